This design comes from an exercise in tuning for small area, a short achievable clock period and few clock cycles on the open sky130 flow, not from production work.
Function was checked by simulation only, so behaviour that the tests miss may differ from the original.
The runs stand in the order in which they began. Some may have run side by side, so a run need not build on the results above it, and the first need not be the original design.
Some runs may be left out. An edit can pass the tests and still lose a function that they never use.
Power is estimated from default activity; no workload was simulated.

[design/flow/run.sh]
#!/bin/bash
# synth_recipe.tcl (not shown) runs the flow's synth.tcl, then flattens the netlist and writes it again
# the make line also repeats each setting of config.mk as NAME=value (left out here)
make -C /OpenROAD-flow-scripts/flow DESIGN_CONFIG=/design/flow/config.mk WORK_HOME=/design/flow/orfs CLKGATE_MAP_FILE= SYNTH_SCRIPT=/design/flow/synth_recipe.tcl finish
[design/flow/config.mk]
export PLATFORM = sky130hd
export DESIGN_NAME = DT
export DESIGN_NICKNAME = DT
export VERILOG_FILES = /design/flow/design.v
export SDC_FILE = /design/flow/constraint.sdc
export NUM_CORES = 4
export LEC_CHECK = 0
export CAP_MARGIN = 20
export CORE_MARGIN = 2
export CORE_UTILIZATION = 40
export SLEW_MARGIN = 20
[design/flow/constraint.sdc]
create_clock -name core_clock -period 5.0 [get_ports {clk}]
set_input_delay 1.0000 -clock core_clock [delete_from_list [all_inputs] [get_ports {clk}]]
set_output_delay 1.0000 -clock core_clock [all_outputs]
set_load 0.01 [all_outputs]
[design/flow/design.v]
`timescale 1ns/10ps
module DT(
	input 			clk, 
	input			reset,
	output	reg		done ,
	output	reg		sti_rd ,
	output	reg 	[9:0]	sti_addr ,
	input		[15:0]	sti_di,
	output	reg		res_wr ,
	output	reg		res_rd ,
	output	reg 	[13:0]	res_addr ,
	output	reg 	[7:0]	res_do,
	input		[7:0]	res_di,
	output  reg fwpass_finish
	);
reg[3:0] current_state;
reg[3:0] next_state;
reg[3:0] counter;
reg[7:0] min;  
parameter INIT = 4'd0;
parameter READ_ROM_I = 4'd1;
parameter READ_ROM = 4'd2;
parameter FORWARD_R = 4'd3;
parameter FORWARD = 4'd4;
parameter FORWARD_W = 4'd5;
parameter FORWARD_FINISH = 4'd6;
parameter BACKWARD = 4'd7;
always@(posedge clk or negedge reset)
begin
	if(!reset) current_state <= INIT;
	else current_state <= next_state;
end 
always@(*)
begin
	case(current_state)
	INIT:
	begin
		next_state = READ_ROM_I;
	end
	READ_ROM_I:
	begin
		next_state = READ_ROM;
	end
	READ_ROM:
	begin
		if(counter == 4'd15) 
		begin 
			if(res_addr == 14'd16383) next_state = FORWARD_R;
			else next_state = READ_ROM_I; 
		end
        else next_state = READ_ROM;
	end
    FORWARD_R:
	begin
		if(res_addr == 14'd16254) next_state = FORWARD_FINISH;
        else if(res_di == 8'd1) next_state = FORWARD;
		else next_state = FORWARD_R;
	end
    FORWARD:
    begin
		if(counter == 14'd5) next_state = FORWARD_W;
        else next_state = FORWARD;
	end
    FORWARD_W:
    begin
		next_state = FORWARD_R;
	end
	FORWARD_FINISH:
	begin
		next_state = BACKWARD;
	end
	BACKWARD:
	begin
		next_state = BACKWARD;
	end
	default: next_state = INIT;
	endcase
end
always@(posedge clk or negedge reset)
begin 
	if(!reset)	sti_rd <= 1'd0;
	else if(next_state == READ_ROM_I) sti_rd <= 1'd1;
	else sti_rd <= 1'd0;
end
always@(posedge clk or negedge reset)
begin
	if(!reset) sti_addr <= 10'd0;
	else if(current_state == READ_ROM_I || current_state == FORWARD_R) sti_addr <= sti_addr + 1'd1;
	else sti_addr <= sti_addr;
end 
always@(posedge clk or negedge reset)
begin
	if(!reset) res_addr <= 14'd16383;
	else if(next_state == FORWARD_R && res_addr == 14'd16383) res_addr <= 14'd128;
	else if(next_state == READ_ROM ) res_addr <= res_addr + 1'd1;
	else if(next_state == FORWARD_R) res_addr <= res_addr + 1'd1;
    else if(next_state == FORWARD)
    begin
        case(counter)
        4'd0:res_addr <= res_addr - 14'd129;
        4'd1:res_addr <= res_addr + 14'd1;
        4'd2:res_addr <= res_addr + 14'd1;
        4'd3:res_addr <= res_addr + 14'd126;
        4'd4:res_addr <= res_addr + 14'd1;
		default: res_addr <= res_addr;
        endcase
    end
	else if(current_state == BACKWARD || current_state == FORWARD_FINISH ) 
	begin
		case(counter)
        4'd0:res_addr <= res_addr + 14'd129;
        4'd1:res_addr <= res_addr - 14'd1;
        4'd2:res_addr <= res_addr - 14'd1;
        4'd3:res_addr <= res_addr - 14'd126;
        4'd4:res_addr <= res_addr - 14'd1;
		4'd7:res_addr <= res_addr - 14'd1;
		default: res_addr <= res_addr;
        endcase
	end
	else res_addr <= res_addr;
end 
always@(posedge clk or negedge reset)
begin 
	if(!reset) counter <= 4'd15;
	else if(next_state == READ_ROM) counter <= counter - 1'd1;
	else if(next_state == READ_ROM_I) counter <= 4'd15;
    else if(next_state == FORWARD) counter <= counter + 1'd1;
	else if(next_state == BACKWARD && counter != 4'd7) counter <= counter + 1'd1;
	else counter <= 4'd0;
end
always@(posedge clk or negedge reset)
begin 
	if(!reset) res_rd <= 1'd0;
	else if(next_state == FORWARD_R || next_state == FORWARD || next_state == BACKWARD) res_rd <= 1'd1;
	else res_rd <= 1'd0;
end  
always@(posedge clk or negedge reset)
begin 
	if(!reset) res_wr <= 1'd0;
	else if(next_state == READ_ROM || next_state == FORWARD_W) res_wr <= 1'd1;
	else if(current_state == BACKWARD && counter == 4'd6) res_wr <= 1'd1;
	else res_wr <= 1'd0;
end
always@(posedge clk or negedge reset)
begin 
	if(!reset) res_do <= 8'd0;
	else if(next_state == READ_ROM || current_state == READ_ROM) res_do <= sti_di[counter];
	else if(next_state == FORWARD_W) res_do<= min + 8'd1;
	else if(next_state == BACKWARD) res_do <= min;
	else res_do <= 8'd0;
end
always@(posedge clk or negedge reset)
begin 
	if(!reset) min <= 8'd0;
	else if(current_state == FORWARD) 
    begin
        if(counter == 4'd1) min <= res_di;
        else if(res_di < min) min <= res_di;
    end
	else if(next_state == BACKWARD)
	begin 
		if(counter == 4'd1) min <= res_di + 1;
		else if(counter != 4'd5)
			begin
				if(res_di + 1 < min) min <= res_di + 1;
			end
		else 
			begin
				if(res_di < min) min <= res_di;
			end
	end
	else min <= 8'd0;
end
always@(posedge clk or negedge reset)
begin 
	if(!reset) fwpass_finish <= 1'd0;
	else if(next_state == FORWARD_FINISH) fwpass_finish <= 1'd1;
	else fwpass_finish <= 1'd0;
end
always@(posedge clk or negedge reset)
begin
	if(!reset) done <= 1'd0;
	else if(next_state == BACKWARD && res_addr == 14'd128) done <= 1'd1;
	else done <= 1'd0;
end
endmodule
==> impl_metrics.ini, run 1 <==
[logic_synthesis]
avgSynthCellArea_sq_um = 8.01
synth_top_area_share_pct = 15.4
synth_area_leader_cell = dfrtp_1
synth_edf_count = 0
synth_cell_type_count = 81
ys_seq_area_share_pct = 23.9
syn_inst = 691
synth_area_sq_mm = 0.00553
async_reset_ff_share_pct = 100
synthTopCellsByArea = dfrtp_1 15%, ha_1 9.5%, dfstp_2 8.5%
synth_warnings = 1
synth_flop_cell = dfrtp_1
ys_seq_elements = 52

[drt]
wirelength_mm = 16.6
wl_per_cell_um = 18.6
dr.first_iter.drc_count = 540
dr.pass1.iters = 5
routed_via_density = 6.22
drc_errors = 0
ant_nets = 0
vias = 5547

[global_routing]
antenna_found_initial = 0
overflow = 0
grt_pass1_wl_mm = 26.7
grt.total_usage_pct = 22.7
grt_max_degree = 53
grt_pass1_vias = 4935

[cts]
cts_resized = 0
cts_hold_buffers = 0
cts_buffers = 5
clock_path_buffers = 2
worstSkewPairLatency_ns = 0.30
h-tree-depth = 2
clk_pin_slew_ns = 0.08
postCtsSetupBuffers = 0
cts-root-buf = clkbuf_16
tritoncts = built
cts.sinks = 52

[timing]
finalSetupViolCount = 0
maxSlewHeadroom_pct = 34.9
slew_viol_final = 0
final.setup.tns_ns = 0
rsz0062_at_grt = false
fin_crit_ns = 4.45
hold_violations = 0
tightest_slew_ns = 0.976
fin_skew_ns = 0.0137
fin_crit_sh_pct = 89.1
fmax_mhz = 225
whs_ns = 0.487

[worst_setup_path]
path_class = flip-flop to flip-flop
cp-startpoint = counter[0]
cp_max_fo = 14
r2r_cells = 15
crit_end = res_addr[11]
slowest_delay_ns = 0.72
ff2ff_setup_slack_ns = 0.55
cp-start-kind = flip-flop
cp.arrival_ns = 4.65
worstPathCellList = inv_1 > ha_1 > nor3_1 > or3_1 > buf_4 > nand2_1 > ha_1 > o21ai_0 > o21ai_0 > a31oi_1 > and2_1 > xor2_1 > a211oi_1 > a221oi_1 > o21ai_0
crit_required_ns = 5.20
crit_top_cell = o21ai_0
reg2reg_from = counter[0]
cp_slowest_cell = dfstp_2
rr_endpoint = res_addr[11]
end_kind = flip-flop

[layout]
seqCellArea_sq_mm = 0.00132
final_cell_mix = 68 x nand2_1, 61 x clkdlybuf4s50_1, 54 x nor2_1, 54 x o21ai_0, 42 x ha_1
fin_nets = 784
drive_gt1_share_pct = 8.66
syn2layout_area_growth_pct = 14.2
antenna_cells = 0
layout_commonest_cell = nand2_1
nFillCells = 1361
multi_input_area_sq_mm = 0.00388
postLayoutCoreUtil_pct = 47.2

[floorplanning]
die_area_sq_mm = 0.0148
initial_utilization_pct = 41.3
dieWidth_um = 122
rows = 42
core_sq_mm = 0.0134
io_pins = 63
die_h_um = 122

[status]
status = finished clean

[power_and_ir_drop]
max-vdd-ir-drop_mv = 0.118
powerDensity_mw_per_mm2 = 134
p_leak_nw = 2.47

[placement]
io_buffers = 62
place_hpwl_mm = 12.0
gp_congestion = 0.902

[flow_run]
maxCapViolCount = 0

[worst_hold_path]
hold_path.class = flip-flop to flip-flop
synthesized netlist by cell type (4+ instances only):
library cell	n
a221o_1	6
xnor2_1	27
and2_1	7
o21a_1	4
a22oi_1	8
nor3_1	26
xor2_1	18
a211oi_1	7
mux2i_1	5
o31ai_1	4
nand4_1	9
o22ai_1	8
mux4_2	5
o21ai_0	54
o221ai_1	6
nand3_1	26
buf_2	18
a221oi_1	11
a32oi_1	5
inv_1	24
clkbuf_1	25
nor4_1	9
nor2b_1	8
a31oi_1	11
or3_1	9
nand2_1	68
and3_1	8
nor2_1	54
dfstp_2	18
nor3b_1	5
o211ai_1	11
a21o_1	6
a21oi_1	36
ha_1	42
dfrtp_1	34
logic make-up (layout without fill, tap and decap cells):
| logic type | after synthesis | after routing | share of synthesized area [%] |
|---|---|---|---|
| AND/OR/NAND/NOR | 247 | 247 | 22.0 |
| AO/OA/AOI/OAI | 217 | 217 | 27.8 |
| buffers and inverters | 76 | 101 | 6.17 |
| flip-flops | 52 | 52 | 23.9 |
| XOR/XNOR | 45 | 45 | 7.12 |
| adder cells (fa/ha/maj) | 43 | 43 | 9.86 |
| multiplexers | 11 | 11 | 3.14 |
power by group:
group          switching [mW]  internal (mW)
clock                   0.163          0.187
sequential           0.000130          0.422
combinational          0.0387         0.0370
total                   0.202          0.646
layer usage:
layer	share of wire, %	wire length [um]	up-vias	global-route usage [%]
met1	48	8020	2669	34.0
li1	-	-	2635	-
met2	44	7300	230	35.0
met3	6.8	1140	13	3.23
met5	0	0	-	0
met4	0.75	125	0	3.95
flip-flops by register name, summed over array words and instances (netlist names):
register	count
res_do	8
min	8
sti_rd	1
current_state	3
res_rd	1
counter	4
fwpass_finish	1
res_addr	14
done	1
res_wr	1
sti_addr	10
area by class of cell:
class | instances | area share (%)
timing repair buffer | 68 | 10.5
clock inverter | 2 | 0.218
tap | 176 | 3.48
inverter | 25 | 1.48
multi-input combinational | 563 | 61.4
clock buffer | 6 | 2.04
sequential | 52 | 20.9
critical path, delay by kind of cell, from the launching register on:
family,cells,cell delay (ns)
compound gates,6,1.28
xor+xnor,1,0.15
flops,1,0.72
fa+ha+maj,2,0.78
simple gates,4,1.09
buf+inv,2,0.34
worst min-delay path by stage:
stage	from	slack, ns	endpoint	cells past startpoint
5_1_grt	sti_addr[6]	0.52	sti_addr[6]	1
3_3_place_gp	sti_addr[9]	0.46	sti_addr[9]	1
3_5_place_dp	sti_addr[6]	0.48	sti_addr[6]	1
6_report	sti_addr[6]	0.49	sti_addr[6]	1
4_1_cts	sti_addr[6]	0.49	sti_addr[6]	1
2_1_floorplan	min[7]	0.49	res_do[7]	1
stage by stage:
stage	setup WS, ns	instances	instance area (sq um)	power [mW]
global placement	0.662	884	6180	0.504
detailed placement	0.600	884	6180	0.505
global route	0.186	892	6320	0.885
CTS	0.565	892	6320	0.858
finish	0.547	892	6320	0.848
floorplan	0.989	691	5530	0.466
Testbench counts, summed over its fixed seeds: cycles 3,540,294.
==> run 2: changes to the inputs <==
==> design/flow/design.v (replaced) <==
`timescale 1ns/10ps
module DT(
	input 			clk,
	input			reset,
	output	reg		done ,
	output	reg		sti_rd ,
	output	reg 	[9:0]	sti_addr ,
	input		[15:0]	sti_di,
	output	reg		res_wr ,
	output	reg		res_rd ,
	output	reg 	[13:0]	res_addr ,
	output		[7:0]	res_do,
	input		[7:0]	res_di,
	output  reg fwpass_finish
	);
localparam OP_INIT  = 3'd0;
localparam OP_W     = 3'd1;    
localparam OP_RD    = 3'd2;    
localparam OP_FETCH = 3'd3;    
localparam OP_F     = 3'd4;    
localparam OP_FIX   = 3'd5;    
localparam OP_DONE  = 3'd6;
reg [2:0] op;
reg       bwd;
reg [1:0] slot;           
reg [13:0] P;
reg [5:0] far, mid, near;
reg       vf, vm, vn;
reg [5:0] rdo;
reg       pred, fresh, procd;
assign res_do = {2'b00, rdo};
wire [6:0] prow = P[13:7];
wire [6:0] pcol = P[6:0];
wire [5:0] di = res_di[5:0];
wire [5:0] mA = (rdo < far) ? rdo : far;
wire [5:0] mB = (mid < di) ? mid : di;
wire [5:0] mn = (mA < mB) ? mA : mB;
wire [5:0] m1 = (&mn) ? mn : mn + 6'd1;
wire [6:0] rowadj = bwd ? prow + 7'd1 : prow - 7'd1;
wire [15:0] bits;
genvar gi;
generate for (gi = 0; gi < 16; gi = gi + 1) begin : g_bits
	assign bits[gi] = sti_di[15-gi];
end endgenerate
wire [15:0] meff = bits & {bits[14:0], 1'b1};
wire [3:0] ppos = pcol[3:0];
reg [15:0] below;
integer k;
always @(*) begin
	for (k = 0; k < 16; k = k + 1) below[k] = fresh || (k < ppos);
end
wire [15:0] cand = meff & below;
reg [3:0] nx;
always @(*) begin
	nx = 4'd0;
	for (k = 0; k < 16; k = k + 1) if (cand[k]) nx = k[3:0];
end
wire any = |cand;
wire adj = procd && (fresh ? (ppos == 4'd0 && meff[15]) : (ppos != 4'd0 && meff[ppos - 4'd1]));
reg [2:0] n_op; reg n_bwd; reg [1:0] n_slot; reg [13:0] n_P;
reg [5:0] n_far, n_mid, n_near; reg n_vf, n_vm, n_vn;
reg [5:0] n_rdo; reg n_pred, n_fresh, n_procd;
reg [13:0] n_addr; reg n_rd, n_wr, n_srd; reg [9:0] n_saddr; reg n_done, n_fw;
reg [13:0] xn;
reg obj, zk, lt, gt, fix;
reg [5:0] rval;
reg [1:0] s;
reg [6:0] coff;
always @(*) begin
	n_op = op; n_bwd = bwd; n_slot = slot; n_P = P;
	n_far = far; n_mid = mid; n_near = near; n_vf = vf; n_vm = vm; n_vn = vn;
	n_rdo = rdo; n_pred = pred; n_fresh = fresh; n_procd = procd;
	n_addr = res_addr; n_rd = 1'b0; n_wr = 1'b0; n_srd = 1'b0; n_saddr = sti_addr;
	n_done = 1'b0; n_fw = 1'b0;
	xn = P + 14'd1; obj = 1'b0; zk = 1'b0; lt = 1'b0; gt = 1'b0; fix = 1'b0;
	rval = rdo; s = 2'd0; coff = 7'd0;
	case (op)
	OP_INIT: begin
		n_bwd = 1'b0; n_P = 14'd0; n_op = OP_W; n_wr = 1'b1; n_addr = 14'd0; n_rdo = 6'd0;
		n_saddr = 10'd1; n_vf = 1'b0; n_vm = 1'b0; n_vn = 1'b0;
	end
	OP_W: begin
		if (sti_rd) n_saddr = sti_addr + 10'd1;
		if (P == 14'd16383) begin
			n_op = OP_FETCH; n_bwd = 1'b1; n_srd = 1'b1; n_saddr = 10'd1015;
			n_fresh = 1'b1; n_procd = 1'b0; n_pred = 1'b1;
		end else begin
			n_P = xn;
			n_far = mid; n_mid = near; n_vf = vm; n_vm = vn; n_vn = 1'b0;
			obj = (xn[13:7] != 7'd0) && (xn[13:7] != 7'd127) && (xn[6:0] != 7'd0) && (xn[6:0] != 7'd127)
			      && sti_di[~xn[3:0]];
			zk = (rdo == 6'd0) || (vm && mid == 6'd0) || (vn && near == 6'd0);
			if (!obj || zk) begin
				n_op = OP_W; n_wr = 1'b1; n_addr = xn; n_rdo = {5'd0, obj};
				n_srd = (xn[3:0] == 4'hf); n_fw = (xn == 14'd16383);
			end else begin
				s = !vm ? 2'd0 : !vn ? 2'd1 : 2'd2;
				n_op = OP_RD; n_slot = s; n_rd = 1'b1;
				n_addr = {prow - 7'd1, pcol + {5'd0, s}};
			end
		end
	end
	OP_RD: begin
		if (slot == 2'd2) begin
			n_near = di; n_vn = 1'b1;
			n_rdo = m1; n_addr = P;
			if (!bwd) begin
				n_op = OP_W; n_wr = 1'b1; n_srd = (P[3:0] == 4'hf);
			end else begin
				n_op = OP_F; n_rd = 1'b1; n_wr = pred || (mn == 6'd0);
			end
		end else begin
			if (slot == 2'd0) begin n_far = di; n_vf = 1'b1; end
			else begin n_mid = di; n_vm = 1'b1; end
			s = (slot == 2'd0 && !vm) ? 2'd1 : 2'd2;
			n_slot = s; n_op = OP_RD; n_rd = 1'b1;
			coff = bwd ? (7'd1 - {5'd0, s}) : ({5'd0, s} - 7'd1);
			n_addr = {rowadj, pcol + coff};
		end
	end
	OP_DONE: begin
		n_done = 1'b1;
	end
	default: begin  
		if (op == OP_F) begin
			lt = di < rdo; gt = di > rdo;
			n_pred = !lt;
			rval = lt ? di : rdo;
			fix = res_wr ? lt : gt;
		end
		n_rdo = rval;
		if (fix) begin
			n_op = OP_FIX; n_wr = 1'b1;
		end else if (any) begin
			n_P = {sti_addr, nx}; n_fresh = 1'b0; n_procd = 1'b1;
			if (adj) begin
				n_far = mid; n_mid = near; n_vf = vm; n_vm = vn; n_vn = 1'b0;
				zk = (vm && mid == 6'd0) || (vn && near == 6'd0);
			end else begin
				n_vf = 1'b0; n_vm = 1'b0; n_vn = 1'b0;
			end
			if (adj && !zk) begin
				s = !vm ? 2'd0 : !vn ? 2'd1 : 2'd2;
				n_op = OP_RD; n_slot = s; n_rd = 1'b1;
				n_addr = {prow + 7'd1, pcol - {5'd0, s}};
			end else begin
				n_op = OP_F; n_rd = 1'b1; n_wr = 1'b1; n_rdo = 6'd1; n_addr = {sti_addr, nx};
			end
		end else if (sti_addr == 10'd8) begin
			n_op = OP_DONE; n_done = 1'b1;
		end else begin
			n_op = OP_FETCH; n_srd = 1'b1; n_saddr = sti_addr - 10'd1;
			n_fresh = 1'b1; n_procd = procd && !fresh;
		end
	end
	endcase
end
always @(posedge clk or negedge reset) begin
	if (!reset) begin
		op <= OP_INIT; res_rd <= 1'b0; res_wr <= 1'b0; sti_rd <= 1'b0;
		done <= 1'b0; fwpass_finish <= 1'b0;
	end else begin
		op <= n_op; res_rd <= n_rd; res_wr <= n_wr; sti_rd <= n_srd;
		done <= n_done; fwpass_finish <= n_fw;
	end
end
always @(posedge clk) begin
	bwd <= n_bwd; slot <= n_slot; P <= n_P;
	far <= n_far; mid <= n_mid; near <= n_near; vf <= n_vf; vm <= n_vm; vn <= n_vn;
	rdo <= n_rdo; pred <= n_pred; fresh <= n_fresh; procd <= n_procd;
	res_addr <= n_addr; sti_addr <= n_saddr;
end
endmodule
==> run 2 against run 1 <==
First-iteration DRC count rose by 26%. Setup slack got worse by 0.31 ns. Sequential cell count rose by 26. Global-route usage rose by 0.64 points. Non-clock buffer count rose by 39. Count of clock-buffer cells in the layout rose by 5. Sequential share of layout area rose by 5.1 points. Worst hold slack improved by 0.041 ns. Critical path depth rose by 1. Routed wire length rose by 38%. Critical endpoint is now rdo[0].
==> impl_metrics.ini, run 2 <==
[logic_synthesis]
synth_top_area_share_pct = 28.1
yosysMostFrequentCell = nand2_1
syn_inst = 903
async_reset_ff_share_pct = 10.3
synth_edf_count = 70
ys_seq_elements = 78
synth_warnings = 1
synth_flop_cell = edfxtp_1
ys_seq_area_share_pct = 30.8
synthTopCellsByArea = edfxtp_1 28%, ha_1 7.0%, nand2_1 6.2%
synth_cell_type_count = 81
synth_common_cells = 124 x nand2_1, 77 x nor2_1, 70 x edfxtp_1, 57 x a21oi_1, 52 x o21ai_0
synth_area_leader_cell = edfxtp_1
synth_area_sq_mm = 0.00747
avgSynthCellArea_sq_um = 8.28

[drt]
dr.pass1.iters = 7
ant_nets = 0
routed_via_density = 5.92
wirelength_mm = 23.0
wl_per_cell_um = 19.1
dr.first_iter.drc_count = 680
vias = 7093
drc_errors = 0

[global_routing]
grt_pass1_vias = 6473
antenna_found_initial = 0
grt.total_usage_pct = 23.3
overflow = 0
grt_pass1_wl_mm = 36.3
grt_max_degree = 28

[cts]
clk_pin_slew_ns = 0.06
tritoncts = built
clock_path_buffers = 2
cts.sinks = 78
worstSkewPairLatency_ns = 0.35
cts_hold_buffers = 0
cts-root-buf = clkbuf_16
cts_buffers = 9
h-tree-depth = 3

[worst_setup_path]
end_kind = flip-flop
cp.arrival_ns = 4.95
worstPathCellList = clkdlybuf4s50_1 > inv_1 > ha_1 > nand4_1 > o211ai_4 > mux2i_1 > ha_1 > and4_4 > buf_4 > a41oi_1 > and3_4 > buf_4 > mux2i_4 > and4bb_2 > or4b_1 > o211ai_1
cp_slowest_cell = clkdlybuf4s50_1
slowest_delay_ns = 0.48
path_class = primary input to flip-flop
cp-start-kind = primary input
crit_required_ns = 5.19
cp_max_fo = 6

[timing]
fin_crit_sh_pct = 95.3
slew_viol_final = 0
maxSlewHeadroom_pct = 27.6
finalSetupViolCount = 0
fin_crit_ns = 4.76
whs_ns = 0.527
fin_skew_ns = 0.0124
hold_violations = 0
tightest_slew_ns = 1.08
rsz0062_at_grt = false
fmax_mhz = 210

[layout]
drive_gt1_share_pct = 10.5
syn2layout_area_growth_pct = 18.3
reg.largest.list = P: 14 flops, res_addr: 14 flops, sti_addr: 10 flops
final_area_sq_mm = 0.00884
fin_nets = 1037
antenna_cells = 0
final_cell_mix = 123 x nand2_1, 76 x nor2_1, 70 x edfxtp_1, 58 x clkdlybuf4s50_1, 55 x a21oi_1
layout_commonest_cell = nand2_1
postLayoutCoreUtil_pct = 48.7

[floorplanning]
io_pins = 63
rows = 49
die_area_sq_mm = 0.0198
core_sq_mm = 0.0181
dieWidth_um = 141
die_h_um = 141
initial_utilization_pct = 41.2

[placement]
post_dp_cell_area_sq_mm = 0.00845
gp_congestion = 0.915
io_buffers = 58
place_hpwl_mm = 16.9

[status]
status = finished clean

[worst_hold_path]
hold_path.class = flip-flop to flip-flop

[flow_run]
maxCapViolCount = 0
run 2: cell families after synthesis:
| group | count (synthesis) | synth area share, % |
|---|---|---|
| other | 1 | 0.0502 |
| buffers and inverters | 106 | 5.73 |
| multiplexers | 48 | 7.18 |
| adder cells (fa/ha/maj) | 45 | 7.84 |
| XOR/XNOR | 46 | 5.49 |
| flip-flops | 78 | 30.8 |
| AND/OR/NAND/NOR | 341 | 22.2 |
| AO/OA/AOI/OAI | 238 | 20.7 |
run 2: per-stage QoR:
step	cells	TNS [ns]	setup slack (ns)
6_report	1199	0	0.235
5_1_grt	1199	0	0.0129
4_1_cts	1196	0	0.00570
3_5_place_dp	1180	-2.08	-0.435
3_3_place_gp	1180	-1.35	-0.316
2_1_floorplan	904	0	0.107
run 2: cell type report:
| cell class | instances | area (sq um) |
|---|---|---|
| inverters | 50 | 188 |
| repair buffers | 107 | 948 |
| flip-flops and latches | 78 | 2300 |
| clock inverters | 4 | 48.8 |
| well taps | 229 | 287 |
| fillers | 1755 | 9300 |
| clock buffers | 11 | 233 |
| multi-input cells | 720 | 4840 |
run 2: critical path: cells and delay by family:
| family | cells | cell delay (ns) |
|---|---|---|
| compound gates | 3 | 0.63 |
| fa+ha+maj | 2 | 0.62 |
| buf+inv | 4 | 0.82 |
| mux | 2 | 0.57 |
| simple gates | 5 | 1.32 |
run 2: final timing paths:
check / startpoint / to / slack (ns) / depth (start not counted)
min reg2reg: pred / res_wr / 0.53 / 2
min in group asynchronous: reset / op[2] / 0.94 / 1
max: res_di[5] / rdo[0] / 0.24 / 16
max reg2reg: rdo[5] / rdo[0] / 0.48 / 18
max in group asynchronous: reset / res_wr / 3.77 / 1
min: pred / res_wr / 0.53 / 2
run 2: repair_timing:
item | in CTS | in global routing
resized for setup | 2 | 16
pin swaps | 1 | 7
setup buffers | 1 | 3
setup endpoints to repair | 2 | 7
run 2: per-layer routing:
metal | part of all wire [%] | global-route usage, % | vias up | wire length [um]
met5 | 0 | 0 | - | 0
met3 | 5.7 | 2.68 | 29 | 1310
met4 | 1.7 | 7.00 | 0 | 379
li1 | - | - | 3447 | -
met1 | 47 | 33.8 | 3370 | 10800
met2 | 45 | 36.6 | 247 | 10400
Testbench counts for the RTL of run 2, summed over its fixed seeds: cycles 592,173.
Power of run 2 is not shown: the default activity estimate is doubtful for this run.
==> run 3: changes to the inputs <==
==> design/flow/design.v (replaced) <==
`timescale 1ns/10ps
module DT(
	input 			clk,
	input			reset,
	output	reg		done ,
	output	reg		sti_rd ,
	output	reg 	[9:0]	sti_addr ,
	input		[15:0]	sti_di,
	output	reg		res_wr ,
	output	reg		res_rd ,
	output	reg 	[13:0]	res_addr ,
	output		[7:0]	res_do,
	input		[7:0]	res_di,
	output  reg fwpass_finish
	);
localparam OP_INIT  = 3'd0;
localparam OP_W     = 3'd1;    
localparam OP_RD    = 3'd2;    
localparam OP_FETCH = 3'd3;    
localparam OP_F     = 3'd4;    
localparam OP_FIX   = 3'd5;    
localparam OP_DONE  = 3'd6;
reg [2:0] op;
reg       bwd;
reg [1:0] slot;           
reg [5:0] far, mid, near;
reg       vf, vm, vn;
reg [5:0] rdo;
reg       pred, fresh, procd;
assign res_do = {2'b00, rdo};
wire [6:0] arow = res_addr[13:7];
wire [6:0] acol = res_addr[6:0];
wire [3:0] apos = res_addr[3:0];
wire [5:0] di = res_di[5:0];
wire       c_fr = far < rdo;
wire       c_mr = mid < rdo;
wire       c_mf = mid < far;
wire [5:0] mk = (!c_fr && !c_mr) ? rdo : (!c_mf ? far : mid);    
wire [5:0] mk1 = (&mk) ? mk : mk + 6'd1;
wire [5:0] di1 = di + 6'd1;                              
wire       flt = di < rdo;
wire       dlt = flt && (di < far) && (di < mid);
wire [5:0] m1 = dlt ? di1 : mk1;
wire       mz = (mk == 6'd0) || (di == 6'd0);
wire       feq = di == rdo;
wire       zks = (vm && mid == 6'd0) || (vn && near == 6'd0);
wire [1:0] s0 = !vm ? 2'd0 : !vn ? 2'd1 : 2'd2;
wire [6:0] rowp1 = arow + 7'd1;
wire [6:0] rowm1 = arow - 7'd1;
wire [6:0] colp1 = acol + 7'd1;
wire [6:0] colp2 = acol + 7'd2;
wire [6:0] colm1 = acol - 7'd1;
wire [6:0] colm2 = acol - 7'd2;
wire [6:0] colps = (s0 == 2'd0) ? acol : (s0 == 2'd1) ? colp1 : colp2;
wire [6:0] colms = (s0 == 2'd0) ? acol : (s0 == 2'd1) ? colm1 : colm2;
wire [15:0] rb;
genvar gi;
generate for (gi = 0; gi < 16; gi = gi + 1) begin : g_rb
	assign rb[gi] = sti_di[(14 - gi) & 15];
end endgenerate
wire inter_n = (arow != 7'd0) && (arow != 7'd127) && (acol <= 7'd125);
wire objn = inter_n && rb[apos];
wire [15:0] bits;
generate for (gi = 0; gi < 16; gi = gi + 1) begin : g_bits
	assign bits[gi] = sti_di[15-gi];
end endgenerate
wire [15:0] meff = bits & {bits[14:0], 1'b1};
reg [15:0] below;
integer k;
always @(*) begin
	for (k = 0; k < 16; k = k + 1) below[k] = fresh || (k < apos);
end
wire [15:0] cand = meff & below;
reg [3:0] nx;
always @(*) begin
	nx = 4'd0;
	for (k = 0; k < 16; k = k + 1) if (cand[k]) nx = k[3:0];
end
wire any = |cand;
reg [15:0] pre;
always @(*) begin
	pre[0] = 1'b0;
	for (k = 1; k < 16; k = k + 1) pre[k] = pre[k-1] | cand[k-1];
end
wire more = |(cand & pre);
wire [3:0] aposm1 = apos - 4'd1;
wire adj = procd && (fresh ? (apos == 4'd0 && meff[15]) : (apos != 4'd0 && meff[aposm1]));
reg [2:0] n_op; reg n_bwd; reg [1:0] n_slot;
reg [5:0] n_far, n_mid, n_near; reg n_vf, n_vm, n_vn;
reg [5:0] n_rdo; reg n_pred, n_fresh, n_procd;
reg [13:0] n_addr; reg n_rd, n_wr, n_srd; reg [9:0] n_saddr; reg n_done, n_fw;
reg fix;
reg [5:0] rval;
always @(*) begin
	n_op = op; n_bwd = bwd; n_slot = slot;
	n_far = far; n_mid = mid; n_near = near; n_vf = vf; n_vm = vm; n_vn = vn;
	n_rdo = rdo; n_pred = pred; n_fresh = fresh; n_procd = procd;
	n_addr = res_addr; n_rd = 1'b0; n_wr = 1'b0; n_srd = 1'b0; n_saddr = sti_addr;
	n_done = 1'b0; n_fw = 1'b0;
	fix = 1'b0; rval = rdo;
	case (op)
	OP_INIT: begin
		n_bwd = 1'b0; n_op = OP_W; n_wr = 1'b1; n_addr = 14'd0; n_rdo = 6'd0;
		n_saddr = 10'd1; n_vf = 1'b0; n_vm = 1'b0; n_vn = 1'b0;
	end
	OP_W: begin
		if (sti_rd) n_saddr = sti_addr + 10'd1;
		if (res_addr == 14'd16383) begin
			n_op = OP_FETCH; n_bwd = 1'b1; n_srd = 1'b1; n_saddr = 10'd1015;
			n_fresh = 1'b1; n_procd = 1'b0; n_pred = 1'b1;
		end else begin
			n_far = mid; n_mid = near; n_vf = vm; n_vm = vn; n_vn = 1'b0;
			if (objn && !(rdo == 6'd0 || zks)) begin
				n_op = OP_RD; n_slot = s0; n_rd = 1'b1;
				n_addr = {rowm1, colps};
			end else begin
				n_op = OP_W; n_wr = 1'b1; n_rdo = {5'd0, objn};
				n_addr = {(acol == 7'd127) ? rowp1 : arow, colp1};
				n_srd = (apos == 4'he); n_fw = (res_addr == 14'd16382);
			end
		end
	end
	OP_RD: begin
		if (slot == 2'd2) begin
			n_near = di; n_vn = 1'b1;
			n_rdo = m1;
			if (!bwd) begin
				n_op = OP_W; n_wr = 1'b1; n_srd = (apos == 4'h0);
				n_addr = {rowp1, colm1};
			end else begin
				n_op = OP_F; n_rd = 1'b1; n_wr = pred || mz;
				n_addr = {rowm1, colp1};
			end
		end else begin
			if (slot == 2'd0) begin n_far = di; n_vf = 1'b1; end
			else begin n_mid = di; n_vm = 1'b1; end
			n_slot = slot + 2'd1; n_op = OP_RD; n_rd = 1'b1;
			n_addr = {arow, bwd ? colm1 : colp1};
		end
	end
	OP_DONE: begin
		n_done = 1'b1;
	end
	default: begin  
		if (op == OP_F) begin
			n_pred = !flt;
			rval = flt ? di : rdo;
			fix = res_wr ? flt : !(flt || feq);
		end
		n_rdo = rval;
		if (fix) begin
			n_op = OP_FIX; n_wr = 1'b1;
		end else if (any) begin
			n_procd = 1'b1;
			if (!more && sti_addr != 10'd8) begin
				n_srd = 1'b1; n_saddr = sti_addr - 10'd1; n_fresh = 1'b1;
			end else n_fresh = 1'b0;
			if (adj) begin
				n_far = mid; n_mid = near; n_vf = vm; n_vm = vn; n_vn = 1'b0;
			end else begin
				n_vf = 1'b0; n_vm = 1'b0; n_vn = 1'b0;
			end
			if (adj && !zks) begin
				n_op = OP_RD; n_slot = s0; n_rd = 1'b1;
				n_addr = {rowp1, colms};
			end else begin
				n_op = OP_F; n_rd = 1'b1; n_wr = 1'b1; n_rdo = 6'd1; n_addr = {sti_addr, nx};
			end
		end else if (sti_addr == 10'd8) begin
			n_op = OP_DONE; n_done = 1'b1;
		end else begin
			n_op = OP_FETCH; n_srd = 1'b1; n_saddr = sti_addr - 10'd1;
			n_fresh = 1'b1; n_procd = procd && !fresh;
		end
	end
	endcase
end
always @(posedge clk or negedge reset) begin
	if (!reset) begin
		op <= OP_INIT; res_rd <= 1'b0; res_wr <= 1'b0; sti_rd <= 1'b0;
		done <= 1'b0; fwpass_finish <= 1'b0;
	end else begin
		op <= n_op; res_rd <= n_rd; res_wr <= n_wr; sti_rd <= n_srd;
		done <= n_done; fwpass_finish <= n_fw;
	end
end
always @(posedge clk) begin
	bwd <= n_bwd; slot <= n_slot;
	far <= n_far; mid <= n_mid; near <= n_near; vf <= n_vf; vm <= n_vm; vn <= n_vn;
	rdo <= n_rdo; pred <= n_pred; fresh <= n_fresh; procd <= n_procd;
	res_addr <= n_addr; sti_addr <= n_saddr;
end
endmodule
==> run 3 against run 2 <==
Maximum frequency grew 15%. Clock skew shrank 0.0033 ns. Routed wire length shrank 11%. Worst hold slack gained 0.013 ns. Via count shrank 8.8%. Largest cell class unchanged. Sequential cell count shrank 14. Non-clock buffer count shrank 26. Setup slack gained 0.64 ns. Critical path depth shrank 4.
==> impl_metrics.ini, run 3 <==
[logic_synthesis]
synth_edf_count = 56
synth_warnings = 1
synth_common_cells = 102 x nand2_1, 59 x o21ai_0, 56 x edfxtp_1, 49 x ha_1, 49 x nor2_1
synth_cell_type_count = 78
synth_top_area_share_pct = 25.7
synthTopCellsByArea = edfxtp_1 26%, ha_1 9.4%, nand2_1 5.9%
syn_inst = 784
async_reset_ff_share_pct = 12.5
synth_area_sq_mm = 0.00654
yosysMostFrequentCell = nand2_1
synth_area_leader_cell = edfxtp_1
ys_seq_area_share_pct = 28.8
synth_flop_cell = edfxtp_1
ys_seq_elements = 64
avgSynthCellArea_sq_um = 8.34

[cts]
cts_buffers = 9
clock_path_buffers = 2
tritoncts = built
worstSkewPairLatency_ns = 0.35
h-tree-depth = 3
cts_resized = 0
cts.sinks = 64
cts-root-buf = clkbuf_16
cts_hold_buffers = 0
postCtsSetupBuffers = 0
clk_pin_slew_ns = 0.06

[worst_setup_path]
r2r_cells = 12
ff2ff_setup_slack_ns = 0.87
crit_required_ns = 5.05
rr_endpoint = sti_addr[8]
end_kind = flip-flop
reg2reg_from = res_addr[1]
cp-start-kind = flip-flop
path_class = flip-flop to flip-flop
cp_max_fo = 15
cp.arrival_ns = 4.18

[placement]
place_hpwl_mm = 15.2
io_buffers = 58
gp_congestion = 0.936

[timing]
final.setup.tns_ns = 0
fmax_mhz = 242
fin_crit_sh_pct = 82.6
finalSetupViolCount = 0
hold_violations = 0
fin_skew_ns = 0.00911
rsz0062_at_grt = false
tightest_slew_ns = 1.02
whs_ns = 0.540
maxSlewHeadroom_pct = 31.3
fin_crit_ns = 4.13
slew_viol_final = 0

[layout]
regMostFlops = res_addr
drive_gt1_share_pct = 8.33
final_cell_mix = 102 x nand2_1, 59 x o21ai_0, 58 x clkdlybuf4s50_1, 56 x edfxtp_1
layout_commonest_cell = nand2_1
reg.largest.list = res_addr: 14 flops, sti_addr: 10 flops
antenna_cells = 0
fin_nets = 910
largest_register_ffs = 14
syn2layout_area_growth_pct = 17.7

[global_routing]
grt.total_usage_pct = 23.5
grt_max_degree = 29
grt_pass1_vias = 6140
overflow = 0
antenna_found_initial = 0
grt_pass1_wl_mm = 32.9

[floorplanning]
die_h_um = 132
io_pins = 63
dieWidth_um = 132
initial_utilization_pct = 41.0
rows = 46
core_sq_mm = 0.0159
die_area_sq_mm = 0.0174

[drt]
ant_nets = 0
dr.pass1.iters = 6
wirelength_mm = 20.4
vias = 6470
routed_via_density = 6.13
drc_errors = 0
dr.first_iter.drc_count = 697
wl_per_cell_um = 19.3

[worst_hold_path]
min_to = mid[5]
hold_path_depth = 2
hold_path.class = flip-flop to flip-flop
worstHoldStart = near[5]

[flow_run]
maxCapViolCount = 0

[status]
status = finished clean
run 3: cell count changes in the layout (fill, tap and decap cells not counted), moves of 8 or more:
cell,before,now
o21ai_0,51,59
edfxtp_1,70,56
buf_4,49,23
inv_1,50,39
mux2i_1,37,25
nor2_1,76,49
a21oi_1,55,41
o211ai_1,14,6
nand2_1,123,102
o31ai_1,3,11
ha_1,40,49
xnor2_1,32,14
run 3: final cells by class:
type	instances	area, sq um
clock inverter	7	96.3
fill	1570	8250
multi-input combinational	638	4310
inverter	41	154
tap	216	270
timing repair buffer	81	753
sequential	64	1880
clock buffer	9	225
run 3: worst max path at each step:
stage | from | endpoint | slack, ns | depth (start not counted)
final | res_addr[1] | sti_addr[8] | 0.87 | 12
after global routing | res_addr[1] | sti_addr[8] | 0.54 | 12
after CTS | res_addr[1] | sti_addr[3] | 0.91 | 12
after detailed placement | sti_di[10] | res_addr[11] | 0.79 | 10
after global placement | res_di[4] | res_addr[11] | 0.79 | 12
after floorplan | res_addr[0] | sti_addr[0] | 1.04 | 13
run 3: cell families after synthesis:
group,synth area share (%)
AND/OR/NAND/NOR,21.4
AO/OA/AOI/OAI,24.1
buffers and inverters,5.26
adder cells (fa/ha/maj),9.69
multiplexers,7.10
XOR/XNOR,3.62
other,0.0574
flip-flops,28.8
run 3: worst max-delay path: stages (launching register included):
cell and delay, ns:
edfxtp_1 0.36, buf_4 0.21, inv_1 0.16, ha_1 0.37, nor2b_1 0.11, o311ai_0 0.73, nand4_1 0.39, nor4_1 0.37
nand2_1 0.08, o21ai_0 0.08, nand4_1 0.19, a211oi_1 0.50, buf_4 0.27
run 3: per-stage QoR:
step           instance area [sq um]  setup slack [ns]  util (%)  cells
4_1_cts                         7690             0.910      48.3   1056
2_1_floorplan                   6540              1.04         -    785
3_3_place_gp                    7370             0.795      46.2   1040
5_1_grt                         7690             0.537      48.3   1056
3_5_place_dp                    7370             0.790      46.2   1040
6_report                        7690             0.871      48.3   1056
run 3: routing by layer:
layer,wire (um),GRT usage [%]
met1,8830,31.3
met2,9740,38.5
met3,1180,3.58
met4,602,8.82
met5,0,0
Testbench counts for the RTL of run 3, summed over its fixed seeds: cycles 583,583.
Power of run 3 is not shown: the default activity estimate is doubtful for this run.
==> run 4: changes to the inputs <==
--- a/design/flow/config.mk
+++ b/design/flow/config.mk
@@ -8,4 +8,5 @@
 export CAP_MARGIN = 20
 export CORE_MARGIN = 2
 export CORE_UTILIZATION = 40
+export SETUP_SLACK_MARGIN = 2.0
 export SLEW_MARGIN = 20
==> run 4 against run 3 <==
Still clean. Synthesized cell count is the same. Setup slack gained 1.1 ns. Via count grew 7.9%. Non-clock buffer count grew 75. Count of clock-buffer cells in the layout is the same. Register-to-register slack gained 1.1 ns. Sequential cell count is the same. Cell count grew 7.1%. Critical path type is now primary input to flip-flop.
==> impl_metrics.ini, run 4 <==
[drt]
wl_per_cell_um = 20.4
met2_length_mm = 11.1
ant_nets = 0
highest_layer = met4
wl_met1_mm = 9.61
dr.first_iter.drc_count = 550
vias = 6981
wl_met3_mm = 1.41
routed_via_density = 6.17
dr.pass1.iters = 6
wirelength_mm = 23.1
drc_errors = 0

[layout]
regMostFlops = res_addr
final_area_sq_mm = 0.00915
fin_cells = 1131
drive_gt1_share_pct = 29.9
antenna_cells = 0
final_cell_mix = 98 x nand2_1, 79 x buf_4, 56 x edfxtp_1, 44 x nor2_1, 41 x o21ai_0
syn2layout_area_growth_pct = 40.0
fin_nets = 985
layout_commonest_cell = nand2_1
largest_register_ffs = 14
nFillCells = 1407
postLayoutCoreUtil_pct = 57.4
reg.largest.list = res_addr: 14 flops, sti_addr: 10 flops

[worst_setup_path]
r2r_cells = 12
path_class = primary input to flip-flop
crit_required_ns = 5.06
crit_end = res_addr[11]
cp_slowest_cell = a221oi_4
slowest_delay_ns = 0.37
cp.arrival_ns = 3.11
worstPathCellList = buf_8 > ha_4 > a21oi_2 > nand2_1 > a221oi_4 > mux2i_4 > nor2_4 > a211oi_4 > o21a_1 > a21boi_4 > buf_12
cp_max_fo = 7
rr_endpoint = res_addr[9]
cp-startpoint = res_di[4]
end_kind = flip-flop
cp-start-kind = primary input
ff2ff_setup_slack_ns = 1.97
reg2reg_from = res_addr[0]

[timing]
finalSetupViolCount = 0
fin_skew_ns = 0.00571
tightest_slew_ns = 0.798
fin_crit_sh_pct = 61.0
final.setup.tns_ns = 0
fmax_mhz = 328
slew_viol_final = 0
fin_crit_ns = 3.05
maxSlewHeadroom_pct = 46.8
hold_violations = 0
rsz0062_at_grt = true

[logic_synthesis]
synth_edf_count = 56
async_reset_ff_share_pct = 12.5
synth_common_cells = 102 x nand2_1, 59 x o21ai_0, 56 x edfxtp_1, 49 x ha_1, 49 x nor2_1
syn_inst = 784
ys_seq_elements = 64
synth_cell_type_count = 78
synthTopCellsByArea = edfxtp_1 26%, ha_1 9.4%, nand2_1 5.9%
synth_warnings = 1
yosysMostFrequentCell = nand2_1
ys_seq_area_share_pct = 28.8
synth_top_area_share_pct = 25.7
synth_flop_cell = edfxtp_1
synth_area_sq_mm = 0.00654
avgSynthCellArea_sq_um = 8.34
synth_area_leader_cell = edfxtp_1

[placement]
gp_congestion = 0.863
place_hpwl_mm = 15.4
post_dp_cell_area_sq_mm = 0.00764
place_inst = 1034
io_buffers = 58

[floorplanning]
die_h_um = 132
core_sq_mm = 0.0159
die_area_sq_mm = 0.0174
rows = 46
io_pins = 63
initial_utilization_pct = 41.0
dieWidth_um = 132

[global_routing]
grt_pass1_vias = 6721
grt_pass1_wl_mm = 36.2
grt_max_degree = 22
antenna_found_initial = 0
overflow = 0
grt.total_usage_pct = 25.9

[cts]
cts.sinks = 64
tritoncts = built
h-tree-depth = 3
cts-root-buf = clkbuf_16
clk_pin_slew_ns = 0.05
worstSkewPairLatency_ns = 0.34
clock_path_buffers = 2
cts_buffers = 9

[status]
status = finished clean

[flow_run]
maxCapViolCount = 0

[worst_hold_path]
hold_path_depth = 2
worstHoldStart = near[5]
hold_path.class = flip-flop to flip-flop
[run 4: critical path, delay by kind of cell]
family / cells / cell delay (ns)
compound gates: 5 / 1.13
mux: 1 / 0.34
fa+ha+maj: 1 / 0.21
buf+inv: 2 / 0.24
simple gates: 2 / 0.19
[run 4: final cells by class]
type	count	area, sq um	share of cell area, %
inverters	41	173	1.89
flip-flops and latches	64	1880	20.6
clock inverters	7	62.6	0.684
well taps	216	270	2.95
repair buffers	156	1380	15.1
multi-input cells	638	5160	56.4
clock buffers	9	225	2.46
[run 4: logic make-up after synthesis]
group | synth area share [%]
adders and majority gates | 9.69
xor gates and xnor gates | 3.62
muxes | 7.10
AOI/OAI and AO/OA | 24.1
and+or+nand+nor | 21.4
buffers and inverters | 5.26
other | 0.0574
DFF | 28.8
[run 4: how the worst min path moves through the flow]
| stage | to | slack [ns] |
|---|---|---|
| after floorplan | mid[3] | 0.51 |
| after global placement | mid[5] | 0.52 |
| after detailed placement | mid[5] | 0.53 |
| after CTS | mid[5] | 0.55 |
| after global routing | mid[5] | 0.58 |
| final | mid[5] | 0.55 |
[run 4: metal layers]
metal / global-route usage [%] / up-vias
li1: - / 3204
met5: 0 / -
met4: 11.8 / 0
met2: 43.0 / 301
met1: 33.3 / 3414
met3: 4.19 / 62
[run 4: per-stage QoR]
| stage | hold slack, ns | setup WS [ns] |
|---|---|---|
| after floorplan | 0.508 | 1.83 |
| after global placement | 0.523 | 0.825 |
| after detailed placement | 0.531 | 0.751 |
| after CTS | 0.546 | 1.94 |
| after global routing | 0.585 | 1.83 |
| final | 0.547 | 1.95 |
[run 4: timing repair]
action,CTS,global route
gates cloned,0,0
pin swaps,26,14
setup endpoints to repair,78,73
setup buffers,69,12
hold buffers,0,0
gates resized for setup,142,68
Power of run 4 is not shown: the default activity estimate is doubtful for this run.
==> run 5: changes to the inputs <==
--- a/design/flow/config.mk
+++ b/design/flow/config.mk
@@ -8,5 +8,5 @@
 export CAP_MARGIN = 20
 export CORE_MARGIN = 2
 export CORE_UTILIZATION = 40
-export SETUP_SLACK_MARGIN = 2.0
+export SETUP_SLACK_MARGIN = 2.6
 export SLEW_MARGIN = 20
==> run 5 against run 4 <==
First-iteration DRC count grew 6.2%. Register-to-register slack got worse by 0.11 ns. Sequential share of layout area fell by 2.2 points. Via count rose by 6.5%. Critical endpoint is now res_addr[12]. Largest cell class unchanged.
==> impl_metrics.ini, run 5 <==
[drt]
routed_via_density = 6.13
ant_nets = 0
wl_per_cell_um = 20.6
drc_errors = 0
vias = 7438
dr.first_iter.drc_count = 584
wirelength_mm = 25.0
dr.pass1.iters = 5

[timing]
fin_crit_ns = 3.18
fin_skew_ns = 0.00735
slew_viol_final = 0
tightest_slew_ns = 1.03
hold_violations = 0
fin_crit_sh_pct = 63.6
rsz0062_at_grt = true
final.setup.tns_ns = 0
fmax_mhz = 314
whs_ns = 0.549
finalSetupViolCount = 0
maxSlewHeadroom_pct = 31.3

[global_routing]
antenna_found_initial = 0
grt_max_degree = 28
grt_pass1_vias = 7190
grt.total_usage_pct = 27.2
grt_pass1_wl_mm = 37.9
overflow = 0

[layout]
antenna_cells = 0
final_cell_mix = 133 x buf_4, 89 x nand2_1, 56 x edfxtp_1, 45 x buf_6, 41 x nor2_1
regMostFlops = res_addr
seqCellArea_sq_mm = 0.00188
drive_gt1_share_pct = 40.5
fin_cells = 1213
syn2layout_area_growth_pct = 57.0
final_area_sq_mm = 0.0103
fin_nets = 1067
layout_commonest_cell = buf_4
nFillCells = 1265
largest_register_ffs = 14
reg.largest.list = res_addr: 14 flops, sti_addr: 10 flops
multi_input_area_sq_mm = 0.00545

[status]
status = finished clean

[placement]
gp_congestion = 0.869
place_hpwl_mm = 15.6
io_buffers = 58
place_inst = 1035
post_dp_cell_area_sq_mm = 0.00768

[cts]
tritoncts = built
h-tree-depth = 3
worstSkewPairLatency_ns = 0.35
clock_path_buffers = 2
cts_buffers = 9
cts.sinks = 64
cts-root-buf = clkbuf_16
clk_pin_slew_ns = 0.06

[floorplanning]
rows = 46
dieWidth_um = 132
initial_utilization_pct = 41.0
die_area_sq_mm = 0.0174
core_sq_mm = 0.0159
die_h_um = 132
io_pins = 63

[worst_setup_path]
cp_slowest_cell = mux2i_4
end_kind = flip-flop
cp_max_fo = 7
path_class = primary input to flip-flop
path_buf_inv = 3
cp.arrival_ns = 3.20
worstPathCellList = buf_4 > inv_4 > ha_4 > inv_2 > a21o_1 > a221oi_4 > mux2i_4 > nor2_4 > a211oi_4 > o21a_1 > a21boi_4
crit_family = compound AO/OA/AOI/OAI gates
cp-start-kind = primary input
slowest_delay_ns = 0.36
crit_required_ns = 5.02

[logic_synthesis]
yosysMostFrequentCell = nand2_1
synth_area_sq_mm = 0.00654
ys_seq_area_share_pct = 28.8
async_reset_ff_share_pct = 12.5
synth_area_leader_cell = edfxtp_1
synth_common_cells = 102 x nand2_1, 59 x o21ai_0, 56 x edfxtp_1, 49 x ha_1, 49 x nor2_1
synth_cell_type_count = 78
synth_flop_cell = edfxtp_1
synth_top_area_share_pct = 25.7
avgSynthCellArea_sq_um = 8.34
synth_edf_count = 56
synthTopCellsByArea = edfxtp_1 26%, ha_1 9.4%, nand2_1 5.9%
synth_warnings = 1
syn_inst = 784
ys_seq_elements = 64

[flow_run]
maxCapViolCount = 0

[worst_hold_path]
hold_path.class = flip-flop to flip-flop
run 5: cell counts after synthesis:
Identical to the previous run, type by type.
run 5: path summary, 6_finish.rpt:
| kind | start | endpoint | slack [ns] | cells after the start |
|---|---|---|---|---|
| worst max-delay path | res_di[0] | res_addr[12] | 1.82 | 11 |
| worst min-delay path | near[5] | mid[5] | 0.55 | 2 |
| worst max register to register | res_addr[0] | sti_addr[4] | 1.86 | 13 |
| worst min register to register | near[5] | mid[5] | 0.55 | 2 |
| max in group asynchronous | reset | op[0] | 3.76 | 1 |
| min in group asynchronous | reset | done | 0.94 | 1 |
run 5: stage by stage:
step | util [%] | worst slack [ns]
6_report | 64.4 | 1.82
5_1_grt | 64.4 | 1.78
4_1_cts | 58.9 | 1.84
3_5_place_dp | 48.2 | 0.822
3_3_place_gp | 48.2 | 0.864
2_1_floorplan | - | 1.83
run 5: worst register-to-register path, delay by kind of cell (launching register included):
family | cells | cell delay, ns
buf+inv | 4 | 0.56
compound gates | 4 | 0.86
flops | 1 | 0.38
simple gates | 4 | 0.88
fa+ha+maj | 1 | 0.17
run 5: repair_timing:
action,CTS,global route
setup endpoints to repair,116,99
pin swaps,51,41
gates cloned,1,0
buffers inserted,105,56
gates resized for setup,264,91
hold buffers,0,0
run 5: cell type report:
cell class,instances,share of cell area [%]
repair buffers,238,21.2
flip-flops and latches,64,18.4
inverters,41,1.71
clock buffers,9,2.19
well taps,216,2.63
clock inverters,7,0.841
multi-input cells,638,53.1
run 5: cell families after synthesis:
kind of cell | count (synthesis) | share of synthesized area, %
other | 1 | 0.0574
flip-flops | 64 | 28.8
multiplexers | 39 | 7.10
AO/OA/AOI/OAI | 231 | 24.1
XOR/XNOR | 27 | 3.62
adder cells (fa/ha/maj) | 51 | 9.69
AND/OR/NAND/NOR | 288 | 21.4
buffers and inverters | 83 | 5.26
run 5: metal layers:
layer  wire length, um  GRT usage [%]
met1              9920           33.7
met2             12600           46.5
met3              1480           4.19
met4               996           12.8
met5                 0              0
Power of run 5 is not shown: the default activity estimate is doubtful for this run.
==> run 6: changes to the inputs <==
--- a/design/flow/config.mk
+++ b/design/flow/config.mk
@@ -8,5 +8,5 @@
 export CAP_MARGIN = 20
 export CORE_MARGIN = 2
 export CORE_UTILIZATION = 40
-export SETUP_SLACK_MARGIN = 2.6
+export SETUP_SLACK_MARGIN = 3.2
 export SLEW_MARGIN = 20
==> run 6 against run 5 <==
Routed wire length up 4.2%. Worst hold slack better by 0.011 ns. Critical path depth up 2. Maximum frequency up 2.0%. Sequential share of layout area down 0.53 points. Via count up 2.5%. Cell count up 2.6%. Global-route usage up 0.91 points. Clock skew up 0.0053 ns. Die area unchanged. Critical path type is now flip-flop to flip-flop. Critical endpoint is now sti_addr[2]. Largest cell class unchanged. Highest routed layer unchanged.
==> impl_metrics.ini, run 6 <==
[timing]
fin_crit_ns = 3.12
hold_violations = 0
maxSlewHeadroom_pct = 27.5
finalSetupViolCount = 0
fmax_mhz = 321
slew_viol_final = 0
final.setup.tns_ns = 0
fin_skew_ns = 0.0127
tightest_slew_ns = 1.08
fin_crit_sh_pct = 62.4
rsz0062_at_grt = true

[drt]
drc_errors = 0
highest_layer = met4
ant_nets = 0
routed_via_density = 6.12
dr.pass1.iters = 8
vias = 7623
met2_length_mm = 13.1
wl_per_cell_um = 20.9
wirelength_mm = 26.1
dr.first_iter.drc_count = 643
wl_met1_mm = 10.1
wl_met3_mm = 1.65

[cts]
clk_pin_slew_ns = 0.06
h-tree-depth = 3
cts-root-buf = clkbuf_16
worstSkewPairLatency_ns = 0.35
tritoncts = built
cts.sinks = 64
cts_buffers = 9
clock_path_buffers = 2
cts_hold_buffers = 0

[floorplanning]
dieWidth_um = 132
io_pins = 63
core_sq_mm = 0.0159
initial_utilization_pct = 41.0
die_h_um = 132
die_area_sq_mm = 0.0174
rows = 46

[layout]
syn2layout_area_growth_pct = 62.1
reg.largest.list = res_addr: 14 flops, sti_addr: 10 flops
final_cell_mix = 127 x buf_4, 99 x buf_6, 86 x nand2_1, 56 x edfxtp_1, 41 x nor2_1
fin_nets = 1099
antenna_cells = 0
drive_gt1_share_pct = 46.6
layout_commonest_cell = buf_4
regMostFlops = res_addr
largest_register_ffs = 14

[global_routing]
antenna_found_initial = 0
grt_max_degree = 22
overflow = 0
grt.total_usage_pct = 28.1
grt_pass1_vias = 7223
grt_pass1_wl_mm = 38.8

[logic_synthesis]
synth_edf_count = 56
synth_area_leader_cell = edfxtp_1
synth_warnings = 1
yosysMostFrequentCell = nand2_1
ys_seq_elements = 64
synth_area_sq_mm = 0.00654
synth_cell_type_count = 78
synth_top_area_share_pct = 25.7
synth_flop_cell = edfxtp_1
synthTopCellsByArea = edfxtp_1 26%, ha_1 9.4%, nand2_1 5.9%
synth_common_cells = 102 x nand2_1, 59 x o21ai_0, 56 x edfxtp_1, 49 x ha_1, 49 x nor2_1
async_reset_ff_share_pct = 12.5
syn_inst = 784
ys_seq_area_share_pct = 28.8
avgSynthCellArea_sq_um = 8.34

[worst_hold_path]
hold_path.class = flip-flop to flip-flop

[worst_setup_path]
cp_max_fo = 10
worstPathCellList = buf_12 > inv_8 > ha_4 > or3b_4 > o21ai_2 > nand4_1 > nor4_1 > nand2_1 > o21ai_0 > nand4_1 > buf_6 > a211oi_4 > buf_12
crit_family = simple AND/OR/NAND/NOR gates
ff2ff_setup_slack_ns = 1.88
end_kind = flip-flop
crit_required_ns = 5.06
slowest_delay_ns = 0.42
cp-start-kind = flip-flop
path_class = flip-flop to flip-flop
cp_slowest_cell = edfxtp_1
path_buf_inv = 4
cp.arrival_ns = 3.18

[placement]
place_hpwl_mm = 15.6
io_buffers = 58
gp_congestion = 0.901

[flow_run]
maxCapViolCount = 0

[status]
status = finished clean
==> run 6: cell count changes in the layout (fill, tap and decap cells not counted), moves of 4 or more <==
cell	delta
a21oi_2	+5
buf_2	+15
buf_4	-6
buf_6	+54
clkdlybuf4s50_1	-18
dlygate4sd2_1	-8
dlymetal6s2s_1	-5
o21ai_0	-7
o21ai_1	+10
o21ai_2	-4
==> run 6: layout make-up <==
cell class,instances,area [sq um]
fill,1232,5350
sequential,64,1890
clock inverter,7,119
tap,216,270
timing repair inverter,1,3.75
timing repair buffer,269,2470
multi-input combinational,638,5430
clock buffer,9,225
inverter,41,190
==> run 6: cells by family after synthesis <==
family | synth area share (%)
AOI/OAI and AO/OA | 24.1
and+or+nand+nor | 21.4
DFF | 28.8
xor gates and xnor gates | 3.62
muxes | 7.10
adders and majority gates | 9.69
other | 0.0574
buffers and inverters | 5.26
==> run 6: what timing repair did <==
action | CTS | global route
resized for setup | 408 | 103
buffers inserted | 148 | 47
pin swaps | 52 | 31
cloned | 1 | 0
hold endpoints to repair | 0 | 0
setup endpoints to repair | 148 | 133
==> run 6: layer usage <==
layer | vias up | global-route usage (%)
met5 | - | 0
met4 | 0 | 12.8
met3 | 88 | 4.27
met2 | 375 | 49.4
met1 | 3708 | 33.8
li1 | 3452 | -
==> run 6: worst paths after layout <==
kind / start / end / cells past startpoint
min reg2reg: near[3] / mid[3] / 2
min: near[3] / mid[3] / 2
max in group asynchronous: reset / op[0] / 1
max: res_addr[0] / sti_addr[2] / 13
max reg2reg: res_addr[0] / sti_addr[2] / 13
min in group asynchronous: reset / fwpass_finish / 1
==> run 6: worst register-to-register path, cell delays in order, from the launching register on <==
cell and delay, ns:
edfxtp_1 0.42, buf_12 0.17, inv_8 0.05, ha_4 0.16, or3b_4 0.40, o21ai_2 0.16
nand4_1 0.24, nor4_1 0.32, nand2_1 0.08, o21ai_0 0.08, nand4_1 0.13, buf_6 0.16
a211oi_4 0.26, buf_12 0.18
==> run 6: per-stage QoR <==
step	std cells	area, sq um	hold WS [ns]	worst slack [ns]	util, %
after floorplan	785	7090	0.508	1.83	-
after global placement	1033	7770	0.523	0.858	48.7
after detailed placement	1033	7770	0.543	0.782	48.7
after CTS	1198	9850	0.558	1.92	61.8
after global routing	1245	10600	0.614	1.62	66.5
final	1245	10600	0.559	1.88	66.5
Power of run 6 is not shown: the default activity estimate is doubtful for this run.
==> run 7: changes to the inputs <==
--- a/design/flow/design.v
+++ b/design/flow/design.v
@@ -89,15 +89,39 @@
 reg [5:0] n_far, n_mid, n_near; reg n_vf, n_vm, n_vn;
 reg [5:0] n_rdo; reg n_pred, n_fresh, n_procd;
 reg [13:0] n_addr; reg n_rd, n_wr, n_srd; reg [9:0] n_saddr; reg n_done, n_fw;
-reg fix;
-reg [5:0] rval;
+reg [2:0] np_op; reg [1:0] np_slot;
+reg np_vf, np_vm, np_sh, np_fresh, np_procd, np_one;
+reg [13:0] np_addr; reg np_rd, np_wr, np_srd, np_done;
+always @(*) begin
+	np_op = OP_FETCH; np_slot = s0; np_vf = 1'b0; np_vm = 1'b0; np_sh = 1'b0;
+	np_fresh = 1'b1; np_procd = procd && !fresh; np_one = 1'b0;
+	np_addr = res_addr; np_rd = 1'b0; np_wr = 1'b0; np_srd = 1'b0; np_done = 1'b0;
+	if (any) begin
+		np_procd = 1'b1;
+		np_fresh = !more && sti_addr != 10'd8;
+		np_srd = np_fresh;
+		np_sh = adj;
+		np_vf = adj && vm; np_vm = adj && vn;
+		np_rd = 1'b1;
+		if (adj && !zks) begin
+			np_op = OP_RD; np_addr = {rowp1, colms};
+		end else begin
+			np_op = OP_F; np_wr = 1'b1; np_one = 1'b1; np_addr = {sti_addr, nx};
+		end
+	end else if (sti_addr == 10'd8) begin
+		np_op = OP_DONE; np_done = 1'b1; np_fresh = fresh; np_procd = procd;
+	end else begin
+		np_srd = 1'b1;
+	end
+end
+wire fix = (op == OP_F) && (res_wr ? flt : !(flt || feq));
+wire [5:0] rval = (op == OP_F && flt) ? di : rdo;
 always @(*) begin
 	n_op = op; n_bwd = bwd; n_slot = slot;
 	n_far = far; n_mid = mid; n_near = near; n_vf = vf; n_vm = vm; n_vn = vn;
 	n_rdo = rdo; n_pred = pred; n_fresh = fresh; n_procd = procd;
 	n_addr = res_addr; n_rd = 1'b0; n_wr = 1'b0; n_srd = 1'b0; n_saddr = sti_addr;
 	n_done = 1'b0; n_fw = 1'b0;
-	fix = 1'b0; rval = rdo;
 	case (op)
 	OP_INIT: begin
 		n_bwd = 1'b0; n_op = OP_W; n_wr = 1'b1; n_addr = 14'd0; n_rdo = 6'd0;
@@ -142,35 +166,19 @@
 		n_done = 1'b1;
 	end
 	default: begin  
-		if (op == OP_F) begin
-			n_pred = !flt;
-			rval = flt ? di : rdo;
-			fix = res_wr ? flt : !(flt || feq);
-		end
-		n_rdo = rval;
+		if (op == OP_F) n_pred = !flt;
 		if (fix) begin
-			n_op = OP_FIX; n_wr = 1'b1;
-		end else if (any) begin
-			n_procd = 1'b1;
-			if (!more && sti_addr != 10'd8) begin
-				n_srd = 1'b1; n_saddr = sti_addr - 10'd1; n_fresh = 1'b1;
-			end else n_fresh = 1'b0;
-			if (adj) begin
-				n_far = mid; n_mid = near; n_vf = vm; n_vm = vn; n_vn = 1'b0;
-			end else begin
-				n_vf = 1'b0; n_vm = 1'b0; n_vn = 1'b0;
+			n_op = OP_FIX; n_wr = 1'b1; n_rdo = rval;
+		end else begin
+			n_op = np_op; n_slot = np_slot; n_addr = np_addr;
+			n_rd = np_rd; n_wr = np_wr; n_srd = np_srd; n_done = np_done;
+			n_fresh = np_fresh; n_procd = np_procd;
+			n_rdo = np_one ? 6'd1 : rval;
+			if (np_srd) n_saddr = sti_addr - 10'd1;
+			if (any) begin
+				n_vf = np_vf; n_vm = np_vm; n_vn = 1'b0;
+				if (np_sh) begin n_far = mid; n_mid = near; end
 			end
-			if (adj && !zks) begin
-				n_op = OP_RD; n_slot = s0; n_rd = 1'b1;
-				n_addr = {rowp1, colms};
-			end else begin
-				n_op = OP_F; n_rd = 1'b1; n_wr = 1'b1; n_rdo = 6'd1; n_addr = {sti_addr, nx};
-			end
-		end else if (sti_addr == 10'd8) begin
-			n_op = OP_DONE; n_done = 1'b1;
-		end else begin
-			n_op = OP_FETCH; n_srd = 1'b1; n_saddr = sti_addr - 10'd1;
-			n_fresh = 1'b1; n_procd = procd && !fresh;
 		end
 	end
 	endcase
--- a/design/flow/config.mk
+++ b/design/flow/config.mk
@@ -8,5 +8,5 @@
 export CAP_MARGIN = 20
 export CORE_MARGIN = 2
 export CORE_UTILIZATION = 40
-export SETUP_SLACK_MARGIN = 3.2
+export SETUP_SLACK_MARGIN = 2.0
 export SLEW_MARGIN = 20
==> run 7 against run 6 <==
Setup slack got worse by 0.36 ns. Utilization shrank 8.4 points. Cell count shrank 8.1%. Largest cell class unchanged. Critical path depth rose by 4. Register-to-register slack got worse by 0.36 ns. Count of clock-buffer cells in the layout increased by 2. First-iteration DRC count increased by 9.8%. Synthesized cell count is 0.51% lower. Cell area decreased by 13%. Via count down 7.7%.
==> impl_metrics.ini, run 7 <==
[status]
status = finished clean

[logic_synthesis]
synth_common_cells = 103 x nand2_1, 60 x nor2_1, 56 x edfxtp_1, 50 x ha_1, 44 x a21oi_1
yosysMostFrequentCell = nand2_1
synth_warnings = 1
synth_flop_cell = edfxtp_1
synth_edf_count = 56
ys_seq_elements = 64
synth_cell_type_count = 79
synth_area_leader_cell = edfxtp_1
synthTopCellsByArea = edfxtp_1 26%, ha_1 9.6%, nand2_1 5.9%
ys_seq_area_share_pct = 28.8
avgSynthCellArea_sq_um = 8.38
syn_inst = 780
synth_area_sq_mm = 0.00654
synth_top_area_share_pct = 25.7
async_reset_ff_share_pct = 12.5

[layout]
drive_gt1_share_pct = 27.7
multi_input_area_sq_mm = 0.00499
seqCellArea_sq_mm = 0.00189
reg.largest.list = res_addr: 14 flops, sti_addr: 10 flops
regMostFlops = res_addr
syn2layout_area_growth_pct = 41.6
final_cell_mix = 95 x nand2_1, 83 x buf_4, 58 x nor2_1, 56 x edfxtp_1, 42 x ha_1
fin_nets = 999
antenna_cells = 0
nFillCells = 1398
layout_commonest_cell = nand2_1
largest_register_ffs = 14

[timing]
whs_ns = 0.534
rsz0062_at_grt = true
maxSlewHeadroom_pct = 57.0
fin_skew_ns = 0.00996
fin_crit_ns = 3.48
fin_crit_sh_pct = 69.6
finalSetupViolCount = 0
hold_violations = 0
worst_slack_ns = 1.52
fmax_mhz = 287
final.setup.tns_ns = 0
slew_viol_final = 0
tightest_slew_ns = 0.638

[cts]
worstSkewPairLatency_ns = 0.34
h-tree-depth = 3
cts_buffers = 9
cts-root-buf = clkbuf_16
clk_pin_slew_ns = 0.06
cts_hold_buffers = 0
cts.sinks = 64
tritoncts = built
clock_path_buffers = 2

[floorplanning]
die_area_sq_mm = 0.0174
core_sq_mm = 0.0159
rows = 46
dieWidth_um = 132
io_pins = 63
initial_utilization_pct = 41.0
die_h_um = 132

[global_routing]
grt.total_usage_pct = 25.9
antenna_found_initial = 0
grt_pass1_vias = 6654
grt_max_degree = 25
grt_pass1_wl_mm = 36.4
overflow = 0

[worst_setup_path]
end_kind = flip-flop
worstPathCellList = buf_6 > ha_4 > o21a_1 > o21ai_2 > a221oi_2 > o221ai_1 > buf_4 > buf_6 > mux2i_4 > ha_4 > nand3_2 > nor2_1 > mux2_4 > mux2i_4 > mux2_4 > mux2i_1 > o22ai_1
cp.arrival_ns = 3.56
crit_family = multiplexers
cp_max_fo = 5
path_buf_inv = 3
cp-start-kind = flip-flop
slowest_delay_ns = 0.43
crit_required_ns = 5.08
cp_slowest_cell = edfxtp_1
path_class = flip-flop to flip-flop

[drt]
dr.first_iter.drc_count = 706
ant_nets = 0
wl_per_cell_um = 20.4
routed_via_density = 6.15
vias = 7037
dr.pass1.iters = 6
wirelength_mm = 23.4
drc_errors = 0

[placement]
place_hpwl_mm = 15.4
gp_congestion = 0.903
io_buffers = 58
dp_slack_ns = 0.697

[power_and_ir_drop]
powerDensity_mw_per_mm2 = 152
p_leak_nw = 3.86
max-vdd-ir-drop_mv = 0.181
design_power_total_mw = 1.41

[worst_hold_path]
hold_path.class = flip-flop to flip-flop

[flow_run]
maxCapViolCount = 0
-- run 7: kinds of logic (layout without fill, tap and decap cells) --
logic type | Yosys count | count (layout) | share of synthesized area [%]
xor gates and xnor gates | 35 | 35 | 4.69
muxes | 41 | 41 | 7.40
other | 1 | 2 | 0.0573
DFF | 64 | 64 | 28.8
AOI/OAI and AO/OA | 216 | 218 | 22.6
and+or+nand+nor | 289 | 289 | 21.3
adders and majority gates | 51 | 51 | 9.72
buffers and inverters | 83 | 228 | 5.47
-- run 7: power breakdown --
| group | switching (mW) | internal (mW) | total [mW] |
|---|---|---|---|
| Combinational | 0.0825 | 0.0730 | 0.156 |
| Clock | 0.244 | 0.437 | 0.680 |
| Sequential | 0 | 0.576 | 0.576 |
-- run 7: layer usage --
layer	global-route usage [%]	share of wire, %	vias to the layer above
li1	-	-	3210
met1	33.8	42	3438
met2	43.3	48	323
met3	4.69	6.7	66
met4	8.94	3.3	0
met5	0	0	-
-- run 7: worst reg2reg max path, cell delays in order (launching register included) --
cell	delay, ns
edfxtp_1	0.43
buf_6	0.16
ha_4	0.24
o21a_1	0.11
o21ai_2	0.05
a221oi_2	0.25
o221ai_1	0.17
buf_4	0.18
buf_6	0.12
mux2i_4	0.19
ha_4	0.20
nand3_2	0.07
nor2_1	0.04
mux2_4	0.28
mux2i_4	0.17
mux2_4	0.32
mux2i_1	0.13
o22ai_1	0.09
-- run 7: layout make-up --
| type | instances | share of cell area [%] |
|---|---|---|
| clock buffers | 11 | 2.51 |
| repair buffers | 172 | 17.6 |
| multi-input cells | 636 | 53.9 |
| clock inverters | 5 | 0.878 |
| inverters | 40 | 1.77 |
| well taps | 216 | 2.92 |
| flip-flops and latches | 64 | 20.4 |
-- run 7: timing repair --
action,CTS,global route
resized for setup,138,47
setup endpoints to repair,79,75
buffers inserted,67,35
cloned,2,2
pin swaps,30,31
-- run 7: worst paths after layout --
check	from	endpoint	slack, ns	cells after the start
min in group asynchronous	reset	done	0.95	1
max reg2reg	mid[2]	rdo[1]	1.52	17
min reg2reg	pred	res_wr	0.53	2
max	mid[2]	rdo[1]	1.52	17
max in group asynchronous	reset	op[0]	3.72	1
min	pred	res_wr	0.53	2
-- run 7: through the flow --
step / cells / instance area [sq um] / util, %
floorplan: 781 / 6820 / -
global placement: 1022 / 7510 / 47.1
detailed placement: 1022 / 7510 / 47.1
CTS: 1107 / 8770 / 55.0
global route: 1144 / 9260 / 58.1
finish: 1144 / 9260 / 58.1
Testbench counts for the RTL of run 7, summed over its fixed seeds: cycles 583,583.
==> run 8: changes to the inputs <==
--- a/design/flow/design.v
+++ b/design/flow/design.v
@@ -35,14 +35,19 @@
 wire       c_fr = far < rdo;
 wire       c_mr = mid < rdo;
 wire       c_mf = mid < far;
-wire [5:0] mk = (!c_fr && !c_mr) ? rdo : (!c_mf ? far : mid);    
-wire [5:0] mk1 = (&mk) ? mk : mk + 6'd1;
+wire       sel_r = !c_fr && !c_mr;
+wire       sel_f = !sel_r && !c_mf;
+wire [5:0] mk = sel_r ? rdo : (sel_f ? far : mid);        
+wire [5:0] rdo1 = (&rdo) ? rdo : rdo + 6'd1;
+wire [5:0] far1 = (&far) ? far : far + 6'd1;
+wire [5:0] mid1 = (&mid) ? mid : mid + 6'd1;
+wire [5:0] mk1 = sel_r ? rdo1 : (sel_f ? far1 : mid1);
 wire [5:0] di1 = di + 6'd1;                              
 wire       flt = di < rdo;
+wire       fgt = rdo < di;
 wire       dlt = flt && (di < far) && (di < mid);
 wire [5:0] m1 = dlt ? di1 : mk1;
 wire       mz = (mk == 6'd0) || (di == 6'd0);
-wire       feq = di == rdo;
 wire       zks = (vm && mid == 6'd0) || (vn && near == 6'd0);
 wire [1:0] s0 = !vm ? 2'd0 : !vn ? 2'd1 : 2'd2;
 wire [6:0] rowp1 = arow + 7'd1;
@@ -65,26 +70,37 @@
 	assign bits[gi] = sti_di[15-gi];
 end endgenerate
 wire [15:0] meff = bits & {bits[14:0], 1'b1};
+integer k;
 reg [15:0] below;
-integer k;
 always @(*) begin
 	for (k = 0; k < 16; k = k + 1) below[k] = fresh || (k < apos);
 end
 wire [15:0] cand = meff & below;
-reg [3:0] nx;
-always @(*) begin
-	nx = 4'd0;
-	for (k = 0; k < 16; k = k + 1) if (cand[k]) nx = k[3:0];
-end
-wire any = |cand;
-reg [15:0] pre;
-always @(*) begin
-	pre[0] = 1'b0;
-	for (k = 1; k < 16; k = k + 1) pre[k] = pre[k-1] | cand[k-1];
-end
-wire more = |(cand & pre);
-wire [3:0] aposm1 = apos - 4'd1;
-wire adj = procd && (fresh ? (apos == 4'd0 && meff[15]) : (apos != 4'd0 && meff[aposm1]));
+wire [7:0] a1, m1t; wire [7:0] i1;
+wire [3:0] a2, m2; wire [7:0] i2;
+wire [1:0] a3, m3; wire [5:0] i3;
+generate for (gi = 0; gi < 8; gi = gi + 1) begin : g_t1
+	assign a1[gi] = cand[2*gi+1] | cand[2*gi];
+	assign m1t[gi] = cand[2*gi+1] & cand[2*gi];
+	assign i1[gi] = cand[2*gi+1];
+end endgenerate
+generate for (gi = 0; gi < 4; gi = gi + 1) begin : g_t2
+	assign a2[gi] = a1[2*gi+1] | a1[2*gi];
+	assign m2[gi] = m1t[2*gi+1] | m1t[2*gi] | (a1[2*gi+1] & a1[2*gi]);
+	assign i2[2*gi+1] = a1[2*gi+1];
+	assign i2[2*gi] = a1[2*gi+1] ? i1[2*gi+1] : i1[2*gi];
+end endgenerate
+generate for (gi = 0; gi < 2; gi = gi + 1) begin : g_t3
+	assign a3[gi] = a2[2*gi+1] | a2[2*gi];
+	assign m3[gi] = m2[2*gi+1] | m2[2*gi] | (a2[2*gi+1] & a2[2*gi]);
+	assign i3[3*gi+2] = a2[2*gi+1];
+	assign i3[3*gi+1:3*gi] = a2[2*gi+1] ? i2[4*gi+3:4*gi+2] : i2[4*gi+1:4*gi];
+end endgenerate
+wire any = a3[1] | a3[0];
+wire more = m3[1] | m3[0] | (a3[1] & a3[0]);
+wire [3:0] nx = a3[1] ? {1'b1, i3[5:3]} : {1'b0, i3[2:0]};
+wire [15:0] msh = {meff[14:0], 1'b0};
+wire adj = procd && (fresh ? (apos == 4'd0 && meff[15]) : msh[apos]);
 reg [2:0] n_op; reg n_bwd; reg [1:0] n_slot;
 reg [5:0] n_far, n_mid, n_near; reg n_vf, n_vm, n_vn;
 reg [5:0] n_rdo; reg n_pred, n_fresh, n_procd;
@@ -114,7 +130,7 @@
 		np_srd = 1'b1;
 	end
 end
-wire fix = (op == OP_F) && (res_wr ? flt : !(flt || feq));
+wire fix = (op == OP_F) && (res_wr ? flt : fgt);
 wire [5:0] rval = (op == OP_F && flt) ? di : rdo;
 always @(*) begin
 	n_op = op; n_bwd = bwd; n_slot = slot;
==> run 8 against run 7 <==
Global-route usage decreased by 0.059 points. Critical path depth shrank 8. Utilization is 3.5 points lower. Synthesized cell count grew 4.7%. Worst hold slack improved by 0.026 ns. Via count up 1.1%. Non-clock buffer count fell by 21. Setup slack gained 0.43 ns. First-iteration DRC count shrank 18%. Cell count grew 1.7%. Sequential share of layout area is 0.51 points higher. Critical endpoint is now sti_addr[0]. Highest routed layer unchanged.
==> impl_metrics.ini, run 8 <==
[timing]
fin_crit_ns = 3.05
final.setup.tns_ns = 0
fmax_mhz = 328
slew_viol_final = 0
hold_violations = 0
maxSlewHeadroom_pct = 59.5
tightest_slew_ns = 0.607
fin_crit_sh_pct = 60.9
fin_skew_ns = 0.00658
rsz0062_at_grt = true
finalSetupViolCount = 0

[global_routing]
antenna_found_initial = 0
grt_pass1_vias = 6677
grt_max_degree = 26
grt_pass1_wl_mm = 36.5
overflow = 0
grt.total_usage_pct = 25.9

[logic_synthesis]
synth_flop_cell = edfxtp_1
ys_seq_area_share_pct = 27.9
synth_warnings = 1
synth_area_sq_mm = 0.00674
avgSynthCellArea_sq_um = 8.25
ys_seq_elements = 64
yosysMostFrequentCell = nand2_1
synth_cell_type_count = 79
async_reset_ff_share_pct = 12.5
synth_common_cells = 93 x nand2_1, 60 x nor2_1, 56 x edfxtp_1, 56 x o21ai_0, 54 x ha_1
synth_area_leader_cell = edfxtp_1
syn_inst = 817
synthTopCellsByArea = edfxtp_1 25%, ha_1 10%, nand2_1 5.2%
synth_edf_count = 56
synth_top_area_share_pct = 24.9

[drt]
highest_layer = met4
wl_per_cell_um = 20.3
ant_nets = 0
dr.pass1.iters = 6
dr.first_iter.drc_count = 580
routed_via_density = 6.12
wirelength_mm = 23.6
drc_errors = 0
wl_met1_mm = 10.1
vias = 7117
met2_length_mm = 11.1
wl_met3_mm = 1.58

[layout]
nFillCells = 1522
fin_nets = 1018
regMostFlops = res_addr
reg.largest.list = res_addr: 14 flops, sti_addr: 10 flops
largest_register_ffs = 14
syn2layout_area_growth_pct = 33.8
antenna_cells = 0
final_area_sq_mm = 0.00902
final_cell_mix = 88 x nand2_1, 78 x buf_4, 56 x edfxtp_1, 53 x nor2_1, 52 x o21ai_0
seqCellArea_sq_mm = 0.00188
drive_gt1_share_pct = 23.4
layout_commonest_cell = nand2_1
multi_input_area_sq_mm = 0.00499

[cts]
worstSkewPairLatency_ns = 0.34
cts-root-buf = clkbuf_16
cts.sinks = 64
tritoncts = built
clock_path_buffers = 2
cts_buffers = 9
h-tree-depth = 3
clk_pin_slew_ns = 0.06

[floorplanning]
dieWidth_um = 134
initial_utilization_pct = 40.8
io_pins = 63
die_area_sq_mm = 0.0179
core_sq_mm = 0.0165
rows = 47
die_h_um = 134

[placement]
post_dp_cell_area_sq_mm = 0.00758
io_buffers = 58
gp_congestion = 0.851
place_hpwl_mm = 16.1

[worst_hold_path]
hold_path.class = flip-flop to flip-flop

[flow_run]
maxCapViolCount = 0

[worst_setup_path]
cp-start-kind = primary input
cp_max_fo = 5
crit_required_ns = 5.04
cp.arrival_ns = 3.09
end_kind = flip-flop
path_class = primary input to flip-flop
ff2ff_setup_slack_ns = 1.98

[status]
status = finished clean
-- run 8: kinds of logic (layout without fill, tap and decap cells) --
| group | after synthesis | in the layout | share of synthesized area [%] |
|---|---|---|---|
| buffers and inverters | 90 | 214 | 5.88 |
| AND/OR/NAND/NOR | 296 | 296 | 21.4 |
| flip-flops | 64 | 64 | 27.9 |
| other | 1 | 2 | 0.0556 |
| AO/OA/AOI/OAI | 248 | 249 | 25.1 |
| multiplexers | 36 | 36 | 5.92 |
| adder cells (fa/ha/maj) | 54 | 54 | 10.0 |
| XOR/XNOR | 28 | 28 | 3.64 |
-- run 8: final timing paths --
check,start,endpoint,cells past startpoint
max,sti_di[0],sti_addr[0],9
min,near[3],mid[3],2
max reg2reg,res_addr[0],sti_addr[0],11
min reg2reg,near[3],mid[3],2
max in group asynchronous,reset,op[1],1
min in group asynchronous,reset,done,1
-- run 8: what timing repair did --
item | CTS | global route
hold buffers | 0 | 0
pin swaps | 28 | 30
setup buffers | 52 | 26
setup endpoints to repair | 88 | 68
cloned | 2 | 1
hold endpoints to repair | 0 | 0
resized for setup | 128 | 48
-- run 8: stage by stage --
| step | hold WS [ns] | instances | util, % | worst slack [ns] |
|---|---|---|---|---|
| floorplan | 0.517 | 818 | - | 1.88 |
| global placement | 0.536 | 1066 | 45.9 | 0.863 |
| detailed placement | 0.546 | 1066 | 45.9 | 0.838 |
| CTS | 0.561 | 1136 | 52.2 | 1.94 |
| global route | 0.617 | 1163 | 54.6 | 1.87 |
| finish | 0.561 | 1163 | 54.6 | 1.95 |
-- run 8: final cells by class --
class                           instances  area share [%]
Sequential cell                        64            20.9
Tap cell                              220            3.05
Inverter                               46            2.11
Timing Repair Buffer                  151            15.0
Timing Repair inverter                  1          0.0555
Multi-Input combinational cell        665            55.3
Clock buffer                            9            2.50
Clock inverter                          7            1.05
-- run 8: per-layer routing --
layer	global-route usage [%]	vias to the layer above
met5	0	-
met4	10.4	0
met3	4.01	67
met2	42.3	336
met1	34.3	3387
li1	-	3327
-- run 8: worst max-delay path, stage by stage --
cell           delay [ns]
dlygate4sd2_1        0.25
and3_4               0.17
o21bai_4             0.18
nand3b_1             0.17
buf_6                0.15
or2_1                0.22
o21bai_2             0.21
a221oi_4             0.42
o221a_4              0.31
Testbench counts for the RTL of run 8, summed over its fixed seeds: cycles 583,583.
Power of run 8 is not shown: the default activity estimate is doubtful for this run.
==> run 9: changes to the inputs <==
--- a/design/flow/config.mk
+++ b/design/flow/config.mk
@@ -8,5 +8,5 @@
 export CAP_MARGIN = 20
 export CORE_MARGIN = 2
 export CORE_UTILIZATION = 40
-export SETUP_SLACK_MARGIN = 2.0
+export SETUP_SLACK_MARGIN = 2.4
 export SLEW_MARGIN = 20
==> run 9 against run 8 <==
Still clean on timing, DRC and antenna. Cell count up 2.7%. Synthesized cell count unchanged. Sequential share of layout area down 1.3 points. Critical path depth up 2.
==> impl_metrics.ini, run 9 <==
[status]
status = finished clean

[logic_synthesis]
avgSynthCellArea_sq_um = 8.25
synthSimpleGateAreaFrac_pct = 21.4
syn_inst = 817
yosysMostFrequentCell = nand2_1
synth_common_cells = 93 x nand2_1, 60 x nor2_1, 56 x edfxtp_1, 56 x o21ai_0, 54 x ha_1
synth_compound_area_share_pct = 25.1
synth_cell_type_count = 79
synth_flop_cell = edfxtp_1
synth_fa_ha_area_share_pct = 10.0
synth_xor_area_share_pct = 3.64
ys_seq_elements = 64
synth_warnings = 1
synth_edf_count = 56
synth_area_sq_mm = 0.00674
synthTopCellsByArea = edfxtp_1 25%, ha_1 10%, nand2_1 5.2%
synth_top_area_share_pct = 24.9
synth_area_leader_cell = edfxtp_1
synth_top_family_by_area = compound AO/OA/AOI/OAI gates
ys_seq_area_share_pct = 27.9
synth_mux_area_share_pct = 5.92
async_reset_ff_share_pct = 12.5

[worst_setup_path]
cp-start-kind = flip-flop
cp_max_fo = 8
crit_required_ns = 5.10
rr_endpoint = res_addr[8]
r2r_cells = 11
ff2ff_setup_slack_ns = 1.96
cp-startpoint = res_addr[0]
end_kind = flip-flop
path_class = flip-flop to flip-flop
reg2reg_from = res_addr[0]
cp.arrival_ns = 3.14

[drt]
wirelength_mm = 25.1
drc_errors = 0
vias = 7393
dr.pass1.iters = 5
wl_per_cell_um = 21.0
dr.first_iter.drc_count = 625
routed_via_density = 6.19
ant_nets = 0

[cts]
h-tree-depth = 3
cts_hold_buffers = 0
cts.sinks = 64
cts_buffers = 9
worstSkewPairLatency_ns = 0.35
clock_path_buffers = 2
tritoncts = built
clk_pin_slew_ns = 0.06
cts-root-buf = clkbuf_16

[global_routing]
antenna_found_initial = 0
grt_pass1_vias = 7130
grt_max_degree = 26
grt_pass1_wl_mm = 38.9
overflow = 0
grt.total_usage_pct = 27.6

[timing]
hold_violations = 0
finalSetupViolCount = 0
fin_skew_ns = 0.00583
rsz0062_at_grt = true
whs_ns = 0.553
slew_viol_final = 0
fmax_mhz = 329
tightest_slew_ns = 0.690
fin_crit_ns = 3.04
final.setup.tns_ns = 0
fin_crit_sh_pct = 60.8
maxSlewHeadroom_pct = 53.6

[floorplanning]
die_h_um = 134
io_pins = 63
die_area_sq_mm = 0.0179
core_sq_mm = 0.0165
dieWidth_um = 134
initial_utilization_pct = 40.8
rows = 47

[layout]
antenna_cells = 0
largest_register_ffs = 14
fin_nets = 1049
layout_commonest_cell = buf_4
final_cell_mix = 95 x buf_4, 81 x nand2_1, 56 x edfxtp_1, 48 x nor2_1, 48 x ha_1
fin_cells = 1194
regMostFlops = res_addr
drive_gt1_share_pct = 28.9
final_area_sq_mm = 0.00960
syn2layout_area_growth_pct = 42.5
reg.largest.list = res_addr: 14 flops, sti_addr: 10 flops

[placement]
gp_congestion = 0.919
place_hpwl_mm = 16.5
post_dp_cell_area_sq_mm = 0.00767
place_inst = 1064
io_buffers = 58

[worst_hold_path]
hold_path_depth = 2
worstHoldStart = near[2]
hold_path.class = flip-flop to flip-flop
min_to = mid[2]

[flow_run]
maxCapViolCount = 0
==> run 9: worst max-delay path, cell delays in order (launching register included) <==
cell	delay [ns]
edfxtp_1	0.49
buf_4	0.17
buf_6	0.13
mux4_2	0.49
or3_1	0.36
nand4_1	0.14
nor4_4	0.08
and2_4	0.23
a22oi_4	0.24
buf_12	0.15
nor3_2	0.04
a211o_1	0.26
==> run 9: cells by family (layout without fill, tap and decap cells) <==
logic type,count (synthesis),after routing
buf+inv,90,245
flops,64,64
fa+ha+maj,54,54
other cells,1,2
mux,36,36
simple gates,296,296
compound gates,248,249
xor+xnor,28,28
==> run 9: how the worst max path moves through the flow <==
stage | endpoint | slack, ns | cells after the start
6_report | res_addr[8] | 1.96 | 11
4_1_cts | vn | 2.02 | 12
3_5_place_dp | res_addr[11] | 0.83 | 9
3_3_place_gp | res_addr[11] | 0.88 | 9
5_1_grt | sti_addr[9] | 1.84 | 11
2_1_floorplan | sti_addr[0] | 1.88 | 12
==> run 9: per-layer routing <==
metal  share of wire, %  up-vias  global-route usage, %
met2                 49      329                   47.3
met5                  0        -                      0
met4                4.2        0                   14.5
li1                   -     3403                      -
met3                5.9       74                   4.01
met1                 40     3587                   33.8
==> run 9: through the flow <==
stage / utilization [%] / worst slack, ns
floorplan: - / 1.88
finish: 58.1 / 1.96
CTS: 54.5 / 2.02
detailed placement: 46.4 / 0.832
global route: 58.1 / 1.84
global placement: 46.4 / 0.875
==> run 9: area by class of cell <==
type                       count  area, sq um
clock buffer                   9          225
timing repair inverter         1         7.51
fill                        1418         6920
clock inverter                 7          119
inverter                      46          201
sequential                    64         1880
tap                          220          275
multi-input combinational    665         5190
timing repair buffer         182         1710
==> run 9: what timing repair did <==
item | CTS | global route
endpoints found under the setup margin | 98 | 98
pin swaps | 43 | 41
gates cloned | 2 | 0
gates resized for setup | 187 | 58
buffers inserted | 66 | 46
Power of run 9 is not shown: the default activity estimate is doubtful for this run.
==> run 10: changes to the inputs <==
--- a/design/flow/config.mk
+++ b/design/flow/config.mk
@@ -7,6 +7,8 @@
 export LEC_CHECK = 0
 export CAP_MARGIN = 20
 export CORE_MARGIN = 2
-export CORE_UTILIZATION = 40
-export SETUP_SLACK_MARGIN = 2.4
+export CORE_UTILIZATION = 65
+export CTS_BUF_LIST = sky130_fd_sc_hd__clkbuf_8
+export CTS_CLUSTER_SIZE = 40
+export SETUP_SLACK_MARGIN = 2.0
 export SLEW_MARGIN = 20
==> run 10 against run 9 <==
Still clean on timing, DRC and antenna. Global-route usage increased by 13 points. Maximum frequency down 1.3%. Synthesized cell count unchanged. First-iteration DRC count is 140% higher. Critical path type unchanged.
==> impl_metrics.ini, run 10 <==
[timing]
rsz0062_at_grt = true
tightest_slew_ns = 0.854
worst_slack_ns = 1.92
finalSetupViolCount = 0
slew_viol_final = 0
fin_crit_sh_pct = 61.6
final.setup.tns_ns = 0
fin_crit_ns = 3.08
hold_violations = 0
fin_skew_ns = 0.0215
maxSlewHeadroom_pct = 42.6
fmax_mhz = 325

[logic_synthesis]
synth_warnings = 1
syn_inst = 817
yosysMostFrequentCell = nand2_1
avgSynthCellArea_sq_um = 8.25
synth_top_area_share_pct = 24.9
synth_flop_cell = edfxtp_1
synthTopCellsByArea = edfxtp_1 25%, ha_1 10%, nand2_1 5.2%
synth_cell_type_count = 79
synth_common_cells = 93 x nand2_1, 60 x nor2_1, 56 x edfxtp_1, 56 x o21ai_0, 54 x ha_1
synth_area_sq_mm = 0.00674
synth_edf_count = 56
ys_seq_area_share_pct = 27.9
synth_area_leader_cell = edfxtp_1
async_reset_ff_share_pct = 12.5
ys_seq_elements = 64

[layout]
postLayoutCoreUtil_pct = 83.9
final_cell_mix = 89 x nand2_1, 59 x buf_4, 56 x edfxtp_1, 55 x nor2_1
drive_gt1_share_pct = 20.1
syn2layout_area_growth_pct = 26.7
regMostFlops = res_addr
fin_nets = 997
largest_register_ffs = 14
reg.largest.list = res_addr: 14 flops, sti_addr: 10 flops
layout_commonest_cell = nand2_1
antenna_cells = 0
fin_cells = 1058

[cts]
cts_buffers = 9
worstSkewPairLatency_ns = 0.38
clk_pin_slew_ns = 0.10
cts.sinks = 64
h-tree-depth = 3
tritoncts = built
clock_path_buffers = 2
cts-root-buf = clkbuf_8

[placement]
dp_slack_ns = 0.738
place_hpwl_mm = 15.4
io_buffers = 58
place_inst = 974
gp_congestion = 0.951

[worst_hold_path]
hold_path.class = flip-flop to flip-flop
worstHoldStart = near[2]
hold_path_depth = 2
min_to = mid[2]

[status]
status = finished clean

[worst_setup_path]
crit_required_ns = 5.21
crit_top_cell = inv_1
ff2ff_setup_slack_ns = 1.92
cp_slowest_cell = dfrtp_2
worstPathCellList = inv_1 > nor2_1 > nand2b_1 > inv_1 > nand2_1 > clkinvlp_4 > a22oi_4 > buf_4 > buf_6 > o221a_2 > o22ai_1
cp_max_fo = 16
r2r_cells = 11
rr_endpoint = res_addr[10]
slowest_delay_ns = 0.59
cp.arrival_ns = 3.29
path_class = flip-flop to flip-flop
cp-start-kind = flip-flop
reg2reg_from = op[1]
end_kind = flip-flop
cp-startpoint = op[1]

[flow_run]
maxCapViolCount = 0

[floorplanning]
die_area_sq_mm = 0.0112
initial_utilization_pct = 66.2
die_h_um = 106
rows = 37
core_sq_mm = 0.0102
io_pins = 63
dieWidth_um = 106

[global_routing]
grt_max_degree = 28
grt.total_usage_pct = 40.5
antenna_found_initial = 0
overflow = 0
grt_pass1_wl_mm = 36.0
grt_pass1_vias = 7095

[drt]
dr.pass1.iters = 6
drc_errors = 0
wirelength_mm = 24.6
dr.first_iter.drc_count = 1476
vias = 7699
routed_via_density = 7.28
wl_per_cell_um = 23.2
ant_nets = 0
-- run 10: critical path: cells and delay by family, from the launching register on --
| family | cells | cell delay (ns) |
|---|---|---|
| buf+inv | 5 | 0.97 |
| flops | 1 | 0.59 |
| simple gates | 3 | 0.89 |
| compound gates | 3 | 0.45 |
-- run 10: worst max path at each step --
stage                        end  slack [ns]
floorplan            sti_addr[0]        1.88
global placement          rdo[5]        0.78
detailed placement        far[5]        0.74
CTS                  res_addr[8]        1.96
global route        res_addr[10]        1.84
finish              res_addr[10]        1.92
-- run 10: routing by layer --
layer	wire [um]	GRT usage, %	up-vias
li1	-	-	3283
met1	8680	49.3	3536
met2	11300	67.2	680
met3	2650	6.86	200
met4	1950	24.5	0
met5	0	0	-
-- run 10: layout make-up --
class	instances	area, sq um
multi-input combinational	665	4890
sequential	64	1880
fill	595	1640
timing repair buffer	131	1220
inverter	46	188
tap	136	170
clock buffer	9	124
clock inverter	7	63.8
-- run 10: logic make-up after synthesis --
| kind of cell | after synthesis | share of synthesized area, % |
|---|---|---|
| AND/OR/NAND/NOR | 296 | 21.4 |
| AO/OA/AOI/OAI | 248 | 25.1 |
| buffers and inverters | 90 | 5.88 |
| flip-flops | 64 | 27.9 |
| adder cells (fa/ha/maj) | 54 | 10.0 |
| multiplexers | 36 | 5.92 |
| XOR/XNOR | 28 | 3.64 |
| other | 1 | 0.0556 |
-- run 10: timing repair --
item / in CTS / in global routing
gates cloned: 2 / 1
setup endpoints to repair: 87 / 69
resized for setup: 104 / 66
hold buffers: 0 / 0
pin swaps: 24 / 25
buffers inserted: 34 / 31
hold endpoints to repair: 0 / 0
-- run 10: through the flow --
step | hold WS [ns] | area [sq um]
final | 0.555 | 8540
after global routing | 0.580 | 8540
after CTS | 0.555 | 8050
after detailed placement | 0.536 | 7410
after global placement | 0.536 | 7410
after floorplan | 0.517 | 6850
Power of run 10 is not shown: the default activity estimate is doubtful for this run.
==> run 11: changes to the inputs <==
--- a/design/flow/design.v
+++ b/design/flow/design.v
@@ -26,7 +26,10 @@
 reg [5:0] far, mid, near;
 reg       vf, vm, vn;
 reg [5:0] rdo;
-reg       pred, fresh, procd;
+reg       pred;
+reg       nb;             
+reg       la_any, la_more, la_adj, pos0;
+reg [3:0] la_nx;          
 assign res_do = {2'b00, rdo};
 wire [6:0] arow = res_addr[13:7];
 wire [6:0] acol = res_addr[6:0];
@@ -58,25 +61,25 @@
 wire [6:0] colm2 = acol - 7'd2;
 wire [6:0] colps = (s0 == 2'd0) ? acol : (s0 == 2'd1) ? colp1 : colp2;
 wire [6:0] colms = (s0 == 2'd0) ? acol : (s0 == 2'd1) ? colm1 : colm2;
-wire [15:0] rb;
+wire [15:0] bits;                        
 genvar gi;
-generate for (gi = 0; gi < 16; gi = gi + 1) begin : g_rb
-	assign rb[gi] = sti_di[(14 - gi) & 15];
-end endgenerate
-wire inter_n = (arow != 7'd0) && (arow != 7'd127) && (acol <= 7'd125);
-wire objn = inter_n && rb[apos];
-wire [15:0] bits;
 generate for (gi = 0; gi < 16; gi = gi + 1) begin : g_bits
 	assign bits[gi] = sti_di[15-gi];
 end endgenerate
+wire [3:0] nbi = (op == OP_W) ? apos + 4'd2 : apos;
+wire       nb_n = bits[nbi];
+wire inter_n = (arow != 7'd0) && (arow != 7'd127) && (acol <= 7'd125);
+wire objn = inter_n && nb;
 wire [15:0] meff = bits & {bits[14:0], 1'b1};
+wire [15:0] msh = {meff[14:0], 1'b0};
+wire        refresh = sti_rd;           
 integer k;
 reg [15:0] below;
 always @(*) begin
-	for (k = 0; k < 16; k = k + 1) below[k] = fresh || (k < apos);
+	for (k = 0; k < 16; k = k + 1) below[k] = refresh || (k < la_nx);
 end
 wire [15:0] cand = meff & below;
-wire [7:0] a1, m1t; wire [7:0] i1;
+wire [7:0] a1, m1t, i1;
 wire [3:0] a2, m2; wire [7:0] i2;
 wire [1:0] a3, m3; wire [5:0] i3;
 generate for (gi = 0; gi < 8; gi = gi + 1) begin : g_t1
@@ -96,38 +99,41 @@
 	assign i3[3*gi+2] = a2[2*gi+1];
 	assign i3[3*gi+1:3*gi] = a2[2*gi+1] ? i2[4*gi+3:4*gi+2] : i2[4*gi+1:4*gi];
 end endgenerate
-wire any = a3[1] | a3[0];
-wire more = m3[1] | m3[0] | (a3[1] & a3[0]);
-wire [3:0] nx = a3[1] ? {1'b1, i3[5:3]} : {1'b0, i3[2:0]};
-wire [15:0] msh = {meff[14:0], 1'b0};
-wire adj = procd && (fresh ? (apos == 4'd0 && meff[15]) : msh[apos]);
+wire       s_any = a3[1] | a3[0];
+wire       s_more = m3[1] | m3[0] | (a3[1] & a3[0]);
+wire [3:0] s_nx = a3[1] ? {1'b1, i3[5:3]} : {1'b0, i3[2:0]};
+wire       s_adj = refresh ? (pos0 && meff[15]) : msh[la_nx];
+wire       wany = |meff;
 reg [2:0] n_op; reg n_bwd; reg [1:0] n_slot;
 reg [5:0] n_far, n_mid, n_near; reg n_vf, n_vm, n_vn;
-reg [5:0] n_rdo; reg n_pred, n_fresh, n_procd;
+reg [5:0] n_rdo; reg n_pred;
 reg [13:0] n_addr; reg n_rd, n_wr, n_srd; reg [9:0] n_saddr; reg n_done, n_fw;
-reg [2:0] np_op; reg [1:0] np_slot;
-reg np_vf, np_vm, np_sh, np_fresh, np_procd, np_one;
-reg [13:0] np_addr; reg np_rd, np_wr, np_srd, np_done;
+reg mv;                   
+reg n_pos0;
+reg [2:0] np_op;
+reg np_mv, np_one, np_srd, np_done, np_rd, np_wr, np_pos0;
+reg [13:0] np_addr;
+wire lastw = (sti_addr == 10'd8);
 always @(*) begin
-	np_op = OP_FETCH; np_slot = s0; np_vf = 1'b0; np_vm = 1'b0; np_sh = 1'b0;
-	np_fresh = 1'b1; np_procd = procd && !fresh; np_one = 1'b0;
-	np_addr = res_addr; np_rd = 1'b0; np_wr = 1'b0; np_srd = 1'b0; np_done = 1'b0;
-	if (any) begin
-		np_procd = 1'b1;
-		np_fresh = !more && sti_addr != 10'd8;
-		np_srd = np_fresh;
-		np_sh = adj;
-		np_vf = adj && vm; np_vm = adj && vn;
-		np_rd = 1'b1;
-		if (adj && !zks) begin
+	np_op = OP_FETCH; np_mv = 1'b0; np_one = 1'b0; np_srd = 1'b0; np_done = 1'b0;
+	np_rd = 1'b0; np_wr = 1'b0; np_addr = res_addr; np_pos0 = pos0;
+	if (sti_rd) begin
+		if (op == OP_FETCH && !wany) begin
+			if (lastw) begin np_op = OP_DONE; np_done = 1'b1; end
+			else begin np_srd = 1'b1; np_pos0 = 1'b0; end
+		end
+	end else if (la_any) begin
+		np_mv = 1'b1; np_rd = 1'b1; np_pos0 = (la_nx == 4'd0);
+		np_srd = !la_more && !lastw;
+		if (la_adj && !zks) begin
 			np_op = OP_RD; np_addr = {rowp1, colms};
 		end else begin
-			np_op = OP_F; np_wr = 1'b1; np_one = 1'b1; np_addr = {sti_addr, nx};
-		end
-	end else if (sti_addr == 10'd8) begin
-		np_op = OP_DONE; np_done = 1'b1; np_fresh = fresh; np_procd = procd;
+			np_op = OP_F; np_wr = 1'b1; np_one = 1'b1; np_addr = {sti_addr, la_nx};
+		end
+	end else if (lastw) begin
+		np_op = OP_DONE; np_done = 1'b1;
 	end else begin
-		np_srd = 1'b1;
+		np_srd = 1'b1; np_pos0 = 1'b0;
 	end
 end
 wire fix = (op == OP_F) && (res_wr ? flt : fgt);
@@ -135,9 +141,9 @@
 always @(*) begin
 	n_op = op; n_bwd = bwd; n_slot = slot;
 	n_far = far; n_mid = mid; n_near = near; n_vf = vf; n_vm = vm; n_vn = vn;
-	n_rdo = rdo; n_pred = pred; n_fresh = fresh; n_procd = procd;
+	n_rdo = rdo; n_pred = pred;
 	n_addr = res_addr; n_rd = 1'b0; n_wr = 1'b0; n_srd = 1'b0; n_saddr = sti_addr;
-	n_done = 1'b0; n_fw = 1'b0;
+	n_done = 1'b0; n_fw = 1'b0; mv = 1'b0; n_pos0 = pos0;
 	case (op)
 	OP_INIT: begin
 		n_bwd = 1'b0; n_op = OP_W; n_wr = 1'b1; n_addr = 14'd0; n_rdo = 6'd0;
@@ -147,7 +153,7 @@
 		if (sti_rd) n_saddr = sti_addr + 10'd1;
 		if (res_addr == 14'd16383) begin
 			n_op = OP_FETCH; n_bwd = 1'b1; n_srd = 1'b1; n_saddr = 10'd1015;
-			n_fresh = 1'b1; n_procd = 1'b0; n_pred = 1'b1;
+			n_pred = 1'b1; n_pos0 = 1'b0;
 		end else begin
 			n_far = mid; n_mid = near; n_vf = vm; n_vm = vn; n_vn = 1'b0;
 			if (objn && !(rdo == 6'd0 || zks)) begin
@@ -156,7 +162,7 @@
 			end else begin
 				n_op = OP_W; n_wr = 1'b1; n_rdo = {5'd0, objn};
 				n_addr = {(acol == 7'd127) ? rowp1 : arow, colp1};
-				n_srd = (apos == 4'he); n_fw = (res_addr == 14'd16382);
+				n_srd = (apos == 4'hd); n_fw = (res_addr == 14'd16382);
 			end
 		end
 	end
@@ -165,7 +171,7 @@
 			n_near = di; n_vn = 1'b1;
 			n_rdo = m1;
 			if (!bwd) begin
-				n_op = OP_W; n_wr = 1'b1; n_srd = (apos == 4'h0);
+				n_op = OP_W; n_wr = 1'b1; n_srd = (apos == 4'hf);
 				n_addr = {rowp1, colm1};
 			end else begin
 				n_op = OP_F; n_rd = 1'b1; n_wr = pred || mz;
@@ -186,14 +192,18 @@
 		if (fix) begin
 			n_op = OP_FIX; n_wr = 1'b1; n_rdo = rval;
 		end else begin
-			n_op = np_op; n_slot = np_slot; n_addr = np_addr;
+			n_op = np_op; n_slot = s0; n_addr = np_addr;
 			n_rd = np_rd; n_wr = np_wr; n_srd = np_srd; n_done = np_done;
-			n_fresh = np_fresh; n_procd = np_procd;
+			n_pos0 = np_pos0; mv = np_mv;
 			n_rdo = np_one ? 6'd1 : rval;
 			if (np_srd) n_saddr = sti_addr - 10'd1;
-			if (any) begin
-				n_vf = np_vf; n_vm = np_vm; n_vn = 1'b0;
-				if (np_sh) begin n_far = mid; n_mid = near; end
+			if (np_mv) begin
+				n_vn = 1'b0;
+				if (la_adj) begin
+					n_far = mid; n_mid = near; n_vf = vm; n_vm = vn;
+				end else begin
+					n_vf = 1'b0; n_vm = 1'b0;
+				end
 			end
 		end
 	end
@@ -211,7 +221,13 @@
 always @(posedge clk) begin
 	bwd <= n_bwd; slot <= n_slot;
 	far <= n_far; mid <= n_mid; near <= n_near; vf <= n_vf; vm <= n_vm; vn <= n_vn;
-	rdo <= n_rdo; pred <= n_pred; fresh <= n_fresh; procd <= n_procd;
+	rdo <= n_rdo; pred <= n_pred; pos0 <= n_pos0;
 	res_addr <= n_addr; sti_addr <= n_saddr;
+	if (!bwd) begin
+		if (op != OP_RD || slot == 2'd2) nb <= nb_n;
+	end
+	if (bwd && (refresh || mv)) begin
+		la_any <= s_any; la_more <= s_more; la_nx <= s_nx; la_adj <= s_adj;
+	end
 end
 endmodule
--- a/design/flow/config.mk
+++ b/design/flow/config.mk
@@ -7,8 +7,6 @@
 export LEC_CHECK = 0
 export CAP_MARGIN = 20
 export CORE_MARGIN = 2
-export CORE_UTILIZATION = 65
-export CTS_BUF_LIST = sky130_fd_sc_hd__clkbuf_8
-export CTS_CLUSTER_SIZE = 40
+export CORE_UTILIZATION = 40
 export SETUP_SLACK_MARGIN = 2.0
 export SLEW_MARGIN = 20
==> run 11 against run 10 <==
Sequential share of layout area is 2.9 points higher. Register-to-register slack better by 0.14 ns. Critical path depth is 1 lower. Clock skew is 0.014 ns lower.
==> impl_metrics.ini, run 11 <==
[status]
status = finished clean

[drt]
routed_via_density = 6.12
highest_layer = met4
wl_met1_mm = 9.97
met2_length_mm = 10.1
vias = 6841
drc_errors = 0
wl_per_cell_um = 19.7
dr.pass1.iters = 5
dr.first_iter.drc_count = 661
wirelength_mm = 22.1
wl_met3_mm = 1.41
ant_nets = 0

[logic_synthesis]
syn_inst = 838
ys_seq_elements = 71
synthTopCellsByArea = edfxtp_1 27%, ha_1 9.6%, nand2_1 5.6%
avgSynthCellArea_sq_um = 8.37
async_reset_ff_share_pct = 11.3
synth_edf_count = 63
synth_area_sq_mm = 0.00701
synth_flop_cell = edfxtp_1
synth_cell_type_count = 76
synth_warnings = 1
ys_seq_area_share_pct = 29.8
synth_top_area_share_pct = 27.0
synth_area_leader_cell = edfxtp_1
yosysMostFrequentCell = nand2_1
synth_common_cells = 104 x nand2_1, 63 x edfxtp_1, 59 x o21ai_0, 54 x ha_1, 50 x a21oi_1

[layout]
regMostFlops = res_addr
reg.largest.list = res_addr: 14 flops, sti_addr: 10 flops
syn2layout_area_growth_pct = 19.9
seqCellArea_sq_mm = 0.00209
final_area_sq_mm = 0.00841
final_cell_mix = 103 x nand2_1, 63 x edfxtp_1, 56 x o21ai_0, 49 x ha_1
layout_commonest_cell = nand2_1
largest_register_ffs = 14
fin_nets = 967
nFillCells = 1657
drive_gt1_share_pct = 11.0
multi_input_area_sq_mm = 0.00480

[floorplanning]
io_pins = 63
initial_utilization_pct = 40.7
die_area_sq_mm = 0.0186
rows = 48
dieWidth_um = 136
core_sq_mm = 0.0172
die_h_um = 136

[global_routing]
antenna_found_initial = 1
overflow = 0
grt_pass1_vias = 6404
grt.total_usage_pct = 24.2
grt_pass1_wl_mm = 34.9
grt_max_degree = 27

[placement]
gp_congestion = 0.876
place_hpwl_mm = 15.8
io_buffers = 58
post_dp_cell_area_sq_mm = 0.00779

[cts]
cts.sinks = 71
cts_hold_buffers = 0
clock_path_buffers = 2
tritoncts = built
cts_buffers = 9
cts-root-buf = clkbuf_16
worstSkewPairLatency_ns = 0.35
h-tree-depth = 3
clk_pin_slew_ns = 0.06

[timing]
fin_skew_ns = 0.00737
whs_ns = 0.551
rsz0062_at_grt = true
fin_crit_ns = 2.99
hold_violations = 0
slew_viol_final = 0
maxSlewHeadroom_pct = 47.8
final.setup.tns_ns = 0
fmax_mhz = 335
finalSetupViolCount = 0
tightest_slew_ns = 0.777
fin_crit_sh_pct = 59.8

[worst_setup_path]
cp-start-kind = primary input
cp.arrival_ns = 3.08
cp-startpoint = res_di[3]
r2r_cells = 8
end_kind = flip-flop
reg2reg_from = res_addr[2]
crit_required_ns = 5.09
rr_endpoint = res_addr[10]
path_class = primary input to flip-flop
ff2ff_setup_slack_ns = 2.06
crit_end = rdo[0]
cp_max_fo = 8

[flow_run]
maxCapViolCount = 0

[worst_hold_path]
hold_path.class = flip-flop to flip-flop
[run 11: cell count changes after synthesis, sizes merged, moves of 7 or more]
cell	before	now
nand4	7	18
nand2	93	104
and3	5	13
nor2	60	49
edfxtp	56	63
clkbuf	24	32
[run 11: through the flow]
step           util, %  setup slack [ns]  std cells
2_1_floorplan        -              2.00        839
3_3_place_gp      45.2             0.819       1088
3_5_place_dp      45.2             0.736       1088
4_1_cts           48.0              2.00       1115
5_1_grt           48.8              1.92       1117
6_report          48.8              2.01       1118
[run 11: timing repair]
| item | in CTS | in global routing |
|---|---|---|
| pin swaps | 6 | 10 |
| gates cloned | 0 | 1 |
| gates resized for setup | 45 | 33 |
| setup buffers | 11 | 1 |
| endpoints found under the setup margin | 68 | 54 |
[run 11: cell families after synthesis]
family / synth area share, %
other cells: 0.0535
xor+xnor: 4.99
buf+inv: 5.51
compound gates: 21.4
fa+ha+maj: 9.63
flops: 29.8
mux: 6.14
simple gates: 22.5
[run 11: layout make-up]
class | instances | share of cell area (%)
Timing Repair Buffer | 84 | 9.64
Clock buffer | 14 | 2.90
Tap cell | 225 | 3.35
Clock inverter | 2 | 0.119
Inverter | 43 | 2.01
Sequential cell | 71 | 24.9
Antenna cell | 1 | 0.0297
Multi-Input combinational cell | 678 | 57.1
[run 11: critical path: stages]
cell and delay, ns:
dlygate4sd2_1 0.26, buf_6 0.16, ha_1 0.31, o2111ai_1 0.10, a21oi_2 0.08, a311oi_4 0.37, nand4b_1 0.19, buf_6 0.19
mux2i_1 0.12, o31a_1 0.30
[run 11: how the worst min path moves through the flow]
stage | startpoint | end | slack [ns] | cells after the start
after floorplan | near[2] | mid[2] | 0.52 | 2
after global placement | near[2] | mid[2] | 0.54 | 2
after detailed placement | near[0] | mid[0] | 0.54 | 2
after CTS | near[2] | mid[2] | 0.55 | 2
after global routing | near[0] | mid[0] | 0.57 | 2
final | near[0] | mid[0] | 0.55 | 2
[run 11: metal layers]
| metal | GRT usage [%] | vias up |
|---|---|---|
| met3 | 3.17 | 38 |
| li1 | - | 3243 |
| met5 | 0 | - |
| met4 | 9.09 | 0 |
| met1 | 33.7 | 3263 |
| met2 | 38.3 | 297 |
Testbench counts for the RTL of run 11, summed over its fixed seeds: cycles 587,452.
Power of run 11 is not shown: the default activity estimate is doubtful for this run.
==> run 12: changes to the inputs <==
--- a/design/flow/design.v
+++ b/design/flow/design.v
@@ -23,8 +23,9 @@
 reg [2:0] op;
 reg       bwd;
 reg [1:0] slot;           
-reg [5:0] far, mid, near;
-reg       vf, vm, vn;
+reg [5:0] far, mid;
+reg       vf, vm;
+reg       sh;             
 reg [5:0] rdo;
 reg       pred;
 reg       nb;             
@@ -51,8 +52,11 @@
 wire       dlt = flt && (di < far) && (di < mid);
 wire [5:0] m1 = dlt ? di1 : mk1;
 wire       mz = (mk == 6'd0) || (di == 6'd0);
-wire       zks = (vm && mid == 6'd0) || (vn && near == 6'd0);
-wire [1:0] s0 = !vm ? 2'd0 : !vn ? 2'd1 : 2'd2;
+wire [5:0] wf = sh ? far : mid;
+wire       wvf = sh ? vf : vm;
+wire       wvm = sh && vm;
+wire       zks = (wvf && wf == 6'd0) || (wvm && mid == 6'd0);
+wire [1:0] s0 = !wvf ? 2'd0 : !wvm ? 2'd1 : 2'd2;
 wire [6:0] rowp1 = arow + 7'd1;
 wire [6:0] rowm1 = arow - 7'd1;
 wire [6:0] colp1 = acol + 7'd1;
@@ -105,7 +109,7 @@
 wire       s_adj = refresh ? (pos0 && meff[15]) : msh[la_nx];
 wire       wany = |meff;
 reg [2:0] n_op; reg n_bwd; reg [1:0] n_slot;
-reg [5:0] n_far, n_mid, n_near; reg n_vf, n_vm, n_vn;
+reg [5:0] n_far, n_mid; reg n_vf, n_vm, n_sh;
 reg [5:0] n_rdo; reg n_pred;
 reg [13:0] n_addr; reg n_rd, n_wr, n_srd; reg [9:0] n_saddr; reg n_done, n_fw;
 reg mv;                   
@@ -140,14 +144,14 @@
 wire [5:0] rval = (op == OP_F && flt) ? di : rdo;
 always @(*) begin
 	n_op = op; n_bwd = bwd; n_slot = slot;
-	n_far = far; n_mid = mid; n_near = near; n_vf = vf; n_vm = vm; n_vn = vn;
+	n_far = far; n_mid = mid; n_vf = vf; n_vm = vm; n_sh = sh;
 	n_rdo = rdo; n_pred = pred;
 	n_addr = res_addr; n_rd = 1'b0; n_wr = 1'b0; n_srd = 1'b0; n_saddr = sti_addr;
 	n_done = 1'b0; n_fw = 1'b0; mv = 1'b0; n_pos0 = pos0;
 	case (op)
 	OP_INIT: begin
 		n_bwd = 1'b0; n_op = OP_W; n_wr = 1'b1; n_addr = 14'd0; n_rdo = 6'd0;
-		n_saddr = 10'd1; n_vf = 1'b0; n_vm = 1'b0; n_vn = 1'b0;
+		n_saddr = 10'd1; n_vf = 1'b0; n_vm = 1'b0; n_sh = 1'b0;
 	end
 	OP_W: begin
 		if (sti_rd) n_saddr = sti_addr + 10'd1;
@@ -155,7 +159,7 @@
 			n_op = OP_FETCH; n_bwd = 1'b1; n_srd = 1'b1; n_saddr = 10'd1015;
 			n_pred = 1'b1; n_pos0 = 1'b0;
 		end else begin
-			n_far = mid; n_mid = near; n_vf = vm; n_vm = vn; n_vn = 1'b0;
+			n_far = wf; n_vf = wvf; n_vm = wvm; n_sh = 1'b0;
 			if (objn && !(rdo == 6'd0 || zks)) begin
 				n_op = OP_RD; n_slot = s0; n_rd = 1'b1;
 				n_addr = {rowm1, colps};
@@ -168,7 +172,7 @@
 	end
 	OP_RD: begin
 		if (slot == 2'd2) begin
-			n_near = di; n_vn = 1'b1;
+			n_far = mid; n_mid = di; n_vf = 1'b1; n_vm = 1'b1; n_sh = 1'b1;
 			n_rdo = m1;
 			if (!bwd) begin
 				n_op = OP_W; n_wr = 1'b1; n_srd = (apos == 4'hf);
@@ -198,9 +202,9 @@
 			n_rdo = np_one ? 6'd1 : rval;
 			if (np_srd) n_saddr = sti_addr - 10'd1;
 			if (np_mv) begin
-				n_vn = 1'b0;
+				n_sh = 1'b0;
 				if (la_adj) begin
-					n_far = mid; n_mid = near; n_vf = vm; n_vm = vn;
+					n_far = wf; n_vf = wvf; n_vm = wvm;
 				end else begin
 					n_vf = 1'b0; n_vm = 1'b0;
 				end
@@ -220,7 +224,7 @@
 end
 always @(posedge clk) begin
 	bwd <= n_bwd; slot <= n_slot;
-	far <= n_far; mid <= n_mid; near <= n_near; vf <= n_vf; vm <= n_vm; vn <= n_vn;
+	far <= n_far; mid <= n_mid; vf <= n_vf; vm <= n_vm; sh <= n_sh;
 	rdo <= n_rdo; pred <= n_pred; pos0 <= n_pos0;
 	res_addr <= n_addr; sti_addr <= n_saddr;
 	if (!bwd) begin
--- a/design/flow/config.mk
+++ b/design/flow/config.mk
@@ -8,5 +8,5 @@
 export CAP_MARGIN = 20
 export CORE_MARGIN = 2
 export CORE_UTILIZATION = 40
-export SETUP_SLACK_MARGIN = 2.0
+export SETUP_SLACK_MARGIN = 2.5
 export SLEW_MARGIN = 20
==> run 12 against run 11 <==
Global-route usage up 2.3 points. Synthesized area fell by 1.1%. Non-clock buffer count is 98 higher. First-iteration DRC count rose by 3.0%. Worst hold slack better by 0.029 ns. Maximum frequency is 8.1% higher. Routed wire length increased by 12%. Sequential cell count shrank 5. Critical path type unchanged. Critical endpoint is now sti_addr[2]. Largest cell class unchanged.
==> impl_metrics.ini, run 12 <==
[cts]
cts.sinks = 66
worstSkewPairLatency_ns = 0.35
clk_pin_slew_ns = 0.06
tritoncts = built
cts-root-buf = clkbuf_16
cts_buffers = 9
clock_path_buffers = 2
h-tree-depth = 3
cts_hold_buffers = 0

[timing]
fmax_mhz = 362
fin_skew_ns = 0.00790
maxSlewHeadroom_pct = 47.2
fin_crit_sh_pct = 55.3
hold_violations = 0
tightest_slew_ns = 0.789
rsz0062_at_grt = true
finalSetupViolCount = 0
final.setup.tns_ns = 0
worst_slack_ns = 2.24
slew_viol_final = 0
fin_crit_ns = 2.76

[placement]
dp_slack_ns = 0.816
gp_congestion = 0.890
place_hpwl_mm = 16.5
io_buffers = 58

[drt]
vias = 7444
drc_errors = 0
dr.pass1.iters = 6
wirelength_mm = 24.8
routed_via_density = 6.09
dr.first_iter.drc_count = 681
ant_nets = 0
wl_per_cell_um = 20.3

[worst_hold_path]
min_to = slot[0]
hold_path.class = flip-flop to flip-flop
worstHoldStart = slot[0]
hold_path_depth = 1

[floorplanning]
core_sq_mm = 0.0171
die_area_sq_mm = 0.0184
initial_utilization_pct = 40.5
dieWidth_um = 136
rows = 48
die_h_um = 136
io_pins = 63

[global_routing]
grt_pass1_wl_mm = 37.7
grt.total_usage_pct = 26.5
antenna_found_initial = 0
grt_max_degree = 22
grt_pass1_vias = 6675
overflow = 0

[layout]
reg.largest.list = res_addr: 14 flops, sti_addr: 10 flops
postLayoutCoreUtil_pct = 55.8
regMostFlops = res_addr
seqCellArea_sq_mm = 0.00194
antenna_cells = 0
syn2layout_area_growth_pct = 37.7
final_cell_mix = 106 x buf_4, 81 x nand2_1, 66 x nor2_1, 58 x edfxtp_1
largest_register_ffs = 14
fin_nets = 1071
multi_input_area_sq_mm = 0.00525
layout_commonest_cell = buf_4
nFillCells = 1587
drive_gt1_share_pct = 28.7

[status]
status = finished clean

[worst_setup_path]
r2r_cells = 8
rr_endpoint = nb
slowest_delay_ns = 0.28
ff2ff_setup_slack_ns = 2.31
worstPathCellList = buf_4 > inv_6 > ha_4 > nand2b_1 > a21oi_2 > nor3_4 > mux2i_4 > buf_12 > buf_6 > o311ai_4 > a21oi_4 > buf_12 > buf_16
reg2reg_from = op[2]
crit_required_ns = 5.07
cp-start-kind = primary input
cp_max_fo = 7
cp_slowest_cell = mux2i_4
crit_top_cell = buf_12
cp.arrival_ns = 2.83
path_class = primary input to flip-flop
end_kind = flip-flop

[logic_synthesis]
synth_flop_cell = edfxtp_1
synth_cell_type_count = 89
synth_top_area_share_pct = 25.1
yosysMostFrequentCell = nand2_1
synth_area_sq_mm = 0.00694
ys_seq_elements = 66
avgSynthCellArea_sq_um = 8.24
synth_edf_count = 58
synth_warnings = 1
synthTopCellsByArea = edfxtp_1 25%, ha_1 9.6%, nand2_1 4.8%
async_reset_ff_share_pct = 12.1
syn_inst = 842
ys_seq_area_share_pct = 28.0
synth_area_leader_cell = edfxtp_1
synth_common_cells = 88 x nand2_1, 77 x nor2_1, 58 x edfxtp_1, 58 x o21ai_0, 54 x a21oi_1

[flow_run]
maxCapViolCount = 0
## run 12: layout make-up
cell class                      instances  share of cell area, %
Clock buffer                           10                   2.40
Tap cell                              225                   2.95
Timing Repair Buffer                  182                   16.5
Inverter                               47                   2.28
Clock inverter                          6                  0.603
Sequential cell                        66                   20.4
Multi-Input combinational cell        686                   54.9
## run 12: routing by layer
metal	vias to the layer above	track usage [%]	part of all wire, %
met4	0	7.23	2.0
li1	3450	-	-
met1	3616	39.4	45
met2	344	40.2	45
met5	-	0	0
met3	34	3.48	7.9
## run 12: logic make-up after synthesis
group | after synthesis | share of synthesized area, %
xor+xnor | 34 | 4.29
simple gates | 321 | 22.9
mux | 33 | 5.92
compound gates | 242 | 23.3
flops | 66 | 28.0
buf+inv | 91 | 5.86
fa+ha+maj | 54 | 9.72
other cells | 1 | 0.0541
## run 12: repair_timing
action                                  in CTS  in global routing
endpoints found under the setup margin     106                 85
pin swaps                                   28                 37
cloned                                       1                  0
gates resized for setup                    147                 80
buffers inserted                            65                 47
## run 12: worst max path at each step
stage               from      endpoint  slack, ns  depth (start not counted)
2_1_floorplan  res_di[4]  res_addr[10]       2.05                          8
3_3_place_gp   res_di[4]   res_addr[6]       0.84                          9
3_5_place_dp   res_di[4]   res_addr[4]       0.82                          9
4_1_cts        res_di[4]  res_addr[12]       2.19                         12
5_1_grt        res_di[4]  res_addr[11]       2.14                         12
6_report       res_di[1]   sti_addr[2]       2.24                         13
## run 12: critical path: cells and delay by family
| kind | cells | cell delay [ns] |
|---|---|---|
| adder cells (fa/ha/maj) | 1 | 0.20 |
| multiplexers | 1 | 0.28 |
| buffers and inverters | 6 | 0.69 |
| AO/OA/AOI/OAI | 3 | 0.35 |
| AND/OR/NAND/NOR | 2 | 0.30 |
## run 12: stage by stage
step / hold WS [ns] / cell area [sq um] / instances
after floorplan: 0.522 / 7100 / 843
after global placement: 0.564 / 7820 / 1093
after detailed placement: 0.570 / 7820 / 1093
after CTS: 0.577 / 8970 / 1175
after global routing: 0.601 / 9550 / 1222
final: 0.580 / 9550 / 1222
Testbench counts for the RTL of run 12, summed over its fixed seeds: cycles 587,452.
Power of run 12 is not shown: the default activity estimate is doubtful for this run.
==> run 13: changes to the inputs <==
==> design/flow/design.v: back to that of run 11 <==
--- a/design/flow/config.mk
+++ b/design/flow/config.mk
@@ -8,5 +8,7 @@
 export CAP_MARGIN = 20
 export CORE_MARGIN = 2
 export CORE_UTILIZATION = 40
-export SETUP_SLACK_MARGIN = 2.5
+export CTS_BUF_LIST = sky130_fd_sc_hd__clkbuf_8
+export CTS_CLUSTER_SIZE = 40
+export SETUP_SLACK_MARGIN = 2.0
 export SLEW_MARGIN = 20
==> run 13 against run 12 <==
Die area increased by 1.1%. Cell area fell by 14%. Utilization down 7.9 points. Synthesized cell count shrank 0.48%.
==> impl_metrics.ini, run 13 <==
[worst_setup_path]
rr_endpoint = nb
cp.arrival_ns = 3.05
ff2ff_setup_slack_ns = 2.04
crit_required_ns = 5.10
path_class = flip-flop to flip-flop
cp_max_fo = 16
reg2reg_from = op[1]
cp-start-kind = flip-flop
r2r_cells = 7
end_kind = flip-flop

[placement]
dp_slack_ns = 0.736
io_buffers = 58
gp_congestion = 0.876
place_hpwl_mm = 15.8

[timing]
finalSetupViolCount = 0
final.setup.tns_ns = 0
fmax_mhz = 338
maxSlewHeadroom_pct = 47.8
rsz0062_at_grt = true
fin_skew_ns = 0.0142
hold_violations = 0
tightest_slew_ns = 0.778
fin_crit_sh_pct = 59.1
fin_crit_ns = 2.96
worst_slack_ns = 2.04
slew_viol_final = 0
whs_ns = 0.553

[logic_synthesis]
synth_fa_ha_area_share_pct = 9.63
synth_area_sq_mm = 0.00701
synth_flop_cell = edfxtp_1
synth_top_area_share_pct = 27.0
synthTopCellsByArea = edfxtp_1 27%, ha_1 9.6%, nand2_1 5.6%
synth_warnings = 1
async_reset_ff_share_pct = 11.3
synth_xor_area_share_pct = 4.99
synth_top_family_by_area = simple AND/OR/NAND/NOR gates
synth_edf_count = 63
synth_mux_area_share_pct = 6.14
yosysMostFrequentCell = nand2_1
synth_compound_area_share_pct = 21.4
synth_cell_type_count = 76
synth_area_leader_cell = edfxtp_1
avgSynthCellArea_sq_um = 8.37
ys_seq_elements = 71
syn_inst = 838
synthSimpleGateAreaFrac_pct = 22.5
ys_seq_area_share_pct = 29.8
synth_common_cells = 104 x nand2_1, 63 x edfxtp_1, 59 x o21ai_0, 54 x ha_1, 50 x a21oi_1

[layout]
regMostFlops = res_addr
reg.largest.list = res_addr: 14 flops, sti_addr: 10 flops
syn2layout_area_growth_pct = 17.6
drive_gt1_share_pct = 10.5
layout_commonest_cell = nand2_1
final_cell_mix = 103 x nand2_1, 63 x edfxtp_1, 58 x o21ai_0, 52 x ha_1, 47 x a21oi_1
largest_register_ffs = 14
antenna_cells = 0
fin_nets = 964

[cts]
h-tree-depth = 3
tritoncts = built
worstSkewPairLatency_ns = 0.37
cts_buffers = 9
clock_path_buffers = 2
cts-root-buf = clkbuf_8
clk_pin_slew_ns = 0.08
cts.sinks = 71
cts_hold_buffers = 0

[worst_hold_path]
hold_path.class = flip-flop to flip-flop
min_to = mid[0]
worstHoldStart = near[0]
hold_path_depth = 2

[drt]
routed_via_density = 6.10
wl_per_cell_um = 19.7
dr.first_iter.drc_count = 684
wirelength_mm = 21.9
dr.pass1.iters = 6
vias = 6796
drc_errors = 0
ant_nets = 0

[global_routing]
grt_max_degree = 27
grt.total_usage_pct = 24.1
antenna_found_initial = 1
grt_pass1_wl_mm = 34.7
overflow = 0
grt_pass1_vias = 6398

[floorplanning]
die_h_um = 136
die_area_sq_mm = 0.0186
initial_utilization_pct = 40.7
core_sq_mm = 0.0172
rows = 48
dieWidth_um = 136
io_pins = 63

[flow_run]
maxCapViolCount = 0

[status]
status = finished clean
run 13: layout make-up:
| cell class | instances | area, sq um |
|---|---|---|
| clock buffer | 9 | 124 |
| clock inverter | 7 | 28.8 |
| fill | 1676 | 8990 |
| inverter | 43 | 166 |
| multi-input combinational | 678 | 4770 |
| sequential | 71 | 2090 |
| tap | 225 | 282 |
| timing repair buffer | 81 | 779 |
run 13: layer usage:
metal	vias to the layer above	share of wire, %	global-route usage, %
li1	3220	-	-
met1	3255	45	33.8
met2	279	46	37.7
met3	42	6.5	3.69
met4	0	2.2	8.33
met5	-	0	0
run 13: logic make-up (layout without fill, tap and decap cells):
group / count (synthesis) / in the layout
other: 1 / 2
muxes: 36 / 36
xor gates and xnor gates: 40 / 40
AOI/OAI and AO/OA: 231 / 231
and+or+nand+nor: 315 / 315
DFF: 71 / 71
buffers and inverters: 90 / 140
adders and majority gates: 54 / 54
run 13: how the worst max path moves through the flow:
stage                from     endpoint  slack (ns)  cells past startpoint
6_report            op[1]           nb        2.04                      7
5_1_grt            rdo[2]       rdo[1]        1.99                      9
4_1_cts        sti_di[11]  sti_addr[4]        2.00                      8
3_5_place_dp    res_di[5]       far[2]        0.74                     11
3_3_place_gp    res_di[5]  res_addr[7]        0.82                     10
2_1_floorplan   res_di[1]       far[0]        2.00                      9
run 13: repair_timing:
action,in CTS,in global routing
gates resized for setup,39,30
pin swaps,5,5
buffers inserted,10,0
hold endpoints to repair,0,0
setup endpoints to repair,68,47
run 13: stage by stage:
stage | cell area [sq um] | utilization [%] | std cells
6_report | 8250 | 47.8 | 1114
5_1_grt | 8250 | 47.8 | 1114
4_1_cts | 8150 | 47.3 | 1114
3_5_place_dp | 7790 | 45.2 | 1088
3_3_place_gp | 7790 | 45.2 | 1088
2_1_floorplan | 7050 | - | 839
run 13: critical path, stage by stage, from the launching register on:
cell and delay, ns:
dfrtp_2 0.52, nor2_1 0.17, buf_4 0.22, nand2_2 0.23, inv_4 0.28, xnor2_4 0.18
mux4_2 0.53, mux4_2 0.54
Testbench counts for the RTL of run 13, summed over its fixed seeds: cycles 587,452.
Power of run 13 is not shown: the default activity estimate is doubtful for this run.
==> run 14: changes to the inputs <==
--- a/design/flow/config.mk
+++ b/design/flow/config.mk
@@ -7,7 +7,7 @@
 export LEC_CHECK = 0
 export CAP_MARGIN = 20
 export CORE_MARGIN = 2
-export CORE_UTILIZATION = 40
+export CORE_UTILIZATION = 65
 export CTS_BUF_LIST = sky130_fd_sc_hd__clkbuf_8
 export CTS_CLUSTER_SIZE = 40
 export SETUP_SLACK_MARGIN = 2.0
==> run 14 against run 13 <==
Register-to-register slack better by 0.05 ns. Still clean on timing, DRC and antenna. Cell area down 2.2%. Clock skew up 0.0040 ns. First-iteration DRC count is 65% higher. Cell count fell by 8.6%. Sequential cell count is the same. Largest cell class unchanged. Count of clock-buffer cells in the layout is the same.
==> impl_metrics.ini, run 14 <==
[logic_synthesis]
synth_warnings = 1
synth_xor_area_share_pct = 4.99
synth_cell_type_count = 76
synth_flop_cell = edfxtp_1
synthSimpleGateAreaFrac_pct = 22.5
ys_seq_area_share_pct = 29.8
synth_common_cells = 104 x nand2_1, 63 x edfxtp_1, 59 x o21ai_0, 54 x ha_1, 50 x a21oi_1
synth_fa_ha_area_share_pct = 9.63
synth_area_sq_mm = 0.00701
synth_area_leader_cell = edfxtp_1
synth_compound_area_share_pct = 21.4
synth_edf_count = 63
synth_mux_area_share_pct = 6.14
yosysMostFrequentCell = nand2_1
ys_seq_elements = 71
synth_top_family_by_area = simple AND/OR/NAND/NOR gates
avgSynthCellArea_sq_um = 8.37
synth_top_area_share_pct = 27.0
synthTopCellsByArea = edfxtp_1 27%, ha_1 9.6%, nand2_1 5.6%
async_reset_ff_share_pct = 11.3
syn_inst = 838

[timing]
tightest_slew_ns = 1.10
maxSlewHeadroom_pct = 26.9
fin_crit_ns = 2.96
fin_skew_ns = 0.0182
slew_viol_final = 0
fin_crit_sh_pct = 59.3
rsz0062_at_grt = true
final.setup.tns_ns = 0
hold_violations = 0
fmax_mhz = 337
finalSetupViolCount = 0

[layout]
regMostFlops = res_addr
reg.largest.list = res_addr: 14 flops, sti_addr: 10 flops
fin_nets = 957
nFillCells = 753
drive_gt1_share_pct = 10.8
final_cell_mix = 101 x nand2_1, 63 x edfxtp_1, 58 x o21ai_0, 52 x ha_1, 52 x clkdlybuf4s50_1
antenna_cells = 0
syn2layout_area_growth_pct = 14.9
largest_register_ffs = 14
layout_commonest_cell = nand2_1
postLayoutCoreUtil_pct = 77.4

[global_routing]
grt.total_usage_pct = 37.5
grt_max_degree = 27
antenna_found_initial = 0
grt_pass1_wl_mm = 33.9
overflow = 0
grt_pass1_vias = 6665

[cts]
h-tree-depth = 3
clk_pin_slew_ns = 0.08
cts_buffers = 9
tritoncts = built
cts-root-buf = clkbuf_8
cts.sinks = 71
clock_path_buffers = 2
worstSkewPairLatency_ns = 0.37

[worst_hold_path]
hold_path.class = flip-flop to flip-flop

[worst_setup_path]
crit_required_ns = 5.09
cp-start-kind = primary input
cp_max_fo = 7
cp.arrival_ns = 3.05
end_kind = flip-flop
path_class = primary input to flip-flop

[placement]
io_buffers = 58
place_hpwl_mm = 15.7
gp_congestion = 0.987

[drt]
routed_via_density = 7.12
wl_per_cell_um = 21.5
dr.first_iter.drc_count = 1126
wirelength_mm = 21.9
drc_errors = 0
vias = 7252
dr.pass1.iters = 5
ant_nets = 0

[floorplanning]
die_h_um = 108
io_pins = 63
initial_utilization_pct = 67.3
dieWidth_um = 108
core_sq_mm = 0.0104
rows = 37
die_area_sq_mm = 0.0116

[status]
status = finished clean

[flow_run]
maxCapViolCount = 0
==> run 14: area by class of cell <==
class / instances / area, sq um / area share [%]
Inverter: 43 / 168 / 2.08
Tap cell: 136 / 170 / 2.11
Clock buffer: 9 / 124 / 1.54
Multi-Input combinational cell: 678 / 4740 / 58.8
Clock inverter: 7 / 72.6 / 0.900
Sequential cell: 71 / 2090 / 26.0
Timing Repair Buffer: 73 / 688 / 8.54
Timing Repair inverter: 1 / 5.00 / 0.0621
==> run 14: routing by layer <==
layer	up-vias	track usage (%)	share of wire (%)
met5	-	0	0
met4	0	15.6	3.2
met3	71	6.90	11
met2	547	61.2	48
met1	3422	49.0	38
li1	3212	-	-
==> run 14: kinds of logic after synthesis <==
logic type | count (synthesis)
and+or+nand+nor | 315
other | 1
adders and majority gates | 54
buffers and inverters | 90
xor gates and xnor gates | 40
AOI/OAI and AO/OA | 231
DFF | 71
muxes | 36
==> run 14: critical path: stages <==
cell and delay [ns]:
buf_4 0.15, inv_1 0.09, ha_1 0.29, nor2b_1 0.14
o21a_1 0.18, o21bai_2 0.19, a21o_1 0.22, and3_4 0.22
o221ai_4 0.15, a211oi_4 0.26, buf_12 0.16
==> run 14: final timing paths <==
kind,cells past startpoint,slack [ns],to,start
max,11,2.04,res_addr[13],res_di[1]
min in group asynchronous,1,0.92,op[0],reset
max reg2reg,7,2.09,nb,op[1]
min reg2reg,2,0.57,mid[2],near[2]
max in group asynchronous,1,3.75,op[1],reset
min,2,0.57,mid[2],near[2]
==> run 14: metrics by stage <==
step,hold slack [ns],instance area [sq um],worst slack (ns),cells
6_report,0.566,8060,2.04,1018
5_1_grt,0.592,8060,1.95,1018
4_1_cts,0.560,7900,2.01,1014
3_5_place_dp,0.538,7610,0.882,990
3_3_place_gp,0.547,7610,0.890,990
2_1_floorplan,0.518,7050,2.00,839
==> run 14: repair_timing <==
action	4_1_cts	5_1_grt
hold buffers	0	0
pin swaps	3	3
gates resized for setup	38	35
buffers inserted	8	3
setup endpoints to repair	70	63
endpoints found under the hold margin	0	0
gates cloned	0	1
Power of run 14 is not shown: the default activity estimate is doubtful for this run.
==> run 15: changes to the inputs <==
==> design/flow/flow/run.sh (new file) <==
#!/bin/bash
# The standard layout, with the port buffers made from the smallest buffer cell.
set -euo pipefail
bash standard.sh 'BUFFER_PORTS_ARGS=-buffer_cell sky130_fd_sc_hd__buf_1' finish > layout.log 2>&1
==> design/flow/standard.sh (new file) <==
#!/bin/bash
# synth_recipe.tcl (not shown) runs the flow's synth.tcl, then flattens the netlist and writes it again
# the make line also repeats each setting of config.mk as NAME=value (left out here)
make -C /OpenROAD-flow-scripts/flow DESIGN_CONFIG=/design/flow/config.mk WORK_HOME=/design/flow/orfs CLKGATE_MAP_FILE= SYNTH_SCRIPT=/design/flow/synth_recipe.tcl "${@:-finish}"
--- a/design/flow/config.mk
+++ b/design/flow/config.mk
@@ -7,7 +7,7 @@
 export LEC_CHECK = 0
 export CAP_MARGIN = 20
 export CORE_MARGIN = 2
-export CORE_UTILIZATION = 65
+export CORE_UTILIZATION = 40
 export CTS_BUF_LIST = sky130_fd_sc_hd__clkbuf_8
 export CTS_CLUSTER_SIZE = 40
 export SETUP_SLACK_MARGIN = 2.0
removed: design/flow/run.sh
==> run 15 against run 14 <==
Die area rose by 60%. Non-clock buffer count is 7 higher. Cell count up 9.3%. Maximum frequency shrank 0.34%. Sequential share of layout area grew 0.51 points. Count of clock-buffer cells in the layout rose by 2. Cell area shrank 1.9%. Critical path depth did not move.
==> impl_metrics.ini, run 15 <==
[global_routing]
grt_max_degree = 24
grt_pass1_vias = 6219
grt_pass1_wl_mm = 33.6
antenna_found_initial = 0
overflow = 0
grt.total_usage_pct = 23.1

[logic_synthesis]
synth_top_area_share_pct = 27.0
synth_cell_type_count = 76
async_reset_ff_share_pct = 11.3
yosysMostFrequentCell = nand2_1
synth_area_leader_cell = edfxtp_1
avgSynthCellArea_sq_um = 8.37
synthTopCellsByArea = edfxtp_1 27%, ha_1 9.6%, nand2_1 5.6%
ys_seq_area_share_pct = 29.8
synth_edf_count = 63
ys_seq_elements = 71
synth_warnings = 1
syn_inst = 838
synth_common_cells = 104 x nand2_1, 63 x edfxtp_1, 59 x o21ai_0, 54 x ha_1, 50 x a21oi_1
synth_area_sq_mm = 0.00701
synth_flop_cell = edfxtp_1

[drt]
dr.pass1.iters = 5
vias = 6830
dr.first_iter.drc_count = 647
ant_nets = 0
drc_errors = 0
routed_via_density = 6.14
wl_per_cell_um = 19.3
wirelength_mm = 21.4

[cts]
cts_buffers = 9
h-tree-depth = 3
clk_pin_slew_ns = 0.09
tritoncts = built
cts.sinks = 71
worstSkewPairLatency_ns = 0.39
cts-root-buf = clkbuf_8
clock_path_buffers = 2
cts_hold_buffers = 0

[worst_setup_path]
path_class = primary input to flip-flop
cp_max_fo = 10
cp_slowest_cell = a311oi_2
cp.arrival_ns = 3.10
cp-start-kind = primary input
crit_top_cell = buf_6
r2r_cells = 8
end_kind = flip-flop
reg2reg_from = op[2]
ff2ff_setup_slack_ns = 2.10
rr_endpoint = nb
worstPathCellList = buf_2 > buf_6 > ha_4 > a211oi_2 > nand2_1 > a311oi_2 > nand4b_1 > buf_6 > buf_4 > mux2i_1 > o31a_1
crit_required_ns = 5.12
slowest_delay_ns = 0.38

[timing]
maxSlewHeadroom_pct = 46.4
whs_ns = 0.539
final.setup.tns_ns = 0
rsz0062_at_grt = true
fin_skew_ns = 0.0132
hold_violations = 0
fin_crit_ns = 2.97
fin_crit_sh_pct = 59.5
slew_viol_final = 0
fmax_mhz = 336
tightest_slew_ns = 0.799
finalSetupViolCount = 0

[floorplanning]
initial_utilization_pct = 40.7
dieWidth_um = 136
rows = 48
die_h_um = 136
core_sq_mm = 0.0172
io_pins = 63
die_area_sq_mm = 0.0186

[placement]
gp_congestion = 0.893
io_buffers = 58
place_hpwl_mm = 15.7
post_dp_cell_area_sq_mm = 0.00740

[status]
status = finished clean

[layout]
final_cell_mix = 102 x nand2_1, 63 x edfxtp_1, 59 x o21ai_0, 54 x buf_1, 53 x ha_1
antenna_cells = 0
fin_nets = 963
layout_commonest_cell = nand2_1
drive_gt1_share_pct = 10.6
final_area_sq_mm = 0.00791
nFillCells = 1743
largest_register_ffs = 14
syn2layout_area_growth_pct = 12.8
reg.largest.list = res_addr: 14 flops, sti_addr: 10 flops
regMostFlops = res_addr

[flow_run]
maxCapViolCount = 0

[worst_hold_path]
hold_path.class = primary input to asynchronous set/reset pin
run 15: cells by family (layout without fill, tap and decap cells):
logic type / after synthesis / after routing / share of synthesized area [%]
simple gates: 315 / 315 / 22.5
compound gates: 231 / 231 / 21.4
buf+inv: 90 / 139 / 5.51
flops: 71 / 71 / 29.8
fa+ha+maj: 54 / 54 / 9.63
xor+xnor: 40 / 40 / 4.99
mux: 36 / 36 / 6.14
other cells: 1 / 2 / 0.0535
run 15: repair_timing:
item | in CTS | in global routing
setup buffers | 5 | 7
gates resized for setup | 24 | 19
pin swaps | 2 | 3
setup endpoints to repair | 61 | 60
run 15: metrics by stage:
step / setup WS (ns) / std cells / util, %
final: 2.03 / 1113 / 45.9
after global placement: 1.07 / 1085 / 42.9
after floorplan: 2.00 / 839 / -
after detailed placement: 1.04 / 1085 / 42.9
after CTS: 1.99 / 1106 / 45.1
after global routing: 1.97 / 1113 / 45.9
run 15: final cells by class:
type,instances,area [sq um],share of cell area [%]
sequential,71,2090,26.5
timing repair buffer,80,410,5.19
multi-input combinational,678,4730,59.8
clock inverter,5,80.1,1.01
tap,225,282,3.56
inverter,43,166,2.10
clock buffer,11,151,1.91
run 15: worst max-delay path by stage:
stage / startpoint / end / depth (start not counted)
2_1_floorplan: res_di[1] / far[0] / 9
3_3_place_gp: res_di[3] / rdo[4] / 7
3_5_place_dp: res_di[3] / rdo[3] / 7
4_1_cts: res_di[5] / far[0] / 11
5_1_grt: res_di[5] / rdo[0] / 11
6_report: res_di[5] / rdo[0] / 11
run 15: routing by layer:
layer | GRT usage, % | routed length [um] | vias to the layer above
met2 | 36.5 | 9940 | 308
met5 | 0 | 0 | -
li1 | - | - | 3221
met3 | 3.80 | 1460 | 41
met1 | 32.7 | 9510 | 3260
met4 | 6.60 | 523 | 0
run 15: worst max-delay path: cells and delay by family:
family	cells	cell delay (ns)
compound gates	3	0.90
fa+ha+maj	1	0.25
buf+inv	4	0.57
mux	1	0.11
simple gates	2	0.28
Power of run 15 is not shown: the default activity estimate is doubtful for this run.
==> run 16: changes to the inputs <==
==> design/flow/design.v: back to that of run 12 <==
==> design/flow/run.sh (new file) <==
#!/bin/bash
# synth_recipe.tcl (not shown) runs the flow's synth.tcl, then flattens the netlist and writes it again
# the make line also repeats each setting of config.mk as NAME=value (left out here)
make -C /OpenROAD-flow-scripts/flow DESIGN_CONFIG=/design/flow/config.mk WORK_HOME=/design/flow/orfs CLKGATE_MAP_FILE= SYNTH_SCRIPT=/design/flow/synth_recipe.tcl finish
--- a/design/flow/config.mk
+++ b/design/flow/config.mk
@@ -7,7 +7,7 @@
 export LEC_CHECK = 0
 export CAP_MARGIN = 20
 export CORE_MARGIN = 2
-export CORE_UTILIZATION = 40
+export CORE_UTILIZATION = 65
 export CTS_BUF_LIST = sky130_fd_sc_hd__clkbuf_8
 export CTS_CLUSTER_SIZE = 40
 export SETUP_SLACK_MARGIN = 2.0
removed: design/flow/flow/run.sh
removed: design/flow/standard.sh
==> run 16 against run 15 <==
Routed wire length increased by 6.5%. Still clean. Sequential cell count shrank 5. Utilization increased by 34 points. Non-clock buffer count rose by 17.
==> impl_metrics.ini, run 16 <==
[worst_setup_path]
cp.arrival_ns = 3.05
worstPathCellList = buf_4 > inv_2 > ha_4 > nand4_1 > a21oi_4 > nor3_4 > mux2i_2 > buf_6 > buf_4 > o21ai_2 > a32oi_1 > o21ai_0
crit_family = compound AO/OA/AOI/OAI gates
crit_required_ns = 5.08
slowest_delay_ns = 0.27
end_kind = flip-flop
cp_max_fo = 6
path_class = primary input to flip-flop
crit_top_cell = buf_4
ff2ff_setup_slack_ns = 2.07
reg2reg_from = op[1]
path_buf_inv = 4
cp_slowest_cell = ha_4
cp-start-kind = primary input
cp-startpoint = res_di[5]

[layout]
syn2layout_area_growth_pct = 18.6
layout_commonest_cell = nand2_1
final_cell_mix = 87 x nand2_1, 75 x nor2_1, 58 x edfxtp_1, 56 x o21ai_0, 49 x ha_1
final_area_sq_mm = 0.00822
regMostFlops = res_addr
drive_gt1_share_pct = 13.9
nFillCells = 696
reg.largest.list = res_addr: 14 flops, sti_addr: 10 flops
fin_nets = 986
antenna_cells = 0
fin_cells = 1048
largest_register_ffs = 14

[logic_synthesis]
synth_area_sq_mm = 0.00694
synth_common_cells = 88 x nand2_1, 77 x nor2_1, 58 x edfxtp_1, 58 x o21ai_0, 54 x a21oi_1
syn_inst = 842
synth_flop_cell = edfxtp_1
ys_seq_elements = 66
async_reset_ff_share_pct = 12.1
synth_edf_count = 58
ys_seq_area_share_pct = 28.0
synthTopCellsByArea = edfxtp_1 25%, ha_1 9.6%, nand2_1 4.8%
synth_cell_type_count = 89
synth_top_area_share_pct = 25.1
yosysMostFrequentCell = nand2_1
avgSynthCellArea_sq_um = 8.24
synth_area_leader_cell = edfxtp_1
synth_warnings = 1

[timing]
hold_violations = 0
slew_viol_final = 0
final.setup.tns_ns = 0
fin_crit_ns = 2.97
fmax_mhz = 337
maxSlewHeadroom_pct = 43.3
fin_crit_sh_pct = 59.4
fin_skew_ns = 0.0158
rsz0062_at_grt = true
finalSetupViolCount = 0
tightest_slew_ns = 0.851
whs_ns = 0.586

[floorplanning]
initial_utilization_pct = 67.2
die_area_sq_mm = 0.0115
io_pins = 63
dieWidth_um = 107
rows = 37
die_h_um = 107
core_sq_mm = 0.0103

[cts]
cts.sinks = 66
tritoncts = built
worstSkewPairLatency_ns = 0.36
cts_buffers = 9
cts-root-buf = clkbuf_8
clock_path_buffers = 2
h-tree-depth = 3
clk_pin_slew_ns = 0.08

[drt]
wirelength_mm = 22.8
dr.first_iter.drc_count = 1114
ant_nets = 0
vias = 7463
dr.pass1.iters = 6
drc_errors = 0
wl_per_cell_um = 21.8
routed_via_density = 7.12

[placement]
io_buffers = 58
place_inst = 1002
place_hpwl_mm = 15.9
post_dp_cell_area_sq_mm = 0.00761
gp_congestion = 0.994

[status]
status = finished clean

[flow_run]
maxCapViolCount = 0

[worst_hold_path]
hold_path.class = flip-flop to flip-flop
worstHoldStart = slot[0]

[global_routing]
grt_max_degree = 22
grt_pass1_vias = 6889
grt_pass1_wl_mm = 35.5
antenna_found_initial = 0
overflow = 0
grt.total_usage_pct = 39.3
## run 16: layer usage
layer | routed length (um) | track usage, % | vias up
li1 | - | - | 3287
met1 | 8560 | 51.5 | 3423
met2 | 10500 | 63.7 | 609
met3 | 2500 | 5.87 | 144
met4 | 1320 | 18.7 | 0
met5 | 0 | 0 | -
## run 16: path summary, 6_finish.rpt
path	to	cells past startpoint
setup / recovery	rdo[5]	12
hold / removal	slot[0]	1
setup reg to reg	res_addr[10]	9
hold reg to reg	slot[0]	1
max in group asynchronous	op[1]	1
min in group asynchronous	res_rd	1
## run 16: through the flow
stage	utilization [%]	setup WS [ns]
floorplan	-	2.01
global placement	73.7	1.09
detailed placement	73.7	0.950
CTS	78.2	2.00
global route	79.7	1.95
finish	79.7	2.03
## run 16: layout make-up
class	count	area, sq um	share of cell area (%)
timing repair buffer	97	903	11.0
clock buffer	9	124	1.51
inverter	47	181	2.21
multi-input combinational	686	4810	58.4
sequential	66	1940	23.6
tap	136	170	2.07
clock inverter	7	93.8	1.14
## run 16: worst reg2reg max path, delay by kind of cell, from the launching register on
kind / cells / cell delay [ns]
flip-flops: 1 / 0.55
AND/OR/NAND/NOR: 4 / 1.10
AO/OA/AOI/OAI: 4 / 0.80
buffers and inverters: 1 / 0.33
## run 16: cells by family after synthesis
logic type / Yosys count / share of synthesized area (%)
xor+xnor: 34 / 4.29
fa+ha+maj: 54 / 9.72
mux: 33 / 5.92
other cells: 1 / 0.0541
compound gates: 242 / 23.3
flops: 66 / 28.0
buf+inv: 91 / 5.86
simple gates: 321 / 22.9
## run 16: repair_timing
| action | 4_1_cts | 5_1_grt |
|---|---|---|
| resized for setup | 37 | 26 |
| hold buffers | 0 | 0 |
| cloned | 1 | 0 |
| setup buffers | 17 | 12 |
| endpoints found under the setup margin | 65 | 71 |
| pin swaps | 11 | 9 |
Testbench counts for the RTL of run 16, summed over its fixed seeds: cycles 587,452.
Power of run 16 is not shown: the default activity estimate is doubtful for this run.
==> run 17: changes to the inputs <==
--- a/design/flow/design.v
+++ b/design/flow/design.v
@@ -42,10 +42,7 @@
 wire       sel_r = !c_fr && !c_mr;
 wire       sel_f = !sel_r && !c_mf;
 wire [5:0] mk = sel_r ? rdo : (sel_f ? far : mid);        
-wire [5:0] rdo1 = (&rdo) ? rdo : rdo + 6'd1;
-wire [5:0] far1 = (&far) ? far : far + 6'd1;
-wire [5:0] mid1 = (&mid) ? mid : mid + 6'd1;
-wire [5:0] mk1 = sel_r ? rdo1 : (sel_f ? far1 : mid1);
+wire [5:0] mk1 = (&mk) ? mk : mk + 6'd1;
 wire [5:0] di1 = di + 6'd1;                              
 wire       flt = di < rdo;
 wire       fgt = rdo < di;
==> design/flow/flow/run.sh (new file) <==
#!/bin/bash
# The standard layout, with the port buffers made from the smallest buffer cell.
set -euo pipefail
bash standard.sh 'BUFFER_PORTS_ARGS=-buffer_cell sky130_fd_sc_hd__buf_1' finish > layout.log 2>&1
==> design/flow/standard.sh (new file) <==
#!/bin/bash
# synth_recipe.tcl (not shown) runs the flow's synth.tcl, then flattens the netlist and writes it again
# the make line also repeats each setting of config.mk as NAME=value (left out here)
make -C /OpenROAD-flow-scripts/flow DESIGN_CONFIG=/design/flow/config.mk WORK_HOME=/design/flow/orfs CLKGATE_MAP_FILE= SYNTH_SCRIPT=/design/flow/synth_recipe.tcl "${@:-finish}"
--- a/design/flow/config.mk
+++ b/design/flow/config.mk
@@ -7,7 +7,7 @@
 export LEC_CHECK = 0
 export CAP_MARGIN = 20
 export CORE_MARGIN = 2
-export CORE_UTILIZATION = 65
+export CORE_UTILIZATION = 40
 export CTS_BUF_LIST = sky130_fd_sc_hd__clkbuf_8
 export CTS_CLUSTER_SIZE = 40
 export SETUP_SLACK_MARGIN = 2.0
removed: design/flow/run.sh
==> run 17 against run 16 <==
Non-clock buffer count grew 24. Maximum frequency shrank 4.5%. Global-route usage shrank 15 points. First-iteration DRC count shrank 54%. Synthesized area shrank 3.5%. Sequential share of layout area is essentially flat. Clock skew shrank 0.0089 ns. Routed wire length shrank 2.8%. Utilization shrank 30 points. Count of clock-buffer cells in the layout grew 5. Via count shrank 9.0%. Cell area grew 0.14%. Critical path type is now flip-flop to flip-flop.
==> impl_metrics.ini, run 17 <==
[layout]
drive_gt1_share_pct = 20.1
largest_register_ffs = 14
fin_cells = 1130
reg.largest.list = res_addr: 14 flops, sti_addr: 10 flops
fin_nets = 981
syn2layout_area_growth_pct = 23.0
layout_commonest_cell = nand2_1
regMostFlops = res_addr
antenna_cells = 0
final_cell_mix = 95 x nand2_1, 61 x nor2_1, 58 x edfxtp_1, 56 x buf_1, 55 x o21ai_0

[cts]
h-tree-depth = 3
cts_hold_buffers = 0
cts.sinks = 66
tritoncts = built
clk_pin_slew_ns = 0.07
cts-root-buf = clkbuf_8
clock_path_buffers = 2
cts_buffers = 9
worstSkewPairLatency_ns = 0.37

[logic_synthesis]
async_reset_ff_share_pct = 12.1
synth_top_area_share_pct = 26.0
synthTopCellsByArea = edfxtp_1 26%, ha_1 9.3%, nand2_1 5.5%
synth_compound_area_share_pct = 23.2
synth_fa_ha_area_share_pct = 9.49
synth_cell_type_count = 78
synth_warnings = 1
synth_top_family_by_area = compound AO/OA/AOI/OAI gates
synth_edf_count = 58
synth_area_sq_mm = 0.00670
synth_xor_area_share_pct = 4.06
synth_area_leader_cell = edfxtp_1
ys_seq_elements = 66
synth_flop_cell = edfxtp_1
synthSimpleGateAreaFrac_pct = 22.3
yosysMostFrequentCell = nand2_1
synth_mux_area_share_pct = 6.17
syn_inst = 815
avgSynthCellArea_sq_um = 8.21
synth_common_cells = 98 x nand2_1, 67 x nor2_1, 59 x o21ai_0, 58 x edfxtp_1, 50 x ha_1
ys_seq_area_share_pct = 29.0

[worst_setup_path]
cp_max_fo = 4
end_kind = flip-flop
cp_slowest_cell = or4_4
slowest_delay_ns = 0.52
ff2ff_setup_slack_ns = 1.89
cp.arrival_ns = 3.22
reg2reg_from = far[2]
cp-start-kind = flip-flop
path_class = flip-flop to flip-flop
r2r_cells = 12
rr_endpoint = rdo[0]
worstPathCellList = ha_4 > nand2_4 > o21ai_4 > a221oi_4 > or2_4 > buf_6 > o21ai_4 > ha_4 > inv_4 > or4_4 > mux2i_2 > a21oi_1
crit_required_ns = 5.11

[timing]
fmax_mhz = 322
fin_skew_ns = 0.00690
maxSlewHeadroom_pct = 49.1
finalSetupViolCount = 0
whs_ns = 0.525
fin_crit_ns = 3.11
final.setup.tns_ns = 0
tightest_slew_ns = 0.761
hold_violations = 0
slew_viol_final = 0
fin_crit_sh_pct = 62.2
rsz0062_at_grt = true

[placement]
gp_congestion = 0.945
place_hpwl_mm = 15.5
io_buffers = 58
place_inst = 1058

[drt]
wirelength_mm = 22.2
vias = 6793
drc_errors = 0
wl_per_cell_um = 19.6
dr.pass1.iters = 5
dr.first_iter.drc_count = 514
ant_nets = 0
routed_via_density = 6.01

[floorplanning]
die_h_um = 133
dieWidth_um = 133
io_pins = 63
core_sq_mm = 0.0165
initial_utilization_pct = 40.7
die_area_sq_mm = 0.0178
rows = 47

[worst_hold_path]
hold_path.class = flip-flop to flip-flop
hold_path_depth = 2
worstHoldStart = pred
min_to = res_wr

[global_routing]
overflow = 0
grt_pass1_wl_mm = 34.7
grt.total_usage_pct = 24.7
antenna_found_initial = 0
grt_max_degree = 23
grt_pass1_vias = 6364

[status]
status = finished clean

[flow_run]
maxCapViolCount = 0
-- run 17: metal layers --
layer / vias up / global-route usage, % / share of wire, %
met5: - / 0 / 0
met2: 279 / 40.2 / 48
li1: 3216 / - / -
met1: 3247 / 32.4 / 42
met3: 51 / 3.23 / 6.3
met4: 0 / 11.9 / 3.3
-- run 17: worst max-delay path by stage --
stage / slack (ns) / start / cells past startpoint / to
5_1_grt: 1.85 / mid[2] / 12 / rdo[0]
3_3_place_gp: 1.15 / res_di[2] / 10 / rdo[0]
2_1_floorplan: 2.01 / rdo[4] / 13 / rdo[0]
3_5_place_dp: 1.17 / res_di[2] / 10 / rdo[0]
4_1_cts: 1.87 / far[2] / 12 / rdo[1]
6_report: 1.89 / far[2] / 12 / rdo[0]
-- run 17: kinds of logic (layout without fill, tap and decap cells) --
kind of cell               after synthesis  after routing
adders and majority gates               51             51
muxes                                   33             33
xor gates and xnor gates                31             31
AOI/OAI and AO/OA                      238            238
and+or+nand+nor                        306            306
DFF                                     66             66
buffers and inverters                   89            183
other                                    1              2
-- run 17: worst max-delay path: cells and delay by family (launching register included) --
kind	cells	cell delay, ns
buffers and inverters	2	0.16
and+or+nand+nor	3	0.87
AOI/OAI and AO/OA	4	0.56
muxes	1	0.23
adders and majority gates	2	0.52
DFF	1	0.51
-- run 17: metrics by stage --
stage               cell area (sq um)  utilization [%]  setup slack, ns
global placement                 7170             43.6             1.15
CTS                              7780             47.3             1.87
floorplan                        6840                -             2.01
finish                           8230             50.0             1.89
detailed placement               7170             43.6             1.17
global route                     8230             50.0             1.85
-- run 17: area by class of cell --
cell class                 instances  area (sq um)
inverter                          46           181
tap                              220           275
timing repair buffer             121           748
clock inverter                     2          33.8
fill                            1621          8230
sequential                        66          1940
multi-input combinational        661          4860
clock buffer                      14           193
-- run 17: repair_timing --
action,in CTS,in global routing
setup buffers,35,21
endpoints found under the setup margin,72,73
pin swaps,16,23
gates cloned,0,0
gates resized for setup,25,66
Testbench counts for the RTL of run 17, summed over its fixed seeds: cycles 587,452.
Power of run 17 is not shown: the default activity estimate is doubtful for this run.
==> run 18: changes to the inputs <==
==> design/flow/design.v: back to that of run 11 <==
==> design/flow/config.mk (replaced) <==
export PLATFORM = sky130hd
export DESIGN_NAME = DT
export DESIGN_NICKNAME = DT
export VERILOG_FILES = /design/flow/design.v
export SDC_FILE = /design/flow/constraint.sdc
export NUM_CORES = 4
export LEC_CHECK = 0
export CAP_MARGIN = 0
export CORE_MARGIN = 2
export CORE_UTILIZATION = 40
export CTS_BUF_LIST = sky130_fd_sc_hd__clkbuf_8
export CTS_CLUSTER_SIZE = 40
export SETUP_SLACK_MARGIN = 2.0
export SLEW_MARGIN = 0
==> run 18 against run 17 <==
Still clean. Global-route usage is 1.5 points lower. Die area is 4.6% higher. Via count is 0.54% higher. Register-to-register slack better by 0.21 ns. Sequential cell count is 5 higher. Count of clock-buffer cells in the layout is 3 lower. Critical path depth is 1 lower. Synthesized area is 4.8% higher. Highest routed layer unchanged.
==> impl_metrics.ini, run 18 <==
[layout]
final_cell_mix = 102 x nand2_1, 63 x edfxtp_1, 59 x o21ai_0, 54 x buf_1, 53 x ha_1
reg.largest.list = res_addr: 14 flops, sti_addr: 10 flops
nFillCells = 1743
regMostFlops = res_addr
antenna_cells = 0
layout_commonest_cell = nand2_1
fin_nets = 963
final_area_sq_mm = 0.00791
largest_register_ffs = 14
drive_gt1_share_pct = 10.6
syn2layout_area_growth_pct = 12.8

[status]
status = finished clean

[cts]
worstSkewPairLatency_ns = 0.39
h-tree-depth = 3
clk_pin_slew_ns = 0.09
cts_buffers = 9
tritoncts = built
clock_path_buffers = 2
cts-root-buf = clkbuf_8
cts.sinks = 71
cts_hold_buffers = 0

[logic_synthesis]
synth_area_sq_mm = 0.00701
ys_seq_area_share_pct = 29.8
synthTopCellsByArea = edfxtp_1 27%, ha_1 9.6%, nand2_1 5.6%
synth_warnings = 1
synth_top_area_share_pct = 27.0
synth_common_cells = 104 x nand2_1, 63 x edfxtp_1, 59 x o21ai_0, 54 x ha_1, 50 x a21oi_1
avgSynthCellArea_sq_um = 8.37
ys_seq_elements = 71
synth_area_leader_cell = edfxtp_1
yosysMostFrequentCell = nand2_1
synth_flop_cell = edfxtp_1
syn_inst = 838
synth_edf_count = 63
async_reset_ff_share_pct = 11.3
synth_cell_type_count = 76

[timing]
fin_crit_ns = 2.97
final.setup.tns_ns = 0
finalSetupViolCount = 0
tightest_slew_ns = 0.799
maxSlewHeadroom_pct = 46.4
slew_viol_final = 0
fin_crit_sh_pct = 59.5
rsz0062_at_grt = true
fin_skew_ns = 0.0132
fmax_mhz = 336
hold_violations = 0

[drt]
wl_met1_mm = 9.51
routed_via_density = 6.14
wirelength_mm = 21.4
wl_per_cell_um = 19.3
highest_layer = met4
dr.pass1.iters = 5
dr.first_iter.drc_count = 647
wl_met3_mm = 1.46
drc_errors = 0
vias = 6830
met2_length_mm = 9.94
ant_nets = 0

[placement]
place_hpwl_mm = 15.7
gp_congestion = 0.893
post_dp_cell_area_sq_mm = 0.00740
io_buffers = 58

[worst_setup_path]
crit_required_ns = 5.12
cp-start-kind = primary input
cp_max_fo = 10
path_class = primary input to flip-flop
cp.arrival_ns = 3.10
end_kind = flip-flop

[flow_run]
maxCapViolCount = 0

[floorplanning]
dieWidth_um = 136
initial_utilization_pct = 40.7
core_sq_mm = 0.0172
rows = 48
io_pins = 63
die_area_sq_mm = 0.0186
die_h_um = 136

[global_routing]
grt.total_usage_pct = 23.1
grt_pass1_vias = 6219
overflow = 0
antenna_found_initial = 0
grt_max_degree = 24
grt_pass1_wl_mm = 33.6

[worst_hold_path]
hold_path.class = primary input to asynchronous set/reset pin
==> run 18: cell types whose count changed after synthesis, moves of 5 or more <==
cell / before / now
nor3_1: 25 / 19
nor2b_1: 6 / 13
xnor2_1: 17 / 26
nor2_1: 67 / 49
inv_1: 46 / 41
edfxtp_1: 58 / 63
nand2_1: 98 / 104
nand3_1: 31 / 45
a221oi_1: 2 / 8
nand4_1: 10 / 18
a31oi_1: 18 / 9
o22ai_1: 16 / 9
==> run 18: path summary, 6_finish.rpt <==
check / start / endpoint / slack (ns) / cells after the start
min in group core_clock: near[0] / mid[0] / 0.55 / 2
worst min-delay path: reset / op[0] / 0.54 / 1
worst min register to register: near[0] / mid[0] / 0.55 / 2
max in group asynchronous: reset / op[1] / 4.09 / 1
worst max register to register: op[2] / nb / 2.10 / 8
worst max-delay path: res_di[5] / rdo[0] / 2.03 / 11
==> run 18: repair_timing <==
action,in CTS,in global routing
buffers inserted,5,7
gates resized for setup,24,19
setup endpoints to repair,61,60
pin swaps,2,3
==> run 18: layer usage <==
layer  up-vias  track usage (%)
met3        41             3.80
met5         -                0
li1       3221                -
met2       308             36.5
met1      3260             32.7
met4         0             6.60
==> run 18: final cells by class <==
class	count	area (sq um)	share of cell area [%]
clock buffer	11	151	1.91
clock inverter	5	80.1	1.01
inverter	43	166	2.10
multi-input combinational	678	4730	59.8
sequential	71	2090	26.5
tap	225	282	3.56
timing repair buffer	80	410	5.19
==> run 18: worst max-delay path, stage by stage <==
cell      delay, ns
buf_2          0.12
buf_6          0.14
ha_4           0.25
a211oi_2       0.23
nand2_1        0.10
a311oi_2       0.38
nand4b_1       0.18
buf_6          0.18
buf_4          0.13
mux2i_1        0.11
o31a_1         0.29
==> run 18: logic make-up (layout without fill, tap and decap cells) <==
group	count (synthesis)	count (layout)	synth area share, %
AND/OR/NAND/NOR	315	315	22.5
AO/OA/AOI/OAI	231	231	21.4
buffers and inverters	90	139	5.51
flip-flops	71	71	29.8
adder cells (fa/ha/maj)	54	54	9.63
XOR/XNOR	40	40	4.99
multiplexers	36	36	6.14
other	1	2	0.0535
==> run 18: metrics by stage <==
stage / std cells / setup WS, ns / hold slack [ns] / util (%)
6_report: 1113 / 2.03 / 0.539 / 45.9
5_1_grt: 1113 / 1.97 / 0.592 / 45.9
4_1_cts: 1106 / 1.99 / 0.552 / 45.1
3_5_place_dp: 1085 / 1.04 / 0.532 / 42.9
3_3_place_gp: 1085 / 1.07 / 0.534 / 42.9
2_1_floorplan: 839 / 2.00 / 0.518 / -
Testbench counts for the RTL of run 18, summed over its fixed seeds: cycles 587,452.
Power of run 18 is not shown: the default activity estimate is doubtful for this run.
==> run 19: changes to the inputs <==
==> design/flow/config.mk (replaced) <==
export PLATFORM = sky130hd
export DESIGN_NAME = DT
export DESIGN_NICKNAME = DT
export VERILOG_FILES = /design/flow/design.v
export SDC_FILE = /design/flow/constraint.sdc
export NUM_CORES = 4
export LEC_CHECK = 0
export CAP_MARGIN = 20
export CORE_MARGIN = 2
export CORE_UTILIZATION = 65
export CTS_BUF_LIST = sky130_fd_sc_hd__clkbuf_8
export CTS_CLUSTER_SIZE = 40
export SETUP_SLACK_MARGIN = 2.0
export SLEW_MARGIN = 20
==> run 19 against run 18 <==
Count of clock-buffer cells in the layout is 2 lower. Maximum frequency is 0.26% lower. Synthesized area did not move. Worst hold slack better by 0.0056 ns. Register-to-register slack lost 0.08 ns. First-iteration DRC count grew 57%. Sequential cell count unchanged. Utilization is 28 points higher. Largest cell class unchanged.
==> impl_metrics.ini, run 19 <==
[floorplanning]
die_area_sq_mm = 0.0116
initial_utilization_pct = 67.3
core_sq_mm = 0.0104
dieWidth_um = 108
die_h_um = 108
rows = 37
io_pins = 63

[cts]
worstSkewPairLatency_ns = 0.38
cts.sinks = 71
cts-root-buf = clkbuf_8
h-tree-depth = 3
clk_pin_slew_ns = 0.10
cts_buffers = 9
tritoncts = built
clock_path_buffers = 2
cts_hold_buffers = 0

[layout]
reg.largest.list = res_addr: 14 flops, sti_addr: 10 flops
drive_gt1_share_pct = 9.45
layout_commonest_cell = nand2_1
largest_register_ffs = 14
multi_input_area_sq_mm = 0.00470
syn2layout_area_growth_pct = 9.04
nFillCells = 821
fin_nets = 953
postLayoutCoreUtil_pct = 73.4
regMostFlops = res_addr
antenna_cells = 0
final_cell_mix = 101 x nand2_1, 63 x edfxtp_1, 59 x o21ai_0, 54 x ha_1, 52 x buf_1
seqCellArea_sq_mm = 0.00209

[drt]
highest_layer = met4
dr.pass1.iters = 8
met2_length_mm = 10.0
drc_errors = 0
wl_met3_mm = 2.22
wl_per_cell_um = 21.3
wl_met1_mm = 8.53
dr.first_iter.drc_count = 1018
wirelength_mm = 21.6
vias = 7119
ant_nets = 0
routed_via_density = 7.02

[global_routing]
grt_pass1_vias = 6613
antenna_found_initial = 0
grt_max_degree = 27
overflow = 0
grt.total_usage_pct = 37.5
grt_pass1_wl_mm = 33.7

[worst_setup_path]
end_kind = flip-flop
cp-start-kind = flip-flop
cp.arrival_ns = 3.07
crit_required_ns = 5.09
path_class = flip-flop to flip-flop
cp_max_fo = 10

[logic_synthesis]
avgSynthCellArea_sq_um = 8.37
synth_edf_count = 63
synth_flop_cell = edfxtp_1
synth_warnings = 1
synthTopCellsByArea = edfxtp_1 27%, ha_1 9.6%, nand2_1 5.6%
synth_cell_type_count = 76
ys_seq_elements = 71
synth_common_cells = 104 x nand2_1, 63 x edfxtp_1, 59 x o21ai_0, 54 x ha_1, 50 x a21oi_1
synth_top_area_share_pct = 27.0
synth_area_leader_cell = edfxtp_1
ys_seq_area_share_pct = 29.8
yosysMostFrequentCell = nand2_1
async_reset_ff_share_pct = 11.3
synth_area_sq_mm = 0.00701
syn_inst = 838

[placement]
io_buffers = 58
gp_congestion = 0.967
place_hpwl_mm = 15.6

[timing]
fin_crit_sh_pct = 59.6
fmax_mhz = 335
fin_crit_ns = 2.98
final.setup.tns_ns = 0
tightest_slew_ns = 1.10
rsz0062_at_grt = true
finalSetupViolCount = 0
fin_skew_ns = 0.0253
maxSlewHeadroom_pct = 26.7
slew_viol_final = 0
hold_violations = 0

[worst_hold_path]
hold_path.class = primary input to asynchronous set/reset pin

[flow_run]
maxCapViolCount = 0

[status]
status = finished clean
[run 19: worst paths after layout]
path / start / to / slack [ns] / depth (start not counted)
max in group asynchronous: reset / op[2] / 4.07 / 1
min in group core_clock: near[1] / mid[1] / 0.58 / 2
max reg2reg: rdo[2] / rdo[1] / 2.02 / 9
max: rdo[2] / rdo[1] / 2.02 / 9
min reg2reg: near[1] / mid[1] / 0.58 / 2
min: reset / res_rd / 0.54 / 1
[run 19: final cells by class]
| class | count | area share, % |
|---|---|---|
| Multi-Input combinational cell | 678 | 61.4 |
| Tap cell | 136 | 2.22 |
| Timing Repair inverter | 1 | 0.0654 |
| Sequential cell | 71 | 27.4 |
| Timing Repair Buffer | 69 | 4.48 |
| Clock inverter | 7 | 0.605 |
| Inverter | 43 | 2.19 |
| Clock buffer | 9 | 1.62 |
[run 19: layer usage]
| layer | up-vias | track usage, % |
|---|---|---|
| li1 | 3200 | - |
| met1 | 3341 | 50.6 |
| met2 | 487 | 60.1 |
| met3 | 91 | 5.02 |
| met4 | 0 | 16.9 |
| met5 | - | 0 |
[run 19: worst max-delay path, stage by stage (launching register included)]
cell       delay [ns]
edfxtp_1         0.50
inv_1            0.15
ha_1             0.35
a21oi_1          0.16
o21ai_0          0.14
a2111oi_1        0.68
nor3_4           0.19
mux2_2           0.32
mux2i_1          0.13
o22ai_1          0.10
[run 19: what timing repair did]
item,4_1_cts,5_1_grt
pin swaps,3,3
endpoints found under the setup margin,59,59
resized for setup,22,20
buffers inserted,7,2
gates cloned,0,1
[run 19: kinds of logic after synthesis]
family                   after synthesis  share of synthesized area [%]
AND/OR/NAND/NOR                      315                           22.5
other                                  1                         0.0535
XOR/XNOR                              40                           4.99
adder cells (fa/ha/maj)               54                           9.63
AO/OA/AOI/OAI                        231                           21.4
flip-flops                            71                           29.8
buffers and inverters                 90                           5.51
multiplexers                          36                           6.14
[run 19: through the flow]
stage | setup WS (ns) | hold slack (ns) | area [sq um] | std cells
after floorplan | 2.00 | 0.518 | 7050 | 839
after global placement | 1.11 | 0.545 | 7230 | 988
after detailed placement | 1.06 | 0.557 | 7230 | 988
after CTS | 1.96 | 0.559 | 7560 | 1011
after global routing | 1.89 | 0.579 | 7650 | 1014
final | 2.02 | 0.544 | 7650 | 1014
Power of run 19 is not shown: the default activity estimate is doubtful for this run.
==> run 20: changes to the inputs <==
--- a/design/flow/config.mk
+++ b/design/flow/config.mk
@@ -7,8 +7,9 @@
 export LEC_CHECK = 0
 export CAP_MARGIN = 20
 export CORE_MARGIN = 2
-export CORE_UTILIZATION = 65
+export CORE_UTILIZATION = 40
 export CTS_BUF_LIST = sky130_fd_sc_hd__clkbuf_8
 export CTS_CLUSTER_SIZE = 40
-export SETUP_SLACK_MARGIN = 2.0
+export PLACE_DENSITY = 0.8
+export SETUP_SLACK_MARGIN = 2.2
 export SLEW_MARGIN = 20
==> run 20 against run 19 <==
Die area up 60%. Synthesized area is the same. Register-to-register slack better by 0.21 ns. Synthesized cell count is the same. Count of clock-buffer cells in the layout is the same. Setup slack improved by 0.20 ns. Non-clock buffer count rose by 20. Utilization decreased by 27 points. Critical path depth rose by 2.
==> impl_metrics.ini, run 20 <==
[status]
status = finished clean

[floorplanning]
core_sq_mm = 0.0172
io_pins = 63
dieWidth_um = 136
initial_utilization_pct = 40.7
die_h_um = 136
rows = 48
die_area_sq_mm = 0.0186

[global_routing]
overflow = 0
grt_pass1_wl_mm = 33.5
grt_pass1_vias = 6489
grt_max_degree = 27
grt.total_usage_pct = 22.9
antenna_found_initial = 0

[timing]
final.setup.tns_ns = 0
fin_crit_ns = 2.78
maxSlewHeadroom_pct = 39.0
fin_crit_sh_pct = 55.6
finalSetupViolCount = 0
hold_violations = 0
rsz0062_at_grt = true
fin_skew_ns = 0.0131
fmax_mhz = 360
tightest_slew_ns = 0.913
whs_ns = 0.533
slew_viol_final = 0

[logic_synthesis]
synth_edf_count = 63
ys_seq_area_share_pct = 29.8
synth_area_leader_cell = edfxtp_1
synth_top_area_share_pct = 27.0
synth_mux_area_share_pct = 6.14
synth_fa_ha_area_share_pct = 9.63
synth_common_cells = 104 x nand2_1, 63 x edfxtp_1, 59 x o21ai_0, 54 x ha_1, 50 x a21oi_1
synth_flop_cell = edfxtp_1
synth_area_sq_mm = 0.00701
synthSimpleGateAreaFrac_pct = 22.5
yosysMostFrequentCell = nand2_1
syn_inst = 838
async_reset_ff_share_pct = 11.3
avgSynthCellArea_sq_um = 8.37
synth_compound_area_share_pct = 21.4
ys_seq_elements = 71
synthTopCellsByArea = edfxtp_1 27%, ha_1 9.6%, nand2_1 5.6%
synth_warnings = 1
synth_top_family_by_area = simple AND/OR/NAND/NOR gates
synth_xor_area_share_pct = 4.99
synth_cell_type_count = 76

[worst_setup_path]
path_class = primary input to flip-flop
crit_end = rdo[0]
end_kind = flip-flop
cp-startpoint = res_di[2]
rr_endpoint = res_addr[4]
ff2ff_setup_slack_ns = 2.23
crit_required_ns = 5.13
r2r_cells = 8
cp-start-kind = primary input
cp_max_fo = 6
reg2reg_from = res_addr[0]
cp.arrival_ns = 2.91

[layout]
fin_nets = 972
regMostFlops = res_addr
final_area_sq_mm = 0.00805
final_cell_mix = 101 x nand2_1, 63 x edfxtp_1, 58 x o21ai_0, 54 x buf_1, 50 x ha_1
reg.largest.list = res_addr: 14 flops, sti_addr: 10 flops
antenna_cells = 0
largest_register_ffs = 14
layout_commonest_cell = nand2_1
drive_gt1_share_pct = 12.6
syn2layout_area_growth_pct = 14.8

[drt]
wl_per_cell_um = 18.9
vias = 7052
dr.first_iter.drc_count = 935
routed_via_density = 6.29
ant_nets = 0
drc_errors = 0
dr.pass1.iters = 6
wirelength_mm = 21.2

[cts]
cts_buffers = 9
cts_hold_buffers = 0
tritoncts = built
clk_pin_slew_ns = 0.08
clock_path_buffers = 2
h-tree-depth = 3
cts.sinks = 71
worstSkewPairLatency_ns = 0.38
cts-root-buf = clkbuf_8

[placement]
io_buffers = 58
place_hpwl_mm = 14.8
post_dp_cell_area_sq_mm = 0.00744
gp_congestion = 0.963

[worst_hold_path]
hold_path.class = primary input to asynchronous set/reset pin

[flow_run]
maxCapViolCount = 0
-- run 20: cell counts after synthesis --
Identical to the previous run, type by type.
-- run 20: worst max-delay path: stages --
cell and delay (ns):
buf_1 0.08, buf_6 0.13, ha_1 0.30, o2111ai_2 0.19
a21oi_1 0.08, a311oi_2 0.30, nand4b_1 0.17, buf_6 0.17
buf_4 0.14, mux2i_1 0.11, o31a_1 0.25
-- run 20: logic make-up after synthesis --
family	Yosys count
AND/OR/NAND/NOR	315
adder cells (fa/ha/maj)	54
other	1
buffers and inverters	90
AO/OA/AOI/OAI	231
flip-flops	71
XOR/XNOR	40
multiplexers	36
-- run 20: repair_timing --
| action | 4_1_cts | 5_1_grt |
|---|---|---|
| endpoints found under the setup margin | 80 | 51 |
| resized for setup | 41 | 16 |
| pin swaps | 10 | 2 |
| endpoints found under the hold margin | 0 | 0 |
| gates cloned | 0 | 0 |
| setup buffers | 15 | 11 |
-- run 20: per-layer routing --
layer  vias up  track usage [%]  share of wire [%]  wire length [um]
met5         -                0                  0                 0
met4         0             8.51                2.5               529
met3        46             3.02                8.7              1830
met2       397             37.5                 48             10100
met1      3363             30.8                 41              8730
li1       3246                -                  -                 -
-- run 20: worst min-delay path by stage --
stage | to | slack (ns) | cells after the start
floorplan | mid[2] | 0.52 | 2
global placement | mid[0] | 0.53 | 2
detailed placement | mid[1] | 0.54 | 2
CTS | fwpass_finish | 0.54 | 1
global route | fwpass_finish | 0.56 | 1
finish | fwpass_finish | 0.53 | 1
-- run 20: per-stage QoR --
step                      setup WS, ns  util [%]  cells
after floorplan                   2.14         -    839
after global placement            1.02      43.1   1080
after detailed placement         0.970      43.1   1080
after CTS                         2.15      45.9   1111
after global routing              2.14      46.7   1122
final                             2.22      46.7   1122
-- run 20: cell type report --
cell class,count,area [sq um]
Clock buffer,9,124
Tap cell,225,282
Multi-Input combinational cell,678,4810
Fill cell,1626,9190
Timing Repair Buffer,89,522
Clock inverter,7,33.8
Sequential cell,71,2090
Inverter,43,186
Power of run 20 is not shown: the default activity estimate is doubtful for this run.
==> run 21: changes to the inputs <==
--- a/design/flow/config.mk
+++ b/design/flow/config.mk
@@ -10,6 +10,6 @@
 export CORE_UTILIZATION = 40
 export CTS_BUF_LIST = sky130_fd_sc_hd__clkbuf_8
 export CTS_CLUSTER_SIZE = 40
-export PLACE_DENSITY = 0.8
-export SETUP_SLACK_MARGIN = 2.2
+export PLACE_DENSITY = 0.85
+export SETUP_SLACK_MARGIN = 2.4
 export SLEW_MARGIN = 20
==> run 21 against run 20 <==
Non-clock buffer count up 35. Still clean. Critical path depth grew 1. Count of clock-buffer cells in the layout is the same. Sequential cell count stayed put. First-iteration DRC count grew 13%. Sequential share of layout area fell by 1.5 points. Cell count grew 3.3%. Worst hold slack improved by 0.018 ns. Register-to-register slack improved by 0.09 ns. Synthesized cell count is the same. Die area stayed put. Maximum frequency decreased by 0.15%.
==> impl_metrics.ini, run 21 <==
[worst_setup_path]
crit_end = rdo[2]
path_buf_inv = 5
worstPathCellList = buf_6 > buf_8 > buf_6 > ha_4 > o21ai_1 > a21oi_2 > a311oi_2 > nand4b_1 > buf_6 > buf_6 > mux2i_2 > o22ai_2
cp_max_fo = 8
reg2reg_from = rdo[4]
end_kind = flip-flop
r2r_cells = 9
crit_top_cell = buf_6
rr_endpoint = rdo[2]
cp-startpoint = res_di[1]
cp_slowest_cell = a311oi_2
path_depth = 12
slowest_delay_ns = 0.34
path_class = primary input to flip-flop
ff2ff_setup_slack_ns = 2.32
cp.arrival_ns = 2.89
crit_required_ns = 5.10
crit_family = buffers and inverters
cp-start-kind = primary input

[floorplanning]
rows = 48
dieWidth_um = 136
die_area_sq_mm = 0.0186
core_sq_mm = 0.0172
die_h_um = 136
initial_utilization_pct = 40.7
io_pins = 63

[timing]
final.setup.tns_ns = 0
slew_viol_final = 0
finalSetupViolCount = 0
fmax_mhz = 359
tightest_slew_ns = 0.959
hold_violations = 0
worst_slack_ns = 2.22
fin_skew_ns = 0.0208
rsz0062_at_grt = true
fin_crit_ns = 2.78
fin_crit_sh_pct = 55.7
maxSlewHeadroom_pct = 36.0

[logic_synthesis]
synth_area_sq_mm = 0.00701
ys_seq_elements = 71
synth_fa_ha_area_share_pct = 9.63
synth_top_area_share_pct = 27.0
ys_seq_area_share_pct = 29.8
async_reset_ff_share_pct = 11.3
synth_warnings = 1
synthTopCellsByArea = edfxtp_1 27%, ha_1 9.6%, nand2_1 5.6%
synthSimpleGateAreaFrac_pct = 22.5
avgSynthCellArea_sq_um = 8.37
synth_compound_area_share_pct = 21.4
synth_cell_type_count = 76
synth_edf_count = 63
synth_common_cells = 104 x nand2_1, 63 x edfxtp_1, 59 x o21ai_0, 54 x ha_1, 50 x a21oi_1
yosysMostFrequentCell = nand2_1
synth_xor_area_share_pct = 4.99
syn_inst = 838
synth_flop_cell = edfxtp_1
synth_mux_area_share_pct = 6.14
synth_area_leader_cell = edfxtp_1
synth_top_family_by_area = simple AND/OR/NAND/NOR gates

[layout]
fin_cells = 1159
antenna_cells = 0
largest_register_ffs = 14
layout_commonest_cell = nand2_1
drive_gt1_share_pct = 18.4
fin_nets = 1009
final_cell_mix = 102 x nand2_1, 63 x edfxtp_1, 55 x o21ai_0, 55 x buf_4, 53 x buf_1
reg.largest.list = res_addr: 14 flops, sti_addr: 10 flops
syn2layout_area_growth_pct = 22.2
regMostFlops = res_addr

[global_routing]
grt_max_degree = 27
grt_pass1_vias = 6830
grt.total_usage_pct = 23.4
grt_pass1_wl_mm = 34.7
antenna_found_initial = 0
overflow = 0

[drt]
routed_via_density = 6.34
wl_met3_mm = 2.38
met2_length_mm = 10.8
wl_per_cell_um = 19.7
highest_layer = met4
wirelength_mm = 22.8
dr.first_iter.drc_count = 1060
dr.pass1.iters = 6
vias = 7348
ant_nets = 0
wl_met1_mm = 8.86
drc_errors = 0

[cts]
cts.sinks = 71
cts_buffers = 9
tritoncts = built
clock_path_buffers = 2
cts-root-buf = clkbuf_8
cts_hold_buffers = 0
clk_pin_slew_ns = 0.08
worstSkewPairLatency_ns = 0.38
h-tree-depth = 3

[flow_run]
maxCapViolCount = 0

[placement]
dp_slack_ns = 1.06
gp_congestion = 0.974
io_buffers = 58
place_hpwl_mm = 15.0
place_inst = 1081

[worst_hold_path]
hold_path.class = primary input to asynchronous set/reset pin

[status]
status = finished clean
==> run 21: changes by cell type in the layout (fill, tap and decap cells not counted), moves of 3 or more <==
cell,change
ha_1,-3
a21oi_1,-3
buf_4,+32
o21ai_1,+3
a21oi_4,+3
o21ai_0,-3
==> run 21: routing by layer <==
layer	up-vias	GRT usage, %
met2	505	39.2
li1	3309	-
met4	0	8.80
met3	91	4.03
met5	-	0
met1	3443	30.2
==> run 21: worst min-delay path by stage <==
| stage | slack (ns) | cells after the start | endpoint | from |
|---|---|---|---|---|
| 2_1_floorplan | 0.52 | 2 | mid[2] | near[2] |
| 3_3_place_gp | 0.53 | 2 | mid[1] | near[1] |
| 3_5_place_dp | 0.54 | 2 | mid[0] | near[0] |
| 4_1_cts | 0.54 | 1 | op[0] | reset |
| 5_1_grt | 0.57 | 1 | fwpass_finish | reset |
| 6_report | 0.55 | 1 | fwpass_finish | reset |
==> run 21: kinds of logic (layout without fill, tap and decap cells) <==
group | after synthesis | after routing
AO/OA/AOI/OAI | 231 | 231
XOR/XNOR | 40 | 40
adder cells (fa/ha/maj) | 54 | 54
buffers and inverters | 90 | 183
flip-flops | 71 | 71
multiplexers | 36 | 36
other | 1 | 2
AND/OR/NAND/NOR | 315 | 317
==> run 21: what timing repair did <==
action	in CTS	in global routing
pin swaps	14	16
gates resized for setup	46	40
setup endpoints to repair	81	73
buffers inserted	26	33
cloned	0	3
==> run 21: final cells by class <==
type | instances | area (sq um)
Fill cell | 1553 | 8670
Multi-Input combinational cell | 680 | 5030
Sequential cell | 71 | 2100
Timing Repair Buffer | 124 | 801
Tap cell | 225 | 282
Inverter | 43 | 181
Clock buffer | 9 | 124
Clock inverter | 7 | 56.3
==> run 21: through the flow <==
step / hold WS [ns] / util, % / cell area [sq um]
after global routing: 0.572 / 49.7 / 8570
final: 0.550 / 49.7 / 8570
after global placement: 0.526 / 43.7 / 7530
after detailed placement: 0.543 / 43.7 / 7530
after CTS: 0.542 / 47.1 / 8120
after floorplan: 0.518 / - / 7220
==> run 21: worst reg2reg max path, stage by stage (launching register included) <==
cell	delay, ns
edfxtp_1	0.50
inv_1	0.16
ha_1	0.33
a21o_1	0.18
a221oi_1	0.47
nor3_4	0.14
buf_4	0.20
mux2i_1	0.14
mux2i_2	0.19
o22ai_2	0.12
Power of run 21 is not shown: the default activity estimate is doubtful for this run.
==> run 22: changes to the inputs <==
--- a/design/flow/design.v
+++ b/design/flow/design.v
@@ -67,9 +67,10 @@
 	assign bits[gi] = sti_di[15-gi];
 end endgenerate
 wire [3:0] nbi = (op == OP_W) ? apos + 4'd2 : apos;
-wire       nb_n = bits[nbi];
-wire inter_n = (arow != 7'd0) && (arow != 7'd127) && (acol <= 7'd125);
-wire objn = inter_n && nb;
+wire       colw = (op == OP_W) ? (acol != 7'd125 && acol != 7'd126) : (acol != 7'd0 && acol != 7'd127);
+wire [6:0] nrow = (op == OP_W && acol < 7'd126) ? arow : rowp1;
+wire       nb_n = bits[nbi] && colw && nrow != 7'd0 && nrow != 7'd127;
+wire objn = nb;
 wire [15:0] meff = bits & {bits[14:0], 1'b1};
 wire [15:0] msh = {meff[14:0], 1'b0};
 wire        refresh = sti_rd;           
@@ -151,7 +152,7 @@
 	end
 	OP_W: begin
 		if (sti_rd) n_saddr = sti_addr + 10'd1;
-		if (res_addr == 14'd16383) begin
+		if (fwpass_finish) begin
 			n_op = OP_FETCH; n_bwd = 1'b1; n_srd = 1'b1; n_saddr = 10'd1015;
 			n_pred = 1'b1; n_pos0 = 1'b0;
 		end else begin
--- a/design/flow/config.mk
+++ b/design/flow/config.mk
@@ -10,6 +10,6 @@
 export CORE_UTILIZATION = 40
 export CTS_BUF_LIST = sky130_fd_sc_hd__clkbuf_8
 export CTS_CLUSTER_SIZE = 40
-export PLACE_DENSITY = 0.85
-export SETUP_SLACK_MARGIN = 2.4
+export PLACE_DENSITY = 0.8
+export SETUP_SLACK_MARGIN = 2.2
 export SLEW_MARGIN = 20
==> run 22 against run 21 <==
Sequential share of layout area up 0.41 points. First-iteration DRC count up 5.5%. Worst hold slack worse by 0.0025 ns. Die area up 2.4%. Critical endpoint is now rdo[1]. Utilization down 2.3 points. Synthesized cell count up 3.7%. Still clean on timing, DRC and antenna. Non-clock buffer count down 24. Synthesized area up 2.5%. Cell area down 1.7%. Sequential cell count unchanged. Critical path depth up 1.
==> impl_metrics.ini, run 22 <==
[power_and_ir_drop]
p_leak_nw = 3.24
max-vdd-ir-drop_mv = 0.110
powerDensity_mw_per_mm2 = 145
design_power_total_mw = 1.22

[layout]
drive_gt1_share_pct = 14.6
reg.largest.list = res_addr: 14 flops, sti_addr: 10 flops
postLayoutCoreUtil_pct = 47.4
largest_register_ffs = 14
regMostFlops = res_addr
final_cell_mix = 95 x nand2_1, 63 x edfxtp_1, 61 x nor2_1, 56 x buf_1, 49 x o21ai_0
syn2layout_area_growth_pct = 17.2
fin_cells = 1162
fin_nets = 1006
antenna_cells = 0
layout_commonest_cell = nand2_1

[drt]
drc_errors = 0
dr.pass1.iters = 7
wirelength_mm = 21.6
ant_nets = 0
wl_met1_mm = 9.00
highest_layer = met4
vias = 7361
wl_met3_mm = 1.92
met2_length_mm = 10.1
dr.first_iter.drc_count = 1118
wl_per_cell_um = 18.6
routed_via_density = 6.33

[timing]
final.setup.tns_ns = 0
hold_violations = 0
maxSlewHeadroom_pct = 23.9
slew_viol_final = 0
fin_crit_ns = 2.80
fin_crit_sh_pct = 56.0
tightest_slew_ns = 1.14
fmax_mhz = 357
fin_skew_ns = 0.00944
finalSetupViolCount = 0
rsz0062_at_grt = true

[placement]
place_inst = 1112
gp_congestion = 0.930
place_hpwl_mm = 14.7
io_buffers = 58

[worst_setup_path]
crit_required_ns = 5.09
cp_max_fo = 7
end_kind = flip-flop
cp.arrival_ns = 2.89
cp-start-kind = primary input
path_class = primary input to flip-flop

[flow_run]
maxCapViolCount = 0

[global_routing]
overflow = 0
antenna_found_initial = 0
grt_pass1_wl_mm = 34.0
grt_pass1_vias = 6673
grt.total_usage_pct = 21.4
grt_max_degree = 29

[floorplanning]
die_h_um = 138
initial_utilization_pct = 40.4
io_pins = 63
rows = 49
core_sq_mm = 0.0178
die_area_sq_mm = 0.0191
dieWidth_um = 138

[cts]
tritoncts = built
cts_buffers = 9
clock_path_buffers = 2
clk_pin_slew_ns = 0.08
h-tree-depth = 3
cts-root-buf = clkbuf_8
worstSkewPairLatency_ns = 0.36
cts.sinks = 71

[logic_synthesis]
synth_flop_cell = edfxtp_1
ys_seq_elements = 71
syn_inst = 869
async_reset_ff_share_pct = 11.3
synth_top_area_share_pct = 26.3
synth_cell_type_count = 84
synth_edf_count = 63
synthTopCellsByArea = edfxtp_1 26%, ha_1 9.1%, nand2_1 5.0%
synth_common_cells = 95 x nand2_1, 65 x nor2_1, 63 x edfxtp_1, 52 x ha_1, 52 x inv_1
avgSynthCellArea_sq_um = 8.27
synth_warnings = 1
synth_area_sq_mm = 0.00719
yosysMostFrequentCell = nand2_1
ys_seq_area_share_pct = 29.1
synth_area_leader_cell = edfxtp_1

[status]
status = finished clean

[worst_hold_path]
hold_path.class = flip-flop to flip-flop
==> run 22: cell count changes after synthesis, sizes merged, moves of 8 or more <==
| cell | delta |
|---|---|
| clkbuf | +10 |
| inv | +12 |
| nand2 | -9 |
| nand3 | -8 |
| nor2 | +16 |
| o21ai | -8 |
| o22ai | +8 |
==> run 22: kinds of logic (layout without fill, tap and decap cells) <==
family                     count (synthesis)  after routing  synth area share (%)
AOI/OAI and AO/OA                        245            245                  23.5
DFF                                       71             71                  29.1
adders and majority gates                 54             54                  9.33
buffers and inverters                    108            171                  5.83
and+or+nand+nor                          316            316                  21.6
muxes                                     38             38                  6.15
other                                      1              2                0.0522
xor gates and xnor gates                  36             36                  4.49
==> run 22: where the power goes <==
group          switching (mW)  internal, mW
clock                   0.246         0.231
sequential                  0         0.638
combinational          0.0621        0.0464
total                   0.308         0.916
==> run 22: layer usage <==
metal,global-route usage (%),vias to the layer above
li1,-,3384
met1,29.0,3466
met2,34.8,454
met3,3.46,57
met4,7.25,0
met5,0,-
==> run 22: what timing repair did <==
item,in CTS,in global routing
setup endpoints to repair,80,70
hold buffers,0,0
pin swaps,11,15
buffers inserted,13,21
resized for setup,32,33
gates cloned,0,0
==> run 22: cell type report <==
class	count	area, sq um
timing repair buffer	100	616
fill	1666	9360
clock buffer	9	124
inverter	55	220
tap	229	287
clock inverter	7	73.8
sequential	71	2100
multi-input combinational	691	5010
==> run 22: worst max-delay path: stages <==
cell      delay, ns
buf_1          0.09
buf_6          0.15
inv_4          0.05
ha_4           0.25
nand4_1        0.13
o21bai_4       0.24
buf_6          0.14
a211oi_4       0.27
buf_12         0.16
buf_4          0.11
nor2_1         0.03
a21oi_1        0.14
o22ai_1        0.12
==> run 22: path summary, 6_finish.rpt <==
kind / startpoint / endpoint / slack [ns] / depth (start not counted)
setup / recovery: res_di[2] / rdo[1] / 2.20 / 13
hold / removal: near[0] / mid[0] / 0.55 / 2
setup reg to reg: rdo[1] / res_wr / 2.25 / 8
hold reg to reg: near[0] / mid[0] / 0.55 / 2
max in group asynchronous: reset / op[0] / 4.09 / 1
min in group asynchronous: reset / fwpass_finish / 0.56 / 1
==> run 22: stage by stage <==
stage	instance area (sq um)	setup slack [ns]	hold slack [ns]
after global placement	7620	1.54	0.518
final	8420	2.20	0.548
after CTS	8130	2.12	0.543
after detailed placement	7620	1.47	0.525
after floorplan	7270	2.19	0.507
after global routing	8420	2.13	0.567
Testbench counts for the RTL of run 22, summed over its fixed seeds: cycles 587,452.
==> run 23: changes to the inputs <==
--- a/design/flow/design.v
+++ b/design/flow/design.v
@@ -67,10 +67,9 @@
 	assign bits[gi] = sti_di[15-gi];
 end endgenerate
 wire [3:0] nbi = (op == OP_W) ? apos + 4'd2 : apos;
-wire       colw = (op == OP_W) ? (acol != 7'd125 && acol != 7'd126) : (acol != 7'd0 && acol != 7'd127);
-wire [6:0] nrow = (op == OP_W && acol < 7'd126) ? arow : rowp1;
-wire       nb_n = bits[nbi] && colw && nrow != 7'd0 && nrow != 7'd127;
-wire objn = nb;
+wire       nb_n = bits[nbi];
+wire inter_n = (arow != 7'd0) && (arow != 7'd127) && (acol <= 7'd125);
+wire objn = inter_n && nb;
 wire [15:0] meff = bits & {bits[14:0], 1'b1};
 wire [15:0] msh = {meff[14:0], 1'b0};
 wire        refresh = sti_rd;           
@@ -152,7 +151,7 @@
 	end
 	OP_W: begin
 		if (sti_rd) n_saddr = sti_addr + 10'd1;
-		if (fwpass_finish) begin
+		if (res_addr == 14'd16383) begin
 			n_op = OP_FETCH; n_bwd = 1'b1; n_srd = 1'b1; n_saddr = 10'd1015;
 			n_pred = 1'b1; n_pos0 = 1'b0;
 		end else begin
==> design/flow/flow/run.sh (replaced) <==
#!/bin/bash
# The standard layout, with the port buffers made from the smallest buffer cell
# and the non-critical cells downsized after global routing.
set -euo pipefail
bash standard.sh 'BUFFER_PORTS_ARGS=-buffer_cell sky130_fd_sc_hd__buf_1' 'RECOVER_POWER=50' finish > layout.log 2>&1
==> run 23 against run 22 <==
Still clean. Maximum frequency fell by 17%. Synthesized area fell by 2.4%. Routed wire length fell by 2.2%. Worst hold slack got worse by 0.015 ns. Non-clock buffer count fell by 11. Count of clock-buffer cells in the layout did not move. Die area fell by 2.3%. Clock skew rose by 0.0048 ns. Cell count fell by 3.4%. Critical endpoint is now res_addr[1].
==> impl_metrics.ini, run 23 <==
[timing]
fmax_mhz = 295
fin_skew_ns = 0.0142
tightest_slew_ns = 1.27
finalSetupViolCount = 0
final.setup.tns_ns = 0
maxSlewHeadroom_pct = 15.6
whs_ns = 0.533
hold_violations = 0
slew_viol_final = 0
rsz0062_at_grt = true
fin_crit_ns = 3.39
fin_crit_sh_pct = 67.7

[logic_synthesis]
synth_top_area_share_pct = 27.0
ys_seq_elements = 71
synth_edf_count = 63
synth_area_sq_mm = 0.00701
yosysMostFrequentCell = nand2_1
synthTopCellsByArea = edfxtp_1 27%, ha_1 9.6%, nand2_1 5.6%
synth_flop_cell = edfxtp_1
synth_common_cells = 104 x nand2_1, 63 x edfxtp_1, 59 x o21ai_0, 54 x ha_1, 50 x a21oi_1
avgSynthCellArea_sq_um = 8.37
ys_seq_area_share_pct = 29.8
synth_area_leader_cell = edfxtp_1
async_reset_ff_share_pct = 11.3
syn_inst = 838
synth_cell_type_count = 76
synth_warnings = 1

[cts]
clk_pin_slew_ns = 0.08
cts_buffers = 9
clock_path_buffers = 2
cts-root-buf = clkbuf_8
cts_hold_buffers = 0
cts.sinks = 71
h-tree-depth = 3
worstSkewPairLatency_ns = 0.38
tritoncts = built

[worst_setup_path]
cp_max_fo = 26
r2r_cells = 8
crit_required_ns = 5.09
cp-start-kind = flip-flop
rr_endpoint = res_addr[1]
ff2ff_setup_slack_ns = 1.61
reg2reg_from = mid[1]
cp.arrival_ns = 3.47
path_class = flip-flop to flip-flop
end_kind = flip-flop
crit_end = res_addr[1]
cp-startpoint = mid[1]

[drt]
wl_per_cell_um = 18.8
routed_via_density = 6.33
vias = 7100
dr.first_iter.drc_count = 934
dr.pass1.iters = 8
ant_nets = 0
wirelength_mm = 21.1
drc_errors = 0

[layout]
fin_nets = 972
regMostFlops = res_addr
largest_register_ffs = 14
reg.largest.list = res_addr: 14 flops, sti_addr: 10 flops
drive_gt1_share_pct = 10.6
syn2layout_area_growth_pct = 13.6
nFillCells = 1643
final_cell_mix = 104 x nand2_1, 63 x edfxtp_1, 58 x o21ai_0, 52 x buf_1, 50 x ha_1
antenna_cells = 0
layout_commonest_cell = nand2_1

[floorplanning]
initial_utilization_pct = 40.7
io_pins = 63
dieWidth_um = 136
die_area_sq_mm = 0.0186
die_h_um = 136
rows = 48
core_sq_mm = 0.0172

[flow_run]
maxCapViolCount = 0

[worst_hold_path]
hold_path.class = primary input to asynchronous set/reset pin

[status]
status = finished clean

[global_routing]
grt_max_degree = 27
antenna_found_initial = 0
grt.total_usage_pct = 22.9
grt_pass1_vias = 6489
overflow = 0
grt_pass1_wl_mm = 33.5

[placement]
place_hpwl_mm = 14.8
io_buffers = 58
gp_congestion = 0.963
## run 23: cell count changes after synthesis, sizes merged, moves of 8 or more
cell and change:
clkbuf -10, nand3 +8, o22ai -8, nor2 -16, nand2 +9, o21ai +8
inv -12
## run 23: cell type report
type | count | area (sq um) | area share [%]
clock inverter | 7 | 33.8 | 0.424
inverter | 43 | 186 | 2.34
sequential | 71 | 2090 | 26.3
timing repair buffer | 89 | 472 | 5.92
clock buffer | 9 | 124 | 1.55
tap | 225 | 282 | 3.53
multi-input combinational | 678 | 4780 | 60.0
## run 23: per-layer routing
metal  vias up  share of wire [%]  global-route usage (%)
met3        68                8.7                    3.02
met5         -                  0                       0
met2       431                 47                    37.5
li1       3250                  -                       -
met4         0                3.0                    8.51
met1      3351                 41                    30.8
## run 23: repair_timing
| action | CTS | global route |
|---|---|---|
| resized for setup | 41 | 16 |
| endpoints found under the setup margin | 80 | 51 |
| pin swaps | 10 | 2 |
| setup buffers | 15 | 11 |
## run 23: logic make-up after synthesis
logic type                 after synthesis  synth area share [%]
AOI/OAI and AO/OA                      231                  21.4
buffers and inverters                   90                  5.51
and+or+nand+nor                        315                  22.5
xor gates and xnor gates                40                  4.99
muxes                                   36                  6.14
DFF                                     71                  29.8
adders and majority gates               54                  9.63
other                                    1                0.0535
## run 23: through the flow
step	instances	utilization, %	instance area (sq um)	worst slack, ns
final	1122	46.2	7970	1.61
after global routing	1122	46.2	7970	1.55
after CTS	1111	45.9	7910	2.15
after detailed placement	1080	43.1	7440	0.970
after global placement	1080	43.1	7440	1.02
after floorplan	839	-	7120	2.14
## run 23: how the worst min path moves through the flow
stage / from / to / slack (ns)
after detailed placement: near[1] / mid[1] / 0.54
final: reset / fwpass_finish / 0.53
after global placement: near[0] / mid[0] / 0.53
after global routing: reset / fwpass_finish / 0.55
after CTS: reset / fwpass_finish / 0.54
after floorplan: near[2] / mid[2] / 0.52
## run 23: worst max-delay path: stages (launching register included)
cell      delay [ns]
edfxtp_1        0.48
inv_1           0.15
ha_1            0.23
and2_0          0.18
a221oi_1        0.32
clkbuf_1        0.97
mux2_2          0.42
a32oi_1         0.15
o221ai_1        0.18
Testbench counts for the RTL of run 23, summed over its fixed seeds: cycles 587,452.
Power of run 23 is not shown: the default activity estimate is doubtful for this run.
==> run 24: changes to the inputs <==
==> design/flow/flow/run.sh (replaced) <==
#!/bin/bash
# The standard layout, with the port buffers made from the smallest buffer cell.
set -euo pipefail
bash standard.sh 'BUFFER_PORTS_ARGS=-buffer_cell sky130_fd_sc_hd__buf_1' finish > layout.log 2>&1
--- a/design/flow/config.mk
+++ b/design/flow/config.mk
@@ -10,6 +10,6 @@
 export CORE_UTILIZATION = 40
 export CTS_BUF_LIST = sky130_fd_sc_hd__clkbuf_8
 export CTS_CLUSTER_SIZE = 40
-export PLACE_DENSITY = 0.8
+export PLACE_DENSITY = 0.9
 export SETUP_SLACK_MARGIN = 2.2
 export SLEW_MARGIN = 20
==> run 24 against run 23 <==
Still clean. Routed wire length is 6.1% higher. Cell area is 2.8% higher. Sequential cell count stayed put.
==> impl_metrics.ini, run 24 <==
[layout]
final_cell_mix = 101 x nand2_1, 63 x edfxtp_1, 57 x o21ai_0, 53 x buf_1, 50 x ha_1
drive_gt1_share_pct = 14.2
layout_commonest_cell = nand2_1
fin_nets = 982
syn2layout_area_growth_pct = 16.8
largest_register_ffs = 14
antenna_cells = 0
reg.largest.list = res_addr: 14 flops, sti_addr: 10 flops
regMostFlops = res_addr
postLayoutCoreUtil_pct = 47.5

[drt]
drc_errors = 0
wirelength_mm = 22.4
vias = 7298
wl_per_cell_um = 19.8
dr.pass1.iters = 6
ant_nets = 0
routed_via_density = 6.45
dr.first_iter.drc_count = 1089

[timing]
fin_skew_ns = 0.00936
tightest_slew_ns = 1.03
finalSetupViolCount = 0
final.setup.tns_ns = 0
fmax_mhz = 352
fin_crit_ns = 2.84
fin_crit_sh_pct = 56.8
hold_violations = 0
rsz0062_at_grt = true
slew_viol_final = 0
maxSlewHeadroom_pct = 31.0

[cts]
clk_pin_slew_ns = 0.08
worstSkewPairLatency_ns = 0.37
clock_path_buffers = 2
cts_buffers = 9
h-tree-depth = 3
cts.sinks = 71
cts-root-buf = clkbuf_8
tritoncts = built

[logic_synthesis]
ys_seq_elements = 71
synth_area_sq_mm = 0.00701
synth_area_leader_cell = edfxtp_1
synth_flop_cell = edfxtp_1
synth_edf_count = 63
avgSynthCellArea_sq_um = 8.37
synth_cell_type_count = 76
ys_seq_area_share_pct = 29.8
synth_warnings = 1
yosysMostFrequentCell = nand2_1
async_reset_ff_share_pct = 11.3
synth_top_area_share_pct = 27.0
synthTopCellsByArea = edfxtp_1 27%, ha_1 9.6%, nand2_1 5.6%
syn_inst = 838
synth_common_cells = 104 x nand2_1, 63 x edfxtp_1, 59 x o21ai_0, 54 x ha_1, 50 x a21oi_1

[status]
status = finished clean

[placement]
place_hpwl_mm = 15.2
gp_congestion = 0.964
io_buffers = 58

[worst_hold_path]
hold_path.class = primary input to asynchronous set/reset pin

[global_routing]
grtUsageMet3_pct = 3.84
grt_pass1_vias = 6766
overflow = 0
grt.total_usage_pct = 23.5
grt_pass1_wl_mm = 34.3
use_met1_pct = 29.3
antenna_found_initial = 0
use_met2_pct = 39.9
grt_max_degree = 26
top_usage_layer = met2

[worst_setup_path]
cp_max_fo = 7
cp.arrival_ns = 2.92
cp-start-kind = primary input
crit_required_ns = 5.08
end_kind = flip-flop
path_class = primary input to flip-flop

[floorplanning]
io_pins = 63
die_area_sq_mm = 0.0186
rows = 48
core_sq_mm = 0.0172
dieWidth_um = 136
die_h_um = 136
initial_utilization_pct = 40.7

[flow_run]
maxCapViolCount = 0
-- run 24: cell counts after synthesis --
No cell type changed its count.
-- run 24: path summary, 6_finish.rpt --
kind | startpoint | end | slack [ns] | cells after the start
max | res_di[1] | res_addr[10] | 2.16 | 12
min | reset | fwpass_finish | 0.55 | 1
min reg2reg | near[0] | mid[0] | 0.56 | 2
min in group core_clock | near[0] | mid[0] | 0.56 | 2
max reg2reg | res_addr[1] | far[4] | 2.18 | 8
max in group asynchronous | reset | op[1] | 4.12 | 1
-- run 24: through the flow --
step                      hold slack, ns  setup WS [ns]  cell area (sq um)  std cells
after floorplan                    0.518           2.14               7120        839
after global placement             0.533           1.14               7430       1079
after detailed placement           0.536           1.03               7430       1079
after CTS                          0.548           2.18               7920       1112
after global routing               0.564           2.10               8190       1132
final                              0.546           2.16               8190       1132
-- run 24: what timing repair did --
item / in CTS / in global routing
buffers inserted: 16 / 20
cloned: 1 / 0
gates resized for setup: 38 / 27
hold buffers: 0 / 0
pin swaps: 7 / 8
endpoints found under the setup margin: 79 / 69
-- run 24: area by class of cell --
cell class | count | area (sq um)
Tap cell | 225 | 282
Timing Repair inverter | 1 | 5.00
Fill cell | 1581 | 9040
Multi-Input combinational cell | 678 | 4850
Sequential cell | 71 | 2090
Clock inverter | 6 | 52.6
Timing Repair Buffer | 98 | 589
Inverter | 43 | 185
Clock buffer | 10 | 138
-- run 24: cells by family (layout without fill, tap and decap cells) --
kind of cell,Yosys count,count (layout),synth area share (%)
XOR/XNOR,40,40,4.99
buffers and inverters,90,158,5.51
adder cells (fa/ha/maj),54,54,9.63
multiplexers,36,36,6.14
flip-flops,71,71,29.8
AND/OR/NAND/NOR,315,315,22.5
other,1,2,0.0535
AO/OA/AOI/OAI,231,231,21.4
-- run 24: metal layers --
layer  wire [um]  vias to the layer above
met2       10800                      536
li1            -                     3249
met1        8450                     3417
met4         852                        0
met3        2280                       96
met5           0                        -
-- run 24: worst max-delay path, stage by stage --
cell and delay, ns:
buf_6 0.09, buf_8 0.13, inv_12 0.05, ha_4 0.18, nor2b_1 0.12, o21a_1 0.17
o21bai_2 0.20, a21o_1 0.20, and3_4 0.22, o221ai_4 0.14, a211oi_4 0.25, buf_12 0.16
Power of run 24 is not shown: the default activity estimate is doubtful for this run.
==> run 25: changes to the inputs <==
--- a/design/flow/config.mk
+++ b/design/flow/config.mk
@@ -10,6 +10,6 @@
 export CORE_UTILIZATION = 40
 export CTS_BUF_LIST = sky130_fd_sc_hd__clkbuf_8
 export CTS_CLUSTER_SIZE = 40
-export PLACE_DENSITY = 0.9
-export SETUP_SLACK_MARGIN = 2.2
+export PLACE_DENSITY = 0.8
+export SETUP_SLACK_MARGIN = 2.3
 export SLEW_MARGIN = 20
==> run 25 against run 24 <==
Register-to-register slack better by 0.05 ns. Cell area up 2.5%. Sequential cell count unchanged. Utilization up 1.2 points. Via count down 2.2%. Non-clock buffer count up 8.
==> impl_metrics.ini, run 25 <==
[status]
status = finished clean

[cts]
tritoncts = built
clk_pin_slew_ns = 0.08
cts_buffers = 9
cts_hold_buffers = 0
cts.sinks = 71
clock_path_buffers = 2
worstSkewPairLatency_ns = 0.38
cts-root-buf = clkbuf_8
h-tree-depth = 3

[timing]
final.setup.tns_ns = 0
maxSlewHeadroom_pct = 27.6
hold_violations = 0
whs_ns = 0.533
fin_crit_sh_pct = 56.9
tightest_slew_ns = 1.09
finalSetupViolCount = 0
rsz0062_at_grt = true
fin_skew_ns = 0.0116
fin_crit_ns = 2.85
slew_viol_final = 0
fmax_mhz = 351

[global_routing]
overflow = 0
antenna_found_initial = 0
grt.total_usage_pct = 23.0
grt_pass1_wl_mm = 33.9
grt_max_degree = 26
grt_pass1_vias = 6583

[layout]
multi_input_area_sq_mm = 0.00496
reg.largest.list = res_addr: 14 flops, sti_addr: 10 flops
seqCellArea_sq_mm = 0.00209
fin_nets = 990
fin_cells = 1140
drive_gt1_share_pct = 16.4
postLayoutCoreUtil_pct = 48.7
syn2layout_area_growth_pct = 19.7
nFillCells = 1582
layout_commonest_cell = nand2_1
antenna_cells = 0
largest_register_ffs = 14
final_cell_mix = 100 x nand2_1, 63 x edfxtp_1, 56 x o21ai_0, 54 x buf_1, 48 x ha_1
regMostFlops = res_addr

[placement]
io_buffers = 58
gp_congestion = 0.953
place_hpwl_mm = 14.9
place_inst = 1080

[logic_synthesis]
synth_cell_type_count = 76
yosysMostFrequentCell = nand2_1
avgSynthCellArea_sq_um = 8.37
synth_top_area_share_pct = 27.0
synth_flop_cell = edfxtp_1
ys_seq_area_share_pct = 29.8
synthTopCellsByArea = edfxtp_1 27%, ha_1 9.6%, nand2_1 5.6%
synth_edf_count = 63
ys_seq_elements = 71
synth_common_cells = 104 x nand2_1, 63 x edfxtp_1, 59 x o21ai_0, 54 x ha_1, 50 x a21oi_1
synth_area_leader_cell = edfxtp_1
synth_warnings = 1
syn_inst = 838
async_reset_ff_share_pct = 11.3
synth_area_sq_mm = 0.00701

[floorplanning]
initial_utilization_pct = 40.7
die_h_um = 136
rows = 48
die_area_sq_mm = 0.0186
io_pins = 63
dieWidth_um = 136
core_sq_mm = 0.0172

[worst_setup_path]
crit_required_ns = 5.06
crit_family = compound AO/OA/AOI/OAI gates
slowest_delay_ns = 0.35
cp-start-kind = primary input
worstPathCellList = buf_1 > buf_6 > buf_6 > ha_4 > o21ai_1 > a21oi_2 > a311oi_2 > nand4b_1 > buf_6 > buf_6 > a41oi_4
cp_slowest_cell = a311oi_2
crit_top_cell = buf_6
path_buf_inv = 5
end_kind = flip-flop
path_class = primary input to flip-flop
cp_max_fo = 6
cp.arrival_ns = 2.90

[flow_run]
maxCapViolCount = 0

[drt]
vias = 7137
wl_per_cell_um = 19.4
highest_layer = met4
ant_nets = 0
met2_length_mm = 10.5
wl_met1_mm = 9.07
wl_met3_mm = 1.91
wirelength_mm = 22.2
drc_errors = 0
routed_via_density = 6.26
dr.first_iter.drc_count = 896
dr.pass1.iters = 7

[worst_hold_path]
hold_path.class = primary input to asynchronous set/reset pin
[run 25: cell counts after synthesis]
No cell type changed its count.
[run 25: path summary, 6_finish.rpt]
path | start | endpoint | slack [ns] | depth (start not counted)
worst max-delay path | res_di[1] | rdo[4] | 2.15 | 11
worst min-delay path | reset | op[2] | 0.53 | 1
worst max register to register | op[1] | nb | 2.23 | 7
worst min register to register | near[2] | mid[2] | 0.58 | 2
max in group asynchronous | reset | op[1] | 4.14 | 1
min in group core_clock | near[2] | mid[2] | 0.58 | 2
[run 25: layer usage]
layer	global-route usage, %	vias up
met5	0	-
met4	9.78	0
met3	3.58	66
met2	37.2	410
met1	30.5	3390
li1	-	3271
[run 25: metrics by stage]
| step | worst slack (ns) | instance area, sq um |
|---|---|---|
| 2_1_floorplan | 2.12 | 7190 |
| 3_3_place_gp | 1.08 | 7500 |
| 3_5_place_dp | 1.07 | 7500 |
| 4_1_cts | 2.19 | 8120 |
| 5_1_grt | 2.08 | 8400 |
| 6_report | 2.15 | 8400 |
[run 25: kinds of logic after synthesis]
kind of cell / after synthesis / synth area share (%)
AO/OA/AOI/OAI: 231 / 21.4
buffers and inverters: 90 / 5.51
other: 1 / 0.0535
AND/OR/NAND/NOR: 315 / 22.5
flip-flops: 71 / 29.8
XOR/XNOR: 40 / 4.99
adder cells (fa/ha/maj): 54 / 9.63
multiplexers: 36 / 6.14
[run 25: what timing repair did]
item / in CTS / in global routing
pin swaps: 12 / 13
gates cloned: 1 / 0
buffers inserted: 28 / 15
endpoints found under the hold margin: 0 / 0
resized for setup: 42 / 39
setup endpoints to repair: 87 / 68
[run 25: cell type report]
class                   instances  area share [%]
multi-input cells             678            59.0
clock buffers                   9            1.48
repair buffers                106            7.91
inverters                      43            2.21
repair inverters                1          0.0596
flip-flops and latches         71            24.9
clock inverters                 7            1.04
well taps                     225            3.35
Power of run 25 is not shown: the default activity estimate is doubtful for this run.
==> run 26: changes to the inputs <==
--- a/design/flow/config.mk
+++ b/design/flow/config.mk
@@ -7,9 +7,9 @@
 export LEC_CHECK = 0
 export CAP_MARGIN = 20
 export CORE_MARGIN = 2
-export CORE_UTILIZATION = 40
+export CORE_UTILIZATION = 60
 export CTS_BUF_LIST = sky130_fd_sc_hd__clkbuf_8
 export CTS_CLUSTER_SIZE = 40
 export PLACE_DENSITY = 0.8
-export SETUP_SLACK_MARGIN = 2.3
+export SETUP_SLACK_MARGIN = 2.2
 export SLEW_MARGIN = 20
==> run 26 against run 25 <==
Sequential share of layout area up 1.2 points. Cell area is 4.5% lower. Critical endpoint is now res_addr[9]. Count of clock-buffer cells in the layout unchanged. Setup slack improved by 0.077 ns. Cell count shrank 8.9%. Still clean.
==> impl_metrics.ini, run 26 <==
[logic_synthesis]
synth_flop_cell = edfxtp_1
synthTopCellsByArea = edfxtp_1 27%, ha_1 9.6%, nand2_1 5.6%
synth_edf_count = 63
avgSynthCellArea_sq_um = 8.37
synth_top_area_share_pct = 27.0
ys_seq_elements = 71
yosysMostFrequentCell = nand2_1
ys_seq_area_share_pct = 29.8
synth_warnings = 1
synth_cell_type_count = 76
async_reset_ff_share_pct = 11.3
synth_common_cells = 104 x nand2_1, 63 x edfxtp_1, 59 x o21ai_0, 54 x ha_1, 50 x a21oi_1
synth_area_sq_mm = 0.00701
syn_inst = 838
synth_area_leader_cell = edfxtp_1

[layout]
drive_gt1_share_pct = 12.3
reg.largest.list = res_addr: 14 flops, sti_addr: 10 flops
nFillCells = 911
antenna_cells = 0
layout_commonest_cell = nand2_1
syn2layout_area_growth_pct = 14.4
largest_register_ffs = 14
regMostFlops = res_addr
final_cell_mix = 102 x nand2_1, 63 x edfxtp_1, 59 x o21ai_0, 52 x buf_1, 51 x ha_1
fin_nets = 971

[worst_setup_path]
end_kind = flip-flop
cp_max_fo = 7
rr_endpoint = res_addr[10]
ff2ff_setup_slack_ns = 2.27
cp.arrival_ns = 2.87
worstPathCellList = buf_6 > inv_2 > ha_4 > nand3_1 > or2_4 > nand3_1 > a21o_1 > and3_4 > o221ai_4 > a211oi_4 > buf_12
crit_required_ns = 5.10
cp_slowest_cell = ha_4
path_class = primary input to flip-flop
cp-start-kind = primary input
slowest_delay_ns = 0.28
r2r_cells = 8
crit_top_cell = nand3_1
reg2reg_from = res_addr[2]

[global_routing]
grt_pass1_vias = 6583
grt_pass1_wl_mm = 32.9
grt.total_usage_pct = 32.3
antenna_found_initial = 0
overflow = 0
grt_max_degree = 25

[cts]
clock_path_buffers = 2
cts_buffers = 9
cts.sinks = 71
clk_pin_slew_ns = 0.09
h-tree-depth = 3
tritoncts = built
cts-root-buf = clkbuf_8
worstSkewPairLatency_ns = 0.37

[timing]
slew_viol_final = 0
fin_skew_ns = 0.0171
final.setup.tns_ns = 0
tightest_slew_ns = 0.937
fmax_mhz = 361
finalSetupViolCount = 0
fin_crit_ns = 2.77
rsz0062_at_grt = true
hold_violations = 0
fin_crit_sh_pct = 55.4
maxSlewHeadroom_pct = 37.4

[worst_hold_path]
hold_path_depth = 2
worstHoldStart = near[1]
hold_path.class = flip-flop to flip-flop
min_to = mid[1]

[floorplanning]
io_pins = 63
initial_utilization_pct = 61.4
die_area_sq_mm = 0.0126
dieWidth_um = 112
rows = 39
die_h_um = 112
core_sq_mm = 0.0114

[placement]
io_buffers = 58
place_hpwl_mm = 15.3
gp_congestion = 0.965

[drt]
wirelength_mm = 21.1
ant_nets = 0
vias = 7032
dr.pass1.iters = 6
wl_per_cell_um = 20.4
routed_via_density = 6.77
dr.first_iter.drc_count = 890
drc_errors = 0

[status]
status = finished clean

[flow_run]
maxCapViolCount = 0
-- run 26: worst max-delay path: cells and delay by family --
| kind | cells | cell delay (ns) |
|---|---|---|
| simple gates | 4 | 0.69 |
| compound gates | 3 | 0.52 |
| buf+inv | 3 | 0.37 |
| fa+ha+maj | 1 | 0.28 |
-- run 26: final cells by class --
| class | count | area [sq um] | share of cell area, % |
|---|---|---|---|
| inverter | 43 | 186 | 2.32 |
| clock inverter | 7 | 128 | 1.59 |
| multi-input combinational | 678 | 4790 | 59.7 |
| timing repair buffer | 88 | 519 | 6.47 |
| sequential | 71 | 2090 | 26.1 |
| tap | 143 | 179 | 2.23 |
| clock buffer | 9 | 124 | 1.54 |
-- run 26: through the flow --
| step | util [%] | hold WS [ns] | instance area, sq um | cells | setup WS (ns) |
|---|---|---|---|---|---|
| floorplan | - | 0.518 | 7120 | 839 | 2.14 |
| global placement | 64.2 | 0.530 | 7330 | 997 | 1.08 |
| detailed placement | 64.2 | 0.543 | 7330 | 997 | 1.09 |
| CTS | 68.5 | 0.559 | 7830 | 1024 | 2.20 |
| global route | 70.2 | 0.557 | 8020 | 1039 | 2.15 |
| finish | 70.2 | 0.566 | 8020 | 1039 | 2.23 |
-- run 26: what timing repair did --
action                                  in CTS  in global routing
endpoints found under the setup margin      77                 57
setup buffers                               11                 15
pin swaps                                    6                 10
gates cloned                                 0                  0
gates resized for setup                     37                 17
hold buffers                                 0                  0
-- run 26: logic make-up (layout without fill, tap and decap cells) --
kind of cell,count (synthesis),in the layout,share of synthesized area (%)
and+or+nand+nor,315,315,22.5
AOI/OAI and AO/OA,231,231,21.4
buffers and inverters,90,147,5.51
DFF,71,71,29.8
adders and majority gates,54,54,9.63
xor gates and xnor gates,40,40,4.99
muxes,36,36,6.14
other,1,2,0.0535
-- run 26: worst max-delay path by stage --
| stage | start | end | slack, ns |
|---|---|---|---|
| detailed placement | res_di[5] | rdo[3] | 1.09 |
| floorplan | res_di[1] | far[0] | 2.14 |
| global placement | res_di[5] | rdo[3] | 1.08 |
| finish | res_di[5] | res_addr[9] | 2.23 |
| CTS | res_di[1] | res_addr[12] | 2.20 |
| global route | res_di[5] | res_addr[8] | 2.15 |
-- run 26: layer usage --
layer	track usage [%]	wire (um)	vias up
li1	-	-	3243
met1	43.5	8490	3325
met4	11.1	577	0
met2	53.4	10100	407
met3	5.24	1990	57
met5	0	0	-
Power of run 26 is not shown: the default activity estimate is doubtful for this run.
==> run 27: changes to the inputs <==
--- a/design/flow/config.mk
+++ b/design/flow/config.mk
@@ -7,9 +7,9 @@
 export LEC_CHECK = 0
 export CAP_MARGIN = 20
 export CORE_MARGIN = 2
-export CORE_UTILIZATION = 60
+export CORE_UTILIZATION = 40
 export CTS_BUF_LIST = sky130_fd_sc_hd__clkbuf_8
 export CTS_CLUSTER_SIZE = 40
-export PLACE_DENSITY = 0.8
-export SETUP_SLACK_MARGIN = 2.2
+export PLACE_DENSITY = 0.7
+export SETUP_SLACK_MARGIN = 2.1
 export SLEW_MARGIN = 20
==> run 27 against run 26 <==
Die area grew 48%. Non-clock buffer count is 5 higher. Synthesized area stayed put. Register-to-register slack got worse by 0.13 ns. Worst hold slack lost 0.010 ns. Cell area increased by 0.25%. Synthesized cell count is the same. Sequential share of layout area decreased by 0.065 points. Setup slack worse by 0.17 ns. Critical endpoint is now rdo[0]. First-iteration DRC count shrank 34%.
==> impl_metrics.ini, run 27 <==
[worst_setup_path]
crit_top_cell = buf_6
path_buf_inv = 5
cp_max_fo = 6
cp-startpoint = res_di[5]
slowest_delay_ns = 0.37
path_class = primary input to flip-flop
crit_required_ns = 5.11
cp.arrival_ns = 3.05
ff2ff_setup_slack_ns = 2.14
end_kind = flip-flop
cp_slowest_cell = a311oi_2
reg2reg_from = op[1]
crit_family = compound AO/OA/AOI/OAI gates
worstPathCellList = buf_1 > buf_6 > buf_12 > ha_4 > a211oi_2 > nand2_1 > a311oi_2 > nand4b_1 > buf_6 > buf_6 > mux2i_1 > o31a_1
cp-start-kind = primary input

[floorplanning]
initial_utilization_pct = 40.7
die_area_sq_mm = 0.0186
core_sq_mm = 0.0172
dieWidth_um = 136
io_pins = 63
die_h_um = 136
rows = 48

[logic_synthesis]
async_reset_ff_share_pct = 11.3
synth_top_area_share_pct = 27.0
ys_seq_area_share_pct = 29.8
synth_area_leader_cell = edfxtp_1
synth_area_sq_mm = 0.00701
synth_edf_count = 63
avgSynthCellArea_sq_um = 8.37
synth_flop_cell = edfxtp_1
synth_cell_type_count = 76
synth_common_cells = 104 x nand2_1, 63 x edfxtp_1, 59 x o21ai_0, 54 x ha_1, 50 x a21oi_1
yosysMostFrequentCell = nand2_1
synthTopCellsByArea = edfxtp_1 27%, ha_1 9.6%, nand2_1 5.6%
syn_inst = 838
synth_warnings = 1
ys_seq_elements = 71

[global_routing]
antenna_found_initial = 0
overflow = 0
grt_max_degree = 27
grt.total_usage_pct = 22.3
grt_pass1_wl_mm = 32.8
grt_pass1_vias = 6339

[layout]
syn2layout_area_growth_pct = 14.6
largest_register_ffs = 14
final_cell_mix = 102 x nand2_1, 63 x edfxtp_1, 58 x o21ai_0, 54 x buf_1, 52 x ha_1
reg.largest.list = res_addr: 14 flops, sti_addr: 10 flops
fin_cells = 1126
fin_nets = 976
drive_gt1_share_pct = 12.1
antenna_cells = 0
regMostFlops = res_addr
final_area_sq_mm = 0.00804
layout_commonest_cell = nand2_1

[cts]
h-tree-depth = 3
cts-root-buf = clkbuf_8
cts_buffers = 9
cts.sinks = 71
worstSkewPairLatency_ns = 0.36
clock_path_buffers = 2
tritoncts = built
clk_pin_slew_ns = 0.08

[placement]
place_hpwl_mm = 15.0
post_dp_cell_area_sq_mm = 0.00739
gp_congestion = 0.941
io_buffers = 58
place_inst = 1081

[drt]
wl_per_cell_um = 18.5
ant_nets = 0
dr.pass1.iters = 7
wirelength_mm = 20.8
dr.first_iter.drc_count = 588
drc_errors = 0
vias = 6868
routed_via_density = 6.10

[timing]
finalSetupViolCount = 0
tightest_slew_ns = 0.855
rsz0062_at_grt = true
slew_viol_final = 0
maxSlewHeadroom_pct = 42.9
final.setup.tns_ns = 0
fin_skew_ns = 0.00909
hold_violations = 0
fin_crit_sh_pct = 58.7
fmax_mhz = 341
fin_crit_ns = 2.94

[worst_hold_path]
hold_path.class = primary input to asynchronous set/reset pin

[status]
status = finished clean

[flow_run]
maxCapViolCount = 0
## run 27: final cells by class
cell class	count	area (sq um)
fillers	1687	9200
multi-input cells	678	4750
flip-flops and latches	71	2090
repair buffers	93	549
well taps	225	282
inverters	43	169
clock buffers	9	124
clock inverters	7	72.6
## run 27: final timing paths
check                           cells past startpoint      to
worst max-delay path                               12  rdo[0]
worst min-delay path                                1  res_wr
worst max register to register                      7      nb
worst min register to register                      2  mid[2]
max in group asynchronous                           1   op[1]
min in group core_clock                             2  mid[2]
## run 27: repair_timing
item | 4_1_cts | 5_1_grt
gates resized for setup | 22 | 25
endpoints found under the setup margin | 67 | 65
pin swaps | 5 | 12
buffers inserted | 18 | 11
hold buffers | 0 | 0
## run 27: logic make-up (layout without fill, tap and decap cells)
family | Yosys count | in the layout | share of synthesized area [%]
other cells | 1 | 2 | 0.0535
fa+ha+maj | 54 | 54 | 9.63
buf+inv | 90 | 152 | 5.51
compound gates | 231 | 231 | 21.4
mux | 36 | 36 | 6.14
simple gates | 315 | 315 | 22.5
xor+xnor | 40 | 40 | 4.99
flops | 71 | 71 | 29.8
## run 27: per-layer routing
layer	vias to the layer above	share of wire [%]	track usage, %
met5	-	0	0
met4	0	2.7	8.74
met3	41	5.9	2.76
met2	294	47	35.8
met1	3290	44	30.6
li1	3243	-	-
## run 27: metrics by stage
stage / hold slack (ns) / util [%] / setup WS, ns
CTS: 0.557 / 45.5 / 2.01
detailed placement: 0.535 / 42.9 / 1.05
global route: 0.578 / 46.7 / 2.04
finish: 0.555 / 46.7 / 2.06
floorplan: 0.518 / - / 2.09
global placement: 0.537 / 42.9 / 1.14
Power of run 27 is not shown: the default activity estimate is doubtful for this run.
==> run 28: changes to the inputs <==
--- a/design/flow/config.mk
+++ b/design/flow/config.mk
@@ -9,7 +9,7 @@
 export CORE_MARGIN = 2
 export CORE_UTILIZATION = 40
 export CTS_BUF_LIST = sky130_fd_sc_hd__clkbuf_8
-export CTS_CLUSTER_SIZE = 40
-export PLACE_DENSITY = 0.7
-export SETUP_SLACK_MARGIN = 2.1
+export CTS_CLUSTER_SIZE = 30
+export PLACE_DENSITY = 0.8
+export SETUP_SLACK_MARGIN = 2.2
 export SLEW_MARGIN = 20
==> run 28 against run 27 <==
Sequential cell count unchanged. Via count grew 2.7%. Worst hold slack got worse by 0.023 ns. Utilization increased by 0.051 points. Clock skew rose by 0.0040 ns. Still clean on timing, DRC and antenna. Count of clock-buffer cells in the layout is the same. Largest cell class unchanged.
==> impl_metrics.ini, run 28 <==
[logic_synthesis]
synth_common_cells = 104 x nand2_1, 63 x edfxtp_1, 59 x o21ai_0, 54 x ha_1, 50 x a21oi_1
synth_area_leader_cell = edfxtp_1
synthSimpleGateAreaFrac_pct = 22.5
synth_fa_ha_area_share_pct = 9.63
async_reset_ff_share_pct = 11.3
synth_flop_cell = edfxtp_1
syn_inst = 838
yosysMostFrequentCell = nand2_1
synth_xor_area_share_pct = 4.99
synth_warnings = 1
synth_top_family_by_area = simple AND/OR/NAND/NOR gates
synth_mux_area_share_pct = 6.14
avgSynthCellArea_sq_um = 8.37
ys_seq_area_share_pct = 29.8
synth_cell_type_count = 76
synth_compound_area_share_pct = 21.4
synth_top_area_share_pct = 27.0
synth_edf_count = 63
synthTopCellsByArea = edfxtp_1 27%, ha_1 9.6%, nand2_1 5.6%
synth_area_sq_mm = 0.00701
ys_seq_elements = 71

[timing]
fin_crit_sh_pct = 55.6
slew_viol_final = 0
final.setup.tns_ns = 0
fmax_mhz = 360
fin_skew_ns = 0.0131
tightest_slew_ns = 0.913
hold_violations = 0
maxSlewHeadroom_pct = 39.0
finalSetupViolCount = 0
rsz0062_at_grt = true
fin_crit_ns = 2.78

[worst_hold_path]
hold_path.class = primary input to asynchronous set/reset pin

[drt]
wirelength_mm = 21.2
dr.first_iter.drc_count = 935
vias = 7052
drc_errors = 0
wl_per_cell_um = 18.9
ant_nets = 0
routed_via_density = 6.29
dr.pass1.iters = 6

[worst_setup_path]
reg2reg_from = res_addr[0]
ff2ff_setup_slack_ns = 2.23
cp_max_fo = 6
rr_endpoint = res_addr[4]
crit_top_cell = buf_6
worstPathCellList = buf_1 > buf_6 > ha_1 > o2111ai_2 > a21oi_1 > a311oi_2 > nand4b_1 > buf_6 > buf_4 > mux2i_1 > o31a_1
path_class = primary input to flip-flop
cp_slowest_cell = ha_1
crit_required_ns = 5.13
end_kind = flip-flop
r2r_cells = 8
slowest_delay_ns = 0.30
cp-start-kind = primary input
cp.arrival_ns = 2.91

[placement]
gp_congestion = 0.963
place_hpwl_mm = 14.8
io_buffers = 58

[layout]
final_cell_mix = 101 x nand2_1, 63 x edfxtp_1, 58 x o21ai_0, 54 x buf_1, 50 x ha_1
antenna_cells = 0
fin_nets = 972
largest_register_ffs = 14
reg.largest.list = res_addr: 14 flops, sti_addr: 10 flops
syn2layout_area_growth_pct = 14.8
regMostFlops = res_addr
nFillCells = 1626
layout_commonest_cell = nand2_1
drive_gt1_share_pct = 12.6

[floorplanning]
dieWidth_um = 136
die_area_sq_mm = 0.0186
io_pins = 63
initial_utilization_pct = 40.7
rows = 48
die_h_um = 136
core_sq_mm = 0.0172

[global_routing]
grt_max_degree = 27
overflow = 0
grt_pass1_vias = 6489
grt_pass1_wl_mm = 33.5
grt.total_usage_pct = 22.9
antenna_found_initial = 0

[flow_run]
maxCapViolCount = 0

[cts]
clock_path_buffers = 2
worstSkewPairLatency_ns = 0.38
clk_pin_slew_ns = 0.08
cts.sinks = 71
cts_buffers = 9
h-tree-depth = 3
cts-root-buf = clkbuf_8
tritoncts = built

[status]
status = finished clean
## run 28: changes by cell type in the layout (fill, tap and decap cells not counted), moves of 2 or more
cell | previous run | this run
clkinvlp_4 | 2 | 0
ha_1 | 52 | 50
buf_4 | 30 | 23
ha_4 | 2 | 4
inv_2 | 0 | 2
buf_6 | 5 | 9
## run 28: final cells by class
class	count	area [sq um]	area share, %
clock inverter	7	33.8	0.420
clock buffer	9	124	1.54
timing repair buffer	89	522	6.48
multi-input combinational	678	4810	59.7
tap	225	282	3.50
inverter	43	186	2.32
sequential	71	2090	26.0
## run 28: worst max-delay path: cells and delay by family
family	cells	cell delay [ns]
compound gates	4	0.82
fa+ha+maj	1	0.30
buf+inv	4	0.52
mux	1	0.11
simple gates	1	0.17
## run 28: repair_timing
item	4_1_cts	5_1_grt
pin swaps	10	2
buffers inserted	15	11
resized for setup	41	16
hold buffers	0	0
endpoints found under the setup margin	80	51
endpoints found under the hold margin	0	0
## run 28: worst max-delay path by stage
stage	startpoint	slack, ns	end	cells after the start
2_1_floorplan	res_di[1]	2.14	far[0]	9
3_3_place_gp	res_di[5]	1.02	rdo[4]	7
3_5_place_dp	res_di[5]	0.97	rdo[5]	7
4_1_cts	op[1]	2.15	nb	7
5_1_grt	res_di[1]	2.14	res_addr[11]	12
6_report	res_di[2]	2.22	rdo[0]	11
## run 28: through the flow
stage / cells / setup slack, ns / area [sq um] / util, % / hold WS (ns)
after floorplan: 839 / 2.14 / 7120 / - / 0.518
final: 1122 / 2.22 / 8050 / 46.7 / 0.533
after global placement: 1080 / 1.02 / 7440 / 43.1 / 0.534
after detailed placement: 1080 / 0.970 / 7440 / 43.1 / 0.540
after CTS: 1111 / 2.15 / 7910 / 45.9 / 0.537
after global routing: 1122 / 2.14 / 8050 / 46.7 / 0.556
## run 28: layer usage
metal	wire, um	part of all wire (%)	global-route usage [%]	vias to the layer above
met4	529	2.5	8.51	0
met2	10100	48	37.5	397
li1	-	-	-	3246
met3	1830	8.7	3.02	46
met1	8730	41	30.8	3363
met5	0	0	0	-
## run 28: cells by family after synthesis
family / after synthesis
AND/OR/NAND/NOR: 315
AO/OA/AOI/OAI: 231
buffers and inverters: 90
flip-flops: 71
adder cells (fa/ha/maj): 54
XOR/XNOR: 40
multiplexers: 36
other: 1
Power of run 28 is not shown: the default activity estimate is doubtful for this run.
==> run 29: changes to the inputs <==
==> design/flow/design.v: back to that of run 12 <==
--- a/design/flow/config.mk
+++ b/design/flow/config.mk
@@ -9,7 +9,7 @@
 export CORE_MARGIN = 2
 export CORE_UTILIZATION = 40
 export CTS_BUF_LIST = sky130_fd_sc_hd__clkbuf_8
-export CTS_CLUSTER_SIZE = 30
+export CTS_CLUSTER_SIZE = 40
 export PLACE_DENSITY = 0.8
 export SETUP_SLACK_MARGIN = 2.2
 export SLEW_MARGIN = 20
==> run 29 against run 28 <==
Via count up 4.5%. Critical endpoint is now nb. Utilization rose by 1.2 points. Sequential cell count fell by 5. Clock skew decreased by 0.0013 ns. Non-clock buffer count is 20 higher. Worst hold slack gained 0.052 ns. First-iteration DRC count increased by 1.6%. Synthesized cell count is 0.48% higher. Critical path depth is 2 lower. Count of clock-buffer cells in the layout is 1 higher. Setup slack lost 0.093 ns. Sequential share of layout area is 2.3 points lower.
==> impl_metrics.ini, run 29 <==
[global_routing]
use_met1_pct = 31.6
grt.total_usage_pct = 23.1
grt_pass1_wl_mm = 34.1
overflow = 0
use_met2_pct = 36.7
grtUsageMet3_pct = 3.55
antenna_found_initial = 0
grt_pass1_vias = 6594
grt_max_degree = 23
top_usage_layer = met2

[floorplanning]
initial_utilization_pct = 40.5
dieWidth_um = 136
io_pins = 63
rows = 48
die_area_sq_mm = 0.0184
core_sq_mm = 0.0171
die_h_um = 136

[logic_synthesis]
yosysMostFrequentCell = nand2_1
synth_area_sq_mm = 0.00694
synth_flop_cell = edfxtp_1
ys_seq_elements = 66
avgSynthCellArea_sq_um = 8.24
async_reset_ff_share_pct = 12.1
ys_seq_area_share_pct = 28.0
synth_warnings = 1
synth_cell_type_count = 89
syn_inst = 842
synth_common_cells = 88 x nand2_1, 77 x nor2_1, 58 x edfxtp_1, 58 x o21ai_0, 54 x a21oi_1
synth_top_area_share_pct = 25.1
synth_edf_count = 58
synth_area_leader_cell = edfxtp_1
synthTopCellsByArea = edfxtp_1 25%, ha_1 9.6%, nand2_1 4.8%

[drt]
drc_errors = 0
dr.first_iter.drc_count = 950
routed_via_density = 6.42
vias = 7368
wl_per_cell_um = 19.5
dr.pass1.iters = 6
wirelength_mm = 22.3
ant_nets = 0

[placement]
dp_slack_ns = 1.05
gp_congestion = 0.964
place_hpwl_mm = 15.2
io_buffers = 58

[status]
status = finished clean

[worst_setup_path]
cp-start-kind = flip-flop
crit_required_ns = 5.09
end_kind = flip-flop
crit_end = nb
reg2reg_from = op[1]
cp_max_fo = 22
cp-startpoint = op[1]
path_class = flip-flop to flip-flop
rr_endpoint = nb
cp.arrival_ns = 2.96
r2r_cells = 9
ff2ff_setup_slack_ns = 2.13

[cts]
cts.sinks = 66
clk_pin_slew_ns = 0.08
h-tree-depth = 3
cts_buffers = 9
worstSkewPairLatency_ns = 0.37
clock_path_buffers = 2
cts_hold_buffers = 0
cts-root-buf = clkbuf_8
tritoncts = built

[timing]
fin_crit_ns = 2.87
tightest_slew_ns = 0.804
maxSlewHeadroom_pct = 46.0
rsz0062_at_grt = true
hold_violations = 0
finalSetupViolCount = 0
worst_slack_ns = 2.13
fin_crit_sh_pct = 57.5
slew_viol_final = 0
fin_skew_ns = 0.0118
final.setup.tns_ns = 0
fmax_mhz = 348

[flow_run]
maxCapViolCount = 0

[layout]
largest_register_ffs = 14
regMostFlops = res_addr
syn2layout_area_growth_pct = 18.2
final_cell_mix = 87 x nand2_1, 73 x nor2_1, 58 x edfxtp_1, 54 x o21ai_0, 54 x buf_1
reg.largest.list = res_addr: 14 flops, sti_addr: 10 flops
layout_commonest_cell = nand2_1
drive_gt1_share_pct = 15.7
antenna_cells = 0
fin_nets = 999

[worst_hold_path]
hold_path_depth = 1
hold_path.class = flip-flop to flip-flop
==> run 29: changes by cell type in the layout (fill, tap and decap cells not counted), sizes merged, moves of 6 or more <==
cell	change
nand4	-6
nand2	-14
nor2	+28
o31ai	-6
buf	+20
==> run 29: worst min path at each step <==
stage	start	endpoint	slack, ns
floorplan	pred	res_wr	0.52
global placement	slot[0]	slot[0]	0.56
detailed placement	slot[0]	slot[0]	0.57
CTS	slot[0]	slot[0]	0.58
global route	slot[0]	slot[0]	0.63
finish	slot[0]	slot[0]	0.58
==> run 29: metrics by stage <==
step | cells | area [sq um] | util (%) | hold slack, ns
finish | 1148 | 8200 | 47.9 | 0.585
global route | 1148 | 8200 | 47.9 | 0.626
CTS | 1124 | 7910 | 46.2 | 0.575
detailed placement | 1090 | 7400 | 43.3 | 0.565
global placement | 1090 | 7400 | 43.3 | 0.562
floorplan | 843 | 7080 | - | 0.522
==> run 29: metal layers <==
layer	wire, um	up-vias
met4	814	0
met3	2220	81
met1	8930	3515
met2	10400	461
li1	-	3311
met5	0	-
==> run 29: what timing repair did <==
item	CTS	global route
cloned	1	0
gates resized for setup	36	24
pin swaps	7	11
setup endpoints to repair	77	65
buffers inserted	19	24
==> run 29: cell families after synthesis <==
family	after synthesis	share of synthesized area (%)
xor gates and xnor gates	34	4.29
adders and majority gates	54	9.72
and+or+nand+nor	321	22.9
muxes	33	5.92
AOI/OAI and AO/OA	242	23.3
DFF	66	28.0
buffers and inverters	91	5.86
other	1	0.0541
==> run 29: cell type report <==
class                           instances  area [sq um]
Tap cell                              225           282
Clock inverter                          4          43.8
Clock buffer                           10           138
Multi-Input combinational cell        687          4910
Timing Repair Buffer                  109           677
Fill cell                            1571          8920
Inverter                               47           210
Sequential cell                        66          1940
==> run 29: critical path: stages (launching register included) <==
cell	delay, ns
dfrtp_1	0.41
nor2_1	0.07
buf_4	0.21
nand2_2	0.33
clkinvlp_4	0.38
xnor2_4	0.36
mux4_2	0.36
mux2_2	0.28
nor2_1	0.10
a21oi_1	0.08
Testbench counts for the RTL of run 29, summed over its fixed seeds: cycles 587,452.
Power of run 29 is not shown: the default activity estimate is doubtful for this run.
==> run 30: changes to the inputs <==
--- a/design/flow/design.v
+++ b/design/flow/design.v
@@ -42,10 +42,7 @@
 wire       sel_r = !c_fr && !c_mr;
 wire       sel_f = !sel_r && !c_mf;
 wire [5:0] mk = sel_r ? rdo : (sel_f ? far : mid);        
-wire [5:0] rdo1 = (&rdo) ? rdo : rdo + 6'd1;
-wire [5:0] far1 = (&far) ? far : far + 6'd1;
-wire [5:0] mid1 = (&mid) ? mid : mid + 6'd1;
-wire [5:0] mk1 = sel_r ? rdo1 : (sel_f ? far1 : mid1);
+wire [5:0] mk1 = (&mk) ? mk : mk + 6'd1;
 wire [5:0] di1 = di + 6'd1;                              
 wire       flt = di < rdo;
 wire       fgt = rdo < di;
==> run 30 against run 29 <==
Highest routed layer unchanged. Sequential cell count is the same. Die area shrank 3.4%. Critical path type unchanged. Routed wire length grew 0.47%. Via count shrank 3.2%. Sequential share of layout area shrank 1.1 points. Critical path depth grew 3. Setup slack lost 0.18 ns. Cell area grew 5.0%. First-iteration DRC count shrank 25%. Synthesized cell count shrank 3.2%. Utilization grew 4.4 points.
==> impl_metrics.ini, run 30 <==
[cts]
h-tree-depth = 3
clk_pin_slew_ns = 0.08
cts.sinks = 66
cts-root-buf = clkbuf_8
cts_buffers = 9
tritoncts = built
clock_path_buffers = 2
worstSkewPairLatency_ns = 0.36
cts_hold_buffers = 0

[drt]
dr.pass1.iters = 5
drc_errors = 0
routed_via_density = 6.16
vias = 7130
wl_per_cell_um = 19.4
ant_nets = 0
wirelength_mm = 22.4
met2_length_mm = 11.0
wl_met1_mm = 8.70
wl_met3_mm = 1.80
highest_layer = met4
dr.first_iter.drc_count = 711

[global_routing]
antenna_found_initial = 0
overflow = 0
grt_max_degree = 22
grt_pass1_wl_mm = 34.1
grt_pass1_vias = 6448
grt.total_usage_pct = 23.9

[logic_synthesis]
syn_inst = 815
synthTopCellsByArea = edfxtp_1 26%, ha_1 9.3%, nand2_1 5.5%
synth_top_family_by_area = compound AO/OA/AOI/OAI gates
ys_seq_area_share_pct = 29.0
async_reset_ff_share_pct = 12.1
synth_area_sq_mm = 0.00670
synth_cell_type_count = 78
ys_seq_elements = 66
synth_area_leader_cell = edfxtp_1
synth_flop_cell = edfxtp_1
synth_edf_count = 58
synth_top_area_share_pct = 26.0
synthSimpleGateAreaFrac_pct = 22.3
synth_common_cells = 98 x nand2_1, 67 x nor2_1, 59 x o21ai_0, 58 x edfxtp_1, 50 x ha_1
synth_mux_area_share_pct = 6.17
synth_fa_ha_area_share_pct = 9.49
avgSynthCellArea_sq_um = 8.21
synth_xor_area_share_pct = 4.06
synth_warnings = 1
synth_compound_area_share_pct = 23.2
yosysMostFrequentCell = nand2_1

[layout]
antenna_cells = 0
syn2layout_area_growth_pct = 28.6
drive_gt1_share_pct = 23.9
largest_register_ffs = 14
regMostFlops = res_addr
fin_nets = 1009
final_cell_mix = 94 x nand2_1, 76 x buf_4, 63 x nor2_1, 58 x edfxtp_1, 55 x o21ai_0
layout_commonest_cell = nand2_1
reg.largest.list = res_addr: 14 flops, sti_addr: 10 flops
fin_cells = 1158

[timing]
slew_viol_final = 0
fin_crit_sh_pct = 61.1
tightest_slew_ns = 0.764
fin_skew_ns = 0.0111
fmax_mhz = 328
maxSlewHeadroom_pct = 48.9
worst_slack_ns = 1.95
rsz0062_at_grt = true
fin_crit_ns = 3.05
final.setup.tns_ns = 0
finalSetupViolCount = 0
whs_ns = 0.569
hold_violations = 0

[placement]
gp_congestion = 1.00
io_buffers = 58
dp_slack_ns = 1.18
place_inst = 1061
place_hpwl_mm = 14.9

[status]
status = finished clean

[floorplanning]
rows = 47
dieWidth_um = 133
io_pins = 63
initial_utilization_pct = 40.7
die_h_um = 133
core_sq_mm = 0.0165
die_area_sq_mm = 0.0178

[worst_setup_path]
cp.arrival_ns = 3.16
cp_max_fo = 4
slowest_delay_ns = 0.59
crit_required_ns = 5.11
cp_slowest_cell = or4_4
crit_top_cell = buf_6
worstPathCellList = buf_6 > ha_4 > nand2_2 > o21ai_2 > a221oi_4 > or2_4 > buf_6 > buf_6 > mux2i_4 > or4_4 > mux2i_1 > o21ai_1
path_class = flip-flop to flip-flop
cp-start-kind = flip-flop
end_kind = flip-flop

[worst_hold_path]
hold_path.class = flip-flop to flip-flop

[flow_run]
maxCapViolCount = 0
[run 30: per-stage QoR]
| step | util [%] | cell area [sq um] |
|---|---|---|
| finish | 52.3 | 8610 |
| global route | 52.3 | 8610 |
| CTS | 49.2 | 8100 |
| detailed placement | 44.1 | 7260 |
| global placement | 44.1 | 7260 |
| floorplan | - | 6900 |
[run 30: what timing repair did]
item | 4_1_cts | 5_1_grt
gates resized for setup | 56 | 58
setup buffers | 49 | 32
setup endpoints to repair | 72 | 70
pin swaps | 24 | 32
[run 30: worst max-delay path, delay by kind of cell, from the launching register on]
family | cells | cell delay (ns)
compound gates | 3 | 0.36
simple gates | 3 | 0.93
flops | 1 | 0.48
buf+inv | 3 | 0.42
fa+ha+maj | 1 | 0.27
mux | 2 | 0.36
[run 30: logic make-up (layout without fill, tap and decap cells)]
logic type | Yosys count | count (layout)
flip-flops | 66 | 66
AND/OR/NAND/NOR | 306 | 306
other | 1 | 2
adder cells (fa/ha/maj) | 51 | 51
XOR/XNOR | 31 | 31
buffers and inverters | 89 | 211
AO/OA/AOI/OAI | 238 | 238
multiplexers | 33 | 33
[run 30: path summary, 6_finish.rpt]
| path | startpoint | endpoint | cells past startpoint | slack (ns) |
|---|---|---|---|---|
| setup / recovery | far[2] | rdo[1] | 12 | 1.95 |
| hold / removal | pred | res_wr | 2 | 0.57 |
| setup reg to reg | far[2] | rdo[1] | 12 | 1.95 |
| hold reg to reg | pred | res_wr | 2 | 0.57 |
| max in group asynchronous | reset | op[1] | 1 | 4.00 |
| min in group asynchronous | reset | op[2] | 1 | 0.60 |
[run 30: metal layers]
layer	up-vias	global-route usage [%]
met1	3353	30.5
met3	71	3.84
met5	-	0
li1	3272	-
met2	434	40.2
met4	0	9.87
[run 30: layout make-up]
type,count,area (sq um)
inverter,46,198
multi-input combinational,661,4970
timing repair buffer,149,1000
clock buffer,10,138
tap,220,275
sequential,66,1940
fill,1484,7860
clock inverter,6,81.3
Testbench counts for the RTL of run 30, summed over its fixed seeds: cycles 587,452.
Power of run 30 is not shown: the default activity estimate is doubtful for this run.
==> run 31: changes to the inputs <==
==> design/flow/design.v: back to that of run 11 <==
--- a/design/flow/config.mk
+++ b/design/flow/config.mk
@@ -7,7 +7,7 @@
 export LEC_CHECK = 0
 export CAP_MARGIN = 20
 export CORE_MARGIN = 2
-export CORE_UTILIZATION = 40
+export CORE_UTILIZATION = 50
 export CTS_BUF_LIST = sky130_fd_sc_hd__clkbuf_8
 export CTS_CLUSTER_SIZE = 40
 export PLACE_DENSITY = 0.8
==> run 31 against run 30 <==
Cell area down 4.7%. Worst hold slack worse by 0.017 ns. Register-to-register slack better by 0.24 ns. Routed wire length down 6.6%. Clock skew about the same. Via count down 0.60%. Highest routed layer unchanged.
==> impl_metrics.ini, run 31 <==
[status]
status = finished clean

[worst_setup_path]
cp.arrival_ns = 2.91
cp_slowest_cell = mux4_2
cp_max_fo = 16
crit_top_cell = mux4_2
ff2ff_setup_slack_ns = 2.19
slowest_delay_ns = 0.55
worstPathCellList = nor2_1 > buf_4 > nand2_4 > inv_8 > xnor2_4 > mux4_2 > mux4_2
end_kind = flip-flop
path_class = flip-flop to flip-flop
r2r_cells = 7
cp-start-kind = flip-flop
crit_required_ns = 5.10

[layout]
postLayoutCoreUtil_pct = 59.5
antenna_cells = 0
layout_commonest_cell = nand2_1
final_cell_mix = 101 x nand2_1, 63 x edfxtp_1, 56 x o21ai_0, 53 x buf_1, 47 x ha_1
regMostFlops = res_addr
multi_input_area_sq_mm = 0.00487
largest_register_ffs = 14
syn2layout_area_growth_pct = 16.9
nFillCells = 1170
drive_gt1_share_pct = 15.1
fin_nets = 985
seqCellArea_sq_mm = 0.00209
reg.largest.list = res_addr: 14 flops, sti_addr: 10 flops

[timing]
fin_crit_sh_pct = 56.2
tightest_slew_ns = 0.796
finalSetupViolCount = 0
hold_violations = 0
fin_crit_ns = 2.81
fin_skew_ns = 0.0116
slew_viol_final = 0
rsz0062_at_grt = true
maxSlewHeadroom_pct = 46.8
final.setup.tns_ns = 0
fmax_mhz = 356

[worst_hold_path]
hold_path.class = primary input to asynchronous set/reset pin

[logic_synthesis]
async_reset_ff_share_pct = 11.3
ys_seq_elements = 71
avgSynthCellArea_sq_um = 8.37
synth_flop_cell = edfxtp_1
synth_top_area_share_pct = 27.0
synthTopCellsByArea = edfxtp_1 27%, ha_1 9.6%, nand2_1 5.6%
synth_area_sq_mm = 0.00701
synth_common_cells = 104 x nand2_1, 63 x edfxtp_1, 59 x o21ai_0, 54 x ha_1, 50 x a21oi_1
synth_edf_count = 63
synth_warnings = 1
syn_inst = 838
ys_seq_area_share_pct = 29.8
synth_cell_type_count = 76
yosysMostFrequentCell = nand2_1
synth_area_leader_cell = edfxtp_1

[global_routing]
grt_max_degree = 27
overflow = 0
antenna_found_initial = 0
grt_pass1_wl_mm = 31.7
grt.total_usage_pct = 27.1
grt_pass1_vias = 6242

[cts]
h-tree-depth = 3
tritoncts = built
clock_path_buffers = 2
cts_hold_buffers = 0
cts.sinks = 71
worstSkewPairLatency_ns = 0.37
cts-root-buf = clkbuf_8
clk_pin_slew_ns = 0.08
cts_buffers = 9

[floorplanning]
die_area_sq_mm = 0.0150
rows = 43
die_h_um = 122
dieWidth_um = 122
core_sq_mm = 0.0138
io_pins = 63
initial_utilization_pct = 50.9

[drt]
vias = 7087
routed_via_density = 6.50
dr.pass1.iters = 5
wl_per_cell_um = 19.2
wirelength_mm = 21.0
dr.first_iter.drc_count = 742
ant_nets = 0
drc_errors = 0

[placement]
place_hpwl_mm = 14.3
io_buffers = 58
gp_congestion = 0.943

[flow_run]
maxCapViolCount = 0
run 31: repair_timing:
item	CTS	global route
setup buffers	13	24
hold endpoints to repair	0	0
setup endpoints to repair	78	67
resized for setup	37	32
pin swaps	8	14
cloned	1	1
run 31: per-layer routing:
layer | share of wire (%) | wire, um | global-route usage (%) | vias up
li1 | - | - | - | 3269
met1 | 41 | 8640 | 35.8 | 3368
met2 | 47 | 9800 | 43.8 | 389
met3 | 9.0 | 1890 | 5.48 | 61
met4 | 3.0 | 622 | 10.3 | 0
met5 | 0 | 0 | 0 | -
run 31: worst paths after layout:
check	endpoint	start
max in group asynchronous	op[2]	reset
setup reg to reg	nb	op[1]
hold reg to reg	mid[2]	near[2]
min in group core_clock	mid[2]	near[2]
hold / removal	fwpass_finish	reset
setup / recovery	nb	op[1]
run 31: layout make-up:
cell class / instances / area share [%]
multi-input cells: 678 / 59.3
flip-flops and latches: 71 / 25.5
repair buffers: 101 / 7.45
well taps: 180 / 2.75
inverters: 43 / 2.26
clock buffers: 9 / 1.51
clock inverters: 7 / 1.10
repair inverters: 1 / 0.0610
run 31: per-stage QoR:
stage	cell area, sq um	setup slack [ns]	hold slack (ns)	std cells
3_3_place_gp	7380	1.01	0.532	1035
4_1_cts	7870	2.16	0.557	1065
3_5_place_dp	7380	0.989	0.543	1035
2_1_floorplan	7120	2.14	0.518	839
6_report	8200	2.19	0.551	1090
5_1_grt	8200	2.13	0.569	1090
run 31: logic make-up (layout without fill, tap and decap cells):
| kind of cell | Yosys count | count (layout) | share of synthesized area [%] |
|---|---|---|---|
| adders and majority gates | 54 | 54 | 9.63 |
| xor gates and xnor gates | 40 | 40 | 4.99 |
| AOI/OAI and AO/OA | 231 | 231 | 21.4 |
| and+or+nand+nor | 315 | 315 | 22.5 |
| other | 1 | 2 | 0.0535 |
| DFF | 71 | 71 | 29.8 |
| muxes | 36 | 36 | 6.14 |
| buffers and inverters | 90 | 161 | 5.51 |
run 31: critical path, delay by kind of cell, from the launching register on:
family / cells / cell delay, ns
AND/OR/NAND/NOR: 2 / 0.32
multiplexers: 2 / 1.09
buffers and inverters: 2 / 0.42
XOR/XNOR: 1 / 0.17
flip-flops: 1 / 0.53
Testbench counts for the RTL of run 31, summed over its fixed seeds: cycles 587,452.
Power of run 31 is not shown: the default activity estimate is doubtful for this run.
==> run 32: changes to the inputs <==
--- a/design/flow/config.mk
+++ b/design/flow/config.mk
@@ -7,9 +7,9 @@
 export LEC_CHECK = 0
 export CAP_MARGIN = 20
 export CORE_MARGIN = 2
-export CORE_UTILIZATION = 50
+export CORE_UTILIZATION = 40
 export CTS_BUF_LIST = sky130_fd_sc_hd__clkbuf_8
 export CTS_CLUSTER_SIZE = 40
 export PLACE_DENSITY = 0.8
-export SETUP_SLACK_MARGIN = 2.2
+export SETUP_SLACK_MARGIN = 2.25
 export SLEW_MARGIN = 20
==> run 32 against run 31 <==
Still clean. Die area up 24%. Critical path depth up 4. Non-clock buffer count down 7. Routed wire length rose by 2.7%. Clock skew is 0.0017 ns higher. Sequential cell count stayed put. Critical path type is now primary input to flip-flop.
==> impl_metrics.ini, run 32 <==
[worst_setup_path]
cp-startpoint = res_di[1]
ff2ff_setup_slack_ns = 2.22
crit_required_ns = 5.21
cp_max_fo = 6
cp.arrival_ns = 3.07
end_kind = flip-flop
path_buf_inv = 4
cp-start-kind = primary input
crit_family = simple AND/OR/NAND/NOR gates
rr_endpoint = nb
worstPathCellList = buf_1 > buf_6 > buf_4 > ha_1 > a21boi_1 > o21ai_1 > a21oi_2 > nand4b_1 > buf_6 > or3_4 > o2111ai_2
path_class = primary input to flip-flop
cp_slowest_cell = or3_4
reg2reg_from = op[1]
slowest_delay_ns = 0.38
r2r_cells = 7
crit_top_cell = buf_6

[global_routing]
antenna_found_initial = 0
overflow = 0
grt_pass1_vias = 6500
grt_max_degree = 26
grt.total_usage_pct = 22.5
grt_pass1_wl_mm = 33.2

[logic_synthesis]
synth_edf_count = 63
avgSynthCellArea_sq_um = 8.37
synth_flop_cell = edfxtp_1
syn_inst = 838
synth_top_area_share_pct = 27.0
ys_seq_elements = 71
yosysMostFrequentCell = nand2_1
synth_warnings = 1
synthTopCellsByArea = edfxtp_1 27%, ha_1 9.6%, nand2_1 5.6%
synth_area_sq_mm = 0.00701
ys_seq_area_share_pct = 29.8
synth_cell_type_count = 76
async_reset_ff_share_pct = 11.3
synth_area_leader_cell = edfxtp_1
synth_common_cells = 104 x nand2_1, 63 x edfxtp_1, 59 x o21ai_0, 54 x ha_1, 50 x a21oi_1

[cts]
clk_pin_slew_ns = 0.08
clock_path_buffers = 2
h-tree-depth = 3
cts_buffers = 9
tritoncts = built
worstSkewPairLatency_ns = 0.38
cts-root-buf = clkbuf_8
cts.sinks = 71

[drt]
wl_per_cell_um = 19.1
ant_nets = 0
wirelength_mm = 21.5
drc_errors = 0
dr.pass1.iters = 5
dr.first_iter.drc_count = 749
vias = 7106
routed_via_density = 6.29

[floorplanning]
die_area_sq_mm = 0.0186
io_pins = 63
core_sq_mm = 0.0172
initial_utilization_pct = 40.7
dieWidth_um = 136
rows = 48
die_h_um = 136

[layout]
layout_commonest_cell = nand2_1
antenna_cells = 0
fin_nets = 979
reg.largest.list = res_addr: 14 flops, sti_addr: 10 flops
regMostFlops = res_addr
drive_gt1_share_pct = 14.3
final_cell_mix = 101 x nand2_1, 63 x edfxtp_1, 56 x o21ai_0, 53 x buf_1, 50 x ha_1
syn2layout_area_growth_pct = 17.6
largest_register_ffs = 14

[timing]
final.setup.tns_ns = 0
fmax_mhz = 350
fin_crit_ns = 2.86
fin_crit_sh_pct = 57.2
rsz0062_at_grt = true
slew_viol_final = 0
tightest_slew_ns = 1.03
fin_skew_ns = 0.0133
finalSetupViolCount = 0
hold_violations = 0
maxSlewHeadroom_pct = 31.1
whs_ns = 0.542

[placement]
gp_congestion = 0.976
io_buffers = 58
place_hpwl_mm = 15.0

[worst_hold_path]
hold_path.class = primary input to asynchronous set/reset pin

[flow_run]
maxCapViolCount = 0

[status]
status = finished clean
-- run 32: cell type report --
| class | count | area [sq um] |
|---|---|---|
| Multi-Input combinational cell | 679 | 4900 |
| Sequential cell | 71 | 2090 |
| Clock buffer | 9 | 124 |
| Inverter | 43 | 185 |
| Clock inverter | 7 | 111 |
| Timing Repair Buffer | 94 | 548 |
| Tap cell | 225 | 282 |
| Fill cell | 1599 | 8990 |
| Timing Repair inverter | 1 | 5.00 |
-- run 32: logic make-up after synthesis --
logic type,Yosys count,synth area share [%]
AO/OA/AOI/OAI,231,21.4
XOR/XNOR,40,4.99
adder cells (fa/ha/maj),54,9.63
buffers and inverters,90,5.51
flip-flops,71,29.8
multiplexers,36,6.14
other,1,0.0535
AND/OR/NAND/NOR,315,22.5
-- run 32: routing by layer --
layer	global-route usage, %	vias to the layer above	share of wire [%]	wire length (um)
met1	30.3	3398	42	9010
met3	3.73	52	7.8	1680
met2	36.5	399	48	10300
met5	0	-	0	0
li1	-	3257	-	-
met4	7.99	0	2.6	566
-- run 32: repair_timing --
item | CTS | global route
gates resized for setup | 38 | 27
cloned | 1 | 2
pin swaps | 8 | 10
endpoints found under the setup margin | 85 | 69
hold buffers | 0 | 0
setup buffers | 15 | 16
-- run 32: how the worst max path moves through the flow --
stage | slack [ns] | cells past startpoint | to
2_1_floorplan | 2.12 | 9 | res_addr[10]
3_3_place_gp | 1.07 | 8 | rdo[5]
3_5_place_dp | 1.01 | 8 | rdo[5]
4_1_cts | 2.18 | 12 | res_addr[9]
5_1_grt | 2.10 | 12 | rdo[1]
6_report | 2.14 | 11 | rdo[5]
-- run 32: metrics by stage --
| step | setup slack (ns) | cell area [sq um] | util, % | instances |
|---|---|---|---|---|
| after floorplan | 2.12 | 7160 | - | 839 |
| after global placement | 1.07 | 7460 | 43.3 | 1079 |
| after detailed placement | 1.01 | 7460 | 43.3 | 1079 |
| after CTS | 2.18 | 7990 | 46.3 | 1111 |
| after global routing | 2.10 | 8250 | 47.8 | 1129 |
| final | 2.14 | 8250 | 47.8 | 1129 |
Power of run 32 is not shown: the default activity estimate is doubtful for this run.
==> run 33: changes to the inputs <==
--- a/design/flow/config.mk
+++ b/design/flow/config.mk
@@ -9,7 +9,8 @@
 export CORE_MARGIN = 2
 export CORE_UTILIZATION = 40
 export CTS_BUF_LIST = sky130_fd_sc_hd__clkbuf_8
-export CTS_CLUSTER_SIZE = 40
+export CTS_CLUSTER_DIAMETER = 200
+export CTS_CLUSTER_SIZE = 100
 export PLACE_DENSITY = 0.8
-export SETUP_SLACK_MARGIN = 2.25
+export SETUP_SLACK_MARGIN = 2.2
 export SLEW_MARGIN = 20
==> run 33 against run 32 <==
Global-route usage rose by 0.36 points. Routed wire length fell by 1.6%. First-iteration DRC count rose by 25%. Die area did not move. Maximum frequency rose by 2.8%. Synthesized cell count did not move. Sequential share of layout area rose by 0.63 points. Highest routed layer unchanged.
==> impl_metrics.ini, run 33 <==
[timing]
whs_ns = 0.533
fin_crit_sh_pct = 55.6
fin_skew_ns = 0.0131
maxSlewHeadroom_pct = 39.0
finalSetupViolCount = 0
rsz0062_at_grt = true
fmax_mhz = 360
slew_viol_final = 0
fin_crit_ns = 2.78
tightest_slew_ns = 0.913
hold_violations = 0
final.setup.tns_ns = 0

[worst_setup_path]
crit_top_cell = buf_6
reg2reg_from = res_addr[0]
ff2ff_setup_slack_ns = 2.23
cp_slowest_cell = ha_1
cp_max_fo = 6
slowest_delay_ns = 0.30
end_kind = flip-flop
cp-startpoint = res_di[2]
crit_required_ns = 5.13
rr_endpoint = res_addr[4]
r2r_cells = 8
path_buf_inv = 4
cp.arrival_ns = 2.91
worstPathCellList = buf_1 > buf_6 > ha_1 > o2111ai_2 > a21oi_1 > a311oi_2 > nand4b_1 > buf_6 > buf_4 > mux2i_1 > o31a_1
crit_family = compound AO/OA/AOI/OAI gates
path_class = primary input to flip-flop
cp-start-kind = primary input

[layout]
reg.largest.list = res_addr: 14 flops, sti_addr: 10 flops
drive_gt1_share_pct = 12.6
nFillCells = 1626
final_cell_mix = 101 x nand2_1, 63 x edfxtp_1, 58 x o21ai_0, 54 x buf_1, 50 x ha_1
regMostFlops = res_addr
final_area_sq_mm = 0.00805
layout_commonest_cell = nand2_1
antenna_cells = 0
fin_nets = 972
largest_register_ffs = 14
syn2layout_area_growth_pct = 14.8

[global_routing]
antenna_found_initial = 0
grt.total_usage_pct = 22.9
grt_pass1_vias = 6489
overflow = 0
grt_pass1_wl_mm = 33.5
grt_max_degree = 27

[placement]
place_hpwl_mm = 14.8
io_buffers = 58
gp_congestion = 0.963
post_dp_cell_area_sq_mm = 0.00744

[logic_synthesis]
synth_area_leader_cell = edfxtp_1
synth_top_area_share_pct = 27.0
synth_common_cells = 104 x nand2_1, 63 x edfxtp_1, 59 x o21ai_0, 54 x ha_1, 50 x a21oi_1
synth_area_sq_mm = 0.00701
synthTopCellsByArea = edfxtp_1 27%, ha_1 9.6%, nand2_1 5.6%
synth_edf_count = 63
syn_inst = 838
ys_seq_area_share_pct = 29.8
synth_flop_cell = edfxtp_1
ys_seq_elements = 71
async_reset_ff_share_pct = 11.3
synth_cell_type_count = 76
yosysMostFrequentCell = nand2_1
synth_warnings = 1
avgSynthCellArea_sq_um = 8.37

[drt]
highest_layer = met4
dr.pass1.iters = 6
wl_per_cell_um = 18.9
drc_errors = 0
wirelength_mm = 21.2
wl_met3_mm = 1.83
routed_via_density = 6.29
dr.first_iter.drc_count = 935
ant_nets = 0
met2_length_mm = 10.1
vias = 7052
wl_met1_mm = 8.73

[cts]
h-tree-depth = 3
cts_hold_buffers = 0
clock_path_buffers = 2
cts-root-buf = clkbuf_8
clk_pin_slew_ns = 0.08
cts.sinks = 71
tritoncts = built
worstSkewPairLatency_ns = 0.38
cts_buffers = 9

[status]
status = finished clean

[floorplanning]
core_sq_mm = 0.0172
io_pins = 63
rows = 48
initial_utilization_pct = 40.7
die_area_sq_mm = 0.0186
die_h_um = 136
dieWidth_um = 136

[worst_hold_path]
hold_path.class = primary input to asynchronous set/reset pin

[flow_run]
maxCapViolCount = 0
run 33: cell counts after synthesis:
No cell type changed its count.
run 33: how the worst max path moves through the flow:
| stage | endpoint | slack (ns) | cells after the start |
|---|---|---|---|
| 2_1_floorplan | far[0] | 2.14 | 9 |
| 6_report | rdo[0] | 2.22 | 11 |
| 3_5_place_dp | rdo[5] | 0.97 | 7 |
| 3_3_place_gp | rdo[4] | 1.02 | 7 |
| 4_1_cts | nb | 2.15 | 7 |
| 5_1_grt | res_addr[11] | 2.14 | 12 |
run 33: area by class of cell:
class / instances / area, sq um / share of cell area, %
sequential: 71 / 2090 / 26.0
tap: 225 / 282 / 3.50
clock inverter: 7 / 33.8 / 0.420
clock buffer: 9 / 124 / 1.54
multi-input combinational: 678 / 4810 / 59.7
inverter: 43 / 186 / 2.32
timing repair buffer: 89 / 522 / 6.48
run 33: timing repair:
action | CTS | global route
buffers inserted | 15 | 11
endpoints found under the setup margin | 80 | 51
pin swaps | 10 | 2
resized for setup | 41 | 16
run 33: cells by family (layout without fill, tap and decap cells):
group | count (synthesis) | in the layout | synth area share, %
simple gates | 315 | 315 | 22.5
compound gates | 231 | 231 | 21.4
buf+inv | 90 | 148 | 5.51
flops | 71 | 71 | 29.8
fa+ha+maj | 54 | 54 | 9.63
xor+xnor | 40 | 40 | 4.99
mux | 36 | 36 | 6.14
other cells | 1 | 2 | 0.0535
run 33: worst register-to-register path: stages, from the launching register on:
cell	delay [ns]
edfxtp_1	0.51
ha_1	0.25
and3_1	0.20
nor3_2	0.28
and4bb_2	0.36
and2_4	0.20
a31o_1	0.25
a211o_1	0.29
a22o_1	0.19
run 33: through the flow:
| step | setup slack, ns | utilization (%) | cells |
|---|---|---|---|
| floorplan | 2.14 | - | 839 |
| global placement | 1.02 | 43.1 | 1080 |
| detailed placement | 0.970 | 43.1 | 1080 |
| CTS | 2.15 | 45.9 | 1111 |
| global route | 2.14 | 46.7 | 1122 |
| finish | 2.22 | 46.7 | 1122 |
run 33: per-layer routing:
| metal | global-route usage, % | vias up |
|---|---|---|
| met2 | 37.5 | 397 |
| met3 | 3.02 | 46 |
| met4 | 8.51 | 0 |
| met5 | 0 | - |
| li1 | - | 3246 |
| met1 | 30.8 | 3363 |
Power of run 33 is not shown: the default activity estimate is doubtful for this run.
==> run 34: changes to the inputs <==
==> design/flow/design.v: back to that of run 8 <==
--- a/design/flow/config.mk
+++ b/design/flow/config.mk
@@ -9,8 +9,7 @@
 export CORE_MARGIN = 2
 export CORE_UTILIZATION = 40
 export CTS_BUF_LIST = sky130_fd_sc_hd__clkbuf_8
-export CTS_CLUSTER_DIAMETER = 200
-export CTS_CLUSTER_SIZE = 100
+export CTS_CLUSTER_SIZE = 40
 export PLACE_DENSITY = 0.8
 export SETUP_SLACK_MARGIN = 2.2
 export SLEW_MARGIN = 20
==> run 34 against run 33 <==
Still clean. First-iteration DRC count grew 18%. Via count up 8.5%. Setup slack got worse by 0.31 ns. Worst hold slack better by 0.011 ns. Cell area rose by 9.5%. Critical path type is now flip-flop to flip-flop. Critical endpoint is now sti_addr[9].
==> impl_metrics.ini, run 34 <==
[status]
status = finished clean

[worst_setup_path]
end_kind = flip-flop
slowest_delay_ns = 0.46
cp_max_fo = 6
path_class = flip-flop to flip-flop
crit_required_ns = 5.07
crit_family = compound AO/OA/AOI/OAI gates
path_buf_inv = 3
cp.arrival_ns = 3.16
cp-start-kind = flip-flop
cp_slowest_cell = edfxtp_1
worstPathCellList = buf_12 > clkinv_8 > ha_4 > and3b_1 > o211ai_1 > nand3b_1 > or2_1 > o21bai_1 > a221oi_2 > buf_4 > o221a_4

[floorplanning]
die_area_sq_mm = 0.0179
initial_utilization_pct = 40.8
core_sq_mm = 0.0165
dieWidth_um = 134
die_h_um = 134
io_pins = 63
rows = 47

[layout]
regMostFlops = res_addr
layout_commonest_cell = nand2_1
syn2layout_area_growth_pct = 30.7
antenna_cells = 0
largest_register_ffs = 14
drive_gt1_share_pct = 24.4
fin_nets = 1023
final_cell_mix = 83 x nand2_1, 71 x buf_4, 56 x edfxtp_1, 50 x o21ai_0
reg.largest.list = res_addr: 14 flops, sti_addr: 10 flops

[timing]
slew_viol_final = 0
fin_crit_ns = 3.09
fmax_mhz = 324
fin_skew_ns = 0.0137
tightest_slew_ns = 0.639
maxSlewHeadroom_pct = 57.2
finalSetupViolCount = 0
rsz0062_at_grt = true
hold_violations = 0
fin_crit_sh_pct = 61.8
final.setup.tns_ns = 0

[logic_synthesis]
async_reset_ff_share_pct = 12.5
synth_area_leader_cell = edfxtp_1
ys_seq_elements = 64
syn_inst = 817
synth_warnings = 1
synth_edf_count = 56
avgSynthCellArea_sq_um = 8.25
synth_cell_type_count = 79
yosysMostFrequentCell = nand2_1
synth_top_area_share_pct = 24.9
synth_area_sq_mm = 0.00674
synth_common_cells = 93 x nand2_1, 60 x nor2_1, 56 x edfxtp_1, 56 x o21ai_0, 54 x ha_1
synth_flop_cell = edfxtp_1
ys_seq_area_share_pct = 27.9
synthTopCellsByArea = edfxtp_1 25%, ha_1 10%, nand2_1 5.2%

[placement]
io_buffers = 58
place_hpwl_mm = 14.7
gp_congestion = 0.929

[global_routing]
grt_pass1_vias = 6806
grt_pass1_wl_mm = 35.7
grt_max_degree = 26
antenna_found_initial = 0
overflow = 0
grt.total_usage_pct = 24.9

[cts]
cts-root-buf = clkbuf_8
cts.sinks = 64
clk_pin_slew_ns = 0.08
cts_buffers = 9
worstSkewPairLatency_ns = 0.37
h-tree-depth = 3
clock_path_buffers = 2
tritoncts = built

[drt]
routed_via_density = 6.55
wirelength_mm = 24.8
wl_per_cell_um = 21.2
vias = 7651
dr.first_iter.drc_count = 1103
ant_nets = 0
drc_errors = 0
dr.pass1.iters = 8

[worst_hold_path]
hold_path.class = flip-flop to flip-flop

[flow_run]
maxCapViolCount = 0
[run 34: cell count changes in the layout (fill, tap and decap cells not counted), sizes merged, moves of 7 or more]
cell,change
edfxtp,-7
buf,+66
nand2,-11
nand4,-11
nor2,+11
and3,-8
[run 34: what timing repair did]
action	4_1_cts	5_1_grt
endpoints found under the setup margin	88	75
hold buffers	0	0
gates resized for setup	77	77
pin swaps	29	32
cloned	2	0
setup buffers	49	39
[run 34: tightest hold or removal path: stages (launching register included)]
cell      delay, ns
edfxtp_1       0.35
nand2_1        0.05
nand2_1        0.06
[run 34: path summary, 6_finish.rpt]
check | from | end | slack [ns] | cells past startpoint
worst max-delay path | res_addr[0] | sti_addr[9] | 1.91 | 11
worst min-delay path | near[4] | mid[4] | 0.54 | 2
worst max register to register | res_addr[0] | sti_addr[9] | 1.91 | 11
worst min register to register | near[4] | mid[4] | 0.54 | 2
max in group asynchronous | reset | op[1] | 4.07 | 1
min in group asynchronous | reset | fwpass_finish | 0.56 | 1
[run 34: area by class of cell]
cell class | instances | area [sq um]
Inverter | 46 | 210
Fill cell | 1395 | 7710
Sequential cell | 64 | 1880
Tap cell | 220 | 275
Clock inverter | 7 | 63.8
Timing Repair inverter | 1 | 5.00
Timing Repair Buffer | 156 | 1150
Clock buffer | 9 | 124
Multi-Input combinational cell | 665 | 5100
[run 34: routing by layer]
metal  wire length (um)  GRT usage, %  up-vias
met4               1380          11.2        0
met1               9330          31.9     3521
met2              11300          39.8      619
li1                   -             -     3351
met3               2720          5.97      160
met5                  0             0        -
[run 34: kinds of logic (layout without fill, tap and decap cells)]
logic type | count (synthesis) | in the layout | share of synthesized area, %
compound gates | 248 | 249 | 25.1
buf+inv | 90 | 219 | 5.88
flops | 64 | 64 | 27.9
simple gates | 296 | 296 | 21.4
other cells | 1 | 2 | 0.0556
fa+ha+maj | 54 | 54 | 10.0
mux | 36 | 36 | 5.92
xor+xnor | 28 | 28 | 3.64
[run 34: per-stage QoR]
stage | setup WS (ns) | cell area (sq um) | util [%] | std cells | hold slack (ns)
after floorplan | 1.88 | 6910 | - | 818 | 0.517
after global placement | 1.29 | 7250 | 43.9 | 1062 | 0.528
after detailed placement | 1.23 | 7250 | 43.9 | 1062 | 0.534
after CTS | 2.07 | 8170 | 49.4 | 1129 | 0.548
after global routing | 1.89 | 8810 | 53.3 | 1168 | 0.578
final | 1.91 | 8810 | 53.3 | 1168 | 0.544
Testbench counts for the RTL of run 34, summed over its fixed seeds: cycles 583,583.
Power of run 34 is not shown: the default activity estimate is doubtful for this run.
==> run 35: changes to the inputs <==
==> design/flow/design.v: back to that of run 11 <==
--- a/design/flow/config.mk
+++ b/design/flow/config.mk
@@ -10,6 +10,7 @@
 export CORE_UTILIZATION = 40
 export CTS_BUF_LIST = sky130_fd_sc_hd__clkbuf_8
 export CTS_CLUSTER_SIZE = 40
-export PLACE_DENSITY = 0.8
+export GPL_TIMING_DRIVEN = 0
+export PLACE_DENSITY = 0.75
 export SETUP_SLACK_MARGIN = 2.2
 export SLEW_MARGIN = 20
==> run 35 against run 34 <==
Count of clock-buffer cells in the layout increased by 1. Cell area decreased by 5.6%. Sequential cell count increased by 7.
==> impl_metrics.ini, run 35 <==
[global_routing]
grt.total_usage_pct = 23.4
antenna_found_initial = 0
grt_pass1_wl_mm = 34.1
grt_max_degree = 12
grt_pass1_vias = 6585
overflow = 0

[worst_setup_path]
path_class = primary input to flip-flop
ff2ff_setup_slack_ns = 2.27
end_kind = flip-flop
cp-startpoint = res_di[5]
reg2reg_from = res_addr[1]
crit_required_ns = 5.11
cp-start-kind = primary input
cp_max_fo = 7
cp.arrival_ns = 2.90

[cts]
cts-root-buf = clkbuf_8
cts_buffers = 9
clock_path_buffers = 2
tritoncts = built
worstSkewPairLatency_ns = 0.37
cts_hold_buffers = 0
h-tree-depth = 3
clk_pin_slew_ns = 0.08
cts.sinks = 71

[floorplanning]
rows = 48
die_area_sq_mm = 0.0186
die_h_um = 136
initial_utilization_pct = 40.7
dieWidth_um = 136
core_sq_mm = 0.0172
io_pins = 63

[layout]
regMostFlops = res_addr
final_area_sq_mm = 0.00832
drive_gt1_share_pct = 13.1
fin_nets = 1015
layout_commonest_cell = nand2_1
reg.largest.list = res_addr: 14 flops, sti_addr: 10 flops
syn2layout_area_growth_pct = 18.6
final_cell_mix = 103 x nand2_1, 63 x edfxtp_1, 57 x o21ai_0, 54 x buf_1, 48 x ha_1
largest_register_ffs = 14
antenna_cells = 0

[drt]
dr.first_iter.drc_count = 779
wl_per_cell_um = 18.8
drc_errors = 0
wirelength_mm = 21.9
ant_nets = 0
vias = 7190
routed_via_density = 6.17
dr.pass1.iters = 6

[timing]
slew_viol_final = 0
fin_crit_ns = 2.79
fin_crit_sh_pct = 55.9
fmax_mhz = 358
final.setup.tns_ns = 0
hold_violations = 0
fin_skew_ns = 0.0108
tightest_slew_ns = 1.09
finalSetupViolCount = 0
worst_slack_ns = 2.21
whs_ns = 0.546
maxSlewHeadroom_pct = 27.6
rsz0062_at_grt = true

[logic_synthesis]
synth_common_cells = 104 x nand2_1, 63 x edfxtp_1, 59 x o21ai_0, 54 x ha_1, 50 x a21oi_1
synth_area_leader_cell = edfxtp_1
synth_area_sq_mm = 0.00701
avgSynthCellArea_sq_um = 8.37
async_reset_ff_share_pct = 11.3
synth_top_area_share_pct = 27.0
ys_seq_elements = 71
synthTopCellsByArea = edfxtp_1 27%, ha_1 9.6%, nand2_1 5.6%
synth_edf_count = 63
yosysMostFrequentCell = nand2_1
synth_warnings = 1
synth_flop_cell = edfxtp_1
syn_inst = 838
synth_cell_type_count = 76
ys_seq_area_share_pct = 29.8

[placement]
gp_congestion = 0.980
dp_slack_ns = 1.19
place_hpwl_mm = 16.1
post_dp_cell_area_sq_mm = 0.00762
io_buffers = 58

[status]
status = finished clean

[flow_run]
maxCapViolCount = 0

[worst_hold_path]
hold_path.class = primary input to asynchronous set/reset pin
[run 35: changes by cell type in the layout (fill, tap and decap cells not counted), sizes merged, moves of 7 or more]
cell    previous run  this run
and3               5        13
clkbuf            10        42
nand4              7        18
nand2             93       104
buf              155       100
edfxtp            56        63
nor2              60        49
[run 35: kinds of logic after synthesis]
group / Yosys count / synth area share, %
and+or+nand+nor: 315 / 22.5
AOI/OAI and AO/OA: 231 / 21.4
buffers and inverters: 90 / 5.51
DFF: 71 / 29.8
adders and majority gates: 54 / 9.63
xor gates and xnor gates: 40 / 4.99
muxes: 36 / 6.14
other: 1 / 0.0535
[run 35: final cells by class]
class                      instances  area (sq um)
buffer                            47           234
tap                              225           282
inverter                          43           174
timing repair buffer              85           507
sequential                        71          2090
clock inverter                     6          76.3
fill                            1629          8920
clock buffer                      10           138
multi-input combinational        678          4820
[run 35: layer usage]
metal,global-route usage [%],part of all wire (%)
met1,32.0,41
met2,37.1,47
met3,3.58,8.7
met4,9.26,2.8
met5,0,0
[run 35: final timing paths]
path	endpoint	cells past startpoint
setup / recovery	rdo[2]	10
hold / removal	op[0]	1
setup reg to reg	far[5]	10
hold reg to reg	mid[2]	2
max in group asynchronous	res_wr	1
min in group core_clock	mid[2]	2
[run 35: worst max-delay path, cell delays in order]
cell and delay, ns:
buf_8 0.13, ha_1 0.35, o2111ai_2 0.10, a21oi_1 0.08, a311oi_2 0.36, nand4b_1 0.24, buf_6 0.20, buf_4 0.13
mux2i_1 0.19, o22ai_1 0.13
[run 35: metrics by stage]
stage	util, %	cells
after CTS	46.8	1150
after detailed placement	44.2	1123
final	48.3	1165
after global routing	48.3	1165
after global placement	44.2	1122
after floorplan	-	839
[run 35: repair_timing]
action | 4_1_cts | 5_1_grt
setup buffers | 11 | 15
cloned | 0 | 0
resized for setup | 32 | 27
endpoints found under the setup margin | 75 | 62
pin swaps | 8 | 9
Testbench counts for the RTL of run 35, summed over its fixed seeds: cycles 587,452.
Power of run 35 is not shown: the default activity estimate is doubtful for this run.
==> run 36: changes to the inputs <==
--- a/design/flow/config.mk
+++ b/design/flow/config.mk
@@ -10,7 +10,6 @@
 export CORE_UTILIZATION = 40
 export CTS_BUF_LIST = sky130_fd_sc_hd__clkbuf_8
 export CTS_CLUSTER_SIZE = 40
-export GPL_TIMING_DRIVEN = 0
-export PLACE_DENSITY = 0.75
+export PLACE_DENSITY = 0.85
 export SETUP_SLACK_MARGIN = 2.2
 export SLEW_MARGIN = 20
==> run 36 against run 35 <==
Synthesized area stayed put. Register-to-register slack worse by 0.05 ns. Cell area is 2.8% lower. Cell count is 3.9% lower. Critical path type unchanged.
==> impl_metrics.ini, run 36 <==
[layout]
drive_gt1_share_pct = 13.0
layout_commonest_cell = nand2_1
regMostFlops = res_addr
antenna_cells = 0
syn2layout_area_growth_pct = 15.3
final_cell_mix = 101 x nand2_1, 63 x edfxtp_1, 56 x o21ai_0, 53 x buf_1, 50 x ha_1
fin_nets = 969
largest_register_ffs = 14
reg.largest.list = res_addr: 14 flops, sti_addr: 10 flops

[drt]
drc_errors = 0
dr.first_iter.drc_count = 980
ant_nets = 0
dr.pass1.iters = 6
wirelength_mm = 21.8
highest_layer = met4
routed_via_density = 6.39
wl_per_cell_um = 19.5
wl_met1_mm = 8.65
vias = 7147
wl_met3_mm = 2.12
met2_length_mm = 10.3

[logic_synthesis]
avgSynthCellArea_sq_um = 8.37
synthSimpleGateAreaFrac_pct = 22.5
synth_top_area_share_pct = 27.0
synth_edf_count = 63
synthTopCellsByArea = edfxtp_1 27%, ha_1 9.6%, nand2_1 5.6%
synth_xor_area_share_pct = 4.99
yosysMostFrequentCell = nand2_1
synth_top_family_by_area = simple AND/OR/NAND/NOR gates
ys_seq_elements = 71
ys_seq_area_share_pct = 29.8
synth_area_sq_mm = 0.00701
syn_inst = 838
synth_cell_type_count = 76
synth_compound_area_share_pct = 21.4
async_reset_ff_share_pct = 11.3
synth_warnings = 1
synth_common_cells = 104 x nand2_1, 63 x edfxtp_1, 59 x o21ai_0, 54 x ha_1, 50 x a21oi_1
synth_area_leader_cell = edfxtp_1
synth_fa_ha_area_share_pct = 9.63
synth_flop_cell = edfxtp_1
synth_mux_area_share_pct = 6.14

[worst_setup_path]
end_kind = flip-flop
ff2ff_setup_slack_ns = 2.22
path_class = primary input to flip-flop
crit_required_ns = 5.10
cp_max_fo = 7
reg2reg_from = op[1]
rr_endpoint = nb
r2r_cells = 7
cp-start-kind = primary input
cp.arrival_ns = 2.95

[global_routing]
overflow = 0
antenna_found_initial = 0
grt.total_usage_pct = 22.4
grt_pass1_vias = 6519
grt_max_degree = 27
grt_pass1_wl_mm = 33.0

[placement]
place_hpwl_mm = 14.9
io_buffers = 58
gp_congestion = 0.939

[cts]
clock_path_buffers = 2
worstSkewPairLatency_ns = 0.38
cts.sinks = 71
cts_buffers = 9
cts_hold_buffers = 0
h-tree-depth = 3
cts-root-buf = clkbuf_8
tritoncts = built
clk_pin_slew_ns = 0.08

[floorplanning]
die_h_um = 136
io_pins = 63
die_area_sq_mm = 0.0186
rows = 48
initial_utilization_pct = 40.7
core_sq_mm = 0.0172
dieWidth_um = 136

[timing]
rsz0062_at_grt = true
finalSetupViolCount = 0
final.setup.tns_ns = 0
slew_viol_final = 0
fin_crit_ns = 2.86
hold_violations = 0
maxSlewHeadroom_pct = 33.8
tightest_slew_ns = 0.993
fin_skew_ns = 0.0131
fin_crit_sh_pct = 57.2
fmax_mhz = 350

[flow_run]
maxCapViolCount = 0

[worst_hold_path]
hold_path.class = primary input to asynchronous set/reset pin

[status]
status = finished clean
==> run 36: critical path, stage by stage <==
cell	delay [ns]
buf_6	0.09
buf_8	0.13
inv_12	0.05
ha_4	0.18
nor2b_4	0.11
o21a_1	0.19
o21bai_2	0.21
a21o_1	0.20
and3_4	0.22
o221ai_4	0.14
a211oi_4	0.25
buf_12	0.16
==> run 36: how the worst max path moves through the flow <==
stage              start           end  slack, ns
6_report       res_di[1]  res_addr[11]       2.14
5_1_grt        res_di[1]  res_addr[10]       2.07
4_1_cts        res_di[1]  res_addr[10]       2.15
3_5_place_dp   res_di[5]        rdo[0]       1.07
3_3_place_gp   res_di[5]        rdo[0]       1.10
2_1_floorplan  res_di[1]        far[0]       2.14
==> run 36: final cells by class <==
class | instances | area, sq um
clock buffer | 9 | 124
clock inverter | 7 | 63.8
fill | 1616 | 9150
inverter | 43 | 185
multi-input combinational | 679 | 4840
sequential | 71 | 2090
tap | 225 | 282
timing repair buffer | 84 | 489
timing repair inverter | 1 | 5.00
==> run 36: layer usage <==
metal	global-route usage (%)	up-vias
met3	4.03	74
met2	36.2	457
li1	-	3234
met5	0	-
met4	9.26	0
met1	29.7	3382
==> run 36: through the flow <==
step / hold WS [ns] / instances / area (sq um) / setup WS (ns) / utilization (%)
after global placement: 0.535 / 1079 / 7430 / 1.10 / 43.1
after CTS: 0.530 / 1112 / 7920 / 2.15 / 45.9
after global routing: 0.569 / 1119 / 8080 / 2.07 / 46.9
after floorplan: 0.518 / 839 / 7120 / 2.14 / -
after detailed placement: 0.545 / 1079 / 7430 / 1.07 / 43.1
final: 0.526 / 1119 / 8080 / 2.14 / 46.9
==> run 36: logic make-up (layout without fill, tap and decap cells) <==
family / after synthesis / count (layout)
multiplexers: 36 / 36
AO/OA/AOI/OAI: 231 / 231
AND/OR/NAND/NOR: 315 / 316
buffers and inverters: 90 / 144
flip-flops: 71 / 71
adder cells (fa/ha/maj): 54 / 54
other: 1 / 2
XOR/XNOR: 40 / 40
==> run 36: repair_timing <==
| action | 4_1_cts | 5_1_grt |
|---|---|---|
| gates cloned | 1 | 1 |
| resized for setup | 36 | 22 |
| setup buffers | 16 | 6 |
| pin swaps | 9 | 11 |
| hold endpoints to repair | 0 | 0 |
| endpoints found under the setup margin | 77 | 69 |
Power of run 36 is not shown: the default activity estimate is doubtful for this run.
==> run 37: changes to the inputs <==
--- a/design/flow/config.mk
+++ b/design/flow/config.mk
@@ -7,9 +7,9 @@
 export LEC_CHECK = 0
 export CAP_MARGIN = 20
 export CORE_MARGIN = 2
-export CORE_UTILIZATION = 40
+export CORE_UTILIZATION = 55
 export CTS_BUF_LIST = sky130_fd_sc_hd__clkbuf_8
 export CTS_CLUSTER_SIZE = 40
-export PLACE_DENSITY = 0.85
+export PLACE_DENSITY = 0.8
 export SETUP_SLACK_MARGIN = 2.2
 export SLEW_MARGIN = 20
==> run 37 against run 36 <==
Global-route usage increased by 8.1 points. Worst hold slack improved by 0.036 ns. Count of clock-buffer cells in the layout unchanged. Synthesized area stayed put. Maximum frequency up 3.4%. Routed wire length fell by 4.8%. Sequential cell count did not move. Via count fell by 1.3%. Synthesized cell count unchanged. Critical path depth down 5. Critical path type is now flip-flop to flip-flop. Critical endpoint is now nb. Register-to-register slack about the same.
==> impl_metrics.ini, run 37 <==
[status]
status = finished clean

[cts]
clk_pin_slew_ns = 0.08
tritoncts = built
clock_path_buffers = 2
cts-root-buf = clkbuf_8
cts.sinks = 71
h-tree-depth = 3
worstSkewPairLatency_ns = 0.37
cts_hold_buffers = 0
cts_buffers = 9

[timing]
final.setup.tns_ns = 0
hold_violations = 0
fin_crit_ns = 2.77
tightest_slew_ns = 0.874
fin_skew_ns = 0.0121
slew_viol_final = 0
maxSlewHeadroom_pct = 41.7
finalSetupViolCount = 0
fmax_mhz = 361
fin_crit_sh_pct = 55.3
rsz0062_at_grt = true

[layout]
drive_gt1_share_pct = 12.6
largest_register_ffs = 14
final_cell_mix = 102 x nand2_1, 63 x edfxtp_1, 58 x o21ai_0, 52 x buf_1, 49 x ha_1
layout_commonest_cell = nand2_1
regMostFlops = res_addr
nFillCells = 1034
reg.largest.list = res_addr: 14 flops, sti_addr: 10 flops
antenna_cells = 0
fin_nets = 970
syn2layout_area_growth_pct = 15.3

[floorplanning]
initial_utilization_pct = 56.0
die_h_um = 117
dieWidth_um = 117
core_sq_mm = 0.0125
die_area_sq_mm = 0.0137
io_pins = 63
rows = 41

[logic_synthesis]
synth_edf_count = 63
ys_seq_elements = 71
synth_top_area_share_pct = 27.0
async_reset_ff_share_pct = 11.3
syn_inst = 838
synth_warnings = 1
avgSynthCellArea_sq_um = 8.37
synth_flop_cell = edfxtp_1
ys_seq_area_share_pct = 29.8
yosysMostFrequentCell = nand2_1
synth_cell_type_count = 76
synth_area_sq_mm = 0.00701
synth_common_cells = 104 x nand2_1, 63 x edfxtp_1, 59 x o21ai_0, 54 x ha_1, 50 x a21oi_1
synthTopCellsByArea = edfxtp_1 27%, ha_1 9.6%, nand2_1 5.6%
synth_area_leader_cell = edfxtp_1

[global_routing]
overflow = 0
antenna_found_initial = 0
grt_pass1_wl_mm = 32.6
grt_pass1_vias = 6428
grt.total_usage_pct = 30.5
grt_max_degree = 25

[flow_run]
maxCapViolCount = 0

[worst_setup_path]
end_kind = flip-flop
cp_max_fo = 16
rr_endpoint = nb
cp-start-kind = flip-flop
r2r_cells = 7
path_class = flip-flop to flip-flop
reg2reg_from = op[2]
crit_required_ns = 5.10
cp.arrival_ns = 2.87
ff2ff_setup_slack_ns = 2.23

[placement]
gp_congestion = 0.947
place_hpwl_mm = 14.7
io_buffers = 58

[worst_hold_path]
worstHoldStart = near[2]
min_to = mid[2]
hold_path_depth = 2
hold_path.class = flip-flop to flip-flop

[drt]
dr.pass1.iters = 6
wl_per_cell_um = 19.4
dr.first_iter.drc_count = 940
ant_nets = 0
routed_via_density = 6.61
drc_errors = 0
wirelength_mm = 20.7
vias = 7057
-- run 37: cell counts after synthesis --
Identical to the previous run, type by type.
-- run 37: worst max-delay path by stage --
| stage | startpoint | endpoint | slack, ns |
|---|---|---|---|
| floorplan | res_di[1] | far[0] | 2.14 |
| detailed placement | res_di[1] | far[2] | 1.27 |
| global placement | res_di[1] | far[1] | 1.33 |
| CTS | op[1] | nb | 2.10 |
| global route | res_di[1] | rdo[5] | 2.12 |
| finish | op[2] | nb | 2.23 |
-- run 37: through the flow --
step	area (sq um)	util, %	hold WS (ns)	instances	setup slack, ns
2_1_floorplan	7120	-	0.518	839	2.14
3_3_place_gp	7370	58.9	0.538	1027	1.33
3_5_place_dp	7370	58.9	0.542	1027	1.27
4_1_cts	7850	62.7	0.567	1053	2.10
5_1_grt	8090	64.6	0.593	1067	2.12
6_report	8090	64.6	0.562	1067	2.23
-- run 37: cell type report --
class	instances	area (sq um)	share of cell area, %
well taps	172	215	2.66
flip-flops and latches	71	2090	25.9
repair buffers	87	517	6.39
multi-input cells	678	4820	59.6
clock buffers	9	124	1.53
clock inverters	7	138	1.70
inverters	43	181	2.24
-- run 37: worst max-delay path, stage by stage (launching register included) --
cell and delay (ns):
dfrtp_2 0.53, nor2_1 0.13, buf_4 0.22, nand2_4 0.17
inv_8 0.20, xnor2_4 0.17, mux4_2 0.55, mux4_2 0.51
-- run 37: cells by family after synthesis --
group | Yosys count | share of synthesized area (%)
other | 1 | 0.0535
adders and majority gates | 54 | 9.63
AOI/OAI and AO/OA | 231 | 21.4
DFF | 71 | 29.8
xor gates and xnor gates | 40 | 4.99
buffers and inverters | 90 | 5.51
muxes | 36 | 6.14
and+or+nand+nor | 315 | 22.5
-- run 37: per-layer routing --
| layer | GRT usage (%) | wire, um |
|---|---|---|
| met1 | 41.8 | 8530 |
| met2 | 48.9 | 9610 |
| met3 | 4.99 | 1920 |
| met4 | 11.7 | 680 |
| met5 | 0 | 0 |
-- run 37: repair_timing --
| action | 4_1_cts | 5_1_grt |
|---|---|---|
| gates cloned | 0 | 1 |
| gates resized for setup | 33 | 27 |
| endpoints found under the setup margin | 78 | 57 |
| pin swaps | 4 | 10 |
| setup buffers | 10 | 13 |
Power of run 37 is not shown: the default activity estimate is doubtful for this run.
==> run 38: changes to the inputs <==
--- a/design/flow/config.mk
+++ b/design/flow/config.mk
@@ -7,7 +7,7 @@
 export LEC_CHECK = 0
 export CAP_MARGIN = 20
 export CORE_MARGIN = 2
-export CORE_UTILIZATION = 55
+export CORE_UTILIZATION = 70
 export CTS_BUF_LIST = sky130_fd_sc_hd__clkbuf_8
 export CTS_CLUSTER_SIZE = 40
 export PLACE_DENSITY = 0.8
==> run 38 against run 37 <==
Global-route usage up 11 points. Sequential share of layout area decreased by 1.2 points. Synthesized cell count unchanged. Sequential cell count unchanged. Routed wire length rose by 25%. Worst hold slack improved by 0.035 ns. Setup slack worse by 0.38 ns. Maximum frequency fell by 12%. Die area shrank 21%. Utilization rose by 22 points.
==> impl_metrics.ini, run 38 <==
[status]
status = finished clean

[drt]
wirelength_mm = 26.0
dr.pass1.iters = 9
drc_errors = 0
ant_nets = 0
dr.first_iter.drc_count = 1478
vias = 8121
routed_via_density = 7.58
wl_per_cell_um = 24.3

[global_routing]
grt_pass1_vias = 7066
grt_pass1_wl_mm = 36.0
antenna_found_initial = 0
overflow = 0
top_usage_layer = met2
use_met1_pct = 52.1
grt_max_degree = 25
use_met2_pct = 68.9
grt.total_usage_pct = 41.3
grtUsageMet3_pct = 8.71

[worst_setup_path]
slowest_delay_ns = 0.75
path_class = flip-flop to flip-flop
end_kind = flip-flop
crit_required_ns = 5.07
crit_top_cell = buf_4
cp.arrival_ns = 3.21
cp-start-kind = flip-flop
path_buf_inv = 3
crit_family = buffers and inverters
cp_slowest_cell = dfrtp_1
worstPathCellList = clkinv_1 > and2_1 > nand4b_1 > buf_4 > nand2_4 > buf_4 > a21oi_2 > o22ai_1
cp_max_fo = 11

[layout]
final_cell_mix = 100 x nand2_1, 63 x edfxtp_1, 62 x buf_4, 57 x o21ai_0, 53 x buf_1
multi_input_area_sq_mm = 0.00496
fin_cells = 1072
fin_nets = 1014
antenna_cells = 0
regMostFlops = res_addr
postLayoutCoreUtil_pct = 87.0
seqCellArea_sq_mm = 0.00209
drive_gt1_share_pct = 19.0
nFillCells = 515
reg.largest.list = res_addr: 14 flops, sti_addr: 10 flops
layout_commonest_cell = nand2_1
largest_register_ffs = 14
syn2layout_area_growth_pct = 20.7

[logic_synthesis]
syn_inst = 838
synth_top_family_by_area = simple AND/OR/NAND/NOR gates
synthTopCellsByArea = edfxtp_1 27%, ha_1 9.6%, nand2_1 5.6%
synth_warnings = 1
synth_fa_ha_area_share_pct = 9.63
synth_area_sq_mm = 0.00701
synth_mux_area_share_pct = 6.14
yosysMostFrequentCell = nand2_1
synth_edf_count = 63
avgSynthCellArea_sq_um = 8.37
ys_seq_elements = 71
synthSimpleGateAreaFrac_pct = 22.5
synth_flop_cell = edfxtp_1
synth_xor_area_share_pct = 4.99
ys_seq_area_share_pct = 29.8
synth_area_leader_cell = edfxtp_1
async_reset_ff_share_pct = 11.3
synth_common_cells = 104 x nand2_1, 63 x edfxtp_1, 59 x o21ai_0, 54 x ha_1, 50 x a21oi_1
synth_top_area_share_pct = 27.0
synth_compound_area_share_pct = 21.4
synth_cell_type_count = 76

[timing]
fin_crit_ns = 3.15
maxSlewHeadroom_pct = 38.4
hold_violations = 0
slew_viol_final = 0
tightest_slew_ns = 0.923
rsz0062_at_grt = true
fin_skew_ns = 0.0209
fin_crit_sh_pct = 62.9
final.setup.tns_ns = 0
finalSetupViolCount = 0
fmax_mhz = 318

[floorplanning]
rows = 36
dieWidth_um = 104
die_area_sq_mm = 0.0108
core_sq_mm = 0.00973
initial_utilization_pct = 72.1
io_pins = 63
die_h_um = 104

[placement]
io_buffers = 58
place_hpwl_mm = 15.4
gp_congestion = 0.957
place_inst = 989

[flow_run]
maxCapViolCount = 0

[cts]
clk_pin_slew_ns = 0.09
cts.sinks = 71
tritoncts = built
clock_path_buffers = 2
h-tree-depth = 3
worstSkewPairLatency_ns = 0.38
cts-root-buf = clkbuf_8
cts_buffers = 9

[worst_hold_path]
hold_path.class = flip-flop to flip-flop
## run 38: worst min-delay path, stage by stage, from the launching register on
cell and delay [ns]:
edfxtp_1 0.37, nand2_1 0.07, nand2_1 0.06
## run 38: final timing paths
| path | from | to | slack [ns] | cells past startpoint |
|---|---|---|---|---|
| max in group asynchronous | reset | op[1] | 3.93 | 1 |
| worst max-delay path | op[0] | rdo[2] | 1.85 | 8 |
| worst max register to register | op[0] | rdo[2] | 1.85 | 8 |
| worst min-delay path | near[1] | mid[1] | 0.60 | 2 |
| min in group asynchronous | reset | fwpass_finish | 0.61 | 1 |
| worst min register to register | near[1] | mid[1] | 0.60 | 2 |
## run 38: final cells by class
| cell class | count | share of cell area [%] |
|---|---|---|
| inverter | 43 | 2.20 |
| clock buffer | 9 | 1.46 |
| sequential | 71 | 24.7 |
| tap | 133 | 1.97 |
| multi-input combinational | 679 | 58.6 |
| clock inverter | 7 | 0.872 |
| timing repair buffer | 130 | 10.2 |
## run 38: per-stage QoR
stage | setup slack [ns] | hold WS [ns] | cell area [sq um]
after global routing | 1.96 | 0.628 | 8470
after detailed placement | 1.06 | 0.543 | 7330
after floorplan | 2.14 | 0.518 | 7120
final | 1.85 | 0.598 | 8470
after global placement | 1.18 | 0.541 | 7330
after CTS | 2.14 | 0.555 | 7940
## run 38: per-layer routing
layer / vias up / wire, um
li1: 3323 / -
met2: 897 / 11600
met3: 287 / 3760
met5: - / 28
met1: 3612 / 8500
met4: 2 / 2130
## run 38: kinds of logic (layout without fill, tap and decap cells)
| kind of cell | after synthesis | count (layout) |
|---|---|---|
| xor gates and xnor gates | 40 | 40 |
| and+or+nand+nor | 315 | 316 |
| DFF | 71 | 71 |
| AOI/OAI and AO/OA | 231 | 231 |
| adders and majority gates | 54 | 54 |
| other | 1 | 2 |
| muxes | 36 | 36 |
| buffers and inverters | 90 | 189 |
## run 38: repair_timing
item                       in CTS  in global routing
setup endpoints to repair      73                 73
resized for setup              35                 53
pin swaps                      16                 18
gates cloned                    1                  2
hold buffers                    0                  0
buffers inserted               30                 34
Power of run 38 is not shown: the default activity estimate is doubtful for this run.

-- re-timing with driven ports --
In the flow no input, the clock included, has a driving cell. The finished layouts below were timed again as built, in two steps.
Step 1 sets driving cells, clkbuf_16 on the clock port and buf_2 on the other inputs (assumed; they add their load-dependent delay and slew).
Step 2 also shifts input and output timing later by t, the mid clock arrival at the registers, as if the neighbouring blocks saw the same clock.
a / b / c = ideal / step 1 / step 2; a / b = the first two.
| run | t, ns | slack for setup (ns) | worst register clock-pin slew, ns | cell pins on the clock port's net |
|---|---|---|---|---|
| run 1 | 0.332 | 0.547 / 0.547 / 0.547 | 0.08 / 0.08 | 1 |
| run 2 | 0.390 | 0.235 / 0.244 / -0.146 | 0.07 / 0.07 | 1 |
| run 3 | 0.385 | 0.871 / 0.871 / 0.713 | 0.06 / 0.06 | 1 |
| run 4 | 0.382 | 1.949 / 1.952 / 1.571 | 0.06 / 0.06 | 1 |
| run 5 | 0.390 | 1.819 / 1.832 / 1.442 | 0.06 / 0.06 | 1 |
| run 6 | 0.384 | 1.880 / 1.880 / 1.536 | 0.06 / 0.06 | 1 |
| run 7 | 0.378 | 1.519 / 1.519 / 1.456 | 0.06 / 0.06 | 1 |
| run 8 | 0.375 | 1.953 / 1.948 / 1.573 | 0.06 / 0.06 | 1 |
| run 9 | 0.394 | 1.959 / 1.959 / 1.589 | 0.06 / 0.06 | 1 |
| run 10 | 0.406 | 1.920 / 1.920 / 1.544 | 0.10 / 0.10 | 1 |
| run 11 | 0.387 | 2.011 / 2.033 / 1.646 | 0.06 / 0.06 | 1 |
| run 12 | 0.385 | 2.236 / 2.218 / 1.833 | 0.06 / 0.06 | 1 |
| run 13 | 0.400 | 2.044 / 2.044 / 1.680 | 0.08 / 0.08 | 1 |
| run 14 | 0.396 | 2.036 / 2.046 / 1.651 | 0.09 / 0.09 | 1 |
| run 15 | 0.417 | 2.026 / 2.045 / 1.628 | 0.09 / 0.09 | 1 |
| run 16 | 0.389 | 2.031 / 2.034 / 1.645 | 0.09 / 0.09 | 1 |
| run 17 | 0.403 | 1.892 / 1.892 / 1.610 | 0.07 / 0.07 | 1 |
| run 18 | 0.417 | 2.026 / 2.045 / 1.628 | 0.09 / 0.09 | 1 |
| run 19 | 0.398 | 2.018 / 2.018 / 1.642 | 0.10 / 0.10 | 1 |
| run 20 | 0.415 | 2.219 / 2.234 / 1.820 | 0.08 / 0.08 | 1 |
| run 21 | 0.403 | 2.215 / 2.215 / 1.812 | 0.09 / 0.09 | 1 |
| run 22 | 0.395 | 2.201 / 2.215 / 1.820 | 0.09 / 0.09 | 1 |
| run 23 | 0.410 | 1.615 / 1.615 / 1.349 | 0.08 / 0.08 | 1 |
| run 24 | 0.403 | 2.159 / 2.168 / 1.764 | 0.08 / 0.08 | 1 |
| run 25 | 0.407 | 2.153 / 2.166 / 1.759 | 0.08 / 0.08 | 1 |
| run 26 | 0.397 | 2.230 / 2.225 / 1.828 | 0.09 / 0.09 | 1 |
| run 27 | 0.394 | 2.064 / 2.080 / 1.687 | 0.08 / 0.08 | 1 |
| run 28 | 0.415 | 2.219 / 2.234 / 1.820 | 0.08 / 0.08 | 1 |
| run 29 | 0.398 | 2.127 / 2.127 / 1.756 | 0.08 / 0.08 | 1 |
| run 30 | 0.389 | 1.947 / 1.947 / 1.628 | 0.08 / 0.08 | 1 |
| run 31 | 0.408 | 2.188 / 2.188 / 1.798 | 0.08 / 0.08 | 1 |
| run 32 | 0.407 | 2.142 / 2.160 / 1.752 | 0.08 / 0.08 | 1 |
| run 33 | 0.415 | 2.219 / 2.234 / 1.820 | 0.08 / 0.08 | 1 |
| run 34 | 0.404 | 1.912 / 1.912 / 1.551 | 0.08 / 0.08 | 1 |
| run 35 | 0.404 | 2.206 / 2.202 / 1.798 | 0.08 / 0.08 | 1 |
| run 36 | 0.409 | 2.140 / 2.144 / 1.735 | 0.08 / 0.08 | 1 |
| run 37 | 0.399 | 2.233 / 2.233 / 1.853 | 0.08 / 0.08 | 1 |
| run 38 | 0.408 | 1.853 / 1.853 / 1.578 | 0.10 / 0.10 | 1 |
With both steps, setup timing fails in run 2, where it was met with ideal ports. For run 35, which loses most, drivers alone change the setup slack by -0.004 ns; drivers and shift together by -0.408 ns.
